From an optimization exercise on the open Yosys and OpenROAD flow, aimed at small area and a short achievable clock period; shortcuts taken in it are not production practice. RTL that was checked went through simulation tests only; none was proved equivalent to the original. The runs stand in the order in which they began. Some may have run side by side, so a run need not build on the results above it, and the first need not be the original design. Some runs may be left out. An edit can pass the tests and still lose a function that they never use. No functional check of the RTL was part of runs 2 to 13, 22, 23, 26, 27, 33 and 40. No activity file was given, so power comes from the tool's default toggle rates.

**config.mk**
```make
export PLATFORM = sky130hd
export DESIGN_NAME = CPU
export DESIGN_NICKNAME = CPU
export VERILOG_FILES = /design/flow/design.v
export SDC_FILE = /design/flow/constraint.sdc
export NUM_CORES = 4
export LEC_CHECK = 0
export CAP_MARGIN = 20
export CORE_MARGIN = 2
export CORE_UTILIZATION = 40
export SLEW_MARGIN = 20
```
**constraint.sdc**
```tcl
create_clock -name core_clock -period 7.5 [get_ports {clk}]
set_input_delay 1.5000 -clock core_clock [delete_from_list [all_inputs] [get_ports {clk}]]
set_output_delay 1.5000 -clock core_clock [all_outputs]
set_load 0.01 [all_outputs]
```
**design.v**
```verilog
`timescale 1ns/1ns
module adder_1(input[11:0] a ,output[11:0] out);
	wire[11:0] b = 12'b000000000001;
	assign out = a + b;
endmodule
module adder(input[11:0] a , b , output[11:0] out);
	assign out = a + b ;
endmodule
`timescale 1ns/1ns
module alu(input[2:0] fun , input[7:0] a,b ,input cin , output logic[7:0] out , output logic zero,cout);
	always @(fun,a,b,cin)begin
    cout = 1'b0;
    case(fun)
      3'b000 : {cout,out} = a + b ;
      3'b001 : {cout,out} = a + b + cin;
      3'b010 : {cout,out} = a - b;
		  3'b011 : {cout,out} = a - b + cin;
		  3'b100 : out = a & b;
		  3'b101 : out = a | b;
		  3'b110 : out = a ^ b;
		  3'b111 : out = ~(a & b);
    endcase
	end
  assign zero = (out == 8'b0) ? 1 : 0;
endmodule
module controller(input[5:0] code,input ze,c,rst,output reg pop,push,memorywrite,memoryread,writeReg,selRR2,selALU2,selpc,ldz,ldc,selz,selc,output reg [1:0] selWD,selRet,output reg [2:0]ALUfn);
  always @(ze,c,code,rst)begin
    pop <= 1'b0;
    push <= 1'b0;
    memorywrite <= 1'b0;
    memoryread <= 1'b0;
    writeReg<= 1'b0;
    selRR2<= 1'b0;
    selALU2<= 1'b0;
    selRet<= 2'b00;
    selpc<= 1'b0;
    ldz<= 1'b0;
    ldc<= 1'b0;
    selz <= 1'b0;
    selc <= 1'b0;
    selWD<= 2'b00;
    ALUfn <= 3'b000;
    if (~rst)begin
    if (code[5:4] == 2'b00) begin
      ALUfn <= code[3:1];
      ldz <= 1'b1;
      ldc <= 1'b1;
      selALU2 <= 1'b1;
      writeReg <= 1'b1;
    end
    if (code [5:4] == 2'b01) begin
      ALUfn <= code[3:1];
      ldz <= 1'b1;
      ldc <= 1'b1;
      writeReg <= 1'b1;
    end
    if (code[5:3] == 3'b110) begin
      selz <= 1'b1;
      selc <= 1'b1;
      ldz <= 1'b1;
      ldc <= 1'b1;
      selWD <= 2'b10;
      writeReg <= 1'b1;
    end
    if (code[5:3] == 3'b100) begin
      selRR2 <= 1'b1;
      ALUfn <= 3'b000;
      if (code [2:1] == 2'b00) begin
        memoryread <= 1'b1;
        selWD<= 2'b01;
        writeReg <= 1'b1;
      end
      if (code [2:1] == 2'b01)begin
        memorywrite<= 1'b1;
      end
    end
    if (code[5:3] == 3'b101) begin
      case(code[2:1])
        2'b00 : selpc <= ze?1:0;
        2'b01 : selpc <= ze?0:1;
        2'b10 : selpc <= c?1:0;
        2'b11 : selpc <= c?0:1;
      endcase
    end
    if (code[5:2] == 4'b1110)begin
      selRet <= 2'b10;
      selpc <= 1'b1;
      if (code[1] == 1'b1)
        push <= 1'b1;
    end
    if (code[5:0] == 6'b111100) begin
      pop <= 1'b1;
      selRet <=2'b01;
    end
    end
  end
endmodule
`timescale 1ns / 1ns
module signExtender(extend, extended );
	input[7:0] extend;
	output[11:0] extended;
	assign extended[7:0] = extend[7:0];
	assign extended[11:8] = {4{extend[7]}};
endmodule
module ff(input in,ld,clk,rst,output logic out);
  always@(posedge clk,posedge rst) begin
    if(rst)
      out <= 1'b0;
    else if(ld)
      out <= in;
  end
endmodule
`timescale 1ns/1ns
module mux2_12(input[11:0] a , b ,input sel , output[11:0] out);
	assign out = (sel) ? b : a ;
endmodule
module mux2_8(input[7:0] a , b , input sel , output[7:0] out);
	assign out = (sel) ? b : a ;
endmodule
module mux2_3(input[2:0] a , b , input sel , output[2:0] out);
	assign out = (sel) ? b : a ;
endmodule
module mux2_1(input a , b , input sel , output out);
	assign out = (sel) ? b : a ;
endmodule
module mux3(input[7:0] a , b , c,input[1:0] sel,output[7:0] out);
  assign out = (sel == 2'b00)?a:(sel == 2'b01)? b:c;
endmodule
module mux3_12(input[11:0] a , b , c,input[1:0] sel,output[11:0] out);
  assign out = (sel == 2'b00)?a:(sel == 2'b01)? b:c;
endmodule
module pc(input[11:0] in,input clk,rst,output logic[11:0] pc);
  always@(posedge clk,posedge rst)begin
    if (rst)
      pc <= 12'b0;
    else
      pc <= in;
  end
endmodule
module registerFile(input[2:0] RR1,RR2,WR,input[7:0] WD,input W,clk,rst,output logic [7:0] RD1,RD2);
  logic[7:0][7:0] registers;
  assign RD1 = registers[RR1];
  assign RD2 = registers[RR2];
  always @(posedge clk,posedge rst)begin
    if (rst)
      registers <= '0;
    else if (W)
      registers[WR] <= WD;
  end
endmodule
`timescale 1ns/1ns
module shiftReg(input[7:0] Data,input[2:0]sc,input[1:0]fn,output logic[7:0] out,output logic c,z);
  logic [15:0] rotl, rotr;
  assign rotl = {Data, Data} << sc;
  assign rotr = {Data, Data} >> sc;
  always@(*)begin
    c = 1'b0;
    case (fn)
      2'b00 : begin
        out = Data << sc;
        if (sc != 3'd0) c = Data[3'd0 - sc];
      end
      2'b01 : begin
        out = Data >> sc;
        if (sc != 3'd0) c = Data[sc - 3'd1];
      end
      2'b10 : out = rotl[15:8];
      default : out = rotr[7:0];
    endcase
  end
  assign z = out?0:1;
endmodule
module stack(input[11:0] in,input push,pop,clk,rst,output logic[11:0] out);
  logic[7:0][11:0] memory;
  assign out = memory[0];
  always@(posedge clk,posedge rst)begin
    if (rst)
      memory <= '0;
    else begin
      if(pop)begin
        for (int i=1; i<8; i++)begin
          memory[i-1] <= memory[i];
        end
        memory[7] <= 12'b0;
      end
      else if (push)begin
        for (int i=0; i<7; i++)begin
          memory[7-i] <= memory[6-i];
        end
        memory[0] <= in;
      end
    end
  end
endmodule
module datapath(input pop,push,memorywrite,memoryread,writeReg,selRR2,selALU2,selpc,ldz,ldc,selz,selc,input [1:0] selWD,selRet,input  [2:0]ALUfn,input clk,rst, output ze,c,output [5:0] code,
                output [11:0] imem_addr, input [18:0] imem_data, output [7:0] dmem_addr, dmem_wdata, input [7:0] dmem_rdata);
  wire [11:0] pc_1 , ret;
  stack Stack(pc_1,push,pop,clk,rst,ret);
  wire[11:0] f_pc,next_pc;
  wire [18:0] ins;
  mux3_12 pc_ret(f_pc , ret , ins[11:0] , selRet ,next_pc);
  wire[11:0] pc;
  pc PC(next_pc ,clk,rst,pc);
  assign imem_addr = pc;
  assign ins = imem_data;
  wire [11:0]extended;
  signExtender Ex(ins[7:0], extended );
  adder_1 In(pc ,pc_1);
  wire[11:0] apc;
  adder Add(pc_1 , extended , apc);
  mux2_12 pc1_apc(pc_1 , apc , selpc , f_pc);
  wire [2:0] RR2;
  mux2_3 sel_RR2(ins[7:5] , ins[13:11] , selRR2, RR2);
  wire [7:0] Out,RD,ALUOut,WD;
  mux3 sel_WD( ALUOut,RD,Out, selWD,WD);
  wire[7:0] RD1,RD2;
  registerFile RF(ins[10:8],RR2,ins[13:11],WD,writeReg,clk,rst,RD1,RD2);
  wire[7:0] ALU2;
  mux2_8 sel_ALU2(ins[7:0] , RD2, selALU2,ALU2);
  wire zero,carry;
  alu Alu(ALUfn ,RD1,ALU2 ,c ,ALUOut ,zero,carry);
  wire shc,shz;
  shiftReg Shr(RD1,ins[7:5],ins[15:14],Out,shc,shz);
  wire ff1;
  mux2_1 sel_z(zero,shz,selz , ff1);
  ff ff_z(ff1,ldz,clk,rst,ze);
  wire ff2;
  mux2_1 sel_c(carry,shc,selc , ff2);
  ff ff_c(ff2,ldc,clk,rst,c);
  assign dmem_addr = ALUOut;
  assign dmem_wdata = RD2;
  assign RD = dmem_rdata;
  assign code = ins[18:13];
endmodule
`timescale 1ns/1ns
module CPU(input clk,rst,
           output [11:0] imem_addr, input [18:0] imem_data,
           output [7:0] dmem_addr, dmem_wdata, output dmem_we, dmem_re, input [7:0] dmem_rdata);
  wire pop,push,memorywrite,memoryread,writeReg,selRR2,selALU2,selpc,ldz,ldc,selz,selc;
  wire[1:0] selWD,selRet;
  wire[2:0] ALUfn;
  wire ze,c;
  wire[5:0] code;
  datapath dp(pop,push,memorywrite,memoryread,writeReg,selRR2,selALU2,selpc,ldz,ldc,selz,selc,selWD,selRet,ALUfn,clk,rst, ze,c,code,
              imem_addr, imem_data, dmem_addr, dmem_wdata, dmem_rdata);
  controller cl( code, ze,c,rst, pop,push,memorywrite,memoryread,writeReg,selRR2,selALU2,selpc,ldz,ldc,selz,selc,selWD,selRet,ALUfn);
  assign dmem_we = memorywrite;
  assign dmem_re = memoryread;
endmodule
```
**run.sh**
```bash
#!/bin/bash
# synth_recipe.tcl (not shown) runs the flow's synth.tcl, then flattens the netlist and writes it again
# the make line also repeats each setting of config.mk as NAME=value (left out here)
make -C /OpenROAD-flow-scripts/flow DESIGN_CONFIG=/design/flow/config.mk WORK_HOME=/design/flow/orfs CLKGATE_MAP_FILE= SYNTH_SCRIPT=/design/flow/synth_recipe.tcl finish
```
==> results of run 1 <==
[layout make-up]
| class | count | share of cell area (%) |
|---|---|---|
| Multi-Input combinational cell | 1064 | 50.3 |
| Sequential cell | 174 | 29.1 |
| Timing Repair Buffer | 224 | 12.2 |
| Tap cell | 390 | 3.26 |
| Clock buffer | 18 | 2.93 |
| Inverter | 51 | 1.31 |
| Clock inverter | 14 | 0.920 |
[synthesized netlist by cell type (28+ instances only)]
| master | n |
|---|---|
| sky130_fd_sc_hd__dfrtp_1 | 174 |
| sky130_fd_sc_hd__nor2_1 | 80 |
| sky130_fd_sc_hd__mux4_2 | 28 |
| sky130_fd_sc_hd__inv_1 | 47 |
| sky130_fd_sc_hd__mux2i_1 | 54 |
| sky130_fd_sc_hd__a22oi_1 | 107 |
| sky130_fd_sc_hd__ha_1 | 47 |
| sky130_fd_sc_hd__nand3_1 | 39 |
| sky130_fd_sc_hd__a21oi_1 | 33 |
| sky130_fd_sc_hd__o21ai_0 | 84 |
| sky130_fd_sc_hd__clkbuf_1 | 49 |
| sky130_fd_sc_hd__nand2_1 | 280 |
[tightest hold or removal path, cell delays in order (launching register included)]
cell	delay (ns)
sky130_fd_sc_hd__dfrtp_1	0.35
sky130_fd_sc_hd__a22oi_1	0.07
sky130_fd_sc_hd__nand2_1	0.05
[kinds of logic (layout without fill, tap and decap cells)]
logic type                 count (synthesis)  in the layout  synth area share, %
and+or+nand+nor                          507            507                 18.5
AOI/OAI and AO/OA                        393            393                 23.4
DFF                                      174            174                 35.9
buffers and inverters                    132            307                 4.87
muxes                                     82             82                 9.66
adders and majority gates                 50             50                 5.34
xor gates and xnor gates                  32             32                 2.31
[per-stage QoR]
stage          instances  util, %  setup slack, ns
2_1_floorplan       1370        -           0.0814
3_3_place_gp        1887     46.9           -0.494
3_5_place_dp        1887     46.9           -0.575
4_1_cts             1925     49.7           0.0210
5_1_grt             1935     50.4          -0.0115
6_report            1935     50.4            0.190
[repair_timing]
action | CTS | global route
buffers inserted | 5 | 10
cloned | 1 | 0
gates resized for setup | 48 | 34
pin swaps | 9 | 20
endpoints found under the setup margin | 7 | 7
[metal layers]
layer  track usage, %  part of all wire (%)  vias to the layer above
met5                0                     0                        -
met4             8.61                   2.6                        0
met3             4.26                   6.8                       62
met2             38.3                    45                      440
met1             36.4                    46                     5685
li1                 -                     -                     5367
[power by group]
| part | switching [mW] | internal, mW | total (mW) |
|---|---|---|---|
| clock | 0.427 | 0.452 | 0.879 |
| sequential | 0.231 | 1.14 | 1.37 |
| combinational | 1.09 | 1.04 | 2.13 |
| total | 1.75 | 2.63 | 4.38 |
[worst max path at each step]
| stage | to | slack (ns) | cells after the start |
|---|---|---|---|
| finish | dmem_addr[7] | 0.19 | 23 |
| floorplan | dmem_addr[7] | 0.08 | 19 |
| CTS | dmem_addr[6] | 0.02 | 22 |
| global route | dmem_addr[7] | -0.01 | 23 |
| global placement | dmem_addr[6] | -0.49 | 21 |
| detailed placement | dmem_addr[6] | -0.58 | 20 |
[registers in the layout (all words and copies together) (netlist names)]
register	flops
dp.PC.pc	12
dp.RF.registers	64
dp.ff_c.out	1
dp.Stack.memory	96
dp.ff_z.out	1
==> results.env, run 1 <==
NUM_ROWS=63
P_LEAK_nW=6.91
RRSETUPSLACK_NS=3.15
LAYOUT_COMMONEST_CELL='sky130_fd_sc_hd__nand2_1'
SYNTHDOMINANTCELLAREASHARE_PCT=35.9
DIE_AREA_SQ_MM=0.0317
VIAS_IN_THE_FIRST_GLOBAL_ROUTE=10989
REGAREA_SQ_MM=0.00435
GLOBALROUTEOVERFLOWTOTAL=0
SYN_STD_CELL_AREA_SQ_MM=0.0121
DRIVE_ABOVE_1_SHARE_PCT=20.3
SYN-INSTANCE-COUNT=1370
GRT_MAX_DEGREE=106
ROUTE.VIAS.TOTAL=11554
CRIT_FAMILY='simple AND/OR/NAND/NOR gates'
DIODES=0
SYNTH_ASYNC_SR_FLOP_SHARE_PCT=100
DR.FIRST_ITER.DRC_COUNT=1276
CTS.REPORTEDPATHS.CLKPINSLEW_NS=0.07
MAX_FREQ_GHz=0.137
CRITICAL_PATH_BUF_INV_COUNT=7
WORST-SETUP-PATH-TYPE='in2out'
HTREEDEPTH=4
FINALNETCOUNT=1611
WORST-SLEW-PIN-TRANSITION_NS=1.06
TRITONCTS='yes'
POST_DRT_VIA_CELL_RATIO=5.97
TIMING.HOLD.WORST.START='dp.Stack.memory[88]'
SLEW_VIOL_FINAL=0
FLOORPLAN.INITIALDENSITY_PCT=40.8
N_FILL_CELL=2711
SYNTH_SEQUENTIAL_AREA_RATIO_PCT=35.9
CRITICAL-PATH-SLOWEST-CELL='sky130_fd_sc_hd__mux4_2'
CP_MAX_FO=3
FINALINSTANCEAREA_SQ_MM=0.0150
CRIT-REG2REG-LAUNCH='dp.RF.registers[32]'
IO_PINS=59
MULTI_INPUT_AREA_SQ_MM=0.00753
POST_DRT_WL_PER_CELL_MICRONS=20.3
YOSYSWARNINGCOUNT=7
OUTCOME='complete, no violations'
TIMING.CRITICAL_PATH.SLOWEST_CELL_DELAY_NS=0.52
PATH_COMMON_CELL='sky130_fd_sc_hd__nor2_1'
SETUP_VIOL=0
PEAKVDDDROP_mV=0.157
SYNTH-SEQ-CELLS=174
DESIGN_POWER_TOTAL_mW=4.38
PERIOD_NEEDED_NS=7.31
DP_HPWL_MICRONS=28900
CTS_MADE_BUFFERS=17
REMAINING_DRC_ERRORS=0
REG2REGPATHDEPTH=18
POSTSYNTH.TOPFLOPCELL='sky130_fd_sc_hd__dfrtp_1'
TIMING.SLEW.HEADROOM_PCT=29.3
LAYOUT.CELLS.MOST_COMMON_LIST='sky130_fd_sc_hd__nand2_1 (280), sky130_fd_sc_hd__dfrtp_1 (174), sky130_fd_sc_hd__buf_4 (161), sky130_fd_sc_hd__a22oi_1 (107), sky130_fd_sc_hd__o21ai_0 (81)'
CTSROOTBUFFERMASTER='sky130_fd_sc_hd__clkbuf_16'
WORSTSKEWPAIRLATENCY_NS=0.44
HOLDPATHEND='dp.Stack.memory[76]'
CHIPHEIGHT_MICRONS=178
HOLDBUFCOUNTCTS=0
CRITPATHLAUNCHTYPE='primary input'
CORE_AREA_SQ_MM=0.0297
CRIT_PATH_CELL_TRACE='dlygate4sd2_1 -> nor4b_4 -> buf_6 -> nor2_1 -> a21oi_2 -> buf_4 -> buf_4 -> mux4_2 -> mux2i_4 -> a21oi_4 -> ha_2 -> inv_2 -> fa_2 -> nand2b_4 -> a211oi_4 -> o311ai_2 -> or2_1 -> or3_4 -> a21oi_4 -> buf_6 -> nor2_1 -> nor2_1 -> buf_2'
STARTPOINT='imem_data[17]'
DRV_CAP=0
SYNTH_TOP_AREA_CELL='sky130_fd_sc_hd__dfrtp_1'
WL_MICRONS=39200
CRITPATHARRIVALTIME_NS=5.81
WORSTHOLDPATHTYPE='reg2reg'
SYNTH.AREA.TOP_CELLS='sky130_fd_sc_hd__dfrtp_1 (36%), sky130_fd_sc_hd__nand2_1 (8.7%), sky130_fd_sc_hd__a22oi_1 (6.6%)'
AREA_GROWTH_SYN_TO_LAYOUT_PCT=23.4
CLOCK_SKEW_NS=0.0133
SYNTH_EDF_COUNT=0
CRIT-REG2REG-CAPTURE='dp.RF.registers[42]'
FINAL.HOLD.WORST_SLACK_NS=0.487
SYN_AREA_PER_CELL_SQ_UM=8.85
CTS_BUFFER_DEPTH=2
SYNTH_NETS=1449
DR.PASS1.ITERS=6
GLOBAL_ROUTE_WIRE_LENGTH_BEFORE_REPAIR_MICRONS=62400
CRIT_PATH_END_KIND='output port'
CRIT_REQUIRED_NS=6.00
DPL-INSTANCE-AREA_SQ_MM=0.0139
GRT.TOTAL_USAGE_PCT=25.2
ANTENNA_FOUND_INITIAL=0
SYNTH_CELL_TYPE_COUNT=88
GP_CONGESTION=0.954
NUMPORTBUFFERS=58
ANTENNA_VIOLATING_NETS_POST_ROUTE=0
TIMING.SETUP.TNS_NS=0
HOLD_DEPTH=2
CHIPWIDTH_MICRONS=178
CLOCK_SINK_COUNT=174
HOLD_VIOLATIONS_FINAL=0
FINAL_MIN_PERIOD_OVER_CLOCK_PERIOD_PCT=97.5
POWER.DENSITY_mW_PER_MM2=292
==> run 2, diff against run 1 <==
==> design.v (replaced) <==
`timescale 1ns/1ns
module add8(input [7:0] a, b, input ci, output [7:0] s, output co);
  assign {co, s} = {1'b0, a} + {1'b0, b} + {8'b0, ci};
endmodule
module inc12(input [11:0] a, output [11:0] s);
  assign s = a + 12'd1;
endmodule
module addoff12(input [11:0] a, input [7:0] imm, output [11:0] s);
  assign s = a + {{4{imm[7]}}, imm};
endmodule
`timescale 1ns/1ns
module alu(input [2:0] fn, input [7:0] a, b, input cin, output [7:0] res, output cout);
  wire sub = fn[1];
  wire [8:0] b9 = sub ? {1'b1, ~b} : {1'b0, b};
  wire [1:0] k = {1'b0, sub} + {1'b0, fn[0] & cin};
  wire [8:0] sum9 = {1'b0, a} + b9 + {7'b0, k};
  logic [7:0] lg;
  always_comb begin
    case (fn[1:0])
      2'b00: lg = a & b;
      2'b01: lg = a | b;
      2'b10: lg = a ^ b;
      default: lg = ~(a & b);
    endcase
  end
  assign res = fn[2] ? lg : sum9[7:0];
  assign cout = ~fn[2] & sum9[8];
endmodule
`timescale 1ns/1ns
module registerFile(input clk, rst, input [2:0] ra, rb, wa, input [7:0] wd, input we,
                    output [7:0] rav, rbv);
  logic [7:0][7:0] R;
  assign rav = R[ra];
  assign rbv = R[rb];
  always_ff @(posedge clk, posedge rst) begin
    if (rst) R <= '0;
    else if (we) R[wa] <= wd;
  end
endmodule
`timescale 1ns/1ns
module shiftReg(input [7:0] d, input [2:0] s, input [1:0] fn, output [7:0] res, output c);
  wire right = fn[0];
  wire [2:0] amt = right ? (3'd0 - s) : s;            
  wire [15:0] dd = {d, d} << amt;
  wire [7:0] rot = dd[15:8];
  wire [7:0] lmask = 8'hff << s;
  wire [7:0] rmask = 8'hff >> s;
  assign res = fn[1] ? rot : (rot & (right ? rmask : lmask));
  assign c = ~fn[1] & (s != 3'd0) & (right ? rot[7] : rot[0]);
endmodule
`timescale 1ns/1ns
module stack(input clk, rst, input push, pop, input [11:0] din, output logic [11:0] top);
  logic [7:0][11:0] stk;
  logic [2:0] sp;
  logic [3:0] cnt;
  logic [7:0] spd;
  always_comb for (int i = 0; i < 8; i++) spd[i] = (sp == i);
  always_comb begin
    top = 12'd0;
    for (int i = 0; i < 8; i++) top = top | (stk[i] & {12{spd[i]}});
    if (cnt == 4'd0) top = 12'd0;
  end
  always_ff @(posedge clk, posedge rst) begin
    if (rst) begin
      sp <= 3'd0;
      cnt <= 4'd0;
    end else if (push) begin
      sp <= sp + 3'd1;
      if (cnt != 4'd8) cnt <= cnt + 4'd1;
    end else if (pop) begin
      sp <= sp - 3'd1;
      if (cnt != 4'd0) cnt <= cnt - 4'd1;
    end
  end
  always_ff @(posedge clk)
    for (int i = 0; i < 8; i++)
      if (push & spd[(i + 7) % 8]) stk[i] <= din;
endmodule
`timescale 1ns/1ns
module CPU(input clk,rst,
           output [11:0] imem_addr, input [18:0] imem_data,
           output [7:0] dmem_addr, dmem_wdata, output dmem_we, dmem_re, input [7:0] dmem_rdata);
  wire [18:0] ins = imem_data;
  logic [11:0] pc;
  logic z, c;
  wire is_alu  = ~ins[18];                            
  wire is_ld   = ins[18:14] == 5'b10000;
  wire is_st   = ins[18:14] == 5'b10001;
  wire is_sh   = ins[18:16] == 3'b110;
  wire is_br   = ins[18:16] == 3'b101;
  wire is_jmp  = ins[18:15] == 4'b1110;               
  wire is_call = ins[18:14] == 5'b11101;
  wire is_ret  = ins[18:13] == 6'b111100;
  wire wr_reg  = is_alu | is_ld | is_sh;
  wire ld_fl   = is_alu | is_sh;
  wire [7:0] imm = ins[7:0];
  wire [7:0] a, rbv;
  wire [7:0] wd;
  registerFile rf(.clk(clk), .rst(rst), .ra(ins[10:8]), .rb(ins[18] ? ins[13:11] : ins[7:5]),
                  .wa(ins[13:11]), .wd(wd), .we(wr_reg), .rav(a), .rbv(rbv));
  wire co_unused;
  add8 agu(.a(a), .b(imm), .ci(1'b0), .s(dmem_addr), .co(co_unused));
  assign dmem_wdata = rbv;
  assign dmem_we    = ~rst & is_st;
  assign dmem_re    = ~rst & is_ld;
  assign imem_addr  = pc;
  wire [7:0] alures, shres;
  wire aluc, shc;
  alu alu0(.fn(ins[16:14]), .a(a), .b(ins[17] ? imm : rbv), .cin(c), .res(alures), .cout(aluc));
  shiftReg sh0(.d(a), .s(ins[7:5]), .fn(ins[15:14]), .res(shres), .c(shc));
  wire [7:0] res = is_sh ? shres : alures;
  wire nc = is_sh ? shc : aluc;
  wire nzf = (res == 8'd0);
  assign wd = is_ld ? dmem_rdata : res;
  wire [11:0] pc1, pcb, top;
  inc12 pcinc(.a(pc), .s(pc1));
  addoff12 pcadd(.a(pc1), .imm(imm), .s(pcb));
  stack rs(.clk(clk), .rst(rst), .push(is_call), .pop(is_ret), .din(pc1), .top(top));
  wire cond = (ins[15] ? c : z) ^ ins[14];
  logic [11:0] npc;
  always_comb begin
    if (is_br & cond)   npc = pcb;
    else if (is_jmp)    npc = ins[11:0];
    else if (is_ret)    npc = top;
    else                npc = pc1;
  end
  always_ff @(posedge clk, posedge rst) begin
    if (rst) begin
      pc <= 12'd0;
      z <= 1'b0;
      c <= 1'b0;
    end else begin
      pc <= npc;
      if (ld_fl) begin
        z <= nzf;
        c <= nc;
      end
    end
  end
endmodule
==> results.env, run 2 <==
IO_PINS=59  # unchanged
MAIN_COMBINATIONAL_CELL_FAMILY_BY_AREA_AFTER_SYNTHESIS='compound AO/OA/AOI/OAI gates'
REG2REGPATHDEPTH=16  # -2
SLEW_VIOL_FINAL=0  # unchanged
CTS_BUFFER_DEPTH=2  # unchanged
YOSYS-TOP-CELLS-COUNT='sky130_fd_sc_hd__edfxtp_1 (96), sky130_fd_sc_hd__dfrtp_1 (85), sky130_fd_sc_hd__ha_1 (66)'
FINAL_MIN_PERIOD_OVER_CLOCK_PERIOD_PCT=96.0  # -1.5 points
ROUTE.VIAS.TOTAL=8419  # -27%
LARGEST-REGISTER='rs.stk'
CRITPATHARRIVALTIME_NS=5.70  # -0.11 ns
POWER.DENSITY_mW_PER_MM2=376  # +29%
FINAL.HOLD.WORST_SLACK_NS=0.487  # +0.000567 ns
GLOBAL_ROUTE_WIRE_LENGTH_BEFORE_REPAIR_MICRONS=48500  # -22%
LAYOUT.CELLS.MOST_COMMON_LIST='sky130_fd_sc_hd__edfxtp_1 (96), sky130_fd_sc_hd__dfrtp_1 (85), sky130_fd_sc_hd__ha_1 (66), sky130_fd_sc_hd__a21oi_1 (61), sky130_fd_sc_hd__a22o_1 (58)'
CRITPATHLAUNCHTYPE='primary input'
HOLD_VIOLATIONS_FINAL=0  # unchanged
POST_DRT_WL_PER_CELL_MICRONS=22.6  # +11%
SYN_STD_CELL_AREA_SQ_MM=0.0112  # -7.8%
SYNTH-XOR-AREA-SHARE_PCT=3.37  # +1.1 points
RRSETUPSLACK_NS=3.13  # -0.02 ns
SYNTH_ASYNC_SR_FLOP_SHARE_PCT=47.0  # -53 points
CRIT_REQUIRED_NS=6.00  # about the same
HOLDBUFCOUNTCTS=0  # unchanged
YOSYS.CELL_COUNT.TOP_TYPE='sky130_fd_sc_hd__edfxtp_1'
CRITICAL-PATH-SLOWEST-CELL='sky130_fd_sc_hd__clkdlybuf4s50_1'
PATH_COMMON_CELL='sky130_fd_sc_hd__a21oi_1'
CTS_MADE_BUFFERS=17  # unchanged
SYNTHESIZED_AREA_FRACTION_OCCUPIED_BY_AO_OA_AOI_AND_OAI_CELLS_PCT=16.8  # -6.7 points
ROUTE.MET2.WL_MICRONS=14600  # -17%
SYNTH_SEQUENTIAL_AREA_RATIO_PCT=44.8  # +8.9 points
TIMING.HOLD.WORST.START='z'
CORE_AREA_SQ_MM=0.0276  # -7.0%
HOLDPATHEND='z'
WORSTSKEWPAIRLATENCY_NS=0.45  # about the same
DIE_AREA_SQ_MM=0.0293  # -7.7%
NUMPORTBUFFERS=58  # unchanged
AREA_GROWTH_SYN_TO_LAYOUT_PCT=14.8
CTSROOTBUFFERMASTER='sky130_fd_sc_hd__clkbuf_16'
CLOCK_SINK_COUNT=181  # +4.0%
WORSTHOLDPATHTYPE='reg2reg'
POST_SYNTHESIS_MUX_AREA_SHARE_PCT=15.2  # +5.6 points
LAYOUT_COMMONEST_CELL='sky130_fd_sc_hd__edfxtp_1'
POSTSYNTH.TOPFLOPCELL='sky130_fd_sc_hd__edfxtp_1'
SYNTH_ADDER_AREA_SHARE_PCT=8.10  # +2.8 points
FIN_UTIL_PCT=46.5  # -3.9 points
FINAL_CELLS=1410  # -27%
CP_MAX_FO=11  # +8
SYNTH_NETS=1065  # -27%
CRIT-REG2REG-CAPTURE='rf.R[54]'
WL_MICRONS=31900  # -19%
ROUTE.LAYER.MET1.WL_MICRONS=14700  # -18%
SYNTH.AREA.TOP_CELLS='sky130_fd_sc_hd__edfxtp_1 (26%), sky130_fd_sc_hd__dfrtp_1 (19%), sky130_fd_sc_hd__ha_1 (7.4%)'
YOSYSWARNINGCOUNT=4  # -3
ANTENNA_FOUND_INITIAL=1  # +1
CTS_SETUP_BUFFERS=0  # -5
SYN-INSTANCE-COUNT=966  # -29%
NUMPLACEDINSTANCES=1377  # -27%
CRIT_PATH_END_KIND='output port'
CLOCK_SKEW_NS=0.0194  # +0.00608 ns
DRV_CAP=0  # unchanged
GRT_MAX_DEGREE=61  # -42%
GRT.TOTAL_USAGE_PCT=22.1  # -3.1 points
SYNTH_EDF_COUNT=96  # +96
FINALINSTANCEAREA_SQ_MM=0.0128  # -14%
HTREEDEPTH=4  # unchanged
SYNTHDOMINANTCELLAREASHARE_PCT=25.8  # -10 points
ANTENNA_VIOLATING_NETS_POST_ROUTE=0  # unchanged
CTS.REPORTEDPATHS.CLKPINSLEW_NS=0.09  # +0.02 ns
P_LEAK_nW=5.15  # -26%
PERIOD_NEEDED_NS=7.20  # -0.111 ns
TRITONCTS='yes'
DR.PASS1.ITERS=7  # +1
MAX_FREQ_GHz=0.139  # +1.5%
SYNTHSIMPLEGATEAREAFRAC_PCT=7.86  # -11 points
CRIT-REG2REG-LAUNCH='rf.R[32]'
TIMING.SLEW.HEADROOM_PCT=23.2  # -6.1 points
PEAKVDDDROP_mV=0.161  # +2.9%
DPL-INSTANCE-AREA_SQ_MM=0.0122  # -13%
DR.FIRST_ITER.DRC_COUNT=886  # -31%
FLOORPLAN.INITIALDENSITY_PCT=40.5  # -0.35 points
DRIVE_ABOVE_1_SHARE_PCT=14.7  # -5.5 points
TIMING.CRITICAL_PATH.SLOWEST_CELL_DELAY_NS=0.90  # +0.38 ns
FINALNETCOUNT=1117  # -31%
DP_HPWL_MICRONS=22400  # -23%
WORST-SETUP-PATH-TYPE='in2out'
UNREPAIRED_SETUP_ENDPOINTS_AFTER_GLOBAL_ROUTING='false'
CHIPHEIGHT_MICRONS=171  # -3.9%
TOP_SIGNAL_LAYER_USED='met4'
SETUP_VIOL=0  # unchanged
CRIT_PATH_CELL_TRACE='clkdlybuf4s50_1 -> nand2b_1 -> o22ai_1 -> a21oi_1 -> inv_1 -> ha_1 -> a21oi_1 -> o21bai_1 -> a21oi_1 -> o21bai_1 -> a21oi_1 -> xnor2_1 -> clkdlybuf4s50_1'
REMAINING_DRC_ERRORS=0  # unchanged
CTSRESIZECOUNT=0  # -100%
SYN_AREA_PER_CELL_SQ_UM=11.6  # +31%
GLOBALROUTEOVERFLOWTOTAL=0  # unchanged
HOLD_DEPTH=2  # unchanged
SYNTH-SEQ-CELLS=181  # +4.0%
VIAS_IN_THE_FIRST_GLOBAL_ROUTE=7953  # -28%
BIGGEST_REGS='rs.stk (96), rf.R (64), pc (12)'
SYNTH_CELL_TYPE_COUNT=64  # -27%
SYNTH_TOP_AREA_CELL='sky130_fd_sc_hd__edfxtp_1'
NUM_ROWS=61  # -3.2%
N_FILL_CELL=2500  # -7.8%
GP_CONGESTION=0.975  # +2.3%
POST_DRT_VIA_CELL_RATIO=5.97  # about the same
WL_MET3_MICRONS=1960  # -27%
OUTCOME='complete, no violations'
TIMING.SETUP.TNS_NS=0  # unchanged
WORST-SLEW-PIN-TRANSITION_NS=1.14  # +0.0823 ns
CHIPWIDTH_MICRONS=171  # -3.9%
MAX_REG_FLOPS=96  # unchanged
-- run 2: layout make-up --
type,count,area [sq um],area share (%)
Antenna cell,1,2.50,0.0195
Clock buffer,17,425,3.31
Clock inverter,15,208,1.62
Inverter,55,213,1.66
Multi-Input combinational cell,683,5760,44.9
Sequential cell,181,5010,39.0
Tap cell,378,473,3.68
Timing Repair Buffer,80,741,5.77
-- run 2: worst max path at each step --
| stage | endpoint | startpoint |
|---|---|---|
| 3_3_place_gp | dmem_addr[7] | imem_data[9] |
| 5_1_grt | dmem_addr[7] | imem_data[9] |
| 4_1_cts | dmem_addr[7] | imem_data[9] |
| 3_5_place_dp | dmem_addr[7] | imem_data[9] |
| 2_1_floorplan | rf.R[6] | imem_data[11] |
| 6_report | dmem_addr[7] | imem_data[9] |
-- run 2: metrics by stage --
stage          setup slack [ns]  power [mW]
2_1_floorplan              1.48        3.10
3_3_place_gp              0.330        3.83
3_5_place_dp              0.325        3.86
4_1_cts                   0.295        4.81
5_1_grt                  0.0451        5.12
6_report                  0.301        4.83
-- run 2: power by group --
| group | internal, mW | switching (mW) | total (mW) |
|---|---|---|---|
| registers | 1.36 | 0.194 | 1.55 |
| logic | 1.06 | 1.26 | 2.32 |
| clock network | 0.467 | 0.484 | 0.951 |
-- run 2: kinds of logic (layout without fill, tap and decap cells) --
| family | count (synthesis) | count (layout) |
|---|---|---|
| XOR/XNOR | 43 | 43 |
| buffers and inverters | 102 | 167 |
| AO/OA/AOI/OAI | 264 | 264 |
| flip-flops | 181 | 181 |
| adder cells (fa/ha/maj) | 70 | 70 |
| AND/OR/NAND/NOR | 185 | 185 |
| multiplexers | 121 | 121 |
| other | 0 | 1 |
-- run 2: critical path: cells and delay by family --
family / cells / cell delay [ns]
buf+inv: 3 / 1.69
xor+xnor: 1 / 0.16
fa+ha+maj: 1 / 0.37
simple gates: 1 / 0.45
compound gates: 7 / 1.51
-- run 2: routing by layer --
layer,track usage [%],up-vias
met1,32.2,4235
met3,3.47,50
met5,0,-
met2,34.4,314
li1,-,3820
met4,6.26,0
==> run 3, diff against run 2 <==
--- a/config.mk
+++ b/config.mk
@@ -10,2 +10,3 @@
 export CORE_UTILIZATION = 40
+export SETUP_SLACK_MARGIN = 2.5
 export SLEW_MARGIN = 20
==> results.env, run 3 <==
OUTCOME='complete, no violations'
BIGGEST_REGS='rs.stk (96), rf.R (64), pc (12)'
LAYOUT.CELLS.MOST_COMMON_LIST='sky130_fd_sc_hd__edfxtp_1 (96), sky130_fd_sc_hd__dfrtp_1 (85), sky130_fd_sc_hd__a22o_1 (58), sky130_fd_sc_hd__ha_1 (55), sky130_fd_sc_hd__buf_4 (54)'
DP_HPWL_MICRONS=22900  # +2.4%
SYNTH_NETS=1065  # unchanged
YOSYS.CELL_COUNT.TOP_TYPE='sky130_fd_sc_hd__edfxtp_1'
SETUP_VIOL=0  # unchanged
GLOBALROUTEOVERFLOWTOTAL=0  # unchanged
SYNTH_SEQUENTIAL_AREA_RATIO_PCT=44.8  # unchanged
SYNTH_EDF_COUNT=96  # unchanged
SYNTH.AREA.TOP_CELLS='sky130_fd_sc_hd__edfxtp_1 (26%), sky130_fd_sc_hd__dfrtp_1 (19%), sky130_fd_sc_hd__ha_1 (7.4%)'
VIAS_IN_THE_FIRST_GLOBAL_ROUTE=8270  # +4.0%
TRITONCTS='yes'
FLOORPLAN.INITIALDENSITY_PCT=40.5  # unchanged
DRIVE_ABOVE_1_SHARE_PCT=28.0  # +13 points
ANTENNA_FOUND_INITIAL=0  # -1
MAX_FREQ_GHz=0.190  # +37%
SYNTH_TOP_AREA_CELL='sky130_fd_sc_hd__edfxtp_1'
CRIT_REQUIRED_NS=6.00  # about the same
DESIGN_POWER_TOTAL_mW=5.45  # +13%
DIODES=0  # -1
POWER_FRAC_CLOCK_PCT=18.1  # -1.6 points
FINAL_CELLS=1461  # +3.6%
YOSYSWARNINGCOUNT=4  # unchanged
HTREEDEPTH=4  # unchanged
WORST-SLEW-PIN-TRANSITION_NS=0.926  # -0.217 ns
CRITICAL_PATH_BUF_INV_COUNT=3  # unchanged
WORSTSKEWPAIRLATENCY_NS=0.45  # about the same
CTS.REPORTEDPATHS.CLKPINSLEW_NS=0.09  # about the same
P_LEAK_nW=5.68  # +10%
REMAINING_DRC_ERRORS=0  # unchanged
NUM_ROWS=61  # unchanged
FINALNETCOUNT=1169  # +4.7%
DRV_CAP=0  # unchanged
PLACE_WS_NS=0.809  # +0.485 ns
NUMPLACEDINSTANCES=1374  # -0.22%
CLOCK_SINK_COUNT=181  # unchanged
PERIOD_NEEDED_NS=5.25  # -1.94 ns
CORE_AREA_SQ_MM=0.0276  # unchanged
ROUTE.VIAS.TOTAL=8764  # +4.1%
DIE_AREA_SQ_MM=0.0293  # unchanged
POSTSYNTH.TOPFLOPCELL='sky130_fd_sc_hd__edfxtp_1'
WORST-SETUP-PATH-TYPE='in2out'
YOSYS-TOP-CELLS-COUNT='sky130_fd_sc_hd__edfxtp_1 (96), sky130_fd_sc_hd__dfrtp_1 (85), sky130_fd_sc_hd__ha_1 (66)'
GRT.TOTAL_USAGE_PCT=23.2  # +1.0 points
HOLD_VIOLATIONS_FINAL=0  # unchanged
SYN_AREA_PER_CELL_SQ_UM=11.6  # unchanged
SYN-INSTANCE-COUNT=966  # unchanged
CRIT_PATH_CELL_TRACE='buf_16 -> mux4_1 -> a21oi_4 -> inv_1 -> ha_1 -> a21oi_2 -> o21bai_1 -> a21oi_2 -> xnor2_1 -> buf_2'
DR.PASS1.ITERS=8  # +1
HOLDBUFCOUNTCTS=0  # unchanged
TIMING.CRITICAL_PATH.SLOWEST_CELL_DELAY_NS=0.64  # -0.26 ns
DR.FIRST_ITER.DRC_COUNT=991  # +12%
CHIPHEIGHT_MICRONS=171  # unchanged
CRIT_FAMILY='compound AO/OA/AOI/OAI gates'
CP_MAX_FO=5  # -6
FINAL_MIN_PERIOD_OVER_CLOCK_PERIOD_PCT=70.1  # -26 points
MAX_REG_FLOPS=96  # unchanged
WORSTHOLDPATHTYPE='reg2reg'
TIMING.SETUP.TNS_NS=0  # unchanged
NETSWITCHINGFRACTION_PCT=41.0  # +0.76 points
IO_PINS=59  # unchanged
CHIPWIDTH_MICRONS=171  # unchanged
WORST_SLACK_NS=2.25  # +1.94 ns
TIMING.SLEW.HEADROOM_PCT=37.8  # +15 points
SYNTH_ASYNC_SR_FLOP_SHARE_PCT=47.0  # unchanged
GRT_MAX_DEGREE=51  # -16%
ANTENNA_VIOLATING_NETS_POST_ROUTE=0  # unchanged
CRIT_PATH_END_KIND='output port'
PEAKVDDDROP_mV=0.188  # +17%
CRITICAL-PATH-SLOWEST-CELL='sky130_fd_sc_hd__mux4_1'
FINALINSTANCEAREA_SQ_MM=0.0141  # +9.7%
GP_CONGESTION=0.913  # -6.4%
POWER.SHARE.COMBINATIONAL_PCT=52.7  # +4.6 points
PATH_COMMON_CELL='sky130_fd_sc_hd__a21oi_2'
SWITCHINGPOWER_mW=2.23  # +15%
CTSROOTBUFFERMASTER='sky130_fd_sc_hd__clkbuf_16'
NUMPORTBUFFERS=58  # unchanged
SLEW_VIOL_FINAL=0  # unchanged
LAYOUT_COMMONEST_CELL='sky130_fd_sc_hd__edfxtp_1'
CLOCK_SKEW_NS=0.0193  # -0.000116 ns
CRITPATHARRIVALTIME_NS=3.75  # -1.95 ns
WL_MICRONS=34000  # +6.6%
UNREPAIRED_SETUP_ENDPOINTS_AFTER_GLOBAL_ROUTING='true'
CTS_MADE_BUFFERS=17  # unchanged
SYN_STD_CELL_AREA_SQ_MM=0.0112  # unchanged
AREA_GROWTH_SYN_TO_LAYOUT_PCT=26.0
POST_DRT_WL_PER_CELL_MICRONS=23.3  # +2.9%
SYNTH-SEQ-CELLS=181  # unchanged
SYNTHDOMINANTCELLAREASHARE_PCT=25.8  # unchanged
CRITPATHLAUNCHTYPE='primary input'
LARGEST-REGISTER='rs.stk'
POWER.DENSITY_mW_PER_MM2=387  # +2.9%
INTPOWER_mW=3.22  # +11%
POST_DRT_VIA_CELL_RATIO=6.00  # +0.46%
CTS_BUFFER_DEPTH=2  # unchanged
GLOBAL_ROUTE_WIRE_LENGTH_BEFORE_REPAIR_MICRONS=50600  # +4.3%
SHARE_OF_TOTAL_POWER_IN_SEQUENTIAL_CELLS_PCT=29.1  # -3.1 points
SYNTH_CELL_TYPE_COUNT=64  # unchanged
DPL-INSTANCE-AREA_SQ_MM=0.0124  # +1.6%
run 3: what timing repair did:
action,4_1_cts,5_1_grt
setup buffers,33,17
endpoints found under the hold margin,0,0
pin swaps,56,40
endpoints found under the setup margin,85,77
resized for setup,135,38
cloned,4,0
run 3: cells by family (layout without fill, tap and decap cells):
logic type      after synthesis  in the layout  share of synthesized area [%]
compound gates              264            264                           16.8
xor+xnor                     43             43                           3.37
fa+ha+maj                    70             70                           8.10
buf+inv                     102            219                           3.88
flops                       181            181                           44.8
mux                         121            121                           15.2
simple gates                185            185                           7.86
run 3: power by group through the flow:
stage	Combinational [mW]	Clock [mW]	Sequential, mW
floorplan	1.70	0	1.52
global placement	2.39	0	1.59
detailed placement	2.41	0	1.59
CTS	2.68	0.994	1.57
global route	3.08	1.03	1.60
finish	2.87	0.988	1.59
run 3: layer usage:
| layer | part of all wire (%) | track usage [%] | vias to the layer above |
|---|---|---|---|
| met5 | 0 | 0 | - |
| met4 | 2.4 | 7.04 | 0 |
| met3 | 7.4 | 3.91 | 57 |
| met2 | 46 | 35.9 | 403 |
| met1 | 45 | 33.4 | 4386 |
| li1 | - | - | 3918 |
run 3: stage by stage:
stage / util, % / hold slack (ns)
floorplan: - / 0.443
global placement: 44.9 / 0.478
finish: 51.0 / 0.508
global route: 51.0 / 0.548
detailed placement: 44.9 / 0.469
CTS: 49.7 / 0.495
run 3: worst paths after layout:
kind                              startpoint           end  slack (ns)  depth (start not counted)
worst min register to register             z             z        0.51                          2
min in group asynchronous                rst      rf.R[27]        1.51                          2
worst max-delay path            imem_data[8]  dmem_addr[7]        2.25                         10
max in group asynchronous                rst         pc[0]        4.85                          3
worst max register to register      rf.R[27]       rf.R[6]        3.50                         14
worst min-delay path                       z             z        0.51                          2
run 3: area by class of cell:
class                   instances  area (sq um)
fillers                      2413         13500
multi-input cells             683          6440
flip-flops and latches        181          5010
repair buffers                132          1290
well taps                     378           473
clock buffers                  17           425
clock inverters                15           229
inverters                      55           216
run 3: tightest hold or removal path: cells and delay by family (launching register included):
| kind | cells | cell delay [ns] |
|---|---|---|
| compound gates | 1 | 0.05 |
| flops | 1 | 0.36 |
| simple gates | 1 | 0.07 |
==> run 4, diff against run 3 <==
--- a/config.mk
+++ b/config.mk
@@ -10,3 +10,3 @@
 export CORE_UTILIZATION = 40
-export SETUP_SLACK_MARGIN = 2.5
+export SETUP_SLACK_MARGIN = 3.5
 export SLEW_MARGIN = 20
==> results.env, run 4 <==
CRIT_REQUIRED_NS=6.00  # about the same
LARGEST-REGISTER='rs.stk'
P_LEAK_nW=5.85  # +2.9%
STARTPOINT='imem_data[8]'
DR.PASS1.ITERS=5  # -3
OUTCOME='complete, no violations'
SETUP_VIOL=0  # unchanged
FINAL_MIN_PERIOD_OVER_CLOCK_PERIOD_PCT=70.1  # about the same
WORSTSKEWPAIRLATENCY_NS=0.44  # about the same
CTS_MADE_BUFFERS=17  # unchanged
HTREEDEPTH=4  # unchanged
MAX_REG_FLOPS=96  # unchanged
GRT_MAX_DEGREE=77  # +51%
MAIN_COMBINATIONAL_CELL_FAMILY_BY_AREA_AFTER_SYNTHESIS='compound AO/OA/AOI/OAI gates'
SYNTH.AREA.TOP_CELLS='sky130_fd_sc_hd__edfxtp_1 (26%), sky130_fd_sc_hd__dfrtp_1 (19%), sky130_fd_sc_hd__ha_1 (7.4%)'
SYNTH_ASYNC_SR_FLOP_SHARE_PCT=47.0  # unchanged
TIMING.HOLD.WORST.START='z'
VIAS_IN_THE_FIRST_GLOBAL_ROUTE=8450  # +2.2%
SYNTH_EDF_COUNT=96  # unchanged
SYNTH-XOR-AREA-SHARE_PCT=3.37  # unchanged
PEAKVDDDROP_mV=0.188  # +0.23%
TRITONCTS='yes'
POST_SYNTHESIS_MUX_AREA_SHARE_PCT=15.2  # unchanged
POST_DRT_VIA_CELL_RATIO=6.01  # +0.18%
PERIOD_NEEDED_NS=5.25  # +0.000270 ns
BIGGEST_REGS='rs.stk (96), rf.R (64), pc (12)'
POST_DRT_WL_PER_CELL_MICRONS=23.5  # +1.2%
CRIT_PATH_END_KIND='output port'
SYN_STD_CELL_AREA_SQ_MM=0.0112  # unchanged
SYNTH_NETS=1065  # unchanged
POSTSYNTH.TOPFLOPCELL='sky130_fd_sc_hd__edfxtp_1'
CTS_BUFFER_DEPTH=2  # unchanged
SWITCHINGPOWER_mW=2.19  # -1.7%
GLOBAL_ROUTE_WIRE_LENGTH_BEFORE_REPAIR_MICRONS=52100  # +3.1%
SYNTHDOMINANTCELLAREASHARE_PCT=25.8  # unchanged
UNREPAIRED_SETUP_ENDPOINTS_AFTER_GLOBAL_ROUTING='true'
CRITPATHLAUNCHTYPE='primary input'
YOSYS.CELL_COUNT.TOP_TYPE='sky130_fd_sc_hd__edfxtp_1'
DR.FIRST_ITER.DRC_COUNT=997  # +0.61%
GLOBALROUTEOVERFLOWTOTAL=0  # unchanged
IO_PINS=59  # unchanged
CLOCK_SKEW_NS=0.0136  # -0.00574 ns
LAYOUT.CELLS.MOST_COMMON_LIST='sky130_fd_sc_hd__edfxtp_1 (96), sky130_fd_sc_hd__dfrtp_1 (85), sky130_fd_sc_hd__buf_4 (60), sky130_fd_sc_hd__a22o_1 (58), sky130_fd_sc_hd__nand2_1 (54)'
CTS.REPORTEDPATHS.CLKPINSLEW_NS=0.07  # -0.02 ns
GRT.TOTAL_USAGE_PCT=24.0  # +0.78 points
WORST-SETUP-PATH-TYPE='in2out'
POWER.DENSITY_mW_PER_MM2=377  # -2.5%
MAX_FREQ_GHz=0.190  # about the same
LAYOUT_COMMONEST_CELL='sky130_fd_sc_hd__edfxtp_1'
CRIT-REG2REG-LAUNCH='rf.R[34]'
DRV_CAP=0  # unchanged
FLOORPLAN.INITIALDENSITY_PCT=40.5  # unchanged
POWER_FRAC_CLOCK_PCT=17.4  # -0.7 points
SYNTH_TOP_AREA_CELL='sky130_fd_sc_hd__edfxtp_1'
CRITPATHARRIVALTIME_NS=3.75  # about the same
ROUTE.VIAS.TOTAL=8894  # +1.5%
AREA_GROWTH_SYN_TO_LAYOUT_PCT=29.2
TIMING.SETUP.TNS_NS=0  # unchanged
SYNTH-SEQ-CELLS=181  # unchanged
HOLD_VIOLATIONS_FINAL=0  # unchanged
CTSROOTBUFFERMASTER='sky130_fd_sc_hd__clkbuf_16'
SYNTH_CELL_TYPE_COUNT=64  # unchanged
REMAINING_DRC_ERRORS=0  # unchanged
NETSWITCHINGFRACTION_PCT=40.3  # -0.68 points
WL_MICRONS=34800  # +2.5%
YOSYSWARNINGCOUNT=4  # unchanged
SYN_AREA_PER_CELL_SQ_UM=11.6  # unchanged
WORSTHOLDPATHTYPE='reg2reg'
TIMING.SLEW.HEADROOM_PCT=27.6  # -10 points
DIODES=0  # unchanged
NUMPORTBUFFERS=58  # unchanged
YOSYS-TOP-CELLS-COUNT='sky130_fd_sc_hd__edfxtp_1 (96), sky130_fd_sc_hd__dfrtp_1 (85), sky130_fd_sc_hd__ha_1 (66)'
CHIPHEIGHT_MICRONS=171  # unchanged
CORE_AREA_SQ_MM=0.0276  # unchanged
N_FILL_CELL=2387  # -1.1%
DP_HPWL_MICRONS=23200  # +1.4%
ANTENNA_FOUND_INITIAL=0  # unchanged
POWER.SHARE.COMBINATIONAL_PCT=53.6  # +0.9 points
INTPOWER_mW=3.25  # +1.1%
NUM_ROWS=61  # unchanged
SLEW_VIOL_FINAL=0  # unchanged
GP_CONGESTION=0.927  # +1.5%
FINAL.HOLD.WORST_SLACK_NS=0.501  # -0.00734 ns
WORST-SLEW-PIN-TRANSITION_NS=1.08  # +0.153 ns
CLOCK_SINK_COUNT=181  # unchanged
DRIVE_ABOVE_1_SHARE_PCT=31.9  # +4.0 points
SYNTH_SEQUENTIAL_AREA_RATIO_PCT=44.8  # unchanged
SYNTHSIMPLEGATEAREAFRAC_PCT=7.86  # unchanged
CP_MAX_FO=7  # +2
SYN-INSTANCE-COUNT=966  # unchanged
DIE_AREA_SQ_MM=0.0293  # unchanged
CHIPWIDTH_MICRONS=171  # unchanged
FINALNETCOUNT=1188  # +1.6%
SYNTHESIZED_AREA_FRACTION_OCCUPIED_BY_AO_OA_AOI_AND_OAI_CELLS_PCT=16.8  # unchanged
SHARE_OF_TOTAL_POWER_IN_SEQUENTIAL_CELLS_PCT=28.9  # -0.2 points
SYNTH_ADDER_AREA_SHARE_PCT=8.10  # unchanged
ANTENNA_VIOLATING_NETS_POST_ROUTE=0  # unchanged
-- run 4: cell counts after synthesis --
Identical to the previous run, type by type.
-- run 4: cell families after synthesis --
group           count (synthesis)
buf+inv                       102
flops                         181
xor+xnor                       43
compound gates                264
mux                           121
fa+ha+maj                      70
simple gates                  185
-- run 4: power by group through the flow --
stage / Sequential [mW] / Combinational, mW / Clock [mW]
after detailed placement: 1.58 / 2.42 / 0
after global placement: 1.58 / 2.38 / 0
after CTS: 1.56 / 2.65 / 0.958
after global routing: 1.60 / 3.15 / 0.999
after floorplan: 1.52 / 1.73 / 0
final: 1.58 / 2.92 / 0.950
-- run 4: per-stage QoR --
step	worst slack (ns)	std cells	power [mW]	cell area, sq um	util, %
floorplan	2.07	966	3.25	11600	-
global placement	0.546	1375	3.97	12500	45.2
detailed placement	0.523	1375	4.00	12500	45.2
CTS	2.11	1449	5.18	13900	50.3
global route	2.09	1480	5.75	14400	52.3
finish	2.25	1480	5.45	14400	52.3
-- run 4: metal layers --
metal	track usage [%]	vias up	wire, microns
li1	-	3965	-
met1	34.1	4500	15300
met2	37.2	381	16200
met3	4.90	48	2490
met4	6.78	0	854
met5	0	-	0
-- run 4: repair_timing --
action / in CTS / in global routing
gates cloned: 3 / 0
buffers inserted: 39 / 31
hold endpoints to repair: 0 / 0
gates resized for setup: 219 / 64
hold buffers: 0 / 0
endpoints found under the setup margin: 190 / 86
pin swaps: 55 / 48
-- run 4: cell type report --
type                       count  area [sq um]  area share, %
multi-input combinational    683          6560           45.4
clock buffer                  17           425           2.95
inverter                      55           223           1.54
timing repair buffer         151          1540           10.7
clock inverter                15           213           1.47
sequential                   181          5010           34.7
tap                          378           473           3.27
-- run 4: critical path: stages --
cell,delay [ns]
sky130_fd_sc_hd__buf_16,0.12
sky130_fd_sc_hd__mux4_2,0.53
sky130_fd_sc_hd__a21oi_4,0.19
sky130_fd_sc_hd__inv_2,0.07
sky130_fd_sc_hd__ha_4,0.21
sky130_fd_sc_hd__a21o_1,0.16
sky130_fd_sc_hd__a21oi_2,0.14
sky130_fd_sc_hd__o21bai_1,0.10
sky130_fd_sc_hd__a21oi_2,0.16
sky130_fd_sc_hd__o21bai_1,0.10
sky130_fd_sc_hd__a21oi_2,0.17
sky130_fd_sc_hd__xnor2_1,0.14
sky130_fd_sc_hd__buf_2,0.17
-- run 4: final timing paths --
check	depth (start not counted)	slack, ns	end
setup / recovery	13	2.25	dmem_addr[7]
hold / removal	2	0.50	z
setup reg to reg	15	3.56	rf.R[54]
hold reg to reg	2	0.50	z
max in group asynchronous	3	5.36	pc[11]
min in group asynchronous	2	1.18	rf.R[1]
==> run 5, diff against run 4 <==
--- a/config.mk
+++ b/config.mk
@@ -9,4 +9,5 @@
 export CORE_MARGIN = 2
-export CORE_UTILIZATION = 40
-export SETUP_SLACK_MARGIN = 3.5
+export CORE_UTILIZATION = 60
+export CTS_BUF_LIST = sky130_fd_sc_hd__clkbuf_8
+export SETUP_SLACK_MARGIN = 2.5
 export SLEW_MARGIN = 20
==> results.env, run 5 <==
CRIT-REG2REG-LAUNCH='rf.R[42]'
CTSROOTBUFFERMASTER='sky130_fd_sc_hd__clkbuf_8'
CRIT-REG2REG-CAPTURE='rf.R[21]'
P_LEAK_nW=5.50  # -5.9%
TIMING.SETUP.TNS_NS=0  # unchanged
CP_MAX_FO=9  # +2
FINAL_MIN_PERIOD_OVER_CLOCK_PERIOD_PCT=69.9  # -0.14 points
PATH_COMMON_CELL='sky130_fd_sc_hd__buf_12'
FINALNETCOUNT=1162  # -2.2%
SYNTH_SEQUENTIAL_AREA_RATIO_PCT=44.8  # unchanged
WORST-SLEW-PIN-TRANSITION_NS=1.02  # -0.0552 ns
REMAINING_DRC_ERRORS=0  # unchanged
NUM_ROWS=49  # -20%
POSTSYNTH.TOPFLOPCELL='sky130_fd_sc_hd__edfxtp_1'
ANTENNA_FOUND_INITIAL=1  # +1
CRIT_REQUIRED_NS=6.00  # about the same
REG2REGPATHDEPTH=14  # -1
RRSETUPSLACK_NS=3.52  # -0.04 ns
CTS.REPORTEDPATHS.CLKPINSLEW_NS=0.12  # +0.05 ns
DRIVE_ABOVE_1_SHARE_PCT=26.5  # -5.5 points
DR.PASS1.ITERS=5  # unchanged
YOSYS-TOP-CELLS-COUNT='sky130_fd_sc_hd__edfxtp_1 (96), sky130_fd_sc_hd__dfrtp_1 (85), sky130_fd_sc_hd__ha_1 (66)'
SWITCHINGPOWER_mW=2.11  # -3.7%
SYNTH_CELL_TYPE_COUNT=64  # unchanged
CTS_MADE_BUFFERS=17  # unchanged
SYNTH.AREA.TOP_CELLS='sky130_fd_sc_hd__edfxtp_1 (26%), sky130_fd_sc_hd__dfrtp_1 (19%), sky130_fd_sc_hd__ha_1 (7.4%)'
LARGEST-REGISTER='rs.stk'
WORSTSKEWPAIRLATENCY_NS=0.49  # +0.05 ns
LAYOUT_COMMONEST_CELL='sky130_fd_sc_hd__edfxtp_1'
FINAL.HOLD.WORST_SLACK_NS=0.518  # +0.0174 ns
CRIT_PATH_CELL_TRACE='buf_12 -> buf_12 -> mux4_2 -> a21oi_2 -> inv_1 -> ha_1 -> a21oi_1 -> xnor2_1 -> buf_2'
CRITICAL-PATH-SLOWEST-CELL='sky130_fd_sc_hd__mux4_2'
NUMPORTBUFFERS=58  # unchanged
YOSYSWARNINGCOUNT=4  # unchanged
IO_PINS=59  # unchanged
YOSYS.CELL_COUNT.TOP_TYPE='sky130_fd_sc_hd__edfxtp_1'
CRIT_PATH_END_KIND='output port'
WL_MICRONS=34400  # -1.3%
CLOCK_SINK_COUNT=181  # unchanged
SLEW_VIOL_FINAL=0  # unchanged
INTPOWER_mW=2.99  # -8.0%
WORSTHOLDPATHTYPE='reg2reg'
TRITONCTS='yes'
SHARE_OF_TOTAL_POWER_IN_SEQUENTIAL_CELLS_PCT=30.8  # +1.9 points
CRITPATHLAUNCHTYPE='primary input'
POWER.SHARE.COMBINATIONAL_PCT=54.8  # +1.2 points
MAX_FREQ_GHz=0.191  # +0.20%
ROUTE.VIAS.TOTAL=9126  # +2.6%
GLOBALROUTEOVERFLOWTOTAL=0  # unchanged
SYNTH_EDF_COUNT=96  # unchanged
CRITPATHARRIVALTIME_NS=3.74  # about the same
TIMING.SLEW.HEADROOM_PCT=31.6  # +4.0 points
SYNTH_ASYNC_SR_FLOP_SHARE_PCT=47.0  # unchanged
POWER.DENSITY_mW_PER_MM2=378  # +0.12%
CORE_AREA_SQ_MM=0.0181  # -34%
MAX_REG_FLOPS=96  # unchanged
DP_HPWL_MICRONS=22700  # -2.2%
HOLDPATHEND='z'
SYN-INSTANCE-COUNT=966  # unchanged
STARTPOINT='imem_data[8]'
SYN_AREA_PER_CELL_SQ_UM=11.6  # unchanged
GP_CONGESTION=1.03  # +12%
DR.FIRST_ITER.DRC_COUNT=931  # -6.6%
DIE_AREA_SQ_MM=0.0197  # -33%
CHIPHEIGHT_MICRONS=141  # -18%
CLOCK_SKEW_NS=0.0268  # +0.0133 ns
CRITICAL_PATH_BUF_INV_COUNT=4  # +1
CHIPWIDTH_MICRONS=141  # -18%
BIGGEST_REGS='rs.stk (96), rf.R (64), pc (12)'
PEAKVDDDROP_mV=0.188  # -0.16%
TIMING.CRITICAL_PATH.SLOWEST_CELL_DELAY_NS=0.53  # about the same
SYNTH_NETS=1065  # unchanged
TIMING.HOLD.WORST.START='z'
VIAS_IN_THE_FIRST_GLOBAL_ROUTE=9218  # +9.1%
GLOBAL_ROUTE_WIRE_LENGTH_BEFORE_REPAIR_MICRONS=51600  # -1.1%
HOLD_VIOLATIONS_FINAL=0  # unchanged
FLOORPLAN.INITIALDENSITY_PCT=61.6  # +21 points
SETUP_VIOL=0  # unchanged
UNREPAIRED_SETUP_ENDPOINTS_AFTER_GLOBAL_ROUTING='true'
ANTENNA_VIOLATING_NETS_POST_ROUTE=0  # unchanged
HTREEDEPTH=4  # unchanged
PERIOD_NEEDED_NS=5.24  # -0.0104 ns
CTS_BUFFER_DEPTH=2  # unchanged
POST_DRT_WL_PER_CELL_MICRONS=26.4  # +12%
DRV_CAP=0  # unchanged
HOLD_DEPTH=2  # unchanged
LAYOUT.CELLS.MOST_COMMON_LIST='sky130_fd_sc_hd__edfxtp_1 (96), sky130_fd_sc_hd__dfrtp_1 (85), sky130_fd_sc_hd__a22o_1 (58), sky130_fd_sc_hd__nand2_1 (54), sky130_fd_sc_hd__ha_1 (54)'
GRT.TOTAL_USAGE_PCT=34.6  # +11 points
POWER_FRAC_CLOCK_PCT=14.4  # -3.0 points
GRT_MAX_DEGREE=86  # +12%
NETSWITCHINGFRACTION_PCT=41.4  # +1.1 points
OUTCOME='complete, no violations'
SYNTH_TOP_AREA_CELL='sky130_fd_sc_hd__edfxtp_1'
SYN_STD_CELL_AREA_SQ_MM=0.0112  # unchanged
AREA_GROWTH_SYN_TO_LAYOUT_PCT=20.9
SYNTHDOMINANTCELLAREASHARE_PCT=25.8  # unchanged
WORST-SETUP-PATH-TYPE='in2out'
POST_DRT_VIA_CELL_RATIO=6.99  # +16%
CRIT_FAMILY='compound AO/OA/AOI/OAI gates'
DIODES=0  # unchanged
SYNTH-SEQ-CELLS=181  # unchanged
run 5: worst max-delay path by stage:
stage	cells after the start	slack, ns	to
5_1_grt	18	2.14	rf.R[61]
3_5_place_dp	14	0.79	dmem_addr[7]
2_1_floorplan	16	2.06	z
4_1_cts	13	2.25	dmem_addr[7]
6_report	9	2.26	dmem_addr[7]
3_3_place_gp	14	0.82	dmem_addr[7]
run 5: power groups by stage:
stage / clock, mW / combinational, mW / sequential (mW)
after floorplan: 0 / 1.70 / 1.52
after global placement: 0 / 2.31 / 1.57
after detailed placement: 0 / 2.40 / 1.58
after CTS: 0.736 / 2.60 / 1.56
after global routing: 0.772 / 2.97 / 1.59
final: 0.735 / 2.80 / 1.57
run 5: cell type report:
class | count | area, sq um
Sequential cell | 181 | 5010
Fill cell | 1201 | 4630
Timing Repair Buffer | 125 | 1200
Clock buffer | 17 | 234
Clock inverter | 15 | 206
Inverter | 55 | 219
Multi-Input combinational cell | 683 | 6370
Tap cell | 229 | 287
run 5: worst reg2reg max path, cell delays in order, from the launching register on:
cell	delay (ns)
sky130_fd_sc_hd__dfrtp_1	0.44
sky130_fd_sc_hd__mux4_2	0.47
sky130_fd_sc_hd__mux2_4	0.29
sky130_fd_sc_hd__mux2_4	0.29
sky130_fd_sc_hd__xnor2_2	0.13
sky130_fd_sc_hd__ha_1	0.33
sky130_fd_sc_hd__ha_4	0.20
sky130_fd_sc_hd__a211oi_2	0.33
sky130_fd_sc_hd__o21bai_4	0.10
sky130_fd_sc_hd__mux2i_2	0.28
sky130_fd_sc_hd__nand2_2	0.14
sky130_fd_sc_hd__o32ai_4	0.32
sky130_fd_sc_hd__o21ai_2	0.12
sky130_fd_sc_hd__a21oi_4	0.30
sky130_fd_sc_hd__a22o_1	0.18
run 5: what timing repair did:
item / 4_1_cts / 5_1_grt
hold endpoints to repair: 0 / 0
cloned: 2 / 0
setup buffers: 35 / 12
endpoints found under the setup margin: 85 / 65
hold buffers: 0 / 0
pin swaps: 52 / 41
resized for setup: 121 / 33
run 5: logic make-up (layout without fill, tap and decap cells):
family	after synthesis	in the layout	synth area share, %
AOI/OAI and AO/OA	264	264	16.8
xor gates and xnor gates	43	43	3.37
adders and majority gates	70	70	8.10
buffers and inverters	102	212	3.88
DFF	181	181	44.8
muxes	121	121	15.2
and+or+nand+nor	185	185	7.86
run 5: metrics by stage:
stage	utilization, %	cells	power, mW	setup WS (ns)	instance area [sq um]
after floorplan	-	966	3.21	2.06	11400
after global placement	67.2	1223	3.87	0.820	12200
after detailed placement	67.3	1223	3.98	0.785	12200
after CTS	72.9	1292	4.90	2.25	13200
after global routing	74.5	1305	5.34	2.14	13500
final	74.5	1305	5.10	2.26	13500
run 5: per-layer routing:
metal	share of wire, %	wire length, microns	global-route usage [%]
met1	37	12800	42.9
met2	48	16600	57.5
met3	8.3	2860	6.63
met4	6.2	2140	19.3
met5	0	0	0
==> run 6, diff against run 5 <==
==> design.v (replaced) <==
`timescale 1ns/1ns
module agu(input [7:0] a, b, output logic [7:0] s);
  logic [7:0] g [0:3];
  logic [7:0] p [0:3];
  always_comb begin
    g[0] = a & b;
    p[0] = a ^ b;
    for (int l = 0; l < 3; l++)
      for (int i = 0; i < 8; i++)
        if (i >= (1 << l)) begin
          g[l+1][i] = g[l][i] | (p[l][i] & g[l][i - (1 << l)]);
          p[l+1][i] = p[l][i] & p[l][i - (1 << l)];
        end else begin
          g[l+1][i] = g[l][i];
          p[l+1][i] = p[l][i];
        end
    s[0] = p[0][0];
    for (int i = 1; i < 8; i++) s[i] = p[0][i] ^ g[3][i-1];
  end
endmodule
`timescale 1ns/1ns
module CPU(input clk,rst,
           output [11:0] imem_addr, input [18:0] imem_data,
           output [7:0] dmem_addr, dmem_wdata, output dmem_we, dmem_re, input [7:0] dmem_rdata);
  wire [18:0] ins = imem_data;
  logic [11:0] pc;
  logic z, c;
  logic [7:0][7:0] R;           
  logic [7:0][11:0] stk;        
  logic [2:0] sp;               
  logic [3:0] cnt;              
  wire is_alu  = ~ins[18];                            
  wire is_ld   = ins[18:14] == 5'b10000;
  wire is_st   = ins[18:14] == 5'b10001;
  wire is_sh   = ins[18:16] == 3'b110;
  wire is_br   = ins[18:16] == 3'b101;
  wire is_jmp  = ins[18:15] == 4'b1110;               
  wire is_call = ins[18:14] == 5'b11101;
  wire is_ret  = ins[18:13] == 6'b111100;
  wire wr_reg  = is_alu | is_ld | is_sh;
  wire ld_fl   = is_alu | is_sh;
  wire [7:0] imm = ins[7:0];
  wire [2:0] ra = ins[10:8];
  wire [2:0] rb = ins[18] ? ins[13:11] : ins[7:5];
  logic [7:0] a, rbv;
  always_comb begin
    a = 8'd0;
    rbv = 8'd0;
    for (int i = 0; i < 8; i++) begin
      a = a | (R[i] & {8{ra == i}});
      rbv = rbv | (R[i] & {8{rb == i}});
    end
  end
  agu agu0(.a(a), .b(imm), .s(dmem_addr));
  assign dmem_wdata = rbv;
  assign dmem_we    = ~rst & is_st;
  assign dmem_re    = ~rst & is_ld;
  assign imem_addr  = pc;
  wire [2:0] fn = ins[16:14];
  wire [7:0] b = ins[17] ? imm : rbv;
  wire sub = fn[1] & ~fn[2];
  wire y = sub & fn[0] & c;                     
  wire ci = sub | (fn[0] & c);
  logic [7:0] ay;                               
  logic ya;
  always_comb begin
    logic t;
    t = y;
    for (int i = 0; i < 8; i++) begin
      ay[i] = a[i] ^ t;
      t = t & a[i];
    end
    ya = t;
  end
  wire [7:0] bb = sub ? ~b : b;
  wire [8:0] sum9 = {1'b0, ay} + {1'b0, bb} + {8'd0, ci};
  wire c8 = sum9[8] ^ ya ^ sub;                 
  wire [7:0] lp = a ^ b;
  wire [7:0] lgg = a & b;
  logic [7:0] lg;
  always_comb begin
    case (fn[1:0])
      2'b00: lg = lgg;
      2'b01: lg = lgg | lp;
      2'b10: lg = lp;
      default: lg = ~lgg;
    endcase
  end
  wire [7:0] pp = ay ^ bb;
  wire [7:0] oo = ay | bb;
  wire zsum = (pp[0] == ci) & (pp[7:1] == oo[6:0]);
  wire [7:0] alures = fn[2] ? lg : sum9[7:0];
  wire aluc = ~fn[2] & c8;
  wire aluz = fn[2] ? (lg == 8'd0) : zsum;
  wire [2:0] s = ins[7:5];
  wire [1:0] fn2 = ins[15:14];
  wire right = fn2[0];
  wire [2:0] amt = right ? (3'd0 - s) : s;            
  wire [15:0] dd = {a, a} << amt;
  wire [7:0] rot = dd[15:8];
  wire [7:0] lmask = 8'hff << s;
  wire [7:0] rmask = 8'hff >> s;
  wire [7:0] shres = fn2[1] ? rot : (rot & (right ? rmask : lmask));
  wire shc = ~fn2[1] & (s != 3'd0) & (right ? rot[7] : rot[0]);
  wire [7:0] res = is_sh ? shres : alures;
  wire nc = is_sh ? shc : aluc;
  wire nz = is_sh ? (shres == 8'd0) : aluz;
  wire [7:0] wd = is_ld ? dmem_rdata : res;
  logic [7:0] spd;
  wire live = cnt != 4'd0;
  always_comb for (int i = 0; i < 8; i++) spd[i] = (sp == i);
  logic [11:0] top;
  always_comb begin
    top = 12'd0;
    for (int i = 0; i < 8; i++) top = top | (stk[i] & {12{spd[i] & live}});
  end
  wire [11:0] pc1 = pc + 12'd1;
  wire [11:0] pcb = pc1 + {{4{imm[7]}}, imm};
  wire cond = (ins[15] ? c : z) ^ ins[14];
  logic [11:0] npc;
  always_comb begin
    if (is_br & cond)   npc = pcb;
    else if (is_jmp)    npc = ins[11:0];
    else if (is_ret)    npc = top;
    else                npc = pc1;
  end
  always_ff @(posedge clk, posedge rst) begin
    if (rst) begin
      pc <= 12'd0;
      z <= 1'b0;
      c <= 1'b0;
      R <= '0;
      sp <= 3'd0;
      cnt <= 4'd0;
    end else begin
      pc <= npc;
      if (ld_fl) begin
        z <= nz;
        c <= nc;
      end
      for (int i = 0; i < 8; i++)
        if (wr_reg && ins[13:11] == i) R[i] <= wd;
      if (is_call) begin
        sp <= sp + 3'd1;
        if (cnt != 4'd8) cnt <= cnt + 4'd1;
      end else if (is_ret) begin
        sp <= sp - 3'd1;
        if (cnt != 4'd0) cnt <= cnt - 4'd1;
      end
    end
  end
  always_ff @(posedge clk)
    for (int i = 0; i < 8; i++)
      if (is_call & spd[(i + 7) % 8]) stk[i] <= pc1;
endmodule
--- a/config.mk
+++ b/config.mk
@@ -13 +13,2 @@
 export SLEW_MARGIN = 20
+export SYNTH_HIERARCHICAL = 1
==> results.env, run 6 <==
CHIPWIDTH_MICRONS=141  # about the same
YOSYS-TOP-CELLS-COUNT='sky130_fd_sc_hd__edfxtp_1 (96), sky130_fd_sc_hd__nand2_1 (95), sky130_fd_sc_hd__dfrtp_1 (85)'
DR.FIRST_ITER.DRC_COUNT=1196  # +28%
ROUTE.VIAS.TOTAL=9319  # +2.1%
NUMPLACEDINSTANCES=1294  # +5.8%
CLOCK_SKEW_NS=0.0226  # -0.00422 ns
REG2REGPATHDEPTH=17  # +3
P_LEAK_nW=5.49  # -0.22%
WL_MICRONS=33700  # -1.9%
IO_PINS=59  # unchanged
GRT.TOTAL_USAGE_PCT=33.6  # -1.0 points
SYNTH_ASYNC_SR_FLOP_SHARE_PCT=47.0  # unchanged
WORSTHOLDPATHTYPE='reg2reg'
LAYOUT.CELLS.MOST_COMMON_LIST='sky130_fd_sc_hd__edfxtp_1 (96), sky130_fd_sc_hd__nand2_1 (91), sky130_fd_sc_hd__dfrtp_1 (85), sky130_fd_sc_hd__buf_4 (77), sky130_fd_sc_hd__ha_1 (59)'
SLEW_VIOL_FINAL=0  # unchanged
SYNTH_EDF_COUNT=96  # unchanged
ANTENNA_FOUND_INITIAL=0  # -1
GLOBAL_ROUTE_WIRE_LENGTH_BEFORE_REPAIR_MICRONS=50500  # -2.0%
CP_MAX_FO=6  # -3
SYN_STD_CELL_AREA_SQ_MM=0.0112  # about the same
FINAL_MIN_PERIOD_OVER_CLOCK_PERIOD_PCT=70.1  # +0.14 points
SYNTH_NETS=1144  # +7.4%
SWITCHINGPOWER_mW=1.86  # -12%
CORE_AREA_SQ_MM=0.0181  # unchanged
OUTCOME='complete, no violations'
DESIGN_POWER_TOTAL_mW=4.52  # -11%
CTSROOTBUFFERMASTER='sky130_fd_sc_hd__clkbuf_8'
REMAINING_DRC_ERRORS=0  # unchanged
YOSYS.CELL_COUNT.TOP_TYPE='sky130_fd_sc_hd__edfxtp_1'
NUMPORTBUFFERS=58  # unchanged
MAX_FREQ_GHz=0.190  # -0.19%
NUM_ROWS=49  # unchanged
BIGGEST_REGS='stk (96), R (64), pc (12)'
PERIOD_NEEDED_NS=5.25  # +0.0101 ns
DIODES=0  # unchanged
SYNTHDOMINANTCELLAREASHARE_PCT=25.8  # about the same
VIAS_IN_THE_FIRST_GLOBAL_ROUTE=8774  # -4.8%
HTREEDEPTH=4  # unchanged
POWER.SHARE.COMBINATIONAL_PCT=49.1  # -5.7 points
CRITPATHLAUNCHTYPE='primary input'
CRIT_PATH_END_KIND='output port'
CHIPHEIGHT_MICRONS=141  # about the same
ANTENNA_VIOLATING_NETS_POST_ROUTE=0  # unchanged
SHARE_OF_TOTAL_POWER_IN_SEQUENTIAL_CELLS_PCT=35.5  # +4.7 points
TIMING.HOLD.WORST.START='cnt[3]'
WORSTSKEWPAIRLATENCY_NS=0.48  # about the same
HOLD_DEPTH=1  # -1
NETSWITCHINGFRACTION_PCT=41.2  # -0.17 points
SYNTH_CELL_TYPE_COUNT=71  # +11%
WORST-SLEW-PIN-TRANSITION_NS=0.923  # -0.101 ns
YOSYSWARNINGCOUNT=10  # +6
INTPOWER_mW=2.65  # -11%
POWER.DENSITY_mW_PER_MM2=330  # -12%
SYNTH_TOP_AREA_CELL='sky130_fd_sc_hd__edfxtp_1'
DRV_CAP=0  # unchanged
DR.PASS1.ITERS=6  # +1
HOLD_VIOLATIONS_FINAL=0  # unchanged
RRSETUPSLACK_NS=3.35  # -0.17 ns
WORST-SETUP-PATH-TYPE='in2out'
SYNTH-SEQ-CELLS=181  # unchanged
POST_DRT_VIA_CELL_RATIO=6.68  # -4.5%
FINAL.HOLD.WORST_SLACK_NS=0.519  # +0.000344 ns
POST_DRT_WL_PER_CELL_MICRONS=24.2  # -8.3%
LAYOUT_COMMONEST_CELL='sky130_fd_sc_hd__edfxtp_1'
GP_CONGESTION=0.976  # -5.7%
CRIT_REQUIRED_NS=6.00  # about the same
TRITONCTS='yes'
CRIT-REG2REG-LAUNCH='R[17]'
POWER_FRAC_CLOCK_PCT=15.4  # +1.0 points
CTS_BUFFER_DEPTH=2  # unchanged
MAX_REG_FLOPS=96  # unchanged
FINAL_CELLS=1396  # +7.0%
CRITPATHARRIVALTIME_NS=3.75  # about the same
AREA_GROWTH_SYN_TO_LAYOUT_PCT=22.2
DIE_AREA_SQ_MM=0.0198  # about the same
POSTSYNTH.TOPFLOPCELL='sky130_fd_sc_hd__edfxtp_1'
WORST_SLACK_NS=2.25  # -0.0101 ns
CTS_MADE_BUFFERS=17  # unchanged
PLACE_WS_NS=0.833  # +0.0473 ns
SYN-INSTANCE-COUNT=1040  # +7.7%
LARGEST-REGISTER='stk'
FLOORPLAN.INITIALDENSITY_PCT=61.6  # about the same
DP_HPWL_MICRONS=22000  # -3.1%
UNREPAIRED_SETUP_ENDPOINTS_AFTER_GLOBAL_ROUTING='true'
TIMING.SETUP.TNS_NS=0  # unchanged
GRT_MAX_DEGREE=84  # -2.3%
SYN_AREA_PER_CELL_SQ_UM=10.8  # -7.1%
TIMING.SLEW.HEADROOM_PCT=38.3  # +6.8 points
SETUP_VIOL=0  # unchanged
SYNTH_SEQUENTIAL_AREA_RATIO_PCT=44.8  # about the same
PEAKVDDDROP_mV=0.220  # +17%
FINALNETCOUNT=1258  # +8.3%
CTS.REPORTEDPATHS.CLKPINSLEW_NS=0.10  # -0.02 ns
DRIVE_ABOVE_1_SHARE_PCT=25.3  # -1.2 points
CRIT-REG2REG-CAPTURE='R[38]'
HOLDPATHEND='cnt[3]'
CLOCK_SINK_COUNT=181  # unchanged
SYNTH.AREA.TOP_CELLS='sky130_fd_sc_hd__edfxtp_1 (26%), sky130_fd_sc_hd__dfrtp_1 (19%), sky130_fd_sc_hd__ha_1 (7.8%)'
GLOBALROUTEOVERFLOWTOTAL=0  # unchanged
run 6: cell count changes in the layout (fill, tap and decap cells not counted), sizes merged, moves of 11 or more:
cell    change
a21oi      -35
a221oi     +24
a22o       -49
a22oi      +41
a31oi      +11
buf        +31
mux2i      -15
mux4       -24
nand2      +39
nand4      +12
o211ai     +11
o21ai      +31
o22ai      -12
xor2       +13
run 6: per-module statistics from Yosys (local to each module, per instance):
module,area (sq um),times used
agu,317,1
CPU,10900,1
run 6: per-stage QoR:
stage / area (sq um) / util [%]
floorplan: 11300 / -
global placement: 12100 / 66.6
detailed placement: 12100 / 66.6
CTS: 13200 / 72.9
global route: 13700 / 75.3
finish: 13700 / 75.3
run 6: worst max-delay path by stage:
stage | cells after the start | startpoint | to | slack, ns
after global placement | 10 | imem_data[8] | dmem_addr[6] | 0.93
after detailed placement | 9 | imem_data[10] | dmem_addr[6] | 0.83
after floorplan | 20 | imem_data[18] | R[14] | 2.42
after CTS | 11 | imem_data[8] | dmem_addr[6] | 2.34
after global routing | 20 | imem_data[18] | R[22] | 2.12
final | 12 | imem_data[10] | dmem_addr[6] | 2.25
run 6: critical path, stage by stage:
cell and delay, ns:
sky130_fd_sc_hd__buf_16 0.12, sky130_fd_sc_hd__buf_6 0.12, sky130_fd_sc_hd__buf_4 0.13, sky130_fd_sc_hd__nor2b_4 0.14, sky130_fd_sc_hd__a221oi_4 0.33, sky130_fd_sc_hd__o21ai_4 0.14, sky130_fd_sc_hd__ha_4 0.30, sky130_fd_sc_hd__buf_4 0.10
sky130_fd_sc_hd__a211oi_2 0.06, sky130_fd_sc_hd__or4b_1 0.54, sky130_fd_sc_hd__o2111ai_1 0.11, sky130_fd_sc_hd__buf_2 0.16
run 6: power by group through the flow:
stage	Sequential, mW	Combinational [mW]	Clock, mW
2_1_floorplan	1.53	1.36	0
3_3_place_gp	1.60	1.90	0
3_5_place_dp	1.60	1.95	0
4_1_cts	1.58	2.09	0.693
5_1_grt	1.63	2.39	0.733
6_report	1.60	2.22	0.693
run 6: cell type report:
class | count | area, sq um
well taps | 229 | 287
multi-input cells | 752 | 6320
clock inverters | 15 | 178
clock buffers | 17 | 234
fillers | 1250 | 4480
inverters | 50 | 211
flip-flops and latches | 181 | 5010
repair buffers | 152 | 1430
run 6: kinds of logic (layout without fill, tap and decap cells):
group | count (synthesis) | after routing | synth area share [%]
compound gates | 288 | 288 | 18.0
xor+xnor | 55 | 55 | 4.31
fa+ha+maj | 75 | 75 | 8.72
buf+inv | 107 | 234 | 3.87
flops | 181 | 181 | 44.8
mux | 89 | 89 | 9.82
simple gates | 245 | 245 | 10.5
run 6: per-layer routing:
metal	wire length, microns	GRT usage (%)	vias to the layer above	share of wire, %
met2	16300	55.0	564	48
met5	0	0	-	0
met4	1330	12.6	0	3.9
li1	-	-	4160	-
met1	13400	45.0	4484	40
met3	2750	6.36	111	8.2
run 6: repair_timing:
item | 4_1_cts | 5_1_grt
hold buffers | 0 | 0
endpoints found under the hold margin | 0 | 0
resized for setup | 166 | 54
endpoints found under the setup margin | 84 | 44
setup buffers | 41 | 27
cloned | 1 | 1
pin swaps | 42 | 41
==> run 7, diff against run 6 <==
--- a/config.mk
+++ b/config.mk
@@ -11,3 +11,3 @@
 export CTS_BUF_LIST = sky130_fd_sc_hd__clkbuf_8
-export SETUP_SLACK_MARGIN = 2.5
+export SETUP_SLACK_MARGIN = 3.0
 export SLEW_MARGIN = 20
==> results.env, run 7 <==
OUTCOME='complete, no violations'
CORE_AREA_SQ_MM=0.0181  # unchanged
CHIPWIDTH_MICRONS=141  # unchanged
CRIT_PATH_CELL_TRACE='buf_4 -> buf_12 -> mux2_2 -> nand2_1 -> o221a_4 -> inv_6 -> ha_4 -> fa_2 -> a211oi_2 -> or4b_1 -> o2111ai_2 -> buf_2'
DESIGN_POWER_TOTAL_mW=4.80  # +6.2%
PERIOD_NEEDED_NS=5.30  # +0.0434 ns
UNREPAIRED_SETUP_ENDPOINTS_AFTER_GLOBAL_ROUTING='true'
VIAS_IN_THE_FIRST_GLOBAL_ROUTE=9283  # +5.8%
WORST-SETUP-PATH-TYPE='in2out'
WORSTHOLDPATHTYPE='reg2reg'
NUMPLACEDINSTANCES=1286  # -0.62%
DR.FIRST_ITER.DRC_COUNT=1253  # +4.8%
SYNTH.AREA.TOP_CELLS='sky130_fd_sc_hd__edfxtp_1 (26%), sky130_fd_sc_hd__dfrtp_1 (19%), sky130_fd_sc_hd__ha_1 (7.8%)'
N_FILL_CELL=1065  # -15%
ANTENNA_FOUND_INITIAL=0  # unchanged
USE_MET3_PCT=7.25  # +0.89 points
AREA_GROWTH_SYN_TO_LAYOUT_PCT=30.2
MAX_REG_FLOPS=96  # unchanged
REMAINING_DRC_ERRORS=0  # unchanged
HTREEDEPTH=4  # unchanged
MAX_FREQ_GHz=0.189  # -0.82%
GLOBALROUTEOVERFLOWTOTAL=0  # unchanged
GP_CONGESTION=0.939  # -3.7%
CRIT_PATH_END_KIND='output port'
DIE_AREA_SQ_MM=0.0198  # unchanged
CTS.REPORTEDPATHS.CLKPINSLEW_NS=0.10  # about the same
NUM_ROWS=49  # unchanged
GRT_MOST_USED_LAYER='met2'
WL_MICRONS=35900  # +6.4%
GRT_MAX_DEGREE=78  # -7.1%
CHIPHEIGHT_MICRONS=141  # unchanged
SYNTH_CELL_TYPE_COUNT=71  # unchanged
SYN-INSTANCE-COUNT=1040  # unchanged
NETSWITCHINGFRACTION_PCT=41.3  # +0.10 points
TRITONCTS='yes'
POSTSYNTH.TOPFLOPCELL='sky130_fd_sc_hd__edfxtp_1'
SYNTH_SEQUENTIAL_AREA_RATIO_PCT=44.8  # unchanged
ROUTE.VIAS.TOTAL=9711  # +4.2%
FLOORPLAN.INITIALDENSITY_PCT=61.6  # unchanged
HOLD_VIOLATIONS_FINAL=0  # unchanged
SYNTH_NETS=1144  # unchanged
INTPOWER_mW=2.82  # +6.0%
GLOBALROUTEMET1UTIL_PCT=45.3  # +0.29 points
FINAL_CELLS=1425  # +2.1%
YOSYS.CELL_COUNT.TOP_TYPE='sky130_fd_sc_hd__edfxtp_1'
DP_HPWL_MICRONS=21900  # -0.45%
REGAREA_SQ_MM=0.00501  # unchanged
NUMPORTBUFFERS=58  # unchanged
FINAL_MIN_PERIOD_OVER_CLOCK_PERIOD_PCT=70.6  # +0.58 points
SWITCHINGPOWER_mW=1.98  # +6.5%
CRIT_REQUIRED_NS=6.00  # about the same
TIMING.SLEW.HEADROOM_PCT=38.6  # +0.33 points
P_LEAK_nW=5.85  # +6.6%
DIODES=0  # unchanged
SYNTH-SEQ-CELLS=181  # unchanged
SHARE_OF_TOTAL_POWER_IN_SEQUENTIAL_CELLS_PCT=33.4  # -2.1 points
SYNTHDOMINANTCELLAREASHARE_PCT=25.8  # unchanged
CLOCK_SKEW_NS=0.0284  # +0.00577 ns
POWER_FRAC_CLOCK_PCT=14.2  # -1.2 points
TIMING.CRITICAL_PATH.SLOWEST_CELL_DELAY_NS=0.38  # -0.16 ns
MET2_USAGE_PCT=57.7  # +2.8 points
CRITPATHARRIVALTIME_NS=3.80  # +0.05 ns
CRITPATHLAUNCHTYPE='primary input'
GLOBAL_ROUTE_WIRE_LENGTH_BEFORE_REPAIR_MICRONS=52800  # +4.6%
SYNTH_EDF_COUNT=96  # unchanged
POWER.SHARE.COMBINATIONAL_PCT=52.4  # +3.3 points
BIGGEST_REGS='stk (96), R (64), pc (12)'
CLOCK_SINK_COUNT=181  # unchanged
POST_DRT_WL_PER_CELL_MICRONS=25.2  # +4.3%
PEAKVDDDROP_mV=0.258  # +18%
DR.PASS1.ITERS=6  # unchanged
LAYOUT.CELLS.MOST_COMMON_LIST='sky130_fd_sc_hd__edfxtp_1 (96), sky130_fd_sc_hd__nand2_1 (91), sky130_fd_sc_hd__dfrtp_1 (85), sky130_fd_sc_hd__buf_4 (84), sky130_fd_sc_hd__ha_1 (50)'
SYN_AREA_PER_CELL_SQ_UM=10.8  # unchanged
SYNTH_ASYNC_SR_FLOP_SHARE_PCT=47.0  # unchanged
ANTENNA_VIOLATING_NETS_POST_ROUTE=0  # unchanged
YOSYSWARNINGCOUNT=10  # unchanged
CTSROOTBUFFERMASTER='sky130_fd_sc_hd__clkbuf_8'
CTS_BUFFER_DEPTH=2  # unchanged
POWER.DENSITY_mW_PER_MM2=329  # -0.31%
YOSYS-TOP-CELLS-COUNT='sky130_fd_sc_hd__edfxtp_1 (96), sky130_fd_sc_hd__nand2_1 (95), sky130_fd_sc_hd__dfrtp_1 (85)'
FIN_UTIL_PCT=80.3  # +4.9 points
CP_MAX_FO=5  # -1
SYNTH_TOP_AREA_CELL='sky130_fd_sc_hd__edfxtp_1'
TIMING.SETUP.TNS_NS=0  # unchanged
MULTI_INPUT_AREA_SQ_MM=0.00684  # +8.2%
LAYOUT_COMMONEST_CELL='sky130_fd_sc_hd__edfxtp_1'
SLEW_VIOL_FINAL=0  # unchanged
POST_DRT_VIA_CELL_RATIO=6.81  # +2.1%
IO_PINS=59  # unchanged
GRT.TOTAL_USAGE_PCT=35.1  # +1.6 points
CRITICAL-PATH-SLOWEST-CELL='sky130_fd_sc_hd__fa_2'
SYN_STD_CELL_AREA_SQ_MM=0.0112  # unchanged
DRV_CAP=0  # unchanged
FINALNETCOUNT=1287  # +2.3%
CTS_MADE_BUFFERS=17  # unchanged
DRIVE_ABOVE_1_SHARE_PCT=33.4  # +8.2 points
WORSTSKEWPAIRLATENCY_NS=0.48  # about the same
SETUP_VIOL=0  # unchanged
WORST-SLEW-PIN-TRANSITION_NS=0.918  # -0.00492 ns
LARGEST-REGISTER='stk'
run 7: cells by family after synthesis:
logic type      Yosys count  synth area share (%)
flops                   181                  44.8
mux                      89                  9.82
fa+ha+maj                75                  8.72
xor+xnor                 55                  4.31
compound gates          288                  18.0
buf+inv                 107                  3.87
simple gates            245                  10.5
run 7: metrics by stage:
step	instance area, sq um	setup slack, ns	hold slack (ns)
after floorplan	11600	2.42	0.464
after global placement	12300	0.779	0.496
after detailed placement	12300	0.688	0.503
after CTS	14100	2.31	0.523
after global routing	14600	2.15	0.551
final	14600	2.20	0.523
run 7: repair_timing:
action,4_1_cts,5_1_grt
buffers inserted,84,18
gates cloned,5,0
gates resized for setup,272,64
setup endpoints to repair,88,77
hold buffers,0,0
pin swaps,85,47
run 7: area by class of cell:
type / count / area share [%]
Tap cell: 229 / 1.97
Inverter: 50 / 1.53
Multi-Input combinational cell: 752 / 46.9
Sequential cell: 181 / 34.4
Timing Repair Buffer: 181 / 12.5
Clock inverter: 15 / 1.12
Clock buffer: 17 / 1.61
run 7: path summary, 6_finish.rpt:
check / to / slack (ns) / from / cells after the start
max: dmem_addr[6] / 2.20 / imem_data[9] / 12
min: R[61] / 0.52 / R[61] / 2
max reg2reg: R[31] / 3.46 / R[41] / 20
min reg2reg: R[61] / 0.52 / R[61] / 2
max in group asynchronous: pc[10] / 5.12 / rst / 4
min in group asynchronous: z / 1.42 / rst / 3
run 7: modules after synthesis (local to each module, per instance):
module,times used,cell area [sq um],cells inside,flip-flops and latches
agu,1,317,39,0
CPU,1,10900,1001,181
run 7: power groups by stage:
| stage | Combinational (mW) | Sequential [mW] | Clock, mW |
|---|---|---|---|
| 2_1_floorplan | 1.43 | 1.53 | 0 |
| 3_3_place_gp | 1.96 | 1.59 | 0 |
| 3_5_place_dp | 2.01 | 1.59 | 0 |
| 4_1_cts | 2.30 | 1.58 | 0.681 |
| 5_1_grt | 2.70 | 1.63 | 0.721 |
| 6_report | 2.51 | 1.60 | 0.681 |
run 7: routing by layer:
metal	share of wire (%)	vias to the layer above
met5	0	-
met4	5.2	0
met3	9.1	148
met2	48	630
met1	38	4709
li1	-	4224
run 7: critical path: cells and delay by family:
family / cells / cell delay [ns]
buffers and inverters: 4 / 0.50
muxes: 1 / 0.34
adders and majority gates: 2 / 0.55
and+or+nand+nor: 2 / 0.26
AOI/OAI and AO/OA: 3 / 0.63
==> run 8, diff against run 7 <==
--- a/design.v
+++ b/design.v
@@ -1,3 +1,4 @@
 `timescale 1ns/1ns
-module agu(input [7:0] a, b, output logic [7:0] s);
+module rd_agu(input [7:0][7:0] R, input [2:0] ra, input [7:0] imm,
+              output logic [7:0] a, output logic [7:0] addr);
   logic [7:0] g [0:3];
@@ -5,4 +6,6 @@
   always_comb begin
-    g[0] = a & b;
-    p[0] = a ^ b;
+    a = 8'd0;
+    for (int i = 0; i < 8; i++) a = a | (R[i] & {8{ra == i}});
+    g[0] = a & imm;
+    p[0] = a ^ imm;
     for (int l = 0; l < 3; l++)
@@ -16,4 +19,10 @@
         end
-    s[0] = p[0][0];
-    for (int i = 1; i < 8; i++) s[i] = p[0][i] ^ g[3][i-1];
+    addr[0] = p[0][0];
+    for (int i = 1; i < 8; i++) addr[i] = p[0][i] ^ g[3][i-1];
+  end
+endmodule
+module rd_b(input [7:0][7:0] R, input sel, input [2:0] r1, r0, output logic [7:0] v);
+  always_comb begin
+    v = 8'd0;
+    for (int i = 0; i < 8; i++) v = v | (R[i] & {8{(sel ? r1 : r0) == i}});
   end
@@ -42,14 +51,5 @@
   wire [7:0] imm = ins[7:0];
-  wire [2:0] ra = ins[10:8];
-  wire [2:0] rb = ins[18] ? ins[13:11] : ins[7:5];
-  logic [7:0] a, rbv;
-  always_comb begin
-    a = 8'd0;
-    rbv = 8'd0;
-    for (int i = 0; i < 8; i++) begin
-      a = a | (R[i] & {8{ra == i}});
-      rbv = rbv | (R[i] & {8{rb == i}});
-    end
-  end
-  agu agu0(.a(a), .b(imm), .s(dmem_addr));
+  wire [7:0] a, rbv;
+  rd_agu rda(.R(R), .ra(ins[10:8]), .imm(imm), .a(a), .addr(dmem_addr));
+  rd_b rdb(.R(R), .sel(ins[18]), .r1(ins[13:11]), .r0(ins[7:5]), .v(rbv));
   assign dmem_wdata = rbv;
--- a/config.mk
+++ b/config.mk
@@ -11,3 +11,3 @@
 export CTS_BUF_LIST = sky130_fd_sc_hd__clkbuf_8
-export SETUP_SLACK_MARGIN = 3.0
+export SETUP_SLACK_MARGIN = 3.5
 export SLEW_MARGIN = 20
==> results.env, run 8 <==
CRITPATHLAUNCHTYPE='primary input'
CRIT_REQUIRED_NS=6.00  # about the same
CORE_AREA_SQ_MM=0.0189  # +4.1%
CRIT_FAMILY='multiplexers'
FIN_UTIL_PCT=78.1  # -2.1 points
YOSYS-TOP-CELLS-COUNT='sky130_fd_sc_hd__nand2_1 (113), sky130_fd_sc_hd__edfxtp_1 (96), sky130_fd_sc_hd__dfrtp_1 (85)'
NUMPLACEDINSTANCES=1348  # +4.8%
DPL-INSTANCE-AREA_SQ_MM=0.0129  # +4.7%
GP_CONGESTION=0.876  # -6.8%
DRV_CAP=0  # unchanged
SYNTH_TOP_AREA_CELL='sky130_fd_sc_hd__edfxtp_1'
NUM_ROWS=50  # +2.0%
SYNTH_NETS=1168  # +2.1%
CHIPHEIGHT_MICRONS=143  # +2.0%
IO_PINS=59  # unchanged
WL_MICRONS=35800  # -0.24%
CP_MAX_FO=6  # +1
HOLDBUFCOUNTCTS=0  # unchanged
SYN_AREA_PER_CELL_SQ_UM=10.9  # +1.7%
SLEW_VIOL_FINAL=0  # unchanged
ANTENNA_FOUND_INITIAL=0  # unchanged
AREA_GROWTH_SYN_TO_LAYOUT_PCT=26.8
DIODES=0  # unchanged
POSTSYNTH.TOPFLOPCELL='sky130_fd_sc_hd__edfxtp_1'
GRT_MAX_DEGREE=68  # -13%
NUMPORTBUFFERS=58  # unchanged
LAYOUT.CELLS.MOST_COMMON_LIST='sky130_fd_sc_hd__nand2_1 (111), sky130_fd_sc_hd__edfxtp_1 (96), sky130_fd_sc_hd__dfrtp_1 (85), sky130_fd_sc_hd__buf_4 (71), sky130_fd_sc_hd__a21oi_1 (57)'
LARGEST-REGISTER='stk'
WORSTHOLDPATHTYPE='reg2reg'
UNREPAIRED_SETUP_ENDPOINTS_AFTER_GLOBAL_ROUTING='true'
WORSTSKEWPAIRLATENCY_NS=0.49  # about the same
HTREEDEPTH=4  # unchanged
HOLD_VIOLATIONS_FINAL=0  # unchanged
CRITICAL-PATH-SLOWEST-CELL='sky130_fd_sc_hd__mux4_2'
SYNTH_CELL_TYPE_COUNT=80  # +13%
CTS_MADE_BUFFERS=17  # unchanged
CTS.REPORTEDPATHS.CLKPINSLEW_NS=0.10  # about the same
FLOORPLAN.INITIALDENSITY_PCT=61.6  # about the same
SYNTH_SEQUENTIAL_AREA_RATIO_PCT=43.0  # -1.7 points
SYNTHDOMINANTCELLAREASHARE_PCT=24.8  # -1.0 points
DP_HPWL_MICRONS=22400  # +2.4%
CRITICAL_PATH_BUF_INV_COUNT=3  # -1
DESIGN_POWER_TOTAL_mW=5.44  # +13%
PERIOD_NEEDED_NS=5.39  # +0.0912 ns
CTSROOTBUFFERMASTER='sky130_fd_sc_hd__clkbuf_8'
SYN_STD_CELL_AREA_SQ_MM=0.0116  # +4.1%
ROUTE.VIAS.TOTAL=9691  # -0.21%
SYN-INSTANCE-COUNT=1064  # +2.3%
SETUP_VIOL=0  # unchanged
YOSYS.CELL_COUNT.TOP_TYPE='sky130_fd_sc_hd__nand2_1'
CLOCK_SINK_COUNT=181  # unchanged
FINAL_CELLS=1471  # +3.2%
PEAKVDDDROP_mV=0.259  # +0.40%
GRT.TOTAL_USAGE_PCT=34.2  # -0.93 points
FINAL_MIN_PERIOD_OVER_CLOCK_PERIOD_PCT=71.8  # +1.2 points
REMAINING_DRC_ERRORS=0  # unchanged
DR.FIRST_ITER.DRC_COUNT=1254  # +0.080%
WORST-SLEW-PIN-TRANSITION_NS=1.21  # +0.289 ns
BIGGEST_REGS='stk (96), R (64), pc (12)'
FINALNETCOUNT=1302  # +1.2%
DR.PASS1.ITERS=7  # +1
POST_DRT_VIA_CELL_RATIO=6.59  # -3.3%
TRITONCTS='yes'
SYNTH_ASYNC_SR_FLOP_SHARE_PCT=47.0  # unchanged
MAX_FREQ_GHz=0.186  # -1.7%
YOSYSWARNINGCOUNT=11  # +1
TIMING.SETUP.TNS_NS=0  # unchanged
CRITPATHARRIVALTIME_NS=3.89  # +0.09 ns
CRIT_PATH_CELL_TRACE='buf_12 -> mux4_2 -> mux2_4 -> ha_4 -> inv_2 -> fa_2 -> nor2b_1 -> o21ai_1 -> a21boi_1 -> or4b_1 -> nand3_2 -> buf_6'
VIAS_IN_THE_FIRST_GLOBAL_ROUTE=9029  # -2.7%
POST_DRT_WL_PER_CELL_MICRONS=24.4  # -3.4%
DRIVE_ABOVE_1_SHARE_PCT=32.2  # -1.2 points
GLOBALROUTEOVERFLOWTOTAL=0  # unchanged
TIMING.CRITICAL_PATH.SLOWEST_CELL_DELAY_NS=0.50  # +0.12 ns
SYNTH.AREA.TOP_CELLS='sky130_fd_sc_hd__edfxtp_1 (25%), sky130_fd_sc_hd__dfrtp_1 (18%), sky130_fd_sc_hd__ha_1 (7.5%)'
CTS_BUFFER_DEPTH=2  # unchanged
P_LEAK_nW=6.08  # +3.9%
MAX_REG_FLOPS=96  # unchanged
OUTCOME='complete, no violations'
POWER.DENSITY_mW_PER_MM2=368  # +12%
SYNTH_EDF_COUNT=96  # unchanged
CHIPWIDTH_MICRONS=143  # +2.0%
CLOCK_SKEW_NS=0.0204  # -0.00802 ns
GLOBAL_ROUTE_WIRE_LENGTH_BEFORE_REPAIR_MICRONS=52200  # -1.1%
ANTENNA_VIOLATING_NETS_POST_ROUTE=0  # unchanged
WORST-SETUP-PATH-TYPE='in2out'
CRIT_PATH_END_KIND='output port'
FINALINSTANCEAREA_SQ_MM=0.0148  # +1.3%
TIMING.SLEW.HEADROOM_PCT=19.2  # -19 points
DIE_AREA_SQ_MM=0.0205  # +3.9%
LAYOUT_COMMONEST_CELL='sky130_fd_sc_hd__nand2_1'
SYNTH-SEQ-CELLS=181  # unchanged
-- run 8: final cells by class --
type,count,area (sq um)
Multi-Input combinational cell,775,7070
Tap cell,260,325
Clock buffer,17,234
Timing Repair Buffer,169,1690
Sequential cell,181,5010
Inverter,54,215
Fill cell,1202,4130
Clock inverter,15,219
-- run 8: repair_timing --
action                     CTS  global route
pin swaps                   44            37
resized for setup          240            66
buffers inserted            50            35
gates cloned                 6             0
setup endpoints to repair  159            85
-- run 8: worst paths after layout --
check,startpoint,end,slack [ns],cells after the start
setup / recovery,imem_data[8],dmem_addr[6],2.11,12
hold / removal,R[28],R[28],0.54,1
setup reg to reg,R[40],R[63],3.31,17
hold reg to reg,R[28],R[28],0.54,1
max in group asynchronous,rst,R[44],4.87,3
min in group asynchronous,rst,pc[2],1.41,2
-- run 8: stage by stage --
step	hold WS (ns)	worst slack, ns
2_1_floorplan	0.494	2.16
3_3_place_gp	0.518	0.693
3_5_place_dp	0.515	0.620
4_1_cts	0.541	2.16
5_1_grt	0.567	2.00
6_report	0.544	2.11
-- run 8: modules after synthesis, one instance, submodules excluded --
module | flops+latches | cell area (sq um) | times used | cells
CPU | 181 | 10200 | 1 | 859
rd_agu | 0 | 835 | 1 | 82
rd_b | 0 | 594 | 1 | 123
-- run 8: power breakdown --
part	internal, mW	leakage [nW]	switching, mW
clock	0.323	0.226	0.423
combinational	1.50	3.97	1.57
sequential	1.38	1.89	0.250
total	3.20	6.08	2.24
-- run 8: logic make-up after synthesis --
group / after synthesis / synth area share (%)
AND/OR/NAND/NOR: 264 / 11.5
AO/OA/AOI/OAI: 252 / 14.2
flip-flops: 181 / 43.0
multiplexers: 132 / 14.4
buffers and inverters: 110 / 4.56
adder cells (fa/ha/maj): 75 / 8.38
XOR/XNOR: 50 / 3.83
-- run 8: per-layer routing --
layer / track usage [%] / part of all wire, % / vias to the layer above
li1: - / - / 4261
met5: 1.25 / 0 / -
met2: 52.3 / 45 / 547
met4: 10.3 / 2.9 / 0
met3: 8.16 / 10 / 88
met1: 48.8 / 42 / 4795
-- run 8: worst reg2reg max path, delay by kind of cell (launching register included) --
kind            cells  cell delay (ns)
flops               1             0.43
mux                 3             1.14
simple gates        1             0.06
compound gates      2             0.55
buf+inv             2             0.28
fa+ha+maj           9             1.63
==> run 9, diff against run 8 <==
--- a/config.mk
+++ b/config.mk
@@ -11,3 +11,3 @@
 export CTS_BUF_LIST = sky130_fd_sc_hd__clkbuf_8
-export SETUP_SLACK_MARGIN = 3.5
+export SETUP_SLACK_MARGIN = 2.5
 export SLEW_MARGIN = 20
==> results.env, run 9 <==
CRITPATHLAUNCHTYPE='primary input'
SETUP_VIOL=0  # unchanged
POST_DRT_WL_PER_CELL_MICRONS=23.2  # -4.8%
NUMPLACEDINSTANCES=1348  # unchanged
AREA_GROWTH_SYN_TO_LAYOUT_PCT=17.8
POWER.SHARE.COMBINATIONAL_PCT=54.3  # -2.0 points
POSTSYNTH.TOPFLOPCELL='sky130_fd_sc_hd__edfxtp_1'
HOLDBUFCOUNTCTS=0  # unchanged
YOSYS-TOP-CELLS-COUNT='sky130_fd_sc_hd__nand2_1 (113), sky130_fd_sc_hd__edfxtp_1 (96), sky130_fd_sc_hd__dfrtp_1 (85)'
UNREPAIRED_SETUP_ENDPOINTS_AFTER_GLOBAL_ROUTING='true'
ROUTE.VIAS.TOTAL=9327  # -3.8%
DRIVE_ABOVE_1_SHARE_PCT=25.2  # -7.0 points
FLOORPLAN.INITIALDENSITY_PCT=61.6  # unchanged
CTS_BUFFER_DEPTH=2  # unchanged
DESIGN_POWER_TOTAL_mW=5.02  # -7.7%
WORST-SETUP-PATH-TYPE='in2out'
SYNTH_NETS=1168  # unchanged
DR.PASS1.ITERS=5  # -2
CRIT-REG2REG-LAUNCH='R[32]'
CHIPWIDTH_MICRONS=143  # unchanged
WORST-SLEW-PIN-TRANSITION_NS=1.15  # -0.0604 ns
SYNTH_EDF_COUNT=96  # unchanged
DP_HPWL_MICRONS=22200  # -0.74%
INTPOWER_mW=2.92  # -8.7%
CTS.REPORTEDPATHS.CLKPINSLEW_NS=0.10  # about the same
HOLD_DEPTH=1  # unchanged
RRSETUPSLACK_NS=3.29  # -0.02 ns
TIMING.SETUP.TNS_NS=0  # unchanged
HOLDPATHEND='R[17]'
WORST_SLACK_NS=2.12  # +0.00945 ns
CTSROOTBUFFERMASTER='sky130_fd_sc_hd__clkbuf_8'
HTREEDEPTH=4  # unchanged
BIGGEST_REGS='stk (96), R (64), pc (12)'
WORSTHOLDPATHTYPE='reg2reg'
WL_MICRONS=33100  # -7.6%
DR.FIRST_ITER.DRC_COUNT=889  # -29%
SYN-INSTANCE-COUNT=1064  # unchanged
POST_DRT_VIA_CELL_RATIO=6.54  # -0.79%
MAX_FREQ_GHz=0.186  # +0.18%
MAX_REG_FLOPS=96  # unchanged
LAYOUT.CELLS.MOST_COMMON_LIST='sky130_fd_sc_hd__nand2_1 (113), sky130_fd_sc_hd__edfxtp_1 (96), sky130_fd_sc_hd__dfrtp_1 (85), sky130_fd_sc_hd__a21oi_1 (65), sky130_fd_sc_hd__mux2_2 (64)'
SLEW_VIOL_FINAL=0  # unchanged
GLOBAL_ROUTE_WIRE_LENGTH_BEFORE_REPAIR_MICRONS=50300  # -3.7%
PLACE_WS_NS=0.649  # +0.0293 ns
SYNTH_ASYNC_SR_FLOP_SHARE_PCT=47.0  # unchanged
CRIT-REG2REG-CAPTURE='R[39]'
STARTPOINT='imem_data[8]'
SYNTH_CELL_TYPE_COUNT=80  # unchanged
IO_PINS=59  # unchanged
REMAINING_DRC_ERRORS=0  # unchanged
SYNTH.AREA.TOP_CELLS='sky130_fd_sc_hd__edfxtp_1 (25%), sky130_fd_sc_hd__dfrtp_1 (18%), sky130_fd_sc_hd__ha_1 (7.5%)'
LARGEST-REGISTER='stk'
ANTENNA_FOUND_INITIAL=1  # +1
SHARE_OF_TOTAL_POWER_IN_SEQUENTIAL_CELLS_PCT=32.0  # +2.1 points
CORE_AREA_SQ_MM=0.0189  # unchanged
CLOCK_SINK_COUNT=181  # unchanged
GLOBALROUTEOVERFLOWTOTAL=0  # unchanged
TOP_SIGNAL_LAYER_USED='met4'
NUMPORTBUFFERS=58  # unchanged
VIAS_IN_THE_FIRST_GLOBAL_ROUTE=8821  # -2.3%
POWER.DENSITY_mW_PER_MM2=366  # -0.58%
TIMING.HOLD.WORST.START='R[17]'
TRITONCTS='yes'
CHIPHEIGHT_MICRONS=143  # unchanged
YOSYS.CELL_COUNT.TOP_TYPE='sky130_fd_sc_hd__nand2_1'
LAYOUT_COMMONEST_CELL='sky130_fd_sc_hd__nand2_1'
REGAREA_SQ_MM=0.00501  # unchanged
GP_CONGESTION=0.904  # +3.2%
SWITCHINGPOWER_mW=2.10  # -6.1%
GRT_MAX_DEGREE=76  # +12%
SYN_STD_CELL_AREA_SQ_MM=0.0116  # unchanged
CRIT_PATH_END_KIND='output port'
SYNTH_SEQUENTIAL_AREA_RATIO_PCT=43.0  # unchanged
CLOCK_SKEW_NS=0.0167  # -0.00367 ns
DPL-INSTANCE-AREA_SQ_MM=0.0126  # -2.2%
FINAL.HOLD.WORST_SLACK_NS=0.540  # -0.00344 ns
WORSTSKEWPAIRLATENCY_NS=0.49  # about the same
FIN_UTIL_PCT=72.6  # -5.6 points
CRIT_REQUIRED_NS=6.00  # about the same
REG2REGPATHDEPTH=18  # +1
SYN_AREA_PER_CELL_SQ_UM=10.9  # unchanged
FINAL_MIN_PERIOD_OVER_CLOCK_PERIOD_PCT=71.7  # -0.13 points
DIE_AREA_SQ_MM=0.0205  # unchanged
OUTCOME='complete, no violations'
WL_MET3_MICRONS=3130  # -16%
ROUTE.MET2.WL_MICRONS=15000  # -6.1%
FINAL_CELLS=1427  # -3.0%
POWER_FRAC_CLOCK_PCT=13.7  # about the same
MULTI_INPUT_AREA_SQ_MM=0.00660  # -6.6%
DIODES=0  # unchanged
PEAKVDDDROP_mV=0.211  # -19%
SYNTH_TOP_AREA_CELL='sky130_fd_sc_hd__edfxtp_1'
SYNTH-SEQ-CELLS=181  # unchanged
FINALINSTANCEAREA_SQ_MM=0.0137  # -7.1%
N_FILL_CELL=1427  # +19%
GRT.TOTAL_USAGE_PCT=33.0  # -1.2 points
CRITPATHARRIVALTIME_NS=3.88  # about the same
CTS_MADE_BUFFERS=17  # unchanged
NETSWITCHINGFRACTION_PCT=41.9  # +0.67 points
NUM_ROWS=50  # unchanged
FINALNETCOUNT=1258  # -3.4%
DRV_CAP=0  # unchanged
CP_MAX_FO=8  # +2
SYNTHDOMINANTCELLAREASHARE_PCT=24.8  # unchanged
HOLD_VIOLATIONS_FINAL=0  # unchanged
YOSYSWARNINGCOUNT=11  # unchanged
PERIOD_NEEDED_NS=5.38  # -0.00945 ns
ANTENNA_VIOLATING_NETS_POST_ROUTE=0  # unchanged
ROUTE.LAYER.MET1.WL_MICRONS=14400  # -4.9%
P_LEAK_nW=5.55  # -8.8%
TIMING.SLEW.HEADROOM_PCT=23.3  # +4.1 points
## run 9: cell counts after synthesis
No cell type changed its count.
## run 9: layout make-up
type                    count  share of cell area [%]
multi-input cells         774                    48.1
flip-flops and latches    181                    36.5
repair buffers            126                    8.39
well taps                 260                    2.37
clock buffers              17                    1.71
inverters                  54                    1.52
clock inverters            15                    1.34
## run 9: repair_timing
action,4_1_cts,5_1_grt
buffers inserted,28,18
endpoints found under the setup margin,84,53
gates resized for setup,117,32
pin swaps,21,16
gates cloned,1,0
## run 9: per-module statistics from Yosys (local to each module, per instance)
module | flip-flops and latches | area (sq um)
rd_b | 0 | 594
CPU | 181 | 10200
rd_agu | 0 | 835
## run 9: per-layer routing
metal / vias to the layer above / GRT usage, %
met3: 52 / 7.03
met5: - / 0
li1: 4177 / -
met1: 4611 / 48.7
met4: 0 / 9.08
met2: 487 / 49.8
## run 9: worst max-delay path: stages
cell and delay (ns):
sky130_fd_sc_hd__buf_12 0.11, sky130_fd_sc_hd__mux4_2 0.51, sky130_fd_sc_hd__mux2_4 0.32, sky130_fd_sc_hd__ha_4 0.17, sky130_fd_sc_hd__inv_2 0.05, sky130_fd_sc_hd__fa_2 0.18
sky130_fd_sc_hd__nor2b_1 0.04, sky130_fd_sc_hd__o21ai_1 0.20, sky130_fd_sc_hd__a21boi_2 0.10, sky130_fd_sc_hd__or4b_4 0.49, sky130_fd_sc_hd__nand3_2 0.09, sky130_fd_sc_hd__buf_6 0.10
## run 9: worst max path at each step
| stage | cells past startpoint | slack, ns | endpoint |
|---|---|---|---|
| floorplan | 12 | 2.16 | dmem_addr[6] |
| global placement | 10 | 0.69 | dmem_addr[6] |
| detailed placement | 10 | 0.65 | dmem_addr[6] |
| CTS | 12 | 2.16 | dmem_addr[6] |
| global route | 12 | 2.03 | dmem_addr[6] |
| finish | 12 | 2.12 | dmem_addr[6] |
## run 9: power by group through the flow
stage	clock (mW)	sequential [mW]	combinational (mW)
final	0.688	1.61	2.73
after global routing	0.732	1.64	2.96
after CTS	0.695	1.60	2.58
after detailed placement	0	1.62	2.46
after global placement	0	1.62	2.41
after floorplan	0	1.55	1.77
## run 9: cells by family (layout without fill, tap and decap cells)
family                     count (synthesis)  after routing  share of synthesized area [%]
adders and majority gates                 75             75                           8.38
DFF                                      181            181                           43.0
buffers and inverters                    110            212                           4.56
muxes                                    132            133                           14.4
and+or+nand+nor                          264            264                           11.5
xor gates and xnor gates                  50             50                           3.83
AOI/OAI and AO/OA                        252            252                           14.2
==> run 10, diff against run 9 <==
--- a/design.v
+++ b/design.v
@@ -1,4 +1,3 @@
 `timescale 1ns/1ns
-module rd_agu(input [7:0][7:0] R, input [2:0] ra, input [7:0] imm,
-              output logic [7:0] a, output logic [7:0] addr);
+module agu(input [7:0] a, b, output logic [7:0] s);
   logic [7:0] g [0:3];
@@ -6,6 +5,4 @@
   always_comb begin
-    a = 8'd0;
-    for (int i = 0; i < 8; i++) a = a | (R[i] & {8{ra == i}});
-    g[0] = a & imm;
-    p[0] = a ^ imm;
+    g[0] = a & b;
+    p[0] = a ^ b;
     for (int l = 0; l < 3; l++)
@@ -19,10 +16,4 @@
         end
-    addr[0] = p[0][0];
-    for (int i = 1; i < 8; i++) addr[i] = p[0][i] ^ g[3][i-1];
-  end
-endmodule
-module rd_b(input [7:0][7:0] R, input sel, input [2:0] r1, r0, output logic [7:0] v);
-  always_comb begin
-    v = 8'd0;
-    for (int i = 0; i < 8; i++) v = v | (R[i] & {8{(sel ? r1 : r0) == i}});
+    s[0] = p[0][0];
+    for (int i = 1; i < 8; i++) s[i] = p[0][i] ^ g[3][i-1];
   end
@@ -51,5 +42,14 @@
   wire [7:0] imm = ins[7:0];
-  wire [7:0] a, rbv;
-  rd_agu rda(.R(R), .ra(ins[10:8]), .imm(imm), .a(a), .addr(dmem_addr));
-  rd_b rdb(.R(R), .sel(ins[18]), .r1(ins[13:11]), .r0(ins[7:5]), .v(rbv));
+  wire [2:0] ra = ins[10:8];
+  wire [2:0] rb = ins[18] ? ins[13:11] : ins[7:5];
+  logic [7:0] a, rbv;
+  always_comb begin
+    a = 8'd0;
+    rbv = 8'd0;
+    for (int i = 0; i < 8; i++) begin
+      a = a | (R[i] & {8{ra == i}});
+      rbv = rbv | (R[i] & {8{rb == i}});
+    end
+  end
+  agu agu0(.a(a), .b(imm), .s(dmem_addr));
   assign dmem_wdata = rbv;
--- a/config.mk
+++ b/config.mk
@@ -7,2 +7,3 @@
 export LEC_CHECK = 0
+export ABC_AREA = 1
 export CAP_MARGIN = 20
@@ -11,4 +12,4 @@
 export CTS_BUF_LIST = sky130_fd_sc_hd__clkbuf_8
-export SETUP_SLACK_MARGIN = 2.5
+export SETUP_SLACK_MARGIN = 3.0
 export SLEW_MARGIN = 20
-export SYNTH_HIERARCHICAL = 1
+export SYNTH_HIERARCHICAL = 0
==> results.env, run 10 <==
GP_CONGESTION=1.02  # +13%
TIMING.SLEW.HEADROOM_PCT=26.4  # +3.1 points
RRSETUPSLACK_NS=3.65  # +0.36 ns
GRT.TOTAL_USAGE_PCT=36.9  # +4.0 points
DR.FIRST_ITER.DRC_COUNT=1324  # +49%
WORST-SLEW-PIN-TRANSITION_NS=1.10  # -0.0460 ns
CRIT-REG2REG-CAPTURE='R[31]'
SLEW_VIOL_FINAL=0  # unchanged
FINAL_CELLS=1874  # +31%
OUTCOME='complete, no violations'
FINAL.HOLD.WORST_SLACK_NS=0.501  # -0.0392 ns
PEAKVDDDROP_mV=0.206  # -2.2%
CTS_MADE_BUFFERS=17  # unchanged
HOLDPATHEND='R[15]'
SYNTH_SEQUENTIAL_AREA_RATIO_PCT=42.8  # -0.23 points
IO_PINS=59  # unchanged
ANTENNA_FOUND_INITIAL=0  # -1
BIGGEST_REGS='stk (96), R (64), pc (12)'
PERIOD_NEEDED_NS=5.15  # -0.225 ns
CTS.REPORTEDPATHS.CLKPINSLEW_NS=0.11  # about the same
CRIT_REQUIRED_NS=6.00  # about the same
CTS_BUFFER_DEPTH=2  # unchanged
AREA_GROWTH_SYN_TO_LAYOUT_PCT=27.6
SYNTH_TOP_AREA_CELL='sky130_fd_sc_hd__edfxtp_1'
YOSYSWARNINGCOUNT=4  # -7
POWER.DENSITY_mW_PER_MM2=305  # -17%
VIAS_IN_THE_FIRST_GLOBAL_ROUTE=10463  # +19%
HOLD_DEPTH=2  # +1
DR.PASS1.ITERS=6  # +1
TIMING.CRITICAL_PATH.SLOWEST_CELL_DELAY_NS=0.29  # -0.22 ns
POST_DRT_WL_PER_CELL_MICRONS=20.7  # -11%
STARTPOINT='imem_data[10]'
MAX_FREQ_GHz=0.194  # +4.4%
TIMING.SETUP.TNS_NS=0  # unchanged
WL_MET3_MICRONS=3620  # +16%
POSTSYNTH.TOPFLOPCELL='sky130_fd_sc_hd__edfxtp_1'
SETUP_VIOL=0  # unchanged
ROUTE.VIAS.TOTAL=11292  # +21%
ROUTE.MET2.WL_MICRONS=18000  # +20%
WL_MICRONS=38900  # +18%
P_LEAK_nW=6.57  # +18%
REG2REGPATHDEPTH=21  # +3
FLOORPLAN.INITIALDENSITY_PCT=60.7  # -0.88 points
SYNTH_CELL_TYPE_COUNT=54  # -33%
DP_HPWL_MICRONS=26900  # +21%
UNREPAIRED_SETUP_ENDPOINTS_AFTER_GLOBAL_ROUTING='true'
TOP_SIGNAL_LAYER_USED='met4'
WORSTSKEWPAIRLATENCY_NS=0.49  # about the same
LAYOUT_COMMONEST_CELL='sky130_fd_sc_hd__nand2_1'
YOSYS.CELL_COUNT.TOP_TYPE='sky130_fd_sc_hd__nand2_1'
NUMPORTBUFFERS=58  # unchanged
CRITICAL-PATH-SLOWEST-CELL='sky130_fd_sc_hd__ha_4'
NUM_ROWS=51  # +2.0%
SYNTHDOMINANTCELLAREASHARE_PCT=24.6  # -0.13 points
YOSYS-TOP-CELLS-COUNT='sky130_fd_sc_hd__nand2_1 (379), sky130_fd_sc_hd__nand3_1 (171), sky130_fd_sc_hd__inv_1 (157)'
POST_DRT_VIA_CELL_RATIO=6.03  # -7.8%
ANTENNA_VIOLATING_NETS_POST_ROUTE=0  # unchanged
GLOBAL_ROUTE_WIRE_LENGTH_BEFORE_REPAIR_MICRONS=57300  # +14%
CRIT_PATH_CELL_TRACE='buf_12 -> buf_12 -> buf_6 -> nand3_4 -> o21ai_2 -> nor2_2 -> nand2_2 -> ha_4 -> a21oi_4 -> nand2_2 -> a21oi_2 -> o21bai_1 -> nand2_1 -> nand2_1 -> a21oi_2 -> xor2_1 -> buf_2'
CRITPATHARRIVALTIME_NS=3.65  # -0.23 ns
ROUTE.LAYER.MET1.WL_MICRONS=15100  # +5.1%
SYNTH_NETS=1565  # +34%
SYN-INSTANCE-COUNT=1461  # +37%
CORE_AREA_SQ_MM=0.0193  # +2.0%
SYN_STD_CELL_AREA_SQ_MM=0.0117  # +0.54%
CLOCK_SINK_COUNT=181  # unchanged
HOLD_VIOLATIONS_FINAL=0  # unchanged
WORSTHOLDPATHTYPE='reg2reg'
NUMPLACEDINSTANCES=1755  # +30%
CLOCK_SKEW_NS=0.0279  # +0.0112 ns
DESIGN_POWER_TOTAL_mW=4.55  # -9.5%
CRIT_PATH_END_KIND='output port'
TIMING.HOLD.WORST.START='R[15]'
FINAL_MIN_PERIOD_OVER_CLOCK_PERIOD_PCT=68.7  # -3.0 points
DIE_AREA_SQ_MM=0.0206  # +0.52%
LAYOUT.CELLS.MOST_COMMON_LIST='sky130_fd_sc_hd__nand2_1 (349), sky130_fd_sc_hd__inv_1 (149), sky130_fd_sc_hd__nand3_1 (122), sky130_fd_sc_hd__edfxtp_1 (96)'
GLOBALROUTEOVERFLOWTOTAL=0  # unchanged
WORST-SETUP-PATH-TYPE='in2out'
LARGEST-REGISTER='stk'
CRIT-REG2REG-LAUNCH='R[8]'
SYNTH_EDF_COUNT=96  # unchanged
HOLDBUFCOUNTCTS=0  # unchanged
GRT_MAX_DEGREE=72  # -5.3%
FIN_UTIL_PCT=77.5  # +4.9 points
CHIPHEIGHT_MICRONS=144  # +0.26%
MAX_REG_FLOPS=96  # unchanged
CHIPWIDTH_MICRONS=144  # +0.26%
CTSROOTBUFFERMASTER='sky130_fd_sc_hd__clkbuf_8'
SYN_AREA_PER_CELL_SQ_UM=8.01  # -27%
SYNTH.AREA.TOP_CELLS='sky130_fd_sc_hd__edfxtp_1 (25%), sky130_fd_sc_hd__dfrtp_1 (18%), sky130_fd_sc_hd__nand2_1 (12%)'
SYNTH-SEQ-CELLS=181  # unchanged
CRITPATHLAUNCHTYPE='primary input'
DIODES=0  # unchanged
CP_MAX_FO=8  # unchanged
DRV_CAP=0  # unchanged
FINALNETCOUNT=1700  # +35%
REMAINING_DRC_ERRORS=0  # unchanged
HTREEDEPTH=4  # unchanged
TRITONCTS='yes'
SYNTH_ASYNC_SR_FLOP_SHARE_PCT=47.0  # unchanged
DRIVE_ABOVE_1_SHARE_PCT=24.3  # -0.89 points
## run 10: power breakdown
part | switching (mW) | leakage (nW) | total, mW | internal, mW
registers | 0.214 | 1.92 | 1.54 | 1.32
clock network | 0.432 | 0.208 | 0.693 | 0.261
logic | 1.42 | 4.45 | 2.32 | 0.896
## run 10: timing repair
item                                    CTS  global route
endpoints found under the setup margin  109            79
setup buffers                            59            24
gates resized for setup                 268           138
pin swaps                                62            76
gates cloned                              4             0
## run 10: worst max path at each step
stage,endpoint,slack [ns]
2_1_floorplan,dmem_addr[6],2.63
3_3_place_gp,dmem_addr[6],1.02
3_5_place_dp,dmem_addr[6],0.96
4_1_cts,dmem_addr[6],2.40
5_1_grt,dmem_addr[7],2.22
6_report,dmem_addr[7],2.35
## run 10: critical path: cells and delay by family
kind                       cells  cell delay (ns)
adders and majority gates      1             0.29
xor gates and xnor gates       1             0.14
buffers and inverters          4             0.53
AOI/OAI and AO/OA              5             0.64
and+or+nand+nor                6             0.55
## run 10: logic make-up (layout without fill, tap and decap cells)
kind of cell,after synthesis,count (layout),share of synthesized area [%]
XOR/XNOR,39,39,2.92
adder cells (fa/ha/maj),75,75,8.34
buffers and inverters,219,365,7.39
AO/OA/AOI/OAI,198,198,10.5
flip-flops,181,181,42.8
AND/OR/NAND/NOR,748,750,28.0
multiplexers,1,1,0.0962
## run 10: cell type report
| class | instances | area [sq um] |
|---|---|---|
| Multi-Input combinational cell | 1063 | 7000 |
| Sequential cell | 181 | 5010 |
| Fill cell | 1351 | 4340 |
| Timing Repair Buffer | 161 | 1480 |
| Inverter | 172 | 692 |
| Tap cell | 265 | 332 |
| Clock buffer | 17 | 234 |
| Clock inverter | 15 | 188 |
## run 10: routing by layer
| metal | vias to the layer above | GRT usage (%) |
|---|---|---|
| met5 | - | 0 |
| met3 | 158 | 8.73 |
| li1 | 5229 | - |
| met2 | 610 | 58.4 |
| met4 | 0 | 18.4 |
| met1 | 5295 | 47.8 |
## run 10: metrics by stage
stage	cell area, sq um	setup slack [ns]
2_1_floorplan	11900	2.63
5_1_grt	14900	2.22
3_3_place_gp	12700	1.02
3_5_place_dp	12700	0.964
4_1_cts	14100	2.40
6_report	14900	2.35
==> run 11, diff against run 10 <==
--- a/design.v
+++ b/design.v
@@ -1,3 +1,4 @@
 `timescale 1ns/1ns
-module agu(input [7:0] a, b, output logic [7:0] s);
+module rd_agu(input [7:0][7:0] R, input [2:0] ra, input [7:0] imm,
+              output logic [7:0] a, output logic [7:0] addr);
   logic [7:0] g [0:3];
@@ -5,4 +6,6 @@
   always_comb begin
-    g[0] = a & b;
-    p[0] = a ^ b;
+    a = 8'd0;
+    for (int i = 0; i < 8; i++) a = a | (R[i] & {8{ra == i}});
+    g[0] = a & imm;
+    p[0] = a ^ imm;
     for (int l = 0; l < 3; l++)
@@ -16,4 +19,10 @@
         end
-    s[0] = p[0][0];
-    for (int i = 1; i < 8; i++) s[i] = p[0][i] ^ g[3][i-1];
+    addr[0] = p[0][0];
+    for (int i = 1; i < 8; i++) addr[i] = p[0][i] ^ g[3][i-1];
+  end
+endmodule
+module rd_b(input [7:0][7:0] R, input sel, input [2:0] r1, r0, output logic [7:0] v);
+  always_comb begin
+    v = 8'd0;
+    for (int i = 0; i < 8; i++) v = v | (R[i] & {8{(sel ? r1 : r0) == i}});
   end
@@ -42,14 +51,5 @@
   wire [7:0] imm = ins[7:0];
-  wire [2:0] ra = ins[10:8];
-  wire [2:0] rb = ins[18] ? ins[13:11] : ins[7:5];
-  logic [7:0] a, rbv;
-  always_comb begin
-    a = 8'd0;
-    rbv = 8'd0;
-    for (int i = 0; i < 8; i++) begin
-      a = a | (R[i] & {8{ra == i}});
-      rbv = rbv | (R[i] & {8{rb == i}});
-    end
-  end
-  agu agu0(.a(a), .b(imm), .s(dmem_addr));
+  wire [7:0] a, rbv;
+  rd_agu rda(.R(R), .ra(ins[10:8]), .imm(imm), .a(a), .addr(dmem_addr));
+  rd_b rdb(.R(R), .sel(ins[18]), .r1(ins[13:11]), .r0(ins[7:5]), .v(rbv));
   assign dmem_wdata = rbv;
--- a/config.mk
+++ b/config.mk
@@ -14,2 +14,2 @@
 export SLEW_MARGIN = 20
-export SYNTH_HIERARCHICAL = 0
+export SYNTH_HIERARCHICAL = 1
==> results.env, run 11 <==
CHIPWIDTH_MICRONS=150  # +4.6%
TRITONCTS='yes'
WORSTHOLDPATHTYPE='reg2reg'
TIMING.SETUP.TNS_NS=0  # unchanged
LAYOUT_COMMONEST_CELL='sky130_fd_sc_hd__nand2_1'
MAX_REG_FLOPS=96  # unchanged
CTSROOTBUFFERMASTER='sky130_fd_sc_hd__clkbuf_8'
SYNTH_TOP_AREA_CELL='sky130_fd_sc_hd__edfxtp_1'
TIMING.SLEW.HEADROOM_PCT=22.2  # -4.2 points
WORST_SLACK_NS=2.50  # +0.153 ns
DIODES=0  # unchanged
WORST-SLEW-PIN-TRANSITION_NS=1.16  # +0.0625 ns
CHIPHEIGHT_MICRONS=150  # +4.6%
MAX_FREQ_GHz=0.200  # +3.1%
CLOCK_SKEW_NS=0.0238  # -0.00411 ns
SYNTH_CELL_TYPE_COUNT=53  # -1.9%
CP_MAX_FO=7  # -1
PLACE_WS_NS=0.959  # -0.00554 ns
DIE_AREA_SQ_MM=0.0226  # +9.5%
NUMPLACEDINSTANCES=1972  # +12%
P_LEAK_nW=7.27  # +11%
AREA_GROWTH_SYN_TO_LAYOUT_PCT=21.8
SYNTH_EDF_COUNT=96  # unchanged
YOSYSWARNINGCOUNT=11  # +7
HOLDBUFCOUNTCTS=0  # unchanged
POST_DRT_VIA_CELL_RATIO=6.18  # +2.6%
CRIT_REQUIRED_NS=6.00  # about the same
SYNTH_NETS=1795  # +15%
PERIOD_NEEDED_NS=5.00  # -0.153 ns
POWER.DENSITY_mW_PER_MM2=303  # -0.40%
DRV_CAP=0  # unchanged
UNREPAIRED_SETUP_ENDPOINTS_AFTER_GLOBAL_ROUTING='true'
VIAS_IN_THE_FIRST_GLOBAL_ROUTE=11701  # +12%
HTREEDEPTH=4  # unchanged
WORST-SETUP-PATH-TYPE='in2out'
REGAREA_SQ_MM=0.00501  # unchanged
HOLD_VIOLATIONS_FINAL=0  # unchanged
CTS.REPORTEDPATHS.CLKPINSLEW_NS=0.10  # about the same
FINAL_MIN_PERIOD_OVER_CLOCK_PERIOD_PCT=66.7  # -2.0 points
SLEW_VIOL_FINAL=0  # unchanged
HOLD_DEPTH=2  # unchanged
SYNTH.AREA.TOP_CELLS='sky130_fd_sc_hd__edfxtp_1 (22%), sky130_fd_sc_hd__dfrtp_1 (17%), sky130_fd_sc_hd__nand2_1 (14%)'
GLOBALROUTEOVERFLOWTOTAL=0  # unchanged
GRT.TOTAL_USAGE_PCT=39.2  # +2.2 points
SYNTH-SEQ-CELLS=181  # unchanged
CLOCK_SINK_COUNT=181  # unchanged
CRITPATHLAUNCHTYPE='primary input'
FINALINSTANCEAREA_SQ_MM=0.0156  # +4.7%
SYN_AREA_PER_CELL_SQ_UM=7.60  # -5.2%
FIN_UTIL_PCT=74.4  # -3.1 points
DR.FIRST_ITER.DRC_COUNT=1641  # +24%
LARGEST-REGISTER='stk'
SETUP_VIOL=0  # unchanged
DPL-INSTANCE-AREA_SQ_MM=0.0137  # +7.6%
MULTI_INPUT_AREA_SQ_MM=0.00765  # +9.3%
CTS_MADE_BUFFERS=17  # unchanged
WORSTSKEWPAIRLATENCY_NS=0.50  # about the same
DESIGN_POWER_TOTAL_mW=4.74  # +4.3%
FINAL_CELLS=2088  # +11%
SYNTH_SEQUENTIAL_AREA_RATIO_PCT=39.0  # -3.8 points
ANTENNA_VIOLATING_NETS_POST_ROUTE=0  # unchanged
NUMPORTBUFFERS=58  # unchanged
PEAKVDDDROP_mV=0.183  # -11%
FINAL.HOLD.WORST_SLACK_NS=0.504  # +0.00333 ns
ROUTE.VIAS.TOTAL=12903  # +14%
ANTENNA_FOUND_INITIAL=0  # unchanged
CTS_BUFFER_DEPTH=2  # unchanged
CRIT_PATH_END_KIND='output port'
DR.PASS1.ITERS=8  # +2
SYNTHDOMINANTCELLAREASHARE_PCT=22.4  # -2.2 points
SYN_STD_CELL_AREA_SQ_MM=0.0128  # +9.7%
SYN-INSTANCE-COUNT=1691  # +16%
SYNTH_ASYNC_SR_FLOP_SHARE_PCT=47.0  # unchanged
FLOORPLAN.INITIALDENSITY_PCT=61.1  # +0.37 points
GLOBAL_ROUTE_WIRE_LENGTH_BEFORE_REPAIR_MICRONS=66100  # +15%
IO_PINS=59  # unchanged
GRT_MAX_DEGREE=92  # +28%
CRITPATHARRIVALTIME_NS=3.50  # -0.15 ns
REG2REGPATHDEPTH=25  # +19%
N_FILL_CELL=1617  # +20%
REMAINING_DRC_ERRORS=0  # unchanged
DP_HPWL_MICRONS=29800  # +11%
BIGGEST_REGS='stk (96), R (64), pc (12)'
YOSYS-TOP-CELLS-COUNT='sky130_fd_sc_hd__nand2_1 (479), sky130_fd_sc_hd__nand3_1 (232), sky130_fd_sc_hd__inv_1 (171)'
NUM_ROWS=53  # +3.9%
POSTSYNTH.TOPFLOPCELL='sky130_fd_sc_hd__edfxtp_1'
LAYOUT.CELLS.MOST_COMMON_LIST='sky130_fd_sc_hd__nand2_1 (441), sky130_fd_sc_hd__nand3_1 (206), sky130_fd_sc_hd__inv_1 (163), sky130_fd_sc_hd__nor2_1 (121), sky130_fd_sc_hd__edfxtp_1 (96)'
WL_MICRONS=44500  # +15%
FINALNETCOUNT=1904  # +12%
CORE_AREA_SQ_MM=0.0210  # +9.1%
POST_DRT_WL_PER_CELL_MICRONS=21.3  # +2.8%
GP_CONGESTION=0.994  # -2.5%
YOSYS.CELL_COUNT.TOP_TYPE='sky130_fd_sc_hd__nand2_1'
OUTCOME='complete, no violations'
DRIVE_ABOVE_1_SHARE_PCT=21.1  # -3.2 points
run 11: area by class of cell:
class                   count  share of cell area, %
clock buffers              17                   1.50
clock inverters            15                   1.01
inverters                 195                   5.02
multi-input cells        1250                   48.9
flip-flops and latches    181                   32.0
well taps                 275                   2.20
repair buffers            154                   9.26
repair inverters            1                 0.0560
run 11: timing repair:
| item | CTS | global route |
|---|---|---|
| pin swaps | 36 | 49 |
| setup endpoints to repair | 84 | 74 |
| gates cloned | 5 | 0 |
| gates resized for setup | 224 | 109 |
| buffers inserted | 57 | 22 |
run 11: report_power, final:
part | internal (mW) | leakage [nW] | total (mW) | switching [mW]
Clock | 0.277 | 0.207 | 0.685 | 0.408
Sequential | 1.33 | 1.90 | 1.57 | 0.242
Combinational | 0.917 | 5.16 | 2.49 | 1.57
Total | 2.52 | 7.27 | 4.74 | 2.22
run 11: cells by family after synthesis:
family / share of synthesized area [%]
DFF: 39.0
adders and majority gates: 7.60
and+or+nand+nor: 36.1
xor gates and xnor gates: 2.05
buffers and inverters: 8.80
AOI/OAI and AO/OA: 6.46
run 11: final timing paths:
path / startpoint / end / slack, ns
hold reg to reg: cnt[3] / cnt[3] / 0.50
max in group asynchronous: rst / sp[0] / 4.97
hold / removal: cnt[3] / cnt[3] / 0.50
setup / recovery: imem_data[9] / dmem_addr[6] / 2.50
setup reg to reg: R[1] / R[47] / 3.53
min in group asynchronous: rst / z / 1.32
run 11: per-module statistics from Yosys (local to each module, per instance):
module / flops+latches / cell area (sq um) / times used / cells
CPU: 181 / 11000 / 1 / 1359
rd_agu: 0 / 1020 / 1 / 174
rd_b: 0 / 802 / 1 / 158
run 11: layer usage:
metal / vias to the layer above / global-route usage (%) / wire length, microns
met5: - / 0 / 0
met3: 204 / 8.39 / 4910
met4: 0 / 20.9 / 2830
met2: 870 / 62.7 / 20700
li1: 5869 / - / -
met1: 5960 / 49.9 / 16100
run 11: critical path: stages:
cell	delay, ns
sky130_fd_sc_hd__buf_12	0.12
sky130_fd_sc_hd__buf_8	0.13
sky130_fd_sc_hd__nor3_4	0.16
sky130_fd_sc_hd__buf_6	0.14
sky130_fd_sc_hd__a221oi_2	0.06
sky130_fd_sc_hd__nand2_2	0.13
sky130_fd_sc_hd__ha_4	0.16
sky130_fd_sc_hd__inv_4	0.04
sky130_fd_sc_hd__fa_2	0.37
sky130_fd_sc_hd__inv_2	0.07
sky130_fd_sc_hd__nand3_2	0.06
sky130_fd_sc_hd__nand2_2	0.08
sky130_fd_sc_hd__nand2_2	0.06
sky130_fd_sc_hd__a21oi_2	0.15
sky130_fd_sc_hd__nor2_1	0.06
sky130_fd_sc_hd__nand2_1	0.07
sky130_fd_sc_hd__nand2_2	0.05
sky130_fd_sc_hd__buf_6	0.12
==> run 12, diff against run 11 <==
--- a/design.v
+++ b/design.v
@@ -1,4 +1,3 @@
 `timescale 1ns/1ns
-module rd_agu(input [7:0][7:0] R, input [2:0] ra, input [7:0] imm,
-              output logic [7:0] a, output logic [7:0] addr);
+module agu(input [7:0] a, b, output logic [7:0] s);
   logic [7:0] g [0:3];
@@ -6,6 +5,4 @@
   always_comb begin
-    a = 8'd0;
-    for (int i = 0; i < 8; i++) a = a | (R[i] & {8{ra == i}});
-    g[0] = a & imm;
-    p[0] = a ^ imm;
+    g[0] = a & b;
+    p[0] = a ^ b;
     for (int l = 0; l < 3; l++)
@@ -19,10 +16,4 @@
         end
-    addr[0] = p[0][0];
-    for (int i = 1; i < 8; i++) addr[i] = p[0][i] ^ g[3][i-1];
-  end
-endmodule
-module rd_b(input [7:0][7:0] R, input sel, input [2:0] r1, r0, output logic [7:0] v);
-  always_comb begin
-    v = 8'd0;
-    for (int i = 0; i < 8; i++) v = v | (R[i] & {8{(sel ? r1 : r0) == i}});
+    s[0] = p[0][0];
+    for (int i = 1; i < 8; i++) s[i] = p[0][i] ^ g[3][i-1];
   end
@@ -51,5 +42,14 @@
   wire [7:0] imm = ins[7:0];
-  wire [7:0] a, rbv;
-  rd_agu rda(.R(R), .ra(ins[10:8]), .imm(imm), .a(a), .addr(dmem_addr));
-  rd_b rdb(.R(R), .sel(ins[18]), .r1(ins[13:11]), .r0(ins[7:5]), .v(rbv));
+  wire [2:0] ra = ins[10:8];
+  wire [2:0] rb = ins[18] ? ins[13:11] : ins[7:5];
+  logic [7:0] a, rbv;
+  always_comb begin
+    a = 8'd0;
+    rbv = 8'd0;
+    for (int i = 0; i < 8; i++) begin
+      a = a | (R[i] & {8{ra == i}});
+      rbv = rbv | (R[i] & {8{rb == i}});
+    end
+  end
+  agu agu0(.a(a), .b(imm), .s(dmem_addr));
   assign dmem_wdata = rbv;
==> flow/run.sh (new file) <==
#!/bin/bash
# Own layout flow: the standard ORFS flow, with two changes to synthesis
# (no full/half-adder extraction, and an area-oriented abc mapping) and
# plain buffers on the ports. Each step's output goes to a log of its own.
set -euo pipefail
HERE=$(pwd)
FL=$HERE/flow

# synthesis script: the standard flow's, sourcing ORFS's synth.tcl with the abc call
# switched to flow/synth.abc
sed "s#log_cmd abc {\\*}\$abc_args#log_cmd abc -script $FL/synth.abc {*}[lrange \$abc_args 2 end]#" \
  "$FLOW_HOME/scripts/synth.tcl" > "$HERE/own_synth_core.tcl"
grep -q 'synth.abc' "$HERE/own_synth_core.tcl"
sed "s#source \$::env(SCRIPTS_DIR)/synth.tcl#source $HERE/own_synth_core.tcl#" \
  "$HERE/synth_recipe.tcl" > "$HERE/own_synth.tcl"
grep -q own_synth_core "$HERE/own_synth.tcl"

bash standard.sh SYNTH_SCRIPT="$HERE/own_synth.tcl" ADDER_MAP_FILE= SYNTH_OPERATIONS_ARGS=" " synth > "$HERE/synth.log" 2>&1

EXTRA=()
if [[ -f $FL/extra.mk ]]; then
  while read -r l; do [[ -n $l && $l != \#* ]] && EXTRA+=("$l"); done < "$FL/extra.mk"
fi
bash standard.sh "${EXTRA[@]}" finish > "$HERE/layout.log" 2>&1
==> flow/extra.mk (new file) <==
# make variables for the layout steps, one per line
BUFFER_PORTS_ARGS=-buffer_cell sky130_fd_sc_hd__buf_2
==> flow/synth.abc (new file) <==
strash
dch
map -D 3500
topo
buffer -c
upsize -c -D 3500
dnsize -c -D 3500
==> standard.sh (new file) <==
#!/bin/bash
# synth_recipe.tcl (not shown) runs the flow's synth.tcl, then flattens the netlist and writes it again
# the make line also repeats each setting of config.mk as NAME=value (left out here)
make -C /OpenROAD-flow-scripts/flow DESIGN_CONFIG=/design/flow/config.mk WORK_HOME=/design/flow/orfs CLKGATE_MAP_FILE= SYNTH_SCRIPT=/design/flow/synth_recipe.tcl "${@:-finish}"
--- a/config.mk
+++ b/config.mk
@@ -7,3 +7,2 @@
 export LEC_CHECK = 0
-export ABC_AREA = 1
 export CAP_MARGIN = 20
@@ -12,4 +11,3 @@
 export CTS_BUF_LIST = sky130_fd_sc_hd__clkbuf_8
-export SETUP_SLACK_MARGIN = 3.0
+export SETUP_SLACK_MARGIN = 2.5
 export SLEW_MARGIN = 20
-export SYNTH_HIERARCHICAL = 1
removed: run.sh
==> results.env, run 12 <==
OUTCOME='complete, no violations'
PERIOD_NEEDED_NS=5.51  # +0.512 ns
ANTENNA_FOUND_INITIAL=0  # unchanged
POST_DRT_VIA_CELL_RATIO=6.23  # +0.84%
UNREPAIRED_SETUP_ENDPOINTS_AFTER_GLOBAL_ROUTING='true'
DP_HPWL_MICRONS=22300  # -25%
CHIPWIDTH_MICRONS=134  # -11%
WL_MICRONS=32200  # -28%
DIE_AREA_SQ_MM=0.0180  # -20%
LAYOUT.CELLS.MOST_COMMON_LIST='sky130_fd_sc_hd__nand2_1 (189), sky130_fd_sc_hd__nor2_1 (186), sky130_fd_sc_hd__inv_1 (133), sky130_fd_sc_hd__o21ai_0 (128), sky130_fd_sc_hd__edfxtp_1 (96)'
LAYOUT_COMMONEST_CELL='sky130_fd_sc_hd__nand2_1'
TIMING.SLEW.HEADROOM_PCT=25.5  # +3.3 points
WORST_SLACK_NS=1.99  # -0.512 ns
HOLDBUFCOUNTCTS=0  # unchanged
REG2REGPATHDEPTH=27  # +8.0%
DR.FIRST_ITER.DRC_COUNT=1311  # -20%
POST_DRT_WL_PER_CELL_MICRONS=20.4  # -4.3%
YOSYSWARNINGCOUNT=4  # -7
CTS_BUFFER_DEPTH=2  # unchanged
SYNTHDOMINANTCELLAREASHARE_PCT=28.3  # +5.9 points
CRITPATHARRIVALTIME_NS=4.01  # +0.51 ns
VIAS_IN_THE_FIRST_GLOBAL_ROUTE=9006  # -23%
GRT.TOTAL_USAGE_PCT=36.0  # -3.2 points
WORST-SETUP-PATH-TYPE='in2out'
SYNTH_CELL_TYPE_COUNT=47  # -11%
CRIT-REG2REG-LAUNCH='pc[0]'
SYNTH_EDF_COUNT=96  # unchanged
REMAINING_DRC_ERRORS=0  # unchanged
HOLD_VIOLATIONS_FINAL=0  # unchanged
ANTENNA_VIOLATING_NETS_POST_ROUTE=0  # unchanged
WORSTHOLDPATHTYPE='reg2reg'
WORST-SLEW-PIN-TRANSITION_NS=1.11  # -0.0495 ns
CRIT_PATH_END_KIND='output port'
HOLD_DEPTH=2  # unchanged
CRITPATHLAUNCHTYPE='primary input'
DPL-INSTANCE-AREA_SQ_MM=0.0108  # -21%
FIN_UTIL_PCT=72.5  # -1.9 points
SYNTH-SEQ-CELLS=181  # unchanged
WORSTSKEWPAIRLATENCY_NS=0.47  # -0.03 ns
P_LEAK_nW=5.07  # -30%
SYNTH_ASYNC_SR_FLOP_SHARE_PCT=47.0  # unchanged
FINALINSTANCEAREA_SQ_MM=0.0120  # -23%
GRT_MAX_DEGREE=79  # -14%
SETUP_VIOL=0  # unchanged
NUM_ROWS=47  # -11%
DIODES=0  # unchanged
CRIT_REQUIRED_NS=6.00  # about the same
SYNTH.AREA.TOP_CELLS='sky130_fd_sc_hd__edfxtp_1 (28%), sky130_fd_sc_hd__dfrtp_1 (21%), sky130_fd_sc_hd__nor2_1 (8.3%)'
SYNTH_SEQUENTIAL_AREA_RATIO_PCT=49.3  # +10 points
CLOCK_SINK_COUNT=181  # unchanged
TRITONCTS='yes'
CTSROOTBUFFERMASTER='sky130_fd_sc_hd__clkbuf_8'
MAX_REG_FLOPS=96  # unchanged
FINALNETCOUNT=1373  # -28%
LARGEST-REGISTER='stk'
SYN-INSTANCE-COUNT=1235  # -27%
MAX_FREQ_GHz=0.181  # -9.3%
SYN_AREA_PER_CELL_SQ_UM=8.23  # +8.4%
SLEW_VIOL_FINAL=0  # unchanged
DR.PASS1.ITERS=6  # -2
CLOCK_SKEW_NS=0.0224  # -0.00140 ns
YOSYS.CELL_COUNT.TOP_TYPE='sky130_fd_sc_hd__nor2_1'
POSTSYNTH.TOPFLOPCELL='sky130_fd_sc_hd__edfxtp_1'
BIGGEST_REGS='stk (96), R (64), pc (12)'
PLACE_WS_NS=1.51  # +0.553 ns
DESIGN_POWER_TOTAL_mW=3.88  # -18%
N_FILL_CELL=1246  # -23%
HTREEDEPTH=4  # unchanged
PEAKVDDDROP_mV=0.174  # -5.1%
POWER.DENSITY_mW_PER_MM2=322  # +6.3%
CTS_MADE_BUFFERS=17  # unchanged
GLOBAL_ROUTE_WIRE_LENGTH_BEFORE_REPAIR_MICRONS=49200  # -26%
YOSYS-TOP-CELLS-COUNT='sky130_fd_sc_hd__nor2_1 (224), sky130_fd_sc_hd__nand2_1 (192), sky130_fd_sc_hd__inv_1 (145)'
SYNTH_NETS=1264  # -30%
FINAL_CELLS=1577  # -24%
CORE_AREA_SQ_MM=0.0166  # -21%
CRIT-REG2REG-CAPTURE='pc[11]'
NUMPORTBUFFERS=58  # unchanged
FINAL.HOLD.WORST_SLACK_NS=0.531  # +0.0265 ns
IO_PINS=59  # unchanged
DRV_CAP=0  # unchanged
DRIVE_ABOVE_1_SHARE_PCT=18.6  # -2.4 points
SYN_STD_CELL_AREA_SQ_MM=0.0102  # -21%
TIMING.SETUP.TNS_NS=0  # unchanged
GLOBALROUTEOVERFLOWTOTAL=0  # unchanged
ROUTE.VIAS.TOTAL=9827  # -24%
CTS.REPORTEDPATHS.CLKPINSLEW_NS=0.10  # about the same
HOLDPATHEND='z'
TIMING.HOLD.WORST.START='z'
FLOORPLAN.INITIALDENSITY_PCT=61.3  # +0.22 points
RRSETUPSLACK_NS=3.05  # -0.48 ns
SYNTH_TOP_AREA_CELL='sky130_fd_sc_hd__edfxtp_1'
AREA_GROWTH_SYN_TO_LAYOUT_PCT=18.2
FINAL_MIN_PERIOD_OVER_CLOCK_PERIOD_PCT=73.5  # +6.8 points
NUMPLACEDINSTANCES=1494  # -24%
CP_MAX_FO=7  # unchanged
GP_CONGESTION=0.973  # -2.2%
CHIPHEIGHT_MICRONS=134  # -11%
-- run 12: critical path: stages --
cell	delay, ns
sky130_fd_sc_hd__buf_12	0.08
sky130_fd_sc_hd__clkinvlp_4	0.14
sky130_fd_sc_hd__nand2_4	0.11
sky130_fd_sc_hd__inv_4	0.07
sky130_fd_sc_hd__a22oi_1	0.21
sky130_fd_sc_hd__nand4_1	0.26
sky130_fd_sc_hd__buf_4	0.23
sky130_fd_sc_hd__nor2_4	0.10
sky130_fd_sc_hd__nor2_4	0.05
sky130_fd_sc_hd__a21oi_2	0.17
sky130_fd_sc_hd__o21ai_2	0.09
sky130_fd_sc_hd__a21oi_2	0.15
sky130_fd_sc_hd__nor2_1	0.05
sky130_fd_sc_hd__nor2_1	0.10
sky130_fd_sc_hd__inv_1	0.06
sky130_fd_sc_hd__nand2_1	0.07
sky130_fd_sc_hd__inv_2	0.05
sky130_fd_sc_hd__nor2_4	0.08
sky130_fd_sc_hd__buf_4	0.11
sky130_fd_sc_hd__buf_6	0.09
sky130_fd_sc_hd__xnor2_2	0.10
sky130_fd_sc_hd__buf_2	0.15
-- run 12: how the worst max path moves through the flow --
stage | from | cells past startpoint | end | slack, ns
CTS | imem_data[10] | 22 | dmem_addr[7] | 2.15
global placement | imem_data[8] | 21 | dmem_addr[7] | 1.60
finish | imem_data[10] | 22 | dmem_addr[6] | 1.99
detailed placement | imem_data[8] | 21 | dmem_addr[7] | 1.51
floorplan | imem_data[8] | 19 | dmem_addr[7] | 2.29
global route | imem_data[10] | 22 | dmem_addr[7] | 1.84
-- run 12: timing repair --
action | 4_1_cts | 5_1_grt
pin swaps | 20 | 25
gates resized for setup | 62 | 64
setup buffers | 35 | 16
setup endpoints to repair | 36 | 49
-- run 12: area by class of cell --
| cell class | count | area, sq um | share of cell area [%] |
|---|---|---|---|
| Clock buffer | 20 | 275 | 2.29 |
| Clock inverter | 12 | 91.3 | 0.760 |
| Inverter | 149 | 584 | 4.86 |
| Multi-Input combinational cell | 870 | 4890 | 40.6 |
| Sequential cell | 181 | 5010 | 41.7 |
| Tap cell | 220 | 275 | 2.29 |
| Timing Repair Buffer | 125 | 900 | 7.48 |
-- run 12: routing by layer --
| metal | GRT usage (%) | routed length, microns |
|---|---|---|
| met1 | 49.1 | 12800 |
| met2 | 58.3 | 15000 |
| met3 | 5.44 | 2900 |
| met4 | 14.6 | 1470 |
| met5 | 0 | 0 |
-- run 12: cell families (layout without fill, tap and decap cells) --
kind of cell    count (synthesis)  in the layout  share of synthesized area, %
buf+inv                       184            306                          6.84
simple gates                  486            486                          19.4
flops                         181            181                          49.3
compound gates                348            348                          21.4
xor+xnor                       36             36                          3.10
-- run 12: report_power, final --
part           internal [mW]  switching [mW]
combinational          0.608            1.12
sequential              1.32           0.191
clock                  0.262           0.377
total                   2.19            1.69
==> run 13, diff against run 12 <==
==> flow/run.sh (replaced) <==
#!/bin/bash
# Own layout flow: the standard ORFS flow with changes to synthesis (no
# full/half-adder extraction; abc maps the top module for area and the
# modules in KEEP for speed) and plain buffers on the ports. Each step's
# output goes to a log of its own in this folder.
set -euo pipefail
HERE=$(pwd)
FL=$HERE/flow
KEEP=$(cat "$FL/keep_modules.txt")

# synthesis script: the standard flow's, sourcing ORFS's synth.tcl with the abc call
# replaced by flow/abc_step.tcl
sed "s#@FL@#$FL#g" "$FL/abc_step.tcl" > "$HERE/own_abc_step.tcl"
sed "s#log_cmd abc {\\*}\$abc_args#source $HERE/own_abc_step.tcl#" \
  "$FLOW_HOME/scripts/synth.tcl" > "$HERE/own_synth_core.tcl"
grep -q 'own_abc_step' "$HERE/own_synth_core.tcl"
sed "s#source \$::env(SCRIPTS_DIR)/synth.tcl#source $HERE/own_synth_core.tcl#" \
  "$HERE/synth_recipe.tcl" > "$HERE/own_synth.tcl"
grep -q own_synth_core "$HERE/own_synth.tcl"

bash standard.sh SYNTH_SCRIPT="$HERE/own_synth.tcl" ADDER_MAP_FILE= SYNTH_OPERATIONS_ARGS=" " \
  SYNTH_KEEP_MODULES="$KEEP" synth > "$HERE/synth.log" 2>&1

EXTRA=()
if [[ -f $FL/extra.mk ]]; then
  while read -r l; do [[ -n $l && $l != \#* ]] && EXTRA+=("$l"); done < "$FL/extra.mk"
fi
bash standard.sh "${EXTRA[@]}" finish > "$HERE/layout.log" 2>&1
==> flow/abc_step.tcl (new file) <==
# abc mapping: the modules kept apart (SYNTH_KEEP_MODULES) for speed, the
# top module for area. @FL@ is replaced by the flow folder.
set own_rest [lrange $abc_args 2 end]
foreach own_m $::env(SYNTH_KEEP_MODULES) {
  log_cmd abc -script @FL@/fast.abc {*}$own_rest $own_m
}
log_cmd abc -script @FL@/synth.abc {*}$own_rest $::env(DESIGN_NAME)
==> flow/fast.abc (new file) <==
strash
dch
map -D 700
topo
buffer -c
upsize -c -D 700
dnsize -c -D 700
==> flow/keep_modules.txt (new file) <==
agu
==> results.env, run 13 <==
OUTCOME='complete, no violations'
WORST-SLEW-PIN-TRANSITION_NS=1.07  # -0.0454 ns
CTS_MADE_BUFFERS=17  # unchanged
LARGEST-REGISTER='stk'
VIAS_IN_THE_FIRST_GLOBAL_ROUTE=8987  # -0.21%
CRITICAL_PATH_BUF_INV_COUNT=8  # -1
CRIT_REQUIRED_NS=6.00  # about the same
CRITICAL-PATH-SLOWEST-CELL='sky130_fd_sc_hd__nor3_4'
ROUTE.VIAS.TOTAL=10106  # +2.8%
WORST-SETUP-PATH-TYPE='in2out'
CRIT-REG2REG-LAUNCH='pc[0]'
LAYOUT_COMMONEST_CELL='sky130_fd_sc_hd__nand2_1'
POWER.DENSITY_mW_PER_MM2=335  # +3.8%
TIMING.CRITICAL_PATH.SLOWEST_CELL_DELAY_NS=0.26  # about the same
WORSTSKEWPAIRLATENCY_NS=0.48  # about the same
STARTPOINT='imem_data[9]'
SYNTHDOMINANTCELLAREASHARE_PCT=27.8  # -0.50 points
NUM_ROWS=48  # +2.1%
CTS.REPORTEDPATHS.CLKPINSLEW_NS=0.11  # about the same
NUMPORTBUFFERS=58  # unchanged
GP_CONGESTION=0.944  # -3.0%
REG2REGPATHDEPTH=22  # -19%
DP_HPWL_MICRONS=22500  # +0.89%
DIE_AREA_SQ_MM=0.0183  # +1.7%
N_FILL_CELL=1300  # +4.3%
POST_DRT_VIA_CELL_RATIO=6.31  # +1.3%
AREA_GROWTH_SYN_TO_LAYOUT_PCT=21.7
FLOORPLAN.INITIALDENSITY_PCT=60.7  # -0.64 points
SYNTH-SEQ-CELLS=181  # unchanged
CTS_BUFFER_DEPTH=2  # unchanged
SYN_AREA_PER_CELL_SQ_UM=8.33  # +1.1%
CRIT_FAMILY='buffers and inverters'
SYNTH_NETS=1272  # +0.63%
HOLD_VIOLATIONS_FINAL=0  # unchanged
WL_MICRONS=34200  # +6.3%
CTSROOTBUFFERMASTER='sky130_fd_sc_hd__clkbuf_8'
HOLDBUFCOUNTCTS=0  # unchanged
POST_DRT_WL_PER_CELL_MICRONS=21.4  # +4.7%
HTREEDEPTH=4  # unchanged
PEAKVDDDROP_mV=0.167  # -3.7%
RRSETUPSLACK_NS=3.10  # +0.05 ns
TIMING.CRITICAL_PATH.TO='dmem_addr[4]'
SYNTH_SEQUENTIAL_AREA_RATIO_PCT=48.4  # -0.86 points
ANTENNA_VIOLATING_NETS_POST_ROUTE=0  # unchanged
DPL-INSTANCE-AREA_SQ_MM=0.0109  # +0.34%
TIMING.SETUP.TNS_NS=0  # unchanged
TRITONCTS='yes'
PERIOD_NEEDED_NS=5.13  # -0.380 ns
CLOCK_SKEW_NS=0.0220  # -0.000404 ns
YOSYS-TOP-CELLS-COUNT='sky130_fd_sc_hd__nand2_1 (226), sky130_fd_sc_hd__nor2_1 (182), sky130_fd_sc_hd__o21ai_0 (136)'
CP.DEPTH=16  # -27%
DRIVE_ABOVE_1_SHARE_PCT=22.1  # +3.4 points
DR.FIRST_ITER.DRC_COUNT=1221  # -6.9%
REMAINING_DRC_ERRORS=0  # unchanged
SLEW_VIOL_FINAL=0  # unchanged
CRITPATHLAUNCHTYPE='primary input'
ANTENNA_FOUND_INITIAL=0  # unchanged
SETUP_VIOL=0  # unchanged
P_LEAK_nW=5.18  # +2.2%
CRIT_PATH_CELL_TRACE='buf_12 -> clkinvlp_4 -> buf_6 -> nor3_4 -> buf_4 -> a22oi_2 -> nand2_2 -> nor2_4 -> inv_2 -> buf_12 -> nand2_8 -> o21ai_4 -> buf_6 -> a31oi_4 -> xnor2_1 -> buf_2'
SYNTH.AREA.TOP_CELLS='sky130_fd_sc_hd__edfxtp_1 (28%), sky130_fd_sc_hd__dfrtp_1 (21%), sky130_fd_sc_hd__nand2_1 (8.2%)'
FINALINSTANCEAREA_SQ_MM=0.0126  # +4.8%
CHIPWIDTH_MICRONS=135  # +0.86%
CRIT_PATH_END_KIND='output port'
CRIT-REG2REG-CAPTURE='pc[11]'
DIODES=0  # unchanged
POSTSYNTH.TOPFLOPCELL='sky130_fd_sc_hd__edfxtp_1'
UNREPAIRED_SETUP_ENDPOINTS_AFTER_GLOBAL_ROUTING='true'
SYN-INSTANCE-COUNT=1243  # +0.65%
DR.PASS1.ITERS=6  # unchanged
TIMING.SLEW.HEADROOM_PCT=28.0  # +2.5 points
GLOBAL_ROUTE_WIRE_LENGTH_BEFORE_REPAIR_MICRONS=50100  # +1.8%
SYNTH_ASYNC_SR_FLOP_SHARE_PCT=47.0  # unchanged
SYNTH_TOP_AREA_CELL='sky130_fd_sc_hd__edfxtp_1'
BIGGEST_REGS='stk (96), R (64), pc (12)'
SYN_STD_CELL_AREA_SQ_MM=0.0104  # +1.8%
SYNTH_CELL_TYPE_COUNT=55  # +17%
SYNTH_EDF_COUNT=96  # unchanged
CLOCK_SINK_COUNT=181  # unchanged
FINAL_MIN_PERIOD_OVER_CLOCK_PERIOD_PCT=68.4  # -5.1 points
TIMING.HOLD.WORST.START='R[61]'
LAYOUT.CELLS.MOST_COMMON_LIST='sky130_fd_sc_hd__nand2_1 (216), sky130_fd_sc_hd__nor2_1 (141), sky130_fd_sc_hd__o21ai_0 (128), sky130_fd_sc_hd__inv_1 (106), sky130_fd_sc_hd__edfxtp_1 (96)'
CHIPHEIGHT_MICRONS=135  # +0.86%
MAX_REG_FLOPS=96  # unchanged
YOSYSWARNINGCOUNT=4  # unchanged
WORSTHOLDPATHTYPE='reg2reg'
DRV_CAP=0  # unchanged
CP_MAX_FO=6  # -1
FINALNETCOUNT=1392  # +1.4%
GLOBALROUTEOVERFLOWTOTAL=0  # unchanged
GRT_MAX_DEGREE=85  # +7.6%
IO_PINS=59  # unchanged
CRITPATHARRIVALTIME_NS=3.63  # -0.38 ns
YOSYS.CELL_COUNT.TOP_TYPE='sky130_fd_sc_hd__nand2_1'
MAX_FREQ_GHz=0.195  # +7.4%
CORE_AREA_SQ_MM=0.0171  # +2.9%
GRT.TOTAL_USAGE_PCT=36.2  # +0.20 points
-- run 13: cell types whose count changed after synthesis, sizes merged, moves of 5 or more --
cell / delta
inv: -26
o221ai: +5
nand3: +6
nand2: +34
o21ai: +6
a21oi: -5
clkinv: +6
nor3: +6
nor2: -38
o22ai: +9
-- run 13: final cells by class --
cell class,count,area [sq um],share of cell area (%)
Multi-Input combinational cell,900,5330,42.3
Sequential cell,181,5010,39.8
Timing Repair Buffer,134,1010,8.02
Inverter,129,513,4.07
Tap cell,225,282,2.23
Clock buffer,17,234,1.86
Clock inverter,15,215,1.71
-- run 13: cell families (layout without fill, tap and decap cells) --
kind of cell    after synthesis  in the layout  share of synthesized area [%]
simple gates                496            496                           19.8
compound gates              361            361                           22.1
flops                       181            181                           48.4
buf+inv                     162            295                           5.92
xor+xnor                     43             43                           3.71
-- run 13: Yosys stat by module, one instance, submodules excluded --
module  flip-flops and latches  times used  area [sq um]  cells inside
agu                          0           1           368            70
CPU                        181           1          9980          1173
-- run 13: worst min-delay path by stage --
stage / to / slack, ns / depth (start not counted)
6_report: R[61] / 0.53 / 2
5_1_grt: cnt[0] / 0.56 / 1
4_1_cts: R[18] / 0.52 / 2
3_5_place_dp: R[18] / 0.50 / 2
3_3_place_gp: R[50] / 0.49 / 2
2_1_floorplan: R[58] / 0.47 / 2
-- run 13: power breakdown --
group          switching [mW]  internal [mW]
clock                   0.414          0.318
sequential              0.197           1.32
combinational            1.30          0.664
-- run 13: per-layer routing --
metal  vias to the layer above  routed length [microns]  track usage, %
met1                      4725                    13000            48.4
met5                         -                        0               0
li1                       4621                        -               -
met4                         0                     1870            16.2
met3                       117                     3260            6.40
met2                       643                    16100            58.3
-- run 13: what timing repair did --
| item | in CTS | in global routing |
|---|---|---|
| setup endpoints to repair | 154 | 166 |
| gates resized for setup | 77 | 116 |
| pin swaps | 22 | 54 |
| setup buffers | 37 | 34 |
-- run 13: worst min-delay path, delay by kind of cell, from the launching register on --
family / cells / cell delay, ns
AOI/OAI and AO/OA: 1 / 0.06
DFF: 1 / 0.38
and+or+nand+nor: 1 / 0.06
-- run 13: through the flow --
step | hold WS, ns | util (%) | total power, mW | setup WS (ns) | std cells
6_report | 0.529 | 73.9 | 4.22 | 2.37 | 1601
5_1_grt | 0.558 | 73.9 | 4.43 | 2.28 | 1601
2_1_floorplan | 0.467 | - | 2.60 | 2.73 | 1243
3_3_place_gp | 0.492 | 63.6 | 3.14 | 1.50 | 1498
4_1_cts | 0.524 | 69.7 | 3.98 | 2.48 | 1567
3_5_place_dp | 0.499 | 63.6 | 3.17 | 1.46 | 1498
==> run 14, diff against run 13 <==
--- a/design.v
+++ b/design.v
@@ -77,4 +77,5 @@
   wire c8 = sum9[8] ^ ya ^ sub;                 
-  wire [7:0] lp = a ^ b;
-  wire [7:0] lgg = a & b;
+  wire [7:0] pp = ay ^ bb;
+  wire [7:0] gg = ay & bb;
+  wire [7:0] oo = ay | bb;
   logic [7:0] lg;
@@ -82,10 +83,8 @@
     case (fn[1:0])
-      2'b00: lg = lgg;
-      2'b01: lg = lgg | lp;
-      2'b10: lg = lp;
-      default: lg = ~lgg;
+      2'b00: lg = gg;
+      2'b01: lg = oo;
+      2'b10: lg = pp;
+      default: lg = ~gg;
     endcase
   end
-  wire [7:0] pp = ay ^ bb;
-  wire [7:0] oo = ay | bb;
   wire zsum = (pp[0] == ci) & (pp[7:1] == oo[6:0]);
@@ -116,11 +115,10 @@
   end
-  wire [11:0] pc1 = pc + 12'd1;
-  wire [11:0] pcb = pc1 + {{4{imm[7]}}, imm};
   wire cond = (ins[15] ? c : z) ^ ins[14];
+  wire taken = is_br & cond;
+  wire [11:0] pcn = pc + ({{4{imm[7]}}, imm} & {12{taken}}) + 12'd1;
   logic [11:0] npc;
   always_comb begin
-    if (is_br & cond)   npc = pcb;
-    else if (is_jmp)    npc = ins[11:0];
+    if (is_jmp)         npc = ins[11:0];
     else if (is_ret)    npc = top;
-    else                npc = pc1;
+    else                npc = pcn;
   end
@@ -153,3 +151,3 @@
     for (int i = 0; i < 8; i++)
-      if (is_call & spd[(i + 7) % 8]) stk[i] <= pc1;
+      if (is_call & spd[(i + 7) % 8]) stk[i] <= pcn;
 endmodule
--- a/config.mk
+++ b/config.mk
@@ -11,3 +11,3 @@
 export CTS_BUF_LIST = sky130_fd_sc_hd__clkbuf_8
-export SETUP_SLACK_MARGIN = 2.5
+export SETUP_SLACK_MARGIN = 3.0
 export SLEW_MARGIN = 20
==> results.env, run 14 <==
OUTCOME='complete, no violations'
VIAS_IN_THE_FIRST_GLOBAL_ROUTE=8958  # -0.32%
ANTENNA_VIOLATING_NETS_POST_ROUTE=0  # unchanged
DRV_CAP=0  # unchanged
CRIT_PATH_END_KIND='output port'
CHIPHEIGHT_MICRONS=133  # -1.6%
SYNTH.AREA.TOP_CELLS='sky130_fd_sc_hd__edfxtp_1 (29%), sky130_fd_sc_hd__dfrtp_1 (21%), sky130_fd_sc_hd__nand2_1 (9.2%)'
SYN_STD_CELL_AREA_SQ_MM=0.0100  # -3.2%
DIODES=0  # unchanged
YOSYS.CELL_COUNT.TOP_TYPE='sky130_fd_sc_hd__nand2_1'
FINALNETCOUNT=1363  # -2.1%
SYNTH_NETS=1206  # -5.2%
CTS_MADE_BUFFERS=17  # unchanged
UNREPAIRED_SETUP_ENDPOINTS_AFTER_GLOBAL_ROUTING='true'
REMAINING_DRC_ERRORS=0  # unchanged
POST_DRT_VIA_CELL_RATIO=6.35  # +0.64%
SYNTH_EDF_COUNT=96  # unchanged
POST_DRT_WL_PER_CELL_MICRONS=21.5  # +0.52%
DRIVE_ABOVE_1_SHARE_PCT=31.0  # +8.9 points
TIMING.HOLD.WORST.START='R[29]'
GLOBALROUTEOVERFLOWTOTAL=0  # unchanged
SYN-INSTANCE-COUNT=1177  # -5.3%
MAX_FREQ_GHz=0.199  # +2.2%
N_FILL_CELL=1100  # -15%
ANTENNA_FOUND_INITIAL=0  # unchanged
HOLD_VIOLATIONS_FINAL=0  # unchanged
YOSYS-TOP-CELLS-COUNT='sky130_fd_sc_hd__nand2_1 (246), sky130_fd_sc_hd__nor2_1 (140), sky130_fd_sc_hd__o21ai_0 (127)'
GLOBAL_ROUTE_WIRE_LENGTH_BEFORE_REPAIR_MICRONS=48700  # -2.7%
REGAREA_SQ_MM=0.00501  # unchanged
TIMING.SETUP.TNS_NS=0  # unchanged
FLOORPLAN.INITIALDENSITY_PCT=60.8  # +0.15 points
DR.PASS1.ITERS=7  # +1
SYNTH_SEQUENTIAL_AREA_RATIO_PCT=50.0  # +1.6 points
WORST_SLACK_NS=2.48  # +0.110 ns
GRT.TOTAL_USAGE_PCT=35.6  # -0.65 points
CORE_AREA_SQ_MM=0.0165  # -3.5%
MAX_REG_FLOPS=96  # unchanged
HTREEDEPTH=4  # unchanged
FINAL_MIN_PERIOD_OVER_CLOCK_PERIOD_PCT=67.0  # -1.5 points
DR.FIRST_ITER.DRC_COUNT=1465  # +20%
SYN_AREA_PER_CELL_SQ_UM=8.51  # +2.2%
LAYOUT_COMMONEST_CELL='sky130_fd_sc_hd__nand2_1'
CRIT_REQUIRED_NS=6.00  # about the same
WORST-SETUP-PATH-TYPE='in2out'
LAYOUT.CELLS.MOST_COMMON_LIST='sky130_fd_sc_hd__nand2_1 (221), sky130_fd_sc_hd__o21ai_0 (97), sky130_fd_sc_hd__edfxtp_1 (96), sky130_fd_sc_hd__buf_4 (94), sky130_fd_sc_hd__nor2_1 (92)'
DP_HPWL_MICRONS=21300  # -5.4%
IO_PINS=59  # unchanged
POWER.DENSITY_mW_PER_MM2=318  # -5.0%
SYNTHDOMINANTCELLAREASHARE_PCT=28.8  # +0.93 points
REG2REGPATHDEPTH=22  # unchanged
CTS.REPORTEDPATHS.CLKPINSLEW_NS=0.10  # about the same
BIGGEST_REGS='stk (96), R (64), pc (12)'
WL_MICRONS=33700  # -1.6%
NUMPORTBUFFERS=58  # unchanged
PERIOD_NEEDED_NS=5.02  # -0.110 ns
STARTPOINT='imem_data[9]'
SYNTH-SEQ-CELLS=181  # unchanged
SYNTH_ASYNC_SR_FLOP_SHARE_PCT=47.0  # unchanged
CLOCK_SKEW_NS=0.0204  # -0.00160 ns
GRT_MAX_DEGREE=86  # +1.2%
RRSETUPSLACK_NS=4.03  # +0.93 ns
CRITPATHARRIVALTIME_NS=3.52  # -0.11 ns
DIE_AREA_SQ_MM=0.0177  # -3.1%
PEAKVDDDROP_mV=0.191  # +14%
TRITONCTS='yes'
SYNTH_TOP_AREA_CELL='sky130_fd_sc_hd__edfxtp_1'
CTS_BUFFER_DEPTH=2  # unchanged
POSTSYNTH.TOPFLOPCELL='sky130_fd_sc_hd__edfxtp_1'
P_LEAK_nW=5.33  # +2.9%
PLACE_WS_NS=1.76  # +0.298 ns
AREA_GROWTH_SYN_TO_LAYOUT_PCT=29.4
SLEW_VIOL_FINAL=0  # unchanged
CHIPWIDTH_MICRONS=133  # -1.6%
ROUTE.VIAS.TOTAL=9955  # -1.5%
NUM_ROWS=47  # -2.1%
WORSTSKEWPAIRLATENCY_NS=0.46  # -0.02 ns
TIMING.SLEW.HEADROOM_PCT=8.68  # -19 points
SYNTH_CELL_TYPE_COUNT=49  # -11%
CRITPATHLAUNCHTYPE='primary input'
CP_MAX_FO=5  # -1
SETUP_VIOL=0  # unchanged
WORSTHOLDPATHTYPE='reg2reg'
MULTI_INPUT_AREA_SQ_MM=0.00550  # +3.0%
CTSROOTBUFFERMASTER='sky130_fd_sc_hd__clkbuf_8'
LARGEST-REGISTER='stk'
GP_CONGESTION=1.02  # +7.6%
WORST-SLEW-PIN-TRANSITION_NS=1.36  # +0.287 ns
TIMING.CRITICAL_PATH.TO='dmem_addr[7]'
YOSYSWARNINGCOUNT=4  # unchanged
CRIT-REG2REG-LAUNCH='c'
CRIT-REG2REG-CAPTURE='stk[10]'
CLOCK_SINK_COUNT=181  # unchanged
HOLDBUFCOUNTCTS=0  # unchanged
## run 14: area by class of cell
cell class	instances	area share [%]
Clock inverter	15	1.12
Clock buffer	17	1.80
Multi-Input combinational cell	851	42.4
Tap cell	220	2.12
Timing Repair Buffer	169	10.2
Sequential cell	181	38.6
Inverter	114	3.70
## run 14: worst min-delay path by stage
stage	depth (start not counted)	end
after detailed placement	2	R[32]
after global routing	2	R[34]
after CTS	2	R[32]
after global placement	2	R[41]
final	2	R[29]
after floorplan	2	R[41]
## run 14: per-stage QoR
stage          power [mW]  area [sq um]  utilization, %  hold slack [ns]  std cells
3_5_place_dp         3.01         10700            64.9            0.506       1440
3_3_place_gp         2.99         10700            64.9            0.468       1440
6_report             4.13         13000            78.7            0.534       1567
5_1_grt              4.33         13000            78.7            0.566       1567
2_1_floorplan        2.50         10100               -            0.453       1177
4_1_cts              3.81         11900            72.4            0.529       1516
## run 14: critical path: stages
cell	delay, ns
sky130_fd_sc_hd__buf_12	0.11
sky130_fd_sc_hd__clkinvlp_4	0.15
sky130_fd_sc_hd__buf_6	0.13
sky130_fd_sc_hd__nor3_4	0.04
sky130_fd_sc_hd__buf_6	0.14
sky130_fd_sc_hd__a22oi_2	0.19
sky130_fd_sc_hd__nand2_2	0.09
sky130_fd_sc_hd__nor2_4	0.20
sky130_fd_sc_hd__inv_2	0.09
sky130_fd_sc_hd__nand2_4	0.09
sky130_fd_sc_hd__inv_2	0.05
sky130_fd_sc_hd__nor2_4	0.14
sky130_fd_sc_hd__nand4_1	0.16
sky130_fd_sc_hd__a21oi_1	0.16
sky130_fd_sc_hd__o22ai_1	0.08
sky130_fd_sc_hd__nand2_1	0.07
sky130_fd_sc_hd__buf_2	0.12
## run 14: power by group
part	internal [mW]	switching [mW]
sequential	1.34	0.219
combinational	0.689	1.23
clock	0.271	0.374
## run 14: layer usage
metal	track usage (%)	vias to the layer above	routed length [microns]
met5	0	-	0
li1	-	4440	-
met3	5.37	194	3280
met1	46.5	4631	12500
met2	59.3	690	16000
met4	16.0	0	1930
## run 14: what timing repair did
action                                  CTS  global route
resized for setup                       152           171
endpoints found under the setup margin  107           119
buffers inserted                         44            51
pin swaps                                48            76
## run 14: cells by family after synthesis
group	count (synthesis)	synth area share, %
simple gates	467	19.2
compound gates	337	21.1
flops	181	50.0
buf+inv	145	5.48
xor+xnor	45	4.01
mux	2	0.200
## run 14: Yosys stat by module (local to each module, per instance)
module | cell area [sq um] | copies in the design
CPU | 9650 | 1
agu | 368 | 1
==> run 15, diff against run 14 <==
--- a/config.mk
+++ b/config.mk
@@ -11,3 +11,3 @@
 export CTS_BUF_LIST = sky130_fd_sc_hd__clkbuf_8
-export SETUP_SLACK_MARGIN = 3.0
+export SETUP_SLACK_MARGIN = 2.5
 export SLEW_MARGIN = 20
==> results.env, run 15 <==
SLEW_VIOL_FINAL=0  # unchanged
LARGEST-REGISTER='stk'
IO_PINS=59  # unchanged
SYNTH-SEQ-CELLS=181  # unchanged
REMAINING_DRC_ERRORS=0  # unchanged
WORST_SLACK_NS=2.46  # -0.0189 ns
SHARE_OF_TOTAL_POWER_IN_SEQUENTIAL_CELLS_PCT=40.4  # +2.5 points
POST_DRT_WL_PER_CELL_MICRONS=20.4  # -5.0%
YOSYS-TOP-CELLS-COUNT='sky130_fd_sc_hd__nand2_1 (246), sky130_fd_sc_hd__nor2_1 (140), sky130_fd_sc_hd__o21ai_0 (127)'
CTS_MADE_BUFFERS=17  # unchanged
FINALINSTANCEAREA_SQ_MM=0.0119  # -8.6%
P_LEAK_nW=4.93  # -7.5%
DRIVE_ABOVE_1_SHARE_PCT=20.7  # -10 points
WORSTHOLDPATHTYPE='reg2reg'
PLACE_WS_NS=1.55  # -0.212 ns
CHIPWIDTH_MICRONS=133  # unchanged
POST_DRT_VIA_CELL_RATIO=6.21  # -2.3%
SYN_AREA_PER_CELL_SQ_UM=8.51  # unchanged
PEAKVDDDROP_mV=0.183  # -4.6%
CLOCK_SKEW_NS=0.0214  # +0.00107 ns
ROUTE.VIAS.TOTAL=9391  # -5.7%
AREA_GROWTH_SYN_TO_LAYOUT_PCT=18.4
ANTENNA_FOUND_INITIAL=0  # unchanged
MAX_REG_FLOPS=96  # unchanged
INTPOWER_mW=2.15  # -6.8%
NUM_ROWS=47  # unchanged
SYNTH_SEQUENTIAL_AREA_RATIO_PCT=50.0  # unchanged
CTS.REPORTEDPATHS.CLKPINSLEW_NS=0.10  # about the same
POSTSYNTH.TOPFLOPCELL='sky130_fd_sc_hd__edfxtp_1'
CP_MAX_FO=5  # unchanged
HOLDBUFCOUNTCTS=0  # unchanged
WORST-SLEW-PIN-TRANSITION_NS=1.14  # -0.215 ns
HTREEDEPTH=4  # unchanged
CRITICAL-PATH-SLOWEST-CELL='sky130_fd_sc_hd__nor3_4'
SYN-INSTANCE-COUNT=1177  # unchanged
WORST-SETUP-PATH-TYPE='in2out'
FINALNETCOUNT=1308  # -4.0%
PERIOD_NEEDED_NS=5.04  # +0.0189 ns
SYNTHDOMINANTCELLAREASHARE_PCT=28.8  # unchanged
WL_MICRONS=30900  # -8.2%
CRITPATHARRIVALTIME_NS=3.54  # +0.02 ns
CRIT_PATH_END_KIND='output port'
LAYOUT_COMMONEST_CELL='sky130_fd_sc_hd__nand2_1'
CORE_AREA_SQ_MM=0.0165  # unchanged
POWER.SHARE.COMBINATIONAL_PCT=43.2  # -3.3 points
CRIT_PATH_CELL_TRACE='buf_12 -> clkinvlp_4 -> nor3_4 -> buf_6 -> buf_4 -> a22oi_2 -> nand2_2 -> nor2_4 -> inv_2 -> nor2_4 -> nor2_4 -> nand4_1 -> a21oi_1 -> o22ai_1 -> nand2_1 -> buf_2'
NETSWITCHINGFRACTION_PCT=43.9  # -0.28 points
DRV_CAP=0  # unchanged
GRT.TOTAL_USAGE_PCT=34.7  # -0.85 points
TIMING.SETUP.TNS_NS=0  # unchanged
FINAL.HOLD.WORST_SLACK_NS=0.513  # -0.0214 ns
BIGGEST_REGS='stk (96), R (64), pc (12)'
TRITONCTS='yes'
SETUP_VIOL=0  # unchanged
DR.PASS1.ITERS=9  # +2
FLOORPLAN.INITIALDENSITY_PCT=60.8  # unchanged
WORSTSKEWPAIRLATENCY_NS=0.46  # about the same
CTSROOTBUFFERMASTER='sky130_fd_sc_hd__clkbuf_8'
CRIT_REQUIRED_NS=6.00  # about the same
FINAL_MIN_PERIOD_OVER_CLOCK_PERIOD_PCT=67.2  # +0.25 points
ANTENNA_VIOLATING_NETS_POST_ROUTE=0  # unchanged
UNREPAIRED_SETUP_ENDPOINTS_AFTER_GLOBAL_ROUTING='true'
POWER_FRAC_CLOCK_PCT=16.4  # +0.8 points
SYNTH_ASYNC_SR_FLOP_SHARE_PCT=47.0  # unchanged
YOSYS.CELL_COUNT.TOP_TYPE='sky130_fd_sc_hd__nand2_1'
SYNTH_EDF_COUNT=96  # unchanged
DIE_AREA_SQ_MM=0.0177  # unchanged
PATH_COMMON_CELL='sky130_fd_sc_hd__nor2_4'
GLOBAL_ROUTE_WIRE_LENGTH_BEFORE_REPAIR_MICRONS=47200  # -3.2%
N_FILL_CELL=1289  # +17%
DR.FIRST_ITER.DRC_COUNT=1071  # -27%
GLOBALROUTEOVERFLOWTOTAL=0  # unchanged
YOSYSWARNINGCOUNT=4  # unchanged
FIN_UTIL_PCT=72.0  # -6.7 points
SWITCHINGPOWER_mW=1.68  # -7.9%
TIMING.SLEW.HEADROOM_PCT=23.7  # +15 points
SYNTH_NETS=1206  # unchanged
OUTCOME='complete, no violations'
POWER.DENSITY_mW_PER_MM2=323  # +1.4%
HOLD_VIOLATIONS_FINAL=0  # unchanged
VIAS_IN_THE_FIRST_GLOBAL_ROUTE=8528  # -4.8%
CLOCK_SINK_COUNT=181  # unchanged
TIMING.CRITICAL_PATH.SLOWEST_CELL_DELAY_NS=0.40  # +0.20 ns
SYNTH_CELL_TYPE_COUNT=49  # unchanged
SYNTH_TOP_AREA_CELL='sky130_fd_sc_hd__edfxtp_1'
GRT_MAX_DEGREE=86  # unchanged
NUMPORTBUFFERS=58  # unchanged
MAX_FREQ_GHz=0.198  # -0.38%
SYNTH.AREA.TOP_CELLS='sky130_fd_sc_hd__edfxtp_1 (29%), sky130_fd_sc_hd__dfrtp_1 (21%), sky130_fd_sc_hd__nand2_1 (9.2%)'
GP_CONGESTION=0.987  # -2.8%
SYN_STD_CELL_AREA_SQ_MM=0.0100  # unchanged
DP_HPWL_MICRONS=21100  # -0.94%
CRITPATHLAUNCHTYPE='primary input'
CHIPHEIGHT_MICRONS=133  # unchanged
DPL-INSTANCE-AREA_SQ_MM=0.0106  # -0.81%
CTS_BUFFER_DEPTH=2  # unchanged
LAYOUT.CELLS.MOST_COMMON_LIST='sky130_fd_sc_hd__nand2_1 (234), sky130_fd_sc_hd__o21ai_0 (117), sky130_fd_sc_hd__nor2_1 (113), sky130_fd_sc_hd__edfxtp_1 (96), sky130_fd_sc_hd__inv_1 (95)'
==> run 15: cell type report <==
class	instances	area [sq um]	share of cell area (%)
inverter	114	448	3.78
timing repair buffer	114	785	6.62
clock inverter	15	140	1.18
multi-input combinational	851	4960	41.9
antenna	1	2.50	0.0211
tap	220	275	2.32
sequential	181	5010	42.3
clock buffer	17	234	1.97
==> run 15: final timing paths <==
| check | startpoint | endpoint | slack (ns) | cells after the start |
|---|---|---|---|---|
| setup / recovery | imem_data[8] | dmem_addr[7] | 2.46 | 16 |
| hold / removal | R[41] | R[41] | 0.51 | 2 |
| setup reg to reg | R[48] | R[31] | 3.72 | 26 |
| hold reg to reg | R[41] | R[41] | 0.51 | 2 |
| max in group asynchronous | rst | R[17] | 5.68 | 3 |
| min in group asynchronous | rst | R[38] | 1.23 | 3 |
==> run 15: cell families (layout without fill, tap and decap cells) <==
family / after synthesis / count (layout) / share of synthesized area (%)
flip-flops: 181 / 181 / 50.0
XOR/XNOR: 45 / 45 / 4.01
multiplexers: 2 / 2 / 0.200
AO/OA/AOI/OAI: 337 / 337 / 21.1
AND/OR/NAND/NOR: 467 / 467 / 19.2
other: 0 / 1 / 0
buffers and inverters: 145 / 260 / 5.48
==> run 15: modules after synthesis (local to each module, per instance) <==
module	area [sq um]	cells inside	copies in the design
CPU	9650	1107	1
agu	368	70	1
==> run 15: timing repair <==
action	in CTS	in global routing
gates cloned	0	0
setup buffers	28	13
setup endpoints to repair	66	77
pin swaps	19	34
gates resized for setup	70	87
==> run 15: critical path, delay by kind of cell <==
| kind | cells | cell delay, ns |
|---|---|---|
| compound gates | 3 | 0.27 |
| simple gates | 7 | 0.97 |
| buf+inv | 6 | 0.79 |
==> run 15: per-layer routing <==
layer  part of all wire (%)  GRT usage, %
met2                     47          56.0
met5                      0             0
met4                    4.6          13.9
met3                    8.8          6.16
met1                     40          47.2
==> run 15: power groups by stage <==
stage               Sequential (mW)  Combinational, mW  Clock (mW)
floorplan                      1.49               1.00           0
global placement               1.56               1.43           0
detailed placement             1.55               1.45           0
CTS                            1.53               1.52       0.631
global route                   1.56               1.81       0.675
finish                         1.55               1.65       0.628
==> run 15: stage by stage <==
| stage | power [mW] | instances |
|---|---|---|
| after global placement | 2.99 | 1439 |
| after detailed placement | 3.00 | 1439 |
| after global routing | 4.05 | 1512 |
| after CTS | 3.68 | 1499 |
| after floorplan | 2.49 | 1177 |
| final | 3.83 | 1513 |
==> run 16, diff against run 15 <==
==> flow/extra.mk (replaced) <==
# make variables for the layout steps, one per line
BUFFER_PORTS_ARGS=-buffer_cell sky130_fd_sc_hd__buf_1
--- a/config.mk
+++ b/config.mk
@@ -7,3 +7,3 @@
 export LEC_CHECK = 0
-export CAP_MARGIN = 20
+export CAP_MARGIN = 5
 export CORE_MARGIN = 2
@@ -12,2 +12,2 @@
 export SETUP_SLACK_MARGIN = 2.5
-export SLEW_MARGIN = 20
+export SLEW_MARGIN = 5
==> results.env, run 16 <==
HOLD_DEPTH=2  # unchanged
CHIPHEIGHT_MICRONS=133  # unchanged
DP_HPWL_MICRONS=21100  # -0.28%
WORSTHOLDPATHTYPE='reg2reg'
DR.PASS1.ITERS=6  # -3
PERIOD_NEEDED_NS=4.91  # -0.130 ns
CRITPATHARRIVALTIME_NS=3.41  # -0.13 ns
LAYOUT.CELLS.MOST_COMMON_LIST='sky130_fd_sc_hd__nand2_1 (238), sky130_fd_sc_hd__nor2_1 (126), sky130_fd_sc_hd__o21ai_0 (113), sky130_fd_sc_hd__inv_1 (98), sky130_fd_sc_hd__edfxtp_1 (96)'
CLOCK_SKEW_NS=0.0199  # -0.00151 ns
HOLD_VIOLATIONS_FINAL=0  # unchanged
REG2REGPATHDEPTH=26  # unchanged
GRT.TOTAL_USAGE_PCT=34.5  # -0.21 points
FLOORPLAN.INITIALDENSITY_PCT=60.8  # unchanged
SYNTH_ASYNC_SR_FLOP_SHARE_PCT=47.0  # unchanged
WL_MICRONS=30400  # -1.6%
STARTPOINT='imem_data[10]'
ANTENNA_FOUND_INITIAL=0  # unchanged
LARGEST-REGISTER='stk'
SWITCHINGPOWER_mW=1.63  # -2.8%
POST_DRT_VIA_CELL_RATIO=6.17  # -0.67%
HTREEDEPTH=4  # unchanged
DRIVE_ABOVE_1_SHARE_PCT=15.3  # -5.3 points
NETSWITCHINGFRACTION_PCT=41.5  # -2.4 points
ANTENNA_VIOLATING_NETS_POST_ROUTE=0  # unchanged
TIMING.SLEW.HEADROOM_PCT=22.2  # -1.5 points
BIGGEST_REGS='stk (96), R (64), pc (12)'
YOSYS-TOP-CELLS-COUNT='sky130_fd_sc_hd__nand2_1 (246), sky130_fd_sc_hd__nor2_1 (140), sky130_fd_sc_hd__o21ai_0 (127)'
FIN_UTIL_PCT=71.4  # -0.59 points
TIMING.SETUP.TNS_NS=0  # unchanged
REMAINING_DRC_ERRORS=0  # unchanged
CTS.REPORTEDPATHS.CLKPINSLEW_NS=0.09  # about the same
MAX_FREQ_GHz=0.204  # +2.6%
UNREPAIRED_SETUP_ENDPOINTS_AFTER_GLOBAL_ROUTING='true'
GRT_MAX_DEGREE=52  # -40%
INTPOWER_mW=2.30  # +7.2%
DIE_AREA_SQ_MM=0.0177  # unchanged
SYNTH_EDF_COUNT=96  # unchanged
CTS_MADE_BUFFERS=17  # unchanged
FINAL_MIN_PERIOD_OVER_CLOCK_PERIOD_PCT=65.5  # -1.7 points
TIMING.HOLD.WORST.START='R[41]'
VIAS_IN_THE_FIRST_GLOBAL_ROUTE=8462  # -0.77%
WORST-SETUP-PATH-TYPE='in2out'
NUMPORTBUFFERS=58  # unchanged
DRV_CAP=0  # unchanged
P_LEAK_nW=4.84  # -1.8%
GLOBAL_ROUTE_WIRE_LENGTH_BEFORE_REPAIR_MICRONS=46700  # -0.86%
CP_MAX_FO=8  # +3
POST_DRT_WL_PER_CELL_MICRONS=20.0  # -1.8%
SYNTH_NETS=1206  # unchanged
CTSROOTBUFFERMASTER='sky130_fd_sc_hd__clkbuf_8'
CTS_BUFFER_DEPTH=2  # unchanged
FINALNETCOUNT=1313  # +0.38%
SYNTH.AREA.TOP_CELLS='sky130_fd_sc_hd__edfxtp_1 (29%), sky130_fd_sc_hd__dfrtp_1 (21%), sky130_fd_sc_hd__nand2_1 (9.2%)'
GP_CONGESTION=0.993  # +0.66%
SYNTH_CELL_TYPE_COUNT=49  # unchanged
MAX_REG_FLOPS=96  # unchanged
POWER_FRAC_CLOCK_PCT=19.7  # +3.3 points
ROUTE.VIAS.TOTAL=9353  # -0.40%
HOLDPATHEND='R[41]'
SHARE_OF_TOTAL_POWER_IN_SEQUENTIAL_CELLS_PCT=39.0  # -1.4 points
SYN_STD_CELL_AREA_SQ_MM=0.0100  # unchanged
POWER.SHARE.COMBINATIONAL_PCT=41.3  # -1.9 points
CLOCK_SINK_COUNT=181  # unchanged
YOSYSWARNINGCOUNT=4  # unchanged
POSTSYNTH.TOPFLOPCELL='sky130_fd_sc_hd__edfxtp_1'
CORE_AREA_SQ_MM=0.0165  # unchanged
SYNTHDOMINANTCELLAREASHARE_PCT=28.8  # unchanged
CRIT-REG2REG-LAUNCH='R[48]'
WORST-SLEW-PIN-TRANSITION_NS=1.16  # +0.0228 ns
RRSETUPSLACK_NS=3.76  # +0.04 ns
YOSYS.CELL_COUNT.TOP_TYPE='sky130_fd_sc_hd__nand2_1'
LAYOUT_COMMONEST_CELL='sky130_fd_sc_hd__nand2_1'
NUM_ROWS=47  # unchanged
CHIPWIDTH_MICRONS=133  # unchanged
GLOBALROUTEOVERFLOWTOTAL=0  # unchanged
DR.FIRST_ITER.DRC_COUNT=1186  # +11%
CRIT_PATH_END_KIND='output port'
CRITPATHLAUNCHTYPE='primary input'
SLEW_VIOL_FINAL=0  # unchanged
SYN-INSTANCE-COUNT=1177  # unchanged
OUTCOME='complete, no violations'
TRITONCTS='yes'
PEAKVDDDROP_mV=0.176  # -3.5%
SYNTH_SEQUENTIAL_AREA_RATIO_PCT=50.0  # unchanged
POWER.DENSITY_mW_PER_MM2=334  # +3.7%
SYN_AREA_PER_CELL_SQ_UM=8.51  # unchanged
CRIT_REQUIRED_NS=6.00  # about the same
SETUP_VIOL=0  # unchanged
HOLDBUFCOUNTCTS=0  # unchanged
IO_PINS=59  # unchanged
CRIT-REG2REG-CAPTURE='R[23]'
SYNTH_TOP_AREA_CELL='sky130_fd_sc_hd__edfxtp_1'
SYNTH-SEQ-CELLS=181  # unchanged
DIODES=0  # -1
WORSTSKEWPAIRLATENCY_NS=0.47  # about the same
AREA_GROWTH_SYN_TO_LAYOUT_PCT=17.4
## run 16: worst max-delay path by stage
stage / endpoint / cells past startpoint
global placement: R[23] / 30
global route: R[47] / 28
CTS: dmem_addr[7] / 14
detailed placement: R[23] / 30
floorplan: R[15] / 28
finish: dmem_addr[7] / 14
## run 16: area by class of cell
cell class | count | area, sq um
multi-input combinational | 851 | 4790
sequential | 181 | 5010
tap | 220 | 275
inverter | 114 | 457
fill | 1336 | 4710
timing repair buffer | 119 | 754
clock buffer | 18 | 248
clock inverter | 14 | 223
## run 16: cells by family (layout without fill, tap and decap cells)
family                 after synthesis  count (layout)  share of synthesized area [%]
multiplexers                         2               2                          0.200
AND/OR/NAND/NOR                    467             467                           19.2
XOR/XNOR                            45              45                           4.01
flip-flops                         181             181                           50.0
AO/OA/AOI/OAI                      337             337                           21.1
buffers and inverters              145             265                           5.48
## run 16: timing repair
item,4_1_cts,5_1_grt
pin swaps,3,37
setup endpoints to repair,56,98
resized for setup,30,112
endpoints found under the hold margin,0,0
setup buffers,4,24
## run 16: metal layers
metal  wire [microns]  global-route usage (%)  vias to the layer above  share of wire, %
met4              994                    12.3                        0               3.3
met1            12400                    47.5                     4367                41
met5                0                       0                        -                 0
li1                 -                       -                     4336                 -
met3             2760                    6.51                       88               9.1
met2            14300                    55.4                      562                47
## run 16: critical path, stage by stage
cell,delay [ns]
sky130_fd_sc_hd__buf_12,0.11
sky130_fd_sc_hd__nor3_1,0.22
sky130_fd_sc_hd__buf_4,0.24
sky130_fd_sc_hd__a22oi_1,0.11
sky130_fd_sc_hd__nand2_1,0.11
sky130_fd_sc_hd__nor2_4,0.08
sky130_fd_sc_hd__inv_2,0.12
sky130_fd_sc_hd__nand2_2,0.12
sky130_fd_sc_hd__nor3_4,0.19
sky130_fd_sc_hd__buf_6,0.13
sky130_fd_sc_hd__a21boi_4,0.06
sky130_fd_sc_hd__o211ai_1,0.17
sky130_fd_sc_hd__nand2_1,0.09
sky130_fd_sc_hd__buf_2,0.14
## run 16: power by group through the flow
stage	sequential, mW	combinational, mW	clock (mW)
floorplan	1.49	1.00	0
global placement	1.55	1.41	0
detailed placement	1.54	1.43	0
CTS	1.52	1.47	0.778
global route	1.55	1.79	0.814
finish	1.53	1.62	0.774
## run 16: through the flow
step                setup slack [ns]  hold WS, ns  std cells  total power, mW  instance area (sq um)
floorplan                       2.76        0.453       1177             2.49                  10000
detailed placement              1.63        0.495       1457             2.97                  10700
finish                          2.59        0.514       1517             3.93                  11800
global route                    2.43        0.544       1517             4.15                  11800
global placement                1.64        0.475       1457             2.95                  10700
CTS                             2.36        0.518       1493             3.77                  11200
## run 16: modules after synthesis (local to each module, per instance)
| module | copies in the design | cells |
|---|---|---|
| CPU | 1 | 1107 |
| agu | 1 | 70 |
==> run 17, diff against run 16 <==
--- a/config.mk
+++ b/config.mk
@@ -11,3 +11,3 @@
 export CTS_BUF_LIST = sky130_fd_sc_hd__clkbuf_8
-export SETUP_SLACK_MARGIN = 2.5
+export SETUP_SLACK_MARGIN = 2.8
 export SLEW_MARGIN = 5
==> results.env, run 17 <==
OUTCOME='complete, no violations'
AREA_GROWTH_SYN_TO_LAYOUT_PCT=23.8
SETUP_VIOL=0  # unchanged
CRIT_FAMILY='simple AND/OR/NAND/NOR gates'
CLOCK_SINK_COUNT=181  # unchanged
CRITICAL_PATH_BUF_INV_COUNT=5  # unchanged
SYNTH.AREA.TOP_CELLS='sky130_fd_sc_hd__edfxtp_1 (29%), sky130_fd_sc_hd__dfrtp_1 (21%), sky130_fd_sc_hd__nand2_1 (9.2%)'
MAX_REG_FLOPS=96  # unchanged
SYNTH_CELL_TYPE_COUNT=49  # unchanged
YOSYS-TOP-CELLS-COUNT='sky130_fd_sc_hd__nand2_1 (246), sky130_fd_sc_hd__nor2_1 (140), sky130_fd_sc_hd__o21ai_0 (127)'
POWER.SHARE.COMBINATIONAL_PCT=45.0  # +3.7 points
DESIGN_POWER_TOTAL_mW=3.94  # +0.14%
BIGGEST_REGS='stk (96), R (64), pc (12)'
CTSROOTBUFFERMASTER='sky130_fd_sc_hd__clkbuf_8'
LAYOUT.CELLS.MOST_COMMON_LIST='sky130_fd_sc_hd__nand2_1 (228), sky130_fd_sc_hd__nor2_1 (105), sky130_fd_sc_hd__o21ai_0 (101), sky130_fd_sc_hd__edfxtp_1 (96), sky130_fd_sc_hd__dfrtp_1 (85)'
MAX_FREQ_GHz=0.203  # -0.20%
NUMPORTBUFFERS=58  # unchanged
REG2REGPATHDEPTH=24  # -7.7%
HOLD_DEPTH=2  # unchanged
CHIPHEIGHT_MICRONS=133  # unchanged
REMAINING_DRC_ERRORS=0  # unchanged
GLOBAL_ROUTE_WIRE_LENGTH_BEFORE_REPAIR_MICRONS=46700  # about the same
YOSYSWARNINGCOUNT=4  # unchanged
PATH_COMMON_CELL='sky130_fd_sc_hd__nand2_1'
POST_DRT_WL_PER_CELL_MICRONS=20.4  # +1.8%
INTPOWER_mW=2.21  # -4.0%
SYNTH_TOP_AREA_CELL='sky130_fd_sc_hd__edfxtp_1'
FLOORPLAN.INITIALDENSITY_PCT=60.8  # unchanged
CLOCK_SKEW_NS=0.0241  # +0.00420 ns
DR.FIRST_ITER.DRC_COUNT=1009  # -15%
CHIPWIDTH_MICRONS=133  # unchanged
SYNTH_SEQUENTIAL_AREA_RATIO_PCT=50.0  # unchanged
CRIT_PATH_END_KIND='output port'
ROUTE.VIAS.TOTAL=9680  # +3.5%
CORE_AREA_SQ_MM=0.0165  # unchanged
POWER.DENSITY_mW_PER_MM2=318  # -5.0%
CTS_BUFFER_DEPTH=2  # unchanged
UNREPAIRED_SETUP_ENDPOINTS_AFTER_GLOBAL_ROUTING='true'
YOSYS.CELL_COUNT.TOP_TYPE='sky130_fd_sc_hd__nand2_1'
TRITONCTS='yes'
POWER_FRAC_CLOCK_PCT=16.0  # -3.7 points
SHARE_OF_TOTAL_POWER_IN_SEQUENTIAL_CELLS_PCT=39.0  # about the same
CRIT_PATH_CELL_TRACE='buf_12 -> clkinv_8 -> nor3_4 -> buf_6 -> a22oi_2 -> nand4_1 -> nand2_1 -> inv_2 -> nor2_4 -> nand2_1 -> nor3_2 -> o22ai_1 -> nand2_1 -> buf_2'
CP_MAX_FO=8  # unchanged
SYNTHDOMINANTCELLAREASHARE_PCT=28.8  # unchanged
SYN-INSTANCE-COUNT=1177  # unchanged
DRIVE_ABOVE_1_SHARE_PCT=23.7  # +8.3 points
SYNTH-SEQ-CELLS=181  # unchanged
VIAS_IN_THE_FIRST_GLOBAL_ROUTE=8619  # +1.9%
CRITICAL-PATH-SLOWEST-CELL='sky130_fd_sc_hd__nand4_1'
SYNTH_ASYNC_SR_FLOP_SHARE_PCT=47.0  # unchanged
HTREEDEPTH=4  # unchanged
POSTSYNTH.TOPFLOPCELL='sky130_fd_sc_hd__edfxtp_1'
LAYOUT_COMMONEST_CELL='sky130_fd_sc_hd__nand2_1'
LARGEST-REGISTER='stk'
SYNTH_EDF_COUNT=96  # unchanged
SYN_STD_CELL_AREA_SQ_MM=0.0100  # unchanged
ANTENNA_VIOLATING_NETS_POST_ROUTE=0  # unchanged
TIMING.SLEW.HEADROOM_PCT=25.2  # +3.0 points
DIODES=0  # unchanged
CTS.REPORTEDPATHS.CLKPINSLEW_NS=0.11  # +0.02 ns
WL_MICRONS=31600  # +3.8%
FINAL_MIN_PERIOD_OVER_CLOCK_PERIOD_PCT=65.6  # +0.13 points
DRV_CAP=0  # unchanged
CRITPATHARRIVALTIME_NS=3.42  # about the same
GRT_MAX_DEGREE=86  # +65%
HOLD_VIOLATIONS_FINAL=0  # unchanged
DP_HPWL_MICRONS=20400  # -3.4%
NETSWITCHINGFRACTION_PCT=43.9  # +2.4 points
SLEW_VIOL_FINAL=0  # unchanged
WORST-SLEW-PIN-TRANSITION_NS=1.12  # -0.0413 ns
FINALNETCOUNT=1343  # +2.3%
SYN_AREA_PER_CELL_SQ_UM=8.51  # unchanged
ANTENNA_FOUND_INITIAL=0  # unchanged
PEAKVDDDROP_mV=0.182  # +3.5%
GRT.TOTAL_USAGE_PCT=34.4  # -0.12 points
HOLDBUFCOUNTCTS=0  # unchanged
DR.PASS1.ITERS=8  # +2
NUM_ROWS=47  # unchanged
DIE_AREA_SQ_MM=0.0177  # unchanged
GP_CONGESTION=1.00  # +0.87%
TIMING.SETUP.TNS_NS=0  # unchanged
P_LEAK_nW=5.05  # +4.4%
IO_PINS=59  # unchanged
WORSTSKEWPAIRLATENCY_NS=0.46  # about the same
PERIOD_NEEDED_NS=4.92  # +0.00996 ns
CP.DEPTH=14  # unchanged
CRIT_REQUIRED_NS=6.00  # about the same
WORST-SETUP-PATH-TYPE='in2out'
SYNTH_NETS=1206  # unchanged
CRITPATHLAUNCHTYPE='primary input'
TIMING.CRITICAL_PATH.SLOWEST_CELL_DELAY_NS=0.30  # +0.06 ns
WORSTHOLDPATHTYPE='reg2reg'
CTS_MADE_BUFFERS=17  # unchanged
POST_DRT_VIA_CELL_RATIO=6.26  # +1.5%
GLOBALROUTEOVERFLOWTOTAL=0  # unchanged
SWITCHINGPOWER_mW=1.73  # +6.0%
-- run 17: cell types whose count changed in the layout (fill, tap and decap cells not counted), moves of 8 or more --
cell / previous run / this run
sky130_fd_sc_hd__nor2_1: 126 / 105
sky130_fd_sc_hd__inv_1: 98 / 83
sky130_fd_sc_hd__nand2_1: 238 / 228
sky130_fd_sc_hd__nor2_4: 12 / 31
sky130_fd_sc_hd__nand2_2: 8 / 16
sky130_fd_sc_hd__buf_4: 54 / 81
sky130_fd_sc_hd__o21ai_0: 113 / 101
-- run 17: worst reg2reg max path: cells and delay by family, from the launching register on --
kind / cells / cell delay [ns]
simple gates: 11 / 1.11
compound gates: 6 / 1.14
flops: 1 / 0.42
buf+inv: 6 / 0.72
xor+xnor: 1 / 0.20
-- run 17: modules after synthesis, one instance, submodules excluded --
| module | cells inside | copies in the design | flip-flops and latches | area (sq um) |
|---|---|---|---|---|
| agu | 70 | 1 | 0 | 368 |
| CPU | 1107 | 1 | 181 | 9650 |
-- run 17: metrics by stage --
| stage | hold slack [ns] | worst slack, ns | utilization, % | std cells | area [sq um] |
|---|---|---|---|---|---|
| 2_1_floorplan | 0.453 | 2.81 | - | 1177 | 10000 |
| 3_3_place_gp | 0.470 | 1.46 | 64.5 | 1451 | 10600 |
| 3_5_place_dp | 0.487 | 1.35 | 64.5 | 1451 | 10600 |
| 4_1_cts | 0.507 | 2.64 | 70.4 | 1512 | 11600 |
| 5_1_grt | 0.524 | 2.47 | 75.3 | 1547 | 12400 |
| 6_report | 0.508 | 2.58 | 75.3 | 1547 | 12400 |
-- run 17: cells by family (layout without fill, tap and decap cells) --
family                 after synthesis  count (layout)  synth area share [%]
AND/OR/NAND/NOR                    467             467                  19.2
AO/OA/AOI/OAI                      337             337                  21.1
flip-flops                         181             181                  50.0
buffers and inverters              145             295                  5.48
XOR/XNOR                            45              45                  4.01
multiplexers                         2               2                 0.200
-- run 17: repair_timing --
item                                    CTS  global route
buffers inserted                         29            34
resized for setup                       118           161
gates cloned                              0             1
endpoints found under the setup margin  121            93
pin swaps                                26            68
-- run 17: power groups by stage --
stage,clock network (mW),registers (mW),logic [mW]
2_1_floorplan,0,1.49,1.00
3_3_place_gp,0,1.54,1.40
3_5_place_dp,0,1.54,1.43
4_1_cts,0.630,1.52,1.55
5_1_grt,0.671,1.56,1.93
6_report,0.632,1.53,1.77
-- run 17: area by class of cell --
cell class / instances / area, sq um
tap: 220 / 275
timing repair buffer: 149 / 1050
fill: 1194 / 4070
clock buffer: 17 / 234
sequential: 181 / 5010
inverter: 114 / 484
clock inverter: 15 / 139
multi-input combinational: 851 / 5200
-- run 17: metal layers --
metal	global-route usage (%)	part of all wire [%]	wire (microns)
met5	0	0	0
met3	6.85	9.2	2900
met4	12.9	3.8	1210
met1	46.2	39	12400
met2	55.9	48	15100
-- run 17: final timing paths --
kind                                   start            to  slack [ns]
max in group asynchronous                rst         R[57]        5.36
worst min-delay path                   R[41]         R[41]        0.51
worst max-delay path            imem_data[8]  dmem_addr[5]        2.58
min in group asynchronous                rst          R[7]        1.36
worst max register to register         R[34]         R[31]        3.84
worst min register to register         R[41]         R[41]        0.51
==> run 18, diff against run 17 <==
==> flow/synth.abc (replaced) <==
strash
balance
rewrite
refactor
balance
rewrite
rewrite -z
balance
refactor -z
rewrite -z
balance
dch
map -a
topo
--- a/config.mk
+++ b/config.mk
@@ -11,3 +11,3 @@
 export CTS_BUF_LIST = sky130_fd_sc_hd__clkbuf_8
-export SETUP_SLACK_MARGIN = 2.8
+export SETUP_SLACK_MARGIN = 2.5
 export SLEW_MARGIN = 5
==> results.env, run 18 <==
ANTENNA_VIOLATING_NETS_POST_ROUTE=0  # unchanged
WORSTSKEWPAIRLATENCY_NS=0.48  # +0.02 ns
REMAINING_DRC_ERRORS=0  # unchanged
FINAL_CELLS=1500  # -3.0%
CTSROOTBUFFERMASTER='sky130_fd_sc_hd__clkbuf_8'
SYNTH_TOP_AREA_CELL='sky130_fd_sc_hd__edfxtp_1'
CRITPATHARRIVALTIME_NS=3.46  # +0.04 ns
STARTPOINT='imem_data[9]'
SYNTH-SEQ-CELLS=181  # unchanged
FLOORPLAN.INITIALDENSITY_PCT=61.2  # +0.36 points
MAIN_COMBINATIONAL_CELL_FAMILY_BY_AREA_AFTER_SYNTHESIS='compound AO/OA/AOI/OAI gates'
CTS_MADE_BUFFERS=17  # unchanged
GRT_MAX_DEGREE=49  # -43%
PERIOD_NEEDED_NS=4.96  # +0.0363 ns
HOLD_DEPTH=1  # -1
WORSTHOLDPATHTYPE='reg2reg'
YOSYS.CELL_COUNT.TOP_TYPE='sky130_fd_sc_hd__nand2_1'
CTS_BUFFER_DEPTH=2  # unchanged
MAX_REG_FLOPS=96  # unchanged
RRSETUPSLACK_NS=3.42  # -0.42 ns
FINAL_MIN_PERIOD_OVER_CLOCK_PERIOD_PCT=66.1  # +0.48 points
FINALNETCOUNT=1300  # -3.2%
DRV_CAP=0  # unchanged
DESIGN_POWER_TOTAL_mW=3.74  # -5.0%
POST_SYNTHESIS_MUX_AREA_SHARE_PCT=0  # -0.20 points
LAYOUT.CELLS.MOST_COMMON_LIST='sky130_fd_sc_hd__nand2_1 (194), sky130_fd_sc_hd__nor2_1 (111), sky130_fd_sc_hd__o21ai_0 (102), sky130_fd_sc_hd__edfxtp_1 (96), sky130_fd_sc_hd__clkinv_1 (90)'
WORST-SETUP-PATH-TYPE='in2out'
BIGGEST_REGS='stk (96), R (64), pc (12)'
CP_MAX_FO=8  # unchanged
SYN-INSTANCE-COUNT=1105  # -6.1%
DIODES=0  # unchanged
SYNTH_NETS=1134  # -6.0%
CRIT-REG2REG-LAUNCH='c'
SYN_STD_CELL_AREA_SQ_MM=0.00972  # -3.0%
GRT.TOTAL_USAGE_PCT=36.8  # +2.4 points
CRIT-REG2REG-CAPTURE='stk[71]'
MAX_FREQ_GHz=0.202  # -0.73%
GLOBALROUTEOVERFLOWTOTAL=0  # unchanged
REG2REGPATHDEPTH=24  # unchanged
SYNTHSIMPLEGATEAREAFRAC_PCT=18.7  # -0.51 points
DR.PASS1.ITERS=6  # -2
DP_HPWL_MICRONS=21400  # +4.9%
HOLD_VIOLATIONS_FINAL=0  # unchanged
NUMPORTBUFFERS=58  # unchanged
YOSYS-TOP-CELLS-COUNT='sky130_fd_sc_hd__nand2_1 (206), sky130_fd_sc_hd__nor2_1 (142), sky130_fd_sc_hd__o21ai_0 (107)'
CRIT_REQUIRED_NS=6.00  # about the same
N_FILL_CELL=1151  # -3.6%
SYNTH-XOR-AREA-SHARE_PCT=3.41  # -0.60 points
SYNTH_ASYNC_SR_FLOP_SHARE_PCT=47.0  # unchanged
SYNTH.AREA.TOP_CELLS='sky130_fd_sc_hd__edfxtp_1 (30%), sky130_fd_sc_hd__dfrtp_1 (22%), sky130_fd_sc_hd__nand2_1 (8.0%)'
FIN_UTIL_PCT=75.8  # +0.53 points
TIMING.CRITICAL_PATH.SLOWEST_CELL_DELAY_NS=0.25  # -0.05 ns
POST_DRT_VIA_CELL_RATIO=6.58  # +5.1%
SYNTH_CELL_TYPE_COUNT=46  # -6.1%
TIMING.CRITICAL_PATH.TO='dmem_addr[7]'
LAYOUT_COMMONEST_CELL='sky130_fd_sc_hd__nand2_1'
CRITPATHLAUNCHTYPE='primary input'
SYN_AREA_PER_CELL_SQ_UM=8.80  # +3.4%
CRIT_PATH_END_KIND='output port'
MULTI_INPUT_AREA_SQ_MM=0.00484  # -6.9%
LARGEST-REGISTER='stk'
CHIPWIDTH_MICRONS=131  # -1.4%
CLOCK_SINK_COUNT=181  # unchanged
DIE_AREA_SQ_MM=0.0172  # -2.9%
SYNTH_EDF_COUNT=96  # unchanged
CRITICAL-PATH-SLOWEST-CELL='sky130_fd_sc_hd__nor3_4'
TIMING.SETUP.TNS_NS=0  # unchanged
GLOBAL_ROUTE_WIRE_LENGTH_BEFORE_REPAIR_MICRONS=49200  # +5.3%
WL_MICRONS=33200  # +5.2%
CLOCK_SKEW_NS=0.0150  # -0.00914 ns
DRIVE_ABOVE_1_SHARE_PCT=19.9  # -3.8 points
CHIPHEIGHT_MICRONS=131  # -1.4%
NUMPLACEDINSTANCES=1397  # -3.7%
PEAKVDDDROP_mV=0.233  # +28%
NUM_ROWS=46  # -2.1%
ROUTE.VIAS.TOTAL=9869  # +2.0%
GP_CONGESTION=0.977  # -2.4%
TIMING.SLEW.HEADROOM_PCT=18.2  # -7.0 points
POSTSYNTH.TOPFLOPCELL='sky130_fd_sc_hd__edfxtp_1'
WORST-SLEW-PIN-TRANSITION_NS=1.22  # +0.0980 ns
POST_DRT_WL_PER_CELL_MICRONS=22.1  # +8.5%
SYNTH_SEQUENTIAL_AREA_RATIO_PCT=51.5  # +1.5 points
IO_PINS=59  # unchanged
SYNTH_ADDER_AREA_SHARE_PCT=0  # unchanged
DR.FIRST_ITER.DRC_COUNT=1555  # +54%
CTS.REPORTEDPATHS.CLKPINSLEW_NS=0.10  # about the same
REGAREA_SQ_MM=0.00501  # unchanged
TRITONCTS='yes'
SLEW_VIOL_FINAL=0  # unchanged
ANTENNA_FOUND_INITIAL=0  # unchanged
P_LEAK_nW=4.56  # -9.7%
SETUP_VIOL=0  # unchanged
YOSYSWARNINGCOUNT=4  # unchanged
UNREPAIRED_SETUP_ENDPOINTS_AFTER_GLOBAL_ROUTING='true'
CRIT_PATH_CELL_TRACE='buf_12 -> clkinv_8 -> nor3_4 -> buf_12 -> a22oi_2 -> nand4_1 -> buf_4 -> nand2_4 -> inv_2 -> nor3_4 -> nand2_1 -> a21oi_2 -> o22ai_1 -> nand2_1 -> buf_2'
OUTCOME='complete, no violations'
CORE_AREA_SQ_MM=0.0159  # -3.5%
SYNTHDOMINANTCELLAREASHARE_PCT=29.7  # +0.88 points
SYNTHESIZED_AREA_FRACTION_OCCUPIED_BY_AO_OA_AOI_AND_OAI_CELLS_PCT=22.1  # +0.94 points
AREA_GROWTH_SYN_TO_LAYOUT_PCT=23.9
VIAS_IN_THE_FIRST_GLOBAL_ROUTE=8813  # +2.3%
POWER.DENSITY_mW_PER_MM2=310  # -2.3%
HTREEDEPTH=4  # unchanged
## run 18: worst min path at each step
stage	start	to	slack, ns
CTS	R[60]	R[60]	0.53
detailed placement	R[60]	R[60]	0.51
finish	cnt[3]	cnt[3]	0.53
floorplan	cnt[3]	cnt[3]	0.47
global placement	cnt[3]	cnt[3]	0.49
global route	R[59]	R[59]	0.56
## run 18: modules after synthesis, one instance, submodules excluded
module  flip-flops and latches  cell area, sq um  times used  cells inside
CPU                        181              9350           1          1035
agu                          0               368           1            70
## run 18: cell type report
cell class	instances	area share [%]
Tap cell	216	2.24
Inverter	110	3.89
Multi-Input combinational cell	813	40.2
Clock inverter	15	1.46
Clock buffer	17	1.94
Sequential cell	181	41.6
Timing Repair Buffer	148	8.67
## run 18: what timing repair did
item,CTS,global route
buffers inserted,30,41
hold endpoints to repair,0,0
hold buffers,0,0
resized for setup,60,105
pin swaps,18,37
setup endpoints to repair,102,92
## run 18: power by group
part           total, mW  switching, mW  internal [mW]
logic               1.52           1.01          0.512
clock network      0.690          0.406          0.284
registers           1.53          0.205           1.33
## run 18: kinds of logic (layout without fill, tap and decap cells)
family                 Yosys count  count (layout)
AO/OA/AOI/OAI                  340             340
buffers and inverters          111             290
AND/OR/NAND/NOR                436             436
flip-flops                     181             181
XOR/XNOR                        37              37
## run 18: routing by layer
layer / vias up / part of all wire, % / GRT usage (%)
li1: 4350 / - / -
met1: 4663 / 40 / 52.9
met2: 744 / 45 / 55.7
met3: 110 / 12 / 9.34
met4: 2 / 3.1 / 10.9
met5: - / 0.24 / 0
## run 18: critical path, delay by kind of cell
kind                   cells  cell delay (ns)
AO/OA/AOI/OAI              3             0.42
buffers and inverters      6             0.75
AND/OR/NAND/NOR            6             0.79
## run 18: metrics by stage
step	hold slack, ns	cell area [sq um]	worst slack (ns)
final	0.532	12000	2.54
after global placement	0.491	10400	1.23
after CTS	0.531	11300	2.49
after detailed placement	0.507	10400	1.03
after floorplan	0.467	9780	2.50
after global routing	0.558	12000	2.35
==> run 19, diff against run 18 <==
==> flow/synth.abc (replaced) <==
strash
dch
map -D 3500
topo
buffer -c
upsize -c -D 3500
dnsize -c -D 3500
--- a/config.mk
+++ b/config.mk
@@ -11,3 +11,4 @@
 export CTS_BUF_LIST = sky130_fd_sc_hd__clkbuf_8
-export SETUP_SLACK_MARGIN = 2.5
+export SETUP_SLACK_MARGIN = 3.0
 export SLEW_MARGIN = 5
+export TNS_END_PERCENT = 0
==> results.env, run 19 <==
CTS.REPORTEDPATHS.CLKPINSLEW_NS=0.10  # about the same
GLOBALROUTEOVERFLOWTOTAL=0  # unchanged
POWER_FRAC_CLOCK_PCT=16.4  # -2.1 points
NUM_ROWS=47  # +2.2%
SYNTHDOMINANTCELLAREASHARE_PCT=28.8  # -0.88 points
CRITICAL-PATH-SLOWEST-CELL='sky130_fd_sc_hd__a22oi_2'
DPL-INSTANCE-AREA_SQ_MM=0.0106  # +1.8%
LAYOUT_COMMONEST_CELL='sky130_fd_sc_hd__nand2_1'
SYNTH_ASYNC_SR_FLOP_SHARE_PCT=47.0  # unchanged
DIODES=0  # unchanged
POST_DRT_WL_PER_CELL_MICRONS=20.2  # -8.8%
IO_PINS=59  # unchanged
TIMING.SLEW.HEADROOM_PCT=21.5  # +3.3 points
YOSYS.CELL_COUNT.TOP_TYPE='sky130_fd_sc_hd__nand2_1'
SLEW_VIOL_FINAL=0  # unchanged
DRIVE_ABOVE_1_SHARE_PCT=19.4  # -0.44 points
DR.FIRST_ITER.DRC_COUNT=1027  # -34%
CTS_MADE_BUFFERS=17  # unchanged
SYN_AREA_PER_CELL_SQ_UM=8.51  # -3.3%
POSTSYNTH.TOPFLOPCELL='sky130_fd_sc_hd__edfxtp_1'
VIAS_IN_THE_FIRST_GLOBAL_ROUTE=8562  # -2.8%
PLACE_WS_NS=1.35  # +0.319 ns
CRIT_FAMILY='simple AND/OR/NAND/NOR gates'
TRITONCTS='yes'
CRIT_PATH_END_KIND='output port'
FLOORPLAN.INITIALDENSITY_PCT=60.8  # -0.36 points
YOSYS-TOP-CELLS-COUNT='sky130_fd_sc_hd__nand2_1 (246), sky130_fd_sc_hd__nor2_1 (140), sky130_fd_sc_hd__o21ai_0 (127)'
CTSROOTBUFFERMASTER='sky130_fd_sc_hd__clkbuf_8'
AREA_GROWTH_SYN_TO_LAYOUT_PCT=19.9
POWER.SHARE.COMBINATIONAL_PCT=43.7  # +3.1 points
CHIPHEIGHT_MICRONS=133  # +1.5%
FIN_UTIL_PCT=72.9  # -2.9 points
BIGGEST_REGS='stk (96), R (64), pc (12)'
LARGEST-REGISTER='stk'
SYNTH_TOP_AREA_CELL='sky130_fd_sc_hd__edfxtp_1'
WORSTSKEWPAIRLATENCY_NS=0.46  # -0.02 ns
POWER.DENSITY_mW_PER_MM2=320  # +3.0%
FINALNETCOUNT=1319  # +1.5%
ANTENNA_VIOLATING_NETS_POST_ROUTE=0  # unchanged
SYN_STD_CELL_AREA_SQ_MM=0.0100  # +3.1%
MAX_FREQ_GHz=0.205  # +1.4%
FINAL.HOLD.WORST_SLACK_NS=0.508  # -0.0241 ns
HTREEDEPTH=4  # unchanged
GRT.TOTAL_USAGE_PCT=34.2  # -2.6 points
SYNTH_SEQUENTIAL_AREA_RATIO_PCT=50.0  # -1.5 points
REMAINING_DRC_ERRORS=0  # unchanged
NETSWITCHINGFRACTION_PCT=43.9  # +0.59 points
SYNTH_EDF_COUNT=96  # unchanged
DP_HPWL_MICRONS=20400  # -4.7%
SHARE_OF_TOTAL_POWER_IN_SEQUENTIAL_CELLS_PCT=39.9  # -1.0 points
SYNTH_NETS=1206  # +6.3%
GRT_MAX_DEGREE=86  # +76%
INTPOWER_mW=2.16  # +1.6%
WORST_SLACK_NS=2.61  # +0.0695 ns
OUTCOME='complete, no violations'
SYNTH.AREA.TOP_CELLS='sky130_fd_sc_hd__edfxtp_1 (29%), sky130_fd_sc_hd__dfrtp_1 (21%), sky130_fd_sc_hd__nand2_1 (9.2%)'
FINAL_MIN_PERIOD_OVER_CLOCK_PERIOD_PCT=65.2  # -0.93 points
YOSYSWARNINGCOUNT=4  # unchanged
CORE_AREA_SQ_MM=0.0165  # +3.7%
P_LEAK_nW=4.87  # +6.7%
CRIT_PATH_CELL_TRACE='buf_12 -> clkinv_8 -> nor3_2 -> buf_4 -> a22oi_2 -> nand2_2 -> nor2_4 -> inv_2 -> nand2_4 -> inv_4 -> nor2_4 -> nand4_1 -> a21oi_2 -> o22ai_1 -> nand2_1 -> buf_2'
PERIOD_NEEDED_NS=4.89  # -0.0695 ns
CRITICAL_PATH_BUF_INV_COUNT=6  # unchanged
CRIT_REQUIRED_NS=6.00  # about the same
SYNTH_CELL_TYPE_COUNT=49  # +6.5%
CHIPWIDTH_MICRONS=133  # +1.5%
TIMING.CRITICAL_PATH.SLOWEST_CELL_DELAY_NS=0.21  # -0.04 ns
WORSTHOLDPATHTYPE='reg2reg'
SETUP_VIOL=0  # unchanged
FINALINSTANCEAREA_SQ_MM=0.0120  # -0.32%
GLOBAL_ROUTE_WIRE_LENGTH_BEFORE_REPAIR_MICRONS=46400  # -5.6%
LAYOUT.CELLS.MOST_COMMON_LIST='sky130_fd_sc_hd__nand2_1 (234), sky130_fd_sc_hd__o21ai_0 (113), sky130_fd_sc_hd__nor2_1 (113), sky130_fd_sc_hd__edfxtp_1 (96), sky130_fd_sc_hd__inv_1 (89)'
CRITPATHARRIVALTIME_NS=3.39  # -0.07 ns
GP_CONGESTION=1.00  # +2.5%
PEAKVDDDROP_mV=0.163  # -30%
ANTENNA_FOUND_INITIAL=0  # unchanged
HOLD_VIOLATIONS_FINAL=0  # unchanged
UNREPAIRED_SETUP_ENDPOINTS_AFTER_GLOBAL_ROUTING='true'
SWITCHINGPOWER_mW=1.68  # +4.1%
TIMING.SETUP.TNS_NS=0  # unchanged
CLOCK_SINK_COUNT=181  # unchanged
NUMPORTBUFFERS=58  # unchanged
PATH_COMMON_CELL='sky130_fd_sc_hd__nor2_4'
CLOCK_SKEW_NS=0.0232  # +0.00824 ns
DRV_CAP=0  # unchanged
POST_DRT_VIA_CELL_RATIO=6.16  # -6.3%
CTS_BUFFER_DEPTH=2  # unchanged
DR.PASS1.ITERS=6  # unchanged
WORST-SLEW-PIN-TRANSITION_NS=1.17  # -0.0548 ns
WL_MICRONS=30700  # -7.4%
SYNTH-SEQ-CELLS=181  # unchanged
CP_MAX_FO=8  # unchanged
ROUTE.VIAS.TOTAL=9387  # -4.9%
MAX_REG_FLOPS=96  # unchanged
DIE_AREA_SQ_MM=0.0177  # +3.0%
SYN-INSTANCE-COUNT=1177  # +6.5%
CRITPATHLAUNCHTYPE='primary input'
WORST-SETUP-PATH-TYPE='in2out'
==> run 19: cell types whose count changed in the layout (fill, tap and decap cells not counted), moves of 8 or more <==
cell                       previous run  this run
sky130_fd_sc_hd__nand4_1             25        16
sky130_fd_sc_hd__o21ai_0            102       113
sky130_fd_sc_hd__buf_4               78        59
sky130_fd_sc_hd__o21ai_2              1        16
sky130_fd_sc_hd__a21oi_1             52        42
sky130_fd_sc_hd__inv_2                5        13
sky130_fd_sc_hd__o22ai_1             13         5
sky130_fd_sc_hd__inv_1                5        89
sky130_fd_sc_hd__clkinv_1            90         1
sky130_fd_sc_hd__nand2_1            194       234
sky130_fd_sc_hd__a22oi_1             89        69
==> run 19: logic make-up (layout without fill, tap and decap cells) <==
kind of cell,Yosys count,count (layout),share of synthesized area [%]
AOI/OAI and AO/OA,337,337,21.1
xor gates and xnor gates,45,45,4.01
buffers and inverters,145,271,5.48
DFF,181,181,50.0
muxes,2,2,0.200
and+or+nand+nor,467,467,19.2
==> run 19: final timing paths <==
| kind | start | to | slack [ns] | cells past startpoint |
|---|---|---|---|---|
| hold / removal | R[41] | R[41] | 0.51 | 2 |
| setup / recovery | imem_data[9] | dmem_addr[7] | 2.61 | 16 |
| setup reg to reg | c | pc[10] | 3.76 | 23 |
| max in group asynchronous | rst | R[57] | 5.37 | 3 |
| min in group asynchronous | rst | R[7] | 1.37 | 3 |
| hold reg to reg | R[41] | R[41] | 0.51 | 2 |
==> run 19: worst reg2reg max path, stage by stage (launching register included) <==
cell and delay (ns):
sky130_fd_sc_hd__dfrtp_1 0.37, sky130_fd_sc_hd__inv_1 0.09, sky130_fd_sc_hd__nand2_1 0.07, sky130_fd_sc_hd__o21ai_0 0.14, sky130_fd_sc_hd__or2_2 0.30, sky130_fd_sc_hd__nand3_1 0.18, sky130_fd_sc_hd__nor2_1 0.09, sky130_fd_sc_hd__nor2_1 0.16
sky130_fd_sc_hd__inv_1 0.09, sky130_fd_sc_hd__a21oi_2 0.18, sky130_fd_sc_hd__o21ai_0 0.17, sky130_fd_sc_hd__a21oi_2 0.20, sky130_fd_sc_hd__inv_1 0.07, sky130_fd_sc_hd__a21oi_2 0.19, sky130_fd_sc_hd__a21oi_1 0.06, sky130_fd_sc_hd__nor2_1 0.15
sky130_fd_sc_hd__nor2_1 0.06, sky130_fd_sc_hd__nor3_1 0.13, sky130_fd_sc_hd__nor2_1 0.10, sky130_fd_sc_hd__a21oi_1 0.14, sky130_fd_sc_hd__o21ai_0 0.15, sky130_fd_sc_hd__xnor2_2 0.24, sky130_fd_sc_hd__a21oi_1 0.10, sky130_fd_sc_hd__o21ai_0 0.22
==> run 19: final cells by class <==
cell class                 count  area [sq um]
clock buffer                  17           234
clock inverter                15           139
fill                        1260          4460
inverter                     114           480
multi-input combinational    851          5050
sequential                   181          5010
tap                          220           275
timing repair buffer         125           821
==> run 19: per-stage QoR <==
step / instances / total power, mW
detailed placement: 1451 / 2.96
global route: 1523 / 4.06
CTS: 1506 / 3.66
global placement: 1451 / 2.94
finish: 1523 / 3.84
floorplan: 1177 / 2.49
==> run 19: modules after synthesis, one instance, submodules excluded <==
module	flops+latches	times used	area [sq um]
agu	0	1	368
CPU	181	1	9650
==> run 19: per-layer routing <==
metal	routed length [microns]	up-vias	track usage [%]
met2	14700	530	55.4
met5	0	-	0
met4	1040	0	12.8
met1	12300	4421	45.7
li1	-	4355	-
met3	2650	81	7.42
==> run 19: power groups by stage <==
| stage | clock [mW] | combinational [mW] | sequential, mW |
|---|---|---|---|
| 2_1_floorplan | 0 | 1.00 | 1.49 |
| 3_3_place_gp | 0 | 1.40 | 1.54 |
| 3_5_place_dp | 0 | 1.43 | 1.54 |
| 4_1_cts | 0.630 | 1.51 | 1.52 |
| 5_1_grt | 0.672 | 1.84 | 1.55 |
| 6_report | 0.629 | 1.68 | 1.53 |
==> run 19: what timing repair did <==
| item | 4_1_cts | 5_1_grt |
|---|---|---|
| hold buffers | 0 | 0 |
| pin swaps | 24 | 45 |
| endpoints found under the setup margin | 147 | 138 |
| gates resized for setup | 87 | 122 |
| setup buffers | 23 | 17 |
==> run 20, diff against run 19 <==
--- a/config.mk
+++ b/config.mk
@@ -11,4 +11,3 @@
 export CTS_BUF_LIST = sky130_fd_sc_hd__clkbuf_8
-export SETUP_SLACK_MARGIN = 3.0
+export SETUP_SLACK_MARGIN = 2.3
 export SLEW_MARGIN = 5
-export TNS_END_PERCENT = 0
==> results.env, run 20 <==
SYNTH_TOP_AREA_CELL='sky130_fd_sc_hd__edfxtp_1'
GRT_MAX_DEGREE=52  # -40%
FINAL_MIN_PERIOD_OVER_CLOCK_PERIOD_PCT=68.0  # +2.9 points
SYNTH_ASYNC_SR_FLOP_SHARE_PCT=47.0  # unchanged
CTS.REPORTEDPATHS.CLKPINSLEW_NS=0.10  # about the same
DIE_AREA_SQ_MM=0.0177  # unchanged
TIMING.SLEW.HEADROOM_PCT=22.5  # +0.97 points
WORSTSKEWPAIRLATENCY_NS=0.46  # about the same
VIAS_IN_THE_FIRST_GLOBAL_ROUTE=8389  # -2.0%
AREA_GROWTH_SYN_TO_LAYOUT_PCT=13.5
LAYOUT.CELLS.MOST_COMMON_LIST='sky130_fd_sc_hd__nand2_1 (246), sky130_fd_sc_hd__nor2_1 (131), sky130_fd_sc_hd__o21ai_0 (119), sky130_fd_sc_hd__inv_1 (106), sky130_fd_sc_hd__edfxtp_1 (96)'
HOLD_DEPTH=2  # unchanged
DRV_CAP=0  # unchanged
SYNTHDOMINANTCELLAREASHARE_PCT=28.8  # unchanged
WORST-SLEW-PIN-TRANSITION_NS=1.16  # -0.00653 ns
REGAREA_SQ_MM=0.00501  # unchanged
NUM_ROWS=47  # unchanged
WORSTHOLDPATHTYPE='reg2reg'
SYNTH.AREA.TOP_CELLS='sky130_fd_sc_hd__edfxtp_1 (29%), sky130_fd_sc_hd__dfrtp_1 (21%), sky130_fd_sc_hd__nand2_1 (9.2%)'
POSTSYNTH.TOPFLOPCELL='sky130_fd_sc_hd__edfxtp_1'
CORE_AREA_SQ_MM=0.0165  # unchanged
SYNTH_SEQUENTIAL_AREA_RATIO_PCT=50.0  # unchanged
DIODES=0  # unchanged
SLEW_VIOL_FINAL=0  # unchanged
DR.FIRST_ITER.DRC_COUNT=1275  # +24%
CTS_BUFFER_DEPTH=2  # unchanged
MAX_REG_FLOPS=96  # unchanged
NUMPLACEDINSTANCES=1457  # +0.41%
CRITPATHARRIVALTIME_NS=3.60  # +0.21 ns
P_LEAK_nW=4.68  # -3.8%
LARGEST-REGISTER='stk'
SYNTH_NETS=1206  # unchanged
SYN_STD_CELL_AREA_SQ_MM=0.0100  # unchanged
DP_HPWL_MICRONS=21100  # +3.5%
PERIOD_NEEDED_NS=5.10  # +0.216 ns
GRT.TOTAL_USAGE_PCT=34.4  # +0.22 points
POST_DRT_VIA_CELL_RATIO=6.12  # -0.66%
SYN-INSTANCE-COUNT=1177  # unchanged
PEAKVDDDROP_mV=0.176  # +8.0%
GLOBALROUTEOVERFLOWTOTAL=0  # unchanged
SYNTH-SEQ-CELLS=181  # unchanged
GLOBAL_ROUTE_WIRE_LENGTH_BEFORE_REPAIR_MICRONS=46600  # +0.39%
CHIPWIDTH_MICRONS=133  # unchanged
FINAL.HOLD.WORST_SLACK_NS=0.527  # +0.0194 ns
CRIT_PATH_END_KIND='output port'
ROUTE.VIAS.TOTAL=9178  # -2.2%
YOSYS.CELL_COUNT.TOP_TYPE='sky130_fd_sc_hd__nand2_1'
IO_PINS=59  # unchanged
CLOCK_SKEW_NS=0.0207  # -0.00253 ns
DESIGN_POWER_TOTAL_mW=3.84  # -0.13%
N_FILL_CELL=1404  # +11%
OUTCOME='complete, no violations'
DR.PASS1.ITERS=9  # +3
YOSYSWARNINGCOUNT=4  # unchanged
YOSYS-TOP-CELLS-COUNT='sky130_fd_sc_hd__nand2_1 (246), sky130_fd_sc_hd__nor2_1 (140), sky130_fd_sc_hd__o21ai_0 (127)'
CLOCK_SINK_COUNT=181  # unchanged
POWER.DENSITY_mW_PER_MM2=338  # +5.5%
REG2REGPATHDEPTH=20  # -13%
ANTENNA_FOUND_INITIAL=0  # unchanged
MAX_FREQ_GHz=0.196  # -4.2%
CTS_MADE_BUFFERS=17  # unchanged
UNREPAIRED_SETUP_ENDPOINTS_AFTER_GLOBAL_ROUTING='true'
SYN_AREA_PER_CELL_SQ_UM=8.51  # unchanged
POST_DRT_WL_PER_CELL_MICRONS=20.0  # -0.96%
MULTI_INPUT_AREA_SQ_MM=0.00463  # -8.3%
FINALNETCOUNT=1295  # -1.8%
GP_CONGESTION=0.993  # -0.86%
TRITONCTS='yes'
SYNTH_CELL_TYPE_COUNT=49  # unchanged
LAYOUT_COMMONEST_CELL='sky130_fd_sc_hd__nand2_1'
CRIT_REQUIRED_NS=6.00  # about the same
CRITPATHLAUNCHTYPE='primary input'
RRSETUPSLACK_NS=3.63  # -0.13 ns
FLOORPLAN.INITIALDENSITY_PCT=60.8  # unchanged
FIN_UTIL_PCT=69.0  # -3.9 points
ANTENNA_VIOLATING_NETS_POST_ROUTE=0  # unchanged
REMAINING_DRC_ERRORS=0  # unchanged
CP_MAX_FO=8  # unchanged
HOLD_VIOLATIONS_FINAL=0  # unchanged
HTREEDEPTH=4  # unchanged
CTSROOTBUFFERMASTER='sky130_fd_sc_hd__clkbuf_8'
DRIVE_ABOVE_1_SHARE_PCT=10.8  # -8.6 points
SETUP_VIOL=0  # unchanged
NUMPORTBUFFERS=58  # unchanged
CHIPHEIGHT_MICRONS=133  # unchanged
WORST-SETUP-PATH-TYPE='in2out'
BIGGEST_REGS='stk (96), R (64), pc (12)'
SYNTH_EDF_COUNT=96  # unchanged
FINAL_CELLS=1499  # -1.6%
WL_MICRONS=30000  # -2.5%
TIMING.SETUP.TNS_NS=0  # unchanged
run 20: cell counts after synthesis:
Identical to the previous run, type by type.
run 20: repair_timing:
action / CTS / global route
pin swaps: 2 / 6
hold buffers: 0 / 0
setup buffers: 2 / 8
setup endpoints to repair: 35 / 82
gates resized for setup: 15 / 38
run 20: where the power goes:
part	total, mW	switching [mW]	internal (mW)
clock network	0.773	0.362	0.411
logic	1.53	1.04	0.494
registers	1.53	0.187	1.34
run 20: cells by family (layout without fill, tap and decap cells):
group	Yosys count	in the layout	share of synthesized area, %
AND/OR/NAND/NOR	467	467	19.2
AO/OA/AOI/OAI	337	337	21.1
flip-flops	181	181	50.0
buffers and inverters	145	247	5.48
XOR/XNOR	45	45	4.01
multiplexers	2	2	0.200
run 20: layout make-up:
type	instances	area share, %
clock buffers	18	2.18
inverters	114	3.78
well taps	220	2.42
repair buffers	101	4.86
clock inverters	14	1.96
multi-input cells	851	40.7
flip-flops and latches	181	44.1
run 20: path summary, 6_finish.rpt:
path                                from      endpoint
max                        imem_data[10]  dmem_addr[7]
min                                R[44]         R[44]
max reg2reg                            c        pc[11]
min reg2reg                        R[44]         R[44]
max in group asynchronous            rst         pc[9]
min in group asynchronous            rst             z
run 20: critical path, stage by stage:
cell and delay [ns]:
sky130_fd_sc_hd__clkbuf_2 0.14, sky130_fd_sc_hd__inv_2 0.11, sky130_fd_sc_hd__nor3_1 0.06, sky130_fd_sc_hd__buf_4 0.19
sky130_fd_sc_hd__a22oi_1 0.21, sky130_fd_sc_hd__o211ai_1 0.13, sky130_fd_sc_hd__nor2_2 0.22, sky130_fd_sc_hd__inv_1 0.11
sky130_fd_sc_hd__nand2_1 0.11, sky130_fd_sc_hd__inv_1 0.07, sky130_fd_sc_hd__nor2_4 0.14, sky130_fd_sc_hd__nand4_1 0.16
sky130_fd_sc_hd__a21oi_2 0.15, sky130_fd_sc_hd__o22ai_1 0.10, sky130_fd_sc_hd__nand2_1 0.08, sky130_fd_sc_hd__clkbuf_2 0.13
run 20: metrics by stage:
| stage | setup slack, ns | area [sq um] |
|---|---|---|
| 6_report | 2.40 | 11400 |
| 5_1_grt | 2.22 | 11400 |
| 4_1_cts | 2.27 | 11200 |
| 3_5_place_dp | 1.63 | 10700 |
| 3_3_place_gp | 1.64 | 10700 |
| 2_1_floorplan | 2.76 | 10000 |
run 20: per-module statistics from Yosys (local to each module, per instance):
module  cell area, sq um  times used
CPU                 9650           1
agu                  368           1
run 20: routing by layer:
metal  part of all wire (%)  GRT usage (%)
met1                     41           47.5
met2                     47           55.3
met3                    8.7           6.62
met4                    3.1           11.8
met5                      0              0
==> run 21, diff against run 20 <==
--- a/config.mk
+++ b/config.mk
@@ -11,3 +11,5 @@
 export CTS_BUF_LIST = sky130_fd_sc_hd__clkbuf_8
-export SETUP_SLACK_MARGIN = 2.3
+export CTS_CLUSTER_DIAMETER = 100
+export CTS_CLUSTER_SIZE = 30
+export SETUP_SLACK_MARGIN = 2.5
 export SLEW_MARGIN = 5
==> results.env, run 21 <==
DRV_CAP=0  # unchanged
CHIPHEIGHT_MICRONS=133  # unchanged
FLOORPLAN.INITIALDENSITY_PCT=60.8  # unchanged
GP_CONGESTION=0.993  # unchanged
HOLDPATHEND='R[41]'
TIMING.HOLD.WORST.START='R[41]'
DP_HPWL_MICRONS=21100  # unchanged
DIODES=0  # unchanged
CTSROOTBUFFERMASTER='sky130_fd_sc_hd__clkbuf_8'
SYNTH.AREA.TOP_CELLS='sky130_fd_sc_hd__edfxtp_1 (29%), sky130_fd_sc_hd__dfrtp_1 (21%), sky130_fd_sc_hd__nand2_1 (9.2%)'
ANTENNA_VIOLATING_NETS_POST_ROUTE=0  # unchanged
GLOBAL_ROUTE_WIRE_LENGTH_BEFORE_REPAIR_MICRONS=46700  # +0.28%
CHIPWIDTH_MICRONS=133  # unchanged
REMAINING_DRC_ERRORS=0  # unchanged
TIMING.SLEW.HEADROOM_PCT=22.2  # -0.31 points
GRT_MAX_DEGREE=52  # unchanged
FINALNETCOUNT=1313  # +1.4%
TRITONCTS='yes'
CTS_BUFFER_DEPTH=2  # unchanged
TIMING.SETUP.TNS_NS=0  # unchanged
SYN-INSTANCE-COUNT=1177  # unchanged
HOLDBUFCOUNTCTS=0  # unchanged
NUM_ROWS=47  # unchanged
PERIOD_NEEDED_NS=4.91  # -0.193 ns
SYNTHDOMINANTCELLAREASHARE_PCT=28.8  # unchanged
ROUTE.VIAS.TOTAL=9353  # +1.9%
CRITPATHLAUNCHTYPE='primary input'
DR.FIRST_ITER.DRC_COUNT=1186  # -7.0%
YOSYSWARNINGCOUNT=4  # unchanged
HOLD_DEPTH=2  # unchanged
MAX_REG_FLOPS=96  # unchanged
DR.PASS1.ITERS=6  # -3
CORE_AREA_SQ_MM=0.0165  # unchanged
SLEW_VIOL_FINAL=0  # unchanged
SYNTH_ASYNC_SR_FLOP_SHARE_PCT=47.0  # unchanged
CRIT_PATH_END_KIND='output port'
IO_PINS=59  # unchanged
SYNTH_NETS=1206  # unchanged
REG2REGPATHDEPTH=26  # +30%
SYNTH_TOP_AREA_CELL='sky130_fd_sc_hd__edfxtp_1'
DRIVE_ABOVE_1_SHARE_PCT=15.3  # +4.6 points
CRIT-REG2REG-LAUNCH='R[48]'
AREA_GROWTH_SYN_TO_LAYOUT_PCT=17.4
BIGGEST_REGS='stk (96), R (64), pc (12)'
CRIT-REG2REG-CAPTURE='R[23]'
CTS.REPORTEDPATHS.CLKPINSLEW_NS=0.09  # about the same
NUMPORTBUFFERS=58  # unchanged
WORST-SETUP-PATH-TYPE='in2out'
HTREEDEPTH=4  # unchanged
WL_MICRONS=30400  # +1.5%
MAX_FREQ_GHz=0.204  # +3.9%
POST_DRT_WL_PER_CELL_MICRONS=20.0  # +0.28%
WORSTSKEWPAIRLATENCY_NS=0.47  # about the same
POSTSYNTH.TOPFLOPCELL='sky130_fd_sc_hd__edfxtp_1'
SYNTH_EDF_COUNT=96  # unchanged
OUTCOME='complete, no violations'
ANTENNA_FOUND_INITIAL=0  # unchanged
CRIT_REQUIRED_NS=6.00  # about the same
PEAKVDDDROP_mV=0.176  # +0.13%
CRITPATHARRIVALTIME_NS=3.41  # -0.19 ns
GLOBALROUTEOVERFLOWTOTAL=0  # unchanged
SYN_STD_CELL_AREA_SQ_MM=0.0100  # unchanged
SYN_AREA_PER_CELL_SQ_UM=8.51  # unchanged
LAYOUT.CELLS.MOST_COMMON_LIST='sky130_fd_sc_hd__nand2_1 (238), sky130_fd_sc_hd__nor2_1 (126), sky130_fd_sc_hd__o21ai_0 (113), sky130_fd_sc_hd__inv_1 (98), sky130_fd_sc_hd__edfxtp_1 (96)'
UNREPAIRED_SETUP_ENDPOINTS_AFTER_GLOBAL_ROUTING='true'
FINAL_MIN_PERIOD_OVER_CLOCK_PERIOD_PCT=65.5  # -2.6 points
SETUP_VIOL=0  # unchanged
CLOCK_SKEW_NS=0.0199  # -0.000778 ns
SYNTH_CELL_TYPE_COUNT=49  # unchanged
YOSYS-TOP-CELLS-COUNT='sky130_fd_sc_hd__nand2_1 (246), sky130_fd_sc_hd__nor2_1 (140), sky130_fd_sc_hd__o21ai_0 (127)'
CLOCK_SINK_COUNT=181  # unchanged
YOSYS.CELL_COUNT.TOP_TYPE='sky130_fd_sc_hd__nand2_1'
GRT.TOTAL_USAGE_PCT=34.5  # +0.066 points
SYNTH-SEQ-CELLS=181  # unchanged
POWER.DENSITY_mW_PER_MM2=334  # -0.93%
DIE_AREA_SQ_MM=0.0177  # unchanged
POST_DRT_VIA_CELL_RATIO=6.17  # +0.70%
RRSETUPSLACK_NS=3.76  # +0.13 ns
LAYOUT_COMMONEST_CELL='sky130_fd_sc_hd__nand2_1'
LARGEST-REGISTER='stk'
HOLD_VIOLATIONS_FINAL=0  # unchanged
WORST-SLEW-PIN-TRANSITION_NS=1.16  # +0.00460 ns
WORSTHOLDPATHTYPE='reg2reg'
CTS_MADE_BUFFERS=17  # unchanged
DESIGN_POWER_TOTAL_mW=3.93  # +2.5%
CP_MAX_FO=8  # unchanged
SYNTH_SEQUENTIAL_AREA_RATIO_PCT=50.0  # unchanged
VIAS_IN_THE_FIRST_GLOBAL_ROUTE=8462  # +0.87%
P_LEAK_nW=4.84  # +3.3%
## run 21: area by class of cell
class                      count  area (sq um)
multi-input combinational    851          4790
clock inverter                14           223
fill                        1336          4710
tap                          220           275
timing repair buffer         119           754
inverter                     114           457
sequential                   181          5010
clock buffer                  18           248
## run 21: modules after synthesis (local to each module, per instance)
module	times used	area (sq um)
CPU	1	9650
agu	1	368
## run 21: cells by family (layout without fill, tap and decap cells)
kind of cell | after synthesis | in the layout | share of synthesized area (%)
compound gates | 337 | 337 | 21.1
xor+xnor | 45 | 45 | 4.01
buf+inv | 145 | 265 | 5.48
flops | 181 | 181 | 50.0
mux | 2 | 2 | 0.200
simple gates | 467 | 467 | 19.2
## run 21: how the worst max path moves through the flow
stage                        startpoint            to  slack [ns]  cells past startpoint
after CTS                  imem_data[8]  dmem_addr[7]        2.36                     14
after global routing      imem_data[15]         R[47]        2.43                     28
after detailed placement  imem_data[10]         R[23]        1.63                     30
final                     imem_data[10]  dmem_addr[7]        2.59                     14
after global placement    imem_data[10]         R[23]        1.64                     30
after floorplan           imem_data[15]         R[15]        2.76                     28
## run 21: layer usage
layer  vias up  part of all wire (%)  track usage (%)
met5         -                     0                0
met4         0                   3.3             12.3
met3        88                   9.1             6.51
met2       562                    47             55.4
met1      4367                    41             47.5
li1       4336                     -                -
## run 21: metrics by stage
stage	hold WS [ns]	util, %	cells	setup slack, ns	cell area (sq um)
detailed placement	0.495	64.7	1457	1.63	10700
floorplan	0.453	-	1177	2.76	10000
global route	0.544	71.4	1517	2.43	11800
CTS	0.518	68.3	1493	2.36	11200
global placement	0.475	64.7	1457	1.64	10700
finish	0.514	71.4	1517	2.59	11800
## run 21: repair_timing
item	in CTS	in global routing
buffers inserted	4	24
endpoints found under the setup margin	56	98
pin swaps	3	37
resized for setup	30	112
## run 21: critical path, stage by stage
cell and delay (ns):
sky130_fd_sc_hd__buf_12 0.11, sky130_fd_sc_hd__nor3_1 0.22, sky130_fd_sc_hd__buf_4 0.24, sky130_fd_sc_hd__a22oi_1 0.11, sky130_fd_sc_hd__nand2_1 0.11, sky130_fd_sc_hd__nor2_4 0.08, sky130_fd_sc_hd__inv_2 0.12, sky130_fd_sc_hd__nand2_2 0.12
sky130_fd_sc_hd__nor3_4 0.19, sky130_fd_sc_hd__buf_6 0.13, sky130_fd_sc_hd__a21boi_4 0.06, sky130_fd_sc_hd__o211ai_1 0.17, sky130_fd_sc_hd__nand2_1 0.09, sky130_fd_sc_hd__buf_2 0.14
## run 21: power by group
group | leakage (nW) | internal, mW | switching (mW)
clock | 0.243 | 0.411 | 0.363
sequential | 1.92 | 1.34 | 0.192
combinational | 2.67 | 0.546 | 1.08
total | 4.84 | 2.30 | 1.63
==> run 22, diff against run 21 <==
--- a/design.v
+++ b/design.v
@@ -80,13 +80,11 @@
   wire [7:0] oo = ay | bb;
-  logic [7:0] lg;
-  always_comb begin
-    case (fn[1:0])
-      2'b00: lg = gg;
-      2'b01: lg = oo;
-      2'b10: lg = pp;
-      default: lg = ~gg;
-    endcase
-  end
+  wire [7:0] carries = sum9[7:0] ^ pp;
+  wire lg_and = fn[2] & ~fn[1] & ~fn[0];
+  wire lg_nand = fn[2] & fn[1] & fn[0];
+  wire lg_xor = fn[2] & fn[1] & ~fn[0];
+  wire [7:0] xx = (pp & {8{~lg_and}}) | {8{lg_nand}};
+  wire [7:0] yy = fn[2] ? (gg & {8{~lg_xor}}) : carries;
+  wire [7:0] lg = xx ^ yy;
   wire zsum = (pp[0] == ci) & (pp[7:1] == oo[6:0]);
-  wire [7:0] alures = fn[2] ? lg : sum9[7:0];
+  wire [7:0] alures = lg;
   wire aluc = ~fn[2] & c8;
--- a/config.mk
+++ b/config.mk
@@ -11,4 +11,2 @@
 export CTS_BUF_LIST = sky130_fd_sc_hd__clkbuf_8
-export CTS_CLUSTER_DIAMETER = 100
-export CTS_CLUSTER_SIZE = 30
 export SETUP_SLACK_MARGIN = 2.5
==> results.env, run 22 <==
GRT_MAX_DEGREE=86  # +65%
SLEW_VIOL_FINAL=0  # unchanged
UNREPAIRED_SETUP_ENDPOINTS_AFTER_GLOBAL_ROUTING='true'
POSTSYNTH.TOPFLOPCELL='sky130_fd_sc_hd__edfxtp_1'
CRITPATHLAUNCHTYPE='primary input'
GRT.TOTAL_USAGE_PCT=33.6  # -0.88 points
CLOCK_SKEW_NS=0.0239  # +0.00403 ns
REG2REGPATHDEPTH=24  # -7.7%
DIODES=0  # unchanged
INTPOWER_mW=2.16  # -6.0%
SYN_AREA_PER_CELL_SQ_UM=8.62  # +1.3%
CTSROOTBUFFERMASTER='sky130_fd_sc_hd__clkbuf_8'
NETSWITCHINGFRACTION_PCT=43.6  # +2.1 points
WORSTHOLDPATHTYPE='reg2reg'
ANTENNA_VIOLATING_NETS_POST_ROUTE=0  # unchanged
SYNTH_EDF_COUNT=96  # unchanged
STARTPOINT='imem_data[10]'
CP_MAX_FO=6  # -2
TIMING.CRITICAL_PATH.TO='dmem_addr[3]'
FINALINSTANCEAREA_SQ_MM=0.0118  # +0.69%
POST_DRT_WL_PER_CELL_MICRONS=20.2  # +0.74%
CORE_AREA_SQ_MM=0.0159  # -3.2%
FINAL_CELLS=1498  # -1.3%
WORST-SETUP-PATH-TYPE='in2out'
POWER_FRAC_CLOCK_PCT=16.4  # -3.3 points
POWER.SHARE.COMBINATIONAL_PCT=42.9  # +1.6 points
CTS_MADE_BUFFERS=17  # unchanged
ROUTE.VIAS.TOTAL=9323  # -0.32%
MAX_REG_FLOPS=96  # unchanged
SYNTH.AREA.TOP_CELLS='sky130_fd_sc_hd__edfxtp_1 (29%), sky130_fd_sc_hd__dfrtp_1 (22%), sky130_fd_sc_hd__nor2_1 (7.3%)'
LARGEST-REGISTER='stk'
DRIVE_ABOVE_1_SHARE_PCT=18.7  # +3.4 points
NUM_ROWS=46  # -2.1%
GP_CONGESTION=1.01  # +1.9%
SYNTHDOMINANTCELLAREASHARE_PCT=29.3  # +0.56 points
ANTENNA_FOUND_INITIAL=0  # unchanged
PERIOD_NEEDED_NS=5.21  # +0.301 ns
CRIT_REQUIRED_NS=6.00  # about the same
POWER.DENSITY_mW_PER_MM2=324  # -3.2%
FINALNETCOUNT=1298  # -1.1%
CHIPWIDTH_MICRONS=132  # -0.93%
IO_PINS=59  # unchanged
DRV_CAP=0  # unchanged
YOSYS-TOP-CELLS-COUNT='sky130_fd_sc_hd__nor2_1 (190), sky130_fd_sc_hd__nand2_1 (161), sky130_fd_sc_hd__a21oi_1 (116)'
DIE_AREA_SQ_MM=0.0174  # -1.9%
P_LEAK_nW=4.66  # -3.7%
WORST_SLACK_NS=2.29  # -0.301 ns
FLOORPLAN.INITIALDENSITY_PCT=61.6  # +0.79 points
PLACE_WS_NS=1.48  # -0.141 ns
CTS.REPORTEDPATHS.CLKPINSLEW_NS=0.10  # about the same
GLOBAL_ROUTE_WIRE_LENGTH_BEFORE_REPAIR_MICRONS=45100  # -3.5%
CLOCK_SINK_COUNT=181  # unchanged
SYNTH_CELL_TYPE_COUNT=45  # -8.2%
CTS_BUFFER_DEPTH=2  # unchanged
CHIPHEIGHT_MICRONS=132  # -0.93%
DPL-INSTANCE-AREA_SQ_MM=0.0104  # -2.4%
FINAL.HOLD.WORST_SLACK_NS=0.527  # +0.0129 ns
TIMING.SETUP.TNS_NS=0  # unchanged
LAYOUT_COMMONEST_CELL='sky130_fd_sc_hd__nor2_1'
HOLD_VIOLATIONS_FINAL=0  # unchanged
RRSETUPSLACK_NS=3.50  # -0.26 ns
POST_DRT_VIA_CELL_RATIO=6.22  # +0.94%
TIMING.SLEW.HEADROOM_PCT=15.5  # -6.6 points
SYNTH_NETS=1169  # -3.1%
WL_MICRONS=30200  # -0.53%
DR.FIRST_ITER.DRC_COUNT=1113  # -6.2%
TRITONCTS='yes'
YOSYSWARNINGCOUNT=4  # unchanged
GLOBALROUTEOVERFLOWTOTAL=0  # unchanged
FINAL_MIN_PERIOD_OVER_CLOCK_PERIOD_PCT=69.5  # +4.0 points
DESIGN_POWER_TOTAL_mW=3.83  # -2.5%
CRIT_PATH_END_KIND='output port'
NUMPLACEDINSTANCES=1403  # -3.7%
BIGGEST_REGS='stk (96), R (64), pc (12)'
WORST-SLEW-PIN-TRANSITION_NS=1.26  # +0.0988 ns
VIAS_IN_THE_FIRST_GLOBAL_ROUTE=8274  # -2.2%
SYN-INSTANCE-COUNT=1140  # -3.1%
DP_HPWL_MICRONS=19900  # -5.7%
N_FILL_CELL=1207  # -9.7%
SWITCHINGPOWER_mW=1.67  # +2.4%
HTREEDEPTH=4  # unchanged
PEAKVDDDROP_mV=0.198  # +13%
OUTCOME='complete, no violations'
SYN_STD_CELL_AREA_SQ_MM=0.00983  # -1.9%
CRIT-REG2REG-CAPTURE='pc[11]'
REMAINING_DRC_ERRORS=0  # unchanged
TIMING.HOLD.WORST.START='sp[2]'
CRITPATHARRIVALTIME_NS=3.71  # +0.30 ns
LAYOUT.CELLS.MOST_COMMON_LIST='sky130_fd_sc_hd__nor2_1 (168), sky130_fd_sc_hd__nand2_1 (151), sky130_fd_sc_hd__a21oi_1 (113), sky130_fd_sc_hd__inv_1 (101), sky130_fd_sc_hd__edfxtp_1 (96)'
FIN_UTIL_PCT=74.3  # +2.9 points
SYNTH_TOP_AREA_CELL='sky130_fd_sc_hd__edfxtp_1'
SETUP_VIOL=0  # unchanged
WORSTSKEWPAIRLATENCY_NS=0.48  # about the same
YOSYS.CELL_COUNT.TOP_TYPE='sky130_fd_sc_hd__nor2_1'
CRIT-REG2REG-LAUNCH='c'
SHARE_OF_TOTAL_POWER_IN_SEQUENTIAL_CELLS_PCT=40.7  # +1.7 points
MAX_FREQ_GHz=0.192  # -5.8%
DR.PASS1.ITERS=6  # unchanged
AREA_GROWTH_SYN_TO_LAYOUT_PCT=20.5
NUMPORTBUFFERS=58  # unchanged
SYNTH_SEQUENTIAL_AREA_RATIO_PCT=51.0  # +0.97 points
SYNTH_ASYNC_SR_FLOP_SHARE_PCT=47.0  # unchanged
SYNTH-SEQ-CELLS=181  # unchanged
run 22: timing repair:
action | 4_1_cts | 5_1_grt
hold buffers | 0 | 0
pin swaps | 21 | 37
resized for setup | 85 | 66
buffers inserted | 31 | 32
endpoints found under the setup margin | 83 | 76
run 22: worst min-delay path by stage:
stage | endpoint | cells past startpoint | slack (ns)
after floorplan | cnt[3] | 2 | 0.45
final | sp[2] | 1 | 0.53
after CTS | sp[2] | 1 | 0.53
after global placement | cnt[3] | 2 | 0.48
after global routing | sp[2] | 1 | 0.54
after detailed placement | sp[2] | 1 | 0.51
run 22: routing by layer:
layer / global-route usage [%] / vias to the layer above / part of all wire, %
li1: - / 4277 / -
met1: 45.9 / 4386 / 39
met2: 51.6 / 540 / 47
met3: 6.27 / 120 / 8.7
met4: 17.6 / 0 / 5.2
met5: 0 / - / 0
run 22: worst max-delay path, cell delays in order:
cell and delay, ns:
sky130_fd_sc_hd__buf_12 0.12, sky130_fd_sc_hd__clkinvlp_4 0.13, sky130_fd_sc_hd__buf_4 0.14, sky130_fd_sc_hd__nor3_4 0.03, sky130_fd_sc_hd__buf_4 0.17, sky130_fd_sc_hd__a22oi_2 0.21, sky130_fd_sc_hd__nand4_1 0.31, sky130_fd_sc_hd__nand2_1 0.23
sky130_fd_sc_hd__inv_2 0.08, sky130_fd_sc_hd__nor2_2 0.18, sky130_fd_sc_hd__a21boi_4 0.26, sky130_fd_sc_hd__xnor2_1 0.17, sky130_fd_sc_hd__clkbuf_2 0.18
run 22: layout make-up:
class	count	area, sq um	share of cell area (%)
clock buffers	17	234	1.98
inverters	120	470	3.97
well taps	216	270	2.28
repair buffers	140	961	8.12
flip-flops and latches	181	5010	42.3
clock inverters	15	141	1.19
multi-input cells	809	4750	40.1
run 22: power groups by stage:
stage,Clock [mW],Combinational (mW),Sequential [mW]
2_1_floorplan,0,0.999,1.50
5_1_grt,0.672,1.80,1.58
3_3_place_gp,0,1.39,1.56
6_report,0.630,1.64,1.56
3_5_place_dp,0,1.41,1.56
4_1_cts,0.635,1.51,1.54
run 22: logic make-up after synthesis:
family / count (synthesis) / share of synthesized area, %
simple gates: 430 / 18.2
buf+inv: 150 / 5.77
compound gates: 333 / 20.8
flops: 181 / 51.0
xor+xnor: 45 / 4.09
mux: 1 / 0.102
run 22: per-module statistics from Yosys (local to each module, per instance):
module  copies in the design  flops+latches
CPU                        1            181
agu                        1              0
==> run 23, diff against run 22 <==
==> flow/extra.mk (replaced) <==
# make variables for the layout steps, one per line
BUFFER_PORTS_ARGS=-buffer_cell sky130_fd_sc_hd__buf_1
CTS_ARGS=-sink_clustering_enable -repair_clock_nets -buf_list sky130_fd_sc_hd__clkbuf_8 -dont_use_dummy_load
==> results.env, run 23 <==
OUTCOME='complete, no violations'
REMAINING_DRC_ERRORS=0  # unchanged
GP_CONGESTION=1.01  # unchanged
FINAL_CELLS=1492  # -0.40%
PERIOD_NEEDED_NS=5.10  # -0.115 ns
CP_MAX_FO=6  # unchanged
ROUTE.VIAS.TOTAL=9283  # -0.43%
HOLD_VIOLATIONS_FINAL=0  # unchanged
CRIT_PATH_END_KIND='output port'
GLOBALROUTEMET1UTIL_PCT=45.9  # +0.059 points
POST_DRT_VIA_CELL_RATIO=6.22  # about the same
DRV_CAP=0  # unchanged
POWER.SHARE.COMBINATIONAL_PCT=45.8  # +2.9 points
UNREPAIRED_SETUP_ENDPOINTS_AFTER_GLOBAL_ROUTING='true'
GRT.TOTAL_USAGE_PCT=33.4  # -0.23 points
IO_PINS=59  # unchanged
DIODES=0  # unchanged
MET2_USAGE_PCT=53.1  # +1.5 points
TIMING.SLEW.HEADROOM_PCT=17.0  # +1.5 points
CRITPATHLAUNCHTYPE='primary input'
VIAS_IN_THE_FIRST_GLOBAL_ROUTE=8175  # -1.2%
SHARE_OF_TOTAL_POWER_IN_SEQUENTIAL_CELLS_PCT=41.0  # +0.3 points
SYNTH.AREA.TOP_CELLS='sky130_fd_sc_hd__edfxtp_1 (29%), sky130_fd_sc_hd__dfrtp_1 (22%), sky130_fd_sc_hd__nor2_1 (7.3%)'
SYNTH_TOP_AREA_CELL='sky130_fd_sc_hd__edfxtp_1'
TIMING.SETUP.TNS_NS=0  # unchanged
DP_HPWL_MICRONS=19900  # unchanged
WORSTSKEWPAIRLATENCY_NS=0.46  # -0.02 ns
POWER.DENSITY_mW_PER_MM2=319  # -1.5%
ANTENNA_FOUND_INITIAL=0  # unchanged
TRITONCTS='yes'
USE_MET3_PCT=5.77  # -0.50 points
CTSROOTBUFFERMASTER='sky130_fd_sc_hd__clkbuf_8'
SYNTH_CELL_TYPE_COUNT=45  # unchanged
SYNTH_EDF_COUNT=96  # unchanged
WORST-SETUP-PATH-TYPE='in2out'
NUM_ROWS=46  # unchanged
MAX_REG_FLOPS=96  # unchanged
CRIT_REQUIRED_NS=6.00  # about the same
CLOCK_SKEW_NS=0.0406  # +0.0166 ns
CHIPHEIGHT_MICRONS=132  # unchanged
SWITCHINGPOWER_mW=1.62  # -2.8%
CRIT_PATH_CELL_TRACE='buf_12 -> clkinvlp_4 -> nor3_4 -> buf_6 -> a22oi_2 -> nand4_1 -> nor2_2 -> nor2_1 -> nor2_2 -> a21boi_4 -> o211ai_1 -> nand2_1 -> buf_2'
SYN_STD_CELL_AREA_SQ_MM=0.00983  # unchanged
TIMING.CRITICAL_PATH.SLOWEST_CELL_DELAY_NS=0.30  # about the same
SYNTH-SEQ-CELLS=181  # unchanged
LAYOUT.CELLS.MOST_COMMON_LIST='sky130_fd_sc_hd__nor2_1 (160), sky130_fd_sc_hd__nand2_1 (149), sky130_fd_sc_hd__a21oi_1 (104), sky130_fd_sc_hd__inv_1 (96), sky130_fd_sc_hd__edfxtp_1 (96)'
NUMPORTBUFFERS=58  # unchanged
SYNTH_NETS=1169  # unchanged
CHIPWIDTH_MICRONS=132  # unchanged
GLOBALROUTEOVERFLOWTOTAL=0  # unchanged
CTS.REPORTEDPATHS.CLKPINSLEW_NS=0.09  # about the same
NUMPLACEDINSTANCES=1403  # unchanged
WORSTHOLDPATHTYPE='reg2reg'
POWER_FRAC_CLOCK_PCT=13.2  # -3.2 points
YOSYS.CELL_COUNT.TOP_TYPE='sky130_fd_sc_hd__nor2_1'
NETSWITCHINGFRACTION_PCT=42.8  # -0.81 points
YOSYSWARNINGCOUNT=4  # unchanged
ANTENNA_VIOLATING_NETS_POST_ROUTE=0  # unchanged
CTS_MADE_BUFFERS=17  # unchanged
MAX_FREQ_GHz=0.196  # +2.3%
CTS_BUFFER_DEPTH=2  # unchanged
DIE_AREA_SQ_MM=0.0174  # unchanged
CORE_AREA_SQ_MM=0.0159  # unchanged
SYNTH_SEQUENTIAL_AREA_RATIO_PCT=51.0  # unchanged
LARGEST-REGISTER='stk'
LAYOUT_COMMONEST_CELL='sky130_fd_sc_hd__nor2_1'
SYN_AREA_PER_CELL_SQ_UM=8.62  # unchanged
PLACE_WS_NS=1.48  # unchanged
CRITICAL-PATH-SLOWEST-CELL='sky130_fd_sc_hd__nand4_1'
P_LEAK_nW=4.67  # +0.29%
SYN-INSTANCE-COUNT=1140  # unchanged
HTREEDEPTH=4  # unchanged
GRT_MOST_USED_LAYER='met2'
BIGGEST_REGS='stk (96), R (64), pc (12)'
GRT_MAX_DEGREE=86  # unchanged
WORST_SLACK_NS=2.40  # +0.115 ns
DR.FIRST_ITER.DRC_COUNT=1156  # +3.9%
CRITPATHARRIVALTIME_NS=3.60  # -0.11 ns
FLOORPLAN.INITIALDENSITY_PCT=61.6  # unchanged
SETUP_VIOL=0  # unchanged
POSTSYNTH.TOPFLOPCELL='sky130_fd_sc_hd__edfxtp_1'
SYNTHDOMINANTCELLAREASHARE_PCT=29.3  # unchanged
SLEW_VIOL_FINAL=0  # unchanged
INTPOWER_mW=2.17  # +0.44%
FINAL_MIN_PERIOD_OVER_CLOCK_PERIOD_PCT=68.0  # -1.5 points
WL_MICRONS=30400  # +0.63%
WORST-SLEW-PIN-TRANSITION_NS=1.24  # -0.0218 ns
DR.PASS1.ITERS=6  # unchanged
DRIVE_ABOVE_1_SHARE_PCT=20.3  # +1.6 points
AREA_GROWTH_SYN_TO_LAYOUT_PCT=21.1
SYNTH_ASYNC_SR_FLOP_SHARE_PCT=47.0  # unchanged
PEAKVDDDROP_mV=0.201  # +1.6%
GLOBAL_ROUTE_WIRE_LENGTH_BEFORE_REPAIR_MICRONS=44800  # -0.58%
FINALNETCOUNT=1307  # +0.69%
YOSYS-TOP-CELLS-COUNT='sky130_fd_sc_hd__nor2_1 (190), sky130_fd_sc_hd__nand2_1 (161), sky130_fd_sc_hd__a21oi_1 (116)'
POST_DRT_WL_PER_CELL_MICRONS=20.4  # +1.0%
PATH_COMMON_CELL='sky130_fd_sc_hd__nor2_2'
CLOCK_SINK_COUNT=181  # unchanged
==> run 23: cell counts after synthesis <==
No cell type changed its count.
==> run 23: repair_timing <==
item                                    4_1_cts  5_1_grt
pin swaps                                    16       52
endpoints found under the setup margin       84       76
hold buffers                                  0        0
gates resized for setup                      89      101
setup buffers                                36       36
==> run 23: metal layers <==
layer	share of wire, %	vias up	routed length [microns]
li1	-	4282	-
met4	4.4	0	1350
met1	40	4336	12200
met3	8.3	115	2520
met5	0	-	0
met2	47	550	14400
==> run 23: per-module statistics from Yosys (local to each module, per instance) <==
module / times used / flip-flops and latches
agu: 1 / 0
CPU: 1 / 181
==> run 23: through the flow <==
step / util [%] / cell area (sq um) / hold WS (ns) / power [mW]
3_5_place_dp: 65.3 / 10400 / 0.509 / 2.96
3_3_place_gp: 65.3 / 10400 / 0.478 / 2.94
5_1_grt: 74.7 / 11900 / 0.540 / 4.01
4_1_cts: 70.6 / 11300 / 0.523 / 3.56
2_1_floorplan: - / 9830 / 0.453 / 2.50
6_report: 74.7 / 11900 / 0.529 / 3.79
==> run 23: area by class of cell <==
class	count	area [sq um]
sequential	181	5010
multi-input combinational	809	4890
fill	1197	4040
timing repair buffer	149	1020
inverter	120	478
tap	216	270
clock buffer	17	234
==> run 23: path summary, 6_finish.rpt <==
check                             startpoint      endpoint  slack (ns)  cells after the start
min in group asynchronous                rst             z        1.40                      3
worst max register to register             c        pc[11]        3.57                     24
worst min-delay path                   sp[2]         sp[2]        0.53                      1
max in group asynchronous                rst          R[2]        5.32                      3
worst min register to register         sp[2]         sp[2]        0.53                      1
worst max-delay path            imem_data[8]  dmem_addr[5]        2.40                     13
==> run 23: power groups by stage <==
stage	registers, mW	logic (mW)	clock network, mW
final	1.56	1.74	0.501
after global routing	1.58	1.89	0.537
after CTS	1.54	1.52	0.502
after detailed placement	1.56	1.41	0
after global placement	1.56	1.39	0
after floorplan	1.50	0.999	0
==> run 23: critical path: cells and delay by family <==
| kind | cells | cell delay [ns] |
|---|---|---|
| buffers and inverters | 4 | 0.54 |
| AOI/OAI and AO/OA | 3 | 0.54 |
| and+or+nand+nor | 6 | 1.01 |
==> run 23: logic make-up (layout without fill, tap and decap cells) <==
family / after synthesis / after routing / synth area share (%)
XOR/XNOR: 45 / 45 / 4.09
AND/OR/NAND/NOR: 430 / 430 / 18.2
buffers and inverters: 150 / 286 / 5.77
AO/OA/AOI/OAI: 333 / 333 / 20.8
multiplexers: 1 / 1 / 0.102
flip-flops: 181 / 181 / 51.0
==> run 24, diff against run 23 <==
--- a/design.v
+++ b/design.v
@@ -80,11 +80,13 @@
   wire [7:0] oo = ay | bb;
-  wire [7:0] carries = sum9[7:0] ^ pp;
-  wire lg_and = fn[2] & ~fn[1] & ~fn[0];
-  wire lg_nand = fn[2] & fn[1] & fn[0];
-  wire lg_xor = fn[2] & fn[1] & ~fn[0];
-  wire [7:0] xx = (pp & {8{~lg_and}}) | {8{lg_nand}};
-  wire [7:0] yy = fn[2] ? (gg & {8{~lg_xor}}) : carries;
-  wire [7:0] lg = xx ^ yy;
+  logic [7:0] lg;
+  always_comb begin
+    case (fn[1:0])
+      2'b00: lg = gg;
+      2'b01: lg = oo;
+      2'b10: lg = pp;
+      default: lg = ~gg;
+    endcase
+  end
   wire zsum = (pp[0] == ci) & (pp[7:1] == oo[6:0]);
-  wire [7:0] alures = lg;
+  wire [7:0] alures = fn[2] ? lg : sum9[7:0];
   wire aluc = ~fn[2] & c8;
--- a/config.mk
+++ b/config.mk
@@ -11,2 +11,3 @@
 export CTS_BUF_LIST = sky130_fd_sc_hd__clkbuf_8
+export PLACE_DENSITY = 0.7
 export SETUP_SLACK_MARGIN = 2.5
==> results.env, run 24 <==
OUTCOME='complete, no violations'
AREA_GROWTH_SYN_TO_LAYOUT_PCT=15.2
MAX_REG_FLOPS=96  # unchanged
BIGGEST_REGS='stk (96), R (64), pc (12)'
DP_HPWL_MICRONS=21100  # +6.0%
FLOORPLAN.INITIALDENSITY_PCT=60.8  # -0.79 points
SYNTH_CELL_TYPE_COUNT=49  # +8.9%
SYNTH_SEQUENTIAL_AREA_RATIO_PCT=50.0  # -0.97 points
WORST_SLACK_NS=2.60  # +0.196 ns
CRITPATHLAUNCHTYPE='primary input'
PEAKVDDDROP_mV=0.160  # -21%
DESIGN_POWER_TOTAL_mW=3.66  # -3.5%
CORE_AREA_SQ_MM=0.0165  # +3.3%
DR.FIRST_ITER.DRC_COUNT=1188  # +2.8%
CRIT_PATH_END_KIND='output port'
CRIT_PATH_CELL_TRACE='buf_12 -> clkinv_8 -> nor3_1 -> buf_4 -> a22oi_1 -> nand2_1 -> nor2_2 -> inv_2 -> nand2_2 -> inv_2 -> nor2_4 -> nand4_1 -> a21oi_2 -> o22ai_1 -> nand2_1 -> buf_2'
SYNTH_TOP_AREA_CELL='sky130_fd_sc_hd__edfxtp_1'
GRT_MAX_DEGREE=52  # -40%
GLOBAL_ROUTE_WIRE_LENGTH_BEFORE_REPAIR_MICRONS=46500  # +3.7%
HOLD_VIOLATIONS_FINAL=0  # unchanged
WORST-SLEW-PIN-TRANSITION_NS=1.19  # -0.0518 ns
TIMING.SLEW.HEADROOM_PCT=20.5  # +3.5 points
SYN-INSTANCE-COUNT=1177  # +3.2%
RRSETUPSLACK_NS=3.80  # +0.23 ns
SYNTH.AREA.TOP_CELLS='sky130_fd_sc_hd__edfxtp_1 (29%), sky130_fd_sc_hd__dfrtp_1 (21%), sky130_fd_sc_hd__nand2_1 (9.2%)'
CTS_MADE_BUFFERS=17  # unchanged
YOSYSWARNINGCOUNT=4  # unchanged
FINAL.HOLD.WORST_SLACK_NS=0.512  # -0.0170 ns
SYNTH_EDF_COUNT=96  # unchanged
DIODES=0  # unchanged
CRIT_REQUIRED_NS=6.00  # about the same
POST_SYNTHESIS_MUX_AREA_SHARE_PCT=0.200  # +0.098 points
POST_DRT_WL_PER_CELL_MICRONS=20.3  # -0.71%
SYNTH_ADDER_AREA_SHARE_PCT=0  # unchanged
POWER.DENSITY_mW_PER_MM2=317  # -0.48%
CTS.REPORTEDPATHS.CLKPINSLEW_NS=0.08  # about the same
REMAINING_DRC_ERRORS=0  # unchanged
HTREEDEPTH=4  # unchanged
POSTSYNTH.TOPFLOPCELL='sky130_fd_sc_hd__edfxtp_1'
WORSTSKEWPAIRLATENCY_NS=0.47  # about the same
FINAL_CELLS=1499  # +0.47%
DRIVE_ABOVE_1_SHARE_PCT=15.2  # -5.1 points
MAX_FREQ_GHz=0.204  # +4.0%
VIAS_IN_THE_FIRST_GLOBAL_ROUTE=8395  # +2.7%
GP_CONGESTION=0.993  # -1.9%
CTSROOTBUFFERMASTER='sky130_fd_sc_hd__clkbuf_8'
FINAL_MIN_PERIOD_OVER_CLOCK_PERIOD_PCT=65.3  # -2.6 points
DIE_AREA_SQ_MM=0.0177  # +1.9%
SYNTH_NETS=1206  # +3.2%
ANTENNA_VIOLATING_NETS_POST_ROUTE=0  # unchanged
P_LEAK_nW=4.70  # +0.53%
POST_DRT_VIA_CELL_RATIO=6.16  # -1.1%
HOLDBUFCOUNTCTS=0  # unchanged
NUM_ROWS=47  # +2.2%
SYN_STD_CELL_AREA_SQ_MM=0.0100  # +1.9%
FINALNETCOUNT=1310  # +0.23%
CRIT_FAMILY='simple AND/OR/NAND/NOR gates'
WORST-SETUP-PATH-TYPE='in2out'
SYN_AREA_PER_CELL_SQ_UM=8.51  # -1.3%
LAYOUT.CELLS.MOST_COMMON_LIST='sky130_fd_sc_hd__nand2_1 (236), sky130_fd_sc_hd__nor2_1 (122), sky130_fd_sc_hd__o21ai_0 (114), sky130_fd_sc_hd__edfxtp_1 (96), sky130_fd_sc_hd__inv_1 (92)'
CLOCK_SINK_COUNT=181  # unchanged
PLACE_WS_NS=1.63  # +0.141 ns
ROUTE.VIAS.TOTAL=9227  # -0.60%
SYNTHSIMPLEGATEAREAFRAC_PCT=19.2  # +0.94 points
CP_MAX_FO=8  # +2
SYNTHESIZED_AREA_FRACTION_OCCUPIED_BY_AO_OA_AOI_AND_OAI_CELLS_PCT=21.1  # +0.30 points
TIMING.CRITICAL_PATH.SLOWEST_CELL_DELAY_NS=0.25  # -0.05 ns
SETUP_VIOL=0  # unchanged
PERIOD_NEEDED_NS=4.90  # -0.196 ns
GRT.TOTAL_USAGE_PCT=34.4  # +0.99 points
TRITONCTS='yes'
CRITICAL_PATH_BUF_INV_COUNT=6  # +2
DR.PASS1.ITERS=6  # unchanged
CHIPHEIGHT_MICRONS=133  # +0.94%
LAYOUT_COMMONEST_CELL='sky130_fd_sc_hd__nand2_1'
SYNTH-SEQ-CELLS=181  # unchanged
CTS_BUFFER_DEPTH=2  # unchanged
SYNTH-XOR-AREA-SHARE_PCT=4.01  # -0.078 points
CRITICAL-PATH-SLOWEST-CELL='sky130_fd_sc_hd__nor2_2'
UNREPAIRED_SETUP_ENDPOINTS_AFTER_GLOBAL_ROUTING='false'
CRITPATHARRIVALTIME_NS=3.40  # -0.20 ns
NUMPORTBUFFERS=58  # unchanged
DRV_CAP=0  # unchanged
IO_PINS=59  # unchanged
ANTENNA_FOUND_INITIAL=0  # unchanged
WORSTHOLDPATHTYPE='reg2reg'
MAIN_COMBINATIONAL_CELL_FAMILY_BY_AREA_AFTER_SYNTHESIS='compound AO/OA/AOI/OAI gates'
YOSYS-TOP-CELLS-COUNT='sky130_fd_sc_hd__nand2_1 (246), sky130_fd_sc_hd__nor2_1 (140), sky130_fd_sc_hd__o21ai_0 (127)'
GLOBALROUTEOVERFLOWTOTAL=0  # unchanged
WL_MICRONS=30400  # -0.24%
SLEW_VIOL_FINAL=0  # unchanged
YOSYS.CELL_COUNT.TOP_TYPE='sky130_fd_sc_hd__nand2_1'
N_FILL_CELL=1362  # +14%
NUMPLACEDINSTANCES=1457  # +3.8%
SYNTHDOMINANTCELLAREASHARE_PCT=28.8  # -0.56 points
CLOCK_SKEW_NS=0.0361  # -0.00441 ns
LARGEST-REGISTER='stk'
TIMING.SETUP.TNS_NS=0  # unchanged
CHIPWIDTH_MICRONS=133  # +0.94%
SYNTH_ASYNC_SR_FLOP_SHARE_PCT=47.0  # unchanged
-- run 24: cell types whose count changed after synthesis, moves of 9 or more --
cell,change
sky130_fd_sc_hd__a21oi_1,-67
sky130_fd_sc_hd__nor2_1,-50
sky130_fd_sc_hd__o21ai_2,+9
sky130_fd_sc_hd__nand4_1,-9
sky130_fd_sc_hd__nand3_1,+13
sky130_fd_sc_hd__o21ai_0,+55
sky130_fd_sc_hd__nand2_1,+85
-- run 24: power by group --
part	leakage (nW)	switching, mW	internal, mW
Sequential	1.92	0.194	1.34
Combinational	2.65	1.08	0.542
Clock	0.122	0.302	0.201
Total	4.70	1.58	2.09
-- run 24: per-layer routing --
metal  share of wire [%]  track usage (%)  vias to the layer above
met1                  41             47.3                     4275
met4                 3.5             12.1                        0
met3                 8.8             6.77                       90
li1                    -                -                     4320
met2                  47             55.1                      542
met5                   0                0                        -
-- run 24: worst min-delay path: stages (launching register included) --
cell	delay (ns)
sky130_fd_sc_hd__dfrtp_1	0.35
sky130_fd_sc_hd__nand2_1	0.06
sky130_fd_sc_hd__o21ai_0	0.07
-- run 24: logic make-up after synthesis --
group / count (synthesis)
AND/OR/NAND/NOR: 467
AO/OA/AOI/OAI: 337
flip-flops: 181
buffers and inverters: 145
XOR/XNOR: 45
multiplexers: 2
-- run 24: per-module statistics from Yosys (local to each module, per instance) --
module / times used / area, sq um / flip-flops and latches
CPU: 1 / 9650 / 181
agu: 1 / 368 / 0
-- run 24: what timing repair did --
action	in CTS	in global routing
pin swaps	3	41
buffers inserted	4	21
endpoints found under the hold margin	0	0
gates resized for setup	30	126
endpoints found under the setup margin	56	99
-- run 24: final timing paths --
check                             start      endpoint  cells past startpoint
setup / recovery           imem_data[9]  dmem_addr[7]                     16
hold / removal                    R[41]         R[41]                      2
hold reg to reg                   R[41]         R[41]                      2
min in group asynchronous           rst          R[6]                      2
setup reg to reg                  R[48]         R[47]                     26
max in group asynchronous           rst         pc[9]                      3
-- run 24: area by class of cell --
cell class	count	area (sq um)	area share [%]
Clock buffer	17	234	2.03
Inverter	114	467	4.05
Multi-Input combinational cell	851	4830	41.8
Sequential cell	181	5010	43.4
Tap cell	220	275	2.39
Timing Repair Buffer	116	726	6.29
-- run 24: metrics by stage --
stage | instance area, sq um | utilization [%]
floorplan | 10000 | -
global placement | 10700 | 64.7
detailed placement | 10700 | 64.7
CTS | 11000 | 66.9
global route | 11500 | 70.1
finish | 11500 | 70.1
==> run 25, diff against run 24 <==
--- a/config.mk
+++ b/config.mk
@@ -11,3 +11,2 @@
 export CTS_BUF_LIST = sky130_fd_sc_hd__clkbuf_8
-export PLACE_DENSITY = 0.7
 export SETUP_SLACK_MARGIN = 2.5
==> results.env, run 25 <==
PEAKVDDDROP_mV=0.160  # unchanged
SETUP_VIOL=0  # unchanged
POWER.DENSITY_mW_PER_MM2=317  # unchanged
SYNTH-SEQ-CELLS=181  # unchanged
LAYOUT.CELLS.MOST_COMMON_LIST='sky130_fd_sc_hd__nand2_1 (236), sky130_fd_sc_hd__nor2_1 (122), sky130_fd_sc_hd__o21ai_0 (114), sky130_fd_sc_hd__edfxtp_1 (96), sky130_fd_sc_hd__inv_1 (92)'
WORSTSKEWPAIRLATENCY_NS=0.47  # about the same
CRIT_PATH_CELL_TRACE='buf_12 -> clkinv_8 -> nor3_1 -> buf_4 -> a22oi_1 -> nand2_1 -> nor2_2 -> inv_2 -> nand2_2 -> inv_2 -> nor2_4 -> nand4_1 -> a21oi_2 -> o22ai_1 -> nand2_1 -> buf_2'
CTSROOTBUFFERMASTER='sky130_fd_sc_hd__clkbuf_8'
SYN-INSTANCE-COUNT=1177  # unchanged
MAX_FREQ_GHz=0.204  # unchanged
CHIPWIDTH_MICRONS=133  # unchanged
POSTSYNTH.TOPFLOPCELL='sky130_fd_sc_hd__edfxtp_1'
MAX_REG_FLOPS=96  # unchanged
IO_PINS=59  # unchanged
POST_DRT_VIA_CELL_RATIO=6.16  # unchanged
GRT_MAX_DEGREE=52  # unchanged
CRITPATHARRIVALTIME_NS=3.40  # about the same
SYNTHDOMINANTCELLAREASHARE_PCT=28.8  # unchanged
CHIPHEIGHT_MICRONS=133  # unchanged
CLOCK_SKEW_NS=0.0361  # unchanged
ROUTE.LAYER.MET1.WL_MICRONS=12500  # unchanged
DPL-INSTANCE-AREA_SQ_MM=0.0107  # unchanged
LARGEST-REGISTER='stk'
NUMPORTBUFFERS=58  # unchanged
CTS.REPORTEDPATHS.CLKPINSLEW_NS=0.08  # about the same
DP_HPWL_MICRONS=21100  # unchanged
AREA_GROWTH_SYN_TO_LAYOUT_PCT=15.2  # unchanged
HOLD_VIOLATIONS_FINAL=0  # unchanged
NUM_ROWS=47  # unchanged
WORST-SETUP-PATH-TYPE='in2out'
CRIT_FAMILY='simple AND/OR/NAND/NOR gates'
MULTI_INPUT_AREA_SQ_MM=0.00483  # unchanged
SLEW_VIOL_FINAL=0  # unchanged
GRT.TOTAL_USAGE_PCT=34.4  # unchanged
WL_MET3_MICRONS=2660  # unchanged
SYNTH.AREA.TOP_CELLS='sky130_fd_sc_hd__edfxtp_1 (29%), sky130_fd_sc_hd__dfrtp_1 (21%), sky130_fd_sc_hd__nand2_1 (9.2%)'
OUTCOME='complete, no violations'
SYNTH_SEQUENTIAL_AREA_RATIO_PCT=50.0  # unchanged
TIMING.SETUP.TNS_NS=0  # unchanged
TIMING.CRITICAL_PATH.SLOWEST_CELL_DELAY_NS=0.25  # about the same
CRITICAL-PATH-SLOWEST-CELL='sky130_fd_sc_hd__nor2_2'
WL_MICRONS=30400  # unchanged
N_FILL_CELL=1362  # unchanged
VIAS_IN_THE_FIRST_GLOBAL_ROUTE=8395  # unchanged
TRITONCTS='yes'
DR.FIRST_ITER.DRC_COUNT=1188  # unchanged
ANTENNA_VIOLATING_NETS_POST_ROUTE=0  # unchanged
CRIT_REQUIRED_NS=6.00  # about the same
CORE_AREA_SQ_MM=0.0165  # unchanged
UNREPAIRED_SETUP_ENDPOINTS_AFTER_GLOBAL_ROUTING='false'
WORST-SLEW-PIN-TRANSITION_NS=1.19  # unchanged
TOP_SIGNAL_LAYER_USED='met4'
FLOORPLAN.INITIALDENSITY_PCT=60.8  # unchanged
ROUTE.MET2.WL_MICRONS=14200  # unchanged
SYNTH_ASYNC_SR_FLOP_SHARE_PCT=47.0  # unchanged
YOSYSWARNINGCOUNT=4  # unchanged
DIODES=0  # unchanged
SYN_AREA_PER_CELL_SQ_UM=8.51  # unchanged
P_LEAK_nW=4.70  # unchanged
PERIOD_NEEDED_NS=4.90  # unchanged
GLOBALROUTEOVERFLOWTOTAL=0  # unchanged
POST_DRT_WL_PER_CELL_MICRONS=20.3  # unchanged
REMAINING_DRC_ERRORS=0  # unchanged
DR.PASS1.ITERS=6  # unchanged
CTS_MADE_BUFFERS=17  # unchanged
CRITPATHLAUNCHTYPE='primary input'
REGAREA_SQ_MM=0.00501  # unchanged
DRV_CAP=0  # unchanged
SYNTH_TOP_AREA_CELL='sky130_fd_sc_hd__edfxtp_1'
NUMPLACEDINSTANCES=1457  # unchanged
BIGGEST_REGS='stk (96), R (64), pc (12)'
CRITICAL_PATH_BUF_INV_COUNT=6  # unchanged
CRIT_PATH_END_KIND='output port'
FINAL_CELLS=1499  # unchanged
GLOBAL_ROUTE_WIRE_LENGTH_BEFORE_REPAIR_MICRONS=46500  # unchanged
SYN_STD_CELL_AREA_SQ_MM=0.0100  # unchanged
CTS_BUFFER_DEPTH=2  # unchanged
CP_MAX_FO=8  # unchanged
HOLDBUFCOUNTCTS=0  # unchanged
SYNTH_EDF_COUNT=96  # unchanged
YOSYS.CELL_COUNT.TOP_TYPE='sky130_fd_sc_hd__nand2_1'
DIE_AREA_SQ_MM=0.0177  # unchanged
ANTENNA_FOUND_INITIAL=0  # unchanged
FINALINSTANCEAREA_SQ_MM=0.0115  # unchanged
SYNTH_NETS=1206  # unchanged
ROUTE.VIAS.TOTAL=9227  # unchanged
LAYOUT_COMMONEST_CELL='sky130_fd_sc_hd__nand2_1'
RRSETUPSLACK_NS=3.80  # about the same
CLOCK_SINK_COUNT=181  # unchanged
SYNTH_CELL_TYPE_COUNT=49  # unchanged
FINAL_MIN_PERIOD_OVER_CLOCK_PERIOD_PCT=65.3  # unchanged
WORSTHOLDPATHTYPE='reg2reg'
TIMING.SLEW.HEADROOM_PCT=20.5  # unchanged
GP_CONGESTION=0.993  # unchanged
HTREEDEPTH=4  # unchanged
YOSYS-TOP-CELLS-COUNT='sky130_fd_sc_hd__nand2_1 (246), sky130_fd_sc_hd__nor2_1 (140), sky130_fd_sc_hd__o21ai_0 (127)'
FINALNETCOUNT=1310  # unchanged
DRIVE_ABOVE_1_SHARE_PCT=15.2  # unchanged
## run 25: cell counts after synthesis
No cell type changed its count.
## run 25: tightest hold or removal path, delay by kind of cell, from the launching register on
| family | cells | cell delay [ns] |
|---|---|---|
| AND/OR/NAND/NOR | 1 | 0.06 |
| AO/OA/AOI/OAI | 1 | 0.07 |
| flip-flops | 1 | 0.35 |
## run 25: cell families after synthesis
group | Yosys count | synth area share [%]
muxes | 2 | 0.200
buffers and inverters | 145 | 5.48
xor gates and xnor gates | 45 | 4.01
and+or+nand+nor | 467 | 19.2
AOI/OAI and AO/OA | 337 | 21.1
DFF | 181 | 50.0
## run 25: worst paths after layout
| kind | cells past startpoint | endpoint | from |
|---|---|---|---|
| setup / recovery | 16 | dmem_addr[7] | imem_data[9] |
| hold / removal | 2 | R[41] | R[41] |
| setup reg to reg | 26 | R[47] | R[48] |
| hold reg to reg | 2 | R[41] | R[41] |
| max in group asynchronous | 3 | pc[9] | rst |
| min in group asynchronous | 2 | R[6] | rst |
## run 25: power by group
group	switching [mW]	total, mW	internal (mW)
registers	0.194	1.54	1.34
logic	1.08	1.62	0.542
clock network	0.302	0.503	0.201
## run 25: per-module statistics from Yosys (local to each module, per instance)
| module | cells | times used | cell area [sq um] | flip-flops and latches |
|---|---|---|---|---|
| agu | 70 | 1 | 368 | 0 |
| CPU | 1107 | 1 | 9650 | 181 |
## run 25: area by class of cell
class,instances,share of cell area [%]
repair buffers,116,6.29
well taps,220,2.39
flip-flops and latches,181,43.4
inverters,114,4.05
multi-input cells,851,41.8
clock buffers,17,2.03
## run 25: through the flow
step                total power, mW  hold WS (ns)  setup WS [ns]  util [%]
global placement               2.95         0.475           1.64      64.7
finish                         3.66         0.512           2.60      70.1
global route                   3.88         0.541           2.43      70.1
detailed placement             2.97         0.495           1.63      64.7
floorplan                      2.49         0.453           2.76         -
CTS                            3.49         0.515           2.36      66.9
## run 25: routing by layer
| layer | up-vias | track usage (%) |
|---|---|---|
| met3 | 90 | 6.77 |
| li1 | 4320 | - |
| met5 | - | 0 |
| met4 | 0 | 12.1 |
| met1 | 4275 | 47.3 |
| met2 | 542 | 55.1 |
## run 25: what timing repair did
item / CTS / global route
pin swaps: 3 / 41
setup endpoints to repair: 56 / 99
setup buffers: 4 / 21
resized for setup: 30 / 126
==> run 26, diff against run 25 <==
--- a/design.v
+++ b/design.v
@@ -1,3 +1,4 @@
 `timescale 1ns/1ns
-module agu(input [7:0] a, b, output logic [7:0] s);
+module rd_agu(input [7:0][7:0] R, input [2:0] ra, input [7:0] imm,
+              output logic [7:0] a, output logic [7:0] addr);
   logic [7:0] g [0:3];
@@ -5,4 +6,6 @@
   always_comb begin
-    g[0] = a & b;
-    p[0] = a ^ b;
+    a = 8'd0;
+    for (int i = 0; i < 8; i++) a = a | (R[i] & {8{ra == i}});
+    g[0] = a & imm;
+    p[0] = a ^ imm;
     for (int l = 0; l < 3; l++)
@@ -16,4 +19,4 @@
         end
-    s[0] = p[0][0];
-    for (int i = 1; i < 8; i++) s[i] = p[0][i] ^ g[3][i-1];
+    addr[0] = p[0][0];
+    for (int i = 1; i < 8; i++) addr[i] = p[0][i] ^ g[3][i-1];
   end
@@ -44,12 +47,9 @@
   wire [2:0] rb = ins[18] ? ins[13:11] : ins[7:5];
-  logic [7:0] a, rbv;
+  wire [7:0] a;
+  logic [7:0] rbv;
   always_comb begin
-    a = 8'd0;
     rbv = 8'd0;
-    for (int i = 0; i < 8; i++) begin
-      a = a | (R[i] & {8{ra == i}});
-      rbv = rbv | (R[i] & {8{rb == i}});
-    end
+    for (int i = 0; i < 8; i++) rbv = rbv | (R[i] & {8{rb == i}});
   end
-  agu agu0(.a(a), .b(imm), .s(dmem_addr));
+  rd_agu rda(.R(R), .ra(ra), .imm(imm), .a(a), .addr(dmem_addr));
   assign dmem_wdata = rbv;
==> flow/fast.abc (replaced) <==
strash
dch
map -D 1000
topo
buffer -c
upsize -c -D 1000
dnsize -c -D 1000
==> flow/keep_modules.txt (replaced) <==
rd_agu
==> results.env, run 26 <==
OUTCOME='complete, no violations'
CTS_BUFFER_DEPTH=2  # unchanged
MAX_FREQ_GHz=0.203  # -0.47%
SYNTH_NETS=1292  # +7.1%
CRITICAL-PATH-SLOWEST-CELL='sky130_fd_sc_hd__nand4_1'
ANTENNA_VIOLATING_NETS_POST_ROUTE=0  # unchanged
GRT.TOTAL_USAGE_PCT=35.8  # +1.4 points
YOSYSWARNINGCOUNT=4  # unchanged
CTS_MADE_BUFFERS=17  # unchanged
GRT_MAX_DEGREE=55  # +5.8%
TIMING.HOLD.WORST.START='cnt[0]'
WL_MICRONS=33100  # +8.9%
YOSYS.CELL_COUNT.TOP_TYPE='sky130_fd_sc_hd__nand2_1'
DR.PASS1.ITERS=8  # +2
HOLDBUFCOUNTCTS=0  # unchanged
DP_HPWL_MICRONS=24900  # +18%
DRIVE_ABOVE_1_SHARE_PCT=12.1  # -3.2 points
POST_DRT_WL_PER_CELL_MICRONS=21.2  # +4.8%
CLOCK_SKEW_NS=0.0315  # -0.00461 ns
SYNTH_SEQUENTIAL_AREA_RATIO_PCT=47.2  # -2.8 points
TIMING.SLEW.HEADROOM_PCT=21.2  # +0.76 points
UNREPAIRED_SETUP_ENDPOINTS_AFTER_GLOBAL_ROUTING='true'
CRITPATHARRIVALTIME_NS=3.42  # +0.02 ns
GRT_MOST_USED_LAYER='met2'
PERIOD_NEEDED_NS=4.92  # +0.0233 ns
TIMING.SETUP.TNS_NS=0  # unchanged
CRIT_PATH_CELL_TRACE='buf_6 -> buf_8 -> nand4_1 -> nand4_1 -> buf_4 -> inv_1 -> nand3b_2 -> nand4_2 -> a2111oi_2 -> o22ai_1 -> nand2_1 -> buf_1'
SYN_STD_CELL_AREA_SQ_MM=0.0106  # +6.0%
REG2REGPATHDEPTH=22  # -15%
MAX_REG_FLOPS=96  # unchanged
SHARE_OF_TOTAL_POWER_IN_SEQUENTIAL_CELLS_PCT=42.0  # about the same
SYN-INSTANCE-COUNT=1263  # +7.3%
HTREEDEPTH=4  # unchanged
WORST-SETUP-PATH-TYPE='in2out'
AREA_GROWTH_SYN_TO_LAYOUT_PCT=12.3
DR.FIRST_ITER.DRC_COUNT=1125  # -5.3%
POST_DRT_VIA_CELL_RATIO=6.37  # +3.6%
SYNTH_EDF_COUNT=96  # unchanged
CLOCK_SINK_COUNT=181  # unchanged
SYNTH.AREA.TOP_CELLS='sky130_fd_sc_hd__edfxtp_1 (27%), sky130_fd_sc_hd__dfrtp_1 (20%), sky130_fd_sc_hd__nand2_1 (8.1%)'
YOSYS-TOP-CELLS-COUNT='sky130_fd_sc_hd__nand2_1 (228), sky130_fd_sc_hd__inv_1 (142), sky130_fd_sc_hd__o21ai_0 (134)'
LARGEST-REGISTER='stk'
MULTI_INPUT_AREA_SQ_MM=0.00524  # +8.5%
P_LEAK_nW=4.81  # +2.3%
N_FILL_CELL=1422  # +4.4%
CORE_AREA_SQ_MM=0.0173  # +5.0%
CTSROOTBUFFERMASTER='sky130_fd_sc_hd__clkbuf_8'
SLEW_VIOL_FINAL=0  # unchanged
CRIT-REG2REG-CAPTURE='pc[9]'
POWER.SHARE.COMBINATIONAL_PCT=44.5  # +0.2 points
VIAS_IN_THE_FIRST_GLOBAL_ROUTE=9107  # +8.5%
HOLD_VIOLATIONS_FINAL=0  # unchanged
POST_SYNTHESIS_MUX_AREA_SHARE_PCT=0.283  # +0.083 points
CRITPATHLAUNCHTYPE='primary input'
LAYOUT.CELLS.MOST_COMMON_LIST='sky130_fd_sc_hd__nand2_1 (225), sky130_fd_sc_hd__inv_1 (139), sky130_fd_sc_hd__o21ai_0 (123), sky130_fd_sc_hd__nor2_1 (115), sky130_fd_sc_hd__edfxtp_1 (96)'
GLOBALROUTEOVERFLOWTOTAL=0  # unchanged
REMAINING_DRC_ERRORS=0  # unchanged
SYNTHESIZED_AREA_FRACTION_OCCUPIED_BY_AO_OA_AOI_AND_OAI_CELLS_PCT=20.0  # -1.2 points
CRIT-REG2REG-LAUNCH='c'
POWER.DENSITY_mW_PER_MM2=311  # -2.0%
POSTSYNTH.TOPFLOPCELL='sky130_fd_sc_hd__edfxtp_1'
SYNTH_TOP_AREA_CELL='sky130_fd_sc_hd__edfxtp_1'
MET2_USAGE_PCT=59.7  # +4.6 points
DPL-INSTANCE-AREA_SQ_MM=0.0111  # +4.3%
SYNTH_ASYNC_SR_FLOP_SHARE_PCT=47.0  # unchanged
BIGGEST_REGS='stk (96), R (64), pc (12)'
PATH_COMMON_CELL='sky130_fd_sc_hd__nand4_1'
ROUTE.VIAS.TOTAL=9931  # +7.6%
WORSTHOLDPATHTYPE='reg2reg'
WORST-SLEW-PIN-TRANSITION_NS=1.18  # -0.0114 ns
WORSTSKEWPAIRLATENCY_NS=0.48  # about the same
LAYOUT_COMMONEST_CELL='sky130_fd_sc_hd__nand2_1'
REGAREA_SQ_MM=0.00501  # unchanged
POWER_FRAC_CLOCK_PCT=13.6  # about the same
IO_PINS=59  # unchanged
GP_CONGESTION=1.01  # +1.6%
FINALNETCOUNT=1363  # +4.0%
SYNTH-XOR-AREA-SHARE_PCT=3.71  # -0.30 points
CTS.REPORTEDPATHS.CLKPINSLEW_NS=0.07  # about the same
SYNTH_CELL_TYPE_COUNT=65  # +33%
NUMPORTBUFFERS=58  # unchanged
CRIT_PATH_END_KIND='output port'
INTPOWER_mW=2.06  # -1.0%
CRITICAL_PATH_BUF_INV_COUNT=5  # -1
CRIT_REQUIRED_NS=6.00  # about the same
DIE_AREA_SQ_MM=0.0188  # +5.8%
FLOORPLAN.INITIALDENSITY_PCT=61.4  # +0.53 points
CP_MAX_FO=19  # +11
CHIPHEIGHT_MICRONS=137  # +2.8%
MAIN_COMBINATIONAL_CELL_FAMILY_BY_AREA_AFTER_SYNTHESIS='simple AND/OR/NAND/NOR gates'
RRSETUPSLACK_NS=3.70  # -0.10 ns
SETUP_VIOL=0  # unchanged
DRV_CAP=0  # unchanged
SYNTH_ADDER_AREA_SHARE_PCT=0  # unchanged
HOLD_DEPTH=1  # -1
SYN_AREA_PER_CELL_SQ_UM=8.40  # -1.3%
SYNTHDOMINANTCELLAREASHARE_PCT=27.2  # -1.6 points
CHIPWIDTH_MICRONS=137  # +2.8%
SYNTH-SEQ-CELLS=181  # unchanged
SYNTHSIMPLEGATEAREAFRAC_PCT=21.4  # +2.2 points
USE_MET3_PCT=5.37  # -1.4 points
FINAL_MIN_PERIOD_OVER_CLOCK_PERIOD_PCT=65.7  # +0.31 points
NUM_ROWS=48  # +2.1%
GLOBAL_ROUTE_WIRE_LENGTH_BEFORE_REPAIR_MICRONS=50300  # +8.3%
NETSWITCHINGFRACTION_PCT=44.3  # +1.3 points
FINALINSTANCEAREA_SQ_MM=0.0119  # +3.4%
CRIT_FAMILY='buffers and inverters'
GLOBALROUTEMET1UTIL_PCT=46.7  # -0.54 points
SWITCHINGPOWER_mW=1.64  # +4.4%
CP.DEPTH=12  # -4
PEAKVDDDROP_mV=0.163  # +2.0%
TIMING.CRITICAL_PATH.SLOWEST_CELL_DELAY_NS=0.26  # about the same
HOLDPATHEND='cnt[0]'
ANTENNA_FOUND_INITIAL=0  # unchanged
TRITONCTS='yes'
## run 26: cell count changes after synthesis, sizes merged, moves of 8 or more
cell / delta
a22oi: -38
buf: +8
inv: +32
nand2: -18
nand3: +17
nand4: +44
nor2: -18
o2111ai: +17
o21ai: +8
xnor2: -8
xor2: +8
## run 26: kinds of logic after synthesis
family,count (synthesis)
simple gates,504
compound gates,335
buf+inv,195
flops,181
xor+xnor,45
mux,3
## run 26: worst max path at each step
stage	startpoint	end	slack, ns
finish	imem_data[10]	dmem_addr[5]	2.58
global route	imem_data[5]	R[54]	2.45
CTS	imem_data[13]	dmem_wdata[6]	2.44
detailed placement	imem_data[9]	R[31]	1.22
global placement	imem_data[9]	R[7]	1.23
floorplan	imem_data[8]	R[15]	2.70
## run 26: Yosys stat by module (local to each module, per instance)
module  times used  flops+latches
rd_agu           1              0
CPU              1            181
## run 26: metal layers
layer  vias to the layer above  share of wire [%]
li1                       4591                  -
met5                         -                  0
met2                       536                 48
met3                        95                7.9
met4                         0                3.7
met1                      4709                 40
## run 26: final cells by class
cell class              count  area share, %
multi-input cells         887           43.9
inverters                 150           4.82
repair buffers             97           4.90
flip-flops and latches    181           42.0
well taps                 225           2.36
diodes                      1         0.0210
clock buffers              17           1.96
## run 26: through the flow
step | util [%] | cells | setup WS [ns] | power, mW | hold slack, ns
finish | 68.9 | 1558 | 2.58 | 3.71 | 0.533
global route | 68.9 | 1557 | 2.45 | 3.91 | 0.549
floorplan | - | 1263 | 2.70 | 2.52 | 0.474
detailed placement | 64.3 | 1525 | 1.22 | 3.07 | 0.512
global placement | 64.3 | 1525 | 1.23 | 3.04 | 0.491
CTS | 66.3 | 1544 | 2.44 | 3.58 | 0.527
## run 26: power by group through the flow
| stage | registers, mW | clock network [mW] | logic [mW] |
|---|---|---|---|
| floorplan | 1.48 | 0 | 1.04 |
| global placement | 1.57 | 0 | 1.47 |
| detailed placement | 1.56 | 0 | 1.51 |
| CTS | 1.54 | 0.506 | 1.53 |
| global route | 1.57 | 0.537 | 1.80 |
| finish | 1.56 | 0.504 | 1.65 |
## run 26: repair_timing
action                     CTS  global route
pin swaps                    1            20
setup endpoints to repair   90           103
buffers inserted             2            13
gates resized for setup     36            89
cloned                       0             0
==> run 27, diff against run 26 <==
==> flow/fast.abc (replaced) <==
strash
dch
map -D 1400
topo
buffer -c
upsize -c -D 1400
dnsize -c -D 1400
==> results.env, run 27 <==
MAX_REG_FLOPS=96  # unchanged
VIAS_IN_THE_FIRST_GLOBAL_ROUTE=8336  # -8.5%
CTS_BUFFER_DEPTH=2  # unchanged
FINAL_CELLS=1495  # -4.0%
WORST-SETUP-PATH-TYPE='in2out'
POST_DRT_VIA_CELL_RATIO=6.08  # -4.6%
NUM_ROWS=47  # -2.1%
LAYOUT_COMMONEST_CELL='sky130_fd_sc_hd__nand2_1'
NETSWITCHINGFRACTION_PCT=42.4  # -1.9 points
CORE_AREA_SQ_MM=0.0165  # -4.8%
POST_DRT_WL_PER_CELL_MICRONS=19.5  # -8.3%
DIE_AREA_SQ_MM=0.0178  # -5.3%
PEAKVDDDROP_mV=0.157  # -3.8%
POWER.SHARE.COMBINATIONAL_PCT=43.7  # -0.8 points
WORSTHOLDPATHTYPE='reg2reg'
SYNTH-XOR-AREA-SHARE_PCT=4.36  # +0.65 points
INTPOWER_mW=2.08  # +0.85%
CP_MAX_FO=6  # -13
SYNTH_TOP_AREA_CELL='sky130_fd_sc_hd__edfxtp_1'
FIN_UTIL_PCT=71.0  # +2.1 points
WORST-SLEW-PIN-TRANSITION_NS=1.11  # -0.0654 ns
FLOORPLAN.INITIALDENSITY_PCT=61.0  # -0.40 points
FINAL_MIN_PERIOD_OVER_CLOCK_PERIOD_PCT=67.0  # +1.4 points
SLEW_VIOL_FINAL=0  # unchanged
GRT.TOTAL_USAGE_PCT=32.5  # -3.2 points
SWITCHINGPOWER_mW=1.53  # -6.8%
SYNTH_ADDER_AREA_SHARE_PCT=0.0997  # +0.10 points
DRIVE_ABOVE_1_SHARE_PCT=15.1  # +3.1 points
YOSYS-TOP-CELLS-COUNT='sky130_fd_sc_hd__nand2_1 (218), sky130_fd_sc_hd__o21ai_0 (133), sky130_fd_sc_hd__nor2_1 (131)'
CLOCK_SINK_COUNT=181  # unchanged
SYNTHSIMPLEGATEAREAFRAC_PCT=19.0  # -2.4 points
YOSYSWARNINGCOUNT=4  # unchanged
DIODES=0  # -1
ANTENNA_VIOLATING_NETS_POST_ROUTE=0  # unchanged
FINALINSTANCEAREA_SQ_MM=0.0117  # -2.0%
MAX_FREQ_GHz=0.199  # -2.1%
SYNTH-SEQ-CELLS=181  # unchanged
CRITPATHARRIVALTIME_NS=3.53  # +0.11 ns
CRITPATHLAUNCHTYPE='primary input'
CHIPWIDTH_MICRONS=133  # -2.7%
CRIT_REQUIRED_NS=6.00  # about the same
HOLD_VIOLATIONS_FINAL=0  # unchanged
NUMPLACEDINSTANCES=1430  # -6.2%
DR.PASS1.ITERS=6  # -2
SYNTH_SEQUENTIAL_AREA_RATIO_PCT=49.9  # +2.7 points
P_LEAK_nW=4.73  # -1.7%
IO_PINS=59  # unchanged
GLOBAL_ROUTE_WIRE_LENGTH_BEFORE_REPAIR_MICRONS=44600  # -11%
SYNTH_NETS=1199  # -7.2%
SYNTHESIZED_AREA_FRACTION_OCCUPIED_BY_AO_OA_AOI_AND_OAI_CELLS_PCT=20.2  # +0.20 points
REMAINING_DRC_ERRORS=0  # unchanged
BIGGEST_REGS='stk (96), R (64), pc (12)'
POSTSYNTH.TOPFLOPCELL='sky130_fd_sc_hd__edfxtp_1'
CTSROOTBUFFERMASTER='sky130_fd_sc_hd__clkbuf_8'
POWER.DENSITY_mW_PER_MM2=309  # -0.59%
AREA_GROWTH_SYN_TO_LAYOUT_PCT=16.5
SHARE_OF_TOTAL_POWER_IN_SEQUENTIAL_CELLS_PCT=42.5  # +0.5 points
POST_SYNTHESIS_MUX_AREA_SHARE_PCT=0.299  # +0.016 points
DP_HPWL_MICRONS=20100  # -19%
SYN-INSTANCE-COUNT=1170  # -7.4%
TRITONCTS='yes'
SETUP_VIOL=0  # unchanged
CTS_MADE_BUFFERS=17  # unchanged
UNREPAIRED_SETUP_ENDPOINTS_AFTER_GLOBAL_ROUTING='true'
LAYOUT.CELLS.MOST_COMMON_LIST='sky130_fd_sc_hd__nand2_1 (216), sky130_fd_sc_hd__o21ai_0 (128), sky130_fd_sc_hd__inv_1 (116), sky130_fd_sc_hd__nor2_1 (111), sky130_fd_sc_hd__edfxtp_1 (96)'
SYNTHDOMINANTCELLAREASHARE_PCT=28.7  # +1.6 points
SYNTH_EDF_COUNT=96  # unchanged
DRV_CAP=0  # unchanged
CLOCK_SKEW_NS=0.0258  # -0.00576 ns
CTS.REPORTEDPATHS.CLKPINSLEW_NS=0.07  # about the same
YOSYS.CELL_COUNT.TOP_TYPE='sky130_fd_sc_hd__nand2_1'
FINALNETCOUNT=1306  # -4.2%
GLOBALROUTEOVERFLOWTOTAL=0  # unchanged
ANTENNA_FOUND_INITIAL=0  # unchanged
SYN_STD_CELL_AREA_SQ_MM=0.0100  # -5.4%
DR.FIRST_ITER.DRC_COUNT=974  # -13%
GRT_MAX_DEGREE=86  # +56%
WORSTSKEWPAIRLATENCY_NS=0.46  # -0.02 ns
DPL-INSTANCE-AREA_SQ_MM=0.0106  # -4.9%
GP_CONGESTION=0.972  # -3.7%
SYNTH_CELL_TYPE_COUNT=49  # -25%
MAIN_COMBINATIONAL_CELL_FAMILY_BY_AREA_AFTER_SYNTHESIS='compound AO/OA/AOI/OAI gates'
HTREEDEPTH=4  # unchanged
LARGEST-REGISTER='stk'
OUTCOME='complete, no violations'
TIMING.SETUP.TNS_NS=0  # unchanged
TIMING.SLEW.HEADROOM_PCT=25.3  # +4.0 points
CRIT_PATH_END_KIND='output port'
SYN_AREA_PER_CELL_SQ_UM=8.58  # +2.1%
CHIPHEIGHT_MICRONS=133  # -2.7%
SYNTH_ASYNC_SR_FLOP_SHARE_PCT=47.0  # unchanged
PERIOD_NEEDED_NS=5.03  # +0.103 ns
ROUTE.VIAS.TOTAL=9087  # -8.5%
SYNTH.AREA.TOP_CELLS='sky130_fd_sc_hd__edfxtp_1 (29%), sky130_fd_sc_hd__dfrtp_1 (21%), sky130_fd_sc_hd__nand2_1 (8.2%)'
NUMPORTBUFFERS=58  # unchanged
WL_MICRONS=29100  # -12%
POWER_FRAC_CLOCK_PCT=13.7  # about the same
run 27: changes by cell type in the layout (fill, tap and decap cells not counted), sizes merged, moves of 5 or more:
cell,previous run,this run
nand3,39,22
nand2,229,218
buf,94,118
a22oi,41,70
nand4,60,28
o2111ai,18,4
inv,144,119
nor2,132,137
o21ai,148,137
nand3b,7,1
run 27: critical path: stages:
cell and delay (ns):
sky130_fd_sc_hd__buf_8 0.14, sky130_fd_sc_hd__clkinv_8 0.08, sky130_fd_sc_hd__nor3_4 0.23, sky130_fd_sc_hd__buf_4 0.18, sky130_fd_sc_hd__buf_4 0.13, sky130_fd_sc_hd__a22oi_2 0.06, sky130_fd_sc_hd__nand4_1 0.10, sky130_fd_sc_hd__buf_4 0.16
sky130_fd_sc_hd__nor2_1 0.07, sky130_fd_sc_hd__nor2_4 0.14, sky130_fd_sc_hd__inv_1 0.10, sky130_fd_sc_hd__nor2_2 0.14, sky130_fd_sc_hd__nand3_1 0.10, sky130_fd_sc_hd__nand2_1 0.09, sky130_fd_sc_hd__xor2_1 0.14, sky130_fd_sc_hd__buf_2 0.14
run 27: layout make-up:
type	instances	area, sq um
tap	220	275
inverter	129	531
timing repair buffer	122	786
sequential	181	5010
fill	1329	4770
clock buffer	17	234
multi-input combinational	826	4860
run 27: cells by family (layout without fill, tap and decap cells):
kind of cell | Yosys count | after routing
fa+ha+maj | 1 | 1
compound gates | 329 | 329
buf+inv | 163 | 268
xor+xnor | 50 | 50
flops | 181 | 181
simple gates | 443 | 443
mux | 3 | 3
run 27: stage by stage:
step,total power [mW],setup slack (ns),hold WS [ns]
4_1_cts,3.50,2.42,0.514
3_5_place_dp,2.93,1.15,0.496
6_report,3.61,2.47,0.520
5_1_grt,3.85,2.41,0.553
3_3_place_gp,2.92,1.14,0.500
2_1_floorplan,2.46,2.80,0.475
run 27: per-layer routing:
metal | global-route usage [%] | vias to the layer above | wire length (microns)
li1 | - | 4303 | -
met1 | 42.8 | 4231 | 11500
met2 | 53.2 | 456 | 14100
met3 | 6.01 | 97 | 2300
met4 | 14.2 | 0 | 1120
met5 | 0 | - | 0
run 27: worst paths after layout:
kind / startpoint / depth (start not counted) / slack [ns] / to
min in group asynchronous: rst / 3 / 1.38 / pc[4]
max in group asynchronous: rst / 3 / 5.38 / R[30]
setup / recovery: imem_data[8] / 16 / 2.47 / dmem_addr[7]
hold reg to reg: R[0] / 2 / 0.52 / R[0]
hold / removal: R[0] / 2 / 0.52 / R[0]
setup reg to reg: c / 20 / 3.79 / pc[10]
run 27: power groups by stage:
| stage | clock (mW) | sequential, mW | combinational (mW) |
|---|---|---|---|
| 2_1_floorplan | 0 | 1.48 | 0.984 |
| 3_3_place_gp | 0 | 1.54 | 1.38 |
| 3_5_place_dp | 0 | 1.54 | 1.40 |
| 4_1_cts | 0.500 | 1.52 | 1.47 |
| 5_1_grt | 0.548 | 1.56 | 1.74 |
| 6_report | 0.496 | 1.54 | 1.58 |
run 27: modules after synthesis (local to each module, per instance):
module | cells | times used
CPU | 1058 | 1
rd_agu | 112 | 1
run 27: repair_timing:
item,CTS,global route
buffers inserted,27,21
pin swaps,11,17
cloned,0,0
endpoints found under the setup margin,68,87
gates resized for setup,60,74
hold buffers,0,0
endpoints found under the hold margin,0,0
==> run 28, diff against run 27 <==
--- a/design.v
+++ b/design.v
@@ -1,4 +1,3 @@
 `timescale 1ns/1ns
-module rd_agu(input [7:0][7:0] R, input [2:0] ra, input [7:0] imm,
-              output logic [7:0] a, output logic [7:0] addr);
+module agu(input [7:0] a, b, output logic [7:0] s);
   logic [7:0] g [0:3];
@@ -6,6 +5,4 @@
   always_comb begin
-    a = 8'd0;
-    for (int i = 0; i < 8; i++) a = a | (R[i] & {8{ra == i}});
-    g[0] = a & imm;
-    p[0] = a ^ imm;
+    g[0] = a & b;
+    p[0] = a ^ b;
     for (int l = 0; l < 3; l++)
@@ -19,4 +16,4 @@
         end
-    addr[0] = p[0][0];
-    for (int i = 1; i < 8; i++) addr[i] = p[0][i] ^ g[3][i-1];
+    s[0] = p[0][0];
+    for (int i = 1; i < 8; i++) s[i] = p[0][i] ^ g[3][i-1];
   end
@@ -47,9 +44,12 @@
   wire [2:0] rb = ins[18] ? ins[13:11] : ins[7:5];
-  wire [7:0] a;
-  logic [7:0] rbv;
+  logic [7:0] a, rbv;
   always_comb begin
+    a = 8'd0;
     rbv = 8'd0;
-    for (int i = 0; i < 8; i++) rbv = rbv | (R[i] & {8{rb == i}});
+    for (int i = 0; i < 8; i++) begin
+      a = a | (R[i] & {8{ra == i}});
+      rbv = rbv | (R[i] & {8{rb == i}});
+    end
   end
-  rd_agu rda(.R(R), .ra(ra), .imm(imm), .a(a), .addr(dmem_addr));
+  agu agu0(.a(a), .b(imm), .s(dmem_addr));
   assign dmem_wdata = rbv;
==> flow/fast.abc (replaced) <==
strash
dch
map -D 700
topo
buffer -c
upsize -c -D 700
dnsize -c -D 700
==> flow/keep_modules.txt (replaced) <==
agu
--- a/config.mk
+++ b/config.mk
@@ -11,2 +11,3 @@
 export CTS_BUF_LIST = sky130_fd_sc_hd__clkbuf_8
+export GPL_TIMING_DRIVEN = 0
 export SETUP_SLACK_MARGIN = 2.5
==> results.env, run 28 <==
OUTCOME='complete, no violations'
REGAREA_SQ_MM=0.00501  # unchanged
VIAS_IN_THE_FIRST_GLOBAL_ROUTE=8606  # +3.2%
FINAL.HOLD.WORST_SLACK_NS=0.504  # -0.0157 ns
SYNTH.AREA.TOP_CELLS='sky130_fd_sc_hd__edfxtp_1 (29%), sky130_fd_sc_hd__dfrtp_1 (21%), sky130_fd_sc_hd__nand2_1 (9.2%)'
DR.PASS1.ITERS=6  # unchanged
PEAKVDDDROP_mV=0.181  # +16%
ROUTE.VIAS.TOTAL=9481  # +4.3%
TIMING.CRITICAL_PATH.SLOWEST_CELL_DELAY_NS=0.30  # +0.07 ns
SYNTH_EDF_COUNT=96  # unchanged
NUMPORTBUFFERS=55  # -5.2%
YOSYS.CELL_COUNT.TOP_TYPE='sky130_fd_sc_hd__nand2_1'
SYN-INSTANCE-COUNT=1177  # +0.60%
WL_MICRONS=31500  # +8.3%
SETUP_VIOL=0  # unchanged
SYNTH_NETS=1206  # +0.58%
POWER.DENSITY_mW_PER_MM2=315  # +2.0%
REMAINING_DRC_ERRORS=0  # unchanged
POWER_FRAC_CLOCK_PCT=13.5  # -0.2 points
BIGGEST_REGS='stk (96), R (64), pc (12)'
FLOORPLAN.INITIALDENSITY_PCT=60.8  # -0.13 points
CTSROOTBUFFERMASTER='sky130_fd_sc_hd__clkbuf_8'
INTPOWER_mW=2.12  # +2.0%
CHIPWIDTH_MICRONS=133  # -0.10%
DRIVE_ABOVE_1_SHARE_PCT=17.0  # +1.9 points
FINALINSTANCEAREA_SQ_MM=0.0119  # +1.6%
WORST-SLEW-PIN-TRANSITION_NS=1.28  # +0.172 ns
DP_HPWL_MICRONS=21700  # +8.2%
NETSWITCHINGFRACTION_PCT=43.3  # +0.94 points
GRT.TOTAL_USAGE_PCT=35.1  # +2.6 points
CRITICAL-PATH-SLOWEST-CELL='sky130_fd_sc_hd__xor2_1'
CLOCK_SINK_COUNT=181  # unchanged
MULTI_INPUT_AREA_SQ_MM=0.00503  # +3.5%
IO_PINS=59  # unchanged
NUM_ROWS=47  # unchanged
P_LEAK_nW=4.78  # +1.2%
SYNTH_TOP_AREA_CELL='sky130_fd_sc_hd__edfxtp_1'
N_FILL_CELL=1279  # -3.8%
SYNTH_SEQUENTIAL_AREA_RATIO_PCT=50.0  # +0.11 points
POST_DRT_VIA_CELL_RATIO=6.22  # +2.4%
FINAL_MIN_PERIOD_OVER_CLOCK_PERIOD_PCT=68.0  # +1.0 points
PLACE_WS_NS=1.31  # +0.164 ns
MAX_REG_FLOPS=96  # unchanged
WORSTHOLDPATHTYPE='reg2reg'
SLEW_VIOL_FINAL=0  # unchanged
CHIPHEIGHT_MICRONS=133  # -0.10%
YOSYSWARNINGCOUNT=4  # unchanged
POWER.SHARE.COMBINATIONAL_PCT=45.8  # +2.1 points
TRITONCTS='yes'
GLOBALROUTEOVERFLOWTOTAL=0  # unchanged
CORE_AREA_SQ_MM=0.0165  # unchanged
HOLD_VIOLATIONS_FINAL=0  # unchanged
HTREEDEPTH=4  # unchanged
PERIOD_NEEDED_NS=5.10  # +0.0748 ns
HOLD_DEPTH=2  # unchanged
WORSTSKEWPAIRLATENCY_NS=0.47  # about the same
TIMING.SETUP.TNS_NS=0  # unchanged
LARGEST-REGISTER='stk'
CTS_MADE_BUFFERS=17  # unchanged
GP_CONGESTION=0.960  # -1.3%
DRV_CAP=0  # unchanged
CRIT_PATH_END_KIND='flip-flop'
LAYOUT.CELLS.MOST_COMMON_LIST='sky130_fd_sc_hd__nand2_1 (231), sky130_fd_sc_hd__o21ai_0 (115), sky130_fd_sc_hd__nor2_1 (110), sky130_fd_sc_hd__edfxtp_1 (96), sky130_fd_sc_hd__inv_1 (91)'
YOSYS-TOP-CELLS-COUNT='sky130_fd_sc_hd__nand2_1 (246), sky130_fd_sc_hd__nor2_1 (140), sky130_fd_sc_hd__o21ai_0 (127)'
SYNTH-SEQ-CELLS=181  # unchanged
AREA_GROWTH_SYN_TO_LAYOUT_PCT=18.6
DR.FIRST_ITER.DRC_COUNT=1073  # +10%
TIMING.SLEW.HEADROOM_PCT=13.5  # -12 points
WORST-SETUP-PATH-TYPE='in2reg'
CTS.REPORTEDPATHS.CLKPINSLEW_NS=0.08  # about the same
CTS_BUFFER_DEPTH=2  # unchanged
GRT_MAX_DEGREE=54  # -37%
HOLDBUFCOUNTCTS=0  # unchanged
DIODES=0  # unchanged
ANTENNA_VIOLATING_NETS_POST_ROUTE=0  # unchanged
POSTSYNTH.TOPFLOPCELL='sky130_fd_sc_hd__edfxtp_1'
LAYOUT_COMMONEST_CELL='sky130_fd_sc_hd__nand2_1'
CLOCK_SKEW_NS=0.0332  # +0.00747 ns
SYN_STD_CELL_AREA_SQ_MM=0.0100  # -0.21%
SYN_AREA_PER_CELL_SQ_UM=8.51  # -0.81%
CP_MAX_FO=8  # +2
CRITPATHLAUNCHTYPE='primary input'
SYNTH_CELL_TYPE_COUNT=49  # unchanged
SWITCHINGPOWER_mW=1.62  # +6.0%
FINALNETCOUNT=1335  # +2.2%
ANTENNA_FOUND_INITIAL=0  # unchanged
GLOBAL_ROUTE_WIRE_LENGTH_BEFORE_REPAIR_MICRONS=47200  # +5.9%
CRITPATHARRIVALTIME_NS=5.43  # +1.90 ns
MAX_FREQ_GHz=0.196  # -1.5%
SYNTH_ASYNC_SR_FLOP_SHARE_PCT=47.0  # unchanged
DIE_AREA_SQ_MM=0.0177  # -0.20%
WORST_SLACK_NS=2.40  # -0.0748 ns
UNREPAIRED_SETUP_ENDPOINTS_AFTER_GLOBAL_ROUTING='true'
SYNTHDOMINANTCELLAREASHARE_PCT=28.8  # +0.061 points
DESIGN_POWER_TOTAL_mW=3.75  # +3.7%
DPL-INSTANCE-AREA_SQ_MM=0.0106  # +0.32%
POST_DRT_WL_PER_CELL_MICRONS=20.7  # +6.2%
SHARE_OF_TOTAL_POWER_IN_SEQUENTIAL_CELLS_PCT=40.7  # -1.8 points
CRIT_REQUIRED_NS=7.83  # +1.83 ns
REG2REGPATHDEPTH=27  # +35%
## run 28: cell types whose count changed after synthesis, sizes merged, moves of 4 or more
cell    previous run  this run
nand4             28        16
nor2             137       150
xor2              44        33
a21oi             59        49
inv              124       113
a31oi              5         9
clkbuf            25        20
clkinv             5         1
or2                5         1
a22oi             70        79
nand2            218       247
xnor2              6        12
## run 28: through the flow
step / utilization, % / instances
after floorplan: - / 1177
after global placement: 63.8 / 1452
after detailed placement: 64.4 / 1459
after CTS: 68.6 / 1498
after global routing: 72.2 / 1524
final: 72.2 / 1524
## run 28: kinds of logic after synthesis
group | Yosys count | share of synthesized area, %
AO/OA/AOI/OAI | 337 | 21.1
AND/OR/NAND/NOR | 467 | 19.2
flip-flops | 181 | 50.0
multiplexers | 2 | 0.200
buffers and inverters | 145 | 5.48
XOR/XNOR | 45 | 4.01
## run 28: cell type report
class / instances / share of cell area, %
clock buffer: 17 / 1.97
tap: 220 / 2.32
inverter: 114 / 3.74
timing repair buffer: 110 / 6.43
multi-input combinational: 851 / 42.3
sequential: 181 / 42.2
buffer: 31 / 1.06
## run 28: routing by layer
metal	global-route usage, %	vias to the layer above	routed length [microns]
li1	-	4374	-
met1	47.7	4412	12500
met2	57.7	563	14800
met3	5.56	132	2660
met4	13.2	0	1500
met5	0	-	0
## run 28: worst max-delay path: cells and delay by family
| family | cells | cell delay (ns) |
|---|---|---|
| xor+xnor | 1 | 0.30 |
| buf+inv | 11 | 1.20 |
| simple gates | 13 | 1.39 |
| compound gates | 7 | 1.06 |
## run 28: power by group through the flow
stage / clock network, mW / logic [mW] / registers (mW)
final: 0.507 / 1.71 / 1.53
after global routing: 0.547 / 1.87 / 1.54
after CTS: 0.505 / 1.52 / 1.51
after detailed placement: 0 / 1.44 / 1.53
after global placement: 0 / 1.41 / 1.53
after floorplan: 0 / 1.00 / 1.49
## run 28: final timing paths
path                              start  endpoint  slack, ns
setup / recovery           imem_data[9]     R[31]       2.40
min in group asynchronous           rst     R[43]       1.09
max in group asynchronous           rst    pc[10]       5.77
setup reg to reg                  R[41]     R[31]       3.72
hold / removal                    R[41]     R[41]       0.50
hold reg to reg                   R[41]     R[41]       0.50
## run 28: timing repair
item                       CTS  global route
setup endpoints to repair   75           103
pin swaps                   20            49
cloned                       0             0
gates resized for setup     80           110
buffers inserted            22            25
## run 28: Yosys stat by module (local to each module, per instance)
module / cells inside / area (sq um) / flops+latches / copies in the design
CPU: 1107 / 9650 / 181 / 1
agu: 70 / 368 / 0 / 1
==> run 29, diff against run 28 <==
==> flow/fast.abc (replaced) <==
strash
dch
map -D 500
topo
buffer -c
upsize -c -D 500
dnsize -c -D 500
--- a/config.mk
+++ b/config.mk
@@ -11,3 +11,2 @@
 export CTS_BUF_LIST = sky130_fd_sc_hd__clkbuf_8
-export GPL_TIMING_DRIVEN = 0
 export SETUP_SLACK_MARGIN = 2.5
==> results.env, run 29 <==
POSTSYNTH.TOPFLOPCELL='sky130_fd_sc_hd__edfxtp_1'
WORST_SLACK_NS=2.55  # +0.152 ns
CHIPHEIGHT_MICRONS=134  # +0.39%
POST_DRT_WL_PER_CELL_MICRONS=20.5  # -0.71%
N_FILL_CELL=1380  # +7.9%
MAIN_COMBINATIONAL_CELL_FAMILY_BY_AREA_AFTER_SYNTHESIS='compound AO/OA/AOI/OAI gates'
NUMPORTBUFFERS=58  # +5.5%
BIGGEST_REGS='stk (96), R (64), pc (12)'
CLOCK_SKEW_NS=0.0293  # -0.00390 ns
SYNTH_ASYNC_SR_FLOP_SHARE_PCT=47.0  # unchanged
OUTCOME='complete, no violations'
CRIT_FAMILY='simple AND/OR/NAND/NOR gates'
CRITPATHARRIVALTIME_NS=3.45  # -1.98 ns
CRIT_REQUIRED_NS=6.00  # -1.83 ns
CRIT_PATH_END_KIND='output port'
CTS_MADE_BUFFERS=17  # unchanged
WL_MICRONS=30800  # -2.3%
CLOCK_SINK_COUNT=181  # unchanged
SYNTHSIMPLEGATEAREAFRAC_PCT=19.7  # +0.59 points
SYNTH_EDF_COUNT=96  # unchanged
SYNTH-SEQ-CELLS=181  # unchanged
ROUTE.MET2.WL_MICRONS=14800  # about the same
YOSYS.CELL_COUNT.TOP_TYPE='sky130_fd_sc_hd__nand2_1'
WORST-SETUP-PATH-TYPE='in2out'
PLACE_WS_NS=1.45  # +0.140 ns
SYNTH-XOR-AREA-SHARE_PCT=3.82  # -0.19 points
SYN-INSTANCE-COUNT=1182  # +0.42%
TOP_SIGNAL_LAYER_USED='met4'
GP_CONGESTION=0.954  # -0.54%
SYNTH_ADDER_AREA_SHARE_PCT=0  # unchanged
SYNTHDOMINANTCELLAREASHARE_PCT=28.5  # -0.23 points
LARGEST-REGISTER='stk'
WORST-SLEW-PIN-TRANSITION_NS=1.20  # -0.0807 ns
DR.PASS1.ITERS=5  # -1
MAX_FREQ_GHz=0.202  # +3.1%
DP_HPWL_MICRONS=21500  # -1.1%
SYNTH_SEQUENTIAL_AREA_RATIO_PCT=49.6  # -0.40 points
GLOBAL_ROUTE_WIRE_LENGTH_BEFORE_REPAIR_MICRONS=47100  # -0.32%
REMAINING_DRC_ERRORS=0  # unchanged
WORSTHOLDPATHTYPE='reg2reg'
ROUTE.VIAS.TOTAL=9317  # -1.7%
CP_MAX_FO=8  # unchanged
MAX_REG_FLOPS=96  # unchanged
GRT.TOTAL_USAGE_PCT=34.7  # -0.46 points
CRITICAL-PATH-SLOWEST-CELL='sky130_fd_sc_hd__nor4_4'
SYNTHESIZED_AREA_FRACTION_OCCUPIED_BY_AO_OA_AOI_AND_OAI_CELLS_PCT=21.2  # +0.090 points
YOSYSWARNINGCOUNT=4  # unchanged
ANTENNA_FOUND_INITIAL=0  # unchanged
LAYOUT_COMMONEST_CELL='sky130_fd_sc_hd__nand2_1'
AREA_GROWTH_SYN_TO_LAYOUT_PCT=13.6
WL_MET3_MICRONS=2610  # -2.1%
TIMING.SETUP.TNS_NS=0  # unchanged
VIAS_IN_THE_FIRST_GLOBAL_ROUTE=8615  # +0.10%
ANTENNA_VIOLATING_NETS_POST_ROUTE=0  # unchanged
CORE_AREA_SQ_MM=0.0165  # +0.36%
CTSROOTBUFFERMASTER='sky130_fd_sc_hd__clkbuf_8'
POST_DRT_VIA_CELL_RATIO=6.22  # about the same
CTS_BUFFER_DEPTH=2  # unchanged
GLOBALROUTEOVERFLOWTOTAL=0  # unchanged
CHIPWIDTH_MICRONS=134  # +0.39%
PEAKVDDDROP_mV=0.167  # -7.6%
SETUP_VIOL=0  # unchanged
CRITPATHLAUNCHTYPE='primary input'
ROUTE.LAYER.MET1.WL_MICRONS=12000  # -4.2%
PERIOD_NEEDED_NS=4.95  # -0.152 ns
SLEW_VIOL_FINAL=0  # unchanged
DRIVE_ABOVE_1_SHARE_PCT=13.8  # -3.2 points
SYN_STD_CELL_AREA_SQ_MM=0.0101  # +0.81%
LAYOUT.CELLS.MOST_COMMON_LIST='sky130_fd_sc_hd__nand2_1 (244), sky130_fd_sc_hd__nor2_1 (118), sky130_fd_sc_hd__o21ai_0 (112), sky130_fd_sc_hd__inv_1 (98), sky130_fd_sc_hd__edfxtp_1 (96)'
IO_PINS=59  # unchanged
POWER.DENSITY_mW_PER_MM2=317  # +0.42%
TIMING.SLEW.HEADROOM_PCT=19.5  # +6.0 points
HTREEDEPTH=4  # unchanged
SYNTH.AREA.TOP_CELLS='sky130_fd_sc_hd__edfxtp_1 (29%), sky130_fd_sc_hd__dfrtp_1 (21%), sky130_fd_sc_hd__nand2_1 (9.2%)'
GRT_MAX_DEGREE=65  # +20%
SYN_AREA_PER_CELL_SQ_UM=8.54  # +0.39%
CRIT_PATH_CELL_TRACE='buf_4 -> inv_4 -> nor3_2 -> buf_4 -> a22oi_2 -> o211ai_1 -> nor2_4 -> inv_2 -> and2_4 -> nor4_4 -> nand4_1 -> nand3_1 -> nand2_1 -> buf_1'
DRV_CAP=0  # unchanged
CRITICAL_PATH_BUF_INV_COUNT=5  # -6
TRITONCTS='yes'
SYNTH_CELL_TYPE_COUNT=53  # +8.2%
FINAL_MIN_PERIOD_OVER_CLOCK_PERIOD_PCT=66.0  # -2.0 points
POST_SYNTHESIS_MUX_AREA_SHARE_PCT=0.198  # -0.0016 points
UNREPAIRED_SETUP_ENDPOINTS_AFTER_GLOBAL_ROUTING='true'
SYNTH_TOP_AREA_CELL='sky130_fd_sc_hd__edfxtp_1'
HOLD_VIOLATIONS_FINAL=0  # unchanged
DR.FIRST_ITER.DRC_COUNT=1087  # +1.3%
FLOORPLAN.INITIALDENSITY_PCT=61.1  # +0.28 points
NUM_ROWS=47  # unchanged
YOSYS-TOP-CELLS-COUNT='sky130_fd_sc_hd__nand2_1 (247), sky130_fd_sc_hd__nor2_1 (134), sky130_fd_sc_hd__o21ai_0 (126)'
DIE_AREA_SQ_MM=0.0179  # +0.79%
PATH_COMMON_CELL='sky130_fd_sc_hd__buf_4'
TIMING.CRITICAL_PATH.SLOWEST_CELL_DELAY_NS=0.26  # -0.04 ns
P_LEAK_nW=4.66  # -2.7%
CTS.REPORTEDPATHS.CLKPINSLEW_NS=0.07  # about the same
FINALNETCOUNT=1310  # -1.9%
WORSTSKEWPAIRLATENCY_NS=0.45  # -0.02 ns
SYNTH_NETS=1211  # +0.41%
FINAL.HOLD.WORST_SLACK_NS=0.502  # -0.00188 ns
DIODES=0  # unchanged
==> run 29: changes by cell type after synthesis, sizes merged, moves of 2 or more <==
cell	previous run	this run
nand2	247	250
nand4	16	19
o21a	0	2
and2	2	5
nor2	150	145
==> run 29: Yosys stat by module (local to each module, per instance) <==
module	cells	cell area, sq um	flops+latches	times used
agu	75	449	0	1
CPU	1107	9650	181	1
==> run 29: worst register-to-register path: stages (launching register included) <==
cell	delay (ns)
sky130_fd_sc_hd__dfrtp_1	0.35
sky130_fd_sc_hd__inv_1	0.11
sky130_fd_sc_hd__nand2_1	0.08
sky130_fd_sc_hd__o21ai_0	0.10
sky130_fd_sc_hd__or2_2	0.28
sky130_fd_sc_hd__nand3_1	0.18
sky130_fd_sc_hd__nor2_1	0.08
sky130_fd_sc_hd__nor2_1	0.16
sky130_fd_sc_hd__inv_1	0.08
sky130_fd_sc_hd__a21oi_1	0.20
sky130_fd_sc_hd__o21ai_1	0.15
sky130_fd_sc_hd__a21oi_2	0.18
sky130_fd_sc_hd__inv_1	0.07
sky130_fd_sc_hd__a21oi_2	0.20
sky130_fd_sc_hd__a21oi_1	0.07
sky130_fd_sc_hd__nor2_1	0.17
sky130_fd_sc_hd__nor2_1	0.09
sky130_fd_sc_hd__nor3_1	0.13
sky130_fd_sc_hd__nor2_1	0.09
sky130_fd_sc_hd__a21oi_1	0.12
sky130_fd_sc_hd__o21ai_0	0.15
sky130_fd_sc_hd__xnor2_2	0.28
sky130_fd_sc_hd__a21oi_1	0.10
sky130_fd_sc_hd__o21ai_0	0.20
==> run 29: stage by stage <==
| stage | utilization [%] | total power [mW] | cells | instance area, sq um |
|---|---|---|---|---|
| floorplan | - | 2.50 | 1182 | 10100 |
| finish | 69.4 | 3.63 | 1499 | 11500 |
| CTS | 67.3 | 3.50 | 1486 | 11100 |
| global placement | 65.0 | 2.96 | 1461 | 10700 |
| global route | 69.4 | 3.86 | 1499 | 11500 |
| detailed placement | 65.0 | 2.98 | 1461 | 10700 |
==> run 29: kinds of logic after synthesis <==
family | Yosys count
and+or+nand+nor | 473
AOI/OAI and AO/OA | 338
DFF | 181
buffers and inverters | 144
xor gates and xnor gates | 44
muxes | 2
==> run 29: path summary, 6_finish.rpt <==
path / startpoint / slack (ns) / to / depth (start not counted)
max: imem_data[9] / 2.55 / dmem_addr[6] / 14
min: R[41] / 0.50 / R[41] / 2
max reg2reg: c / 3.83 / pc[10] / 23
min reg2reg: R[41] / 0.50 / R[41] / 2
max in group asynchronous: rst / 5.23 / pc[7] / 3
min in group asynchronous: rst / 1.04 / z / 2
==> run 29: report_power, final <==
group / switching, mW / leakage [nW] / internal [mW]
Clock: 0.296 / 0.122 / 0.201
Combinational: 1.07 / 2.61 / 0.538
Sequential: 0.183 / 1.92 / 1.34
Total: 1.55 / 4.66 / 2.08
==> run 29: timing repair <==
item / in CTS / in global routing
resized for setup: 35 / 81
setup endpoints to repair: 78 / 93
gates cloned: 0 / 0
hold buffers: 0 / 0
buffers inserted: 8 / 13
pin swaps: 4 / 23
==> run 29: layout make-up <==
cell class	instances	area, sq um	area share, %
Sequential cell	181	5010	43.7
Clock buffer	17	234	2.04
Multi-Input combinational cell	857	4860	42.4
Inverter	113	439	3.83
Tap cell	220	275	2.40
Timing Repair Buffer	111	647	5.64
==> run 29: per-layer routing <==
layer | track usage, % | vias up
li1 | - | 4340
met1 | 45.2 | 4363
met2 | 57.6 | 508
met3 | 5.63 | 106
met4 | 15.1 | 0
met5 | 0 | -
==> run 30, diff against run 29 <==
==> flow/fast.abc (replaced) <==
strash
dch
map -D 700
topo
buffer -c
upsize -c -D 700
dnsize -c -D 700
--- a/flow/synth.abc
+++ b/flow/synth.abc
@@ -1 +1,4 @@
+strash
+dch
+map -D 3500
 strash
==> results.env, run 30 <==
NUMPLACEDINSTANCES=1415  # -3.1%
NUMPORTBUFFERS=58  # unchanged
WORSTSKEWPAIRLATENCY_NS=0.48  # +0.03 ns
P_LEAK_nW=4.77  # +2.5%
TRITONCTS='yes'
SYNTH_SEQUENTIAL_AREA_RATIO_PCT=50.7  # +1.1 points
DRV_CAP=0  # unchanged
WORST-SETUP-PATH-TYPE='in2reg'
ANTENNA_VIOLATING_NETS_POST_ROUTE=0  # unchanged
MAX_FREQ_GHz=0.200  # -1.2%
PEAKVDDDROP_mV=0.201  # +20%
DESIGN_POWER_TOTAL_mW=3.58  # -1.3%
SYNTH_EDF_COUNT=96  # unchanged
SYNTH_TOP_AREA_CELL='sky130_fd_sc_hd__edfxtp_1'
HOLDBUFCOUNTCTS=0  # unchanged
IO_PINS=59  # unchanged
YOSYSWARNINGCOUNT=4  # unchanged
SETUP_VIOL=0  # unchanged
YOSYS.CELL_COUNT.TOP_TYPE='sky130_fd_sc_hd__nand2_1'
MULTI_INPUT_AREA_SQ_MM=0.00483  # -0.62%
DR.FIRST_ITER.DRC_COUNT=1387  # +28%
CTS_BUFFER_DEPTH=2  # unchanged
AREA_GROWTH_SYN_TO_LAYOUT_PCT=19.0
GRT_MAX_DEGREE=50  # -23%
VIAS_IN_THE_FIRST_GLOBAL_ROUTE=8850  # +2.7%
DIE_AREA_SQ_MM=0.0175  # -2.0%
CRITPATHLAUNCHTYPE='primary input'
OUTCOME='complete, no violations'
GLOBAL_ROUTE_WIRE_LENGTH_BEFORE_REPAIR_MICRONS=48100  # +2.3%
WORSTHOLDPATHTYPE='reg2reg'
LARGEST-REGISTER='stk'
SYN_STD_CELL_AREA_SQ_MM=0.00989  # -2.1%
SYNTH_ASYNC_SR_FLOP_SHARE_PCT=47.0  # unchanged
DIODES=0  # unchanged
CTS.REPORTEDPATHS.CLKPINSLEW_NS=0.07  # about the same
WORST-SLEW-PIN-TRANSITION_NS=1.23  # +0.0291 ns
GP_CONGESTION=0.991  # +3.9%
ANTENNA_FOUND_INITIAL=0  # unchanged
SYNTHDOMINANTCELLAREASHARE_PCT=29.2  # +0.61 points
LAYOUT_COMMONEST_CELL='sky130_fd_sc_hd__nand2_1'
CLOCK_SINK_COUNT=181  # unchanged
CRIT_PATH_END_KIND='flip-flop'
NETSWITCHINGFRACTION_PCT=42.2  # -0.43 points
SYNTH-SEQ-CELLS=181  # unchanged
CP_MAX_FO=8  # unchanged
REGAREA_SQ_MM=0.00501  # unchanged
ROUTE.VIAS.TOTAL=9541  # +2.4%
FINAL_CELLS=1493  # -0.40%
SWITCHINGPOWER_mW=1.51  # -2.3%
POWER_FRAC_CLOCK_PCT=14.0  # +0.3 points
POWER.SHARE.COMBINATIONAL_PCT=43.5  # -0.8 points
GLOBALROUTEOVERFLOWTOTAL=0  # unchanged
CRITPATHARRIVALTIME_NS=5.31  # +1.86 ns
SYNTH.AREA.TOP_CELLS='sky130_fd_sc_hd__edfxtp_1 (29%), sky130_fd_sc_hd__dfrtp_1 (22%), sky130_fd_sc_hd__nand2_1 (8.4%)'
FLOORPLAN.INITIALDENSITY_PCT=61.8  # +0.67 points
N_FILL_CELL=1270  # -8.0%
SLEW_VIOL_FINAL=0  # unchanged
SYN_AREA_PER_CELL_SQ_UM=8.59  # +0.53%
PERIOD_NEEDED_NS=5.01  # +0.0603 ns
DR.PASS1.ITERS=7  # +2
BIGGEST_REGS='stk (96), R (64), pc (12)'
WL_MICRONS=31700  # +3.0%
CHIPWIDTH_MICRONS=132  # -1.0%
POST_DRT_WL_PER_CELL_MICRONS=21.2  # +3.5%
POWER.DENSITY_mW_PER_MM2=305  # -3.8%
GRT.TOTAL_USAGE_PCT=35.6  # +0.94 points
FINAL_MIN_PERIOD_OVER_CLOCK_PERIOD_PCT=66.8  # +0.80 points
CRIT_REQUIRED_NS=7.80  # +1.80 ns
DP_HPWL_MICRONS=21000  # -2.2%
CLOCK_SKEW_NS=0.0392  # +0.00982 ns
DRIVE_ABOVE_1_SHARE_PCT=18.6  # +4.8 points
SHARE_OF_TOTAL_POWER_IN_SEQUENTIAL_CELLS_PCT=42.5  # +0.5 points
POST_DRT_VIA_CELL_RATIO=6.39  # +2.8%
YOSYS-TOP-CELLS-COUNT='sky130_fd_sc_hd__nand2_1 (222), sky130_fd_sc_hd__nor2_1 (135), sky130_fd_sc_hd__o21ai_0 (128)'
TIMING.SLEW.HEADROOM_PCT=17.0  # -2.5 points
REMAINING_DRC_ERRORS=0  # unchanged
FIN_UTIL_PCT=73.5  # +4.1 points
SYNTH_CELL_TYPE_COUNT=50  # -5.7%
CHIPHEIGHT_MICRONS=132  # -1.0%
TIMING.SETUP.TNS_NS=0  # unchanged
NUM_ROWS=46  # -2.1%
CORE_AREA_SQ_MM=0.0160  # -3.2%
POSTSYNTH.TOPFLOPCELL='sky130_fd_sc_hd__edfxtp_1'
CTSROOTBUFFERMASTER='sky130_fd_sc_hd__clkbuf_8'
UNREPAIRED_SETUP_ENDPOINTS_AFTER_GLOBAL_ROUTING='true'
CTS_MADE_BUFFERS=17  # unchanged
INTPOWER_mW=2.07  # -0.58%
HOLD_VIOLATIONS_FINAL=0  # unchanged
MAX_REG_FLOPS=96  # unchanged
SYNTH_NETS=1180  # -2.6%
SYN-INSTANCE-COUNT=1151  # -2.6%
HTREEDEPTH=4  # unchanged
FINALNETCOUNT=1308  # -0.15%
LAYOUT.CELLS.MOST_COMMON_LIST='sky130_fd_sc_hd__nand2_1 (207), sky130_fd_sc_hd__o21ai_0 (121), sky130_fd_sc_hd__nor2_1 (104), sky130_fd_sc_hd__edfxtp_1 (96), sky130_fd_sc_hd__inv_1 (90)'
run 30: cell count changes after synthesis, moves of 5 or more:
cell	change
sky130_fd_sc_hd__o22ai_1	+7
sky130_fd_sc_hd__nand2_1	-25
sky130_fd_sc_hd__nand4_1	-6
sky130_fd_sc_hd__a41oi_1	+6
sky130_fd_sc_hd__inv_1	+7
sky130_fd_sc_hd__a22oi_1	+16
sky130_fd_sc_hd__a211oi_1	-5
sky130_fd_sc_hd__o21ai_2	-9
run 30: cells by family after synthesis:
| logic type | count (synthesis) | share of synthesized area [%] |
|---|---|---|
| mux | 1 | 0.101 |
| simple gates | 428 | 17.6 |
| flops | 181 | 50.7 |
| xor+xnor | 41 | 3.71 |
| compound gates | 347 | 22.0 |
| buf+inv | 153 | 5.86 |
run 30: final timing paths:
| path | start | endpoint | slack (ns) | depth (start not counted) |
|---|---|---|---|---|
| worst max-delay path | imem_data[12] | R[47] | 2.49 | 25 |
| worst min-delay path | R[43] | R[43] | 0.52 | 2 |
| worst max register to register | R[49] | R[47] | 3.72 | 23 |
| worst min register to register | R[43] | R[43] | 0.52 | 2 |
| max in group asynchronous | rst | cnt[3] | 5.26 | 3 |
| min in group asynchronous | rst | pc[11] | 1.17 | 2 |
run 30: repair_timing:
| action | 4_1_cts | 5_1_grt |
|---|---|---|
| pin swaps | 15 | 43 |
| endpoints found under the hold margin | 0 | 0 |
| setup endpoints to repair | 76 | 84 |
| setup buffers | 18 | 43 |
| gates resized for setup | 67 | 128 |
run 30: power groups by stage:
| stage | Sequential [mW] | Clock, mW | Combinational [mW] |
|---|---|---|---|
| finish | 1.52 | 0.502 | 1.56 |
| global route | 1.54 | 0.543 | 1.71 |
| CTS | 1.51 | 0.505 | 1.37 |
| detailed placement | 1.53 | 0 | 1.30 |
| global placement | 1.53 | 0 | 1.28 |
| floorplan | 1.48 | 0 | 0.908 |
run 30: layer usage:
metal / GRT usage, % / vias to the layer above / wire length [microns]
met3: 8.46 / 122 / 3690
met5: 0 / - / 0
li1: - / 4294 / -
met1: 51.9 / 4493 / 12600
met4: 14.8 / 0 / 1130
met2: 51.4 / 632 / 14200
run 30: area by class of cell:
class | instances | area share (%)
flip-flops and latches | 181 | 42.6
multi-input cells | 817 | 41.1
repair buffers | 143 | 7.89
inverters | 119 | 4.13
well taps | 216 | 2.30
clock buffers | 17 | 1.99
run 30: critical path: stages:
cell and delay (ns):
sky130_fd_sc_hd__buf_1 0.26, sky130_fd_sc_hd__nor2_2 0.11, sky130_fd_sc_hd__nor2_2 0.22, sky130_fd_sc_hd__nand2_2 0.15
sky130_fd_sc_hd__nor2_4 0.22, sky130_fd_sc_hd__a22oi_2 0.11, sky130_fd_sc_hd__nand4_1 0.18, sky130_fd_sc_hd__nand2_1 0.08
sky130_fd_sc_hd__nand2_1 0.11, sky130_fd_sc_hd__xor2_2 0.24, sky130_fd_sc_hd__nand2_2 0.11, sky130_fd_sc_hd__inv_1 0.09
sky130_fd_sc_hd__nor2_1 0.07, sky130_fd_sc_hd__and3_4 0.19, sky130_fd_sc_hd__nor2_4 0.07, sky130_fd_sc_hd__inv_1 0.06
sky130_fd_sc_hd__a21oi_2 0.14, sky130_fd_sc_hd__nor2_1 0.06, sky130_fd_sc_hd__a221oi_2 0.25, sky130_fd_sc_hd__nor2_1 0.11
sky130_fd_sc_hd__o31ai_2 0.20, sky130_fd_sc_hd__xor2_1 0.21, sky130_fd_sc_hd__o22ai_2 0.11, sky130_fd_sc_hd__o22ai_4 0.31
sky130_fd_sc_hd__o21ai_0 0.13
run 30: through the flow:
| step | hold WS [ns] | cell area [sq um] | setup WS, ns |
|---|---|---|---|
| 2_1_floorplan | 0.475 | 9890 | 2.61 |
| 3_3_place_gp | 0.498 | 10400 | 1.53 |
| 3_5_place_dp | 0.504 | 10400 | 1.38 |
| 4_1_cts | 0.521 | 11000 | 2.44 |
| 5_1_grt | 0.557 | 11800 | 2.29 |
| 6_report | 0.523 | 11800 | 2.49 |
run 30: per-module statistics from Yosys (local to each module, per instance):
| module | copies in the design | flops+latches | cell area [sq um] |
|---|---|---|---|
| CPU | 1 | 181 | 9520 |
| agu | 1 | 0 | 368 |
==> run 31, diff against run 30 <==
--- a/flow/extra.mk
+++ b/flow/extra.mk
@@ -3 +3,2 @@
 CTS_ARGS=-sink_clustering_enable -repair_clock_nets -buf_list sky130_fd_sc_hd__clkbuf_8 -dont_use_dummy_load
+SETUP_MOVE_SEQUENCE=unbuffer,sizeup,swap,buffer
==> flow/synth.abc (replaced) <==
strash
dch
map -D 3500
topo
buffer -c
upsize -c -D 3500
dnsize -c -D 3500
==> results.env, run 31 <==
OUTCOME='complete, no violations'
WL_MICRONS=30400  # -4.2%
DIODES=0  # unchanged
ANTENNA_FOUND_INITIAL=0  # unchanged
WORST-SETUP-PATH-TYPE='in2out'
SHARE_OF_TOTAL_POWER_IN_SEQUENTIAL_CELLS_PCT=42.0  # -0.5 points
YOSYSWARNINGCOUNT=4  # unchanged
WORST-SLEW-PIN-TRANSITION_NS=1.19  # -0.0434 ns
SYNTH_TOP_AREA_CELL='sky130_fd_sc_hd__edfxtp_1'
TIMING.CRITICAL_PATH.SLOWEST_CELL_DELAY_NS=0.25  # -0.06 ns
CRIT_PATH_CELL_TRACE='buf_12 -> clkinv_8 -> nor3_1 -> buf_4 -> a22oi_1 -> nand2_1 -> nor2_2 -> inv_2 -> nand2_2 -> inv_2 -> nor2_4 -> nand4_1 -> a21oi_2 -> o22ai_1 -> nand2_1 -> buf_2'
SYNTH_NETS=1206  # +2.2%
REMAINING_DRC_ERRORS=0  # unchanged
SYNTH-SEQ-CELLS=181  # unchanged
PERIOD_NEEDED_NS=4.90  # -0.110 ns
SYNTH_CELL_TYPE_COUNT=49  # -2.0%
TIMING.SETUP.TNS_NS=0  # unchanged
POSTSYNTH.TOPFLOPCELL='sky130_fd_sc_hd__edfxtp_1'
MULTI_INPUT_AREA_SQ_MM=0.00483  # -0.16%
CRIT_REQUIRED_NS=6.00  # -1.80 ns
LAYOUT_COMMONEST_CELL='sky130_fd_sc_hd__nand2_1'
CLOCK_SINK_COUNT=181  # unchanged
REGAREA_SQ_MM=0.00501  # unchanged
SYNTH_SEQUENTIAL_AREA_RATIO_PCT=50.0  # -0.66 points
GP_CONGESTION=0.993  # +0.21%
NUMPORTBUFFERS=58  # unchanged
CTS_BUFFER_DEPTH=2  # unchanged
GLOBAL_ROUTE_WIRE_LENGTH_BEFORE_REPAIR_MICRONS=46500  # -3.5%
DPL-INSTANCE-AREA_SQ_MM=0.0107  # +2.2%
WORSTHOLDPATHTYPE='reg2reg'
FLOORPLAN.INITIALDENSITY_PCT=60.8  # -0.95 points
SYNTH_ASYNC_SR_FLOP_SHARE_PCT=47.0  # unchanged
FINALINSTANCEAREA_SQ_MM=0.0115  # -1.9%
POST_DRT_VIA_CELL_RATIO=6.16  # -3.7%
CHIPWIDTH_MICRONS=133  # +0.64%
FINALNETCOUNT=1310  # +0.15%
VIAS_IN_THE_FIRST_GLOBAL_ROUTE=8395  # -5.1%
SWITCHINGPOWER_mW=1.58  # +4.0%
P_LEAK_nW=4.70  # -1.5%
YOSYS.CELL_COUNT.TOP_TYPE='sky130_fd_sc_hd__nand2_1'
LAYOUT.CELLS.MOST_COMMON_LIST='sky130_fd_sc_hd__nand2_1 (236), sky130_fd_sc_hd__nor2_1 (122), sky130_fd_sc_hd__o21ai_0 (114), sky130_fd_sc_hd__edfxtp_1 (96), sky130_fd_sc_hd__inv_1 (92)'
NUM_ROWS=47  # +2.2%
DP_HPWL_MICRONS=21100  # +0.32%
CLOCK_SKEW_NS=0.0361  # -0.00302 ns
FINAL_MIN_PERIOD_OVER_CLOCK_PERIOD_PCT=65.3  # -1.5 points
SYN_AREA_PER_CELL_SQ_UM=8.51  # -0.91%
TIMING.SLEW.HEADROOM_PCT=20.5  # +3.5 points
CRITPATHARRIVALTIME_NS=3.40  # -1.91 ns
UNREPAIRED_SETUP_ENDPOINTS_AFTER_GLOBAL_ROUTING='false'
CRIT_FAMILY='simple AND/OR/NAND/NOR gates'
CTSROOTBUFFERMASTER='sky130_fd_sc_hd__clkbuf_8'
DR.FIRST_ITER.DRC_COUNT=1188  # -14%
NUMPLACEDINSTANCES=1457  # +3.0%
PEAKVDDDROP_mV=0.160  # -21%
CTS_MADE_BUFFERS=17  # unchanged
DRV_CAP=0  # unchanged
CRITPATHLAUNCHTYPE='primary input'
HTREEDEPTH=4  # unchanged
DRIVE_ABOVE_1_SHARE_PCT=15.2  # -3.4 points
N_FILL_CELL=1362  # +7.2%
CTS.REPORTEDPATHS.CLKPINSLEW_NS=0.08  # about the same
YOSYS-TOP-CELLS-COUNT='sky130_fd_sc_hd__nand2_1 (246), sky130_fd_sc_hd__nor2_1 (140), sky130_fd_sc_hd__o21ai_0 (127)'
DESIGN_POWER_TOTAL_mW=3.66  # +2.1%
POST_DRT_WL_PER_CELL_MICRONS=20.3  # -4.6%
GLOBALROUTEOVERFLOWTOTAL=0  # unchanged
CRITICAL-PATH-SLOWEST-CELL='sky130_fd_sc_hd__nor2_2'
FINAL.HOLD.WORST_SLACK_NS=0.512  # -0.0102 ns
MAX_REG_FLOPS=96  # unchanged
TRITONCTS='yes'
ROUTE.VIAS.TOTAL=9227  # -3.3%
GRT.TOTAL_USAGE_PCT=34.4  # -1.2 points
DR.PASS1.ITERS=6  # -1
IO_PINS=59  # unchanged
SYN-INSTANCE-COUNT=1177  # +2.3%
SYNTH.AREA.TOP_CELLS='sky130_fd_sc_hd__edfxtp_1 (29%), sky130_fd_sc_hd__dfrtp_1 (21%), sky130_fd_sc_hd__nand2_1 (9.2%)'
SYNTHDOMINANTCELLAREASHARE_PCT=28.8  # -0.38 points
POWER_FRAC_CLOCK_PCT=13.7  # -0.3 points
LARGEST-REGISTER='stk'
SLEW_VIOL_FINAL=0  # unchanged
CORE_AREA_SQ_MM=0.0165  # +2.9%
NETSWITCHINGFRACTION_PCT=43.0  # +0.78 points
CRITICAL_PATH_BUF_INV_COUNT=6  # +3
CHIPHEIGHT_MICRONS=133  # +0.64%
SYN_STD_CELL_AREA_SQ_MM=0.0100  # +1.3%
INTPOWER_mW=2.09  # +0.77%
FINAL_CELLS=1499  # +0.40%
BIGGEST_REGS='stk (96), R (64), pc (12)'
MAX_FREQ_GHz=0.204  # +2.2%
CRIT_PATH_END_KIND='output port'
AREA_GROWTH_SYN_TO_LAYOUT_PCT=15.2
HOLDBUFCOUNTCTS=0  # unchanged
SYNTH_EDF_COUNT=96  # unchanged
HOLD_VIOLATIONS_FINAL=0  # unchanged
DIE_AREA_SQ_MM=0.0177  # +1.3%
POWER.SHARE.COMBINATIONAL_PCT=44.3  # +0.8 points
GRT_MAX_DEGREE=52  # +4.0%
SETUP_VIOL=0  # unchanged
WORSTSKEWPAIRLATENCY_NS=0.47  # about the same
ANTENNA_VIOLATING_NETS_POST_ROUTE=0  # unchanged
CP_MAX_FO=8  # unchanged
POWER.DENSITY_mW_PER_MM2=317  # +4.1%
-- run 31: cell families (layout without fill, tap and decap cells) --
kind of cell,Yosys count,in the layout,synth area share (%)
AO/OA/AOI/OAI,337,337,21.1
multiplexers,2,2,0.200
AND/OR/NAND/NOR,467,467,19.2
buffers and inverters,145,247,5.48
XOR/XNOR,45,45,4.01
flip-flops,181,181,50.0
-- run 31: tightest hold or removal path: stages (launching register included) --
cell                      delay [ns]
sky130_fd_sc_hd__dfrtp_1        0.35
sky130_fd_sc_hd__nand2_1        0.06
sky130_fd_sc_hd__o21ai_0        0.07
-- run 31: final cells by class --
| type | instances | area share [%] |
|---|---|---|
| multi-input combinational | 851 | 41.8 |
| sequential | 181 | 43.4 |
| tap | 220 | 2.39 |
| timing repair buffer | 116 | 6.29 |
| inverter | 114 | 4.05 |
| clock buffer | 17 | 2.03 |
-- run 31: stage by stage --
step | setup WS, ns | utilization [%]
2_1_floorplan | 2.76 | -
3_3_place_gp | 1.64 | 64.7
3_5_place_dp | 1.63 | 64.7
4_1_cts | 2.36 | 66.9
5_1_grt | 2.43 | 70.1
6_report | 2.60 | 70.1
-- run 31: power by group through the flow --
stage / clock network (mW) / registers (mW) / logic (mW)
after global placement: 0 / 1.55 / 1.41
after CTS: 0.503 / 1.52 / 1.47
after floorplan: 0 / 1.49 / 1.00
after global routing: 0.539 / 1.56 / 1.78
after detailed placement: 0 / 1.54 / 1.43
final: 0.503 / 1.54 / 1.62
-- run 31: per-layer routing --
metal / track usage (%) / part of all wire (%)
met5: 0 / 0
met4: 12.1 / 3.5
met3: 6.77 / 8.8
met2: 55.1 / 47
met1: 47.3 / 41
-- run 31: Yosys stat by module (local to each module, per instance) --
module | cells | area (sq um) | flip-flops and latches | times used
agu | 70 | 368 | 0 | 1
CPU | 1107 | 9650 | 181 | 1
-- run 31: path summary, 6_finish.rpt --
| kind | start | endpoint | slack [ns] | cells after the start |
|---|---|---|---|---|
| worst max-delay path | imem_data[9] | dmem_addr[7] | 2.60 | 16 |
| worst min-delay path | R[41] | R[41] | 0.51 | 2 |
| worst max register to register | R[48] | R[47] | 3.80 | 26 |
| worst min register to register | R[41] | R[41] | 0.51 | 2 |
| max in group asynchronous | rst | pc[9] | 5.25 | 3 |
| min in group asynchronous | rst | R[6] | 1.11 | 2 |
-- run 31: repair_timing --
action / 4_1_cts / 5_1_grt
gates resized for setup: 30 / 126
pin swaps: 3 / 41
buffers inserted: 4 / 21
endpoints found under the setup margin: 56 / 99
==> run 32, diff against run 31 <==
==> flow/extra.mk (replaced) <==
# make variables for the layout steps, one per line
BUFFER_PORTS_ARGS=-buffer_cell sky130_fd_sc_hd__buf_1
CTS_ARGS=-sink_clustering_enable -repair_clock_nets -buf_list {sky130_fd_sc_hd__clkbuf_4 sky130_fd_sc_hd__clkbuf_8} -dont_use_dummy_load
==> results.env, run 32 <==
WORST-SLEW-PIN-TRANSITION_NS=1.19  # unchanged
SYNTH.AREA.TOP_CELLS='sky130_fd_sc_hd__edfxtp_1 (29%), sky130_fd_sc_hd__dfrtp_1 (21%), sky130_fd_sc_hd__nand2_1 (9.2%)'
DRIVE_ABOVE_1_SHARE_PCT=15.2  # unchanged
CTS_BUFFER_DEPTH=2  # unchanged
SLEW_VIOL_FINAL=0  # unchanged
CTS_MADE_BUFFERS=17  # unchanged
DRV_CAP=0  # unchanged
SYNTH-SEQ-CELLS=181  # unchanged
FINAL.HOLD.WORST_SLACK_NS=0.512  # unchanged
HOLD_VIOLATIONS_FINAL=0  # unchanged
DR.FIRST_ITER.DRC_COUNT=1188  # unchanged
CRIT_PATH_CELL_TRACE='buf_12 -> clkinv_8 -> nor3_1 -> buf_4 -> a22oi_1 -> nand2_1 -> nor2_2 -> inv_2 -> nand2_2 -> inv_2 -> nor2_4 -> nand4_1 -> a21oi_2 -> o22ai_1 -> nand2_1 -> buf_2'
GRT.TOTAL_USAGE_PCT=34.4  # unchanged
POST_DRT_WL_PER_CELL_MICRONS=20.3  # unchanged
FINAL_MIN_PERIOD_OVER_CLOCK_PERIOD_PCT=65.3  # unchanged
BIGGEST_REGS='stk (96), R (64), pc (12)'
SYNTH_NETS=1206  # unchanged
CORE_AREA_SQ_MM=0.0165  # unchanged
SYN-INSTANCE-COUNT=1177  # unchanged
TIMING.HOLD.WORST.START='R[41]'
LAYOUT_COMMONEST_CELL='sky130_fd_sc_hd__nand2_1'
ANTENNA_FOUND_INITIAL=0  # unchanged
CP_MAX_FO=8  # unchanged
POWER.DENSITY_mW_PER_MM2=317  # unchanged
LARGEST-REGISTER='stk'
OUTCOME='complete, no violations'
WORST-SETUP-PATH-TYPE='in2out'
PEAKVDDDROP_mV=0.160  # unchanged
HOLD_DEPTH=2  # unchanged
FLOORPLAN.INITIALDENSITY_PCT=60.8  # unchanged
GP_CONGESTION=0.993  # unchanged
PERIOD_NEEDED_NS=4.90  # unchanged
SYNTH_EDF_COUNT=96  # unchanged
SYNTH_CELL_TYPE_COUNT=49  # unchanged
GRT_MAX_DEGREE=52  # unchanged
YOSYS-TOP-CELLS-COUNT='sky130_fd_sc_hd__nand2_1 (246), sky130_fd_sc_hd__nor2_1 (140), sky130_fd_sc_hd__o21ai_0 (127)'
WORSTSKEWPAIRLATENCY_NS=0.47  # about the same
FINALNETCOUNT=1310  # unchanged
POSTSYNTH.TOPFLOPCELL='sky130_fd_sc_hd__edfxtp_1'
MAX_REG_FLOPS=96  # unchanged
NUMPORTBUFFERS=58  # unchanged
REG2REGPATHDEPTH=26  # unchanged
SYNTHDOMINANTCELLAREASHARE_PCT=28.8  # unchanged
CRITPATHLAUNCHTYPE='primary input'
CRIT-REG2REG-LAUNCH='R[48]'
IO_PINS=59  # unchanged
TIMING.SETUP.TNS_NS=0  # unchanged
REMAINING_DRC_ERRORS=0  # unchanged
YOSYS.CELL_COUNT.TOP_TYPE='sky130_fd_sc_hd__nand2_1'
GLOBALROUTEOVERFLOWTOTAL=0  # unchanged
DIODES=0  # unchanged
CLOCK_SKEW_NS=0.0361  # unchanged
WORSTHOLDPATHTYPE='reg2reg'
YOSYSWARNINGCOUNT=4  # unchanged
DR.PASS1.ITERS=6  # unchanged
RRSETUPSLACK_NS=3.80  # about the same
ROUTE.VIAS.TOTAL=9227  # unchanged
UNREPAIRED_SETUP_ENDPOINTS_AFTER_GLOBAL_ROUTING='false'
SYNTH_TOP_AREA_CELL='sky130_fd_sc_hd__edfxtp_1'
FINALINSTANCEAREA_SQ_MM=0.0115  # unchanged
HOLDPATHEND='R[41]'
TIMING.SLEW.HEADROOM_PCT=20.5  # unchanged
MAX_FREQ_GHz=0.204  # unchanged
GLOBAL_ROUTE_WIRE_LENGTH_BEFORE_REPAIR_MICRONS=46500  # unchanged
HOLDBUFCOUNTCTS=0  # unchanged
TRITONCTS='yes'
POST_DRT_VIA_CELL_RATIO=6.16  # unchanged
WL_MICRONS=30400  # unchanged
CRITPATHARRIVALTIME_NS=3.40  # about the same
DPL-INSTANCE-AREA_SQ_MM=0.0107  # unchanged
SYNTH_ASYNC_SR_FLOP_SHARE_PCT=47.0  # unchanged
CRIT_REQUIRED_NS=6.00  # about the same
SETUP_VIOL=0  # unchanged
CHIPHEIGHT_MICRONS=133  # unchanged
CTSROOTBUFFERMASTER='sky130_fd_sc_hd__clkbuf_8'
SYN_STD_CELL_AREA_SQ_MM=0.0100  # unchanged
CLOCK_SINK_COUNT=181  # unchanged
SYN_AREA_PER_CELL_SQ_UM=8.51  # unchanged
NUM_ROWS=47  # unchanged
LAYOUT.CELLS.MOST_COMMON_LIST='sky130_fd_sc_hd__nand2_1 (236), sky130_fd_sc_hd__nor2_1 (122), sky130_fd_sc_hd__o21ai_0 (114), sky130_fd_sc_hd__edfxtp_1 (96), sky130_fd_sc_hd__inv_1 (92)'
CRIT-REG2REG-CAPTURE='R[47]'
DIE_AREA_SQ_MM=0.0177  # unchanged
SYNTH_SEQUENTIAL_AREA_RATIO_PCT=50.0  # unchanged
CTS.REPORTEDPATHS.CLKPINSLEW_NS=0.08  # about the same
DESIGN_POWER_TOTAL_mW=3.66  # unchanged
ANTENNA_VIOLATING_NETS_POST_ROUTE=0  # unchanged
VIAS_IN_THE_FIRST_GLOBAL_ROUTE=8395  # unchanged
CHIPWIDTH_MICRONS=133  # unchanged
AREA_GROWTH_SYN_TO_LAYOUT_PCT=15.2  # unchanged
CRITICAL-PATH-SLOWEST-CELL='sky130_fd_sc_hd__nor2_2'
P_LEAK_nW=4.70  # unchanged
DP_HPWL_MICRONS=21100  # unchanged
CRIT_PATH_END_KIND='output port'
TIMING.CRITICAL_PATH.SLOWEST_CELL_DELAY_NS=0.25  # about the same
HTREEDEPTH=4  # unchanged
[run 32: cell counts after synthesis]
No cell type changed its count.
[run 32: cell families after synthesis]
kind of cell	Yosys count	share of synthesized area [%]
flip-flops	181	50.0
AND/OR/NAND/NOR	467	19.2
XOR/XNOR	45	4.01
multiplexers	2	0.200
AO/OA/AOI/OAI	337	21.1
buffers and inverters	145	5.48
[run 32: final cells by class]
type | instances | area [sq um]
Tap cell | 220 | 275
Multi-Input combinational cell | 851 | 4830
Fill cell | 1362 | 4930
Sequential cell | 181 | 5010
Timing Repair Buffer | 116 | 726
Clock buffer | 17 | 234
Inverter | 114 | 467
[run 32: critical path, delay by kind of cell]
kind | cells | cell delay, ns
simple gates | 7 | 0.87
buf+inv | 6 | 0.62
compound gates | 3 | 0.40
[run 32: per-module statistics from Yosys, one instance, submodules excluded]
module  copies in the design  cell area (sq um)
CPU                        1               9650
agu                        1                368
[run 32: through the flow]
stage          instances  worst slack (ns)  utilization, %
2_1_floorplan       1177              2.76               -
3_3_place_gp        1457              1.64            64.7
3_5_place_dp        1457              1.63            64.7
4_1_cts             1478              2.36            66.9
5_1_grt             1499              2.43            70.1
6_report            1499              2.60            70.1
[run 32: metal layers]
layer / routed length [microns] / GRT usage (%)
met5: 0 / 0
met2: 14200 / 55.1
met3: 2660 / 6.77
met4: 1080 / 12.1
met1: 12500 / 47.3
[run 32: timing repair]
item	in CTS	in global routing
pin swaps	3	41
setup endpoints to repair	56	99
setup buffers	4	21
resized for setup	30	126
[run 32: report_power, final]
| group | internal (mW) | switching (mW) |
|---|---|---|
| Clock | 0.201 | 0.302 |
| Sequential | 1.34 | 0.194 |
| Combinational | 0.542 | 1.08 |
| Total | 2.09 | 1.58 |
[run 32: worst max path at each step]
stage                              from      endpoint  cells past startpoint
final                      imem_data[9]  dmem_addr[7]                     16
after global routing      imem_data[15]         R[47]                     29
after CTS                  imem_data[8]  dmem_addr[7]                     14
after detailed placement  imem_data[10]         R[23]                     30
after global placement    imem_data[10]         R[23]                     30
after floorplan           imem_data[15]         R[15]                     28
==> run 33, diff against run 32 <==
--- a/design.v
+++ b/design.v
@@ -18,2 +18,29 @@
     for (int i = 1; i < 8; i++) s[i] = p[0][i] ^ g[3][i-1];
+  end
+endmodule
+module alucore(input [7:0] a, bb, input y, sub, ci, output logic [7:0] s,
+               output logic c8, zero);
+  logic [7:0] ay, pp, oo;
+  logic [8:0] g [0:4];
+  logic [8:0] p [0:4];
+  always_comb begin
+    for (int i = 0; i < 8; i++) ay[i] = a[i] ^ (y & (&(a | ~((8'd1 << i) - 8'd1))));
+    g[0][0] = ci;
+    p[0][0] = 1'b0;
+    g[0][8:1] = ay & bb;
+    p[0][8:1] = ay ^ bb;
+    for (int l = 0; l < 4; l++)
+      for (int i = 0; i < 9; i++)
+        if (i >= (1 << l)) begin
+          g[l+1][i] = g[l][i] | (p[l][i] & g[l][i - (1 << l)]);
+          p[l+1][i] = p[l][i] & p[l][i - (1 << l)];
+        end else begin
+          g[l+1][i] = g[l][i];
+          p[l+1][i] = p[l][i];
+        end
+    for (int i = 0; i < 8; i++) s[i] = p[0][i+1] ^ g[4][i];
+    c8 = g[4][8] ^ (y & (&a)) ^ sub;
+    pp = ay ^ bb;
+    oo = ay | bb;
+    zero = (pp[0] == ci) & (pp[7:1] == oo[6:0]);
   end
@@ -63,19 +90,9 @@
   wire ci = sub | (fn[0] & c);
-  logic [7:0] ay;                               
-  logic ya;
-  always_comb begin
-    logic t;
-    t = y;
-    for (int i = 0; i < 8; i++) begin
-      ay[i] = a[i] ^ t;
-      t = t & a[i];
-    end
-    ya = t;
-  end
   wire [7:0] bb = sub ? ~b : b;
-  wire [8:0] sum9 = {1'b0, ay} + {1'b0, bb} + {8'd0, ci};
-  wire c8 = sum9[8] ^ ya ^ sub;                 
-  wire [7:0] pp = ay ^ bb;
-  wire [7:0] gg = ay & bb;
-  wire [7:0] oo = ay | bb;
+  wire [7:0] asum;
+  wire c8, zsum;
+  alucore core0(.a(a), .bb(bb), .y(y), .sub(sub), .ci(ci), .s(asum), .c8(c8), .zero(zsum));
+  wire [7:0] pp = a ^ bb;
+  wire [7:0] gg = a & bb;
+  wire [7:0] oo = a | bb;
   logic [7:0] lg;
@@ -89,4 +106,3 @@
   end
-  wire zsum = (pp[0] == ci) & (pp[7:1] == oo[6:0]);
-  wire [7:0] alures = fn[2] ? lg : sum9[7:0];
+  wire [7:0] alures = fn[2] ? lg : asum;
   wire aluc = ~fn[2] & c8;
==> flow/extra.mk (replaced) <==
# make variables for the layout steps, one per line
BUFFER_PORTS_ARGS=-buffer_cell sky130_fd_sc_hd__buf_1
CTS_ARGS=-sink_clustering_enable -repair_clock_nets -buf_list sky130_fd_sc_hd__clkbuf_8 -dont_use_dummy_load
==> flow/keep_modules.txt (replaced) <==
agu alucore
==> results.env, run 33 <==
CLOCK_SINK_COUNT=181  # unchanged
SYNTH_TOP_AREA_CELL='sky130_fd_sc_hd__edfxtp_1'
SYNTH-SEQ-CELLS=181  # unchanged
TIMING.CRITICAL_PATH.SLOWEST_CELL_DELAY_NS=0.32  # +0.07 ns
FLOORPLAN.INITIALDENSITY_PCT=61.2  # +0.33 points
WL_MICRONS=33600  # +11%
IO_PINS=59  # unchanged
SYNTH_CELL_TYPE_COUNT=62  # +27%
CRITICAL-PATH-SLOWEST-CELL='sky130_fd_sc_hd__nor3_4'
ROUTE.VIAS.TOTAL=10146  # +10%
HOLDBUFCOUNTCTS=0  # unchanged
NUM_ROWS=48  # +2.1%
RRSETUPSLACK_NS=3.67  # -0.13 ns
SYNTHDOMINANTCELLAREASHARE_PCT=27.2  # -1.5 points
YOSYSWARNINGCOUNT=7  # +3
UNREPAIRED_SETUP_ENDPOINTS_AFTER_GLOBAL_ROUTING='true'
BIGGEST_REGS='stk (96), R (64), pc (12)'
AREA_GROWTH_SYN_TO_LAYOUT_PCT=16.0
HOLD_VIOLATIONS_FINAL=0  # unchanged
ANTENNA_VIOLATING_NETS_POST_ROUTE=0  # unchanged
WORSTHOLDPATHTYPE='reg2reg'
DRV_CAP=0  # unchanged
SETUP_VIOL=0  # unchanged
CRIT_PATH_CELL_TRACE='buf_12 -> buf_4 -> nor3_4 -> nand2_1 -> nand3_1 -> a221o_1 -> a221oi_2 -> buf_4 -> clkinvlp_4 -> nand2_2 -> buf_4 -> buf_4 -> a21oi_2 -> inv_2 -> o21bai_1 -> o22ai_1 -> nand2_1 -> buf_2'
PEAKVDDDROP_mV=0.211  # +32%
CP_MAX_FO=8  # unchanged
SYN-INSTANCE-COUNT=1240  # +5.4%
FINAL.HOLD.WORST_SLACK_NS=0.490  # -0.0225 ns
TRITONCTS='yes'
YOSYS.CELL_COUNT.TOP_TYPE='sky130_fd_sc_hd__nand2_1'
POSTSYNTH.TOPFLOPCELL='sky130_fd_sc_hd__edfxtp_1'
SYN_STD_CELL_AREA_SQ_MM=0.0106  # +5.6%
SYNTH.AREA.TOP_CELLS='sky130_fd_sc_hd__edfxtp_1 (27%), sky130_fd_sc_hd__dfrtp_1 (20%), sky130_fd_sc_hd__nand2_1 (8.7%)'
DIODES=0  # unchanged
SYNTH_EDF_COUNT=96  # unchanged
GRT.TOTAL_USAGE_PCT=35.8  # +1.4 points
DRIVE_ABOVE_1_SHARE_PCT=15.8  # +0.59 points
REMAINING_DRC_ERRORS=0  # unchanged
CTS.REPORTEDPATHS.CLKPINSLEW_NS=0.08  # about the same
CHIPHEIGHT_MICRONS=137  # +2.7%
CRITPATHLAUNCHTYPE='primary input'
TIMING.SETUP.TNS_NS=0  # unchanged
DIE_AREA_SQ_MM=0.0187  # +5.4%
CLOCK_SKEW_NS=0.0398  # +0.00370 ns
CTS_BUFFER_DEPTH=2  # unchanged
SYN_AREA_PER_CELL_SQ_UM=8.53  # +0.25%
WORST-SETUP-PATH-TYPE='in2out'
CRITPATHARRIVALTIME_NS=3.82  # +0.42 ns
SLEW_VIOL_FINAL=0  # unchanged
GRT_MAX_DEGREE=46  # -12%
FINALNETCOUNT=1389  # +6.0%
POST_DRT_WL_PER_CELL_MICRONS=21.2  # +4.7%
POWER.DENSITY_mW_PER_MM2=313  # -1.3%
FIN_UTIL_PCT=71.0  # +0.89 points
DP_HPWL_MICRONS=23400  # +11%
CTSROOTBUFFERMASTER='sky130_fd_sc_hd__clkbuf_8'
DR.FIRST_ITER.DRC_COUNT=1367  # +15%
SYNTH_NETS=1269  # +5.2%
VIAS_IN_THE_FIRST_GLOBAL_ROUTE=9080  # +8.2%
CRIT_PATH_END_KIND='output port'
CHIPWIDTH_MICRONS=137  # +2.7%
FINALINSTANCEAREA_SQ_MM=0.0123  # +6.4%
LARGEST-REGISTER='stk'
PERIOD_NEEDED_NS=5.32  # +0.415 ns
MAX_FREQ_GHz=0.188  # -7.8%
GP_CONGESTION=0.946  # -4.7%
FINAL_MIN_PERIOD_OVER_CLOCK_PERIOD_PCT=70.9  # +5.5 points
P_LEAK_nW=5.04  # +7.2%
PLACE_WS_NS=1.02  # -0.609 ns
SYNTH_SEQUENTIAL_AREA_RATIO_PCT=47.4  # -2.7 points
CRIT_REQUIRED_NS=6.00  # about the same
WORST-SLEW-PIN-TRANSITION_NS=1.21  # +0.0175 ns
PATH_COMMON_CELL='sky130_fd_sc_hd__buf_4'
WORST_SLACK_NS=2.18  # -0.415 ns
DR.PASS1.ITERS=6  # unchanged
GLOBAL_ROUTE_WIRE_LENGTH_BEFORE_REPAIR_MICRONS=49900  # +7.5%
CTS_MADE_BUFFERS=17  # unchanged
CORE_AREA_SQ_MM=0.0173  # +5.0%
LAYOUT_COMMONEST_CELL='sky130_fd_sc_hd__nand2_1'
LAYOUT.CELLS.MOST_COMMON_LIST='sky130_fd_sc_hd__nand2_1 (242), sky130_fd_sc_hd__o21ai_0 (128), sky130_fd_sc_hd__inv_1 (115), sky130_fd_sc_hd__nor2_1 (106), sky130_fd_sc_hd__edfxtp_1 (96)'
TIMING.SLEW.HEADROOM_PCT=19.3  # -1.2 points
ANTENNA_FOUND_INITIAL=0  # unchanged
POST_DRT_VIA_CELL_RATIO=6.41  # +4.1%
HTREEDEPTH=4  # unchanged
WORSTSKEWPAIRLATENCY_NS=0.48  # about the same
OUTCOME='complete, no violations'
NUMPORTBUFFERS=58  # unchanged
DPL-INSTANCE-AREA_SQ_MM=0.0112  # +4.7%
GLOBALROUTEOVERFLOWTOTAL=0  # unchanged
SYNTH_ASYNC_SR_FLOP_SHARE_PCT=47.0  # unchanged
YOSYS-TOP-CELLS-COUNT='sky130_fd_sc_hd__nand2_1 (246), sky130_fd_sc_hd__o21ai_0 (137), sky130_fd_sc_hd__inv_1 (126)'
MAX_REG_FLOPS=96  # unchanged
## run 33: logic make-up (layout without fill, tap and decap cells)
kind of cell    after synthesis  after routing  synth area share [%]
simple gates                485            485                  19.9
flops                       181            181                  47.4
compound gates              356            356                  21.3
mux                           2              2                 0.189
buf+inv                     166            284                  6.00
xor+xnor                     50             50                  5.29
## run 33: worst paths after layout
path                               from            to  cells after the start
min in group asynchronous           rst         R[61]                      2
hold / removal                    R[45]         R[45]                      2
setup reg to reg                      c        pc[11]                     22
max in group asynchronous           rst        cnt[1]                      3
hold reg to reg                   R[45]         R[45]                      2
setup / recovery           imem_data[8]  dmem_addr[7]                     18
## run 33: final cells by class
class | instances | area [sq um]
Clock buffer | 17 | 234
Inverter | 131 | 531
Tap cell | 225 | 282
Sequential cell | 181 | 5010
Fill cell | 1362 | 5020
Timing Repair inverter | 1 | 5.00
Multi-Input combinational cell | 893 | 5340
Timing Repair Buffer | 135 | 873
## run 33: metrics by stage
| stage | total power [mW] | instances |
|---|---|---|
| 2_1_floorplan | 2.59 | 1240 |
| 3_3_place_gp | 3.08 | 1517 |
| 3_5_place_dp | 3.11 | 1517 |
| 4_1_cts | 3.71 | 1557 |
| 5_1_grt | 4.06 | 1583 |
| 6_report | 3.84 | 1583 |
## run 33: power by group
part           total (mW)  internal, mW  switching [mW]
Sequential           1.52          1.34           0.181
Clock               0.507         0.201           0.307
Combinational        1.82         0.632            1.18
## run 33: modules after synthesis, one instance, submodules excluded
module,area (sq um),cells inside,times used
agu,368,70,1
CPU,9210,1023,1
alucore,1000,147,1
## run 33: timing repair
item	in CTS	in global routing
pin swaps	18	34
gates cloned	0	1
gates resized for setup	79	62
endpoints found under the setup margin	111	111
buffers inserted	23	25
## run 33: layer usage
layer,track usage (%),wire [microns]
met1,48.3,13400
met2,57.9,15800
met3,7.15,3060
met4,12.9,1340
met5,0,0
## run 33: critical path, delay by kind of cell
| kind | cells | cell delay [ns] |
|---|---|---|
| buffers and inverters | 8 | 0.98 |
| AO/OA/AOI/OAI | 5 | 0.66 |
| AND/OR/NAND/NOR | 5 | 0.65 |
==> run 34, diff against run 33 <==
--- a/design.v
+++ b/design.v
@@ -18,29 +18,2 @@
     for (int i = 1; i < 8; i++) s[i] = p[0][i] ^ g[3][i-1];
-  end
-endmodule
-module alucore(input [7:0] a, bb, input y, sub, ci, output logic [7:0] s,
-               output logic c8, zero);
-  logic [7:0] ay, pp, oo;
-  logic [8:0] g [0:4];
-  logic [8:0] p [0:4];
-  always_comb begin
-    for (int i = 0; i < 8; i++) ay[i] = a[i] ^ (y & (&(a | ~((8'd1 << i) - 8'd1))));
-    g[0][0] = ci;
-    p[0][0] = 1'b0;
-    g[0][8:1] = ay & bb;
-    p[0][8:1] = ay ^ bb;
-    for (int l = 0; l < 4; l++)
-      for (int i = 0; i < 9; i++)
-        if (i >= (1 << l)) begin
-          g[l+1][i] = g[l][i] | (p[l][i] & g[l][i - (1 << l)]);
-          p[l+1][i] = p[l][i] & p[l][i - (1 << l)];
-        end else begin
-          g[l+1][i] = g[l][i];
-          p[l+1][i] = p[l][i];
-        end
-    for (int i = 0; i < 8; i++) s[i] = p[0][i+1] ^ g[4][i];
-    c8 = g[4][8] ^ (y & (&a)) ^ sub;
-    pp = ay ^ bb;
-    oo = ay | bb;
-    zero = (pp[0] == ci) & (pp[7:1] == oo[6:0]);
   end
@@ -90,9 +63,19 @@
   wire ci = sub | (fn[0] & c);
+  logic [7:0] ay;                               
+  logic ya;
+  always_comb begin
+    logic t;
+    t = y;
+    for (int i = 0; i < 8; i++) begin
+      ay[i] = a[i] ^ t;
+      t = t & a[i];
+    end
+    ya = t;
+  end
   wire [7:0] bb = sub ? ~b : b;
-  wire [7:0] asum;
-  wire c8, zsum;
-  alucore core0(.a(a), .bb(bb), .y(y), .sub(sub), .ci(ci), .s(asum), .c8(c8), .zero(zsum));
-  wire [7:0] pp = a ^ bb;
-  wire [7:0] gg = a & bb;
-  wire [7:0] oo = a | bb;
+  wire [8:0] sum9 = {1'b0, ay} + {1'b0, bb} + {8'd0, ci};
+  wire c8 = sum9[8] ^ ya ^ sub;                 
+  wire [7:0] pp = ay ^ bb;
+  wire [7:0] gg = ay & bb;
+  wire [7:0] oo = ay | bb;
   logic [7:0] lg;
@@ -106,3 +89,4 @@
   end
-  wire [7:0] alures = fn[2] ? lg : asum;
+  wire zsum = (pp[0] == ci) & (pp[7:1] == oo[6:0]);
+  wire [7:0] alures = fn[2] ? lg : sum9[7:0];
   wire aluc = ~fn[2] & c8;
==> flow/keep_modules.txt (replaced) <==
agu
--- a/config.mk
+++ b/config.mk
@@ -9,3 +9,3 @@
 export CORE_MARGIN = 2
-export CORE_UTILIZATION = 60
+export CORE_UTILIZATION = 50
 export CTS_BUF_LIST = sky130_fd_sc_hd__clkbuf_8
==> results.env, run 34 <==
SYNTH_EDF_COUNT=96  # unchanged
DIE_AREA_SQ_MM=0.0212  # +13%
DRIVE_ABOVE_1_SHARE_PCT=14.8  # -1.1 points
SYN_STD_CELL_AREA_SQ_MM=0.0100  # -5.3%
GRT_MAX_DEGREE=53  # +15%
SYNTH_SEQUENTIAL_AREA_RATIO_PCT=50.0  # +2.7 points
SYNTH_TOP_AREA_CELL='sky130_fd_sc_hd__edfxtp_1'
DR.PASS1.ITERS=7  # +1
LARGEST-REGISTER='stk'
GP_CONGESTION=1.01  # +7.0%
HTREEDEPTH=4  # unchanged
PERIOD_NEEDED_NS=4.88  # -0.436 ns
CRITPATHLAUNCHTYPE='primary input'
SYNTH_ADDER_AREA_SHARE_PCT=0  # unchanged
CRITPATHARRIVALTIME_NS=3.38  # -0.44 ns
CTS_MADE_BUFFERS=17  # unchanged
SETUP_VIOL=0  # unchanged
CLOCK_SINK_COUNT=181  # unchanged
MAIN_COMBINATIONAL_CELL_FAMILY_BY_AREA_AFTER_SYNTHESIS='compound AO/OA/AOI/OAI gates'
SYNTH-XOR-AREA-SHARE_PCT=4.01  # -1.3 points
DR.FIRST_ITER.DRC_COUNT=1005  # -26%
ROUTE.VIAS.TOTAL=9184  # -9.5%
PLACE_WS_NS=1.48  # +0.459 ns
POST_SYNTHESIS_MUX_AREA_SHARE_PCT=0.200  # +0.011 points
GRT.TOTAL_USAGE_PCT=29.3  # -6.5 points
SYNTH.AREA.TOP_CELLS='sky130_fd_sc_hd__edfxtp_1 (29%), sky130_fd_sc_hd__dfrtp_1 (21%), sky130_fd_sc_hd__nand2_1 (9.2%)'
WORST-SLEW-PIN-TRANSITION_NS=1.13  # -0.0744 ns
REG2REGPATHDEPTH=26  # +18%
P_LEAK_nW=4.76  # -5.6%
NETSWITCHINGFRACTION_PCT=43.0  # -0.46 points
CP_MAX_FO=8  # unchanged
RRSETUPSLACK_NS=3.80  # +0.13 ns
INTPOWER_mW=2.09  # -3.6%
CTS_BUFFER_DEPTH=2  # unchanged
DIODES=0  # unchanged
SYN_AREA_PER_CELL_SQ_UM=8.51  # -0.25%
POWER.DENSITY_mW_PER_MM2=316  # +0.99%
CRIT_REQUIRED_NS=6.00  # about the same
FINALNETCOUNT=1319  # -5.0%
CORE_AREA_SQ_MM=0.0196  # +13%
POWER_FRAC_CLOCK_PCT=13.9  # +0.7 points
CLOCK_SKEW_NS=0.0365  # -0.00335 ns
HOLDBUFCOUNTCTS=0  # unchanged
LAYOUT_COMMONEST_CELL='sky130_fd_sc_hd__nand2_1'
POST_DRT_WL_PER_CELL_MICRONS=20.4  # -3.9%
SYNTHDOMINANTCELLAREASHARE_PCT=28.8  # +1.5 points
UNREPAIRED_SETUP_ENDPOINTS_AFTER_GLOBAL_ROUTING='false'
WL_MICRONS=31700  # -5.7%
MAX_REG_FLOPS=96  # unchanged
GLOBAL_ROUTE_WIRE_LENGTH_BEFORE_REPAIR_MICRONS=47700  # -4.4%
SYNTH-SEQ-CELLS=181  # unchanged
HOLD_VIOLATIONS_FINAL=0  # unchanged
CTSROOTBUFFERMASTER='sky130_fd_sc_hd__clkbuf_8'
TIMING.SLEW.HEADROOM_PCT=24.3  # +5.0 points
SYNTHSIMPLEGATEAREAFRAC_PCT=19.2  # -0.77 points
REMAINING_DRC_ERRORS=0  # unchanged
WORST_SLACK_NS=2.62  # +0.436 ns
GLOBALROUTEOVERFLOWTOTAL=0  # unchanged
HOLD_DEPTH=2  # unchanged
TIMING.SETUP.TNS_NS=0  # unchanged
FLOORPLAN.INITIALDENSITY_PCT=51.1  # -10 points
YOSYS-TOP-CELLS-COUNT='sky130_fd_sc_hd__nand2_1 (246), sky130_fd_sc_hd__nor2_1 (140), sky130_fd_sc_hd__o21ai_0 (127)'
DRV_CAP=0  # unchanged
CHIPWIDTH_MICRONS=146  # +6.4%
FINAL_MIN_PERIOD_OVER_CLOCK_PERIOD_PCT=65.1  # -5.8 points
SLEW_VIOL_FINAL=0  # unchanged
NUMPORTBUFFERS=58  # unchanged
IO_PINS=59  # unchanged
YOSYS.CELL_COUNT.TOP_TYPE='sky130_fd_sc_hd__nand2_1'
WORSTSKEWPAIRLATENCY_NS=0.47  # about the same
SHARE_OF_TOTAL_POWER_IN_SEQUENTIAL_CELLS_PCT=41.6  # +2.0 points
OUTCOME='complete, no violations'
CRITICAL-PATH-SLOWEST-CELL='sky130_fd_sc_hd__nor2_4'
WORSTHOLDPATHTYPE='reg2reg'
WORST-SETUP-PATH-TYPE='in2out'
ANTENNA_VIOLATING_NETS_POST_ROUTE=0  # unchanged
VIAS_IN_THE_FIRST_GLOBAL_ROUTE=8213  # -9.5%
PATH_COMMON_CELL='sky130_fd_sc_hd__inv_4'
AREA_GROWTH_SYN_TO_LAYOUT_PCT=16.0  # about the same
MAX_FREQ_GHz=0.205  # +8.9%
CHIPHEIGHT_MICRONS=146  # +6.4%
PEAKVDDDROP_mV=0.159  # -25%
LAYOUT.CELLS.MOST_COMMON_LIST='sky130_fd_sc_hd__nand2_1 (238), sky130_fd_sc_hd__nor2_1 (126), sky130_fd_sc_hd__o21ai_0 (119), sky130_fd_sc_hd__inv_1 (98), sky130_fd_sc_hd__edfxtp_1 (96)'
TRITONCTS='yes'
SYNTH_NETS=1206  # -5.0%
SYNTH_CELL_TYPE_COUNT=49  # -21%
POWER.SHARE.COMBINATIONAL_PCT=44.5  # -2.7 points
DP_HPWL_MICRONS=21900  # -6.4%
SYN-INSTANCE-COUNT=1177  # -5.1%
SWITCHINGPOWER_mW=1.58  # -5.4%
POSTSYNTH.TOPFLOPCELL='sky130_fd_sc_hd__edfxtp_1'
CRIT_PATH_END_KIND='output port'
CTS.REPORTEDPATHS.CLKPINSLEW_NS=0.07  # about the same
NUM_ROWS=51  # +6.3%
SYNTHESIZED_AREA_FRACTION_OCCUPIED_BY_AO_OA_AOI_AND_OAI_CELLS_PCT=21.1  # -0.12 points
YOSYSWARNINGCOUNT=4  # -3
TIMING.CRITICAL_PATH.SLOWEST_CELL_DELAY_NS=0.21  # -0.11 ns
SYNTH_ASYNC_SR_FLOP_SHARE_PCT=47.0  # unchanged
BIGGEST_REGS='stk (96), R (64), pc (12)'
CRIT_PATH_CELL_TRACE='buf_12 -> inv_8 -> nor3_1 -> buf_4 -> a22oi_2 -> o211ai_1 -> nor2_4 -> inv_4 -> nand2_4 -> inv_4 -> nor3_4 -> nand2_2 -> a21oi_2 -> o22ai_1 -> nand2_1 -> buf_2'
ANTENNA_FOUND_INITIAL=0  # unchanged
POST_DRT_VIA_CELL_RATIO=5.91  # -7.7%
[run 34: changes by cell type after synthesis, moves of 8 or more]
cell / previous run / this run
sky130_fd_sc_hd__nor2_1: 124 / 140
sky130_fd_sc_hd__nand4_1: 27 / 16
sky130_fd_sc_hd__o21ai_2: 0 / 9
sky130_fd_sc_hd__o21ai_0: 137 / 127
sky130_fd_sc_hd__nand3_1: 30 / 22
sky130_fd_sc_hd__inv_1: 126 / 109
[run 34: layout make-up]
type / count / area (sq um)
Inverter: 114 / 459
Clock buffer: 17 / 234
Fill cell: 1797 / 7970
Multi-Input combinational cell: 851 / 4800
Tap cell: 265 / 332
Sequential cell: 181 / 5010
Timing Repair Buffer: 125 / 783
[run 34: power by group through the flow]
stage | registers (mW) | clock network (mW) | logic, mW
after detailed placement | 1.54 | 0 | 1.45
after global routing | 1.55 | 0.553 | 1.79
after global placement | 1.55 | 0 | 1.44
final | 1.53 | 0.512 | 1.63
after CTS | 1.52 | 0.520 | 1.50
after floorplan | 1.49 | 0 | 1.00
[run 34: what timing repair did]
item                       CTS  global route
setup endpoints to repair   87            89
gates resized for setup     38            94
setup buffers                7            22
pin swaps                    8            31
[run 34: logic make-up after synthesis]
family | count (synthesis)
AOI/OAI and AO/OA | 337
xor gates and xnor gates | 45
buffers and inverters | 145
DFF | 181
muxes | 2
and+or+nand+nor | 467
[run 34: final timing paths]
kind,end,startpoint
setup / recovery,dmem_addr[7],imem_data[9]
hold / removal,R[41],R[41]
hold reg to reg,R[41],R[41]
min in group asynchronous,R[29],rst
max in group asynchronous,pc[6],rst
setup reg to reg,R[31],R[48]
[run 34: worst max-delay path: cells and delay by family]
family | cells | cell delay [ns]
simple gates | 6 | 0.72
buf+inv | 6 | 0.60
compound gates | 4 | 0.54
[run 34: routing by layer]
layer  vias up  part of all wire, %  track usage [%]  routed length [microns]
met5         -                    0                0                        0
li1       4329                    -                -                        -
met4         0                  3.4             10.9                     1060
met1      4361                   43             40.8                    13500
met3        67                  6.8             3.76                     2140
met2       427                   47             47.4                    14900
[run 34: metrics by stage]
| stage | instances | utilization, % | hold slack [ns] | area [sq um] | power [mW] |
|---|---|---|---|---|---|
| after floorplan | 1177 | - | 0.453 | 10000 | 2.49 |
| after global placement | 1507 | 54.9 | 0.467 | 10800 | 2.99 |
| after detailed placement | 1507 | 54.9 | 0.473 | 10800 | 2.99 |
| after CTS | 1531 | 56.9 | 0.491 | 11200 | 3.54 |
| after global routing | 1553 | 59.3 | 0.532 | 11600 | 3.90 |
| final | 1553 | 59.3 | 0.493 | 11600 | 3.67 |
[run 34: modules after synthesis (local to each module, per instance)]
module | area, sq um | cells | copies in the design | flip-flops and latches
agu | 368 | 70 | 1 | 0
CPU | 9650 | 1107 | 1 | 181
==> run 35, diff against run 34 <==
--- a/config.mk
+++ b/config.mk
@@ -9,3 +9,3 @@
 export CORE_MARGIN = 2
-export CORE_UTILIZATION = 50
+export CORE_UTILIZATION = 67
 export CTS_BUF_LIST = sky130_fd_sc_hd__clkbuf_8
==> results.env, run 35 <==
OUTCOME='complete, no violations'
SYNTH_NETS=1206  # unchanged
POST_DRT_WL_PER_CELL_MICRONS=21.1  # +3.6%
CLOCK_SINK_COUNT=181  # unchanged
SYN_STD_CELL_AREA_SQ_MM=0.0100  # unchanged
FLOORPLAN.INITIALDENSITY_PCT=68.7  # +18 points
FINAL_MIN_PERIOD_OVER_CLOCK_PERIOD_PCT=67.2  # +2.1 points
CRIT_REQUIRED_NS=6.00  # about the same
LAYOUT_COMMONEST_CELL='sky130_fd_sc_hd__nand2_1'
NUM_ROWS=44  # -14%
MAX_FREQ_GHz=0.198  # -3.2%
WORST-SETUP-PATH-TYPE='in2out'
GRT.TOTAL_USAGE_PCT=37.9  # +8.5 points
DPL-INSTANCE-AREA_SQ_MM=0.0105  # -2.1%
DR.PASS1.ITERS=6  # -1
GRT_MAX_DEGREE=85  # +60%
WORST-SLEW-PIN-TRANSITION_NS=1.24  # +0.104 ns
WL_MICRONS=31000  # -2.0%
GLOBALROUTEOVERFLOWTOTAL=0  # unchanged
WORSTSKEWPAIRLATENCY_NS=0.46  # about the same
CTS_MADE_BUFFERS=17  # unchanged
TIMING.SLEW.HEADROOM_PCT=17.3  # -7.0 points
TRITONCTS='yes'
PERIOD_NEEDED_NS=5.04  # +0.160 ns
ROUTE.VIAS.TOTAL=9529  # +3.8%
ANTENNA_VIOLATING_NETS_POST_ROUTE=0  # unchanged
SYNTH_ASYNC_SR_FLOP_SHARE_PCT=47.0  # unchanged
POWER.DENSITY_mW_PER_MM2=318  # +0.41%
GLOBAL_ROUTE_WIRE_LENGTH_BEFORE_REPAIR_MICRONS=46200  # -3.2%
VIAS_IN_THE_FIRST_GLOBAL_ROUTE=8477  # +3.2%
LARGEST-REGISTER='stk'
SYN_AREA_PER_CELL_SQ_UM=8.51  # unchanged
FINALINSTANCEAREA_SQ_MM=0.0116  # -0.39%
WORSTHOLDPATHTYPE='reg2reg'
REMAINING_DRC_ERRORS=0  # unchanged
CRITPATHLAUNCHTYPE='primary input'
CP_MAX_FO=6  # -2
CHIPHEIGHT_MICRONS=126  # -13%
ANTENNA_FOUND_INITIAL=0  # unchanged
DESIGN_POWER_TOTAL_mW=3.67  # about the same
FINAL.HOLD.WORST_SLACK_NS=0.524  # +0.0305 ns
CHIPWIDTH_MICRONS=126  # -13%
TIMING.SETUP.TNS_NS=0  # unchanged
PEAKVDDDROP_mV=0.203  # +28%
DIE_AREA_SQ_MM=0.0159  # -25%
YOSYSWARNINGCOUNT=4  # unchanged
SYN-INSTANCE-COUNT=1177  # unchanged
SYNTHDOMINANTCELLAREASHARE_PCT=28.8  # unchanged
P_LEAK_nW=4.74  # -0.41%
SETUP_VIOL=0  # unchanged
CTS.REPORTEDPATHS.CLKPINSLEW_NS=0.07  # about the same
CORE_AREA_SQ_MM=0.0146  # -26%
POST_DRT_VIA_CELL_RATIO=6.48  # +9.6%
CRITPATHARRIVALTIME_NS=3.54  # +0.16 ns
YOSYS.CELL_COUNT.TOP_TYPE='sky130_fd_sc_hd__nand2_1'
SYNTH-SEQ-CELLS=181  # unchanged
DRIVE_ABOVE_1_SHARE_PCT=15.7  # +0.96 points
SYNTH_TOP_AREA_CELL='sky130_fd_sc_hd__edfxtp_1'
HOLDBUFCOUNTCTS=0  # unchanged
GP_CONGESTION=1.05  # +3.7%
CTS_BUFFER_DEPTH=2  # unchanged
SYNTH_EDF_COUNT=96  # unchanged
POSTSYNTH.TOPFLOPCELL='sky130_fd_sc_hd__edfxtp_1'
MAX_REG_FLOPS=96  # unchanged
NUMPORTBUFFERS=58  # unchanged
SYNTH.AREA.TOP_CELLS='sky130_fd_sc_hd__edfxtp_1 (29%), sky130_fd_sc_hd__dfrtp_1 (21%), sky130_fd_sc_hd__nand2_1 (9.2%)'
SYNTH_SEQUENTIAL_AREA_RATIO_PCT=50.0  # unchanged
HTREEDEPTH=4  # unchanged
IO_PINS=59  # unchanged
BIGGEST_REGS='stk (96), R (64), pc (12)'
CTSROOTBUFFERMASTER='sky130_fd_sc_hd__clkbuf_8'
CRIT_PATH_END_KIND='output port'
FINALNETCOUNT=1317  # -0.15%
DP_HPWL_MICRONS=20400  # -6.9%
DRV_CAP=0  # unchanged
DR.FIRST_ITER.DRC_COUNT=1181  # +18%
DIODES=0  # unchanged
SYNTH_CELL_TYPE_COUNT=49  # unchanged
AREA_GROWTH_SYN_TO_LAYOUT_PCT=15.5
CLOCK_SKEW_NS=0.0283  # -0.00817 ns
HOLD_VIOLATIONS_FINAL=0  # unchanged
UNREPAIRED_SETUP_ENDPOINTS_AFTER_GLOBAL_ROUTING='true'
YOSYS-TOP-CELLS-COUNT='sky130_fd_sc_hd__nand2_1 (246), sky130_fd_sc_hd__nor2_1 (140), sky130_fd_sc_hd__o21ai_0 (127)'
SLEW_VIOL_FINAL=0  # unchanged
LAYOUT.CELLS.MOST_COMMON_LIST='sky130_fd_sc_hd__nand2_1 (236), sky130_fd_sc_hd__nor2_1 (123), sky130_fd_sc_hd__o21ai_0 (116), sky130_fd_sc_hd__edfxtp_1 (96), sky130_fd_sc_hd__inv_1 (94)'
==> run 35: cell types whose count changed in the layout (fill, tap and decap cells not counted), moves of 3 or more <==
| cell | change |
|---|---|
| sky130_fd_sc_hd__a21oi_1 | +3 |
| sky130_fd_sc_hd__o21ai_0 | -3 |
| sky130_fd_sc_hd__buf_4 | -4 |
| sky130_fd_sc_hd__nand2_2 | +3 |
| sky130_fd_sc_hd__o21ai_1 | +4 |
| sky130_fd_sc_hd__buf_2 | +3 |
| sky130_fd_sc_hd__a21oi_2 | -3 |
| sky130_fd_sc_hd__nor3_4 | +5 |
| sky130_fd_sc_hd__inv_1 | -4 |
| sky130_fd_sc_hd__inv_2 | +4 |
| sky130_fd_sc_hd__nor2_1 | -3 |
| sky130_fd_sc_hd__nor3_1 | -7 |
==> run 35: metal layers <==
metal  global-route usage [%]  share of wire (%)  vias up
li1                         -                  -     4332
met3                     6.58                 10      146
met5                        0                  0        -
met4                     17.6                5.0        0
met2                     61.1                 47      651
met1                     50.6                 38     4400
==> run 35: cells by family (layout without fill, tap and decap cells) <==
family | count (synthesis) | after routing | share of synthesized area, %
flops | 181 | 181 | 50.0
buf+inv | 145 | 254 | 5.48
simple gates | 467 | 467 | 19.2
mux | 2 | 2 | 0.200
xor+xnor | 45 | 45 | 4.01
compound gates | 337 | 337 | 21.1
==> run 35: layout make-up <==
type | instances | area (sq um)
clock buffers | 17 | 234
fillers | 981 | 3020
inverters | 114 | 452
multi-input cells | 851 | 4860
flip-flops and latches | 181 | 5010
well taps | 184 | 230
repair buffers | 122 | 776
repair inverters | 1 | 5.00
==> run 35: path summary, 6_finish.rpt <==
check,start,to,slack (ns),cells past startpoint
max,imem_data[9],dmem_addr[7],2.46,16
min,R[44],R[44],0.52,2
max reg2reg,R[48],R[15],3.66,27
min reg2reg,R[44],R[44],0.52,2
max in group asynchronous,rst,R[12],5.34,3
min in group asynchronous,rst,z,0.90,2
==> run 35: per-module statistics from Yosys, one instance, submodules excluded <==
module / area (sq um) / times used
agu: 368 / 1
CPU: 9650 / 1
==> run 35: timing repair <==
| item | CTS | global route |
|---|---|---|
| resized for setup | 66 | 80 |
| buffers inserted | 17 | 26 |
| gates cloned | 0 | 1 |
| endpoints found under the hold margin | 0 | 0 |
| pin swaps | 14 | 35 |
| setup endpoints to repair | 84 | 100 |
==> run 35: through the flow <==
step | utilization [%] | worst slack, ns | instances
after floorplan | - | 2.76 | 1177
after global placement | 72.1 | 1.58 | 1409
after detailed placement | 72.1 | 1.52 | 1409
after CTS | 76.4 | 2.45 | 1443
after global routing | 79.3 | 2.38 | 1470
final | 79.3 | 2.46 | 1470
==> run 35: report_power, final <==
part           switching [mW]  internal (mW)  total, mW
Clock                   0.300          0.201      0.500
Sequential              0.188           1.34       1.53
Combinational            1.10          0.544       1.64
==> run 35: critical path: stages <==
cell,delay (ns)
sky130_fd_sc_hd__buf_12,0.10
sky130_fd_sc_hd__buf_4,0.12
sky130_fd_sc_hd__nor3_4,0.04
sky130_fd_sc_hd__buf_4,0.17
sky130_fd_sc_hd__a22oi_1,0.29
sky130_fd_sc_hd__nand2_2,0.12
sky130_fd_sc_hd__nor2_4,0.18
sky130_fd_sc_hd__inv_2,0.09
sky130_fd_sc_hd__nand2_2,0.10
sky130_fd_sc_hd__inv_2,0.06
sky130_fd_sc_hd__nor3_4,0.22
sky130_fd_sc_hd__nand2_1,0.14
sky130_fd_sc_hd__a21oi_2,0.15
sky130_fd_sc_hd__o22ai_1,0.07
sky130_fd_sc_hd__nand2_1,0.06
sky130_fd_sc_hd__buf_2,0.13
==> run 36, diff against run 35 <==
--- a/config.mk
+++ b/config.mk
@@ -9,5 +9,5 @@
 export CORE_MARGIN = 2
-export CORE_UTILIZATION = 67
+export CORE_UTILIZATION = 60
 export CTS_BUF_LIST = sky130_fd_sc_hd__clkbuf_8
-export SETUP_SLACK_MARGIN = 2.5
+export SETUP_SLACK_MARGIN = 2.6
 export SLEW_MARGIN = 5
==> results.env, run 36 <==
CRITPATHLAUNCHTYPE='primary input'
DRIVE_ABOVE_1_SHARE_PCT=17.3  # +1.6 points
SYN_STD_CELL_AREA_SQ_MM=0.0100  # unchanged
NUMPORTBUFFERS=58  # unchanged
P_LEAK_nW=4.80  # +1.3%
REG2REGPATHDEPTH=26  # -3.7%
CRIT_FAMILY='simple AND/OR/NAND/NOR gates'
DESIGN_POWER_TOTAL_mW=3.72  # +1.3%
CRIT_REQUIRED_NS=6.00  # about the same
FINAL_MIN_PERIOD_OVER_CLOCK_PERIOD_PCT=66.1  # -1.1 points
SYNTH-SEQ-CELLS=181  # unchanged
FIN_UTIL_PCT=71.3  # -8.1 points
SLEW_VIOL_FINAL=0  # unchanged
RRSETUPSLACK_NS=3.66  # about the same
WORSTSKEWPAIRLATENCY_NS=0.46  # about the same
CRIT-REG2REG-CAPTURE='R[47]'
DP_HPWL_MICRONS=21100  # +3.2%
DIODES=0  # unchanged
POST_DRT_WL_PER_CELL_MICRONS=20.4  # -3.6%
DPL-INSTANCE-AREA_SQ_MM=0.0107  # +1.3%
CORE_AREA_SQ_MM=0.0165  # +13%
NUMPLACEDINSTANCES=1457  # +3.4%
ANTENNA_VIOLATING_NETS_POST_ROUTE=0  # unchanged
SYNTH_EDF_COUNT=96  # unchanged
POSTSYNTH.TOPFLOPCELL='sky130_fd_sc_hd__edfxtp_1'
SYNTHDOMINANTCELLAREASHARE_PCT=28.8  # unchanged
UNREPAIRED_SETUP_ENDPOINTS_AFTER_GLOBAL_ROUTING='true'
SYNTH_CELL_TYPE_COUNT=49  # unchanged
N_FILL_CELL=1342  # +37%
SYNTH-XOR-AREA-SHARE_PCT=4.01  # unchanged
FINALNETCOUNT=1324  # +0.53%
PATH_COMMON_CELL='sky130_fd_sc_hd__inv_4'
CHIPHEIGHT_MICRONS=133  # +5.5%
CTSROOTBUFFERMASTER='sky130_fd_sc_hd__clkbuf_8'
DR.PASS1.ITERS=6  # unchanged
GRT_MAX_DEGREE=52  # -39%
TIMING.SLEW.HEADROOM_PCT=20.8  # +3.5 points
FLOORPLAN.INITIALDENSITY_PCT=60.8  # -7.8 points
SYNTH.AREA.TOP_CELLS='sky130_fd_sc_hd__edfxtp_1 (29%), sky130_fd_sc_hd__dfrtp_1 (21%), sky130_fd_sc_hd__nand2_1 (9.2%)'
AREA_GROWTH_SYN_TO_LAYOUT_PCT=17.1
GP_CONGESTION=0.993  # -5.4%
YOSYS.CELL_COUNT.TOP_TYPE='sky130_fd_sc_hd__nand2_1'
HTREEDEPTH=4  # unchanged
ANTENNA_FOUND_INITIAL=0  # unchanged
WORST-SETUP-PATH-TYPE='in2out'
SYN-INSTANCE-COUNT=1177  # unchanged
MAIN_COMBINATIONAL_CELL_FAMILY_BY_AREA_AFTER_SYNTHESIS='compound AO/OA/AOI/OAI gates'
PEAKVDDDROP_mV=0.160  # -21%
IO_PINS=59  # unchanged
MAX_REG_FLOPS=96  # unchanged
SYN_AREA_PER_CELL_SQ_UM=8.51  # unchanged
HOLD_VIOLATIONS_FINAL=0  # unchanged
TIMING.HOLD.WORST.START='R[41]'
LARGEST-REGISTER='stk'
TIMING.CRITICAL_PATH.SLOWEST_CELL_DELAY_NS=0.29  # about the same
SETUP_VIOL=0  # unchanged
CHIPWIDTH_MICRONS=133  # +5.5%
CRIT-REG2REG-LAUNCH='R[48]'
DRV_CAP=0  # unchanged
CTS_BUFFER_DEPTH=2  # unchanged
CTS_MADE_BUFFERS=17  # unchanged
SYNTH_ADDER_AREA_SHARE_PCT=0  # unchanged
DIE_AREA_SQ_MM=0.0177  # +11%
POWER.DENSITY_mW_PER_MM2=317  # about the same
GLOBAL_ROUTE_WIRE_LENGTH_BEFORE_REPAIR_MICRONS=46700  # +1.1%
SYNTHSIMPLEGATEAREAFRAC_PCT=19.2  # unchanged
CLOCK_SKEW_NS=0.0349  # +0.00663 ns
SYNTH_NETS=1206  # unchanged
YOSYS-TOP-CELLS-COUNT='sky130_fd_sc_hd__nand2_1 (246), sky130_fd_sc_hd__nor2_1 (140), sky130_fd_sc_hd__o21ai_0 (127)'
MAX_FREQ_GHz=0.202  # +1.7%
VIAS_IN_THE_FIRST_GLOBAL_ROUTE=8495  # +0.21%
FINAL_CELLS=1513  # +2.9%
PERIOD_NEEDED_NS=4.96  # -0.0854 ns
HOLDPATHEND='R[41]'
LAYOUT.CELLS.MOST_COMMON_LIST='sky130_fd_sc_hd__nand2_1 (231), sky130_fd_sc_hd__nor2_1 (120), sky130_fd_sc_hd__o21ai_0 (107), sky130_fd_sc_hd__edfxtp_1 (96), sky130_fd_sc_hd__inv_1 (91)'
LAYOUT_COMMONEST_CELL='sky130_fd_sc_hd__nand2_1'
POST_DRT_VIA_CELL_RATIO=6.23  # -3.9%
WORST-SLEW-PIN-TRANSITION_NS=1.18  # -0.0517 ns
PLACE_WS_NS=1.63  # +0.102 ns
YOSYSWARNINGCOUNT=4  # unchanged
CRIT_PATH_END_KIND='output port'
WL_MICRONS=30800  # -0.80%
REMAINING_DRC_ERRORS=0  # unchanged
CRITICAL_PATH_BUF_INV_COUNT=6  # unchanged
WORSTHOLDPATHTYPE='reg2reg'
CP_MAX_FO=7  # +1
GLOBALROUTEOVERFLOWTOTAL=0  # unchanged
CTS.REPORTEDPATHS.CLKPINSLEW_NS=0.08  # about the same
CRITPATHARRIVALTIME_NS=3.46  # -0.08 ns
ROUTE.VIAS.TOTAL=9421  # -1.1%
CRITICAL-PATH-SLOWEST-CELL='sky130_fd_sc_hd__a22oi_1'
TRITONCTS='yes'
SYNTH_SEQUENTIAL_AREA_RATIO_PCT=50.0  # unchanged
OUTCOME='complete, no violations'
WORST_SLACK_NS=2.54  # +0.0854 ns
SYNTH_ASYNC_SR_FLOP_SHARE_PCT=47.0  # unchanged
SYNTH_TOP_AREA_CELL='sky130_fd_sc_hd__edfxtp_1'
NUM_ROWS=47  # +6.8%
HOLD_DEPTH=2  # unchanged
CRIT_PATH_CELL_TRACE='buf_6 -> inv_4 -> nor3_2 -> buf_4 -> a22oi_1 -> nand2_2 -> nor2_4 -> inv_4 -> nand2_4 -> inv_4 -> nor2_4 -> nand4_1 -> a21oi_2 -> o22ai_1 -> nand2_1 -> buf_2'
SYNTHESIZED_AREA_FRACTION_OCCUPIED_BY_AO_OA_AOI_AND_OAI_CELLS_PCT=21.1  # unchanged
FINALINSTANCEAREA_SQ_MM=0.0117  # +1.4%
FINAL.HOLD.WORST_SLACK_NS=0.512  # -0.0111 ns
GRT.TOTAL_USAGE_PCT=34.6  # -3.3 points
DR.FIRST_ITER.DRC_COUNT=1172  # -0.76%
CLOCK_SINK_COUNT=181  # unchanged
TIMING.SETUP.TNS_NS=0  # unchanged
POST_SYNTHESIS_MUX_AREA_SHARE_PCT=0.200  # unchanged
HOLDBUFCOUNTCTS=0  # unchanged
BIGGEST_REGS='stk (96), R (64), pc (12)'
[run 36: changes by cell type in the layout (fill, tap and decap cells not counted), sizes merged]
cell	before	now
inv	110	111
clkinv	2	3
clkinvlp	3	0
buf	118	128
clkbuf	21	19
[run 36: where the power goes]
| part | total, mW | switching [mW] | internal (mW) |
|---|---|---|---|
| clock network | 0.500 | 0.299 | 0.201 |
| registers | 1.54 | 0.195 | 1.34 |
| logic | 1.69 | 1.11 | 0.578 |
| total | 3.72 | 1.60 | 2.12 |
[run 36: metal layers]
layer,GRT usage (%),part of all wire [%]
met3,6.81,8.9
met1,47.2,40
met4,12.9,4.4
met5,0,0
met2,55.5,46
[run 36: layout make-up]
type / instances / area (sq um) / share of cell area [%]
sequential: 181 / 5010 / 42.7
multi-input combinational: 851 / 4920 / 41.9
timing repair buffer: 130 / 833 / 7.10
inverter: 114 / 462 / 3.93
tap: 220 / 275 / 2.35
clock buffer: 17 / 234 / 1.99
[run 36: logic make-up after synthesis]
| family | after synthesis |
|---|---|
| simple gates | 467 |
| compound gates | 337 |
| flops | 181 |
| buf+inv | 145 |
| xor+xnor | 45 |
| mux | 2 |
[run 36: tightest hold or removal path, cell delays in order (launching register included)]
cell	delay, ns
sky130_fd_sc_hd__dfrtp_1	0.35
sky130_fd_sc_hd__nand2_1	0.06
sky130_fd_sc_hd__o21ai_0	0.07
[run 36: Yosys stat by module, one instance, submodules excluded]
module  times used  flops+latches
agu              1              0
CPU              1            181
[run 36: repair_timing]
action                                  CTS  global route
endpoints found under the setup margin   70            76
cloned                                    0             0
buffers inserted                         12            27
resized for setup                        54           128
pin swaps                                10            50
[run 36: how the worst max path moves through the flow]
stage / cells after the start / slack [ns] / startpoint / end
finish: 16 / 2.54 / imem_data[9] / dmem_addr[7]
global route: 28 / 2.44 / imem_data[10] / R[47]
floorplan: 28 / 2.76 / imem_data[15] / R[15]
detailed placement: 30 / 1.63 / imem_data[10] / R[23]
CTS: 15 / 2.45 / imem_data[10] / dmem_addr[7]
global placement: 30 / 1.64 / imem_data[10] / R[23]
==> run 37, diff against run 36 <==
--- a/config.mk
+++ b/config.mk
@@ -11,3 +11,3 @@
 export CTS_BUF_LIST = sky130_fd_sc_hd__clkbuf_8
-export SETUP_SLACK_MARGIN = 2.6
+export SETUP_SLACK_MARGIN = 2.4
 export SLEW_MARGIN = 5
==> results.env, run 37 <==
DP_HPWL_MICRONS=21100  # unchanged
SYNTH_ASYNC_SR_FLOP_SHARE_PCT=47.0  # unchanged
CP.DEPTH=14  # -2
BIGGEST_REGS='stk (96), R (64), pc (12)'
POWER.DENSITY_mW_PER_MM2=319  # +0.45%
YOSYSWARNINGCOUNT=4  # unchanged
FINAL_MIN_PERIOD_OVER_CLOCK_PERIOD_PCT=66.4  # +0.36 points
SYNTH-SEQ-CELLS=181  # unchanged
SYNTH_EDF_COUNT=96  # unchanged
POSTSYNTH.TOPFLOPCELL='sky130_fd_sc_hd__edfxtp_1'
GRT.TOTAL_USAGE_PCT=34.3  # -0.30 points
SYNTHDOMINANTCELLAREASHARE_PCT=28.8  # unchanged
CRIT_FAMILY='simple AND/OR/NAND/NOR gates'
PATH_COMMON_CELL='sky130_fd_sc_hd__nand2_1'
YOSYS-TOP-CELLS-COUNT='sky130_fd_sc_hd__nand2_1 (246), sky130_fd_sc_hd__nor2_1 (140), sky130_fd_sc_hd__o21ai_0 (127)'
TIMING.HOLD.WORST.START='R[41]'
YOSYS.CELL_COUNT.TOP_TYPE='sky130_fd_sc_hd__nand2_1'
LAYOUT_COMMONEST_CELL='sky130_fd_sc_hd__nand2_1'
NUMPLACEDINSTANCES=1457  # unchanged
REMAINING_DRC_ERRORS=0  # unchanged
SYN_STD_CELL_AREA_SQ_MM=0.0100  # unchanged
PERIOD_NEEDED_NS=4.98  # +0.0271 ns
DIODES=0  # unchanged
HOLD_VIOLATIONS_FINAL=0  # unchanged
HOLDPATHEND='R[41]'
CORE_AREA_SQ_MM=0.0165  # unchanged
CRITPATHARRIVALTIME_NS=3.48  # +0.02 ns
FLOORPLAN.INITIALDENSITY_PCT=60.8  # unchanged
MAX_FREQ_GHz=0.201  # -0.54%
PEAKVDDDROP_mV=0.159  # -0.42%
GRT_MAX_DEGREE=52  # unchanged
PLACE_WS_NS=1.63  # unchanged
WORSTSKEWPAIRLATENCY_NS=0.47  # about the same
CLOCK_SINK_COUNT=181  # unchanged
CHIPHEIGHT_MICRONS=133  # unchanged
WORST-SLEW-PIN-TRANSITION_NS=1.18  # -0.000171 ns
WL_MICRONS=30100  # -2.3%
CHIPWIDTH_MICRONS=133  # unchanged
POST_DRT_WL_PER_CELL_MICRONS=20.2  # -0.88%
HTREEDEPTH=4  # unchanged
TIMING.SETUP.TNS_NS=0  # unchanged
CTS_BUFFER_DEPTH=2  # unchanged
WORSTHOLDPATHTYPE='reg2reg'
CTS_MADE_BUFFERS=17  # unchanged
CRITPATHLAUNCHTYPE='primary input'
GLOBALROUTEOVERFLOWTOTAL=0  # unchanged
N_FILL_CELL=1386  # +3.3%
SYN_AREA_PER_CELL_SQ_UM=8.51  # unchanged
CRIT-REG2REG-CAPTURE='R[47]'
NUMPORTBUFFERS=58  # unchanged
HOLD_DEPTH=2  # unchanged
SYNTH.AREA.TOP_CELLS='sky130_fd_sc_hd__edfxtp_1 (29%), sky130_fd_sc_hd__dfrtp_1 (21%), sky130_fd_sc_hd__nand2_1 (9.2%)'
CLOCK_SKEW_NS=0.0392  # +0.00426 ns
CRIT_PATH_CELL_TRACE='clkbuf_2 -> inv_4 -> nor3_1 -> buf_4 -> a22oi_1 -> nand2_1 -> nor2_4 -> inv_2 -> nor2_1 -> a21oi_1 -> a31oi_1 -> o211ai_1 -> nand2_1 -> buf_1'
SYNTH_CELL_TYPE_COUNT=49  # unchanged
CP_MAX_FO=8  # +1
GLOBAL_ROUTE_WIRE_LENGTH_BEFORE_REPAIR_MICRONS=46300  # -0.84%
ROUTE.VIAS.TOTAL=9189  # -2.5%
TRITONCTS='yes'
DRIVE_ABOVE_1_SHARE_PCT=12.6  # -4.7 points
P_LEAK_nW=4.63  # -3.5%
CRITICAL_PATH_BUF_INV_COUNT=5  # -1
SYNTH_SEQUENTIAL_AREA_RATIO_PCT=50.0  # unchanged
UNREPAIRED_SETUP_ENDPOINTS_AFTER_GLOBAL_ROUTING='true'
RRSETUPSLACK_NS=3.72  # +0.06 ns
MAX_REG_FLOPS=96  # unchanged
IO_PINS=59  # unchanged
ANTENNA_VIOLATING_NETS_POST_ROUTE=0  # unchanged
LARGEST-REGISTER='stk'
LAYOUT.CELLS.MOST_COMMON_LIST='sky130_fd_sc_hd__nand2_1 (239), sky130_fd_sc_hd__nor2_1 (126), sky130_fd_sc_hd__o21ai_0 (118), sky130_fd_sc_hd__inv_1 (99), sky130_fd_sc_hd__edfxtp_1 (96)'
SYNTH_NETS=1206  # unchanged
SLEW_VIOL_FINAL=0  # unchanged
CTSROOTBUFFERMASTER='sky130_fd_sc_hd__clkbuf_8'
ANTENNA_FOUND_INITIAL=0  # unchanged
POST_DRT_VIA_CELL_RATIO=6.16  # -1.1%
DR.FIRST_ITER.DRC_COUNT=1106  # -5.6%
CRIT-REG2REG-LAUNCH='R[48]'
VIAS_IN_THE_FIRST_GLOBAL_ROUTE=8384  # -1.3%
NUM_ROWS=47  # unchanged
SYN-INSTANCE-COUNT=1177  # unchanged
CRIT_PATH_END_KIND='output port'
FIN_UTIL_PCT=68.8  # -2.5 points
TIMING.SLEW.HEADROOM_PCT=20.8  # about the same
FINAL_CELLS=1492  # -1.4%
SYNTH_TOP_AREA_CELL='sky130_fd_sc_hd__edfxtp_1'
WORST_SLACK_NS=2.52  # -0.0271 ns
HOLDBUFCOUNTCTS=0  # unchanged
CRIT_REQUIRED_NS=6.00  # about the same
OUTCOME='complete, no violations'
AREA_GROWTH_SYN_TO_LAYOUT_PCT=13.1
TIMING.CRITICAL_PATH.SLOWEST_CELL_DELAY_NS=0.24  # -0.05 ns
DR.PASS1.ITERS=6  # unchanged
FINALNETCOUNT=1303  # -1.6%
CRITICAL-PATH-SLOWEST-CELL='sky130_fd_sc_hd__a31oi_1'
DRV_CAP=0  # unchanged
SETUP_VIOL=0  # unchanged
CTS.REPORTEDPATHS.CLKPINSLEW_NS=0.08  # about the same
REG2REGPATHDEPTH=26  # unchanged
DIE_AREA_SQ_MM=0.0177  # unchanged
GP_CONGESTION=0.993  # unchanged
WORST-SETUP-PATH-TYPE='in2out'
[run 37: cell counts after synthesis]
Identical to the previous run, type by type.
[run 37: worst min-delay path: stages (launching register included)]
cell,delay (ns)
sky130_fd_sc_hd__dfrtp_1,0.35
sky130_fd_sc_hd__nand2_1,0.06
sky130_fd_sc_hd__o21ai_0,0.07
[run 37: power breakdown]
part / switching [mW] / leakage, nW / total [mW] / internal, mW
Sequential: 0.191 / 1.92 / 1.53 / 1.34
Clock: 0.303 / 0.122 / 0.504 / 0.201
Combinational: 1.06 / 2.58 / 1.57 / 0.515
Total: 1.55 / 4.63 / 3.61 / 2.06
[run 37: kinds of logic (layout without fill, tap and decap cells)]
group	Yosys count	after routing	share of synthesized area, %
compound gates	337	337	21.1
xor+xnor	45	45	4.01
buf+inv	145	240	5.48
flops	181	181	50.0
mux	2	2	0.200
simple gates	467	467	19.2
[run 37: Yosys stat by module, one instance, submodules excluded]
module	copies in the design	cell area (sq um)	flops+latches	cells inside
CPU	1	9650	181	1107
agu	1	368	0	70
[run 37: worst max-delay path by stage]
stage / from / end / slack (ns)
after global placement: imem_data[10] / R[23] / 1.64
final: imem_data[8] / dmem_addr[6] / 2.52
after global routing: imem_data[8] / dmem_addr[5] / 2.36
after detailed placement: imem_data[10] / R[23] / 1.63
after floorplan: imem_data[15] / R[15] / 2.76
after CTS: imem_data[10] / dmem_addr[7] / 2.27
[run 37: layout make-up]
cell class,instances,area [sq um],area share [%]
clock buffers,17,234,2.07
repair buffers,109,638,5.63
multi-input cells,851,4730,41.8
well taps,220,275,2.43
flip-flops and latches,181,5010,44.2
inverters,114,437,3.86
[run 37: repair_timing]
item,4_1_cts,5_1_grt
resized for setup,22,75
endpoints found under the setup margin,56,79
pin swaps,4,28
endpoints found under the hold margin,0,0
setup buffers,3,15
[run 37: per-stage QoR]
stage | total power [mW] | instance area, sq um | hold slack, ns
after global placement | 2.95 | 10700 | 0.475
after global routing | 3.83 | 11300 | 0.541
after floorplan | 2.49 | 10000 | 0.453
final | 3.61 | 11300 | 0.510
after CTS | 3.48 | 11000 | 0.515
after detailed placement | 2.97 | 10700 | 0.495
[run 37: per-layer routing]
metal	routed length (microns)	vias up	track usage, %	share of wire [%]
met2	14100	503	54.7	47
met1	12400	4294	47.1	41
met3	2620	93	6.89	8.7
met4	977	0	12.5	3.2
met5	0	-	0	0
li1	-	4299	-	-
==> run 38, diff against run 37 <==
==> flow/synth.abc (replaced) <==
strash
dch
map -D 3000
topo
buffer -c
upsize -c -D 3000
dnsize -c -D 3000
--- a/config.mk
+++ b/config.mk
@@ -11,3 +11,3 @@
 export CTS_BUF_LIST = sky130_fd_sc_hd__clkbuf_8
-export SETUP_SLACK_MARGIN = 2.4
+export SETUP_SLACK_MARGIN = 2.5
 export SLEW_MARGIN = 5
==> results.env, run 38 <==
OUTCOME='complete, no violations'
NUMPLACEDINSTANCES=1437  # -1.4%
REMAINING_DRC_ERRORS=0  # unchanged
POST_DRT_VIA_CELL_RATIO=6.14  # -0.37%
P_LEAK_nW=4.72  # +1.9%
SYNTH_ASYNC_SR_FLOP_SHARE_PCT=47.0  # unchanged
CRIT_REQUIRED_NS=6.00  # about the same
TRITONCTS='yes'
SYN-INSTANCE-COUNT=1174  # -0.25%
CRITPATHLAUNCHTYPE='primary input'
YOSYS.CELL_COUNT.TOP_TYPE='sky130_fd_sc_hd__nand2_1'
CTS_MADE_BUFFERS=17  # unchanged
NUMPORTBUFFERS=58  # unchanged
SYNTH_TOP_AREA_CELL='sky130_fd_sc_hd__edfxtp_1'
MAX_REG_FLOPS=96  # unchanged
CTS.REPORTEDPATHS.CLKPINSLEW_NS=0.07  # about the same
SLEW_VIOL_FINAL=0  # unchanged
TIMING.SETUP.TNS_NS=0  # unchanged
MAX_FREQ_GHz=0.202  # +0.84%
ANTENNA_FOUND_INITIAL=0  # unchanged
PERIOD_NEEDED_NS=4.94  # -0.0415 ns
SETUP_VIOL=0  # unchanged
IO_PINS=59  # unchanged
ROUTE.VIAS.TOTAL=9094  # -1.0%
DR.PASS1.ITERS=5  # -1
VIAS_IN_THE_FIRST_GLOBAL_ROUTE=8351  # -0.39%
CLOCK_SKEW_NS=0.0315  # -0.00767 ns
SYNTHDOMINANTCELLAREASHARE_PCT=28.0  # -0.80 points
FINAL_CELLS=1482  # -0.67%
CRIT-REG2REG-LAUNCH='c'
FLOORPLAN.INITIALDENSITY_PCT=61.7  # +0.85 points
YOSYSWARNINGCOUNT=4  # unchanged
HOLDBUFCOUNTCTS=0  # unchanged
CRIT_PATH_END_KIND='output port'
GP_CONGESTION=0.990  # -0.29%
CTSROOTBUFFERMASTER='sky130_fd_sc_hd__clkbuf_8'
POSTSYNTH.TOPFLOPCELL='sky130_fd_sc_hd__edfxtp_1'
CORE_AREA_SQ_MM=0.0167  # +1.4%
SYN_AREA_PER_CELL_SQ_UM=8.78  # +3.1%
WORSTSKEWPAIRLATENCY_NS=0.45  # -0.02 ns
DRV_CAP=0  # unchanged
POST_DRT_WL_PER_CELL_MICRONS=20.1  # -0.59%
RRSETUPSLACK_NS=3.77  # +0.05 ns
DR.FIRST_ITER.DRC_COUNT=919  # -17%
WORST-SETUP-PATH-TYPE='in2out'
YOSYS-TOP-CELLS-COUNT='sky130_fd_sc_hd__nand2_1 (236), sky130_fd_sc_hd__nor2_1 (120), sky130_fd_sc_hd__o21ai_0 (99)'
DIE_AREA_SQ_MM=0.0182  # +2.8%
CP_MAX_FO=5  # -3
TIMING.CRITICAL_PATH.TO='dmem_addr[4]'
POWER.DENSITY_mW_PER_MM2=314  # -1.4%
SYNTH.AREA.TOP_CELLS='sky130_fd_sc_hd__edfxtp_1 (28%), sky130_fd_sc_hd__dfrtp_1 (21%), sky130_fd_sc_hd__nand2_1 (8.6%)'
CTS_BUFFER_DEPTH=2  # unchanged
GRT.TOTAL_USAGE_PCT=33.2  # -1.1 points
DRIVE_ABOVE_1_SHARE_PCT=17.6  # +5.0 points
LAYOUT_COMMONEST_CELL='sky130_fd_sc_hd__nand2_1'
FINALNETCOUNT=1293  # -0.77%
HOLD_VIOLATIONS_FINAL=0  # unchanged
SYNTH-SEQ-CELLS=181  # unchanged
GLOBAL_ROUTE_WIRE_LENGTH_BEFORE_REPAIR_MICRONS=45900  # -0.97%
TIMING.SLEW.HEADROOM_PCT=16.2  # -4.5 points
WORSTHOLDPATHTYPE='reg2reg'
AREA_GROWTH_SYN_TO_LAYOUT_PCT=13.8
SYNTH_SEQUENTIAL_AREA_RATIO_PCT=48.6  # -1.4 points
UNREPAIRED_SETUP_ENDPOINTS_AFTER_GLOBAL_ROUTING='true'
GRT_MAX_DEGREE=84  # +62%
DP_HPWL_MICRONS=20400  # -3.4%
PEAKVDDDROP_mV=0.195  # +22%
SYN_STD_CELL_AREA_SQ_MM=0.0103  # +2.8%
REG2REGPATHDEPTH=22  # -15%
SYNTH_CELL_TYPE_COUNT=63  # +29%
GLOBALROUTEOVERFLOWTOTAL=0  # unchanged
FINAL_MIN_PERIOD_OVER_CLOCK_PERIOD_PCT=65.9  # -0.55 points
CHIPWIDTH_MICRONS=135  # +1.4%
HTREEDEPTH=4  # unchanged
LARGEST-REGISTER='stk'
CRITPATHARRIVALTIME_NS=3.44  # -0.04 ns
WL_MICRONS=29700  # -1.3%
WORST-SLEW-PIN-TRANSITION_NS=1.24  # +0.0589 ns
LAYOUT.CELLS.MOST_COMMON_LIST='sky130_fd_sc_hd__nand2_1 (231), sky130_fd_sc_hd__nor2_1 (110), sky130_fd_sc_hd__edfxtp_1 (96), sky130_fd_sc_hd__o21ai_0 (95), sky130_fd_sc_hd__dfrtp_1 (85)'
DIODES=0  # unchanged
ANTENNA_VIOLATING_NETS_POST_ROUTE=0  # unchanged
CRIT-REG2REG-CAPTURE='stk[10]'
CHIPHEIGHT_MICRONS=135  # +1.4%
STARTPOINT='imem_data[8]'
BIGGEST_REGS='stk (96), R (64), pc (12)'
SYNTH_EDF_COUNT=96  # unchanged
SYNTH_NETS=1203  # -0.25%
NUM_ROWS=47  # unchanged
CLOCK_SINK_COUNT=181  # unchanged
run 38: changes by cell type in the layout (fill, tap and decap cells not counted), sizes merged, moves of 3 or more:
cell / delta
clkinv: +5
nor2: -3
nand3: +3
buf: -9
inv: -8
o22ai: -3
run 38: layout make-up:
type                       count  area (sq um)
timing repair buffer         101           652
fill                        1344          4980
tap                          220           275
clock buffer                  17           234
inverter                     112           460
sequential                   181          5010
multi-input combinational    851          5090
run 38: worst min path at each step:
stage / start / depth (start not counted) / slack (ns) / end
2_1_floorplan: R[41] / 2 / 0.45 / R[41]
3_3_place_gp: R[41] / 2 / 0.47 / R[41]
3_5_place_dp: R[41] / 2 / 0.47 / R[41]
4_1_cts: R[41] / 2 / 0.49 / R[41]
5_1_grt: R[41] / 2 / 0.52 / R[41]
6_report: R[41] / 2 / 0.49 / R[41]
run 38: what timing repair did:
item                                    in CTS  in global routing
pin swaps                                   13                 27
endpoints found under the setup margin      89                 94
buffers inserted                            14                 14
resized for setup                           55                 58
run 38: report_power, final:
part	internal, mW	switching [mW]	total (mW)
sequential	1.34	0.183	1.53
combinational	0.555	1.11	1.66
clock	0.201	0.296	0.496
run 38: modules after synthesis (local to each module, per instance):
module,cells inside,area (sq um),times used,flip-flops and latches
CPU,1104,9930,1,181
agu,70,368,1,0
run 38: logic make-up (layout without fill, tap and decap cells):
logic type      Yosys count  after routing  share of synthesized area (%)
compound gates          332            332                           21.2
buf+inv                 142            230                           5.26
simple gates            471            471                           20.6
xor+xnor                 46             46                           4.06
flops                   181            181                           48.6
mux                       2              2                          0.194
run 38: routing by layer:
metal  share of wire [%]  vias up  global-route usage [%]
met3                 7.9       67                    4.65
met5                   0        -                       0
li1                    -     4298                       -
met1                  41     4299                    45.8
met4                 3.1        0                    10.7
met2                  48      430                    54.6
run 38: worst max-delay path, stage by stage:
cell and delay, ns:
sky130_fd_sc_hd__buf_6 0.13, sky130_fd_sc_hd__inv_8 0.09, sky130_fd_sc_hd__nor3_4 0.05, sky130_fd_sc_hd__buf_4 0.16, sky130_fd_sc_hd__a22oi_1 0.18, sky130_fd_sc_hd__nand2_1 0.14
sky130_fd_sc_hd__nor2_4 0.20, sky130_fd_sc_hd__inv_4 0.07, sky130_fd_sc_hd__nor2_2 0.25, sky130_fd_sc_hd__o21ai_4 0.11, sky130_fd_sc_hd__a31oi_1 0.20, sky130_fd_sc_hd__xnor2_1 0.17
sky130_fd_sc_hd__buf_1 0.18
run 38: through the flow:
stage          hold WS (ns)  power (mW)  cell area [sq um]  util, %  worst slack, ns
2_1_floorplan         0.453        2.57              10300        -             2.75
3_3_place_gp          0.470        3.03              10800     64.7             1.56
3_5_place_dp          0.474        3.05              10800     64.7             1.51
4_1_cts               0.492        3.59              11400     68.4             2.47
5_1_grt               0.517        3.92              11700     70.2             2.47
6_report              0.487        3.69              11700     70.2             2.56
==> run 39, diff against run 38 <==
==> flow/synth.abc (replaced) <==
strash
dch
map -D 4500
topo
buffer -c
upsize -c -D 4500
dnsize -c -D 4500
==> results.env, run 39 <==
WORSTHOLDPATHTYPE='reg2reg'
TIMING.CRITICAL_PATH.TO='dmem_addr[6]'
HOLD_VIOLATIONS_FINAL=0  # unchanged
CHIPHEIGHT_MICRONS=133  # -1.7%
CP_MAX_FO=8  # +3
AREA_GROWTH_SYN_TO_LAYOUT_PCT=15.9
POWER.DENSITY_mW_PER_MM2=320  # +1.6%
REG2REGPATHDEPTH=23  # +4.5%
CRIT_PATH_CELL_TRACE='buf_6 -> clkinv_4 -> buf_4 -> nor3_4 -> buf_12 -> a22oi_1 -> nand2_1 -> nor2_4 -> inv_1 -> nand2_1 -> inv_1 -> nor2_4 -> buf_4 -> nand3_2 -> o21ai_2 -> nand2_1 -> nand2_1 -> buf_2'
SYN-INSTANCE-COUNT=1177  # +0.26%
GRT.TOTAL_USAGE_PCT=33.8  # +0.63 points
SYNTH_TOP_AREA_CELL='sky130_fd_sc_hd__edfxtp_1'
POSTSYNTH.TOPFLOPCELL='sky130_fd_sc_hd__edfxtp_1'
SYNTH-SEQ-CELLS=181  # unchanged
LAYOUT_COMMONEST_CELL='sky130_fd_sc_hd__nand2_1'
OUTCOME='complete, no violations'
P_LEAK_nW=4.68  # -0.87%
DP_HPWL_MICRONS=20600  # +1.2%
HOLDBUFCOUNTCTS=0  # unchanged
SYN_STD_CELL_AREA_SQ_MM=0.00995  # -3.4%
STARTPOINT='imem_data[10]'
TRITONCTS='yes'
IO_PINS=59  # unchanged
WORST-SLEW-PIN-TRANSITION_NS=1.20  # -0.0386 ns
ANTENNA_FOUND_INITIAL=0  # unchanged
DR.PASS1.ITERS=6  # +1
CTSROOTBUFFERMASTER='sky130_fd_sc_hd__clkbuf_8'
ANTENNA_VIOLATING_NETS_POST_ROUTE=0  # unchanged
DRV_CAP=0  # unchanged
GLOBAL_ROUTE_WIRE_LENGTH_BEFORE_REPAIR_MICRONS=45500  # -0.75%
SYNTHDOMINANTCELLAREASHARE_PCT=29.0  # +1.0 points
POST_DRT_WL_PER_CELL_MICRONS=20.1  # +0.18%
WL_MICRONS=30100  # +1.3%
FIN_UTIL_PCT=70.3  # about the same
DRIVE_ABOVE_1_SHARE_PCT=14.3  # -3.3 points
SYNTH.AREA.TOP_CELLS='sky130_fd_sc_hd__edfxtp_1 (29%), sky130_fd_sc_hd__dfrtp_1 (21%), sky130_fd_sc_hd__nand2_1 (9.3%)'
NUM_ROWS=47  # unchanged
DIE_AREA_SQ_MM=0.0176  # -3.3%
SETUP_VIOL=0  # unchanged
PLACE_WS_NS=1.38  # -0.132 ns
SYNTH_SEQUENTIAL_AREA_RATIO_PCT=50.4  # +1.7 points
CTS.REPORTEDPATHS.CLKPINSLEW_NS=0.08  # about the same
BIGGEST_REGS='stk (96), R (64), pc (12)'
CRIT-REG2REG-CAPTURE='pc[10]'
SYNTH_ASYNC_SR_FLOP_SHARE_PCT=47.0  # unchanged
NUMPORTBUFFERS=58  # unchanged
YOSYS.CELL_COUNT.TOP_TYPE='sky130_fd_sc_hd__nand2_1'
YOSYSWARNINGCOUNT=4  # unchanged
UNREPAIRED_SETUP_ENDPOINTS_AFTER_GLOBAL_ROUTING='true'
POST_DRT_VIA_CELL_RATIO=6.14  # about the same
TIMING.SETUP.TNS_NS=0  # unchanged
SYNTH_EDF_COUNT=96  # unchanged
SYNTH_CELL_TYPE_COUNT=44  # -30%
FLOORPLAN.INITIALDENSITY_PCT=60.6  # -1.1 points
LARGEST-REGISTER='stk'
LAYOUT.CELLS.MOST_COMMON_LIST='sky130_fd_sc_hd__nand2_1 (242), sky130_fd_sc_hd__o21ai_0 (119), sky130_fd_sc_hd__nor2_1 (116), sky130_fd_sc_hd__inv_1 (98), sky130_fd_sc_hd__edfxtp_1 (96)'
SLEW_VIOL_FINAL=0  # unchanged
GP_CONGESTION=0.978  # -1.3%
CTS_BUFFER_DEPTH=2  # unchanged
TIMING.SLEW.HEADROOM_PCT=19.4  # +3.2 points
CRIT-REG2REG-LAUNCH='c'
TIMING.CRITICAL_PATH.SLOWEST_CELL_DELAY_NS=0.18  # -0.07 ns
HTREEDEPTH=4  # unchanged
ROUTE.VIAS.TOTAL=9195  # +1.1%
CLOCK_SINK_COUNT=181  # unchanged
CRITPATHLAUNCHTYPE='primary input'
YOSYS-TOP-CELLS-COUNT='sky130_fd_sc_hd__nand2_1 (247), sky130_fd_sc_hd__nor2_1 (146), sky130_fd_sc_hd__o21ai_0 (137)'
REMAINING_DRC_ERRORS=0  # unchanged
FINAL_MIN_PERIOD_OVER_CLOCK_PERIOD_PCT=66.8  # +0.92 points
SYN_AREA_PER_CELL_SQ_UM=8.45  # -3.7%
MAX_FREQ_GHz=0.200  # -1.4%
CTS_MADE_BUFFERS=17  # unchanged
WORSTSKEWPAIRLATENCY_NS=0.46  # about the same
MAX_REG_FLOPS=96  # unchanged
CRITPATHARRIVALTIME_NS=3.51  # +0.07 ns
CHIPWIDTH_MICRONS=133  # -1.7%
CRIT_REQUIRED_NS=6.00  # about the same
DIODES=0  # unchanged
WORST-SETUP-PATH-TYPE='in2out'
N_FILL_CELL=1355  # +0.82%
FINALNETCOUNT=1309  # +1.2%
CLOCK_SKEW_NS=0.0218  # -0.00972 ns
PATH_COMMON_CELL='sky130_fd_sc_hd__nand2_1'
CRIT_PATH_END_KIND='output port'
CRITICAL-PATH-SLOWEST-CELL='sky130_fd_sc_hd__a22oi_1'
PERIOD_NEEDED_NS=5.01  # +0.0687 ns
CORE_AREA_SQ_MM=0.0164  # -1.8%
DR.FIRST_ITER.DRC_COUNT=1011  # +10%
SYNTH_NETS=1206  # +0.25%
GLOBALROUTEOVERFLOWTOTAL=0  # unchanged
VIAS_IN_THE_FIRST_GLOBAL_ROUTE=8246  # -1.3%
RRSETUPSLACK_NS=3.85  # +0.08 ns
GRT_MAX_DEGREE=59  # -30%
PEAKVDDDROP_mV=0.169  # -13%
WORST_SLACK_NS=2.49  # -0.0687 ns
[run 39: cell types whose count changed after synthesis, moves of 13 or more]
cell,change
sky130_fd_sc_hd__o21ai_0,+38
sky130_fd_sc_hd__nor2_1,+26
sky130_fd_sc_hd__inv_1,+24
sky130_fd_sc_hd__o21ai_2,-20
sky130_fd_sc_hd__inv_2,-18
sky130_fd_sc_hd__o21ai_1,-15
sky130_fd_sc_hd__nor2_2,-13
[run 39: how the worst min path moves through the flow]
stage | from | to | cells after the start
5_1_grt | R[41] | R[41] | 2
2_1_floorplan | R[41] | R[41] | 2
3_5_place_dp | R[41] | R[41] | 2
6_report | R[36] | R[36] | 2
4_1_cts | R[41] | R[41] | 2
3_3_place_gp | R[41] | R[41] | 2
[run 39: critical path: cells and delay by family]
| kind | cells | cell delay [ns] |
|---|---|---|
| buffers and inverters | 8 | 0.86 |
| AND/OR/NAND/NOR | 8 | 0.80 |
| AO/OA/AOI/OAI | 2 | 0.34 |
[run 39: cell families (layout without fill, tap and decap cells)]
group,count (synthesis),after routing,share of synthesized area [%]
and+or+nand+nor,467,467,19.0
DFF,181,181,50.4
muxes,2,2,0.201
xor gates and xnor gates,45,45,4.04
AOI/OAI and AO/OA,337,337,20.9
buffers and inverters,145,246,5.51
[run 39: final cells by class]
cell class	count	area, sq um	share of cell area, %
multi-input cells	851	4860	42.2
well taps	220	275	2.39
clock buffers	17	234	2.03
inverters	114	444	3.85
flip-flops and latches	181	5010	43.5
repair buffers	115	702	6.09
[run 39: metrics by stage]
step	power [mW]	area [sq um]	hold WS (ns)	cells
after floorplan	2.47	9960	0.453	1177
after global placement	2.92	10500	0.468	1449
after detailed placement	2.94	10500	0.493	1449
after CTS	3.48	11000	0.511	1474
after global routing	3.91	11500	0.530	1498
final	3.68	11500	0.510	1498
[run 39: routing by layer]
| layer | up-vias | wire length [microns] | global-route usage, % |
|---|---|---|---|
| met1 | 4339 | 12200 | 45.4 |
| li1 | 4319 | - | - |
| met4 | 0 | 969 | 11.2 |
| met3 | 81 | 2480 | 5.67 |
| met5 | - | 0 | 0 |
| met2 | 456 | 14500 | 56.2 |
[run 39: modules after synthesis (local to each module, per instance)]
module,flip-flops and latches,cells,area [sq um],times used
CPU,181,1107,9580,1
agu,0,70,368,1
[run 39: power breakdown]
part | leakage [nW] | switching (mW) | internal (mW)
combinational | 2.63 | 1.08 | 0.565
clock | 0.122 | 0.304 | 0.201
sequential | 1.92 | 0.187 | 1.34
total | 4.68 | 1.57 | 2.11
[run 39: timing repair]
action,in CTS,in global routing
gates cloned,0,0
endpoints found under the setup margin,83,81
setup buffers,8,24
pin swaps,8,34
resized for setup,56,106
==> run 40, diff against run 39 <==
--- a/design.v
+++ b/design.v
@@ -63,13 +63,6 @@
   wire ci = sub | (fn[0] & c);
-  logic [7:0] ay;                               
-  logic ya;
-  always_comb begin
-    logic t;
-    t = y;
-    for (int i = 0; i < 8; i++) begin
-      ay[i] = a[i] ^ t;
-      t = t & a[i];
-    end
-    ya = t;
-  end
+  logic [7:0] ay;
+  always_comb
+    for (int i = 0; i < 8; i++) ay[i] = a[i] ^ (y & (&(a | ~((8'd1 << i) - 8'd1))));
+  wire ya = y & (&a);
   wire [7:0] bb = sub ? ~b : b;
==> flow/synth.abc (replaced) <==
strash
dch
map -D 3500
topo
buffer -c
upsize -c -D 3500
dnsize -c -D 3500
==> results.env, run 40 <==
IO_PINS=59  # unchanged
NUMPORTBUFFERS=58  # unchanged
CHIPHEIGHT_MICRONS=133  # +0.55%
WORSTHOLDPATHTYPE='reg2reg'
CHIPWIDTH_MICRONS=133  # +0.55%
OUTCOME='complete, no violations'
HOLDBUFCOUNTCTS=0  # unchanged
ANTENNA_VIOLATING_NETS_POST_ROUTE=0  # unchanged
YOSYS.CELL_COUNT.TOP_TYPE='sky130_fd_sc_hd__nand2_1'
FLOORPLAN.INITIALDENSITY_PCT=61.1  # +0.47 points
CRIT_PATH_END_KIND='output port'
BIGGEST_REGS='stk (96), R (64), pc (12)'
NETSWITCHINGFRACTION_PCT=42.4  # -0.33 points
GLOBALROUTEOVERFLOWTOTAL=0  # unchanged
N_FILL_CELL=1377  # +1.6%
DR.PASS1.ITERS=6  # unchanged
LAYOUT_COMMONEST_CELL='sky130_fd_sc_hd__nand2_1'
LAYOUT.CELLS.MOST_COMMON_LIST='sky130_fd_sc_hd__nand2_1 (225), sky130_fd_sc_hd__nor2_1 (133), sky130_fd_sc_hd__o21ai_0 (114), sky130_fd_sc_hd__edfxtp_1 (96)'
CTS_BUFFER_DEPTH=2  # unchanged
MET2_USAGE_PCT=55.5  # -0.72 points
SYN_AREA_PER_CELL_SQ_UM=8.41  # -0.56%
SLEW_VIOL_FINAL=0  # unchanged
USE_MET3_PCT=5.63  # -0.039 points
ROUTE.VIAS.TOTAL=9472  # +3.0%
SYNTH_CELL_TYPE_COUNT=51  # +16%
VIAS_IN_THE_FIRST_GLOBAL_ROUTE=8566  # +3.9%
WL_MICRONS=30500  # +1.4%
SYNTH_EDF_COUNT=96  # unchanged
TRITONCTS='yes'
CORE_AREA_SQ_MM=0.0165  # +0.36%
SYNTHDOMINANTCELLAREASHARE_PCT=28.7  # -0.32 points
DP_HPWL_MICRONS=21100  # +2.6%
NUM_ROWS=47  # unchanged
MAX_FREQ_GHz=0.200  # about the same
SYNTH_NETS=1226  # +1.7%
TIMING.SETUP.TNS_NS=0  # unchanged
SYNTH-SEQ-CELLS=181  # unchanged
POWER.DENSITY_mW_PER_MM2=314  # -1.8%
GRT_MAX_DEGREE=56  # -5.1%
SYNTH_SEQUENTIAL_AREA_RATIO_PCT=49.8  # -0.56 points
ANTENNA_FOUND_INITIAL=0  # unchanged
DRV_CAP=0  # unchanged
CTS_MADE_BUFFERS=17  # unchanged
CRIT_REQUIRED_NS=6.00  # about the same
FIN_UTIL_PCT=70.2  # -0.12 points
AREA_GROWTH_SYN_TO_LAYOUT_PCT=14.8
CTSROOTBUFFERMASTER='sky130_fd_sc_hd__clkbuf_8'
CLOCK_SKEW_NS=0.0405  # +0.0186 ns
CLOCK_SINK_COUNT=181  # unchanged
PEAKVDDDROP_mV=0.158  # -6.7%
CRIT_FAMILY='simple AND/OR/NAND/NOR gates'
SYN-INSTANCE-COUNT=1197  # +1.7%
HOLD_VIOLATIONS_FINAL=0  # unchanged
WORST-SLEW-PIN-TRANSITION_NS=1.17  # -0.0304 ns
TIMING.CRITICAL_PATH.SLOWEST_CELL_DELAY_NS=0.30  # +0.12 ns
SETUP_VIOL=0  # unchanged
CRITICAL_PATH_BUF_INV_COUNT=5  # -3
HTREEDEPTH=4  # unchanged
SWITCHINGPOWER_mW=1.54  # -2.4%
FINALNETCOUNT=1331  # +1.7%
SYNTH_TOP_AREA_CELL='sky130_fd_sc_hd__edfxtp_1'
CRITPATHLAUNCHTYPE='primary input'
YOSYSWARNINGCOUNT=4  # unchanged
GP_CONGESTION=0.978  # unchanged
TIMING.SLEW.HEADROOM_PCT=21.4  # +2.0 points
CP_MAX_FO=7  # -1
GRT_MOST_USED_LAYER='met2'
SYN_STD_CELL_AREA_SQ_MM=0.0101  # +1.1%
GLOBALROUTEMET1UTIL_PCT=47.2  # +1.8 points
CTS.REPORTEDPATHS.CLKPINSLEW_NS=0.08  # about the same
POST_DRT_VIA_CELL_RATIO=6.23  # +1.5%
CRITPATHARRIVALTIME_NS=3.51  # about the same
P_LEAK_nW=4.66  # -0.32%
DIODES=0  # unchanged
YOSYS-TOP-CELLS-COUNT='sky130_fd_sc_hd__nand2_1 (238), sky130_fd_sc_hd__nor2_1 (161), sky130_fd_sc_hd__o21ai_0 (118)'
REMAINING_DRC_ERRORS=0  # unchanged
DIE_AREA_SQ_MM=0.0178  # +1.1%
SYNTH_ASYNC_SR_FLOP_SHARE_PCT=47.0  # unchanged
POWER_FRAC_CLOCK_PCT=13.8  # about the same
FINAL_MIN_PERIOD_OVER_CLOCK_PERIOD_PCT=66.8  # about the same
DR.FIRST_ITER.DRC_COUNT=1191  # +18%
CRITICAL-PATH-SLOWEST-CELL='sky130_fd_sc_hd__nor2_1'
SHARE_OF_TOTAL_POWER_IN_SEQUENTIAL_CELLS_PCT=42.1  # +0.5 points
POST_DRT_WL_PER_CELL_MICRONS=20.1  # about the same
GLOBAL_ROUTE_WIRE_LENGTH_BEFORE_REPAIR_MICRONS=46700  # +2.6%
POWER.SHARE.COMBINATIONAL_PCT=44.1  # -0.6 points
SYNTH.AREA.TOP_CELLS='sky130_fd_sc_hd__edfxtp_1 (29%), sky130_fd_sc_hd__dfrtp_1 (21%), sky130_fd_sc_hd__nand2_1 (8.9%)'
WORST-SETUP-PATH-TYPE='in2out'
LARGEST-REGISTER='stk'
MAX_REG_FLOPS=96  # unchanged
DRIVE_ABOVE_1_SHARE_PCT=15.5  # +1.1 points
GRT.TOTAL_USAGE_PCT=34.2  # +0.45 points
WORSTSKEWPAIRLATENCY_NS=0.46  # about the same
PERIOD_NEEDED_NS=5.01  # +0.000330 ns
UNREPAIRED_SETUP_ENDPOINTS_AFTER_GLOBAL_ROUTING='true'
INTPOWER_mW=2.09  # -1.1%
CRIT_PATH_CELL_TRACE='buf_2 -> inv_2 -> nor3_1 -> buf_4 -> a22oi_1 -> nand2_1 -> nor2_4 -> inv_2 -> nor2_1 -> o21ai_0 -> a31oi_1 -> o211ai_1 -> nand2_1 -> buf_1'
POSTSYNTH.TOPFLOPCELL='sky130_fd_sc_hd__edfxtp_1'
-- run 40: cell type report --
class	instances	area [sq um]	area share (%)
Clock buffer	17	234	2.03
Inverter	115	450	3.90
Multi-Input combinational cell	868	4870	42.1
Sequential cell	181	5010	43.4
Tap cell	220	275	2.38
Timing Repair Buffer	119	713	6.17
-- run 40: modules after synthesis (local to each module, per instance) --
module | flops+latches | cells inside | cell area [sq um]
agu | 0 | 70 | 368
CPU | 181 | 1127 | 9690
-- run 40: path summary, 6_finish.rpt --
path	slack (ns)	to	startpoint	cells past startpoint
worst max-delay path	2.49	dmem_addr[6]	imem_data[9]	14
worst min-delay path	0.51	sp[2]	sp[2]	1
worst max register to register	3.79	pc[9]	c	19
worst min register to register	0.51	sp[2]	sp[2]	1
max in group asynchronous	5.26	R[20]	rst	3
min in group asynchronous	1.10	R[18]	rst	2
-- run 40: layer usage --
layer / share of wire (%) / up-vias / wire length [microns]
met3: 8.7 / 91 / 2640
met4: 3.6 / 0 / 1110
met2: 47 / 507 / 14400
met5: 0 / - / 0
li1: - / 4376 / -
met1: 40 / 4498 / 12300
-- run 40: logic make-up (layout without fill, tap and decap cells) --
| logic type | after synthesis | in the layout | share of synthesized area (%) |
|---|---|---|---|
| DFF | 181 | 181 | 49.8 |
| and+or+nand+nor | 482 | 482 | 19.8 |
| buffers and inverters | 148 | 251 | 5.61 |
| xor gates and xnor gates | 42 | 42 | 3.73 |
| AOI/OAI and AO/OA | 344 | 344 | 21.0 |
-- run 40: per-stage QoR --
step | instance area, sq um | std cells | hold WS (ns) | worst slack [ns] | total power, mW
floorplan | 10100 | 1197 | 0.467 | 2.57 | 2.47
global placement | 10700 | 1474 | 0.496 | 1.21 | 2.93
detailed placement | 10700 | 1474 | 0.499 | 1.15 | 2.95
CTS | 11100 | 1498 | 0.513 | 2.51 | 3.50
global route | 11600 | 1520 | 0.552 | 2.35 | 3.84
finish | 11600 | 1520 | 0.513 | 2.49 | 3.62
-- run 40: power by group through the flow --
stage | Combinational (mW) | Clock [mW] | Sequential, mW
after floorplan | 0.989 | 0 | 1.49
after global placement | 1.39 | 0 | 1.53
after detailed placement | 1.42 | 0 | 1.53
after CTS | 1.48 | 0.502 | 1.51
after global routing | 1.76 | 0.539 | 1.55
final | 1.60 | 0.499 | 1.53
-- run 40: repair_timing --
action	4_1_cts	5_1_grt
gates resized for setup	43	91
endpoints found under the setup margin	103	88
pin swaps	3	35
buffers inserted	7	22
==> run 41, diff against run 40 <==
--- a/design.v
+++ b/design.v
@@ -63,6 +63,13 @@
   wire ci = sub | (fn[0] & c);
-  logic [7:0] ay;
-  always_comb
-    for (int i = 0; i < 8; i++) ay[i] = a[i] ^ (y & (&(a | ~((8'd1 << i) - 8'd1))));
-  wire ya = y & (&a);
+  logic [7:0] ay;                               
+  logic ya;
+  always_comb begin
+    logic t;
+    t = y;
+    for (int i = 0; i < 8; i++) begin
+      ay[i] = a[i] ^ t;
+      t = t & a[i];
+    end
+    ya = t;
+  end
   wire [7:0] bb = sub ? ~b : b;
--- a/config.mk
+++ b/config.mk
@@ -11,2 +11,3 @@
 export CTS_BUF_LIST = sky130_fd_sc_hd__clkbuf_8
+export GPL_ROUTABILITY_DRIVEN = 0
 export SETUP_SLACK_MARGIN = 2.5
==> results.env, run 41 <==
CRIT_PATH_CELL_TRACE='buf_4 -> inv_4 -> nor3_2 -> buf_6 -> buf_4 -> a22oi_2 -> o211ai_1 -> nor2_2 -> inv_2 -> nand2_2 -> inv_2 -> nor2_4 -> nand2_1 -> nor3_1 -> o22ai_1 -> nand2_1 -> buf_2'
CTSROOTBUFFERMASTER='sky130_fd_sc_hd__clkbuf_8'
WORST-SETUP-PATH-TYPE='in2out'
SYNTH_TOP_AREA_CELL='sky130_fd_sc_hd__edfxtp_1'
YOSYS.CELL_COUNT.TOP_TYPE='sky130_fd_sc_hd__nand2_1'
CTS_MADE_BUFFERS=17  # unchanged
SYN-INSTANCE-COUNT=1177  # -1.7%
CRITICAL-PATH-SLOWEST-CELL='sky130_fd_sc_hd__nor3_1'
CRIT_REQUIRED_NS=6.00  # about the same
DR.PASS1.ITERS=8  # +2
POSTSYNTH.TOPFLOPCELL='sky130_fd_sc_hd__edfxtp_1'
ANTENNA_FOUND_INITIAL=0  # unchanged
UNREPAIRED_SETUP_ENDPOINTS_AFTER_GLOBAL_ROUTING='true'
SYNTH.AREA.TOP_CELLS='sky130_fd_sc_hd__edfxtp_1 (29%), sky130_fd_sc_hd__dfrtp_1 (21%), sky130_fd_sc_hd__nand2_1 (9.2%)'
PERIOD_NEEDED_NS=5.17  # +0.163 ns
GRT.TOTAL_USAGE_PCT=34.4  # +0.15 points
BIGGEST_REGS='stk (96), R (64), pc (12)'
TIMING.SETUP.TNS_NS=0  # unchanged
LAYOUT_COMMONEST_CELL='sky130_fd_sc_hd__nand2_1'
GRT_MAX_DEGREE=83  # +48%
WL_MICRONS=30900  # +1.1%
SYNTH_EDF_COUNT=96  # unchanged
IO_PINS=59  # unchanged
WORSTHOLDPATHTYPE='reg2reg'
DRV_CAP=0  # unchanged
SYNTHDOMINANTCELLAREASHARE_PCT=28.8  # +0.13 points
TRITONCTS='yes'
P_LEAK_nW=4.73  # +1.6%
WORST-SLEW-PIN-TRANSITION_NS=1.17  # -0.00793 ns
REMAINING_DRC_ERRORS=0  # unchanged
FLOORPLAN.INITIALDENSITY_PCT=60.8  # -0.27 points
DRIVE_ABOVE_1_SHARE_PCT=16.8  # +1.3 points
SYNTH_NETS=1206  # -1.6%
TIMING.CRITICAL_PATH.SLOWEST_CELL_DELAY_NS=0.28  # -0.02 ns
POST_DRT_WL_PER_CELL_MICRONS=20.5  # +2.0%
LAYOUT.CELLS.MOST_COMMON_LIST='sky130_fd_sc_hd__nand2_1 (238), sky130_fd_sc_hd__nor2_1 (118), sky130_fd_sc_hd__o21ai_0 (112), sky130_fd_sc_hd__edfxtp_1 (96), sky130_fd_sc_hd__inv_1 (91)'
LARGEST-REGISTER='stk'
CHIPHEIGHT_MICRONS=133  # -0.21%
SYNTH-SEQ-CELLS=181  # unchanged
AREA_GROWTH_SYN_TO_LAYOUT_PCT=16.2
SYN_STD_CELL_AREA_SQ_MM=0.0100  # -0.44%
CLOCK_SKEW_NS=0.0397  # -0.000734 ns
CP.DEPTH=17  # +3
CRITPATHLAUNCHTYPE='primary input'
TIMING.SLEW.HEADROOM_PCT=22.0  # +0.53 points
SETUP_VIOL=0  # unchanged
CRITPATHARRIVALTIME_NS=3.67  # +0.16 ns
DR.FIRST_ITER.DRC_COUNT=1203  # +1.0%
DIODES=0  # unchanged
CTS_BUFFER_DEPTH=2  # unchanged
N_FILL_CELL=1300  # -5.6%
CRIT_PATH_END_KIND='output port'
SYNTH_SEQUENTIAL_AREA_RATIO_PCT=50.0  # +0.22 points
NUM_ROWS=47  # unchanged
CP_MAX_FO=8  # +1
FINAL_MIN_PERIOD_OVER_CLOCK_PERIOD_PCT=69.0  # +2.2 points
VIAS_IN_THE_FIRST_GLOBAL_ROUTE=8477  # -1.0%
PEAKVDDDROP_mV=0.169  # +7.2%
GLOBAL_ROUTE_WIRE_LENGTH_BEFORE_REPAIR_MICRONS=46400  # -0.64%
SYNTH_ASYNC_SR_FLOP_SHARE_PCT=47.0  # unchanged
CRITICAL_PATH_BUF_INV_COUNT=7  # +2
CHIPWIDTH_MICRONS=133  # -0.21%
HOLD_DEPTH=2  # +1
FIN_UTIL_PCT=70.7  # +0.52 points
YOSYSWARNINGCOUNT=4  # unchanged
CTS.REPORTEDPATHS.CLKPINSLEW_NS=0.06  # -0.02 ns
CORE_AREA_SQ_MM=0.0165  # unchanged
CRIT_FAMILY='simple AND/OR/NAND/NOR gates'
DPL-INSTANCE-AREA_SQ_MM=0.0106  # -0.45%
SLEW_VIOL_FINAL=0  # unchanged
MAX_REG_FLOPS=96  # unchanged
GLOBALROUTEOVERFLOWTOTAL=0  # unchanged
HOLD_VIOLATIONS_FINAL=0  # unchanged
CLOCK_SINK_COUNT=181  # unchanged
MAX_FREQ_GHz=0.193  # -3.1%
REG2REGPATHDEPTH=23  # +4
YOSYS-TOP-CELLS-COUNT='sky130_fd_sc_hd__nand2_1 (246), sky130_fd_sc_hd__nor2_1 (140), sky130_fd_sc_hd__o21ai_0 (127)'
POWER.DENSITY_mW_PER_MM2=316  # +0.68%
FINALNETCOUNT=1317  # -1.1%
SYNTH_CELL_TYPE_COUNT=49  # -3.9%
OUTCOME='complete, no violations'
HTREEDEPTH=4  # unchanged
POST_DRT_VIA_CELL_RATIO=6.19  # -0.67%
ANTENNA_VIOLATING_NETS_POST_ROUTE=0  # unchanged
NUMPORTBUFFERS=58  # unchanged
ROUTE.VIAS.TOTAL=9322  # -1.6%
SYN_AREA_PER_CELL_SQ_UM=8.51  # +1.3%
DP_HPWL_MICRONS=20800  # -1.6%
FINALINSTANCEAREA_SQ_MM=0.0116  # +0.74%
WORSTSKEWPAIRLATENCY_NS=0.47  # about the same
DIE_AREA_SQ_MM=0.0177  # -0.42%
-- run 41: cell types whose count changed in the layout (fill, tap and decap cells not counted), sizes merged, moves of 3 or more --
cell | previous run | this run
a21oi | 60 | 49
a221oi | 10 | 13
o21ai | 137 | 140
nand3 | 17 | 22
nor2 | 175 | 150
o2111ai | 4 | 1
clkbuf | 18 | 21
a31oi | 16 | 9
o211ai | 5 | 12
nand2 | 238 | 247
-- run 41: layout make-up --
class,count,area (sq um),area share (%)
Clock buffer,17,234,2.01
Inverter,114,457,3.92
Sequential cell,181,5010,43.1
Tap cell,220,275,2.37
Multi-Input combinational cell,851,4900,42.1
Timing Repair Buffer,123,761,6.54
-- run 41: cell families (layout without fill, tap and decap cells) --
logic type	Yosys count	in the layout	share of synthesized area, %
compound gates	337	337	21.1
xor+xnor	45	45	4.01
buf+inv	145	254	5.48
flops	181	181	50.0
mux	2	2	0.200
simple gates	467	467	19.2
-- run 41: Yosys stat by module, one instance, submodules excluded --
module,cells inside,area (sq um),times used
CPU,1107,9650,1
agu,70,368,1
-- run 41: worst min-delay path: cells and delay by family (launching register included) --
| family | cells | cell delay (ns) |
|---|---|---|
| AO/OA/AOI/OAI | 1 | 0.06 |
| flip-flops | 1 | 0.35 |
| AND/OR/NAND/NOR | 1 | 0.05 |
-- run 41: path summary, 6_finish.rpt --
kind                                   start            to  slack, ns
min in group asynchronous                rst             z       0.89
worst max-delay path            imem_data[8]  dmem_addr[5]       2.33
worst max register to register             c        pc[10]       3.76
worst min-delay path                   R[41]         R[41]       0.49
worst min register to register         R[41]         R[41]       0.49
max in group asynchronous                rst        pc[11]       5.29
-- run 41: what timing repair did --
item,CTS,global route
hold buffers,0,0
gates resized for setup,44,123
pin swaps,8,40
buffers inserted,11,27
setup endpoints to repair,97,84
-- run 41: metrics by stage --
| step | setup slack (ns) | hold WS (ns) | std cells | total power, mW |
|---|---|---|---|---|
| after floorplan | 2.76 | 0.453 | 1177 | 2.49 |
| after global placement | 1.56 | 0.473 | 1451 | 2.92 |
| after detailed placement | 1.49 | 0.476 | 1451 | 2.95 |
| after CTS | 2.45 | 0.492 | 1479 | 3.49 |
| after global routing | 2.26 | 0.511 | 1506 | 3.89 |
| final | 2.33 | 0.488 | 1506 | 3.68 |
-- run 41: metal layers --
metal  wire (microns)  vias up  track usage (%)
li1                 -     4337                -
met1            12300     4353             47.7
met2            14600      533             55.0
met3             2750       99             4.87
met4             1290        0             14.4
met5                0        -                0
-- run 41: where the power goes --
part           leakage, nW  total [mW]  switching (mW)  internal (mW)
logic                 2.69        1.65            1.09          0.554
registers             1.92        1.53           0.184           1.34
clock network        0.122       0.502           0.302          0.201
total                 4.73        3.68            1.58           2.10
==> run 42, diff against run 41 <==
--- a/config.mk
+++ b/config.mk
@@ -8,2 +8,3 @@
 export CAP_MARGIN = 5
+export CORE_ASPECT_RATIO = 0.6
 export CORE_MARGIN = 2
@@ -11,3 +12,2 @@
 export CTS_BUF_LIST = sky130_fd_sc_hd__clkbuf_8
-export GPL_ROUTABILITY_DRIVEN = 0
 export SETUP_SLACK_MARGIN = 2.5
==> results.env, run 42 <==
OUTCOME='complete, no violations'
DR.PASS1.ITERS=8  # unchanged
SYNTH_EDF_COUNT=96  # unchanged
LARGEST-REGISTER='stk'
TIMING.SETUP.TNS_NS=0  # unchanged
FINALNETCOUNT=1334  # +1.3%
CLOCK_SINK_COUNT=181  # unchanged
SYNTH.AREA.TOP_CELLS='sky130_fd_sc_hd__edfxtp_1 (29%), sky130_fd_sc_hd__dfrtp_1 (21%), sky130_fd_sc_hd__nand2_1 (9.2%)'
CP_MAX_FO=8  # unchanged
CHIPWIDTH_MICRONS=171  # +28%
HTREEDEPTH=4  # unchanged
FINAL.HOLD.WORST_SLACK_NS=0.503  # +0.0159 ns
AREA_GROWTH_SYN_TO_LAYOUT_PCT=18.8
LAYOUT.CELLS.MOST_COMMON_LIST='sky130_fd_sc_hd__nand2_1 (233), sky130_fd_sc_hd__o21ai_0 (114), sky130_fd_sc_hd__nor2_1 (104), sky130_fd_sc_hd__edfxtp_1 (96), sky130_fd_sc_hd__inv_1 (89)'
CRIT-REG2REG-LAUNCH='R[49]'
CRIT_FAMILY='buffers and inverters'
SYNTH-SEQ-CELLS=181  # unchanged
NUM_ROWS=36  # -23%
IO_PINS=59  # unchanged
DESIGN_POWER_TOTAL_mW=3.83  # +4.1%
GP_CONGESTION=0.982
FLOORPLAN.INITIALDENSITY_PCT=61.6  # +0.77 points
GLOBAL_ROUTE_WIRE_LENGTH_BEFORE_REPAIR_MICRONS=47900  # +3.1%
P_LEAK_nW=4.85  # +2.3%
ROUTE.VIAS.TOTAL=9734  # +4.4%
PLACE_WS_NS=1.42  # -0.0713 ns
SYNTH_TOP_AREA_CELL='sky130_fd_sc_hd__edfxtp_1'
DP_HPWL_MICRONS=21900  # +5.2%
FINAL_CELLS=1531  # +1.7%
POST_DRT_WL_PER_CELL_MICRONS=21.4  # +4.3%
POWER.DENSITY_mW_PER_MM2=322  # +1.8%
DIODES=0  # unchanged
CLOCK_SKEW_NS=0.0350  # -0.00471 ns
DPL-INSTANCE-AREA_SQ_MM=0.0106  # +0.31%
TIMING.HOLD.WORST.START='R[41]'
STARTPOINT='imem_data[9]'
TRITONCTS='yes'
PATH_COMMON_CELL='sky130_fd_sc_hd__buf_4'
N_FILL_CELL=1215  # -6.5%
YOSYS-TOP-CELLS-COUNT='sky130_fd_sc_hd__nand2_1 (246), sky130_fd_sc_hd__nor2_1 (140), sky130_fd_sc_hd__o21ai_0 (127)'
HOLD_VIOLATIONS_FINAL=0  # unchanged
MAX_FREQ_GHz=0.199  # +3.2%
DRIVE_ABOVE_1_SHARE_PCT=19.6  # +2.8 points
NUMPORTBUFFERS=58  # unchanged
CORE_AREA_SQ_MM=0.0163  # -1.2%
CRITPATHLAUNCHTYPE='primary input'
SYNTH_NETS=1206  # unchanged
PERIOD_NEEDED_NS=5.01  # -0.159 ns
CRITICAL-PATH-SLOWEST-CELL='sky130_fd_sc_hd__nor2_2'
SYNTH_SEQUENTIAL_AREA_RATIO_PCT=50.0  # unchanged
YOSYSWARNINGCOUNT=4  # unchanged
ANTENNA_VIOLATING_NETS_POST_ROUTE=0  # unchanged
WL_MICRONS=32700  # +6.1%
NUMPLACEDINSTANCES=1462  # +0.76%
CHIPHEIGHT_MICRONS=104  # -22%
WORST-SLEW-PIN-TRANSITION_NS=1.19  # +0.0245 ns
CRITICAL_PATH_BUF_INV_COUNT=13  # +6
FINALINSTANCEAREA_SQ_MM=0.0119  # +2.3%
CRIT_REQUIRED_NS=7.85  # +1.85 ns
POST_DRT_VIA_CELL_RATIO=6.36  # +2.7%
GRT.TOTAL_USAGE_PCT=35.5  # +1.1 points
TIMING.SLEW.HEADROOM_PCT=20.3  # -1.6 points
UNREPAIRED_SETUP_ENDPOINTS_AFTER_GLOBAL_ROUTING='true'
PEAKVDDDROP_mV=0.217  # +28%
CRIT_PATH_END_KIND='flip-flop'
CRITPATHARRIVALTIME_NS=5.36  # +1.69 ns
SLEW_VIOL_FINAL=0  # unchanged
WORST-SETUP-PATH-TYPE='in2reg'
WORSTSKEWPAIRLATENCY_NS=0.47  # about the same
CTS_MADE_BUFFERS=17  # unchanged
LAYOUT_COMMONEST_CELL='sky130_fd_sc_hd__nand2_1'
ANTENNA_FOUND_INITIAL=0  # unchanged
GLOBALROUTEOVERFLOWTOTAL=0  # unchanged
DIE_AREA_SQ_MM=0.0178  # +0.19%
FINAL_MIN_PERIOD_OVER_CLOCK_PERIOD_PCT=66.8  # -2.1 points
YOSYS.CELL_COUNT.TOP_TYPE='sky130_fd_sc_hd__nand2_1'
HOLDBUFCOUNTCTS=0  # unchanged
SYN-INSTANCE-COUNT=1177  # unchanged
DR.FIRST_ITER.DRC_COUNT=1568  # +30%
TIMING.CRITICAL_PATH.SLOWEST_CELL_DELAY_NS=0.24  # -0.04 ns
MAX_REG_FLOPS=96  # unchanged
SYNTH_ASYNC_SR_FLOP_SHARE_PCT=47.0  # unchanged
DRV_CAP=0  # unchanged
SETUP_VIOL=0  # unchanged
FIN_UTIL_PCT=73.2  # +2.5 points
GRT_MAX_DEGREE=78  # -6.0%
SYN_AREA_PER_CELL_SQ_UM=8.51  # unchanged
CTS.REPORTEDPATHS.CLKPINSLEW_NS=0.07  # about the same
REMAINING_DRC_ERRORS=0  # unchanged
POSTSYNTH.TOPFLOPCELL='sky130_fd_sc_hd__edfxtp_1'
BIGGEST_REGS='stk (96), R (64), pc (12)'
WORST_SLACK_NS=2.49  # +0.159 ns
SYNTHDOMINANTCELLAREASHARE_PCT=28.8  # unchanged
VIAS_IN_THE_FIRST_GLOBAL_ROUTE=8616  # +1.6%
WORSTHOLDPATHTYPE='reg2reg'
SYN_STD_CELL_AREA_SQ_MM=0.0100  # unchanged
SYNTH_CELL_TYPE_COUNT=49  # unchanged
CTS_BUFFER_DEPTH=2  # unchanged
CTSROOTBUFFERMASTER='sky130_fd_sc_hd__clkbuf_8'
==> run 42: worst register-to-register path, stage by stage (launching register included) <==
cell and delay, ns:
sky130_fd_sc_hd__dfrtp_1 0.42, sky130_fd_sc_hd__a22oi_2 0.18, sky130_fd_sc_hd__o211ai_1 0.12, sky130_fd_sc_hd__nor2_2 0.24, sky130_fd_sc_hd__inv_2 0.14, sky130_fd_sc_hd__buf_4 0.16, sky130_fd_sc_hd__buf_4 0.12, sky130_fd_sc_hd__buf_4 0.12
sky130_fd_sc_hd__buf_4 0.13, sky130_fd_sc_hd__buf_4 0.13, sky130_fd_sc_hd__buf_4 0.13, sky130_fd_sc_hd__a21oi_2 0.09, sky130_fd_sc_hd__nor2_1 0.06, sky130_fd_sc_hd__inv_1 0.10, sky130_fd_sc_hd__nor2_2 0.09, sky130_fd_sc_hd__nor2_2 0.16
sky130_fd_sc_hd__inv_2 0.08, sky130_fd_sc_hd__nor2_2 0.13, sky130_fd_sc_hd__nor2_4 0.07, sky130_fd_sc_hd__o31ai_4 0.23, sky130_fd_sc_hd__a31oi_2 0.16, sky130_fd_sc_hd__xor2_1 0.17, sky130_fd_sc_hd__o22ai_1 0.21, sky130_fd_sc_hd__o22ai_2 0.11
sky130_fd_sc_hd__buf_4 0.18, sky130_fd_sc_hd__o21ai_0 0.17
==> run 42: layer usage <==
| layer | part of all wire, % | up-vias | GRT usage, % |
|---|---|---|---|
| li1 | - | 4358 | - |
| met2 | 41 | 737 | 46.7 |
| met1 | 41 | 4564 | 56.2 |
| met4 | 1.7 | 0 | 8.17 |
| met5 | 0 | - | 0 |
| met3 | 16 | 75 | 11.7 |
==> run 42: cell families (layout without fill, tap and decap cells) <==
family / count (synthesis) / in the layout / share of synthesized area (%)
simple gates: 467 / 467 / 19.2
mux: 2 / 2 / 0.200
buf+inv: 145 / 271 / 5.48
compound gates: 337 / 337 / 21.1
flops: 181 / 181 / 50.0
xor+xnor: 45 / 45 / 4.01
==> run 42: cell type report <==
cell class	instances	area (sq um)	area share [%]
flip-flops and latches	181	5010	42.1
multi-input cells	851	5000	42.0
repair buffers	139	912	7.67
inverters	114	453	3.81
well taps	228	285	2.40
clock buffers	17	234	1.97
repair inverters	1	5.00	0.0421
==> run 42: timing repair <==
item / CTS / global route
pin swaps: 12 / 57
setup endpoints to repair: 73 / 102
endpoints found under the hold margin: 0 / 0
setup buffers: 21 / 30
cloned: 0 / 1
resized for setup: 55 / 147
==> run 42: worst paths after layout <==
kind	to	slack (ns)	depth (start not counted)
worst max-delay path	R[22]	2.49	29
worst min-delay path	R[41]	0.50	2
worst max register to register	R[22]	3.50	25
worst min register to register	R[41]	0.50	2
max in group asynchronous	pc[0]	5.31	3
min in group asynchronous	R[55]	0.96	2
==> run 42: report_power, final <==
| part | switching, mW | internal, mW |
|---|---|---|
| clock network | 0.308 | 0.201 |
| logic | 1.18 | 0.598 |
| registers | 0.202 | 1.34 |
| total | 1.69 | 2.14 |
==> run 42: Yosys stat by module (local to each module, per instance) <==
module | cell area (sq um) | flops+latches | times used | cells
agu | 368 | 0 | 1 | 70
CPU | 9650 | 181 | 1 | 1107
==> run 43, diff against run 42 <==
--- a/config.mk
+++ b/config.mk
@@ -8,3 +8,3 @@
 export CAP_MARGIN = 5
-export CORE_ASPECT_RATIO = 0.6
+export CORE_ASPECT_RATIO = 1.6
 export CORE_MARGIN = 2
==> results.env, run 43 <==
SYNTH_ASYNC_SR_FLOP_SHARE_PCT=47.0  # unchanged
HOLD_VIOLATIONS_FINAL=0  # unchanged
WORSTSKEWPAIRLATENCY_NS=0.48  # about the same
OUTCOME='complete, no violations'
CP_MAX_FO=8  # unchanged
CTSROOTBUFFERMASTER='sky130_fd_sc_hd__clkbuf_8'
REG2REGPATHDEPTH=22  # -12%
SLEW_VIOL_FINAL=0  # unchanged
POST_DRT_VIA_CELL_RATIO=6.32  # -0.61%
DRV_CAP=0  # unchanged
HTREEDEPTH=4  # unchanged
SYNTH_SEQUENTIAL_AREA_RATIO_PCT=50.0  # unchanged
LAYOUT.CELLS.MOST_COMMON_LIST='sky130_fd_sc_hd__nand2_1 (240), sky130_fd_sc_hd__nor2_1 (117), sky130_fd_sc_hd__o21ai_0 (115), sky130_fd_sc_hd__inv_1 (96), sky130_fd_sc_hd__edfxtp_1 (96)'
SETUP_VIOL=0  # unchanged
SYN-INSTANCE-COUNT=1177  # unchanged
GRT.TOTAL_USAGE_PCT=35.6  # +0.10 points
WORST-SETUP-PATH-TYPE='in2out'
TIMING.HOLD.WORST.START='R[41]'
SYNTH.AREA.TOP_CELLS='sky130_fd_sc_hd__edfxtp_1 (29%), sky130_fd_sc_hd__dfrtp_1 (21%), sky130_fd_sc_hd__nand2_1 (9.2%)'
POSTSYNTH.TOPFLOPCELL='sky130_fd_sc_hd__edfxtp_1'
CLOCK_SINK_COUNT=181  # unchanged
PERIOD_NEEDED_NS=5.01  # -0.00233 ns
FINALINSTANCEAREA_SQ_MM=0.0117  # -1.5%
ANTENNA_FOUND_INITIAL=1  # +1
GLOBAL_ROUTE_WIRE_LENGTH_BEFORE_REPAIR_MICRONS=48000  # +0.23%
NUMPORTBUFFERS=58  # unchanged
SYNTH_TOP_AREA_CELL='sky130_fd_sc_hd__edfxtp_1'
MAX_REG_FLOPS=96  # unchanged
CRIT-REG2REG-CAPTURE='stk[22]'
DIE_AREA_SQ_MM=0.0178  # about the same
GP_CONGESTION=1.05  # +6.6%
CTS_BUFFER_DEPTH=2  # unchanged
HOLDBUFCOUNTCTS=0  # unchanged
CLOCK_SKEW_NS=0.0603  # +0.0253 ns
HOLD_DEPTH=2  # unchanged
CTS.REPORTEDPATHS.CLKPINSLEW_NS=0.07  # about the same
TIMING.SLEW.HEADROOM_PCT=15.3  # -5.0 points
DPL-INSTANCE-AREA_SQ_MM=0.0107  # +0.18%
PEAKVDDDROP_mV=0.182  # -16%
LAYOUT_COMMONEST_CELL='sky130_fd_sc_hd__nand2_1'
FINALNETCOUNT=1326  # -0.60%
CHIPHEIGHT_MICRONS=167  # +61%
AREA_GROWTH_SYN_TO_LAYOUT_PCT=17.1
YOSYS.CELL_COUNT.TOP_TYPE='sky130_fd_sc_hd__nand2_1'
RRSETUPSLACK_NS=3.78  # +0.28 ns
GLOBALROUTEOVERFLOWTOTAL=0  # unchanged
FINAL_MIN_PERIOD_OVER_CLOCK_PERIOD_PCT=66.8  # about the same
DRIVE_ABOVE_1_SHARE_PCT=16.1  # -3.4 points
UNREPAIRED_SETUP_ENDPOINTS_AFTER_GLOBAL_ROUTING='true'
CRITPATHLAUNCHTYPE='primary input'
DR.FIRST_ITER.DRC_COUNT=939  # -40%
WL_MICRONS=32100  # -2.0%
SYNTH_EDF_COUNT=96  # unchanged
SYNTH_NETS=1206  # unchanged
CTS_MADE_BUFFERS=17  # unchanged
TIMING.SETUP.TNS_NS=0  # unchanged
IO_PINS=59  # unchanged
SYNTH-SEQ-CELLS=181  # unchanged
CRIT-REG2REG-LAUNCH='c'
FLOORPLAN.INITIALDENSITY_PCT=61.4  # -0.20 points
YOSYSWARNINGCOUNT=4  # unchanged
MULTI_INPUT_AREA_SQ_MM=0.00486  # -2.8%
CRIT_REQUIRED_NS=6.00  # -1.85 ns
BIGGEST_REGS='stk (96), R (64), pc (12)'
CRITPATHARRIVALTIME_NS=3.51  # -1.85 ns
REGAREA_SQ_MM=0.00501  # unchanged
NUM_ROWS=59  # +64%
FINAL_CELLS=1509  # -1.4%
SYN_STD_CELL_AREA_SQ_MM=0.0100  # unchanged
CRIT_PATH_END_KIND='output port'
DR.PASS1.ITERS=9  # +1
TRITONCTS='yes'
DP_HPWL_MICRONS=22400  # +2.6%
YOSYS-TOP-CELLS-COUNT='sky130_fd_sc_hd__nand2_1 (246), sky130_fd_sc_hd__nor2_1 (140), sky130_fd_sc_hd__o21ai_0 (127)'
SYNTHDOMINANTCELLAREASHARE_PCT=28.8  # unchanged
MAX_FREQ_GHz=0.200  # about the same
P_LEAK_nW=4.80  # -1.0%
SYNTH_CELL_TYPE_COUNT=49  # unchanged
GRT_MAX_DEGREE=86  # +10%
CHIPWIDTH_MICRONS=106  # -38%
CORE_AREA_SQ_MM=0.0163  # +0.33%
NUMPLACEDINSTANCES=1452  # -0.68%
REMAINING_DRC_ERRORS=0  # unchanged
LARGEST-REGISTER='stk'
ROUTE.VIAS.TOTAL=9536  # -2.0%
SYN_AREA_PER_CELL_SQ_UM=8.51  # unchanged
POST_DRT_WL_PER_CELL_MICRONS=21.3  # -0.56%
VIAS_IN_THE_FIRST_GLOBAL_ROUTE=9024  # +4.7%
WORSTHOLDPATHTYPE='reg2reg'
WORST-SLEW-PIN-TRANSITION_NS=1.27  # +0.0751 ns
N_FILL_CELL=1287  # +5.9%
HOLDPATHEND='R[41]'
ANTENNA_VIOLATING_NETS_POST_ROUTE=0  # unchanged
POWER.DENSITY_mW_PER_MM2=317  # -1.5%
run 43: cell count changes in the layout (fill, tap and decap cells not counted), sizes merged:
| cell | delta |
|---|---|
| buf | -7 |
| inv | -4 |
| clkinv | +2 |
| clkinvlp | +1 |
| diode | +1 |
run 43: logic make-up after synthesis:
kind of cell	after synthesis	share of synthesized area, %
and+or+nand+nor	467	19.2
buffers and inverters	145	5.48
AOI/OAI and AO/OA	337	21.1
xor gates and xnor gates	45	4.01
DFF	181	50.0
muxes	2	0.200
run 43: cell type report:
class                      count  share of cell area, %
antenna                        1                 0.0213
clock buffer                  17                   2.00
inverter                     114                   4.05
multi-input combinational    851                   41.5
sequential                   181                   42.7
tap                          213                   2.27
timing repair buffer         132                   7.47
run 43: how the worst max path moves through the flow:
stage | depth (start not counted) | slack (ns) | startpoint | end
finish | 17 | 2.49 | imem_data[8] | dmem_addr[7]
global route | 17 | 2.38 | imem_data[8] | dmem_addr[7]
CTS | 15 | 2.44 | imem_data[8] | dmem_addr[7]
detailed placement | 24 | 1.68 | imem_data[18] | R[45]
global placement | 23 | 1.81 | imem_data[14] | pc[10]
floorplan | 28 | 2.76 | imem_data[15] | R[15]
run 43: per-module statistics from Yosys (local to each module, per instance):
module	cells inside	flops+latches	area (sq um)
CPU	1107	181	9650
agu	70	0	368
run 43: layer usage:
| metal | share of wire [%] | routed length, microns | GRT usage, % |
|---|---|---|---|
| met1 | 35 | 11100 | 39.4 |
| met2 | 51 | 16300 | 62.7 |
| met3 | 7.3 | 2350 | 5.41 |
| met4 | 7.2 | 2320 | 23.2 |
| met5 | 0 | 0 | 0 |
run 43: power by group:
part           switching (mW)  internal, mW
clock                   0.301         0.201
combinational            1.11         0.566
sequential              0.199          1.34
run 43: worst max-delay path: stages:
cell and delay [ns]:
sky130_fd_sc_hd__buf_12 0.12, sky130_fd_sc_hd__inv_8 0.06, sky130_fd_sc_hd__nor3_1 0.04, sky130_fd_sc_hd__buf_4 0.18
sky130_fd_sc_hd__a22oi_1 0.15, sky130_fd_sc_hd__nand3_1 0.14, sky130_fd_sc_hd__nor2_4 0.22, sky130_fd_sc_hd__inv_2 0.10
sky130_fd_sc_hd__nand2_1 0.12, sky130_fd_sc_hd__inv_1 0.09, sky130_fd_sc_hd__nor2_4 0.14, sky130_fd_sc_hd__buf_4 0.13
sky130_fd_sc_hd__nand2_1 0.04, sky130_fd_sc_hd__o21bai_1 0.13, sky130_fd_sc_hd__o22ai_1 0.10, sky130_fd_sc_hd__nand2_1 0.11
sky130_fd_sc_hd__buf_2 0.14
run 43: repair_timing:
action,CTS,global route
buffers inserted,9,29
resized for setup,51,104
cloned,0,1
setup endpoints to repair,74,92
pin swaps,8,46
run 43: metrics by stage:
step / util (%) / power [mW] / hold slack [ns] / setup slack (ns)
final: 71.9 / 3.72 / 0.501 / 2.49
after global routing: 71.9 / 3.92 / 0.539 / 2.38
after CTS: 68.1 / 3.53 / 0.508 / 2.44
after detailed placement: 65.4 / 2.99 / 0.489 / 1.68
after global placement: 65.4 / 2.98 / 0.472 / 1.81
after floorplan: - / 2.49 / 0.453 / 2.76
==> run 44, diff against run 43 <==
--- a/flow/extra.mk
+++ b/flow/extra.mk
@@ -3 +3,2 @@
 CTS_ARGS=-sink_clustering_enable -repair_clock_nets -buf_list sky130_fd_sc_hd__clkbuf_8 -dont_use_dummy_load
+SKIP_GATE_CLONING=1
--- a/config.mk
+++ b/config.mk
@@ -8,3 +8,2 @@
 export CAP_MARGIN = 5
-export CORE_ASPECT_RATIO = 1.6
 export CORE_MARGIN = 2
==> results.env, run 44 <==
HOLD_VIOLATIONS_FINAL=0  # unchanged
FINALINSTANCEAREA_SQ_MM=0.0115  # -1.6%
SYN-INSTANCE-COUNT=1177  # unchanged
CLOCK_SINK_COUNT=181  # unchanged
OUTCOME='complete, no violations'
SYN_AREA_PER_CELL_SQ_UM=8.51  # unchanged
FINAL.HOLD.WORST_SLACK_NS=0.512  # +0.0116 ns
PERIOD_NEEDED_NS=4.90  # -0.110 ns
TRITONCTS='yes'
NUMPLACEDINSTANCES=1457  # +0.34%
POST_DRT_WL_PER_CELL_MICRONS=20.3  # -4.7%
GLOBALROUTEOVERFLOWTOTAL=0  # unchanged
SETUP_VIOL=0  # unchanged
POSTSYNTH.TOPFLOPCELL='sky130_fd_sc_hd__edfxtp_1'
TIMING.SETUP.TNS_NS=0  # unchanged
SYNTH-SEQ-CELLS=181  # unchanged
GRT_MAX_DEGREE=52  # -40%
PEAKVDDDROP_mV=0.160  # -12%
POST_DRT_VIA_CELL_RATIO=6.16  # -2.6%
WL_MICRONS=30400  # -5.3%
SYNTH_EDF_COUNT=96  # unchanged
HOLDBUFCOUNTCTS=0  # unchanged
GLOBAL_ROUTE_WIRE_LENGTH_BEFORE_REPAIR_MICRONS=46500  # -3.1%
PLACE_WS_NS=1.63  # -0.0497 ns
HOLD_DEPTH=2  # unchanged
LARGEST-REGISTER='stk'
CTS_MADE_BUFFERS=17  # unchanged
GRT.TOTAL_USAGE_PCT=34.4  # -1.2 points
REMAINING_DRC_ERRORS=0  # unchanged
DIE_AREA_SQ_MM=0.0177  # -0.16%
DRV_CAP=0  # unchanged
CRIT_REQUIRED_NS=6.00  # about the same
SYN_STD_CELL_AREA_SQ_MM=0.0100  # unchanged
MAX_REG_FLOPS=96  # unchanged
MAX_FREQ_GHz=0.204  # +2.3%
SYNTH_NETS=1206  # unchanged
ANTENNA_FOUND_INITIAL=0  # -1
YOSYS.CELL_COUNT.TOP_TYPE='sky130_fd_sc_hd__nand2_1'
CORE_AREA_SQ_MM=0.0165  # +0.93%
SYNTH_ASYNC_SR_FLOP_SHARE_PCT=47.0  # unchanged
SYNTH_TOP_AREA_CELL='sky130_fd_sc_hd__edfxtp_1'
CRITPATHARRIVALTIME_NS=3.40  # -0.11 ns
CTSROOTBUFFERMASTER='sky130_fd_sc_hd__clkbuf_8'
WORSTHOLDPATHTYPE='reg2reg'
BIGGEST_REGS='stk (96), R (64), pc (12)'
YOSYSWARNINGCOUNT=4  # unchanged
AREA_GROWTH_SYN_TO_LAYOUT_PCT=15.2
FINAL_MIN_PERIOD_OVER_CLOCK_PERIOD_PCT=65.3  # -1.5 points
SYNTH_SEQUENTIAL_AREA_RATIO_PCT=50.0  # unchanged
LAYOUT_COMMONEST_CELL='sky130_fd_sc_hd__nand2_1'
DR.FIRST_ITER.DRC_COUNT=1188  # +27%
CLOCK_SKEW_NS=0.0361  # -0.0242 ns
WORST_SLACK_NS=2.60  # +0.110 ns
SYNTH.AREA.TOP_CELLS='sky130_fd_sc_hd__edfxtp_1 (29%), sky130_fd_sc_hd__dfrtp_1 (21%), sky130_fd_sc_hd__nand2_1 (9.2%)'
CRIT_PATH_END_KIND='output port'
WORST-SLEW-PIN-TRANSITION_NS=1.19  # -0.0772 ns
DPL-INSTANCE-AREA_SQ_MM=0.0107  # about the same
SLEW_VIOL_FINAL=0  # unchanged
ANTENNA_VIOLATING_NETS_POST_ROUTE=0  # unchanged
WORST-SETUP-PATH-TYPE='in2out'
REG2REGPATHDEPTH=26  # +18%
CHIPWIDTH_MICRONS=133  # +25%
LAYOUT.CELLS.MOST_COMMON_LIST='sky130_fd_sc_hd__nand2_1 (236), sky130_fd_sc_hd__nor2_1 (122), sky130_fd_sc_hd__o21ai_0 (114), sky130_fd_sc_hd__edfxtp_1 (96), sky130_fd_sc_hd__inv_1 (92)'
P_LEAK_nW=4.70  # -2.0%
FINALNETCOUNT=1310  # -1.2%
CHIPHEIGHT_MICRONS=133  # -20%
GP_CONGESTION=0.993  # -5.2%
DP_HPWL_MICRONS=21100  # -6.2%
ROUTE.VIAS.TOTAL=9227  # -3.2%
IO_PINS=59  # unchanged
SYNTH_CELL_TYPE_COUNT=49  # unchanged
UNREPAIRED_SETUP_ENDPOINTS_AFTER_GLOBAL_ROUTING='false'
TIMING.SLEW.HEADROOM_PCT=20.5  # +5.2 points
CTS.REPORTEDPATHS.CLKPINSLEW_NS=0.08  # about the same
DESIGN_POWER_TOTAL_mW=3.66  # -1.5%
CTS_BUFFER_DEPTH=2  # unchanged
FLOORPLAN.INITIALDENSITY_PCT=60.8  # -0.56 points
HTREEDEPTH=4  # unchanged
DIODES=0  # -1
DR.PASS1.ITERS=6  # -3
CP_MAX_FO=8  # unchanged
DRIVE_ABOVE_1_SHARE_PCT=15.2  # -0.89 points
FIN_UTIL_PCT=70.1  # -1.8 points
FINAL_CELLS=1499  # -0.66%
YOSYS-TOP-CELLS-COUNT='sky130_fd_sc_hd__nand2_1 (246), sky130_fd_sc_hd__nor2_1 (140), sky130_fd_sc_hd__o21ai_0 (127)'
SYNTHDOMINANTCELLAREASHARE_PCT=28.8  # unchanged
POWER.DENSITY_mW_PER_MM2=317  # +0.14%
VIAS_IN_THE_FIRST_GLOBAL_ROUTE=8395  # -7.0%
NUMPORTBUFFERS=58  # unchanged
CRITPATHLAUNCHTYPE='primary input'
WORSTSKEWPAIRLATENCY_NS=0.47  # about the same
NUM_ROWS=47  # -20%
run 44: what timing repair did:
action | 4_1_cts | 5_1_grt
gates resized for setup | 30 | 126
buffers inserted | 4 | 21
endpoints found under the setup margin | 56 | 99
pin swaps | 3 | 41
endpoints found under the hold margin | 0 | 0
run 44: critical path, cell delays in order:
cell and delay, ns:
sky130_fd_sc_hd__buf_12 0.12, sky130_fd_sc_hd__clkinv_8 0.05, sky130_fd_sc_hd__nor3_1 0.04, sky130_fd_sc_hd__buf_4 0.18, sky130_fd_sc_hd__a22oi_1 0.18, sky130_fd_sc_hd__nand2_1 0.10
sky130_fd_sc_hd__nor2_2 0.25, sky130_fd_sc_hd__inv_2 0.09, sky130_fd_sc_hd__nand2_2 0.09, sky130_fd_sc_hd__inv_2 0.05, sky130_fd_sc_hd__nor2_4 0.15, sky130_fd_sc_hd__nand4_1 0.16
sky130_fd_sc_hd__a21oi_2 0.14, sky130_fd_sc_hd__o22ai_1 0.08, sky130_fd_sc_hd__nand2_1 0.08, sky130_fd_sc_hd__buf_2 0.13
run 44: Yosys stat by module, one instance, submodules excluded:
| module | cell area (sq um) | flip-flops and latches | cells inside | times used |
|---|---|---|---|---|
| agu | 368 | 0 | 70 | 1 |
| CPU | 9650 | 181 | 1107 | 1 |
run 44: final cells by class:
class / count / area (sq um)
clock buffer: 17 / 234
fill: 1362 / 4930
inverter: 114 / 467
multi-input combinational: 851 / 4830
sequential: 181 / 5010
tap: 220 / 275
timing repair buffer: 116 / 726
run 44: final timing paths:
check | from | to | slack (ns)
worst max-delay path | imem_data[9] | dmem_addr[7] | 2.60
worst min-delay path | R[41] | R[41] | 0.51
worst max register to register | R[48] | R[47] | 3.80
worst min register to register | R[41] | R[41] | 0.51
max in group asynchronous | rst | pc[9] | 5.25
min in group asynchronous | rst | R[6] | 1.11
run 44: per-layer routing:
| layer | vias to the layer above | global-route usage (%) | wire length (microns) |
|---|---|---|---|
| li1 | 4320 | - | - |
| met1 | 4275 | 47.3 | 12500 |
| met2 | 542 | 55.1 | 14200 |
| met3 | 90 | 6.77 | 2660 |
| met4 | 0 | 12.1 | 1080 |
| met5 | - | 0 | 0 |
run 44: logic make-up after synthesis:
logic type	count (synthesis)	share of synthesized area, %
AOI/OAI and AO/OA	337	21.1
DFF	181	50.0
and+or+nand+nor	467	19.2
buffers and inverters	145	5.48
muxes	2	0.200
xor gates and xnor gates	45	4.01
run 44: power by group:
group / switching (mW) / internal, mW / total, mW / leakage [nW]
registers: 0.194 / 1.34 / 1.54 / 1.92
logic: 1.08 / 0.542 / 1.62 / 2.65
clock network: 0.302 / 0.201 / 0.503 / 0.122
==> run 45, diff against run 44 <==
--- a/flow/extra.mk
+++ b/flow/extra.mk
@@ -3,2 +3,2 @@
 CTS_ARGS=-sink_clustering_enable -repair_clock_nets -buf_list sky130_fd_sc_hd__clkbuf_8 -dont_use_dummy_load
-SKIP_GATE_CLONING=1
+RECOVER_POWER=100
==> results.env, run 45 <==
DP_HPWL_MICRONS=21100  # unchanged
REG2REGPATHDEPTH=19  # -27%
SYNTHDOMINANTCELLAREASHARE_PCT=28.8  # unchanged
SYNTH_EDF_COUNT=96  # unchanged
CRIT_REQUIRED_NS=7.87  # +1.87 ns
GRT_MOST_USED_LAYER='met2'
GP_CONGESTION=0.993  # unchanged
SYN_STD_CELL_AREA_SQ_MM=0.0100  # unchanged
VIAS_IN_THE_FIRST_GLOBAL_ROUTE=8395  # unchanged
ROUTE.VIAS.TOTAL=9241  # +0.15%
HTREEDEPTH=4  # unchanged
GRT_MAX_DEGREE=52  # unchanged
CRITICAL_PATH_BUF_INV_COUNT=9  # +3
GLOBALROUTEMET1UTIL_PCT=47.3  # unchanged
FINAL_CELLS=1499  # unchanged
CTS_BUFFER_DEPTH=2  # unchanged
POSTSYNTH.TOPFLOPCELL='sky130_fd_sc_hd__edfxtp_1'
CLOCK_SKEW_NS=0.0341  # -0.00202 ns
SYNTH_TOP_AREA_CELL='sky130_fd_sc_hd__edfxtp_1'
LAYOUT.CELLS.MOST_COMMON_LIST='sky130_fd_sc_hd__nand2_1 (237), sky130_fd_sc_hd__nor2_1 (127), sky130_fd_sc_hd__o21ai_0 (125), sky130_fd_sc_hd__edfxtp_1 (96), sky130_fd_sc_hd__inv_1 (94)'
P_LEAK_nW=4.58  # -2.6%
CRIT_FAMILY='simple AND/OR/NAND/NOR gates'
GLOBAL_ROUTE_WIRE_LENGTH_BEFORE_REPAIR_MICRONS=46500  # unchanged
SLEW_VIOL_FINAL=88  # +88
USE_MET3_PCT=6.77  # unchanged
DIE_AREA_SQ_MM=0.0177  # unchanged
SYNTH_NETS=1206  # unchanged
MAX_REG_FLOPS=96  # unchanged
TRITONCTS='yes'
TIMING.SETUP.TNS_NS=0  # unchanged
DR.FIRST_ITER.DRC_COUNT=1095  # -7.8%
YOSYSWARNINGCOUNT=4  # unchanged
NUM_ROWS=47  # unchanged
FLOORPLAN.INITIALDENSITY_PCT=60.8  # unchanged
YOSYS.CELL_COUNT.TOP_TYPE='sky130_fd_sc_hd__nand2_1'
FINALNETCOUNT=1310  # unchanged
SYNTH_CELL_TYPE_COUNT=49  # unchanged
CORE_AREA_SQ_MM=0.0165  # unchanged
PERIOD_NEEDED_NS=5.87  # +0.966 ns
SETUP_VIOL=0  # unchanged
ANTENNA_VIOLATING_NETS_POST_ROUTE=0  # unchanged
WL_MICRONS=30300  # -0.18%
SYNTH-SEQ-CELLS=181  # unchanged
DR.PASS1.ITERS=8  # +2
CTS_MADE_BUFFERS=17  # unchanged
CRITPATHLAUNCHTYPE='primary input'
UNREPAIRED_SETUP_ENDPOINTS_AFTER_GLOBAL_ROUTING='false'
LAYOUT_COMMONEST_CELL='sky130_fd_sc_hd__nand2_1'
MET2_USAGE_PCT=55.1  # unchanged
YOSYS-TOP-CELLS-COUNT='sky130_fd_sc_hd__nand2_1 (246), sky130_fd_sc_hd__nor2_1 (140), sky130_fd_sc_hd__o21ai_0 (127)'
HOLDBUFCOUNTCTS=0  # unchanged
FAILED_LAYOUT_CHECKS='max-capacitance violations, max-slew violations'
N_FILL_CELL=1409  # +3.5%
GLOBALROUTEOVERFLOWTOTAL=0  # unchanged
GRT.TOTAL_USAGE_PCT=34.4  # unchanged
LARGEST-REGISTER='stk'
PEAKVDDDROP_mV=0.153  # -4.3%
CHIPHEIGHT_MICRONS=133  # unchanged
CRITPATHARRIVALTIME_NS=6.23  # +2.83 ns
ANTENNA_FOUND_INITIAL=0  # unchanged
TIMING.SLEW.HEADROOM_PCT=-101  # -120 points
NUMPLACEDINSTANCES=1457  # unchanged
SYNTH.AREA.TOP_CELLS='sky130_fd_sc_hd__edfxtp_1 (29%), sky130_fd_sc_hd__dfrtp_1 (21%), sky130_fd_sc_hd__nand2_1 (9.2%)'
HOLD_VIOLATIONS_FINAL=0  # unchanged
DIODES=0  # unchanged
CRITICAL-PATH-SLOWEST-CELL='sky130_fd_sc_hd__nor3_1'
SYNTH_SEQUENTIAL_AREA_RATIO_PCT=50.0  # unchanged
DRIVE_ABOVE_1_SHARE_PCT=11.6  # -3.6 points
SYN-INSTANCE-COUNT=1177  # unchanged
WORSTSKEWPAIRLATENCY_NS=0.46  # about the same
NUMPORTBUFFERS=58  # unchanged
WORSTHOLDPATHTYPE='reg2reg'
FINAL_MIN_PERIOD_OVER_CLOCK_PERIOD_PCT=78.2  # +13 points
CTSROOTBUFFERMASTER='sky130_fd_sc_hd__clkbuf_8'
AREA_GROWTH_SYN_TO_LAYOUT_PCT=13.1
POST_DRT_VIA_CELL_RATIO=6.16  # +0.15%
CP_MAX_FO=14  # +6
WORST-SLEW-PIN-TRANSITION_NS=3.01  # +1.83 ns
CLOCK_SINK_COUNT=181  # unchanged
TIMING.CRITICAL_PATH.SLOWEST_CELL_DELAY_NS=0.54  # +0.29 ns
CP.DEPTH=28  # +12
IO_PINS=59  # unchanged
WORST-SETUP-PATH-TYPE='in2reg'
DRV_CAP=2  # +2
BIGGEST_REGS='stk (96), R (64), pc (12)'
OUTCOME='complete, but fails checks'
CHIPWIDTH_MICRONS=133  # unchanged
POST_DRT_WL_PER_CELL_MICRONS=20.2  # -0.18%
SYNTH_ASYNC_SR_FLOP_SHARE_PCT=47.0  # unchanged
POWER.DENSITY_mW_PER_MM2=318  # +0.31%
HOLD_DEPTH=2  # unchanged
REMAINING_DRC_ERRORS=0  # unchanged
SYN_AREA_PER_CELL_SQ_UM=8.51  # unchanged
CTS.REPORTEDPATHS.CLKPINSLEW_NS=0.08  # about the same
MAX_FREQ_GHz=0.170  # -16%
CRIT_PATH_END_KIND='flip-flop'
-- run 45: cell types whose count changed in the layout (fill, tap and decap cells not counted), moves of 3 or more --
cell	change
sky130_fd_sc_hd__clkbuf_1	+20
sky130_fd_sc_hd__buf_4	-17
sky130_fd_sc_hd__o21ai_0	+11
sky130_fd_sc_hd__o21ai_2	-6
sky130_fd_sc_hd__nor2_1	+5
sky130_fd_sc_hd__nor2_2	-4
sky130_fd_sc_hd__o21ai_1	-4
sky130_fd_sc_hd__nor3_1	+3
-- run 45: cell type report --
type,instances,area [sq um],share of cell area (%)
multi-input combinational,851,4680,41.3
timing repair buffer,116,658,5.81
tap,220,275,2.43
clock buffer,17,234,2.07
sequential,181,5010,44.2
inverter,114,465,4.11
-- run 45: logic make-up after synthesis --
| group | share of synthesized area, % |
|---|---|
| buffers and inverters | 5.48 |
| AOI/OAI and AO/OA | 21.1 |
| DFF | 50.0 |
| and+or+nand+nor | 19.2 |
| xor gates and xnor gates | 4.01 |
| muxes | 0.200 |
-- run 45: repair_timing --
action	4_1_cts	5_1_grt
setup buffers	4	21
gates resized for setup	30	126
pin swaps	3	41
cloned	0	0
setup endpoints to repair	56	99
hold endpoints to repair	0	0
-- run 45: worst register-to-register path: stages, from the launching register on --
cell                         delay [ns]
sky130_fd_sc_hd__dfrtp_1           0.45
sky130_fd_sc_hd__a22oi_1           0.21
sky130_fd_sc_hd__nand3_1           0.09
sky130_fd_sc_hd__nor2_1            0.51
sky130_fd_sc_hd__clkinvlp_2        0.47
sky130_fd_sc_hd__nand2_1           0.14
sky130_fd_sc_hd__nor2_1            0.09
sky130_fd_sc_hd__nand2_1           0.09
sky130_fd_sc_hd__nor2_1            0.06
sky130_fd_sc_hd__inv_1             0.09
sky130_fd_sc_hd__nand2_1           0.07
sky130_fd_sc_hd__nand2_1           0.16
sky130_fd_sc_hd__inv_1             0.11
sky130_fd_sc_hd__nor2_2            0.16
sky130_fd_sc_hd__inv_1             0.09
sky130_fd_sc_hd__o31ai_1           0.44
sky130_fd_sc_hd__xor2_1            0.12
sky130_fd_sc_hd__o221ai_1          0.23
sky130_fd_sc_hd__o21ai_0           0.48
sky130_fd_sc_hd__o21ai_0           0.37
-- run 45: modules after synthesis, one instance, submodules excluded --
module	cell area (sq um)	copies in the design	cells	flip-flops and latches
CPU	9650	1	1107	181
agu	368	1	70	0
-- run 45: per-layer routing --
metal,up-vias,share of wire (%)
met5,-,0
met4,0,3.4
met3,80,8.8
met2,533,47
met1,4305,41
li1,4323,-
-- run 45: worst paths after layout --
| check | start | endpoint | slack [ns] |
|---|---|---|---|
| max | imem_data[14] | R[7] | 1.63 |
| min reg2reg | R[41] | R[41] | 0.51 |
| max reg2reg | R[48] | R[36] | 2.95 |
| min | R[41] | R[41] | 0.51 |
| min in group asynchronous | rst | R[6] | 1.43 |
| max in group asynchronous | rst | pc[9] | 2.62 |
-- run 45: through the flow --
step	hold slack [ns]	power [mW]	util (%)	area [sq um]	setup slack, ns
floorplan	0.453	2.49	-	10000	2.76
global placement	0.475	2.95	64.7	10700	1.64
detailed placement	0.495	2.97	64.7	10700	1.63
CTS	0.515	3.49	66.9	11000	2.36
global route	0.541	3.82	68.8	11300	1.25
finish	0.514	3.60	68.8	11300	1.63
-- run 45: where the power goes --
part / leakage [nW] / switching [mW] / internal, mW
Combinational: 2.53 / 1.05 / 0.515
Clock: 0.122 / 0.300 / 0.201
Sequential: 1.92 / 0.192 / 1.34
Total: 4.58 / 1.55 / 2.06

==> re-timing with driven ports <==
Ports are ideal in the flow. The routed layouts listed here were re-timed in OpenROAD. Step 1 assumes that a clkbuf_16 drives the clock port and a buf_2 every other input. Step 2 times the ports against the registers' clock, not the clock port: input delays grow and output delays shrink by t, the midpoint of the rising clock arrivals with the driver on. Three values: no drivers, after step 1, after step 2; two values: the first two.
run	shift t [ns]	slack for setup (ns)	worst hold slack (ns)	clock arrival spread, ns
run 1	0.485	0.190 / 0.171 / 0.171	0.487 / 0.487 / 0.487	0.016 / 0.016
run 2	0.489	0.301 / 0.278 / 0.278	0.487 / 0.487 / 0.487	0.020 / 0.020
run 3	0.498	2.246 / 2.019 / 1.754	0.508 / 0.508 / 0.508	0.020 / 0.020
run 4	0.490	2.246 / 2.099 / 1.882	0.501 / 0.501 / 0.501	0.015 / 0.015
run 5	0.514	2.256 / 2.183 / 1.745	0.518 / 0.518 / 0.518	0.026 / 0.027
run 6	0.516	2.246 / 2.187 / 1.691	0.519 / 0.519 / 0.519	0.023 / 0.023
run 7	0.507	2.203 / 2.090 / 1.901	0.523 / 0.523 / 0.523	0.030 / 0.030
run 8	0.525	2.112 / 2.007 / 1.882	0.544 / 0.544 / 0.544	0.021 / 0.020
run 9	0.523	2.121 / 2.060 / 1.994	0.540 / 0.540 / 0.540	0.017 / 0.016
run 10	0.521	2.346 / 2.285 / 2.207	0.501 / 0.501 / 0.501	0.028 / 0.028
run 11	0.534	2.499 / 2.407 / 2.087	0.504 / 0.504 / 0.504	0.025 / 0.025
run 12	0.508	1.988 / 1.894 / 1.894	0.531 / 0.531 / 0.531	0.024 / 0.023
run 13	0.514	2.368 / 2.291 / 2.016	0.529 / 0.529 / 0.529	0.022 / 0.022
run 14	0.495	2.478 / 2.421 / 2.295	0.534 / 0.534 / 0.534	0.020 / 0.021
run 15	0.486	2.459 / 2.395 / 2.051	0.513 / 0.513 / 0.513	0.023 / 0.022
run 16	0.503	2.589 / 2.523 / 2.189	0.514 / 0.514 / 0.514	0.020 / 0.020
run 17	0.493	2.579 / 2.525 / 2.282	0.508 / 0.508 / 0.508	0.025 / 0.025
run 18	0.518	2.543 / 2.481 / 2.100	0.532 / 0.532 / 0.532	0.017 / 0.017
run 19	0.494	2.612 / 2.565 / 2.239	0.508 / 0.508 / 0.508	0.023 / 0.023
run 20	0.499	2.396 / 2.373 / 2.103	0.527 / 0.527 / 0.527	0.021 / 0.021
run 21	0.503	2.589 / 2.523 / 2.189	0.514 / 0.514 / 0.514	0.020 / 0.020
run 22	0.507	2.288 / 2.234 / 2.125	0.527 / 0.527 / 0.527	0.024 / 0.024
run 23	0.487	2.403 / 2.355 / 2.136	0.529 / 0.529 / 0.529	0.042 / 0.041
run 24	0.495	2.599 / 2.549 / 2.237	0.512 / 0.512 / 0.512	0.036 / 0.037
run 25	0.495	2.599 / 2.549 / 2.237	0.512 / 0.512 / 0.512	0.036 / 0.037
run 26	0.508	2.576 / 2.495 / 2.143	0.533 / 0.533 / 0.533	0.032 / 0.032
run 27	0.492	2.473 / 2.422 / 2.139	0.520 / 0.519 / 0.519	0.026 / 0.026
run 28	0.495	2.398 / 2.373 / 1.878	0.504 / 0.504 / 0.504	0.033 / 0.033
run 29	0.477	2.549 / 2.519 / 2.160	0.502 / 0.502 / 0.502	0.030 / 0.030
run 30	0.502	2.489 / 2.502 / 2.000	0.523 / 0.523 / 0.523	0.050 / 0.050
run 31	0.495	2.599 / 2.549 / 2.237	0.512 / 0.512 / 0.512	0.036 / 0.037
run 32	0.495	2.599 / 2.549 / 2.237	0.512 / 0.512 / 0.512	0.036 / 0.037
run 33	0.492	2.184 / 2.131 / 2.071	0.490 / 0.490 / 0.490	0.049 / 0.048
run 34	0.493	2.619 / 2.571 / 2.216	0.493 / 0.493 / 0.493	0.037 / 0.037
run 35	0.490	2.459 / 2.390 / 2.027	0.524 / 0.524 / 0.524	0.028 / 0.029
run 36	0.487	2.544 / 2.505 / 2.116	0.512 / 0.512 / 0.512	0.035 / 0.035
run 37	0.491	2.517 / 2.495 / 2.156	0.510 / 0.510 / 0.510	0.040 / 0.040
run 38	0.481	2.559 / 2.527 / 2.233	0.487 / 0.487 / 0.487	0.031 / 0.032
run 39	0.489	2.490 / 2.458 / 2.069	0.510 / 0.510 / 0.510	0.023 / 0.022
run 40	0.481	2.490 / 2.468 / 2.154	0.513 / 0.513 / 0.513	0.044 / 0.044
run 41	0.488	2.327 / 2.305 / 2.231	0.488 / 0.488 / 0.488	0.039 / 0.040
run 42	0.490	2.486 / 2.449 / 1.988	0.503 / 0.503 / 0.503	0.048 / 0.048
run 43	0.491	2.489 / 2.428 / 2.133	0.501 / 0.501 / 0.501	0.060 / 0.060
run 44	0.495	2.599 / 2.549 / 2.237	0.512 / 0.512 / 0.512	0.036 / 0.037
run 45	0.490	1.633 / 1.651 / 1.160	0.514 / 0.514 / 0.514	0.035 / 0.035
The setup slack of run 6, which loses most, moves by -0.059 ns with the drivers and by -0.555 ns with both steps.
